This is an optimization exercise on Yosys and OpenROAD, whose aim is small area and a short achievable clock period, not a production implementation.
The RTL was checked by simulation tests, not by an equivalence proof against the original design.
Order is by start time. A run may have started before the one above it ended, and the first run may already hold edits.
The series may have gaps, and a smaller design here may also do less where the tests do not look.

File: flow/run.sh
#!/bin/bash
# synth_recipe.tcl (not shown) runs the flow's synth.tcl, then flattens the netlist and writes it again
# the make line also repeats each setting of config.mk as NAME=value (left out here)
make -C /OpenROAD-flow-scripts/flow DESIGN_CONFIG=/design/flow/config.mk WORK_HOME=/design/flow/orfs CLKGATE_MAP_FILE= SYNTH_SCRIPT=/design/flow/synth_recipe.tcl finish
File: flow/design.v
module cnt(
	input wire			clk,
	input wire			rst_n,
	output reg[3:0]		cnt
);
	always@(posedge clk or negedge rst_n)
	begin
		if(!rst_n)
			cnt <= 4'b1111;
		else begin
			cnt <= cnt + 1'b1;
			if (cnt == 4'b0111)
				cnt <= 4'b0;
		end
	end		
endmodule
module mul(
	input wire signed[7:0]    mul1,
	input wire signed[16:0]   mul2,
	output reg signed[16:0]  res
);
always@(*)
begin
	case (mul1)
	8'b1:
		res = mul2;
	8'b11101100:
	begin
		res = (mul2>>>1)+(mul2>>>2)+(mul2>>>3)+(mul2>>>5)+(mul2>>>6);
	end
	8'b01100001:
	begin
		res = (mul2>>>2)+(mul2>>>3)+(mul2>>>8);
	end
	8'b10110101:
	begin
		res = (mul2>>>1)+(mul2>>>3)+(mul2>>>4)+(mul2>>>6)+(mul2>>>8);
	end
	default
		res = mul2;
	endcase
end
endmodule
module butterfly1(
	input wire			clk,
	input wire			rst_n,
	input wire[16:0]	data_i0_R,
	input wire[16:0]	data_i0_I,
	input wire[16:0]	data_i1_R,
	input wire[16:0]	data_i1_I,
	input wire[16:0]	data_i2_R,
	input wire[16:0]	data_i2_I,
	input wire[16:0]	data_i3_R,
	input wire[16:0]	data_i3_I,
	input wire[16:0]	data_i4_R,
	input wire[16:0]	data_i4_I,
	input wire[16:0]	data_i5_R,
	input wire[16:0]	data_i5_I,
	input wire[16:0]	data_i6_R,
	input wire[16:0]	data_i6_I,
	input wire[16:0]	data_i7_R,
	input wire[16:0]	data_i7_I,
	input wire[16:0]	data_i8_R,
	input wire[16:0]	data_i8_I,
	input wire[16:0]	data_i9_R,
	input wire[16:0]	data_i9_I,
	input wire[16:0]	data_i10_R,
	input wire[16:0]	data_i10_I,
	input wire[16:0]	data_i11_R,
	input wire[16:0]	data_i11_I,
	input wire[16:0]	data_i12_R,
	input wire[16:0]	data_i12_I,
	input wire[16:0]	data_i13_R,
	input wire[16:0]	data_i13_I,
	input wire[16:0]	data_i14_R,
	input wire[16:0]	data_i14_I,
	input wire[16:0]	data_i15_R,
	input wire[16:0]	data_i15_I,
	output reg[16:0]	data_o0_R,
	output reg[16:0]	data_o0_I,
	output reg[16:0]	data_o1_R,
	output reg[16:0]	data_o1_I,
	output reg[16:0]	data_o2_R,
	output reg[16:0]	data_o2_I,
	output reg[16:0]	data_o3_R,
	output reg[16:0]	data_o3_I,
	output reg[16:0]	data_o4_R,
	output reg[16:0]	data_o4_I,
	output reg[16:0]	data_o5_R,
	output reg[16:0]	data_o5_I,
	output reg[16:0]	data_o6_R,
	output reg[16:0]	data_o6_I,
	output reg[16:0]	data_o7_R,
	output reg[16:0]	data_o7_I,
	output reg[16:0]	data_o8_R,
	output reg[16:0]	data_o8_I,
	output reg[16:0]	data_o9_R,
	output reg[16:0]	data_o9_I,
	output reg[16:0]	data_o10_R,
	output reg[16:0]	data_o10_I,
	output reg[16:0]	data_o11_R,
	output reg[16:0]	data_o11_I,
	output reg[16:0]	data_o12_R,
	output reg[16:0]	data_o12_I,
	output reg[16:0]	data_o13_R,
	output reg[16:0]	data_o13_I,
	output reg[16:0]	data_o14_R,
	output reg[16:0]	data_o14_I,
	output reg[16:0]	data_o15_R,
	output reg[16:0]	data_o15_I
);
reg	 signed	  [16:0]   far0;
reg	 signed	  [16:0]   fai0;
reg	 signed	  [16:0]   fbr0;
reg	 signed	  [16:0]   fbi0;
reg	 signed	  [16:0]   far1;
reg	 signed	  [16:0]   fai1;
reg	 signed	  [16:0]   fbr1;
reg	 signed	  [16:0]   fbi1;
reg	 signed	  [16:0]   far2;
reg	 signed	  [16:0]   fai2;
reg	 signed	  [16:0]   fbr2;
reg	 signed	  [16:0]   fbi2;
reg	 signed	  [16:0]   far3;
reg	 signed	  [16:0]   fai3;
reg	 signed	  [16:0]   fbr3;
reg	 signed	  [16:0]   fbi3;
reg	 signed	  [16:0]   far4;
reg	 signed	  [16:0]   fai4;
reg	 signed	  [16:0]   fbr4;
reg	 signed	  [16:0]   fbi4;
reg	 signed	  [16:0]   far5;
reg	 signed	  [16:0]   fai5;
reg	 signed	  [16:0]   fbr5;
reg	 signed	  [16:0]   fbi5;
reg	 signed	  [16:0]   far6;
reg	 signed	  [16:0]   fai6;
reg	 signed	  [16:0]   fbr6;
reg	 signed	  [16:0]   fbi6;
reg	 signed	  [16:0]   far7;
reg	 signed	  [16:0]   fai7;
reg	 signed	  [16:0]   fbr7;
reg	 signed	  [16:0]   fbi7;
always@(*)
begin
if(!rst_n)
			begin
				far0=0;
				fai0=0;
				fbr0=0;
				fbi0=0;
				far1=0;
				fai1=0;
				fbr1=0;
				fbi1=0;
				far2=0;
				fai2=0;
				fbr2=0;
				fbi2=0;
				far3=0;
				fai3=0;
				fbr3=0;
				fbi3=0;
				far4=0;
				fai4=0;
				fbr4=0;
				fbi4=0;
				far5=0;
				fai5=0;
				fbr5=0;
				fbi5=0;
				far6=0;
				fai6=0;
				fbr6=0;
				fbi6=0;
				far7=0;
				fai7=0;
				fbr7=0;
				fbi7=0;
			end
		else
	begin 
		far0  = data_i0_R + data_i8_R;
		fai0  = data_i0_I + data_i8_I;
		fbr0  = data_i0_R - data_i8_R;
		fbi0  = data_i0_I - data_i8_I;
		far1  = data_i4_R + data_i12_R;
		fai1  = data_i4_I + data_i12_I;
		fbr1  = data_i4_R - data_i12_R;
		fbi1  = data_i4_I - data_i12_I;
		far2  = data_i2_R + data_i10_R;
		fai2  = data_i2_I + data_i10_I;
		fbr2  = data_i2_R - data_i10_R;
		fbi2  = data_i2_I - data_i10_I;
		far3  = data_i6_R + data_i14_R;
		fai3  = data_i6_I + data_i14_I;
		fbr3  = data_i6_R - data_i14_R;
		fbi3  = data_i6_I - data_i14_I;
		far4  = data_i1_R + data_i9_R;
		fai4  = data_i1_I + data_i9_I;
		fbr4  = data_i1_R - data_i9_R;
		fbi4  = data_i1_I - data_i9_I;
		far5  = data_i5_R + data_i13_R;
		fai5  = data_i5_I + data_i13_I;
		fbr5  = data_i5_R - data_i13_R;
		fbi5  = data_i5_I - data_i13_I;
		far6  = data_i3_R + data_i11_R;
		fai6  = data_i3_I + data_i11_I;
		fbr6  = data_i3_R - data_i11_R;
		fbi6  = data_i3_I - data_i11_I;
		far7  = data_i7_R + data_i15_R;
		fai7  = data_i7_I + data_i15_I;
		fbr7  = data_i7_R - data_i15_R;
		fbi7  = data_i7_I - data_i15_I;
	end
end
always@(posedge clk or negedge rst_n)
	begin
		if(!rst_n)
		begin
			data_o0_R <= 0;
			data_o0_I <= 0;
			data_o1_R <= 0;
			data_o1_I <= 0;
			data_o2_R <= 0;
			data_o2_I <= 0;
			data_o3_R <= 0;
			data_o3_I <= 0;
			data_o4_R <= 0;
			data_o4_I <= 0;
			data_o5_R <= 0;
			data_o5_I <= 0;
			data_o6_R <= 0;
			data_o6_I <= 0;
			data_o7_R <= 0;
			data_o7_I <= 0;
			data_o8_R <= 0;
			data_o8_I <= 0;
			data_o9_R <= 0;
			data_o9_I <= 0;
			data_o10_R <= 0;
			data_o10_I <= 0;
			data_o11_R <= 0;
			data_o11_I <= 0;
			data_o12_R <= 0;
			data_o12_I <= 0;
			data_o13_R <= 0;
			data_o13_I <= 0;
			data_o14_R <= 0;
			data_o14_I <= 0;
			data_o15_R <= 0;
			data_o15_I <= 0;
		end
		else
			begin
			data_o0_R <= far0;
			data_o0_I <= fai0;
			data_o1_R <= far4;
			data_o1_I <= fai4;
			data_o2_R <= far2;
			data_o2_I <= fai2;
			data_o3_R <= far6;
			data_o3_I <= fai6;
			data_o4_R <= far1;
			data_o4_I <= fai1;
			data_o5_R <= far5;
			data_o5_I <= fai5;
			data_o6_R <= far3;
			data_o6_I <= fai3;
			data_o7_R <= far7;
			data_o7_I <= fai7;
			data_o8_R <= fbr0;
			data_o8_I <= fbi0;
			data_o9_R <= fbr4;
			data_o9_I <= fbi4;
			data_o10_R <= fbr2;
			data_o10_I <= fbi2;
			data_o11_R <= fbr6;
			data_o11_I <= fbi6;
			data_o12_R <= fbr1;
			data_o12_I <= fbi1;
			data_o13_R <= fbr5;
			data_o13_I <= fbi5;
			data_o14_R <= fbr3;
			data_o14_I <= fbi3;
			data_o15_R <= fbr7;
			data_o15_I <= fbi7;
			end
	end
endmodule
module butterfly2(
	input wire			clk,
	input wire			rst_n,
	input wire signed[16:0]	data_i0_R,
	input wire signed[16:0]	data_i0_I,
	input wire signed[16:0]	data_i1_R,
	input wire signed[16:0]	data_i1_I,
	input wire signed[16:0]	data_i2_R,
	input wire signed[16:0]	data_i2_I,
	input wire signed[16:0]	data_i3_R,
	input wire signed[16:0]	data_i3_I,
	input wire signed[16:0]	data_i4_R,
	input wire signed[16:0]	data_i4_I,
	input wire signed[16:0]	data_i5_R,
	input wire signed[16:0]	data_i5_I,
	input wire signed[16:0]	data_i6_R,
	input wire signed[16:0]	data_i6_I,
	input wire signed[16:0]	data_i7_R,
	input wire signed[16:0]	data_i7_I,
	input wire signed[16:0]	data_i8_R,
	input wire signed[16:0]	data_i8_I,
	input wire signed[16:0]	data_i9_R,
	input wire signed[16:0]	data_i9_I,
	input wire signed[16:0]	data_i10_R,
	input wire signed[16:0]	data_i10_I,
	input wire signed[16:0]	data_i11_R,
	input wire signed[16:0]	data_i11_I,
	input wire signed[16:0]	data_i12_R,
	input wire signed[16:0]	data_i12_I,
	input wire signed[16:0]	data_i13_R,
	input wire signed[16:0]	data_i13_I,
	input wire signed[16:0]	data_i14_R,
	input wire signed[16:0]	data_i14_I,
	input wire signed[16:0]	data_i15_R,
	input wire signed[16:0]	data_i15_I,
	input wire signed[16:0]    dick_re0,
	input wire signed[16:0]    dick_im0,
	input wire signed[16:0]    dick_re1,
	input wire signed[16:0]    dick_im1,
	input wire signed[16:0]    dick_re2,
	input wire signed[16:0]    dick_im2,
	input wire signed[16:0]    dick_re3,
	input wire signed[16:0]    dick_im3,
	output reg signed[7:0]     sin,
	output reg signed[7:0]     cos,
	output reg signed[16:0]	data_o0_R,
	output reg signed[16:0]	data_o0_I,
	output reg signed[16:0]	data_o1_R,
	output reg signed[16:0]	data_o1_I,
	output reg signed[16:0]	data_o2_R,
	output reg signed[16:0]	data_o2_I,
	output reg signed[16:0]	data_o3_R,
	output reg signed[16:0]	data_o3_I,
	output reg signed[16:0]	data_o4_R,
	output reg signed[16:0]	data_o4_I,
	output reg signed[16:0]	data_o5_R,
	output reg signed[16:0]	data_o5_I,
	output reg signed[16:0]	data_o6_R,
	output reg signed[16:0]	data_o6_I,
	output reg signed[16:0]	data_o7_R,
	output reg signed[16:0]	data_o7_I,
	output reg signed[16:0]	data_o8_R,
	output reg signed[16:0]	data_o8_I,
	output reg signed[16:0]	data_o9_R,
	output reg signed[16:0]	data_o9_I,
	output reg signed[16:0]	data_o10_R,
	output reg signed[16:0]	data_o10_I,
	output reg signed[16:0]	data_o11_R,
	output reg signed[16:0]	data_o11_I,
	output reg signed[16:0]	data_o12_R,
	output reg signed[16:0]	data_o12_I,
	output reg signed[16:0]	data_o13_R,
	output reg signed[16:0]	data_o13_I,
	output reg signed[16:0]	data_o14_R,
	output reg signed[16:0]	data_o14_I,
	output reg signed[16:0]	data_o15_R,
	output reg signed[16:0]	data_o15_I
);
reg	 signed	  [16:0]   far0;
reg	 signed	  [16:0]   fai0;
reg	 signed	  [16:0]   fbr0;
reg	 signed	  [16:0]   fbi0;
reg	 signed	  [16:0]   far1;
reg	 signed	  [16:0]   fai1;
reg	 signed	  [16:0]   fbr1;
reg	 signed	  [16:0]   fbi1;
reg	 signed	  [16:0]   far2;
reg	 signed	  [16:0]   fai2;
reg	 signed	  [16:0]   fbr2;
reg	 signed	  [16:0]   fbi2;
reg	 signed	  [16:0]   far3;
reg	 signed	  [16:0]   fai3;
reg	 signed	  [16:0]   fbr3;
reg	 signed	  [16:0]   fbi3;
reg	 signed	  [16:0]   far4;
reg	 signed	  [16:0]   fai4;
reg	 signed	  [16:0]   fbr4;
reg	 signed	  [16:0]   fbi4;
reg	 signed	  [16:0]   far5;
reg	 signed	  [16:0]   fai5;
reg	 signed	  [16:0]   fbr5;
reg	 signed	  [16:0]   fbi5;
reg	 signed	  [16:0]   far6;
reg	 signed	  [16:0]   fai6;
reg	 signed	  [16:0]   fbr6;
reg	 signed	  [16:0]   fbi6;
reg	 signed	  [16:0]   far7;
reg	 signed	  [16:0]   fai7;
reg	 signed	  [16:0]   fbr7;
reg	 signed	  [16:0]   fbi7;
always@(*)
begin
	sin = 8'b1;
	cos = 8'b0;
	if(!rst_n)
			begin
				far0=0;
				fai0=0;
				fbr0=0;
				fbi0=0;
				far1=0;
				fai1=0;
				fbr1=0;
				fbi1=0;
				far2=0;
				fai2=0;
				fbr2=0;
				fbi2=0;
				far3=0;
				fai3=0;
				fbr3=0;
				fbi3=0;
				far4=0;
				fai4=0;
				fbr4=0;
				fbi4=0;
				far5=0;
				fai5=0;
				fbr5=0;
				fbi5=0;
				far6=0;
				fai6=0;
				fbr6=0;
				fbi6=0;
				far7=0;
				fai7=0;
				fbr7=0;
				fbi7=0;
			end
		else
			begin
				sin = 8'b1; 
				cos = 8'b0;
				far0  = data_i0_R + data_i4_R;
				fai0  = data_i0_I + data_i4_I;
				fbr0  = data_i0_R - data_i4_R;
				fbi0  = data_i0_I - data_i4_I;
				far1  = data_i8_R + dick_re0;
				fai1  = data_i8_I - dick_im0;
				fbr1  = data_i8_R - dick_re0;
				fbi1  = data_i8_I + dick_im0;
				far2  = data_i2_R + data_i6_R;
				fai2  = data_i2_I + data_i6_I;
				fbr2  = data_i2_R - data_i6_R;
				fbi2  = data_i2_I - data_i6_I;
				far3  = data_i10_R + dick_re1;
				fai3  = data_i10_I - dick_im1;
				fbr3  = data_i10_R - dick_re1;
				fbi3  = data_i10_I + dick_im1;
				far4  = data_i1_R + data_i5_R;
				fai4  = data_i1_I + data_i5_I;
				fbr4  = data_i1_R - data_i5_R;
				fbi4  = data_i1_I - data_i5_I;
				far5  = data_i9_R + dick_re2;
				fai5  = data_i9_I - dick_im2;
				fbr5  = data_i9_R - dick_re2;
				fbi5  = data_i9_I + dick_im2;
				far6  = data_i3_R + data_i7_R;
				fai6  = data_i3_I + data_i7_I;
				fbr6  = data_i3_R - data_i7_R;
				fbi6  = data_i3_I - data_i7_I;
				far7  = data_i11_R + dick_re3;
				fai7  = data_i11_I - dick_im3;
				fbr7  = data_i11_R - dick_re3;
				fbi7  = data_i11_I + dick_im3;
			end
end
always@(posedge clk or negedge rst_n)
	begin
		if(!rst_n)
		begin
			data_o0_R <= 0;
			data_o0_I <= 0;
			data_o1_R <= 0;
			data_o1_I <= 0;
			data_o2_R <= 0;
			data_o2_I <= 0;
			data_o3_R <= 0;
			data_o3_I <= 0;
			data_o4_R <= 0;
			data_o4_I <= 0;
			data_o5_R <= 0;
			data_o5_I <= 0;
			data_o6_R <= 0;
			data_o6_I <= 0;
			data_o7_R <= 0;
			data_o7_I <= 0;
			data_o8_R <= 0;
			data_o8_I <= 0;
			data_o9_R <= 0;
			data_o9_I <= 0;
			data_o10_R <= 0;
			data_o10_I <= 0;
			data_o11_R <= 0;
			data_o11_I <= 0;
			data_o12_R <= 0;
			data_o12_I <= 0;
			data_o13_R <= 0;
			data_o13_I <= 0;
			data_o14_R <= 0;
			data_o14_I <= 0;
			data_o15_R <= 0;
			data_o15_I <= 0;
		end
		else
			begin
			data_o0_R <= far0;
			data_o0_I <= fai0;
			data_o1_R <= far4;
			data_o1_I <= fai4;
			data_o2_R <= far2;
			data_o2_I <= fai2;
			data_o3_R <= far6;
			data_o3_I <= fai6;
			data_o4_R <= fbr0;
			data_o4_I <= fbi0;
			data_o5_R <= fbr4;
			data_o5_I <= fbi4;
			data_o6_R <= fbr2;
			data_o6_I <= fbi2;
			data_o7_R <= fbr6;
			data_o7_I <= fbi6;
			data_o8_R <= far1;
			data_o8_I <= fai1;
			data_o9_R <= far5;
			data_o9_I <= fai5;
			data_o10_R <= far3;
			data_o10_I <= fai3;
			data_o11_R <= far7;
			data_o11_I <= fai7;
			data_o12_R <= fbr1;
			data_o12_I <= fbi1;
			data_o13_R <= fbr5;
			data_o13_I <= fbi5;
			data_o14_R <= fbr3;
			data_o14_I <= fbi3;
			data_o15_R <= fbr7;
			data_o15_I <= fbi7;
			end
	end
endmodule
module butterfly3(
	input wire			clk,
	input wire			rst_n,
	input wire[16:0]	data_i0_R,
	input wire[16:0]	data_i0_I,
	input wire[16:0]	data_i1_R,
	input wire[16:0]	data_i1_I,
	input wire[16:0]	data_i2_R,
	input wire[16:0]	data_i2_I,
	input wire[16:0]	data_i3_R,
	input wire[16:0]	data_i3_I,
	input wire[16:0]	data_i4_R,
	input wire[16:0]	data_i4_I,
	input wire[16:0]	data_i5_R,
	input wire[16:0]	data_i5_I,
	input wire[16:0]	data_i6_R,
	input wire[16:0]	data_i6_I,
	input wire[16:0]	data_i7_R,
	input wire[16:0]	data_i7_I,
	input wire[16:0]	data_i8_R,
	input wire[16:0]	data_i8_I,
	input wire[16:0]	data_i9_R,
	input wire[16:0]	data_i9_I,
	input wire[16:0]	data_i10_R,
	input wire[16:0]	data_i10_I,
	input wire[16:0]	data_i11_R,
	input wire[16:0]	data_i11_I,
	input wire[16:0]	data_i12_R,
	input wire[16:0]	data_i12_I,
	input wire[16:0]	data_i13_R,
	input wire[16:0]	data_i13_I,
	input wire[16:0]	data_i14_R,
	input wire[16:0]	data_i14_I,
	input wire[16:0]	data_i15_R,
	input wire[16:0]	data_i15_I,
	input wire[16:0]    dick_re0,
	input wire[16:0]    dick_im0,
	input wire[16:0]    dick_re1,
	input wire[16:0]    dick_im1,
	input wire[16:0]    dick_re2,
	input wire[16:0]    dick_im2,
	input wire[16:0]    dick_re3,
	input wire[16:0]    dick_im3,
	input wire[16:0]    dick_re4,
	input wire[16:0]    dick_im4,
	input wire[16:0]    dick_re5,
	input wire[16:0]    dick_im5,
	input wire[16:0]    dick_re6,
	input wire[16:0]    dick_im6,
	input wire[16:0]    dick_re7,
	input wire[16:0]    dick_im7,
	input wire[16:0]    dick_re8,
	input wire[16:0]    dick_im8,
	input wire[16:0]    dick_re9,
	input wire[16:0]    dick_im9,
	output reg[7:0]     sin31,
	output reg[7:0]     cos31,
	output reg[7:0]     sin32,
	output reg[7:0]     cos32,
	output reg[7:0]     sin33,
	output reg[7:0]     cos33,
	output reg[16:0]	data_o0_R,
	output reg[16:0]	data_o0_I,
	output reg[16:0]	data_o1_R,
	output reg[16:0]	data_o1_I,
	output reg[16:0]	data_o2_R,
	output reg[16:0]	data_o2_I,
	output reg[16:0]	data_o3_R,
	output reg[16:0]	data_o3_I,
	output reg[16:0]	data_o4_R,
	output reg[16:0]	data_o4_I,
	output reg[16:0]	data_o5_R,
	output reg[16:0]	data_o5_I,
	output reg[16:0]	data_o6_R,
	output reg[16:0]	data_o6_I,
	output reg[16:0]	data_o7_R,
	output reg[16:0]	data_o7_I,
	output reg[16:0]	data_o8_R,
	output reg[16:0]	data_o8_I,
	output reg[16:0]	data_o9_R,
	output reg[16:0]	data_o9_I,
	output reg[16:0]	data_o10_R,
	output reg[16:0]	data_o10_I,
	output reg[16:0]	data_o11_R,
	output reg[16:0]	data_o11_I,
	output reg[16:0]	data_o12_R,
	output reg[16:0]	data_o12_I,
	output reg[16:0]	data_o13_R,
	output reg[16:0]	data_o13_I,
	output reg[16:0]	data_o14_R,
	output reg[16:0]	data_o14_I,
	output reg[16:0]	data_o15_R,
	output reg[16:0]	data_o15_I
);
reg	 signed	  [16:0]   far0;
reg	 signed	  [16:0]   fai0;
reg	 signed	  [16:0]   fbr0;
reg	 signed	  [16:0]   fbi0;
reg	 signed	  [16:0]   far1;
reg	 signed	  [16:0]   fai1;
reg	 signed	  [16:0]   fbr1;
reg	 signed	  [16:0]   fbi1;
reg	 signed	  [16:0]   far2;
reg	 signed	  [16:0]   fai2;
reg	 signed	  [16:0]   fbr2;
reg	 signed	  [16:0]   fbi2;
reg	 signed	  [16:0]   far3;
reg	 signed	  [16:0]   fai3;
reg	 signed	  [16:0]   fbr3;
reg	 signed	  [16:0]   fbi3;
reg	 signed	  [16:0]   far4;
reg	 signed	  [16:0]   fai4;
reg	 signed	  [16:0]   fbr4;
reg	 signed	  [16:0]   fbi4;
reg	 signed	  [16:0]   far5;
reg	 signed	  [16:0]   fai5;
reg	 signed	  [16:0]   fbr5;
reg	 signed	  [16:0]   fbi5;
reg	 signed	  [16:0]   far6;
reg	 signed	  [16:0]   fai6;
reg	 signed	  [16:0]   fbr6;
reg	 signed	  [16:0]   fbi6;
reg	 signed	  [16:0]   far7;
reg	 signed	  [16:0]   fai7;
reg	 signed	  [16:0]   fbr7;
reg	 signed	  [16:0]   fbi7;
always@(*)
	begin
	sin31 = 8'b10110101;
	cos31 = 8'b10110101;
	sin32 = 8'b1;
	cos32 = 8'b0;
	sin33 = 8'b10110101;
	cos33 = 8'b10110101;
		if(!rst_n)
			begin
				far0=0;
				fai0=0;
				fbr0=0;
				fbi0=0;
				far1=0;
				fai1=0;
				fbr1=0;
				fbi1=0;
				far2=0;
				fai2=0;
				fbr2=0;
				fbi2=0;
				far3=0;
				fai3=0;
				fbr3=0;
				fbi3=0;
				far4=0;
				fai4=0;
				fbr4=0;
				fbi4=0;
				far5=0;
				fai5=0;
				fbr5=0;
				fbi5=0;
				far6=0;
				fai6=0;
				fbr6=0;
				fbi6=0;
				far7=0;
				fai7=0;
				fbr7=0;
				fbi7=0;
			end
		else
			begin 
				far0  = data_i0_R + data_i2_R;
				fai0  = data_i0_I + data_i2_I;
				fbr0  = data_i0_R - data_i2_R;
				fbi0  = data_i0_I - data_i2_I;
				sin31 = 8'b10110101; 
				cos31 = 8'b10110101;
				far1  = data_i8_R + dick_re0 + dick_re1;
				fai1  = data_i8_I - dick_im1 + dick_im0;
				fbr1  = data_i8_R - dick_re0 - dick_re1;
				fbi1  = data_i8_I + dick_im1 - dick_im0;				
				sin32 = 8'b1;
				cos32 = 8'b0;
				far2  = data_i4_R + dick_re2;
				fai2  = data_i4_I - dick_im2;
				fbr2  = data_i4_R - dick_re2;
				fbi2  = data_i4_I + dick_im2;
				sin33 = 8'b10110101; 
				cos33 = 8'b10110101; 
				far3  = data_i12_R - dick_re3 + dick_re4;
				fai3  = data_i12_I - dick_im4 - dick_im3;
				fbr3  = data_i12_R + dick_re3 - dick_re4;
				fbi3  = data_i12_I + dick_im4 + dick_im3;
				far4  = data_i1_R + data_i3_R;
				fai4  = data_i1_I + data_i3_I;
				fbr4  = data_i1_R - data_i3_R;
				fbi4  = data_i1_I - data_i3_I;
				sin31 = 8'b10110101; 
				cos31 = 8'b10110101;				
				far5  = data_i9_R + dick_re5 + dick_re6;
				fai5  = data_i9_I - dick_im6 + dick_im5;
				fbr5  = data_i9_R - dick_re5 - dick_re6;
				fbi5  = data_i9_I + dick_im6 - dick_im5;				
				sin32 = 8'b1;
				cos32 = 8'b0;
				far6  = data_i5_R + dick_re7;
				fai6  = data_i5_I - dick_im7;
				fbr6  = data_i5_R - dick_re7;
				fbi6  = data_i5_I + dick_im7;
				sin33 = 8'b10110101; 
				cos33 = 8'b10110101; 
				far7  = data_i13_R - dick_re8 + dick_re9;
				fai7  = data_i13_I - dick_im9 - dick_im8;
				fbr7  = data_i13_R + dick_re8 - dick_re9;
				fbi7  = data_i13_I + dick_im9 + dick_im8;
				end		
end
always@(posedge clk or negedge rst_n)
	begin
		if(!rst_n)
		begin
			data_o0_R <= 0;
			data_o0_I <= 0;
			data_o1_R <= 0;
			data_o1_I <= 0;
			data_o2_R <= 0;
			data_o2_I <= 0;
			data_o3_R <= 0;
			data_o3_I <= 0;
			data_o4_R <= 0;
			data_o4_I <= 0;
			data_o5_R <= 0;
			data_o5_I <= 0;
			data_o6_R <= 0;
			data_o6_I <= 0;
			data_o7_R <= 0;
			data_o7_I <= 0;
			data_o8_R <= 0;
			data_o8_I <= 0;
			data_o9_R <= 0;
			data_o9_I <= 0;
			data_o10_R <= 0;
			data_o10_I <= 0;
			data_o11_R <= 0;
			data_o11_I <= 0;
			data_o12_R <= 0;
			data_o12_I <= 0;
			data_o13_R <= 0;
			data_o13_I <= 0;
			data_o14_R <= 0;
			data_o14_I <= 0;
			data_o15_R <= 0;
			data_o15_I <= 0;
		end
		else
			begin
			data_o0_R <= far0;
			data_o0_I <= fai0;
			data_o1_R <= far4;
			data_o1_I <= fai4;
			data_o2_R <= fbr0;
			data_o2_I <= fbi0;
			data_o3_R <= fbr4;
			data_o3_I <= fbi4;
			data_o4_R <= far2;
			data_o4_I <= fai2;
			data_o5_R <= far6;
			data_o5_I <= fai6;
			data_o6_R <= fbr2;
			data_o6_I <= fbi2;
			data_o7_R <= fbr6;
			data_o7_I <= fbi6;
			data_o8_R <= far1;
			data_o8_I <= fai1;
			data_o9_R <= far5;
			data_o9_I <= fai5;
			data_o10_R <= fbr1;
			data_o10_I <= fbi1;
			data_o11_R <= fbr5;
			data_o11_I <= fbi5;
			data_o12_R <= far3;
			data_o12_I <= fai3;
			data_o13_R <= far7;
			data_o13_I <= fai7;
			data_o14_R <= fbr3;
			data_o14_I <= fbi3;
			data_o15_R <= fbr7;
			data_o15_I <= fbi7;
			end
	end
endmodule
module butterfly4(
	input wire			clk,
	input wire			rst_n,
	input wire[16:0]	data_i0_R,
	input wire[16:0]	data_i0_I,
	input wire[16:0]	data_i1_R,
	input wire[16:0]	data_i1_I,
	input wire[16:0]	data_i2_R,
	input wire[16:0]	data_i2_I,
	input wire[16:0]	data_i3_R,
	input wire[16:0]	data_i3_I,
	input wire[16:0]	data_i4_R,
	input wire[16:0]	data_i4_I,
	input wire[16:0]	data_i5_R,
	input wire[16:0]	data_i5_I,
	input wire[16:0]	data_i6_R,
	input wire[16:0]	data_i6_I,
	input wire[16:0]	data_i7_R,
	input wire[16:0]	data_i7_I,
	input wire[16:0]	data_i8_R,
	input wire[16:0]	data_i8_I,
	input wire[16:0]	data_i9_R,
	input wire[16:0]	data_i9_I,
	input wire[16:0]	data_i10_R,
	input wire[16:0]	data_i10_I,
	input wire[16:0]	data_i11_R,
	input wire[16:0]	data_i11_I,
	input wire[16:0]	data_i12_R,
	input wire[16:0]	data_i12_I,
	input wire[16:0]	data_i13_R,
	input wire[16:0]	data_i13_I,
	input wire[16:0]	data_i14_R,
	input wire[16:0]	data_i14_I,
	input wire[16:0]	data_i15_R,
	input wire[16:0]	data_i15_I,
	input wire[16:0]    dick_re0,
	input wire[16:0]    dick_im0,
	input wire[16:0]    dick_re1,
	input wire[16:0]    dick_im1,
	input wire[16:0]    dick_re2,
	input wire[16:0]    dick_im2,
	input wire[16:0]    dick_re3,
	input wire[16:0]    dick_im3,
	input wire[16:0]    dick_re4,
	input wire[16:0]    dick_im4,
	input wire[16:0]    dick_re5,
	input wire[16:0]    dick_im5,
	input wire[16:0]    dick_re6,
	input wire[16:0]    dick_im6,
	input wire[16:0]    dick_re7,
	input wire[16:0]    dick_im7,
	input wire[16:0]    dick_re8,
	input wire[16:0]    dick_im8,
	input wire[16:0]    dick_re9,
	input wire[16:0]    dick_im9,
	input wire[16:0]    dick_re10,
	input wire[16:0]    dick_im10,
	input wire[16:0]    dick_re11,
	input wire[16:0]    dick_im11,
	input wire[16:0]    dick_re12,
	input wire[16:0]    dick_im12,
	output reg[7:0]     sin41,
	output reg[7:0]     cos41,
	output reg[7:0]     sin42,
	output reg[7:0]     cos42,
	output reg[7:0]     sin43,
	output reg[7:0]     cos43,
	output reg[7:0]     sin44,
	output reg[7:0]     cos44,
	output reg[7:0]     sin45,
	output reg[7:0]     cos45,
	output reg[7:0]     sin46,
	output reg[7:0]     cos46,
	output reg[7:0]     sin47,
	output reg[7:0]     cos47,
	output reg[16:0]	data_o0_R,
	output reg[16:0]	data_o0_I,
	output reg[16:0]	data_o1_R,
	output reg[16:0]	data_o1_I,
	output reg[16:0]	data_o2_R,
	output reg[16:0]	data_o2_I,
	output reg[16:0]	data_o3_R,
	output reg[16:0]	data_o3_I,
	output reg[16:0]	data_o4_R,
	output reg[16:0]	data_o4_I,
	output reg[16:0]	data_o5_R,
	output reg[16:0]	data_o5_I,
	output reg[16:0]	data_o6_R,
	output reg[16:0]	data_o6_I,
	output reg[16:0]	data_o7_R,
	output reg[16:0]	data_o7_I,
	output reg[16:0]	data_o8_R,
	output reg[16:0]	data_o8_I,
	output reg[16:0]	data_o9_R,
	output reg[16:0]	data_o9_I,
	output reg[16:0]	data_o10_R,
	output reg[16:0]	data_o10_I,
	output reg[16:0]	data_o11_R,
	output reg[16:0]	data_o11_I,
	output reg[16:0]	data_o12_R,
	output reg[16:0]	data_o12_I,
	output reg[16:0]	data_o13_R,
	output reg[16:0]	data_o13_I,
	output reg[16:0]	data_o14_R,
	output reg[16:0]	data_o14_I,
	output reg[16:0]	data_o15_R,
	output reg[16:0]	data_o15_I
);
reg	 signed	  [16:0]   far0;
reg	 signed	  [16:0]   fai0;
reg	 signed	  [16:0]   fbr0;
reg	 signed	  [16:0]   fbi0;
reg	 signed	  [16:0]   far1;
reg	 signed	  [16:0]   fai1;
reg	 signed	  [16:0]   fbr1;
reg	 signed	  [16:0]   fbi1;
reg	 signed	  [16:0]   far2;
reg	 signed	  [16:0]   fai2;
reg	 signed	  [16:0]   fbr2;
reg	 signed	  [16:0]   fbi2;
reg	 signed	  [16:0]   far3;
reg	 signed	  [16:0]   fai3;
reg	 signed	  [16:0]   fbr3;
reg	 signed	  [16:0]   fbi3;
reg	 signed	  [16:0]   far4;
reg	 signed	  [16:0]   fai4;
reg	 signed	  [16:0]   fbr4;
reg	 signed	  [16:0]   fbi4;
reg	 signed	  [16:0]   far5;
reg	 signed	  [16:0]   fai5;
reg	 signed	  [16:0]   fbr5;
reg	 signed	  [16:0]   fbi5;
reg	 signed	  [16:0]   far6;
reg	 signed	  [16:0]   fai6;
reg	 signed	  [16:0]   fbr6;
reg	 signed	  [16:0]   fbi6;
reg	 signed	  [16:0]   far7;
reg	 signed	  [16:0]   fai7;
reg	 signed	  [16:0]   fbr7;
reg	 signed	  [16:0]   fbi7;
always@(*)
begin
	sin41 = 8'b01100001;
	cos41 = 8'b11101100;
	sin42 = 8'b10110101;
	cos42 = 8'b10110101;
	sin43 = 8'b11101100;
	cos43 = 8'b01100001;
	sin44 = 8'b1;
	cos44 = 8'b0;
	sin45 = 8'b11101100;
	cos45 = 8'b01100001;
	sin46 = 8'b10110101;
	cos46 = 8'b10110101;
	sin47 = 8'b01100001;
	cos47 = 8'b11101100;
	if(!rst_n)
			begin
				far0=0;
				fai0=0;
				fbr0=0;
				fbi0=0;
				far1=0;
				fai1=0;
				fbr1=0;
				fbi1=0;
				far2=0;
				fai2=0;
				fbr2=0;
				fbi2=0;
				far3=0;
				fai3=0;
				fbr3=0;
				fbi3=0;
				far4=0;
				fai4=0;
				fbr4=0;
				fbi4=0;
				far5=0;
				fai5=0;
				fbr5=0;
				fbi5=0;
				far6=0;
				fai6=0;
				fbr6=0;
				fbi6=0;
				far7=0;
				fai7=0;
				fbr7=0;
				fbi7=0;
			end
		else
		begin
				far0  = data_i0_R + data_i1_R;
				fai0  = data_i0_I + data_i1_I;
				fbr0  = data_i0_R - data_i1_R ;
				fbi0  = data_i0_I - data_i1_I;
				sin41 = 8'b01100001; 
				cos41 = 8'b11101100;
				far1  = data_i8_R + dick_re0 + dick_re1;
				fai1  = data_i8_I - dick_im1 + dick_im0;
				fbr1  = data_i8_R - dick_re0 - dick_re1;
				fbi1  = data_i8_I + dick_im1 - dick_im0;
				sin42 = 8'b10110101; 
				cos42 = 8'b10110101;
				far2  = data_i4_R + dick_re2 + dick_re3;
				fai2  = data_i4_I - dick_im3 + dick_im2;
				fbr2  = data_i4_R - dick_re2 - dick_re3;
				fbi2  = data_i4_I + dick_im3 - dick_im2;
				sin43 = 8'b11101100; 
				cos43 = 8'b01100001;
				far3  = data_i12_R + dick_re4 + dick_re5;
				fai3  = data_i12_I - dick_im5 + dick_im4;
				fbr3  = data_i12_R - dick_re4 - dick_re5;
				fbi3  = data_i12_I + dick_im5 - dick_im4;
				sin44 = 8'b1;
				cos44 = 8'b0;				
				far4  = data_i2_R + dick_re6;
				fai4  = data_i2_I - dick_im6;
				fbr4  = data_i2_R - dick_re6;
				fbi4  = data_i2_I + dick_im6;
				sin45 = 8'b11101100; 
				cos45 = 8'b01100001; 
				far5  = data_i10_R - dick_re7 + dick_re8;
				fai5  = data_i10_I - dick_im8 - dick_im7;
				fbr5  = data_i10_R + dick_re7 - dick_re8;
				fbi5  = data_i10_I + dick_im8 + dick_im7;
				sin46 = 8'b10110101; 
				cos46 = 8'b10110101; 
				far6  = data_i6_R - dick_re9 + dick_re10;
				fai6  = data_i6_I - dick_im10 - dick_im9;
				fbr6  = data_i6_R + dick_re9 - dick_re10;
				fbi6  = data_i6_I + dick_im10 + dick_im9;
				sin47 = 8'b01100001; 
				cos47 = 8'b11101100; 
				far7  = data_i14_R - dick_re11 + dick_re12;
				fai7  = data_i14_I - dick_im12 - dick_im11;
				fbr7  = data_i14_R + dick_re11 - dick_re12;
				fbi7  = data_i14_I + dick_im12 + dick_im11;
			end
	end
always@(posedge clk or negedge rst_n)
	begin
		if(!rst_n)
		begin
			data_o0_R <= 0;
			data_o0_I <= 0;
			data_o1_R <= 0;
			data_o1_I <= 0;
			data_o2_R <= 0;
			data_o2_I <= 0;
			data_o3_R <= 0;
			data_o3_I <= 0;
			data_o4_R <= 0;
			data_o4_I <= 0;
			data_o5_R <= 0;
			data_o5_I <= 0;
			data_o6_R <= 0;
			data_o6_I <= 0;
			data_o7_R <= 0;
			data_o7_I <= 0;
			data_o8_R <= 0;
			data_o8_I <= 0;
			data_o9_R <= 0;
			data_o9_I <= 0;
			data_o10_R <= 0;
			data_o10_I <= 0;
			data_o11_R <= 0;
			data_o11_I <= 0;
			data_o12_R <= 0;
			data_o12_I <= 0;
			data_o13_R <= 0;
			data_o13_I <= 0;
			data_o14_R <= 0;
			data_o14_I <= 0;
			data_o15_R <= 0;
			data_o15_I <= 0;
		end
		else
			begin
			data_o0_R <= far0;
			data_o0_I <= fai0;
			data_o1_R <= fbr0;
			data_o1_I <= fbi0;
			data_o2_R <= far4;
			data_o2_I <= fai4;
			data_o3_R <= fbr4;
			data_o3_I <= fbi4;
			data_o4_R <= far2;
			data_o4_I <= fai2;
			data_o5_R <= fbr2;
			data_o5_I <= fbi2;
			data_o6_R <= far6;
			data_o6_I <= fai6;
			data_o7_R <= fbr6;
			data_o7_I <= fbi6;
			data_o8_R <= far1;
			data_o8_I <= fai1;
			data_o9_R <= fbr1;
			data_o9_I <= fbi1;
			data_o10_R <= far5;
			data_o10_I <= fai5;
			data_o11_R <= fbr5;
			data_o11_I <= fbi5;
			data_o12_R <= far3;
			data_o12_I <= fai3;
			data_o13_R <= fbr3;
			data_o13_I <= fbi3;
			data_o14_R <= far7;
			data_o14_I <= fai7;
			data_o15_R <= fbr7;
			data_o15_I <= fbi7;
			end
	end
endmodule
module fft_core(
	input wire			clk,
	input wire			rst_n,
	input wire[16:0]	data_i0_R,
	input wire[16:0]	data_i0_I,
	input wire[16:0]	data_i1_R,
	input wire[16:0]	data_i1_I,
	input wire[16:0]	data_i2_R,
	input wire[16:0]	data_i2_I,
	input wire[16:0]	data_i3_R,
	input wire[16:0]	data_i3_I,
	input wire[16:0]	data_i4_R,
	input wire[16:0]	data_i4_I,
	input wire[16:0]	data_i5_R,
	input wire[16:0]	data_i5_I,
	input wire[16:0]	data_i6_R,
	input wire[16:0]	data_i6_I,
	input wire[16:0]	data_i7_R,
	input wire[16:0]	data_i7_I,
	input wire[16:0]	data_i8_R,
	input wire[16:0]	data_i8_I,
	input wire[16:0]	data_i9_R,
	input wire[16:0]	data_i9_I,
	input wire[16:0]	data_i10_R,
	input wire[16:0]	data_i10_I,
	input wire[16:0]	data_i11_R,
	input wire[16:0]	data_i11_I,
	input wire[16:0]	data_i12_R,
	input wire[16:0]	data_i12_I,
	input wire[16:0]	data_i13_R,
	input wire[16:0]	data_i13_I,
	input wire[16:0]	data_i14_R,
	input wire[16:0]	data_i14_I,
	input wire[16:0]	data_i15_R,
	input wire[16:0]	data_i15_I,
	output wire[16:0]	data_o0_R,
	output wire[16:0]	data_o0_I,
	output wire[16:0]	data_o1_R,
	output wire[16:0]	data_o1_I,
	output wire[16:0]	data_o2_R,
	output wire[16:0]	data_o2_I,
	output wire[16:0]	data_o3_R,
	output wire[16:0]	data_o3_I,
	output wire[16:0]	data_o4_R,
	output wire[16:0]	data_o4_I,
	output wire[16:0]	data_o5_R,
	output wire[16:0]	data_o5_I,
	output wire[16:0]	data_o6_R,
	output wire[16:0]	data_o6_I,
	output wire[16:0]	data_o7_R,
	output wire[16:0]	data_o7_I,
	output wire[16:0]	data_o8_R,
	output wire[16:0]	data_o8_I,
	output wire[16:0]	data_o9_R,
	output wire[16:0]	data_o9_I,
	output wire[16:0]	data_o10_R,
	output wire[16:0]	data_o10_I,
	output wire[16:0]	data_o11_R,
	output wire[16:0]	data_o11_I,
	output wire[16:0]	data_o12_R,
	output wire[16:0]	data_o12_I,
	output wire[16:0]	data_o13_R,
	output wire[16:0]	data_o13_I,
	output wire[16:0]	data_o14_R,
	output wire[16:0]	data_o14_I,
	output wire[16:0]	data_o15_R,
	output wire[16:0]	data_o15_I
);
	wire [16:0]    butterfly1o0_R;
	wire [16:0]    butterfly1o0_I;
	wire [16:0]    butterfly1o1_R;
	wire [16:0]    butterfly1o1_I;
	wire [16:0]    butterfly1o2_R;
	wire [16:0]    butterfly1o2_I;
	wire [16:0]    butterfly1o3_R;
	wire [16:0]    butterfly1o3_I;
	wire [16:0]    butterfly1o4_R;
	wire [16:0]    butterfly1o4_I;
	wire [16:0]    butterfly1o5_R;
	wire [16:0]    butterfly1o5_I;
	wire [16:0]    butterfly1o6_R;
	wire [16:0]    butterfly1o6_I;
	wire [16:0]    butterfly1o7_R;
	wire [16:0]    butterfly1o7_I;
	wire [16:0]    butterfly1o8_R;
	wire [16:0]    butterfly1o8_I;
	wire [16:0]    butterfly1o9_R;
	wire [16:0]    butterfly1o9_I;
	wire [16:0]    butterfly1o10_R;
	wire [16:0]    butterfly1o10_I;
	wire [16:0]    butterfly1o11_R;
	wire [16:0]    butterfly1o11_I;
	wire [16:0]    butterfly1o12_R;
	wire [16:0]    butterfly1o12_I;
	wire [16:0]    butterfly1o13_R;
	wire [16:0]    butterfly1o13_I;
	wire [16:0]    butterfly1o14_R;
	wire [16:0]    butterfly1o14_I;
	wire [16:0]    butterfly1o15_R;
	wire [16:0]    butterfly1o15_I;
	wire [16:0]    dick1_re0;
	wire [16:0]    dick1_im0;
	wire [16:0]    dick1_re1;
	wire [16:0]    dick1_im1;
	wire [16:0]    dick1_re2;
	wire [16:0]    dick1_im2;
	wire [16:0]    dick1_re3;
	wire [16:0]    dick1_im3;
	wire [16:0]    butterfly2o0_R;
	wire [16:0]    butterfly2o0_I;
	wire [16:0]    butterfly2o1_R;
	wire [16:0]    butterfly2o1_I;
	wire [16:0]    butterfly2o2_R;
	wire [16:0]    butterfly2o2_I;
	wire [16:0]    butterfly2o3_R;
	wire [16:0]    butterfly2o3_I;	
	wire [16:0]    butterfly2o4_R;
	wire [16:0]    butterfly2o4_I;
	wire [16:0]    butterfly2o5_R;
	wire [16:0]    butterfly2o5_I;
	wire [16:0]    butterfly2o6_R;
	wire [16:0]    butterfly2o6_I;
	wire [16:0]    butterfly2o7_R;
	wire [16:0]    butterfly2o7_I;
	wire [16:0]    butterfly2o8_R;
	wire [16:0]    butterfly2o8_I;
	wire [16:0]    butterfly2o9_R;
	wire [16:0]    butterfly2o9_I;
	wire [16:0]    butterfly2o10_R;
	wire [16:0]    butterfly2o10_I;
	wire [16:0]    butterfly2o11_R;
	wire [16:0]    butterfly2o11_I;
	wire [16:0]    butterfly2o12_R;
	wire [16:0]    butterfly2o12_I;
	wire [16:0]    butterfly2o13_R;
	wire [16:0]    butterfly2o13_I;	
	wire [16:0]    butterfly2o14_R;
	wire [16:0]    butterfly2o14_I;
	wire [16:0]    butterfly2o15_R;
	wire [16:0]    butterfly2o15_I;
	wire [16:0]    dick2_re0;
	wire [16:0]    dick2_im0;
	wire [16:0]    dick2_re1;
	wire [16:0]    dick2_im1;
	wire [16:0]    dick2_re2;
	wire [16:0]    dick2_im2;
	wire [16:0]    dick2_re3;
	wire [16:0]    dick2_im3;
	wire [16:0]    dick2_re4;
	wire [16:0]    dick2_im4;
	wire [16:0]    dick2_re5;
	wire [16:0]    dick2_im5;
	wire [16:0]    dick2_re6;
	wire [16:0]    dick2_im6;
	wire [16:0]    dick2_re7;
	wire [16:0]    dick2_im7;
	wire [16:0]    dick2_re8;
	wire [16:0]    dick2_im8;
	wire [16:0]    dick2_re9;
	wire [16:0]    dick2_im9;
	wire [7:0]     sin2;
	wire [7:0]     cos2;
	wire [16:0]    butterfly3o0_R;
	wire [16:0]    butterfly3o0_I;
	wire [16:0]    butterfly3o1_R;
	wire [16:0]    butterfly3o1_I;
	wire [16:0]    butterfly3o2_R;
	wire [16:0]    butterfly3o2_I;
	wire [16:0]    butterfly3o3_R;
	wire [16:0]    butterfly3o3_I;
	wire [16:0]    butterfly3o4_R;
	wire [16:0]    butterfly3o4_I;
	wire [16:0]    butterfly3o5_R;
	wire [16:0]    butterfly3o5_I;
	wire [16:0]    butterfly3o6_R;
	wire [16:0]    butterfly3o6_I;
	wire [16:0]    butterfly3o7_R;
	wire [16:0]    butterfly3o7_I;
	wire [16:0]    butterfly3o8_R;
	wire [16:0]    butterfly3o8_I;
	wire [16:0]    butterfly3o9_R;
	wire [16:0]    butterfly3o9_I;
	wire [16:0]    butterfly3o10_R;
	wire [16:0]    butterfly3o10_I;
	wire [16:0]    butterfly3o11_R;
	wire [16:0]    butterfly3o11_I;
	wire [16:0]    butterfly3o12_R;
	wire [16:0]    butterfly3o12_I;
	wire [16:0]    butterfly3o13_R;
	wire [16:0]    butterfly3o13_I;
	wire [16:0]    butterfly3o14_R;
	wire [16:0]    butterfly3o14_I;
	wire [16:0]    butterfly3o15_R;
	wire [16:0]    butterfly3o15_I;
	wire [16:0]    dick3_re0;
	wire [16:0]    dick3_im0;
	wire [16:0]    dick3_re1;
	wire [16:0]    dick3_im1;
	wire [16:0]    dick3_re2;
	wire [16:0]    dick3_im2;
	wire [16:0]    dick3_re3;
	wire [16:0]    dick3_im3;
	wire [16:0]    dick3_re4;
	wire [16:0]    dick3_im4;
	wire [16:0]    dick3_re5;
	wire [16:0]    dick3_im5;
	wire [16:0]    dick3_re6;
	wire [16:0]    dick3_im6;
	wire [16:0]    dick3_re7;
	wire [16:0]    dick3_im7;
	wire [16:0]    dick3_re8;
	wire [16:0]    dick3_im8;
	wire [16:0]    dick3_re9;
	wire [16:0]    dick3_im9;
	wire [16:0]    dick3_re10;
	wire [16:0]    dick3_im10;
	wire [16:0]    dick3_re11;
	wire [16:0]    dick3_im11;
	wire [16:0]    dick3_re12;
	wire [16:0]    dick3_im12;
	wire [7:0]     sin31;
	wire [7:0]     cos31;
	wire [7:0]     sin32;
	wire [7:0]     cos32;
	wire [7:0]     sin33;
	wire [7:0]     cos33;
	wire [7:0]     sin41;
	wire [7:0]     cos41;
	wire [7:0]     sin42;
	wire [7:0]     cos42;
	wire [7:0]     sin43;
	wire [7:0]     cos43;
	wire [7:0]     sin44;
	wire [7:0]     cos44;
	wire [7:0]     sin45;
	wire [7:0]     cos45;
	wire [7:0]     sin46;
	wire [7:0]     cos46;
	wire [7:0]     sin47;
	wire [7:0]     cos47;
	butterfly1 butterfly1(
		.clk(clk),
		.rst_n(rst_n),
		.data_i0_R(data_i0_R),
		.data_i0_I(data_i0_I),
		.data_i1_R(data_i1_R),
		.data_i1_I(data_i1_I),
		.data_i2_R(data_i2_R),
		.data_i2_I(data_i2_I),
		.data_i3_R(data_i3_R),
		.data_i3_I(data_i3_I),
		.data_i4_R(data_i4_R),
		.data_i4_I(data_i4_I),
		.data_i5_R(data_i5_R),
		.data_i5_I(data_i5_I),
		.data_i6_R(data_i6_R),
		.data_i6_I(data_i6_I),
		.data_i7_R(data_i7_R),
		.data_i7_I(data_i7_I),
		.data_i8_R(data_i8_R),
		.data_i8_I(data_i8_I),
		.data_i9_R(data_i9_R),
		.data_i9_I(data_i9_I),
		.data_i10_R(data_i10_R),
		.data_i10_I(data_i10_I),
		.data_i11_R(data_i11_R),
		.data_i11_I(data_i11_I),
		.data_i12_R(data_i12_R),
		.data_i12_I(data_i12_I),
		.data_i13_R(data_i13_R),
		.data_i13_I(data_i13_I),
		.data_i14_R(data_i14_R),
		.data_i14_I(data_i14_I),
		.data_i15_R(data_i15_R),
		.data_i15_I(data_i15_I),
		.data_o0_R(butterfly1o0_R),
		.data_o0_I(butterfly1o0_I),
		.data_o1_R(butterfly1o1_R),
		.data_o1_I(butterfly1o1_I),
		.data_o2_R(butterfly1o2_R),
		.data_o2_I(butterfly1o2_I),
		.data_o3_R(butterfly1o3_R),
		.data_o3_I(butterfly1o3_I),	
		.data_o4_R(butterfly1o4_R),
		.data_o4_I(butterfly1o4_I),
		.data_o5_R(butterfly1o5_R),
		.data_o5_I(butterfly1o5_I),
		.data_o6_R(butterfly1o6_R),
		.data_o6_I(butterfly1o6_I),
		.data_o7_R(butterfly1o7_R),
		.data_o7_I(butterfly1o7_I),
		.data_o8_R(butterfly1o8_R),
		.data_o8_I(butterfly1o8_I),
		.data_o9_R(butterfly1o9_R),
		.data_o9_I(butterfly1o9_I),
		.data_o10_R(butterfly1o10_R),
		.data_o10_I(butterfly1o10_I),
		.data_o11_R(butterfly1o11_R),
		.data_o11_I(butterfly1o11_I),
		.data_o12_R(butterfly1o12_R),
		.data_o12_I(butterfly1o12_I),
		.data_o13_R(butterfly1o13_R),
		.data_o13_I(butterfly1o13_I),	
		.data_o14_R(butterfly1o14_R),
		.data_o14_I(butterfly1o14_I),
		.data_o15_R(butterfly1o15_R),
		.data_o15_I(butterfly1o15_I)
	);
	butterfly2 butterfly2(
		.clk(clk),
		.rst_n(rst_n),
		.data_i0_R(butterfly1o0_R),
		.data_i0_I(butterfly1o0_I),
		.data_i1_R(butterfly1o1_R),
		.data_i1_I(butterfly1o1_I),
		.data_i2_R(butterfly1o2_R),
		.data_i2_I(butterfly1o2_I),
		.data_i3_R(butterfly1o3_R),
		.data_i3_I(butterfly1o3_I),
		.data_i4_R(butterfly1o4_R),
		.data_i4_I(butterfly1o4_I),
		.data_i5_R(butterfly1o5_R),
		.data_i5_I(butterfly1o5_I),
		.data_i6_R(butterfly1o6_R),
		.data_i6_I(butterfly1o6_I),
		.data_i7_R(butterfly1o7_R),
		.data_i7_I(butterfly1o7_I),
		.data_i8_R(butterfly1o8_R),
		.data_i8_I(butterfly1o8_I),
		.data_i9_R(butterfly1o9_R),
		.data_i9_I(butterfly1o9_I),
		.data_i10_R(butterfly1o10_R),
		.data_i10_I(butterfly1o10_I),
		.data_i11_R(butterfly1o11_R),
		.data_i11_I(butterfly1o11_I),
		.data_i12_R(butterfly1o12_R),
		.data_i12_I(butterfly1o12_I),
		.data_i13_R(butterfly1o13_R),
		.data_i13_I(butterfly1o13_I),
		.data_i14_R(butterfly1o14_R),
		.data_i14_I(butterfly1o14_I),
		.data_i15_R(butterfly1o15_R),
		.data_i15_I(butterfly1o15_I),
		.dick_re0(dick1_re0),
		.dick_im0(dick1_im0),
		.dick_re1(dick1_re1),
		.dick_im1(dick1_im1),
		.dick_re2(dick1_re2),
		.dick_im2(dick1_im2),
		.dick_re3(dick1_re3),
		.dick_im3(dick1_im3),
		.sin(sin2),
		.cos(cos2),
		.data_o0_R(butterfly2o0_R),
		.data_o0_I(butterfly2o0_I),
		.data_o1_R(butterfly2o1_R),
		.data_o1_I(butterfly2o1_I),
		.data_o2_R(butterfly2o2_R),
		.data_o2_I(butterfly2o2_I),
		.data_o3_R(butterfly2o3_R),
		.data_o3_I(butterfly2o3_I),	
		.data_o4_R(butterfly2o4_R),
		.data_o4_I(butterfly2o4_I),
		.data_o5_R(butterfly2o5_R),
		.data_o5_I(butterfly2o5_I),
		.data_o6_R(butterfly2o6_R),
		.data_o6_I(butterfly2o6_I),
		.data_o7_R(butterfly2o7_R),
		.data_o7_I(butterfly2o7_I),
		.data_o8_R(butterfly2o8_R),
		.data_o8_I(butterfly2o8_I),
		.data_o9_R(butterfly2o9_R),
		.data_o9_I(butterfly2o9_I),
		.data_o10_R(butterfly2o10_R),
		.data_o10_I(butterfly2o10_I),
		.data_o11_R(butterfly2o11_R),
		.data_o11_I(butterfly2o11_I),
		.data_o12_R(butterfly2o12_R),
		.data_o12_I(butterfly2o12_I),
		.data_o13_R(butterfly2o13_R),
		.data_o13_I(butterfly2o13_I),	
		.data_o14_R(butterfly2o14_R),
		.data_o14_I(butterfly2o14_I),
		.data_o15_R(butterfly2o15_R),
		.data_o15_I(butterfly2o15_I)
	);
	mul mul1(
		.mul1(sin2),
		.mul2(butterfly1o12_R),
		.res(dick1_im0)
	);
	mul mul2(
		.mul1(sin2),
		.mul2(butterfly1o12_I),
		.res(dick1_re0)
	);
	mul mul3(
		.mul1(sin2),
		.mul2(butterfly1o14_R),
		.res(dick1_im1)
	);
	mul mul4(
		.mul1(sin2),
		.mul2(butterfly1o14_I),
		.res(dick1_re1)
	);
	mul mul5(
		.mul1(sin2),
		.mul2(butterfly1o13_R),
		.res(dick1_im2)
	);
	mul mul6(
		.mul1(sin2),
		.mul2(butterfly1o13_I),
		.res(dick1_re2)
	);
	mul mul7(
		.mul1(sin2),
		.mul2(butterfly1o15_R),
		.res(dick1_im3)
	);
	mul mul8(
		.mul1(sin2),
		.mul2(butterfly1o15_I),
		.res(dick1_re3)
	);		
	butterfly3 butterfly3(
		.clk(clk),
		.rst_n(rst_n),
		.data_i0_R(butterfly2o0_R),
		.data_i0_I(butterfly2o0_I),
		.data_i1_R(butterfly2o1_R),
		.data_i1_I(butterfly2o1_I),
		.data_i2_R(butterfly2o2_R),
		.data_i2_I(butterfly2o2_I),
		.data_i3_R(butterfly2o3_R),
		.data_i3_I(butterfly2o3_I),
		.data_i4_R(butterfly2o4_R),
		.data_i4_I(butterfly2o4_I),
		.data_i5_R(butterfly2o5_R),
		.data_i5_I(butterfly2o5_I),
		.data_i6_R(butterfly2o6_R),
		.data_i6_I(butterfly2o6_I),
		.data_i7_R(butterfly2o7_R),
		.data_i7_I(butterfly2o7_I),
		.data_i8_R(butterfly2o8_R),
		.data_i8_I(butterfly2o8_I),
		.data_i9_R(butterfly2o9_R),
		.data_i9_I(butterfly2o9_I),
		.data_i10_R(butterfly2o10_R),
		.data_i10_I(butterfly2o10_I),
		.data_i11_R(butterfly2o11_R),
		.data_i11_I(butterfly2o11_I),
		.data_i12_R(butterfly2o12_R),
		.data_i12_I(butterfly2o12_I),
		.data_i13_R(butterfly2o13_R),
		.data_i13_I(butterfly2o13_I),
		.data_i14_R(butterfly2o14_R),
		.data_i14_I(butterfly2o14_I),
		.data_i15_R(butterfly2o15_R),
		.data_i15_I(butterfly2o15_I),
		.dick_re0(dick2_re0),
		.dick_im0(dick2_im0),
		.dick_re1(dick2_re1),
		.dick_im1(dick2_im1),
		.dick_re2(dick2_re2),
		.dick_im2(dick2_im2),
		.dick_re3(dick2_re3),
		.dick_im3(dick2_im3),
		.dick_re4(dick2_re4),
		.dick_im4(dick2_im4),
		.dick_re5(dick2_re5),
		.dick_im5(dick2_im5),
		.dick_re6(dick2_re6),
		.dick_im6(dick2_im6),
		.dick_re7(dick2_re7),
		.dick_im7(dick2_im7),
		.dick_re8(dick2_re8),
		.dick_im8(dick2_im8),
		.dick_re9(dick2_re9),
		.dick_im9(dick2_im9),
		.sin31(sin31),
		.cos31(cos31),
		.sin32(sin32),
		.cos32(cos32),
		.sin33(sin33),
		.cos33(cos33),
		.data_o0_R(butterfly3o0_R),
		.data_o0_I(butterfly3o0_I),
		.data_o1_R(butterfly3o1_R),
		.data_o1_I(butterfly3o1_I),
		.data_o2_R(butterfly3o2_R),
		.data_o2_I(butterfly3o2_I),
		.data_o3_R(butterfly3o3_R),
		.data_o3_I(butterfly3o3_I),	
		.data_o4_R(butterfly3o4_R),
		.data_o4_I(butterfly3o4_I),
		.data_o5_R(butterfly3o5_R),
		.data_o5_I(butterfly3o5_I),
		.data_o6_R(butterfly3o6_R),
		.data_o6_I(butterfly3o6_I),
		.data_o7_R(butterfly3o7_R),
		.data_o7_I(butterfly3o7_I),
		.data_o8_R(butterfly3o8_R),
		.data_o8_I(butterfly3o8_I),
		.data_o9_R(butterfly3o9_R),
		.data_o9_I(butterfly3o9_I),
		.data_o10_R(butterfly3o10_R),
		.data_o10_I(butterfly3o10_I),
		.data_o11_R(butterfly3o11_R),
		.data_o11_I(butterfly3o11_I),
		.data_o12_R(butterfly3o12_R),
		.data_o12_I(butterfly3o12_I),
		.data_o13_R(butterfly3o13_R),
		.data_o13_I(butterfly3o13_I),
		.data_o14_R(butterfly3o14_R),
		.data_o14_I(butterfly3o14_I),
		.data_o15_R(butterfly3o15_R),
		.data_o15_I(butterfly3o15_I)
	);
	mul mul9(
		.mul1(cos31),
		.mul2(butterfly2o10_R),
		.res(dick2_re0)
	);
	mul mul10(
		.mul1(sin31),
		.mul2(butterfly2o10_I),
		.res(dick2_re1)
	);
	mul mul11(
		.mul1(cos31),
		.mul2(butterfly2o10_I),
		.res(dick2_im0)
	);
	mul mul12(
		.mul1(sin31),
		.mul2(butterfly2o10_R),
		.res(dick2_im1)
	);
	mul mul13(
		.mul1(sin32),
		.mul2(butterfly2o6_I),
		.res(dick2_re2)
	);
	mul mul14(
		.mul1(sin32),
		.mul2(butterfly2o6_R),
		.res(dick2_im2)
	);
	mul mul15(
		.mul1(cos33),
		.mul2(butterfly2o14_R),
		.res(dick2_re3)
	);
	mul mul16(
		.mul1(sin33),
		.mul2(butterfly2o14_I),
		.res(dick2_re4)
	);
	mul mul17(
		.mul1(cos33),
		.mul2(butterfly2o14_I),
		.res(dick2_im3)
	);
	mul mul18(
		.mul1(sin33),
		.mul2(butterfly2o14_R),
		.res(dick2_im4)
	);
	mul mul19(
		.mul1(cos31),
		.mul2(butterfly2o11_R),
		.res(dick2_re5)
	);
	mul mul20(
		.mul1(sin31),
		.mul2(butterfly2o11_I),
		.res(dick2_re6)
	);
	mul mul21(
		.mul1(cos31),
		.mul2(butterfly2o11_I),
		.res(dick2_im5)
	);
	mul mul22(
		.mul1(sin31),
		.mul2(butterfly2o11_R),
		.res(dick2_im6)
	);
	mul mul23(
		.mul1(sin32),
		.mul2(butterfly2o7_I),
		.res(dick2_re7)
	);
	mul mul24(
		.mul1(sin32),
		.mul2(butterfly2o7_R),
		.res(dick2_im7)
	);
	mul mul25(
		.mul1(cos33),
		.mul2(butterfly2o15_R),
		.res(dick2_re8)
	);
	mul mul26(
		.mul1(sin33),
		.mul2(butterfly2o15_I),
		.res(dick2_re9)
	);
	mul mul27(
		.mul1(cos33),
		.mul2(butterfly2o15_I),
		.res(dick2_im8)
	);
	mul mul28(
		.mul1(sin33),
		.mul2(butterfly2o15_R),
		.res(dick2_im9)
	);
	butterfly4 butterfly4(
		.clk(clk),
		.rst_n(rst_n),
		.data_i0_R(butterfly3o0_R),
		.data_i0_I(butterfly3o0_I),
		.data_i1_R(butterfly3o1_R),
		.data_i1_I(butterfly3o1_I),
		.data_i2_R(butterfly3o2_R),
		.data_i2_I(butterfly3o2_I),
		.data_i3_R(butterfly3o3_R),
		.data_i3_I(butterfly3o3_I),
		.data_i4_R(butterfly3o4_R),
		.data_i4_I(butterfly3o4_I),
		.data_i5_R(butterfly3o5_R),
		.data_i5_I(butterfly3o5_I),
		.data_i6_R(butterfly3o6_R),
		.data_i6_I(butterfly3o6_I),
		.data_i7_R(butterfly3o7_R),
		.data_i7_I(butterfly3o7_I),
		.data_i8_R(butterfly3o8_R),
		.data_i8_I(butterfly3o8_I),
		.data_i9_R(butterfly3o9_R),
		.data_i9_I(butterfly3o9_I),
		.data_i10_R(butterfly3o10_R),
		.data_i10_I(butterfly3o10_I),
		.data_i11_R(butterfly3o11_R),
		.data_i11_I(butterfly3o11_I),
		.data_i12_R(butterfly3o12_R),
		.data_i12_I(butterfly3o12_I),
		.data_i13_R(butterfly3o13_R),
		.data_i13_I(butterfly3o13_I),
		.data_i14_R(butterfly3o14_R),
		.data_i14_I(butterfly3o14_I),
		.data_i15_R(butterfly3o15_R),
		.data_i15_I(butterfly3o15_I),
		.dick_re0(dick3_re0),
		.dick_im0(dick3_im0),
		.dick_re1(dick3_re1),
		.dick_im1(dick3_im1),
		.dick_re2(dick3_re2),
		.dick_im2(dick3_im2),
		.dick_re3(dick3_re3),
		.dick_im3(dick3_im3),
		.dick_re4(dick3_re4),
		.dick_im4(dick3_im4),
		.dick_re5(dick3_re5),
		.dick_im5(dick3_im5),
		.dick_re6(dick3_re6),
		.dick_im6(dick3_im6),
		.dick_re7(dick3_re7),
		.dick_im7(dick3_im7),
		.dick_re8(dick3_re8),
		.dick_im8(dick3_im8),
		.dick_re9(dick3_re9),
		.dick_im9(dick3_im9),
		.dick_re10(dick3_re10),
		.dick_im10(dick3_im10),
		.dick_re11(dick3_re11),
		.dick_im11(dick3_im11),
		.dick_re12(dick3_re12),
		.dick_im12(dick3_im12),
		.sin41(sin41),
		.cos41(cos41),
		.sin42(sin42),
		.cos42(cos42),
		.sin43(sin43),
		.cos43(cos43),
		.sin44(sin44),
		.cos44(cos44),
		.sin45(sin45),
		.cos45(cos45),
		.sin46(sin46),
		.cos46(cos46),
		.sin47(sin47),
		.cos47(cos47),
		.data_o0_R(data_o0_R),
		.data_o0_I(data_o0_I),
		.data_o1_R(data_o1_R),
		.data_o1_I(data_o1_I),
		.data_o2_R(data_o2_R),
		.data_o2_I(data_o2_I),
		.data_o3_R(data_o3_R),
		.data_o3_I(data_o3_I),	
		.data_o4_R(data_o4_R),
		.data_o4_I(data_o4_I),
		.data_o5_R(data_o5_R),
		.data_o5_I(data_o5_I),
		.data_o6_R(data_o6_R),
		.data_o6_I(data_o6_I),
		.data_o7_R(data_o7_R),
		.data_o7_I(data_o7_I),
		.data_o8_R(data_o8_R),
		.data_o8_I(data_o8_I),
		.data_o9_R(data_o9_R),
		.data_o9_I(data_o9_I),
		.data_o10_R(data_o10_R),
		.data_o10_I(data_o10_I),
		.data_o11_R(data_o11_R),
		.data_o11_I(data_o11_I),
		.data_o12_R(data_o12_R),
		.data_o12_I(data_o12_I),
		.data_o13_R(data_o13_R),
		.data_o13_I(data_o13_I),
		.data_o14_R(data_o14_R),
		.data_o14_I(data_o14_I),
		.data_o15_R(data_o15_R),
		.data_o15_I(data_o15_I)
	);
	mul mul29(
		.mul1(cos41),
		.mul2(butterfly3o9_R),
		.res(dick3_re0)
	);
	mul mul30(
		.mul1(sin41),
		.mul2(butterfly3o9_I),
		.res(dick3_re1)
	);
	mul mul31(
		.mul1(cos41),
		.mul2(butterfly3o9_I),
		.res(dick3_im0)
	);
	mul mul32(
		.mul1(sin41),
		.mul2(butterfly3o9_R),
		.res(dick3_im1)
	);
	mul mul33(
		.mul1(cos42),
		.mul2(butterfly3o5_R),
		.res(dick3_re2)
	);
	mul mul34(
		.mul1(sin42),
		.mul2(butterfly3o5_I),
		.res(dick3_re3)
	);
	mul mul135(
		.mul1(cos42),
		.mul2(butterfly3o5_I),
		.res(dick3_im2)
	);
	mul mul36(
		.mul1(sin42),
		.mul2(butterfly3o5_R),
		.res(dick3_im3)
	);
	mul mul37(
		.mul1(cos43),
		.mul2(butterfly3o13_R),
		.res(dick3_re4)
	);
	mul mul38(
		.mul1(sin43),
		.mul2(butterfly3o13_I),
		.res(dick3_re5)
	);
	mul mul39(
		.mul1(cos43),
		.mul2(butterfly3o13_I),
		.res(dick3_im4)
	);
	mul mul40(
		.mul1(sin43),
		.mul2(butterfly3o13_R),
		.res(dick3_im5)
	);
	mul mul41(
		.mul1(sin44),
		.mul2(butterfly3o3_I),
		.res(dick3_re6)
	);
	mul mul42(
		.mul1(sin44),
		.mul2(butterfly3o3_R),
		.res(dick3_im6)
	);
	mul mul43(
		.mul1(cos45),
		.mul2(butterfly3o11_R),
		.res(dick3_re7)
	);
	mul mul44(
		.mul1(sin45),
		.mul2(butterfly3o11_I),
		.res(dick3_re8)
	);
	mul mul45(
		.mul1(cos45),
		.mul2(butterfly3o11_I),
		.res(dick3_im7)
	);
	mul mul46(
		.mul1(sin45),
		.mul2(butterfly3o11_R),
		.res(dick3_im8)
	);
	mul mul47(
		.mul1(cos46),
		.mul2(butterfly3o7_R),
		.res(dick3_re9)
	);
	mul mul48(
		.mul1(sin46),
		.mul2(butterfly3o7_I),
		.res(dick3_re10)
	);
	mul mul49(
		.mul1(cos46),
		.mul2(butterfly3o7_I),
		.res(dick3_im9)
	);
	mul mul50(
		.mul1(sin46),
		.mul2(butterfly3o7_R),
		.res(dick3_im10)
	);
	mul mul51(
		.mul1(cos47),
		.mul2(butterfly3o15_R),
		.res(dick3_re11)
	);
	mul mul52(
		.mul1(sin47),
		.mul2(butterfly3o15_I),
		.res(dick3_re12)
	);
	mul mul53(
		.mul1(cos47),
		.mul2(butterfly3o15_I),
		.res(dick3_im11)
	);
	mul mul54(
		.mul1(sin47),
		.mul2(butterfly3o15_R),
		.res(dick3_im12)
	);
endmodule
module ser2par(
	input wire			clk,
	input wire			rst_n,
	input wire[3:0]		cnt,
	input wire[16:0]	data_i0_R,
	input wire[16:0]	data_i0_I,
	input wire[16:0]	data_i1_R,
	input wire[16:0]	data_i1_I,
	output reg[16:0]	data_o0_R,
	output reg[16:0]	data_o0_I,
	output reg[16:0]	data_o1_R,
	output reg[16:0]	data_o1_I,
	output reg[16:0]	data_o2_R,
	output reg[16:0]	data_o2_I,
	output reg[16:0]	data_o3_R,
	output reg[16:0]	data_o3_I,
	output reg[16:0]	data_o4_R,
	output reg[16:0]	data_o4_I,
	output reg[16:0]	data_o5_R,
	output reg[16:0]	data_o5_I,
	output reg[16:0]	data_o6_R,
	output reg[16:0]	data_o6_I,
	output reg[16:0]	data_o7_R,
	output reg[16:0]	data_o7_I,
	output reg[16:0]	data_o8_R,
	output reg[16:0]	data_o8_I,
	output reg[16:0]	data_o9_R,
	output reg[16:0]	data_o9_I,
	output reg[16:0]	data_o10_R,
	output reg[16:0]	data_o10_I,
	output reg[16:0]	data_o11_R,
	output reg[16:0]	data_o11_I,
	output reg[16:0]	data_o12_R,
	output reg[16:0]	data_o12_I,
	output reg[16:0]	data_o13_R,
	output reg[16:0]	data_o13_I,
	output reg[16:0]	data_o14_R,
	output reg[16:0]	data_o14_I,
	output reg[16:0]	data_o15_R,
	output reg[16:0]	data_o15_I
);
	reg[16:0]  data[0:31];
	integer i;
	always@(posedge clk or negedge rst_n)
	begin
		if(!rst_n) begin
			for(i = 0; i < 32; i = i + 1)
				data[i] <= 17'b0;
		end
		else begin
			case(cnt)
			4'd0: begin
				data[0] <= data_i0_R;
				data[1] <= data_i0_I;
				data[2] <= data_i1_R;
				data[3] <= data_i1_I;
			end
			4'd1: begin
				data[4] <= data_i0_R;
				data[5] <= data_i0_I;
				data[6] <= data_i1_R;
				data[7] <= data_i1_I;
			end
			4'd2: begin
				data[8] <= data_i0_R;
				data[9] <= data_i0_I;
				data[10] <= data_i1_R;
				data[11] <= data_i1_I;
			end
			4'd3: begin
				data[12] <= data_i0_R;
				data[13] <= data_i0_I;
				data[14] <= data_i1_R;
				data[15] <= data_i1_I;
			end
			4'd4: begin
				data[16] <= data_i0_R;
				data[17] <= data_i0_I;
				data[18] <= data_i1_R;
				data[19] <= data_i1_I;
			end
			4'd5: begin
				data[20] <= data_i0_R;
				data[21] <= data_i0_I;
				data[22] <= data_i1_R;
				data[23] <= data_i1_I;
			end
			4'd6: begin
				data[24] <= data_i0_R;
				data[25] <= data_i0_I;
				data[26] <= data_i1_R;
				data[27] <= data_i1_I;
			end
			4'd7: ;
			default:
				for(i = 0; i < 32; i = i + 1)
					data[i] <= 17'b0;
			endcase
		end
	end
	always@(posedge clk or negedge rst_n)
	begin
		if(!rst_n) begin
			data_o0_R <= 17'b0;
			data_o0_I <= 17'b0;
			data_o1_R <= 17'b0;
			data_o1_I <= 17'b0;
			data_o2_R <= 17'b0;
			data_o2_I <= 17'b0;
			data_o3_R <= 17'b0;
			data_o3_I <= 17'b0;
			data_o4_R <= 17'b0;
			data_o4_I <= 17'b0;
			data_o5_R <= 17'b0;
			data_o5_I <= 17'b0;
			data_o6_R <= 17'b0;
			data_o6_I <= 17'b0;
			data_o7_R <= 17'b0;
			data_o7_I <= 17'b0;
			data_o8_R <= 17'b0;
			data_o8_I <= 17'b0;
			data_o9_R <= 17'b0;
			data_o9_I <= 17'b0;
			data_o10_R <= 17'b0;
			data_o10_I <= 17'b0;
			data_o11_R <= 17'b0;
			data_o11_I <= 17'b0;
			data_o12_R <= 17'b0;
			data_o12_I <= 17'b0;
			data_o13_R <= 17'b0;
			data_o13_I <= 17'b0;
			data_o14_R <= 17'b0;
			data_o14_I <= 17'b0;
			data_o15_R <= 17'b0;
			data_o15_I <= 17'b0;
		end
		else if(cnt != 4'b0111) begin
			data_o0_R <= 17'b0;
			data_o0_I <= 17'b0;
			data_o1_R <= 17'b0;
			data_o1_I <= 17'b0;
			data_o2_R <= 17'b0;
			data_o2_I <= 17'b0;
			data_o3_R <= 17'b0;
			data_o3_I <= 17'b0;
			data_o4_R <= 17'b0;
			data_o4_I <= 17'b0;
			data_o5_R <= 17'b0;
			data_o5_I <= 17'b0;
			data_o6_R <= 17'b0;
			data_o6_I <= 17'b0;
			data_o7_R <= 17'b0;
			data_o7_I <= 17'b0;
			data_o8_R <= 17'b0;
			data_o8_I <= 17'b0;
			data_o9_R <= 17'b0;
			data_o9_I <= 17'b0;
			data_o10_R <= 17'b0;
			data_o10_I <= 17'b0;
			data_o11_R <= 17'b0;
			data_o11_I <= 17'b0;
			data_o12_R <= 17'b0;
			data_o12_I <= 17'b0;
			data_o13_R <= 17'b0;
			data_o13_I <= 17'b0;
			data_o14_R <= 17'b0;
			data_o14_I <= 17'b0;
			data_o15_R <= 17'b0;
			data_o15_I <= 17'b0;
		end
		else begin
			data_o0_R <= data[0];
			data_o0_I <= data[1];
			data_o1_R <= data[2];
			data_o1_I <= data[3];
			data_o2_R <= data[4];
			data_o2_I <= data[5];
			data_o3_R <= data[6];
			data_o3_I <= data[7];
			data_o4_R <= data[8];
			data_o4_I <= data[9];
			data_o5_R <= data[10];
			data_o5_I <= data[11];
			data_o6_R <= data[12];
			data_o6_I <= data[13];
			data_o7_R <= data[14];
			data_o7_I <= data[15];
			data_o8_R <= data[16];
			data_o8_I <= data[17];
			data_o9_R <= data[18];
			data_o9_I <= data[19];
			data_o10_R <= data[20];
			data_o10_I <= data[21];
			data_o11_R <= data[22];
			data_o11_I <= data[23];
			data_o12_R <= data[24];
			data_o12_I <= data[25];
			data_o13_R <= data[26];
			data_o13_I <= data[27];
			data_o14_R <= data_i0_R;
			data_o14_I <= data_i0_I;
			data_o15_R <= data_i1_R;
			data_o15_I <= data_i1_I;
		end
	end
endmodule
module par2ser(
	input wire			clk,
	input wire			rst_n,
	input wire[3:0]		cnt,
	input wire[16:0]	data_i0_R,
	input wire[16:0]	data_i0_I,
	input wire[16:0]	data_i1_R,
	input wire[16:0]	data_i1_I,
	input wire[16:0]	data_i2_R,
	input wire[16:0]	data_i2_I,
	input wire[16:0]	data_i3_R,
	input wire[16:0]	data_i3_I,
	input wire[16:0]	data_i4_R,
	input wire[16:0]	data_i4_I,
	input wire[16:0]	data_i5_R,
	input wire[16:0]	data_i5_I,
	input wire[16:0]	data_i6_R,
	input wire[16:0]	data_i6_I,
	input wire[16:0]	data_i7_R,
	input wire[16:0]	data_i7_I,
	input wire[16:0]	data_i8_R,
	input wire[16:0]	data_i8_I,
	input wire[16:0]	data_i9_R,
	input wire[16:0]	data_i9_I,
	input wire[16:0]	data_i10_R,
	input wire[16:0]	data_i10_I,
	input wire[16:0]	data_i11_R,
	input wire[16:0]	data_i11_I,
	input wire[16:0]	data_i12_R,
	input wire[16:0]	data_i12_I,
	input wire[16:0]	data_i13_R,
	input wire[16:0]	data_i13_I,
	input wire[16:0]	data_i14_R,
	input wire[16:0]	data_i14_I,
	input wire[16:0]	data_i15_R,
	input wire[16:0]	data_i15_I,
	output reg[16:0]	data_o0_R,
	output reg[16:0]	data_o0_I,
	output reg[16:0]	data_o1_R,
	output reg[16:0]	data_o1_I
);
	reg[16:0]  data[0:31];
	integer i;
	always@(posedge clk or negedge rst_n)
	begin
		if(!rst_n) begin
			for(i = 0; i < 32; i = i + 1)
				data[i] <= 17'b0;
		end
		else if(cnt == 4'b0100) begin
			data[0] <= data_i0_R;
			data[1] <= data_i0_I;
			data[2] <= data_i1_R;
			data[3] <= data_i1_I;
			data[4] <= data_i2_R;
			data[5] <= data_i2_I;
			data[6] <= data_i3_R;
			data[7] <= data_i3_I;
			data[8] <= data_i4_R;
			data[9] <= data_i4_I;
			data[10] <= data_i5_R;
			data[11] <= data_i5_I;
			data[12] <= data_i6_R;
			data[13] <= data_i6_I;
			data[14] <= data_i7_R;
			data[15] <= data_i7_I;
			data[16] <= data_i8_R;
			data[17] <= data_i8_I;
			data[18] <= data_i9_R;
			data[19] <= data_i9_I;
			data[20] <= data_i10_R;
			data[21] <= data_i10_I;
			data[22] <= data_i11_R;
			data[23] <= data_i11_I;
			data[24] <= data_i12_R;
			data[25] <= data_i12_I;
			data[26] <= data_i13_R;
			data[27] <= data_i13_I;
			data[28] <= data_i14_R;
			data[29] <= data_i14_I;
			data[30] <= data_i15_R;
			data[31] <= data_i15_I;
		end
	end
	always@(posedge clk or negedge rst_n)
	begin
		if(!rst_n) begin
			data_o0_R <= 17'b0;
			data_o0_I <= 17'b0;
			data_o1_R <= 17'b0;
			data_o1_I <= 17'b0;
		end
		else begin
			case(cnt)
			4'b0100:
			begin
				data_o0_R <= data_i0_R;
				data_o0_I <= data_i0_I;
				data_o1_R <= data_i8_R;
				data_o1_I <= data_i8_I;
			end
			4'b0101:
			begin
				data_o0_R <= data[8];
				data_o0_I <= data[9];
				data_o1_R <= data[24];
				data_o1_I <= data[25];
			end
			4'b0110:
			begin
				data_o0_R <= data[4];
				data_o0_I <= data[5];
				data_o1_R <= data[20];
				data_o1_I <= data[21];
			end
			4'b0111:
			begin
				data_o0_R <= data[12];
				data_o0_I <= data[13];
				data_o1_R <= data[28];
				data_o1_I <= data[29];
			end
			4'b0000:
			begin
				data_o0_R <= data[2];
				data_o0_I <= data[3];
				data_o1_R <= data[18];
				data_o1_I <= data[19];
			end
			4'b0001:
			begin
				data_o0_R <= data[10];
				data_o0_I <= data[11];
				data_o1_R <= data[26];
				data_o1_I <= data[27];
			end
			4'b0010:
			begin
				data_o0_R <= data[6];
				data_o0_I <= data[7];
				data_o1_R <= data[22];
				data_o1_I <= data[23];
			end
			4'b0011:
			begin
				data_o0_R <= data[14];
				data_o0_I <= data[15];
				data_o1_R <= data[30];
				data_o1_I <= data[31];
			end
			default:
			begin
				data_o0_R <= 17'b0;
				data_o0_I <= 17'b0;
				data_o1_R <= 17'b0;
				data_o1_I <= 17'b0;
			end
			endcase
		end
	end
endmodule
module fft(
	input wire			clk,
	input wire			rst_n,
	input wire[16:0]	data_i0_R,
	input wire[16:0]	data_i0_I,
	input wire[16:0]	data_i1_R,
	input wire[16:0]	data_i1_I,
	output wire[16:0]	data_o0_R,
	output wire[16:0]	data_o0_I,
	output wire[16:0]	data_o1_R,
	output wire[16:0]	data_o1_I
);
	wire [3:0]	cnt;
	wire [16:0]	ser2par_data_o0_R;
	wire [16:0]	ser2par_data_o0_I;
	wire [16:0]	ser2par_data_o1_R;
	wire [16:0]	ser2par_data_o1_I;
	wire [16:0]	ser2par_data_o2_R;
	wire [16:0]	ser2par_data_o2_I;
	wire [16:0]	ser2par_data_o3_R;
	wire [16:0]	ser2par_data_o3_I;
	wire [16:0]	ser2par_data_o4_R;
	wire [16:0]	ser2par_data_o4_I;
	wire [16:0]	ser2par_data_o5_R;
	wire [16:0]	ser2par_data_o5_I;
	wire [16:0]	ser2par_data_o6_R;
	wire [16:0]	ser2par_data_o6_I;
	wire [16:0]	ser2par_data_o7_R;
	wire [16:0]	ser2par_data_o7_I;
	wire [16:0]	ser2par_data_o8_R;
	wire [16:0]	ser2par_data_o8_I;
	wire [16:0]	ser2par_data_o9_R;
	wire [16:0]	ser2par_data_o9_I;
	wire [16:0]	ser2par_data_o10_R;
	wire [16:0]	ser2par_data_o10_I;
	wire [16:0]	ser2par_data_o11_R;
	wire [16:0]	ser2par_data_o11_I;
	wire [16:0]	ser2par_data_o12_R;
	wire [16:0]	ser2par_data_o12_I;
	wire [16:0]	ser2par_data_o13_R;
	wire [16:0]	ser2par_data_o13_I;
	wire [16:0]	ser2par_data_o14_R;
	wire [16:0]	ser2par_data_o14_I;
	wire [16:0]	ser2par_data_o15_R;
	wire [16:0]	ser2par_data_o15_I;
	wire [16:0]	fft_data_o0_R;
	wire [16:0]	fft_data_o0_I;
	wire [16:0]	fft_data_o1_R;
	wire [16:0]	fft_data_o1_I;
	wire [16:0]	fft_data_o2_R;
	wire [16:0]	fft_data_o2_I;
	wire [16:0]	fft_data_o3_R;
	wire [16:0]	fft_data_o3_I;
	wire [16:0]	fft_data_o4_R;
	wire [16:0]	fft_data_o4_I;
	wire [16:0]	fft_data_o5_R;
	wire [16:0]	fft_data_o5_I;
	wire [16:0]	fft_data_o6_R;
	wire [16:0]	fft_data_o6_I;
	wire [16:0]	fft_data_o7_R;
	wire [16:0]	fft_data_o7_I;
	wire [16:0]	fft_data_o8_R;
	wire [16:0]	fft_data_o8_I;
	wire [16:0]	fft_data_o9_R;
	wire [16:0]	fft_data_o9_I;
	wire [16:0]	fft_data_o10_R;
	wire [16:0]	fft_data_o10_I;
	wire [16:0]	fft_data_o11_R;
	wire [16:0]	fft_data_o11_I;
	wire [16:0]	fft_data_o12_R;
	wire [16:0]	fft_data_o12_I;
	wire [16:0]	fft_data_o13_R;
	wire [16:0]	fft_data_o13_I;
	wire [16:0]	fft_data_o14_R;
	wire [16:0]	fft_data_o14_I;
	wire [16:0]	fft_data_o15_R;
	wire [16:0]	fft_data_o15_I;
	cnt cnt0(
		.clk(clk),
		.rst_n(rst_n),
		.cnt(cnt)
	);
	ser2par ser2par0(
		.clk(clk),
		.rst_n(rst_n),
		.cnt(cnt),
		.data_i0_R(data_i0_R),
		.data_i0_I(data_i0_I),
		.data_i1_R(data_i1_R),
		.data_i1_I(data_i1_I),
		.data_o0_R(ser2par_data_o0_R),
		.data_o0_I(ser2par_data_o0_I),
		.data_o1_R(ser2par_data_o1_R),
		.data_o1_I(ser2par_data_o1_I),
		.data_o2_R(ser2par_data_o2_R),
		.data_o2_I(ser2par_data_o2_I),
		.data_o3_R(ser2par_data_o3_R),
		.data_o3_I(ser2par_data_o3_I),	
		.data_o4_R(ser2par_data_o4_R),
		.data_o4_I(ser2par_data_o4_I),
		.data_o5_R(ser2par_data_o5_R),
		.data_o5_I(ser2par_data_o5_I),
		.data_o6_R(ser2par_data_o6_R),
		.data_o6_I(ser2par_data_o6_I),
		.data_o7_R(ser2par_data_o7_R),
		.data_o7_I(ser2par_data_o7_I),
		.data_o8_R(ser2par_data_o8_R),
		.data_o8_I(ser2par_data_o8_I),
		.data_o9_R(ser2par_data_o9_R),
		.data_o9_I(ser2par_data_o9_I),
		.data_o10_R(ser2par_data_o10_R),
		.data_o10_I(ser2par_data_o10_I),
		.data_o11_R(ser2par_data_o11_R),
		.data_o11_I(ser2par_data_o11_I),
		.data_o12_R(ser2par_data_o12_R),
		.data_o12_I(ser2par_data_o12_I),
		.data_o13_R(ser2par_data_o13_R),
		.data_o13_I(ser2par_data_o13_I),	
		.data_o14_R(ser2par_data_o14_R),
		.data_o14_I(ser2par_data_o14_I),
		.data_o15_R(ser2par_data_o15_R),
		.data_o15_I(ser2par_data_o15_I)
	);
	fft_core fft_core0(
		.clk(clk),
		.rst_n(rst_n),
		.data_i0_R(ser2par_data_o0_R),
		.data_i0_I(ser2par_data_o0_I),
		.data_i1_R(ser2par_data_o1_R),
		.data_i1_I(ser2par_data_o1_I),
		.data_i2_R(ser2par_data_o2_R),
		.data_i2_I(ser2par_data_o2_I),
		.data_i3_R(ser2par_data_o3_R),
		.data_i3_I(ser2par_data_o3_I),
		.data_i4_R(ser2par_data_o4_R),
		.data_i4_I(ser2par_data_o4_I),
		.data_i5_R(ser2par_data_o5_R),
		.data_i5_I(ser2par_data_o5_I),
		.data_i6_R(ser2par_data_o6_R),
		.data_i6_I(ser2par_data_o6_I),
		.data_i7_R(ser2par_data_o7_R),
		.data_i7_I(ser2par_data_o7_I),
		.data_i8_R(ser2par_data_o8_R),
		.data_i8_I(ser2par_data_o8_I),
		.data_i9_R(ser2par_data_o9_R),
		.data_i9_I(ser2par_data_o9_I),
		.data_i10_R(ser2par_data_o10_R),
		.data_i10_I(ser2par_data_o10_I),
		.data_i11_R(ser2par_data_o11_R),
		.data_i11_I(ser2par_data_o11_I),
		.data_i12_R(ser2par_data_o12_R),
		.data_i12_I(ser2par_data_o12_I),
		.data_i13_R(ser2par_data_o13_R),
		.data_i13_I(ser2par_data_o13_I),
		.data_i14_R(ser2par_data_o14_R),
		.data_i14_I(ser2par_data_o14_I),
		.data_i15_R(ser2par_data_o15_R),
		.data_i15_I(ser2par_data_o15_I),
		.data_o0_R(fft_data_o0_R),
		.data_o0_I(fft_data_o0_I),
		.data_o1_R(fft_data_o1_R),
		.data_o1_I(fft_data_o1_I),
		.data_o2_R(fft_data_o2_R),
		.data_o2_I(fft_data_o2_I),
		.data_o3_R(fft_data_o3_R),
		.data_o3_I(fft_data_o3_I),	
		.data_o4_R(fft_data_o4_R),
		.data_o4_I(fft_data_o4_I),
		.data_o5_R(fft_data_o5_R),
		.data_o5_I(fft_data_o5_I),
		.data_o6_R(fft_data_o6_R),
		.data_o6_I(fft_data_o6_I),
		.data_o7_R(fft_data_o7_R),
		.data_o7_I(fft_data_o7_I),
		.data_o8_R(fft_data_o8_R),
		.data_o8_I(fft_data_o8_I),
		.data_o9_R(fft_data_o9_R),
		.data_o9_I(fft_data_o9_I),
		.data_o10_R(fft_data_o10_R),
		.data_o10_I(fft_data_o10_I),
		.data_o11_R(fft_data_o11_R),
		.data_o11_I(fft_data_o11_I),
		.data_o12_R(fft_data_o12_R),
		.data_o12_I(fft_data_o12_I),
		.data_o13_R(fft_data_o13_R),
		.data_o13_I(fft_data_o13_I),	
		.data_o14_R(fft_data_o14_R),
		.data_o14_I(fft_data_o14_I),
		.data_o15_R(fft_data_o15_R),
		.data_o15_I(fft_data_o15_I)
	);
	par2ser par2ser0(
		.clk(clk),
		.rst_n(rst_n),
		.cnt(cnt),
		.data_i0_R(fft_data_o0_R),
		.data_i0_I(fft_data_o0_I),
		.data_i1_R(fft_data_o1_R),
		.data_i1_I(fft_data_o1_I),
		.data_i2_R(fft_data_o2_R),
		.data_i2_I(fft_data_o2_I),
		.data_i3_R(fft_data_o3_R),
		.data_i3_I(fft_data_o3_I),	
		.data_i4_R(fft_data_o4_R),
		.data_i4_I(fft_data_o4_I),
		.data_i5_R(fft_data_o5_R),
		.data_i5_I(fft_data_o5_I),
		.data_i6_R(fft_data_o6_R),
		.data_i6_I(fft_data_o6_I),
		.data_i7_R(fft_data_o7_R),
		.data_i7_I(fft_data_o7_I),
		.data_i8_R(fft_data_o8_R),
		.data_i8_I(fft_data_o8_I),
		.data_i9_R(fft_data_o9_R),
		.data_i9_I(fft_data_o9_I),
		.data_i10_R(fft_data_o10_R),
		.data_i10_I(fft_data_o10_I),
		.data_i11_R(fft_data_o11_R),
		.data_i11_I(fft_data_o11_I),
		.data_i12_R(fft_data_o12_R),
		.data_i12_I(fft_data_o12_I),
		.data_i13_R(fft_data_o13_R),
		.data_i13_I(fft_data_o13_I),	
		.data_i14_R(fft_data_o14_R),
		.data_i14_I(fft_data_o14_I),
		.data_i15_R(fft_data_o15_R),
		.data_i15_I(fft_data_o15_I),
		.data_o0_R(data_o0_R),
		.data_o0_I(data_o0_I),
		.data_o1_R(data_o1_R),
		.data_o1_I(data_o1_I)
	);
endmodule	
File: flow/constraint.sdc
create_clock -name core_clock -period 7.5 [get_ports {clk}]
set_input_delay 1.5000 -clock core_clock [delete_from_list [all_inputs] [get_ports {clk}]]
set_output_delay 1.5000 -clock core_clock [all_outputs]
set_load 0.01 [all_outputs]
File: flow/config.mk
export PLATFORM = sky130hd
export DESIGN_NAME = fft
export DESIGN_NICKNAME = fft
export VERILOG_FILES = /design/flow/design.v
export SDC_FILE = /design/flow/constraint.sdc
export NUM_CORES = 8
export LEC_CHECK = 0
export CAP_MARGIN = 20
export CORE_MARGIN = 2
export CORE_UTILIZATION = 40
export SLEW_MARGIN = 20
==> results of run 1 <==
==> placed cells by master (no fill, tap or decap), types with 537 or more instances in the layout <==
cell type	synthesis	final
inv_1	3900	3899
dfrtp_1	3680	3679
nand2_1	3310	3309
ha_1	2802	2801
nor2_1	2426	2425
a21oi_1	1432	1426
fa_1	1396	1396
xnor2_1	1298	1293
o21ai_0	1207	1206
and3_1	821	821
nor3_1	704	701
xor2_1	537	537
==> report_power, final <==
part           internal, mW  switching, mW
logic                  2.87           5.71
clock network          12.7           9.29
registers              21.6           1.47
==> timing repair <==
| item | in CTS | in global routing |
|---|---|---|
| setup endpoints to repair | 0 | 2 |
| resized for setup | 0 | 2 |
| hold buffers | 0 | 0 |
==> cells in the mapped netlist (215+ instances only) <==
cell	number	share of area, %
o21ai_0	1207	2.2
nor2b_1	215	0.50
a22oi_1	274	0.76
xnor2_1	1298	4.2
nand3_1	431	0.80
ha_1	2802	13
dfrtp_1	3680	34
a21oi_1	1432	2.7
xor2_1	537	1.7
and3_1	821	1.9
nand2_1	3310	4.6
nor2_1	2426	3.4
and2_1	307	0.71
fa_1	1396	10
a21o_1	521	1.4
nor3_1	704	1.3
o21bai_1	400	1.1
inv_1	3900	5.4
nand2b_1	265	0.61
clkbuf_1	1081	1.5
or3_1	309	0.72
==> final cells by class <==
type / instances / share of cell area [%]
tap: 8938 / 3.78
sequential: 3684 / 31.2
antenna: 91 / 0.0770
multi-input combinational: 21000 / 53.8
timing repair buffer: 365 / 1.29
clock buffer: 560 / 3.97
inverter: 3900 / 4.95
clock inverter: 213 / 0.983
==> layer usage <==
layer	global-route usage, %	wire length (µm)	vias up
met4	8.28	33500	80
met5	0	529	-
met1	40.9	448000	105000
met2	41.4	413000	6599
li1	-	-	97200
met3	3.73	64100	1135
==> kinds of logic (layout without fill, tap and decap cells) <==
group | Yosys count | count (layout)
other | 0 | 91
DFF | 3684 | 3684
adders and majority gates | 4198 | 4198
xor gates and xnor gates | 1845 | 1845
and+or+nand+nor | 9506 | 9506
buffers and inverters | 5077 | 5038
muxes | 71 | 71
AOI/OAI and AO/OA | 5347 | 5347
==> path summary, 6_finish.rpt <==
kind                                               startpoint                                   to  slack [ns]  depth (start not counted)
min reg2reg                 fft_core0.butterfly4.data_o2_I[5]                  par2ser0.data[5][5]        0.39                          2
min                                                     rst_n               ser2par0.data_o6_R[12]        0.28                          1
max                        fft_core0.butterfly2.data_o15_I[5]  fft_core0.butterfly3.data_o15_R[15]        0.42                         22
max reg2reg                fft_core0.butterfly2.data_o15_I[5]  fft_core0.butterfly3.data_o15_R[15]        0.42                         22
min in group core_clock     fft_core0.butterfly4.data_o2_I[5]                  par2ser0.data[5][5]        0.39                          2
max in group asynchronous                               rst_n   fft_core0.butterfly4.data_o11_R[8]        4.49                          4
==> stage by stage <==
| step | area (µm²) | util [%] | hold WS [ns] | instances |
|---|---|---|---|---|
| 4_1_cts | 296000 | 44.0 | 0.218 | 38600 |
| 6_report | 296000 | 44.0 | 0.284 | 38700 |
| 2_1_floorplan | 270000 | - | 0.414 | 29700 |
| 3_5_place_dp | 281000 | 41.8 | 0.420 | 37900 |
| 3_3_place_gp | 281000 | 41.8 | 0.418 | 37900 |
| 5_1_grt | 296000 | 44.0 | 0.281 | 38700 |
==> worst max-delay path, stage by stage (launching register included) <==
cell	delay, ns
dfrtp_1	0.36
inv_1	0.15
fa_1	0.45
fa_1	0.46
fa_1	0.49
inv_1	0.04
ha_1	0.22
fa_1	0.47
a21oi_1	0.21
nor2_1	0.11
or4_1	0.62
a31oi_1	0.22
o21bai_1	0.11
xor2_1	0.26
inv_1	0.15
fa_1	0.51
inv_1	0.06
ha_1	0.39
nand3_1	0.13
a211oi_1	0.48
o31a_1	0.25
o21ai_0	0.13
o311ai_0	0.60
==> flow_metrics.env, run 1 <==
export IMPL_vias_per_cell=5.43
export IMPL_synth_simple_area_share_pct=16.4
export IMPL_status="timing/DRC/antenna clean"
export IMPL_htreeDepth=5
export IMPL_grt_usage_pct=27.4
export IMPL_die_h_um=826
export IMPL_final_antenna_net_count=0
export IMPL_synth_area_um2=270000
export IMPL_cp_data_required_time_ns=8.37
export IMPL_rsz0062_at_grt="no"
export IMPL_slew_viol_final=0
export IMPL_start_util_pct=40.2
export IMPL_synthFlopType="dfrtp_1"
export IMPL_hold_class="in2async"
export IMPL_cts_made_buffers=417
export IMPL_ys_seq_area_share_pct=34.1
export IMPL_synth_compound_area_share_pct=12.8
export IMPL_coreArea_um2=672000
export IMPL_syn_mean_instance_area_um2=9.08
export IMPL_fmax_ghz=0.141
export IMPL_antenna_found_initial=169
export IMPL_grt_overflow=0
export IMPL_synth_top_family_by_area="adder cells"
export IMPL_max_slew_margin_pct=18.6
export IMPL_multiInputGateArea_um2=159000
export IMPL_grt_pass1_wl_um=1390000
export IMPL_post_drt_wl_per_cell_um=24.8
export IMPL_synth_mux_area_share_pct=0.265
export IMPL_numPortBuffers=137
export IMPL_core_rowCount=301
export IMPL_drt_iter0_markers=21300
export IMPL_endpoint_kind="flop"
export IMPL_synthDistinctLibCells=87
export IMPL_finClkSkew_ns=0.0977
export IMPL_syn_to_final_growth_pct=9.52
export IMPL_drt_total_wl_um=959000
export IMPL_grt_pass1_vias=200000
export IMPL_clock_sinks=3684
export IMPL_power_density_nw_per_um2=181
export IMPL_layout_nets=33600
export IMPL_leakage_nw=152
export IMPL_place_congestion=0.983
export IMPL_syn_inst=29700
export IMPL_finalCritPeriodShare_pct=94.4
export IMPL_setup_viol=0
export IMPL_clock_latency_ns=1.10
export IMPL_synth_nets=34000
export IMPL_synth_fa_ha_area_share_pct=23.3
export IMPL_vias=210000
export IMPL_tightest_slew_ns=1.21
export IMPL_clk_pin_slew_ns=0.06
export IMPL_yosys_warnings=10
export IMPL_cts_root_buf="clkbuf_16"
export IMPL_reg_top3="ser2par0.data (476), par2ser0.data (474)"
export IMPL_cts_buffer_depth=4
export IMPL_finalWorstSetupSlack_ns=0.421
export IMPL_post_place_ws_ns=0.382
export IMPL_layout_drive_gt1_share_pct=3.76
export IMPL_post_cts_buffers=0
export IMPL_path_class="reg2reg"
export IMPL_synthArstFlopShare_pct=100
export IMPL_drc=0
export IMPL_finalHoldViolCount=0
export IMPL_cap_viol_max_count=0
export IMPL_io_pins=138
export IMPL_p_total_mw=53.6
export IMPL_fin_tns_setup_ns=0
export IMPL_ys_ff_latch=3684
export IMPL_grt_max_degree=226
export IMPL_crit_fanout=7
export IMPL_synth_edff_count=0
export IMPL_largest_register_ffs=476
export IMPL_seqCellArea_um2=92200
export IMPL_arrival_ns=7.95
export IMPL_period_needed_ns=7.08
export IMPL_vdd_ir_drop_max_uv=214
export IMPL_start_kind="flop"
export IMPL_largest_register="ser2par0.data"
export IMPL_dp_hpwl_um=778000
export IMPL_fillers=65100
export IMPL_die_w_um=826
export IMPL_dieArea_um2=682000
export IMPL_synth_xor_area_share_pct=6.03
export IMPL_firstDrtPassIters=6
export IMPL_cts_tree="yes"
==> inputs of run 2 (changes only) <==
==> flow/design.v (replaced) <==
module fft(
	input wire			clk,
	input wire			rst_n,
	input wire[16:0]	data_i0_R,
	input wire[16:0]	data_i0_I,
	input wire[16:0]	data_i1_R,
	input wire[16:0]	data_i1_I,
	output reg[16:0]	data_o0_R,
	output reg[16:0]	data_o0_I,
	output reg[16:0]	data_o1_R,
	output reg[16:0]	data_o1_I
);
  reg [2:0] ph;
  reg [1:0] fd;
  wire [2:0] pn = ph + 3'd1;
  wire [1:0] fdn = (ph == 3'd7 && fd != 2'd3) ? fd + 2'd1 : fd;
  reg [3:0] oplus, ominus;
  wire vnext = (fdn == 2'd3) || (fdn == 2'd2 && pn[2]);
  always @(posedge clk or negedge rst_n)
    if (!rst_n) begin ph <= 3'd7; fd <= 2'd0; oplus <= 4'd0; ominus <= 4'd0; end
    else begin ph <= pn; fd <= fdn; oplus <= {4{vnext & pn[2]}}; ominus <= {4{vnext & ~pn[2]}}; end
  reg [16:0] XA0_0_R, XA0_0_I;
  reg [16:0] XA1_0_R, XA1_0_I;
  reg [16:0] XA2_0_R, XA2_0_I;
  reg [16:0] PU_0_R, PU_0_I;
  reg [16:0] PV_0_R, PV_0_I;
  reg [16:0] PP_0_R, PP_0_I;
  reg [16:0] R0_0_R, R0_0_I;
  reg [16:0] R1_0_R, R1_0_I;
  reg [16:0] QP_0_R, QP_0_I;
  reg [16:0] QU_0_R, QU_0_I;
  reg [16:0] M0_0_R, M0_0_I;
  reg [16:0] M1_0_R, M1_0_I;
  reg [16:0] M2_0_R, M2_0_I;
  reg [16:0] M3_0_R, M3_0_I;
  reg [16:0] QT_0_x0, QT_0_x1, QT_0_x2, QT_0_y0, QT_0_y1, QT_0_y2;
  reg [16:0] XA0_1_R, XA0_1_I;
  reg [16:0] XA1_1_R, XA1_1_I;
  reg [16:0] XA2_1_R, XA2_1_I;
  reg [16:0] PU_1_R, PU_1_I;
  reg [16:0] PV_1_R, PV_1_I;
  reg [16:0] R0_1_R, R0_1_I;
  reg [16:0] R1_1_R, R1_1_I;
  reg [16:0] QP_1_R, QP_1_I;
  reg [16:0] QU_1_R, QU_1_I;
  reg [16:0] HV_1_R, HV_1_I;
  reg [16:0] M0_1_R, M0_1_I;
  reg [16:0] M1_1_R, M1_1_I;
  reg [16:0] M2_1_R, M2_1_I;
  reg [16:0] M3_1_R, M3_1_I;
  reg [16:0] QT_1_x0, QT_1_x1, QT_1_x2, QT_1_y0, QT_1_y1, QT_1_y2;
  reg s_w3a;
  reg s_w3b;
  reg s_Ppin0;
  reg s_mP0;
  reg s_mQ0;
  reg s_Ppin1;
  reg s_mP1;
  reg s_mQ1;
  reg s_XA0_0_R_0;
  reg s_XA0_0_R_1;
  reg s_PU_0_R_0;
  reg s_PU_0_R_1;
  reg s_PU_0_R_2;
  reg s_PV_0_R_0;
  reg s_PV_0_R_1;
  reg s_PV_0_R_2;
  reg s_PP_0_R_0;
  reg s_PP_0_R_1;
  reg s_PP_0_R_2;
  reg s_QP_0_R_0;
  reg s_QP_0_R_1;
  reg s_QP_0_R_2;
  reg s_QU_0_R_0;
  reg s_QU_0_R_1;
  reg s_QU_0_R_2;
  reg s_QU_0_R_3;
  reg s_QU_0_R_4;
  reg s_XA0_0_I_0;
  reg s_XA0_0_I_1;
  reg s_PU_0_I_0;
  reg s_PU_0_I_1;
  reg s_PU_0_I_2;
  reg s_PV_0_I_0;
  reg s_PV_0_I_1;
  reg s_PV_0_I_2;
  reg s_PP_0_I_0;
  reg s_PP_0_I_1;
  reg s_PP_0_I_2;
  reg s_QP_0_I_0;
  reg s_QP_0_I_1;
  reg s_QP_0_I_2;
  reg s_QU_0_I_0;
  reg s_QU_0_I_1;
  reg s_QU_0_I_2;
  reg s_QU_0_I_3;
  reg s_QU_0_I_4;
  reg s_QT_0_x0_0;
  reg s_QT_0_x0_1;
  reg s_QT_0_x0_2;
  reg s_QT_0_x0_3;
  reg s_QT_0_x0_4;
  reg s_QT_0_x0_5;
  reg s_QT_0_x1_0;
  reg s_QT_0_x1_1;
  reg s_QT_0_x1_2;
  reg s_QT_0_x1_3;
  reg s_QT_0_x1_4;
  reg s_QT_0_x2_0;
  reg s_QT_0_x2_1;
  reg s_QT_0_x2_2;
  reg s_QT_0_x2_3;
  reg s_QT_0_x2_4;
  reg s_QT_0_y0_0;
  reg s_QT_0_y0_1;
  reg s_QT_0_y0_2;
  reg s_QT_0_y0_3;
  reg s_QT_0_y0_4;
  reg s_QT_0_y0_5;
  reg s_QT_0_y0_6;
  reg s_QT_0_y1_0;
  reg s_QT_0_y1_1;
  reg s_QT_0_y1_2;
  reg s_QT_0_y1_3;
  reg s_QT_0_y1_4;
  reg s_QT_0_y1_5;
  reg s_QT_0_y2_0;
  reg s_QT_0_y2_1;
  reg s_QT_0_y2_2;
  reg s_QT_0_y2_3;
  reg s_QT_0_y2_4;
  reg s_QT_0_y2_5;
  reg s_XA0_1_R_0;
  reg s_XA0_1_R_1;
  reg s_PU_1_R_0;
  reg s_PU_1_R_1;
  reg s_PU_1_R_2;
  reg s_PV_1_R_0;
  reg s_PV_1_R_1;
  reg s_PV_1_R_2;
  reg s_QP_1_R_0;
  reg s_QP_1_R_1;
  reg s_QP_1_R_2;
  reg s_QP_1_R_3;
  reg s_QP_1_R_4;
  reg s_QU_1_R_0;
  reg s_QU_1_R_1;
  reg s_QU_1_R_2;
  reg s_QU_1_R_3;
  reg s_QU_1_R_4;
  reg s_HV_1_R_0;
  reg s_HV_1_R_1;
  reg s_HV_1_R_2;
  reg s_HV_1_R_3;
  reg s_HV_1_R_4;
  reg s_XA0_1_I_0;
  reg s_XA0_1_I_1;
  reg s_PU_1_I_0;
  reg s_PU_1_I_1;
  reg s_PU_1_I_2;
  reg s_PV_1_I_0;
  reg s_PV_1_I_1;
  reg s_PV_1_I_2;
  reg s_QP_1_I_0;
  reg s_QP_1_I_1;
  reg s_QP_1_I_2;
  reg s_QP_1_I_3;
  reg s_QP_1_I_4;
  reg s_QU_1_I_0;
  reg s_QU_1_I_1;
  reg s_QU_1_I_2;
  reg s_QU_1_I_3;
  reg s_QU_1_I_4;
  reg s_HV_1_I_0;
  reg s_HV_1_I_1;
  reg s_HV_1_I_2;
  reg s_HV_1_I_3;
  reg s_HV_1_I_4;
  reg s_QT_1_x0_0;
  reg s_QT_1_x0_1;
  reg s_QT_1_x0_2;
  reg s_QT_1_x0_3;
  reg s_QT_1_x1_0;
  reg s_QT_1_x1_1;
  reg s_QT_1_x1_2;
  reg s_QT_1_x1_3;
  reg s_QT_1_x1_4;
  reg s_QT_1_x2_0;
  reg s_QT_1_x2_1;
  reg s_QT_1_x2_2;
  reg s_QT_1_x2_3;
  reg s_QT_1_x2_4;
  reg s_QT_1_y0_0;
  reg s_QT_1_y0_1;
  reg s_QT_1_y0_2;
  reg s_QT_1_y0_3;
  reg s_QT_1_y0_4;
  reg s_QT_1_y1_0;
  reg s_QT_1_y1_1;
  reg s_QT_1_y1_2;
  reg s_QT_1_y1_3;
  reg s_QT_1_y1_4;
  reg s_QT_1_y1_5;
  reg s_QT_1_y2_0;
  reg s_QT_1_y2_1;
  reg s_QT_1_y2_2;
  reg s_QT_1_y2_3;
  reg s_QT_1_y2_4;
  reg s_QT_1_y2_5;
  wire [16:0] h0rs1 = {{1{QP_0_R[16]}}, QP_0_R[16:1]} ^ {{3{QP_0_R[16]}}, QP_0_R[16:3]} ^ {{4{QP_0_R[16]}}, QP_0_R[16:4]};
  wire [16:0] h0rm2 = (({{1{QP_0_R[16]}}, QP_0_R[16:1]} & {{3{QP_0_R[16]}}, QP_0_R[16:3]}) | ({{1{QP_0_R[16]}}, QP_0_R[16:1]} & {{4{QP_0_R[16]}}, QP_0_R[16:4]}) | ({{3{QP_0_R[16]}}, QP_0_R[16:3]} & {{4{QP_0_R[16]}}, QP_0_R[16:4]}));
  wire [16:0] h0rs3 = h0rs1 ^ {h0rm2[15:0], 1'b0} ^ {{6{QP_0_R[16]}}, QP_0_R[16:6]};
  wire [16:0] h0rm4 = ((h0rs1 & {h0rm2[15:0], 1'b0}) | (h0rs1 & {{6{QP_0_R[16]}}, QP_0_R[16:6]}) | ({h0rm2[15:0], 1'b0} & {{6{QP_0_R[16]}}, QP_0_R[16:6]}));
  wire [16:0] h0rs5 = h0rs3 ^ {h0rm4[15:0], 1'b0} ^ {{8{QP_0_R[16]}}, QP_0_R[16:8]};
  wire [16:0] h0rm6 = ((h0rs3 & {h0rm4[15:0], 1'b0}) | (h0rs3 & {{8{QP_0_R[16]}}, QP_0_R[16:8]}) | ({h0rm4[15:0], 1'b0} & {{8{QP_0_R[16]}}, QP_0_R[16:8]}));
  wire [16:0] h0is7 = {{1{QP_0_I[16]}}, QP_0_I[16:1]} ^ {{3{QP_0_I[16]}}, QP_0_I[16:3]} ^ {{4{QP_0_I[16]}}, QP_0_I[16:4]};
  wire [16:0] h0im8 = (({{1{QP_0_I[16]}}, QP_0_I[16:1]} & {{3{QP_0_I[16]}}, QP_0_I[16:3]}) | ({{1{QP_0_I[16]}}, QP_0_I[16:1]} & {{4{QP_0_I[16]}}, QP_0_I[16:4]}) | ({{3{QP_0_I[16]}}, QP_0_I[16:3]} & {{4{QP_0_I[16]}}, QP_0_I[16:4]}));
  wire [16:0] h0is9 = h0is7 ^ {h0im8[15:0], 1'b0} ^ {{6{QP_0_I[16]}}, QP_0_I[16:6]};
  wire [16:0] h0im10 = ((h0is7 & {h0im8[15:0], 1'b0}) | (h0is7 & {{6{QP_0_I[16]}}, QP_0_I[16:6]}) | ({h0im8[15:0], 1'b0} & {{6{QP_0_I[16]}}, QP_0_I[16:6]}));
  wire [16:0] h0is11 = h0is9 ^ {h0im10[15:0], 1'b0} ^ {{8{QP_0_I[16]}}, QP_0_I[16:8]};
  wire [16:0] h0im12 = ((h0is9 & {h0im10[15:0], 1'b0}) | (h0is9 & {{8{QP_0_I[16]}}, QP_0_I[16:8]}) | ({h0im10[15:0], 1'b0} & {{8{QP_0_I[16]}}, QP_0_I[16:8]}));
  wire [16:0] h0na13 = ~h0rs5;
  wire [16:0] h0nb14 = ~{h0rm6[15:0], 1'b0};
  wire [16:0] h0tras15 = h0rs5 ^ {h0rm6[15:0], 1'b0} ^ h0is11;
  wire [16:0] h0tram16 = ((h0rs5 & {h0rm6[15:0], 1'b0}) | (h0rs5 & h0is11) | ({h0rm6[15:0], 1'b0} & h0is11));
  wire [16:0] h0tias17 = h0is11 ^ h0na13 ^ h0nb14;
  wire [16:0] h0tiam18 = ((h0is11 & h0na13) | (h0is11 & h0nb14) | (h0na13 & h0nb14));
  wire [16:0] h1rs19 = {{1{HV_1_R[16]}}, HV_1_R[16:1]} ^ {{3{HV_1_R[16]}}, HV_1_R[16:3]} ^ {{4{HV_1_R[16]}}, HV_1_R[16:4]};
  wire [16:0] h1rm20 = (({{1{HV_1_R[16]}}, HV_1_R[16:1]} & {{3{HV_1_R[16]}}, HV_1_R[16:3]}) | ({{1{HV_1_R[16]}}, HV_1_R[16:1]} & {{4{HV_1_R[16]}}, HV_1_R[16:4]}) | ({{3{HV_1_R[16]}}, HV_1_R[16:3]} & {{4{HV_1_R[16]}}, HV_1_R[16:4]}));
  wire [16:0] h1rs21 = h1rs19 ^ {h1rm20[15:0], 1'b0} ^ {{6{HV_1_R[16]}}, HV_1_R[16:6]};
  wire [16:0] h1rm22 = ((h1rs19 & {h1rm20[15:0], 1'b0}) | (h1rs19 & {{6{HV_1_R[16]}}, HV_1_R[16:6]}) | ({h1rm20[15:0], 1'b0} & {{6{HV_1_R[16]}}, HV_1_R[16:6]}));
  wire [16:0] h1rs23 = h1rs21 ^ {h1rm22[15:0], 1'b0} ^ {{8{HV_1_R[16]}}, HV_1_R[16:8]};
  wire [16:0] h1rm24 = ((h1rs21 & {h1rm22[15:0], 1'b0}) | (h1rs21 & {{8{HV_1_R[16]}}, HV_1_R[16:8]}) | ({h1rm22[15:0], 1'b0} & {{8{HV_1_R[16]}}, HV_1_R[16:8]}));
  wire [16:0] h1is25 = {{1{HV_1_I[16]}}, HV_1_I[16:1]} ^ {{3{HV_1_I[16]}}, HV_1_I[16:3]} ^ {{4{HV_1_I[16]}}, HV_1_I[16:4]};
  wire [16:0] h1im26 = (({{1{HV_1_I[16]}}, HV_1_I[16:1]} & {{3{HV_1_I[16]}}, HV_1_I[16:3]}) | ({{1{HV_1_I[16]}}, HV_1_I[16:1]} & {{4{HV_1_I[16]}}, HV_1_I[16:4]}) | ({{3{HV_1_I[16]}}, HV_1_I[16:3]} & {{4{HV_1_I[16]}}, HV_1_I[16:4]}));
  wire [16:0] h1is27 = h1is25 ^ {h1im26[15:0], 1'b0} ^ {{6{HV_1_I[16]}}, HV_1_I[16:6]};
  wire [16:0] h1im28 = ((h1is25 & {h1im26[15:0], 1'b0}) | (h1is25 & {{6{HV_1_I[16]}}, HV_1_I[16:6]}) | ({h1im26[15:0], 1'b0} & {{6{HV_1_I[16]}}, HV_1_I[16:6]}));
  wire [16:0] h1is29 = h1is27 ^ {h1im28[15:0], 1'b0} ^ {{8{HV_1_I[16]}}, HV_1_I[16:8]};
  wire [16:0] h1im30 = ((h1is27 & {h1im28[15:0], 1'b0}) | (h1is27 & {{8{HV_1_I[16]}}, HV_1_I[16:8]}) | ({h1im28[15:0], 1'b0} & {{8{HV_1_I[16]}}, HV_1_I[16:8]}));
  wire [16:0] h1na31 = ~h1rs23;
  wire [16:0] h1nb32 = ~{h1rm24[15:0], 1'b0};
  wire [16:0] h1tras33 = h1rs23 ^ {h1rm24[15:0], 1'b0} ^ h1is29;
  wire [16:0] h1tram34 = ((h1rs23 & {h1rm24[15:0], 1'b0}) | (h1rs23 & h1is29) | ({h1rm24[15:0], 1'b0} & h1is29));
  wire [16:0] h1tias35 = h1is29 ^ h1na31 ^ h1nb32;
  wire [16:0] h1tiam36 = ((h1is29 & h1na31) | (h1is29 & h1nb32) | (h1na31 & h1nb32));
  wire [16:0] cpR = QP_1_R;
  wire [16:0] spR = QP_1_I;
  wire [16:0] cpI = QP_1_I;
  wire [16:0] spI = QP_1_R;
  wire [16:0] ucrs37 = {{1{cpR[16]}}, cpR[16:1]} ^ {{2{cpR[16]}}, cpR[16:2]} ^ {{3{cpR[16]}}, cpR[16:3]};
  wire [16:0] ucrm38 = (({{1{cpR[16]}}, cpR[16:1]} & {{2{cpR[16]}}, cpR[16:2]}) | ({{1{cpR[16]}}, cpR[16:1]} & {{3{cpR[16]}}, cpR[16:3]}) | ({{2{cpR[16]}}, cpR[16:2]} & {{3{cpR[16]}}, cpR[16:3]}));
  wire [16:0] ucrs39 = ucrs37 ^ {ucrm38[15:0], 1'b0} ^ {{5{cpR[16]}}, cpR[16:5]};
  wire [16:0] ucrm40 = ((ucrs37 & {ucrm38[15:0], 1'b0}) | (ucrs37 & {{5{cpR[16]}}, cpR[16:5]}) | ({ucrm38[15:0], 1'b0} & {{5{cpR[16]}}, cpR[16:5]}));
  wire [16:0] ucrs41 = ucrs39 ^ {ucrm40[15:0], 1'b0} ^ {{6{cpR[16]}}, cpR[16:6]};
  wire [16:0] ucrm42 = ((ucrs39 & {ucrm40[15:0], 1'b0}) | (ucrs39 & {{6{cpR[16]}}, cpR[16:6]}) | ({ucrm40[15:0], 1'b0} & {{6{cpR[16]}}, cpR[16:6]}));
  wire [16:0] usrs43 = {{2{spR[16]}}, spR[16:2]} ^ {{3{spR[16]}}, spR[16:3]} ^ {{8{spR[16]}}, spR[16:8]};
  wire [16:0] usrm44 = (({{2{spR[16]}}, spR[16:2]} & {{3{spR[16]}}, spR[16:3]}) | ({{2{spR[16]}}, spR[16:2]} & {{8{spR[16]}}, spR[16:8]}) | ({{3{spR[16]}}, spR[16:3]} & {{8{spR[16]}}, spR[16:8]}));
  wire [16:0] utras45 = ucrs41 ^ {ucrm42[15:0], 1'b0} ^ usrs43;
  wire [16:0] utram46 = ((ucrs41 & {ucrm42[15:0], 1'b0}) | (ucrs41 & usrs43) | ({ucrm42[15:0], 1'b0} & usrs43));
  wire [16:0] ucis47 = {{1{cpI[16]}}, cpI[16:1]} ^ {{2{cpI[16]}}, cpI[16:2]} ^ {{3{cpI[16]}}, cpI[16:3]};
  wire [16:0] ucim48 = (({{1{cpI[16]}}, cpI[16:1]} & {{2{cpI[16]}}, cpI[16:2]}) | ({{1{cpI[16]}}, cpI[16:1]} & {{3{cpI[16]}}, cpI[16:3]}) | ({{2{cpI[16]}}, cpI[16:2]} & {{3{cpI[16]}}, cpI[16:3]}));
  wire [16:0] ucis49 = ucis47 ^ {ucim48[15:0], 1'b0} ^ {{5{cpI[16]}}, cpI[16:5]};
  wire [16:0] ucim50 = ((ucis47 & {ucim48[15:0], 1'b0}) | (ucis47 & {{5{cpI[16]}}, cpI[16:5]}) | ({ucim48[15:0], 1'b0} & {{5{cpI[16]}}, cpI[16:5]}));
  wire [16:0] ucis51 = ucis49 ^ {ucim50[15:0], 1'b0} ^ {{6{cpI[16]}}, cpI[16:6]};
  wire [16:0] ucim52 = ((ucis49 & {ucim50[15:0], 1'b0}) | (ucis49 & {{6{cpI[16]}}, cpI[16:6]}) | ({ucim50[15:0], 1'b0} & {{6{cpI[16]}}, cpI[16:6]}));
  wire [16:0] usis53 = {{2{spI[16]}}, spI[16:2]} ^ {{3{spI[16]}}, spI[16:3]} ^ {{8{spI[16]}}, spI[16:8]};
  wire [16:0] usim54 = (({{2{spI[16]}}, spI[16:2]} & {{3{spI[16]}}, spI[16:3]}) | ({{2{spI[16]}}, spI[16:2]} & {{8{spI[16]}}, spI[16:8]}) | ({{3{spI[16]}}, spI[16:3]} & {{8{spI[16]}}, spI[16:8]}));
  wire [16:0] uA55 = ucis51 ^ {17{s_w3b}};
  wire [16:0] uB56 = ({ucim52[15:0], 1'b0} ^ {17{s_w3b}}) | 17'd1;
  wire [16:0] uC57 = usis53 ^ {17{~s_w3b}};
  wire [16:0] uD58 = ({usim54[15:0], 1'b0} ^ {17{~s_w3b}}) | 17'd1;
  wire [16:0] utias59 = uA55 ^ uB56 ^ uC57;
  wire [16:0] utiam60 = ((uA55 & uB56) | (uA55 & uC57) | (uB56 & uC57));
  wire [16:0] vP0_R = s_Ppin0 ? data_i0_R : PV_0_R;
  wire [16:0] vP0_I = s_Ppin0 ? data_i0_I : PV_0_I;
  wire [16:0] plusP0_R = PU_0_R + vP0_R;
  wire [16:0] minusP0_R = PU_0_R - vP0_R;
  wire [17:0] sumP0_I = {PU_0_I, 1'b1} + {vP0_I, s_mP0};
  wire [17:0] difP0_I = {PU_0_I, 1'b1} + {~vP0_I, ~s_mP0};
  wire [16:0] plusP0_I = sumP0_I[17:1];
  wire [16:0] minusP0_I = difP0_I[17:1];
  wire mQc0 = s_mQ0;
  wire [16:0] nQU_0_R = ~QU_0_R;
  wire [16:0] nQU_0_I = ~QU_0_I;
  wire [16:0] q0xs61 = QT_0_x0 ^ QT_0_x1 ^ QT_0_x2;
  wire [16:0] q0xm62 = ((QT_0_x0 & QT_0_x1) | (QT_0_x0 & QT_0_x2) | (QT_0_x1 & QT_0_x2));
  wire [16:0] q0ys63 = QT_0_y0 ^ QT_0_y1 ^ QT_0_y2;
  wire [16:0] q0ym64 = ((QT_0_y0 & QT_0_y1) | (QT_0_y0 & QT_0_y2) | (QT_0_y1 & QT_0_y2));
  wire [16:0] q0prs65 = QU_0_R ^ q0xs61 ^ {q0xm62[15:0], 1'b0};
  wire [16:0] q0prm66 = ((QU_0_R & q0xs61) | (QU_0_R & {q0xm62[15:0], 1'b0}) | (q0xs61 & {q0xm62[15:0], 1'b0}));
  wire [16:0] q0mrs67 = nQU_0_R ^ q0xs61 ^ {q0xm62[15:0], 1'b0};
  wire [16:0] q0mrm68 = ((nQU_0_R & q0xs61) | (nQU_0_R & {q0xm62[15:0], 1'b0}) | (q0xs61 & {q0xm62[15:0], 1'b0}));
  wire [16:0] q0pis69 = QU_0_I ^ q0ys63 ^ {q0ym64[15:0], mQc0};
  wire [16:0] q0pim70 = ((QU_0_I & q0ys63) | (QU_0_I & {q0ym64[15:0], mQc0}) | (q0ys63 & {q0ym64[15:0], mQc0}));
  wire [16:0] q0mis71 = nQU_0_I ^ q0ys63 ^ {q0ym64[15:0], mQc0};
  wire [16:0] q0mim72 = ((nQU_0_I & q0ys63) | (nQU_0_I & {q0ym64[15:0], mQc0}) | (q0ys63 & {q0ym64[15:0], mQc0}));
  wire [16:0] plusQ0_R = q0prs65 + {q0prm66[15:0], 1'b0};
  wire [16:0] minusQ0_R = ~(q0mrs67 + {q0mrm68[15:0], 1'b0});
  wire [17:0] ysum0_p = {q0pis69, 1'b1} + {{q0pim70[15:0], mQc0}, mQc0};
  wire [17:0] ysum0_m = {q0mis71, 1'b1} + {{q0mim72[15:0], mQc0}, mQc0};
  wire [16:0] plusQ0_I = ysum0_p[17:1];
  wire [16:0] minusQ0_I = ~ysum0_m[17:1];
  wire [16:0] vP1_R = s_Ppin1 ? data_i1_R : PV_1_R;
  wire [16:0] vP1_I = s_Ppin1 ? data_i1_I : PV_1_I;
  wire [16:0] plusP1_R = PU_1_R + vP1_R;
  wire [16:0] minusP1_R = PU_1_R - vP1_R;
  wire [17:0] sumP1_I = {PU_1_I, 1'b1} + {vP1_I, s_mP1};
  wire [17:0] difP1_I = {PU_1_I, 1'b1} + {~vP1_I, ~s_mP1};
  wire [16:0] plusP1_I = sumP1_I[17:1];
  wire [16:0] minusP1_I = difP1_I[17:1];
  wire mQc1 = s_mQ1;
  wire [16:0] nQU_1_R = ~QU_1_R;
  wire [16:0] nQU_1_I = ~QU_1_I;
  wire [16:0] q1xs73 = QT_1_x0 ^ QT_1_x1 ^ QT_1_x2;
  wire [16:0] q1xm74 = ((QT_1_x0 & QT_1_x1) | (QT_1_x0 & QT_1_x2) | (QT_1_x1 & QT_1_x2));
  wire [16:0] q1ys75 = QT_1_y0 ^ QT_1_y1 ^ QT_1_y2;
  wire [16:0] q1ym76 = ((QT_1_y0 & QT_1_y1) | (QT_1_y0 & QT_1_y2) | (QT_1_y1 & QT_1_y2));
  wire [16:0] q1prs77 = QU_1_R ^ q1xs73 ^ {q1xm74[15:0], 1'b0};
  wire [16:0] q1prm78 = ((QU_1_R & q1xs73) | (QU_1_R & {q1xm74[15:0], 1'b0}) | (q1xs73 & {q1xm74[15:0], 1'b0}));
  wire [16:0] q1mrs79 = nQU_1_R ^ q1xs73 ^ {q1xm74[15:0], 1'b0};
  wire [16:0] q1mrm80 = ((nQU_1_R & q1xs73) | (nQU_1_R & {q1xm74[15:0], 1'b0}) | (q1xs73 & {q1xm74[15:0], 1'b0}));
  wire [16:0] q1pis81 = QU_1_I ^ q1ys75 ^ {q1ym76[15:0], mQc1};
  wire [16:0] q1pim82 = ((QU_1_I & q1ys75) | (QU_1_I & {q1ym76[15:0], mQc1}) | (q1ys75 & {q1ym76[15:0], mQc1}));
  wire [16:0] q1mis83 = nQU_1_I ^ q1ys75 ^ {q1ym76[15:0], mQc1};
  wire [16:0] q1mim84 = ((nQU_1_I & q1ys75) | (nQU_1_I & {q1ym76[15:0], mQc1}) | (q1ys75 & {q1ym76[15:0], mQc1}));
  wire [16:0] plusQ1_R = q1prs77 + {q1prm78[15:0], 1'b0};
  wire [16:0] minusQ1_R = ~(q1mrs79 + {q1mrm80[15:0], 1'b0});
  wire [17:0] ysum1_p = {q1pis81, 1'b1} + {{q1pim82[15:0], mQc1}, mQc1};
  wire [17:0] ysum1_m = {q1mis83, 1'b1} + {{q1mim84[15:0], mQc1}, mQc1};
  wire [16:0] plusQ1_I = ysum1_p[17:1];
  wire [16:0] minusQ1_I = ~ysum1_m[17:1];
  always @(posedge clk) begin
    s_w3a <= (pn == 3'd4) | (pn == 3'd6);
    s_w3b <= (pn == 3'd4) | (pn == 3'd6);
    s_Ppin0 <= (pn == 3'd4) | (pn == 3'd5) | (pn == 3'd6) | (pn == 3'd7);
    s_mP0 <= (pn == 3'd3);
    s_mQ0 <= (pn == 3'd0) | (pn == 3'd1) | (pn == 3'd3) | (pn == 3'd6) | (pn == 3'd7);
    s_Ppin1 <= (pn == 3'd4) | (pn == 3'd5) | (pn == 3'd6) | (pn == 3'd7);
    s_mP1 <= (pn == 3'd3);
    s_mQ1 <= (pn == 3'd0) | (pn == 3'd1) | (pn == 3'd3) | (pn == 3'd6) | (pn == 3'd7);
    s_XA0_0_R_0 <= (pn == 3'd4) | (pn == 3'd5) | (pn == 3'd6) | (pn == 3'd7);
    s_XA0_0_R_1 <= (pn == 3'd0) | (pn == 3'd1) | (pn == 3'd2) | (pn == 3'd3);
    s_PU_0_R_0 <= (pn == 3'd0) | (pn == 3'd3) | (pn == 3'd4) | (pn == 3'd5) | (pn == 3'd6) | (pn == 3'd7);
    s_PU_0_R_1 <= (pn == 3'd1);
    s_PU_0_R_2 <= (pn == 3'd2);
    s_PV_0_R_0 <= (pn == 3'd0) | (pn == 3'd7);
    s_PV_0_R_1 <= (pn == 3'd1);
    s_PV_0_R_2 <= (pn == 3'd2);
    s_PP_0_R_0 <= (pn == 3'd0) | (pn == 3'd1) | (pn == 3'd2) | (pn == 3'd3);
    s_PP_0_R_1 <= (pn == 3'd4) | (pn == 3'd5) | (pn == 3'd6);
    s_PP_0_R_2 <= (pn == 3'd7);
    s_QP_0_R_0 <= (pn == 3'd0) | (pn == 3'd2) | (pn == 3'd3);
    s_QP_0_R_1 <= (pn == 3'd1);
    s_QP_0_R_2 <= (pn == 3'd4) | (pn == 3'd5) | (pn == 3'd6) | (pn == 3'd7);
    s_QU_0_R_0 <= (pn == 3'd7);
    s_QU_0_R_1 <= (pn == 3'd0);
    s_QU_0_R_2 <= (pn == 3'd1);
    s_QU_0_R_3 <= (pn == 3'd2);
    s_QU_0_R_4 <= (pn == 3'd3) | (pn == 3'd4) | (pn == 3'd5) | (pn == 3'd6);
    s_XA0_0_I_0 <= (pn == 3'd4) | (pn == 3'd5) | (pn == 3'd6) | (pn == 3'd7);
    s_XA0_0_I_1 <= (pn == 3'd0) | (pn == 3'd1) | (pn == 3'd2) | (pn == 3'd3);
    s_PU_0_I_0 <= (pn == 3'd0) | (pn == 3'd3) | (pn == 3'd4) | (pn == 3'd5) | (pn == 3'd6) | (pn == 3'd7);
    s_PU_0_I_1 <= (pn == 3'd1);
    s_PU_0_I_2 <= (pn == 3'd2);
    s_PV_0_I_0 <= (pn == 3'd0) | (pn == 3'd7);
    s_PV_0_I_1 <= (pn == 3'd1);
    s_PV_0_I_2 <= (pn == 3'd2);
    s_PP_0_I_0 <= (pn == 3'd0) | (pn == 3'd1) | (pn == 3'd2) | (pn == 3'd3);
    s_PP_0_I_1 <= (pn == 3'd4) | (pn == 3'd5) | (pn == 3'd6);
    s_PP_0_I_2 <= (pn == 3'd7);
    s_QP_0_I_0 <= (pn == 3'd0) | (pn == 3'd2) | (pn == 3'd3);
    s_QP_0_I_1 <= (pn == 3'd1);
    s_QP_0_I_2 <= (pn == 3'd4) | (pn == 3'd5) | (pn == 3'd6) | (pn == 3'd7);
    s_QU_0_I_0 <= (pn == 3'd7);
    s_QU_0_I_1 <= (pn == 3'd0);
    s_QU_0_I_2 <= (pn == 3'd1);
    s_QU_0_I_3 <= (pn == 3'd2);
    s_QU_0_I_4 <= (pn == 3'd3) | (pn == 3'd4) | (pn == 3'd5) | (pn == 3'd6);
    s_QT_0_x0_0 <= (pn == 3'd1);
    s_QT_0_x0_1 <= (pn == 3'd2);
    s_QT_0_x0_2 <= (pn == 3'd3);
    s_QT_0_x0_3 <= (pn == 3'd4);
    s_QT_0_x0_4 <= (pn == 3'd5);
    s_QT_0_x0_5 <= (pn == 3'd6);
    s_QT_0_x1_0 <= (pn == 3'd7);
    s_QT_0_x1_1 <= (pn == 3'd1);
    s_QT_0_x1_2 <= (pn == 3'd2);
    s_QT_0_x1_3 <= (pn == 3'd4);
    s_QT_0_x1_4 <= (pn == 3'd6);
    s_QT_0_x2_0 <= (pn == 3'd0);
    s_QT_0_x2_1 <= (pn == 3'd1);
    s_QT_0_x2_2 <= (pn == 3'd2);
    s_QT_0_x2_3 <= (pn == 3'd4);
    s_QT_0_x2_4 <= (pn == 3'd6);
    s_QT_0_y0_0 <= (pn == 3'd1);
    s_QT_0_y0_1 <= (pn == 3'd2);
    s_QT_0_y0_2 <= (pn == 3'd3);
    s_QT_0_y0_3 <= (pn == 3'd4);
    s_QT_0_y0_4 <= (pn == 3'd5);
    s_QT_0_y0_5 <= (pn == 3'd6);
    s_QT_0_y0_6 <= (pn == 3'd0) | (pn == 3'd7);
    s_QT_0_y1_0 <= (pn == 3'd7);
    s_QT_0_y1_1 <= (pn == 3'd1);
    s_QT_0_y1_2 <= (pn == 3'd2);
    s_QT_0_y1_3 <= (pn == 3'd4);
    s_QT_0_y1_4 <= (pn == 3'd6);
    s_QT_0_y1_5 <= (pn == 3'd0) | (pn == 3'd5);
    s_QT_0_y2_0 <= (pn == 3'd0);
    s_QT_0_y2_1 <= (pn == 3'd1);
    s_QT_0_y2_2 <= (pn == 3'd2);
    s_QT_0_y2_3 <= (pn == 3'd4);
    s_QT_0_y2_4 <= (pn == 3'd6);
    s_QT_0_y2_5 <= (pn == 3'd5) | (pn == 3'd7);
    s_XA0_1_R_0 <= (pn == 3'd4) | (pn == 3'd5) | (pn == 3'd6) | (pn == 3'd7);
    s_XA0_1_R_1 <= (pn == 3'd0) | (pn == 3'd1) | (pn == 3'd2) | (pn == 3'd3);
    s_PU_1_R_0 <= (pn == 3'd0) | (pn == 3'd3) | (pn == 3'd4) | (pn == 3'd5) | (pn == 3'd6) | (pn == 3'd7);
    s_PU_1_R_1 <= (pn == 3'd1);
    s_PU_1_R_2 <= (pn == 3'd2);
    s_PV_1_R_0 <= (pn == 3'd0) | (pn == 3'd7);
    s_PV_1_R_1 <= (pn == 3'd1);
    s_PV_1_R_2 <= (pn == 3'd2);
    s_QP_1_R_0 <= (pn == 3'd0);
    s_QP_1_R_1 <= (pn == 3'd2);
    s_QP_1_R_2 <= (pn == 3'd3);
    s_QP_1_R_3 <= (pn == 3'd4);
    s_QP_1_R_4 <= (pn == 3'd5);
    s_QU_1_R_0 <= (pn == 3'd7);
    s_QU_1_R_1 <= (pn == 3'd0);
    s_QU_1_R_2 <= (pn == 3'd1);
    s_QU_1_R_3 <= (pn == 3'd2);
    s_QU_1_R_4 <= (pn == 3'd3) | (pn == 3'd4) | (pn == 3'd5) | (pn == 3'd6);
    s_HV_1_R_0 <= (pn == 3'd0);
    s_HV_1_R_1 <= (pn == 3'd1);
    s_HV_1_R_2 <= (pn == 3'd2) | (pn == 3'd3);
    s_HV_1_R_3 <= (pn == 3'd4) | (pn == 3'd5) | (pn == 3'd6);
    s_HV_1_R_4 <= (pn == 3'd7);
    s_XA0_1_I_0 <= (pn == 3'd4) | (pn == 3'd5) | (pn == 3'd6) | (pn == 3'd7);
    s_XA0_1_I_1 <= (pn == 3'd0) | (pn == 3'd1) | (pn == 3'd2) | (pn == 3'd3);
    s_PU_1_I_0 <= (pn == 3'd0) | (pn == 3'd3) | (pn == 3'd4) | (pn == 3'd5) | (pn == 3'd6) | (pn == 3'd7);
    s_PU_1_I_1 <= (pn == 3'd1);
    s_PU_1_I_2 <= (pn == 3'd2);
    s_PV_1_I_0 <= (pn == 3'd0) | (pn == 3'd7);
    s_PV_1_I_1 <= (pn == 3'd1);
    s_PV_1_I_2 <= (pn == 3'd2);
    s_QP_1_I_0 <= (pn == 3'd0);
    s_QP_1_I_1 <= (pn == 3'd2);
    s_QP_1_I_2 <= (pn == 3'd3);
    s_QP_1_I_3 <= (pn == 3'd4);
    s_QP_1_I_4 <= (pn == 3'd5);
    s_QU_1_I_0 <= (pn == 3'd7);
    s_QU_1_I_1 <= (pn == 3'd0);
    s_QU_1_I_2 <= (pn == 3'd1);
    s_QU_1_I_3 <= (pn == 3'd2);
    s_QU_1_I_4 <= (pn == 3'd3) | (pn == 3'd4) | (pn == 3'd5) | (pn == 3'd6);
    s_HV_1_I_0 <= (pn == 3'd0);
    s_HV_1_I_1 <= (pn == 3'd1);
    s_HV_1_I_2 <= (pn == 3'd2) | (pn == 3'd3);
    s_HV_1_I_3 <= (pn == 3'd4) | (pn == 3'd5) | (pn == 3'd6);
    s_HV_1_I_4 <= (pn == 3'd7);
    s_QT_1_x0_0 <= (pn == 3'd1);
    s_QT_1_x0_1 <= (pn == 3'd2);
    s_QT_1_x0_2 <= (pn == 3'd3) | (pn == 3'd4);
    s_QT_1_x0_3 <= (pn == 3'd5) | (pn == 3'd6);
    s_QT_1_x1_0 <= (pn == 3'd7);
    s_QT_1_x1_1 <= (pn == 3'd1);
    s_QT_1_x1_2 <= (pn == 3'd2);
    s_QT_1_x1_3 <= (pn == 3'd3) | (pn == 3'd4);
    s_QT_1_x1_4 <= (pn == 3'd5) | (pn == 3'd6);
    s_QT_1_x2_0 <= (pn == 3'd0);
    s_QT_1_x2_1 <= (pn == 3'd1);
    s_QT_1_x2_2 <= (pn == 3'd2);
    s_QT_1_x2_3 <= (pn == 3'd3) | (pn == 3'd4);
    s_QT_1_x2_4 <= (pn == 3'd5) | (pn == 3'd6);
    s_QT_1_y0_0 <= (pn == 3'd1);
    s_QT_1_y0_1 <= (pn == 3'd2);
    s_QT_1_y0_2 <= (pn == 3'd3) | (pn == 3'd4);
    s_QT_1_y0_3 <= (pn == 3'd5) | (pn == 3'd6);
    s_QT_1_y0_4 <= (pn == 3'd0) | (pn == 3'd7);
    s_QT_1_y1_0 <= (pn == 3'd7);
    s_QT_1_y1_1 <= (pn == 3'd1);
    s_QT_1_y1_2 <= (pn == 3'd2);
    s_QT_1_y1_3 <= (pn == 3'd3) | (pn == 3'd4);
    s_QT_1_y1_4 <= (pn == 3'd5) | (pn == 3'd6);
    s_QT_1_y1_5 <= (pn == 3'd0);
    s_QT_1_y2_0 <= (pn == 3'd0);
    s_QT_1_y2_1 <= (pn == 3'd1);
    s_QT_1_y2_2 <= (pn == 3'd2);
    s_QT_1_y2_3 <= (pn == 3'd3) | (pn == 3'd4);
    s_QT_1_y2_4 <= (pn == 3'd5) | (pn == 3'd6);
    s_QT_1_y2_5 <= (pn == 3'd7);
    XA0_0_R <= ({17{s_XA0_0_R_0}} & plusP0_R) | ({17{s_XA0_0_R_1}} & data_i0_R);
    XA1_0_R <= XA0_0_R; XA2_0_R <= XA1_0_R;
    PU_0_R <= ({17{s_PU_0_R_0}} & XA2_0_R) | ({17{s_PU_0_R_1}} & PP_0_R) | ({17{s_PU_0_R_2}} & R1_0_R);
    PV_0_R <= ({17{s_PV_0_R_0}} & XA0_0_R) | ({17{s_PV_0_R_1}} & plusP0_R) | ({17{s_PV_0_R_2}} & R0_0_I);
    PP_0_R <= ({17{s_PP_0_R_0}} & plusP0_R) | ({17{s_PP_0_R_1}} & R1_0_R) | ({17{s_PP_0_R_2}} & PP_0_R);
    R0_0_R <= minusP0_R; R1_0_R <= R0_0_R;
    QP_0_R <= ({17{s_QP_0_R_0}} & plusQ0_R) | ({17{s_QP_0_R_1}} & M0_0_R) | ({17{s_QP_0_R_2}} & M1_0_R);
    QU_0_R <= ({17{s_QU_0_R_0}} & R1_0_R) | ({17{s_QU_0_R_1}} & PP_0_R) | ({17{s_QU_0_R_2}} & plusQ0_R) | ({17{s_QU_0_R_3}} & M0_0_R) | ({17{s_QU_0_R_4}} & PP_0_R);
    M0_0_R <= minusQ0_R; M1_0_R <= M0_0_R; M2_0_R <= M1_0_R; M3_0_R <= M2_0_R;
    XA0_0_I <= ({17{s_XA0_0_I_0}} & plusP0_I) | ({17{s_XA0_0_I_1}} & data_i0_I);
    XA1_0_I <= XA0_0_I; XA2_0_I <= XA1_0_I;
    PU_0_I <= ({17{s_PU_0_I_0}} & XA2_0_I) | ({17{s_PU_0_I_1}} & PP_0_I) | ({17{s_PU_0_I_2}} & R1_0_I);
    PV_0_I <= ({17{s_PV_0_I_0}} & XA0_0_I) | ({17{s_PV_0_I_1}} & plusP0_I) | ({17{s_PV_0_I_2}} & (~R0_0_R));
    PP_0_I <= ({17{s_PP_0_I_0}} & plusP0_I) | ({17{s_PP_0_I_1}} & R1_0_I) | ({17{s_PP_0_I_2}} & PP_0_I);
    R0_0_I <= minusP0_I; R1_0_I <= R0_0_I;
    QP_0_I <= ({17{s_QP_0_I_0}} & plusQ0_I) | ({17{s_QP_0_I_1}} & M0_0_I) | ({17{s_QP_0_I_2}} & M1_0_I);
    QU_0_I <= ({17{s_QU_0_I_0}} & R1_0_I) | ({17{s_QU_0_I_1}} & PP_0_I) | ({17{s_QU_0_I_2}} & plusQ0_I) | ({17{s_QU_0_I_3}} & M0_0_I) | ({17{s_QU_0_I_4}} & PP_0_I);
    M0_0_I <= minusQ0_I; M1_0_I <= M0_0_I; M2_0_I <= M1_0_I; M3_0_I <= M2_0_I;
    QT_0_x0 <= ({17{s_QT_0_x0_0}} & h0tras15) | ({17{s_QT_0_x0_1}} & h0tias17) | ({17{s_QT_0_x0_2}} & HV_1_R) | ({17{s_QT_0_x0_3}} & h1tras33) | ({17{s_QT_0_x0_4}} & HV_1_I) | ({17{s_QT_0_x0_5}} & h1tias35);
    QT_0_x1 <= ({17{s_QT_0_x1_0}} & minusP0_I) | ({17{s_QT_0_x1_1}} & {h0tram16[15:0], 1'b0}) | ({17{s_QT_0_x1_2}} & {h0tiam18[15:0], 1'b1}) | ({17{s_QT_0_x1_3}} & {h1tram34[15:0], 1'b0}) | ({17{s_QT_0_x1_4}} & {h1tiam36[15:0], 1'b1});
    QT_0_x2 <= ({17{s_QT_0_x2_0}} & R1_0_I) | ({17{s_QT_0_x2_1}} & {h0im12[15:0], 1'b0}) | ({17{s_QT_0_x2_2}} & ({h0im12[15:0], 1'b0} | 17'd1)) | ({17{s_QT_0_x2_3}} & {h1im30[15:0], 1'b0}) | ({17{s_QT_0_x2_4}} & ({h1im30[15:0], 1'b0} | 17'd1));
    QT_0_y0 <= ({17{s_QT_0_y0_0}} & h0tias17) | ({17{s_QT_0_y0_1}} & (~h0tras15)) | ({17{s_QT_0_y0_2}} & HV_1_I) | ({17{s_QT_0_y0_3}} & h1tias35) | ({17{s_QT_0_y0_4}} & (~HV_1_R)) | ({17{s_QT_0_y0_5}} & (~h1tras33)) | ({17{s_QT_0_y0_6}} & 17'h1ffff);
    QT_0_y1 <= ({17{s_QT_0_y1_0}} & (~minusP0_R)) | ({17{s_QT_0_y1_1}} & {h0tiam18[15:0], 1'b1}) | ({17{s_QT_0_y1_2}} & (~{h0tram16[15:0], 1'b0})) | ({17{s_QT_0_y1_3}} & {h1tiam36[15:0], 1'b1}) | ({17{s_QT_0_y1_4}} & (~{h1tram34[15:0], 1'b0})) | ({17{s_QT_0_y1_5}} & 17'h1ffff);
    QT_0_y2 <= ({17{s_QT_0_y2_0}} & (~R1_0_R)) | ({17{s_QT_0_y2_1}} & ({h0im12[15:0], 1'b0} | 17'd1)) | ({17{s_QT_0_y2_2}} & (~{h0im12[15:0], 1'b0})) | ({17{s_QT_0_y2_3}} & ({h1im30[15:0], 1'b0} | 17'd1)) | ({17{s_QT_0_y2_4}} & (~{h1im30[15:0], 1'b0})) | ({17{s_QT_0_y2_5}} & 17'h1ffff);
    XA0_1_R <= ({17{s_XA0_1_R_0}} & plusP1_R) | ({17{s_XA0_1_R_1}} & data_i1_R);
    XA1_1_R <= XA0_1_R; XA2_1_R <= XA1_1_R;
    PU_1_R <= ({17{s_PU_1_R_0}} & XA2_1_R) | ({17{s_PU_1_R_1}} & QP_1_R) | ({17{s_PU_1_R_2}} & R1_1_R);
    PV_1_R <= ({17{s_PV_1_R_0}} & XA0_1_R) | ({17{s_PV_1_R_1}} & plusP1_R) | ({17{s_PV_1_R_2}} & R0_1_I);
    R0_1_R <= minusP1_R; R1_1_R <= R0_1_R;
    QP_1_R <= ({17{s_QP_1_R_0}} & plusP1_R) | ({17{s_QP_1_R_1}} & plusQ1_R) | ({17{s_QP_1_R_2}} & plusQ1_I) | ({17{s_QP_1_R_3}} & M1_1_R) | ({17{s_QP_1_R_4}} & M1_1_I);
    QU_1_R <= ({17{s_QU_1_R_0}} & R1_1_R) | ({17{s_QU_1_R_1}} & HV_1_R) | ({17{s_QU_1_R_2}} & plusQ1_R) | ({17{s_QU_1_R_3}} & M0_1_R) | ({17{s_QU_1_R_4}} & QP_0_R);
    HV_1_R <= ({17{s_HV_1_R_0}} & plusQ1_R) | ({17{s_HV_1_R_1}} & M0_1_R) | ({17{s_HV_1_R_2}} & plusP1_R) | ({17{s_HV_1_R_3}} & R1_1_R) | ({17{s_HV_1_R_4}} & HV_1_R);
    M0_1_R <= minusQ1_R; M1_1_R <= M0_1_R; M2_1_R <= M1_1_R; M3_1_R <= M2_1_R;
    XA0_1_I <= ({17{s_XA0_1_I_0}} & plusP1_I) | ({17{s_XA0_1_I_1}} & data_i1_I);
    XA1_1_I <= XA0_1_I; XA2_1_I <= XA1_1_I;
    PU_1_I <= ({17{s_PU_1_I_0}} & XA2_1_I) | ({17{s_PU_1_I_1}} & QP_1_I) | ({17{s_PU_1_I_2}} & R1_1_I);
    PV_1_I <= ({17{s_PV_1_I_0}} & XA0_1_I) | ({17{s_PV_1_I_1}} & plusP1_I) | ({17{s_PV_1_I_2}} & (~R0_1_R));
    R0_1_I <= minusP1_I; R1_1_I <= R0_1_I;
    QP_1_I <= ({17{s_QP_1_I_0}} & plusP1_I) | ({17{s_QP_1_I_1}} & plusQ1_I) | ({17{s_QP_1_I_2}} & plusQ1_R) | ({17{s_QP_1_I_3}} & M1_1_I) | ({17{s_QP_1_I_4}} & M1_1_R);
    QU_1_I <= ({17{s_QU_1_I_0}} & R1_1_I) | ({17{s_QU_1_I_1}} & HV_1_I) | ({17{s_QU_1_I_2}} & plusQ1_I) | ({17{s_QU_1_I_3}} & M0_1_I) | ({17{s_QU_1_I_4}} & QP_0_I);
    HV_1_I <= ({17{s_HV_1_I_0}} & plusQ1_I) | ({17{s_HV_1_I_1}} & M0_1_I) | ({17{s_HV_1_I_2}} & plusP1_I) | ({17{s_HV_1_I_3}} & R1_1_I) | ({17{s_HV_1_I_4}} & HV_1_I);
    M0_1_I <= minusQ1_I; M1_1_I <= M0_1_I; M2_1_I <= M1_1_I; M3_1_I <= M2_1_I;
    QT_1_x0 <= ({17{s_QT_1_x0_0}} & h1tras33) | ({17{s_QT_1_x0_1}} & h1tias35) | ({17{s_QT_1_x0_2}} & utras45) | ({17{s_QT_1_x0_3}} & utias59);
    QT_1_x1 <= ({17{s_QT_1_x1_0}} & minusP1_I) | ({17{s_QT_1_x1_1}} & {h1tram34[15:0], 1'b0}) | ({17{s_QT_1_x1_2}} & {h1tiam36[15:0], 1'b1}) | ({17{s_QT_1_x1_3}} & {utram46[15:0], 1'b0}) | ({17{s_QT_1_x1_4}} & {utiam60[15:0], 1'b1});
    QT_1_x2 <= ({17{s_QT_1_x2_0}} & R1_1_I) | ({17{s_QT_1_x2_1}} & {h1im30[15:0], 1'b0}) | ({17{s_QT_1_x2_2}} & ({h1im30[15:0], 1'b0} | 17'd1)) | ({17{s_QT_1_x2_3}} & {usrm44[15:0], 1'b0}) | ({17{s_QT_1_x2_4}} & uD58);
    QT_1_y0 <= ({17{s_QT_1_y0_0}} & h1tias35) | ({17{s_QT_1_y0_1}} & (~h1tras33)) | ({17{s_QT_1_y0_2}} & utias59) | ({17{s_QT_1_y0_3}} & (~utras45)) | ({17{s_QT_1_y0_4}} & 17'h1ffff);
    QT_1_y1 <= ({17{s_QT_1_y1_0}} & (~minusP1_R)) | ({17{s_QT_1_y1_1}} & {h1tiam36[15:0], 1'b1}) | ({17{s_QT_1_y1_2}} & (~{h1tram34[15:0], 1'b0})) | ({17{s_QT_1_y1_3}} & {utiam60[15:0], 1'b1}) | ({17{s_QT_1_y1_4}} & (~{utram46[15:0], 1'b0})) | ({17{s_QT_1_y1_5}} & 17'h1ffff);
    QT_1_y2 <= ({17{s_QT_1_y2_0}} & (~R1_1_R)) | ({17{s_QT_1_y2_1}} & ({h1im30[15:0], 1'b0} | 17'd1)) | ({17{s_QT_1_y2_2}} & (~{h1im30[15:0], 1'b0})) | ({17{s_QT_1_y2_3}} & uD58) | ({17{s_QT_1_y2_4}} & (~{usrm44[15:0], 1'b0})) | ({17{s_QT_1_y2_5}} & 17'h1ffff);
  end
  always @(posedge clk or negedge rst_n)
    if (!rst_n) begin
      data_o0_R <= 17'd0; data_o0_I <= 17'd0; data_o1_R <= 17'd0; data_o1_I <= 17'd0;
    end else begin
      data_o0_R <= ({17{oplus[0]}} & plusQ0_R) | ({17{ominus[0]}} & M3_0_R);
      data_o0_I <= ({17{oplus[1]}} & plusQ0_I) | ({17{ominus[1]}} & M3_0_I);
      data_o1_R <= ({17{oplus[2]}} & plusQ1_R) | ({17{ominus[2]}} & M3_1_R);
      data_o1_I <= ({17{oplus[3]}} & plusQ1_I) | ({17{ominus[3]}} & M3_1_I);
    end
endmodule
--- a/flow/config.mk
+++ b/flow/config.mk
@@ -9,3 +9,6 @@
 export CORE_MARGIN = 2
-export CORE_UTILIZATION = 40
+export CORE_UTILIZATION = 50
+export CTS_CLUSTER_DIAMETER = 100
+export CTS_CLUSTER_SIZE = 20
+export SETUP_SLACK_MARGIN = 3.5
 export SLEW_MARGIN = 20
==> run 2 against run 1 <==
Effect of this change:
- critical path depth is 10 lower
- first-iteration DRC count down 64%
- cell area decreased by 76%
- die area is 80% lower
- register-to-register slack better by 3.0 ns
- worst setup slack better by 3.0 ns
- final cell count decreased by 79%
- routed wire length is 74% lower
==> flow_metrics.env, run 2 <==
export IMPL_syn_to_final_growth_pct=10.1
export IMPL_start_util_pct=50.5
export IMPL_synth_xor_area_share_pct=5.11
export IMPL_synth_most_common_cell="dfxtp_1"
export IMPL_synth_nets=7356
export IMPL_use_met1_pct=51.9
export IMPL_dieArea_um2=134000
export IMPL_dp_hpwl_um=190000
export IMPL_synthTopCellsByCount="dfxtp_1, inv_1, fa_1, nand2_1, ha_1"
export IMPL_slew_viol_final=0
export IMPL_synth_area_um2=65700
export IMPL_drc=0
export IMPL_synthDistinctLibCells=88
export IMPL_max_slew_margin_pct=18.8
export IMPL_setup_viol=0
export IMPL_path_buf_inv=3
export IMPL_layout_commonest_cell="dfxtp_1"
export IMPL_grt_pass1_vias=49600
export IMPL_grt_use_met3_pct=11.9
export IMPL_ys_ff_latch=1253
export IMPL_firstDrtPassIters=10
export IMPL_layout_drive_gt1_share_pct=7.28
export IMPL_tightest_slew_ns=1.21
export IMPL_cts_tree="yes"
export IMPL_fin_area_um2=72300
export IMPL_synthTopCellsByArea="dfxtp_1, fa_1, ha_1"
export IMPL_drt_iter0_markers=7567
export IMPL_rsz0062_at_grt="yes"
export IMPL_htreeDepth=3
export IMPL_hold_buffers=0
export IMPL_synth_simple_area_share_pct=7.12
export IMPL_cp_cell_sequence="clkdlybuf4s50_1 > mux2i_1 > inv_1 > fa_1 > nor2b_4 > o21ai_2 > a21oi_2 > o41ai_4 > buf_4 > xnor2_1 > nand2_1 > nand3_1"
export IMPL_synth_edff_count=0
export IMPL_synth_compound_area_share_pct=17.9
export IMPL_synthArstFlopShare_pct=5.99
export IMPL_status="timing/DRC/antenna clean"
export IMPL_synthFlopType="dfxtp_1"
export IMPL_fmax_ghz=0.248
export IMPL_synth_fa_ha_area_share_pct=22.0
export IMPL_finalHoldViolCount=0
export IMPL_layout_cells_most_common_list="dfxtp_1, inv_1, fa_1"
export IMPL_slowest_delay_ns=0.58
export IMPL_ys_seq_area_share_pct=38.8
export IMPL_yosysTopAreaCellShare_pct=35.9
export IMPL_grt_usage_pct=37.1
export IMPL_finalCritPeriodShare_pct=53.8
export IMPL_yosysTopAreaCell="dfxtp_1"
export IMPL_core_rowCount=132
export IMPL_start_kind="input pin"
export IMPL_vias=51200
export IMPL_clock_latency_ns=0.74
export IMPL_hold_class="reg2reg"
export IMPL_clk_pin_slew_ns=0.09
export IMPL_crit_family="buffers and inverters"
export IMPL_grt_pass1_wl_um=359000
export IMPL_grt_busiest_layer="met2"
export IMPL_cp_slowest_cell="xnor2_1"
export IMPL_fin_tns_setup_ns=0
export IMPL_finClkSkew_ns=0.0478
export IMPL_cp_data_required_time_ns=8.14
export IMPL_crit_fanout=3
export IMPL_grt_overflow=0
export IMPL_cap_viol_max_count=0
export IMPL_met2_usage_pct=52.3
export IMPL_cts_made_buffers=74
export IMPL_clock_sinks=1253
export IMPL_drt_total_wl_um=253000
export IMPL_place_area_um2=68700
export IMPL_place_congestion=0.997
export IMPL_path_class="in2reg"
export IMPL_synth_mux_area_share_pct=1.93
export IMPL_syn_inst=6445
export IMPL_coreArea_um2=130000
export IMPL_grt_max_degree=143
export IMPL_numPortBuffers=137
export IMPL_layout_nets=7353
export IMPL_die_w_um=366
export IMPL_yosys_warnings=1
export IMPL_arrival_ns=4.67
export IMPL_die_h_um=366
export IMPL_syn_mean_instance_area_um2=10.2
export IMPL_period_needed_ns=4.03
export IMPL_endpoint_kind="flop"
export IMPL_vias_per_cell=6.23
export IMPL_io_pins=138
export IMPL_synth_top_family_by_area="adder cells"
export IMPL_cts_root_buf="clkbuf_16"
export IMPL_antenna_found_initial=28
export IMPL_cts_buffer_depth=3
export IMPL_final_antenna_net_count=0
export IMPL_post_drt_wl_per_cell_um=30.8
[run 2: cell count changes after synthesis, moves of 802 or more]
cell and change:
a21oi_1 -1199, and3_1 -802, clkbuf_1 -808, dfrtp_1 -3608, dfxtp_1 +1178, fa_1 -872, ha_1 -2485, inv_1 -3003
nand2_1 -2856, nor2_1 -2220, o21ai_0 -1070, xnor2_1 -1033
[run 2: final cells by class]
| cell class | instances | area (µm²) |
|---|---|---|
| antenna | 6 | 15.0 |
| clock buffer | 94 | 1970 |
| clock inverter | 12 | 123 |
| fill | 11700 | 57700 |
| inverter | 909 | 3410 |
| multi-input combinational | 3949 | 36800 |
| sequential | 1253 | 25500 |
| tap | 1742 | 2180 |
| timing repair buffer | 255 | 2300 |
[run 2: cells by family (layout without fill, tap and decap cells)]
logic type | after synthesis | count (layout)
compound gates | 1563 | 1563
flops | 1253 | 1253
buf+inv | 1243 | 1270
simple gates | 1036 | 1036
fa+ha+maj | 841 | 841
xor+xnor | 383 | 383
mux | 126 | 126
other cells | 0 | 6
[run 2: stage by stage]
step           setup slack [ns]  hold WS [ns]  std cells  util (%)
4_1_cts                    3.43         0.318       8195      54.8
3_3_place_gp               2.44         0.310       8080      52.8
5_1_grt                    3.37         0.331       8216      55.6
3_5_place_dp               2.39         0.312       8080      52.9
2_1_floorplan              3.52         0.310       6445         -
6_report                   3.47         0.313       8220      55.6
[run 2: worst paths after layout]
path / depth (start not counted) / start / slack (ns) / to
max in group asynchronous: 2 / rst_n / 5.56 / ominus[0]
worst max register to register: 14 / QT_1_y0[2] / 3.47 / QP_1_R[10]
worst min-delay path: 0 / M2_0_R[6] / 0.31 / M3_0_R[6]
worst min register to register: 0 / M2_0_R[6] / 0.31 / M3_0_R[6]
worst max-delay path: 12 / data_i1_I[0] / 3.47 / QT_1_x1[7]
min in group asynchronous: 1 / rst_n / 0.70 / data_o1_R[6]
[run 2: layer usage]
layer | vias to the layer above | wire [µm]
met5 | - | 93
met4 | 14 | 12700
met3 | 475 | 32700
met2 | 2931 | 104000
met1 | 25700 | 104000
li1 | 22100 | -
[run 2: repair_timing]
action / CTS / global route
pin swaps: 15 / 62
setup buffers: 9 / 19
endpoints found under the hold margin: 0 / 0
setup endpoints to repair: 177 / 159
resized for setup: 81 / 157
Power of run 2 is not shown: default switching activity piles up to over one toggle a cycle in this logic, so the estimate is an artifact.
==> inputs of run 3 (changes only) <==
--- a/flow/design.v
+++ b/flow/design.v
@@ -35,3 +35,3 @@
   reg [16:0] M3_0_R, M3_0_I;
-  reg [16:0] QT_0_x0, QT_0_x1, QT_0_x2, QT_0_y0, QT_0_y1, QT_0_y2;
+  reg [16:0] QT_0_x0, QT_0_x1, QT_0_y0, QT_0_y1;
   reg [16:0] XA0_1_R, XA0_1_I;
@@ -50,3 +50,3 @@
   reg [16:0] M3_1_R, M3_1_I;
-  reg [16:0] QT_1_x0, QT_1_x1, QT_1_x2, QT_1_y0, QT_1_y1, QT_1_y2;
+  reg [16:0] QT_1_x0, QT_1_x1, QT_1_y0, QT_1_y1;
   reg s_w3a;
@@ -108,7 +108,3 @@
   reg s_QT_0_x1_4;
-  reg s_QT_0_x2_0;
-  reg s_QT_0_x2_1;
-  reg s_QT_0_x2_2;
-  reg s_QT_0_x2_3;
-  reg s_QT_0_x2_4;
+  reg s_QT_0_x1_5;
   reg s_QT_0_y0_0;
@@ -126,8 +122,3 @@
   reg s_QT_0_y1_5;
-  reg s_QT_0_y2_0;
-  reg s_QT_0_y2_1;
-  reg s_QT_0_y2_2;
-  reg s_QT_0_y2_3;
-  reg s_QT_0_y2_4;
-  reg s_QT_0_y2_5;
+  reg s_QT_0_y1_6;
   reg s_XA0_1_R_0;
@@ -187,7 +178,3 @@
   reg s_QT_1_x1_4;
-  reg s_QT_1_x2_0;
-  reg s_QT_1_x2_1;
-  reg s_QT_1_x2_2;
-  reg s_QT_1_x2_3;
-  reg s_QT_1_x2_4;
+  reg s_QT_1_x1_5;
   reg s_QT_1_y0_0;
@@ -203,8 +190,2 @@
   reg s_QT_1_y1_5;
-  reg s_QT_1_y2_0;
-  reg s_QT_1_y2_1;
-  reg s_QT_1_y2_2;
-  reg s_QT_1_y2_3;
-  reg s_QT_1_y2_4;
-  reg s_QT_1_y2_5;
   wire [16:0] h0rs1 = {{1{QP_0_R[16]}}, QP_0_R[16:1]} ^ {{3{QP_0_R[16]}}, QP_0_R[16:3]} ^ {{4{QP_0_R[16]}}, QP_0_R[16:4]};
@@ -225,22 +206,30 @@
   wire [16:0] h0tram16 = ((h0rs5 & {h0rm6[15:0], 1'b0}) | (h0rs5 & h0is11) | ({h0rm6[15:0], 1'b0} & h0is11));
-  wire [16:0] h0tias17 = h0is11 ^ h0na13 ^ h0nb14;
-  wire [16:0] h0tiam18 = ((h0is11 & h0na13) | (h0is11 & h0nb14) | (h0na13 & h0nb14));
-  wire [16:0] h1rs19 = {{1{HV_1_R[16]}}, HV_1_R[16:1]} ^ {{3{HV_1_R[16]}}, HV_1_R[16:3]} ^ {{4{HV_1_R[16]}}, HV_1_R[16:4]};
-  wire [16:0] h1rm20 = (({{1{HV_1_R[16]}}, HV_1_R[16:1]} & {{3{HV_1_R[16]}}, HV_1_R[16:3]}) | ({{1{HV_1_R[16]}}, HV_1_R[16:1]} & {{4{HV_1_R[16]}}, HV_1_R[16:4]}) | ({{3{HV_1_R[16]}}, HV_1_R[16:3]} & {{4{HV_1_R[16]}}, HV_1_R[16:4]}));
-  wire [16:0] h1rs21 = h1rs19 ^ {h1rm20[15:0], 1'b0} ^ {{6{HV_1_R[16]}}, HV_1_R[16:6]};
-  wire [16:0] h1rm22 = ((h1rs19 & {h1rm20[15:0], 1'b0}) | (h1rs19 & {{6{HV_1_R[16]}}, HV_1_R[16:6]}) | ({h1rm20[15:0], 1'b0} & {{6{HV_1_R[16]}}, HV_1_R[16:6]}));
-  wire [16:0] h1rs23 = h1rs21 ^ {h1rm22[15:0], 1'b0} ^ {{8{HV_1_R[16]}}, HV_1_R[16:8]};
-  wire [16:0] h1rm24 = ((h1rs21 & {h1rm22[15:0], 1'b0}) | (h1rs21 & {{8{HV_1_R[16]}}, HV_1_R[16:8]}) | ({h1rm22[15:0], 1'b0} & {{8{HV_1_R[16]}}, HV_1_R[16:8]}));
-  wire [16:0] h1is25 = {{1{HV_1_I[16]}}, HV_1_I[16:1]} ^ {{3{HV_1_I[16]}}, HV_1_I[16:3]} ^ {{4{HV_1_I[16]}}, HV_1_I[16:4]};
-  wire [16:0] h1im26 = (({{1{HV_1_I[16]}}, HV_1_I[16:1]} & {{3{HV_1_I[16]}}, HV_1_I[16:3]}) | ({{1{HV_1_I[16]}}, HV_1_I[16:1]} & {{4{HV_1_I[16]}}, HV_1_I[16:4]}) | ({{3{HV_1_I[16]}}, HV_1_I[16:3]} & {{4{HV_1_I[16]}}, HV_1_I[16:4]}));
-  wire [16:0] h1is27 = h1is25 ^ {h1im26[15:0], 1'b0} ^ {{6{HV_1_I[16]}}, HV_1_I[16:6]};
-  wire [16:0] h1im28 = ((h1is25 & {h1im26[15:0], 1'b0}) | (h1is25 & {{6{HV_1_I[16]}}, HV_1_I[16:6]}) | ({h1im26[15:0], 1'b0} & {{6{HV_1_I[16]}}, HV_1_I[16:6]}));
-  wire [16:0] h1is29 = h1is27 ^ {h1im28[15:0], 1'b0} ^ {{8{HV_1_I[16]}}, HV_1_I[16:8]};
-  wire [16:0] h1im30 = ((h1is27 & {h1im28[15:0], 1'b0}) | (h1is27 & {{8{HV_1_I[16]}}, HV_1_I[16:8]}) | ({h1im28[15:0], 1'b0} & {{8{HV_1_I[16]}}, HV_1_I[16:8]}));
-  wire [16:0] h1na31 = ~h1rs23;
-  wire [16:0] h1nb32 = ~{h1rm24[15:0], 1'b0};
-  wire [16:0] h1tras33 = h1rs23 ^ {h1rm24[15:0], 1'b0} ^ h1is29;
-  wire [16:0] h1tram34 = ((h1rs23 & {h1rm24[15:0], 1'b0}) | (h1rs23 & h1is29) | ({h1rm24[15:0], 1'b0} & h1is29));
-  wire [16:0] h1tias35 = h1is29 ^ h1na31 ^ h1nb32;
-  wire [16:0] h1tiam36 = ((h1is29 & h1na31) | (h1is29 & h1nb32) | (h1na31 & h1nb32));
+  wire [16:0] h0trbs17 = h0tras15 ^ {h0tram16[15:0], 1'b0} ^ {h0im12[15:0], 1'b0};
+  wire [16:0] h0trbm18 = ((h0tras15 & {h0tram16[15:0], 1'b0}) | (h0tras15 & {h0im12[15:0], 1'b0}) | ({h0tram16[15:0], 1'b0} & {h0im12[15:0], 1'b0}));
+  wire [16:0] h0tias19 = h0is11 ^ h0na13 ^ h0nb14;
+  wire [16:0] h0tiam20 = ((h0is11 & h0na13) | (h0is11 & h0nb14) | (h0na13 & h0nb14));
+  wire [16:0] h0tibs21 = h0tias19 ^ {h0tiam20[15:0], 1'b1} ^ ({h0im12[15:0], 1'b0} | 17'd1);
+  wire [16:0] h0tibm22 = ((h0tias19 & {h0tiam20[15:0], 1'b1}) | (h0tias19 & ({h0im12[15:0], 1'b0} | 17'd1)) | ({h0tiam20[15:0], 1'b1} & ({h0im12[15:0], 1'b0} | 17'd1)));
+  wire [16:0] h1rs23 = {{1{HV_1_R[16]}}, HV_1_R[16:1]} ^ {{3{HV_1_R[16]}}, HV_1_R[16:3]} ^ {{4{HV_1_R[16]}}, HV_1_R[16:4]};
+  wire [16:0] h1rm24 = (({{1{HV_1_R[16]}}, HV_1_R[16:1]} & {{3{HV_1_R[16]}}, HV_1_R[16:3]}) | ({{1{HV_1_R[16]}}, HV_1_R[16:1]} & {{4{HV_1_R[16]}}, HV_1_R[16:4]}) | ({{3{HV_1_R[16]}}, HV_1_R[16:3]} & {{4{HV_1_R[16]}}, HV_1_R[16:4]}));
+  wire [16:0] h1rs25 = h1rs23 ^ {h1rm24[15:0], 1'b0} ^ {{6{HV_1_R[16]}}, HV_1_R[16:6]};
+  wire [16:0] h1rm26 = ((h1rs23 & {h1rm24[15:0], 1'b0}) | (h1rs23 & {{6{HV_1_R[16]}}, HV_1_R[16:6]}) | ({h1rm24[15:0], 1'b0} & {{6{HV_1_R[16]}}, HV_1_R[16:6]}));
+  wire [16:0] h1rs27 = h1rs25 ^ {h1rm26[15:0], 1'b0} ^ {{8{HV_1_R[16]}}, HV_1_R[16:8]};
+  wire [16:0] h1rm28 = ((h1rs25 & {h1rm26[15:0], 1'b0}) | (h1rs25 & {{8{HV_1_R[16]}}, HV_1_R[16:8]}) | ({h1rm26[15:0], 1'b0} & {{8{HV_1_R[16]}}, HV_1_R[16:8]}));
+  wire [16:0] h1is29 = {{1{HV_1_I[16]}}, HV_1_I[16:1]} ^ {{3{HV_1_I[16]}}, HV_1_I[16:3]} ^ {{4{HV_1_I[16]}}, HV_1_I[16:4]};
+  wire [16:0] h1im30 = (({{1{HV_1_I[16]}}, HV_1_I[16:1]} & {{3{HV_1_I[16]}}, HV_1_I[16:3]}) | ({{1{HV_1_I[16]}}, HV_1_I[16:1]} & {{4{HV_1_I[16]}}, HV_1_I[16:4]}) | ({{3{HV_1_I[16]}}, HV_1_I[16:3]} & {{4{HV_1_I[16]}}, HV_1_I[16:4]}));
+  wire [16:0] h1is31 = h1is29 ^ {h1im30[15:0], 1'b0} ^ {{6{HV_1_I[16]}}, HV_1_I[16:6]};
+  wire [16:0] h1im32 = ((h1is29 & {h1im30[15:0], 1'b0}) | (h1is29 & {{6{HV_1_I[16]}}, HV_1_I[16:6]}) | ({h1im30[15:0], 1'b0} & {{6{HV_1_I[16]}}, HV_1_I[16:6]}));
+  wire [16:0] h1is33 = h1is31 ^ {h1im32[15:0], 1'b0} ^ {{8{HV_1_I[16]}}, HV_1_I[16:8]};
+  wire [16:0] h1im34 = ((h1is31 & {h1im32[15:0], 1'b0}) | (h1is31 & {{8{HV_1_I[16]}}, HV_1_I[16:8]}) | ({h1im32[15:0], 1'b0} & {{8{HV_1_I[16]}}, HV_1_I[16:8]}));
+  wire [16:0] h1na35 = ~h1rs27;
+  wire [16:0] h1nb36 = ~{h1rm28[15:0], 1'b0};
+  wire [16:0] h1tras37 = h1rs27 ^ {h1rm28[15:0], 1'b0} ^ h1is33;
+  wire [16:0] h1tram38 = ((h1rs27 & {h1rm28[15:0], 1'b0}) | (h1rs27 & h1is33) | ({h1rm28[15:0], 1'b0} & h1is33));
+  wire [16:0] h1trbs39 = h1tras37 ^ {h1tram38[15:0], 1'b0} ^ {h1im34[15:0], 1'b0};
+  wire [16:0] h1trbm40 = ((h1tras37 & {h1tram38[15:0], 1'b0}) | (h1tras37 & {h1im34[15:0], 1'b0}) | ({h1tram38[15:0], 1'b0} & {h1im34[15:0], 1'b0}));
+  wire [16:0] h1tias41 = h1is33 ^ h1na35 ^ h1nb36;
+  wire [16:0] h1tiam42 = ((h1is33 & h1na35) | (h1is33 & h1nb36) | (h1na35 & h1nb36));
+  wire [16:0] h1tibs43 = h1tias41 ^ {h1tiam42[15:0], 1'b1} ^ ({h1im34[15:0], 1'b0} | 17'd1);
+  wire [16:0] h1tibm44 = ((h1tias41 & {h1tiam42[15:0], 1'b1}) | (h1tias41 & ({h1im34[15:0], 1'b0} | 17'd1)) | ({h1tiam42[15:0], 1'b1} & ({h1im34[15:0], 1'b0} | 17'd1)));
   wire [16:0] cpR = QP_1_R;
@@ -249,26 +238,30 @@
   wire [16:0] spI = QP_1_R;
-  wire [16:0] ucrs37 = {{1{cpR[16]}}, cpR[16:1]} ^ {{2{cpR[16]}}, cpR[16:2]} ^ {{3{cpR[16]}}, cpR[16:3]};
-  wire [16:0] ucrm38 = (({{1{cpR[16]}}, cpR[16:1]} & {{2{cpR[16]}}, cpR[16:2]}) | ({{1{cpR[16]}}, cpR[16:1]} & {{3{cpR[16]}}, cpR[16:3]}) | ({{2{cpR[16]}}, cpR[16:2]} & {{3{cpR[16]}}, cpR[16:3]}));
-  wire [16:0] ucrs39 = ucrs37 ^ {ucrm38[15:0], 1'b0} ^ {{5{cpR[16]}}, cpR[16:5]};
-  wire [16:0] ucrm40 = ((ucrs37 & {ucrm38[15:0], 1'b0}) | (ucrs37 & {{5{cpR[16]}}, cpR[16:5]}) | ({ucrm38[15:0], 1'b0} & {{5{cpR[16]}}, cpR[16:5]}));
-  wire [16:0] ucrs41 = ucrs39 ^ {ucrm40[15:0], 1'b0} ^ {{6{cpR[16]}}, cpR[16:6]};
-  wire [16:0] ucrm42 = ((ucrs39 & {ucrm40[15:0], 1'b0}) | (ucrs39 & {{6{cpR[16]}}, cpR[16:6]}) | ({ucrm40[15:0], 1'b0} & {{6{cpR[16]}}, cpR[16:6]}));
-  wire [16:0] usrs43 = {{2{spR[16]}}, spR[16:2]} ^ {{3{spR[16]}}, spR[16:3]} ^ {{8{spR[16]}}, spR[16:8]};
-  wire [16:0] usrm44 = (({{2{spR[16]}}, spR[16:2]} & {{3{spR[16]}}, spR[16:3]}) | ({{2{spR[16]}}, spR[16:2]} & {{8{spR[16]}}, spR[16:8]}) | ({{3{spR[16]}}, spR[16:3]} & {{8{spR[16]}}, spR[16:8]}));
-  wire [16:0] utras45 = ucrs41 ^ {ucrm42[15:0], 1'b0} ^ usrs43;
-  wire [16:0] utram46 = ((ucrs41 & {ucrm42[15:0], 1'b0}) | (ucrs41 & usrs43) | ({ucrm42[15:0], 1'b0} & usrs43));
-  wire [16:0] ucis47 = {{1{cpI[16]}}, cpI[16:1]} ^ {{2{cpI[16]}}, cpI[16:2]} ^ {{3{cpI[16]}}, cpI[16:3]};
-  wire [16:0] ucim48 = (({{1{cpI[16]}}, cpI[16:1]} & {{2{cpI[16]}}, cpI[16:2]}) | ({{1{cpI[16]}}, cpI[16:1]} & {{3{cpI[16]}}, cpI[16:3]}) | ({{2{cpI[16]}}, cpI[16:2]} & {{3{cpI[16]}}, cpI[16:3]}));
-  wire [16:0] ucis49 = ucis47 ^ {ucim48[15:0], 1'b0} ^ {{5{cpI[16]}}, cpI[16:5]};
-  wire [16:0] ucim50 = ((ucis47 & {ucim48[15:0], 1'b0}) | (ucis47 & {{5{cpI[16]}}, cpI[16:5]}) | ({ucim48[15:0], 1'b0} & {{5{cpI[16]}}, cpI[16:5]}));
-  wire [16:0] ucis51 = ucis49 ^ {ucim50[15:0], 1'b0} ^ {{6{cpI[16]}}, cpI[16:6]};
-  wire [16:0] ucim52 = ((ucis49 & {ucim50[15:0], 1'b0}) | (ucis49 & {{6{cpI[16]}}, cpI[16:6]}) | ({ucim50[15:0], 1'b0} & {{6{cpI[16]}}, cpI[16:6]}));
-  wire [16:0] usis53 = {{2{spI[16]}}, spI[16:2]} ^ {{3{spI[16]}}, spI[16:3]} ^ {{8{spI[16]}}, spI[16:8]};
-  wire [16:0] usim54 = (({{2{spI[16]}}, spI[16:2]} & {{3{spI[16]}}, spI[16:3]}) | ({{2{spI[16]}}, spI[16:2]} & {{8{spI[16]}}, spI[16:8]}) | ({{3{spI[16]}}, spI[16:3]} & {{8{spI[16]}}, spI[16:8]}));
-  wire [16:0] uA55 = ucis51 ^ {17{s_w3b}};
-  wire [16:0] uB56 = ({ucim52[15:0], 1'b0} ^ {17{s_w3b}}) | 17'd1;
-  wire [16:0] uC57 = usis53 ^ {17{~s_w3b}};
-  wire [16:0] uD58 = ({usim54[15:0], 1'b0} ^ {17{~s_w3b}}) | 17'd1;
-  wire [16:0] utias59 = uA55 ^ uB56 ^ uC57;
-  wire [16:0] utiam60 = ((uA55 & uB56) | (uA55 & uC57) | (uB56 & uC57));
+  wire [16:0] ucrs45 = {{1{cpR[16]}}, cpR[16:1]} ^ {{2{cpR[16]}}, cpR[16:2]} ^ {{3{cpR[16]}}, cpR[16:3]};
+  wire [16:0] ucrm46 = (({{1{cpR[16]}}, cpR[16:1]} & {{2{cpR[16]}}, cpR[16:2]}) | ({{1{cpR[16]}}, cpR[16:1]} & {{3{cpR[16]}}, cpR[16:3]}) | ({{2{cpR[16]}}, cpR[16:2]} & {{3{cpR[16]}}, cpR[16:3]}));
+  wire [16:0] ucrs47 = ucrs45 ^ {ucrm46[15:0], 1'b0} ^ {{5{cpR[16]}}, cpR[16:5]};
+  wire [16:0] ucrm48 = ((ucrs45 & {ucrm46[15:0], 1'b0}) | (ucrs45 & {{5{cpR[16]}}, cpR[16:5]}) | ({ucrm46[15:0], 1'b0} & {{5{cpR[16]}}, cpR[16:5]}));
+  wire [16:0] ucrs49 = ucrs47 ^ {ucrm48[15:0], 1'b0} ^ {{6{cpR[16]}}, cpR[16:6]};
+  wire [16:0] ucrm50 = ((ucrs47 & {ucrm48[15:0], 1'b0}) | (ucrs47 & {{6{cpR[16]}}, cpR[16:6]}) | ({ucrm48[15:0], 1'b0} & {{6{cpR[16]}}, cpR[16:6]}));
+  wire [16:0] usrs51 = {{2{spR[16]}}, spR[16:2]} ^ {{3{spR[16]}}, spR[16:3]} ^ {{8{spR[16]}}, spR[16:8]};
+  wire [16:0] usrm52 = (({{2{spR[16]}}, spR[16:2]} & {{3{spR[16]}}, spR[16:3]}) | ({{2{spR[16]}}, spR[16:2]} & {{8{spR[16]}}, spR[16:8]}) | ({{3{spR[16]}}, spR[16:3]} & {{8{spR[16]}}, spR[16:8]}));
+  wire [16:0] utras53 = ucrs49 ^ {ucrm50[15:0], 1'b0} ^ usrs51;
+  wire [16:0] utram54 = ((ucrs49 & {ucrm50[15:0], 1'b0}) | (ucrs49 & usrs51) | ({ucrm50[15:0], 1'b0} & usrs51));
+  wire [16:0] utrbs55 = utras53 ^ {utram54[15:0], 1'b0} ^ {usrm52[15:0], 1'b0};
+  wire [16:0] utrbm56 = ((utras53 & {utram54[15:0], 1'b0}) | (utras53 & {usrm52[15:0], 1'b0}) | ({utram54[15:0], 1'b0} & {usrm52[15:0], 1'b0}));
+  wire [16:0] ucis57 = {{1{cpI[16]}}, cpI[16:1]} ^ {{2{cpI[16]}}, cpI[16:2]} ^ {{3{cpI[16]}}, cpI[16:3]};
+  wire [16:0] ucim58 = (({{1{cpI[16]}}, cpI[16:1]} & {{2{cpI[16]}}, cpI[16:2]}) | ({{1{cpI[16]}}, cpI[16:1]} & {{3{cpI[16]}}, cpI[16:3]}) | ({{2{cpI[16]}}, cpI[16:2]} & {{3{cpI[16]}}, cpI[16:3]}));
+  wire [16:0] ucis59 = ucis57 ^ {ucim58[15:0], 1'b0} ^ {{5{cpI[16]}}, cpI[16:5]};
+  wire [16:0] ucim60 = ((ucis57 & {ucim58[15:0], 1'b0}) | (ucis57 & {{5{cpI[16]}}, cpI[16:5]}) | ({ucim58[15:0], 1'b0} & {{5{cpI[16]}}, cpI[16:5]}));
+  wire [16:0] ucis61 = ucis59 ^ {ucim60[15:0], 1'b0} ^ {{6{cpI[16]}}, cpI[16:6]};
+  wire [16:0] ucim62 = ((ucis59 & {ucim60[15:0], 1'b0}) | (ucis59 & {{6{cpI[16]}}, cpI[16:6]}) | ({ucim60[15:0], 1'b0} & {{6{cpI[16]}}, cpI[16:6]}));
+  wire [16:0] usis63 = {{2{spI[16]}}, spI[16:2]} ^ {{3{spI[16]}}, spI[16:3]} ^ {{8{spI[16]}}, spI[16:8]};
+  wire [16:0] usim64 = (({{2{spI[16]}}, spI[16:2]} & {{3{spI[16]}}, spI[16:3]}) | ({{2{spI[16]}}, spI[16:2]} & {{8{spI[16]}}, spI[16:8]}) | ({{3{spI[16]}}, spI[16:3]} & {{8{spI[16]}}, spI[16:8]}));
+  wire [16:0] uA65 = ucis61 ^ {17{s_w3b}};
+  wire [16:0] uB66 = ({ucim62[15:0], 1'b0} ^ {17{s_w3b}}) | 17'd1;
+  wire [16:0] uC67 = usis63 ^ {17{~s_w3b}};
+  wire [16:0] uD68 = ({usim64[15:0], 1'b0} ^ {17{~s_w3b}}) | 17'd1;
+  wire [16:0] utias69 = uA65 ^ uB66 ^ uC67;
+  wire [16:0] utiam70 = ((uA65 & uB66) | (uA65 & uC67) | (uB66 & uC67));
+  wire [16:0] utibs71 = utias69 ^ {utiam70[15:0], 1'b1} ^ uD68;
+  wire [16:0] utibm72 = ((utias69 & {utiam70[15:0], 1'b1}) | (utias69 & uD68) | ({utiam70[15:0], 1'b1} & uD68));
   wire [16:0] vP0_R = s_Ppin0 ? data_i0_R : PV_0_R;
@@ -284,18 +277,14 @@
   wire [16:0] nQU_0_I = ~QU_0_I;
-  wire [16:0] q0xs61 = QT_0_x0 ^ QT_0_x1 ^ QT_0_x2;
-  wire [16:0] q0xm62 = ((QT_0_x0 & QT_0_x1) | (QT_0_x0 & QT_0_x2) | (QT_0_x1 & QT_0_x2));
-  wire [16:0] q0ys63 = QT_0_y0 ^ QT_0_y1 ^ QT_0_y2;
-  wire [16:0] q0ym64 = ((QT_0_y0 & QT_0_y1) | (QT_0_y0 & QT_0_y2) | (QT_0_y1 & QT_0_y2));
-  wire [16:0] q0prs65 = QU_0_R ^ q0xs61 ^ {q0xm62[15:0], 1'b0};
-  wire [16:0] q0prm66 = ((QU_0_R & q0xs61) | (QU_0_R & {q0xm62[15:0], 1'b0}) | (q0xs61 & {q0xm62[15:0], 1'b0}));
-  wire [16:0] q0mrs67 = nQU_0_R ^ q0xs61 ^ {q0xm62[15:0], 1'b0};
-  wire [16:0] q0mrm68 = ((nQU_0_R & q0xs61) | (nQU_0_R & {q0xm62[15:0], 1'b0}) | (q0xs61 & {q0xm62[15:0], 1'b0}));
-  wire [16:0] q0pis69 = QU_0_I ^ q0ys63 ^ {q0ym64[15:0], mQc0};
-  wire [16:0] q0pim70 = ((QU_0_I & q0ys63) | (QU_0_I & {q0ym64[15:0], mQc0}) | (q0ys63 & {q0ym64[15:0], mQc0}));
-  wire [16:0] q0mis71 = nQU_0_I ^ q0ys63 ^ {q0ym64[15:0], mQc0};
-  wire [16:0] q0mim72 = ((nQU_0_I & q0ys63) | (nQU_0_I & {q0ym64[15:0], mQc0}) | (q0ys63 & {q0ym64[15:0], mQc0}));
-  wire [16:0] plusQ0_R = q0prs65 + {q0prm66[15:0], 1'b0};
-  wire [16:0] minusQ0_R = ~(q0mrs67 + {q0mrm68[15:0], 1'b0});
-  wire [17:0] ysum0_p = {q0pis69, 1'b1} + {{q0pim70[15:0], mQc0}, mQc0};
-  wire [17:0] ysum0_m = {q0mis71, 1'b1} + {{q0mim72[15:0], mQc0}, mQc0};
+  wire [16:0] q0prs73 = QU_0_R ^ QT_0_x0 ^ QT_0_x1;
+  wire [16:0] q0prm74 = ((QU_0_R & QT_0_x0) | (QU_0_R & QT_0_x1) | (QT_0_x0 & QT_0_x1));
+  wire [16:0] q0mrs75 = nQU_0_R ^ QT_0_x0 ^ QT_0_x1;
+  wire [16:0] q0mrm76 = ((nQU_0_R & QT_0_x0) | (nQU_0_R & QT_0_x1) | (QT_0_x0 & QT_0_x1));
+  wire [16:0] q0pis77 = QU_0_I ^ QT_0_y0 ^ QT_0_y1;
+  wire [16:0] q0pim78 = ((QU_0_I & QT_0_y0) | (QU_0_I & QT_0_y1) | (QT_0_y0 & QT_0_y1));
+  wire [16:0] q0mis79 = nQU_0_I ^ QT_0_y0 ^ QT_0_y1;
+  wire [16:0] q0mim80 = ((nQU_0_I & QT_0_y0) | (nQU_0_I & QT_0_y1) | (QT_0_y0 & QT_0_y1));
+  wire [16:0] plusQ0_R = q0prs73 + {q0prm74[15:0], 1'b0};
+  wire [16:0] minusQ0_R = ~(q0mrs75 + {q0mrm76[15:0], 1'b0});
+  wire [17:0] ysum0_p = {q0pis77, 1'b1} + {{q0pim78[15:0], mQc0}, mQc0};
+  wire [17:0] ysum0_m = {q0mis79, 1'b1} + {{q0mim80[15:0], mQc0}, mQc0};
   wire [16:0] plusQ0_I = ysum0_p[17:1];
@@ -313,18 +302,14 @@
   wire [16:0] nQU_1_I = ~QU_1_I;
-  wire [16:0] q1xs73 = QT_1_x0 ^ QT_1_x1 ^ QT_1_x2;
-  wire [16:0] q1xm74 = ((QT_1_x0 & QT_1_x1) | (QT_1_x0 & QT_1_x2) | (QT_1_x1 & QT_1_x2));
-  wire [16:0] q1ys75 = QT_1_y0 ^ QT_1_y1 ^ QT_1_y2;
-  wire [16:0] q1ym76 = ((QT_1_y0 & QT_1_y1) | (QT_1_y0 & QT_1_y2) | (QT_1_y1 & QT_1_y2));
-  wire [16:0] q1prs77 = QU_1_R ^ q1xs73 ^ {q1xm74[15:0], 1'b0};
-  wire [16:0] q1prm78 = ((QU_1_R & q1xs73) | (QU_1_R & {q1xm74[15:0], 1'b0}) | (q1xs73 & {q1xm74[15:0], 1'b0}));
-  wire [16:0] q1mrs79 = nQU_1_R ^ q1xs73 ^ {q1xm74[15:0], 1'b0};
-  wire [16:0] q1mrm80 = ((nQU_1_R & q1xs73) | (nQU_1_R & {q1xm74[15:0], 1'b0}) | (q1xs73 & {q1xm74[15:0], 1'b0}));
-  wire [16:0] q1pis81 = QU_1_I ^ q1ys75 ^ {q1ym76[15:0], mQc1};
-  wire [16:0] q1pim82 = ((QU_1_I & q1ys75) | (QU_1_I & {q1ym76[15:0], mQc1}) | (q1ys75 & {q1ym76[15:0], mQc1}));
-  wire [16:0] q1mis83 = nQU_1_I ^ q1ys75 ^ {q1ym76[15:0], mQc1};
-  wire [16:0] q1mim84 = ((nQU_1_I & q1ys75) | (nQU_1_I & {q1ym76[15:0], mQc1}) | (q1ys75 & {q1ym76[15:0], mQc1}));
-  wire [16:0] plusQ1_R = q1prs77 + {q1prm78[15:0], 1'b0};
-  wire [16:0] minusQ1_R = ~(q1mrs79 + {q1mrm80[15:0], 1'b0});
-  wire [17:0] ysum1_p = {q1pis81, 1'b1} + {{q1pim82[15:0], mQc1}, mQc1};
-  wire [17:0] ysum1_m = {q1mis83, 1'b1} + {{q1mim84[15:0], mQc1}, mQc1};
+  wire [16:0] q1prs81 = QU_1_R ^ QT_1_x0 ^ QT_1_x1;
+  wire [16:0] q1prm82 = ((QU_1_R & QT_1_x0) | (QU_1_R & QT_1_x1) | (QT_1_x0 & QT_1_x1));
+  wire [16:0] q1mrs83 = nQU_1_R ^ QT_1_x0 ^ QT_1_x1;
+  wire [16:0] q1mrm84 = ((nQU_1_R & QT_1_x0) | (nQU_1_R & QT_1_x1) | (QT_1_x0 & QT_1_x1));
+  wire [16:0] q1pis85 = QU_1_I ^ QT_1_y0 ^ QT_1_y1;
+  wire [16:0] q1pim86 = ((QU_1_I & QT_1_y0) | (QU_1_I & QT_1_y1) | (QT_1_y0 & QT_1_y1));
+  wire [16:0] q1mis87 = nQU_1_I ^ QT_1_y0 ^ QT_1_y1;
+  wire [16:0] q1mim88 = ((nQU_1_I & QT_1_y0) | (nQU_1_I & QT_1_y1) | (QT_1_y0 & QT_1_y1));
+  wire [16:0] plusQ1_R = q1prs81 + {q1prm82[15:0], 1'b0};
+  wire [16:0] minusQ1_R = ~(q1mrs83 + {q1mrm84[15:0], 1'b0});
+  wire [17:0] ysum1_p = {q1pis85, 1'b1} + {{q1pim86[15:0], mQc1}, mQc1};
+  wire [17:0] ysum1_m = {q1mis87, 1'b1} + {{q1mim88[15:0], mQc1}, mQc1};
   wire [16:0] plusQ1_I = ysum1_p[17:1];
@@ -385,11 +370,7 @@
     s_QT_0_x1_0 <= (pn == 3'd7);
-    s_QT_0_x1_1 <= (pn == 3'd1);
-    s_QT_0_x1_2 <= (pn == 3'd2);
-    s_QT_0_x1_3 <= (pn == 3'd4);
-    s_QT_0_x1_4 <= (pn == 3'd6);
-    s_QT_0_x2_0 <= (pn == 3'd0);
-    s_QT_0_x2_1 <= (pn == 3'd1);
-    s_QT_0_x2_2 <= (pn == 3'd2);
-    s_QT_0_x2_3 <= (pn == 3'd4);
-    s_QT_0_x2_4 <= (pn == 3'd6);
+    s_QT_0_x1_1 <= (pn == 3'd0);
+    s_QT_0_x1_2 <= (pn == 3'd1);
+    s_QT_0_x1_3 <= (pn == 3'd2);
+    s_QT_0_x1_4 <= (pn == 3'd4);
+    s_QT_0_x1_5 <= (pn == 3'd6);
     s_QT_0_y0_0 <= (pn == 3'd1);
@@ -402,13 +383,8 @@
     s_QT_0_y1_0 <= (pn == 3'd7);
-    s_QT_0_y1_1 <= (pn == 3'd1);
-    s_QT_0_y1_2 <= (pn == 3'd2);
-    s_QT_0_y1_3 <= (pn == 3'd4);
-    s_QT_0_y1_4 <= (pn == 3'd6);
-    s_QT_0_y1_5 <= (pn == 3'd0) | (pn == 3'd5);
-    s_QT_0_y2_0 <= (pn == 3'd0);
-    s_QT_0_y2_1 <= (pn == 3'd1);
-    s_QT_0_y2_2 <= (pn == 3'd2);
-    s_QT_0_y2_3 <= (pn == 3'd4);
-    s_QT_0_y2_4 <= (pn == 3'd6);
-    s_QT_0_y2_5 <= (pn == 3'd5) | (pn == 3'd7);
+    s_QT_0_y1_1 <= (pn == 3'd0);
+    s_QT_0_y1_2 <= (pn == 3'd1);
+    s_QT_0_y1_3 <= (pn == 3'd2);
+    s_QT_0_y1_4 <= (pn == 3'd4);
+    s_QT_0_y1_5 <= (pn == 3'd6);
+    s_QT_0_y1_6 <= (pn == 3'd5);
     s_XA0_1_R_0 <= (pn == 3'd4) | (pn == 3'd5) | (pn == 3'd6) | (pn == 3'd7);
@@ -464,11 +440,7 @@
     s_QT_1_x1_0 <= (pn == 3'd7);
-    s_QT_1_x1_1 <= (pn == 3'd1);
-    s_QT_1_x1_2 <= (pn == 3'd2);
-    s_QT_1_x1_3 <= (pn == 3'd3) | (pn == 3'd4);
-    s_QT_1_x1_4 <= (pn == 3'd5) | (pn == 3'd6);
-    s_QT_1_x2_0 <= (pn == 3'd0);
-    s_QT_1_x2_1 <= (pn == 3'd1);
-    s_QT_1_x2_2 <= (pn == 3'd2);
-    s_QT_1_x2_3 <= (pn == 3'd3) | (pn == 3'd4);
-    s_QT_1_x2_4 <= (pn == 3'd5) | (pn == 3'd6);
+    s_QT_1_x1_1 <= (pn == 3'd0);
+    s_QT_1_x1_2 <= (pn == 3'd1);
+    s_QT_1_x1_3 <= (pn == 3'd2);
+    s_QT_1_x1_4 <= (pn == 3'd3) | (pn == 3'd4);
+    s_QT_1_x1_5 <= (pn == 3'd5) | (pn == 3'd6);
     s_QT_1_y0_0 <= (pn == 3'd1);
@@ -479,13 +451,7 @@
     s_QT_1_y1_0 <= (pn == 3'd7);
-    s_QT_1_y1_1 <= (pn == 3'd1);
-    s_QT_1_y1_2 <= (pn == 3'd2);
-    s_QT_1_y1_3 <= (pn == 3'd3) | (pn == 3'd4);
-    s_QT_1_y1_4 <= (pn == 3'd5) | (pn == 3'd6);
-    s_QT_1_y1_5 <= (pn == 3'd0);
-    s_QT_1_y2_0 <= (pn == 3'd0);
-    s_QT_1_y2_1 <= (pn == 3'd1);
-    s_QT_1_y2_2 <= (pn == 3'd2);
-    s_QT_1_y2_3 <= (pn == 3'd3) | (pn == 3'd4);
-    s_QT_1_y2_4 <= (pn == 3'd5) | (pn == 3'd6);
-    s_QT_1_y2_5 <= (pn == 3'd7);
+    s_QT_1_y1_1 <= (pn == 3'd0);
+    s_QT_1_y1_2 <= (pn == 3'd1);
+    s_QT_1_y1_3 <= (pn == 3'd2);
+    s_QT_1_y1_4 <= (pn == 3'd3) | (pn == 3'd4);
+    s_QT_1_y1_5 <= (pn == 3'd5) | (pn == 3'd6);
     XA0_0_R <= ({17{s_XA0_0_R_0}} & plusP0_R) | ({17{s_XA0_0_R_1}} & data_i0_R);
@@ -508,8 +474,6 @@
     M0_0_I <= minusQ0_I; M1_0_I <= M0_0_I; M2_0_I <= M1_0_I; M3_0_I <= M2_0_I;
-    QT_0_x0 <= ({17{s_QT_0_x0_0}} & h0tras15) | ({17{s_QT_0_x0_1}} & h0tias17) | ({17{s_QT_0_x0_2}} & HV_1_R) | ({17{s_QT_0_x0_3}} & h1tras33) | ({17{s_QT_0_x0_4}} & HV_1_I) | ({17{s_QT_0_x0_5}} & h1tias35);
-    QT_0_x1 <= ({17{s_QT_0_x1_0}} & minusP0_I) | ({17{s_QT_0_x1_1}} & {h0tram16[15:0], 1'b0}) | ({17{s_QT_0_x1_2}} & {h0tiam18[15:0], 1'b1}) | ({17{s_QT_0_x1_3}} & {h1tram34[15:0], 1'b0}) | ({17{s_QT_0_x1_4}} & {h1tiam36[15:0], 1'b1});
-    QT_0_x2 <= ({17{s_QT_0_x2_0}} & R1_0_I) | ({17{s_QT_0_x2_1}} & {h0im12[15:0], 1'b0}) | ({17{s_QT_0_x2_2}} & ({h0im12[15:0], 1'b0} | 17'd1)) | ({17{s_QT_0_x2_3}} & {h1im30[15:0], 1'b0}) | ({17{s_QT_0_x2_4}} & ({h1im30[15:0], 1'b0} | 17'd1));
-    QT_0_y0 <= ({17{s_QT_0_y0_0}} & h0tias17) | ({17{s_QT_0_y0_1}} & (~h0tras15)) | ({17{s_QT_0_y0_2}} & HV_1_I) | ({17{s_QT_0_y0_3}} & h1tias35) | ({17{s_QT_0_y0_4}} & (~HV_1_R)) | ({17{s_QT_0_y0_5}} & (~h1tras33)) | ({17{s_QT_0_y0_6}} & 17'h1ffff);
-    QT_0_y1 <= ({17{s_QT_0_y1_0}} & (~minusP0_R)) | ({17{s_QT_0_y1_1}} & {h0tiam18[15:0], 1'b1}) | ({17{s_QT_0_y1_2}} & (~{h0tram16[15:0], 1'b0})) | ({17{s_QT_0_y1_3}} & {h1tiam36[15:0], 1'b1}) | ({17{s_QT_0_y1_4}} & (~{h1tram34[15:0], 1'b0})) | ({17{s_QT_0_y1_5}} & 17'h1ffff);
-    QT_0_y2 <= ({17{s_QT_0_y2_0}} & (~R1_0_R)) | ({17{s_QT_0_y2_1}} & ({h0im12[15:0], 1'b0} | 17'd1)) | ({17{s_QT_0_y2_2}} & (~{h0im12[15:0], 1'b0})) | ({17{s_QT_0_y2_3}} & ({h1im30[15:0], 1'b0} | 17'd1)) | ({17{s_QT_0_y2_4}} & (~{h1im30[15:0], 1'b0})) | ({17{s_QT_0_y2_5}} & 17'h1ffff);
+    QT_0_x0 <= ({17{s_QT_0_x0_0}} & h0trbs17) | ({17{s_QT_0_x0_1}} & h0tibs21) | ({17{s_QT_0_x0_2}} & HV_1_R) | ({17{s_QT_0_x0_3}} & h1trbs39) | ({17{s_QT_0_x0_4}} & HV_1_I) | ({17{s_QT_0_x0_5}} & h1tibs43);
+    QT_0_x1 <= ({17{s_QT_0_x1_0}} & minusP0_I) | ({17{s_QT_0_x1_1}} & R1_0_I) | ({17{s_QT_0_x1_2}} & {h0trbm18[15:0], 1'b0}) | ({17{s_QT_0_x1_3}} & {h0tibm22[15:0], 1'b0}) | ({17{s_QT_0_x1_4}} & {h1trbm40[15:0], 1'b0}) | ({17{s_QT_0_x1_5}} & {h1tibm44[15:0], 1'b0});
+    QT_0_y0 <= ({17{s_QT_0_y0_0}} & h0tibs21) | ({17{s_QT_0_y0_1}} & (~h0trbs17)) | ({17{s_QT_0_y0_2}} & HV_1_I) | ({17{s_QT_0_y0_3}} & h1tibs43) | ({17{s_QT_0_y0_4}} & (~HV_1_R)) | ({17{s_QT_0_y0_5}} & (~h1trbs39)) | ({17{s_QT_0_y0_6}} & 17'h1ffff);
+    QT_0_y1 <= ({17{s_QT_0_y1_0}} & (~minusP0_R)) | ({17{s_QT_0_y1_1}} & (~R1_0_R)) | ({17{s_QT_0_y1_2}} & {h0tibm22[15:0], 1'b0}) | ({17{s_QT_0_y1_3}} & (~{h0trbm18[15:0], 1'b0})) | ({17{s_QT_0_y1_4}} & {h1tibm44[15:0], 1'b0}) | ({17{s_QT_0_y1_5}} & (~{h1trbm40[15:0], 1'b0})) | ({17{s_QT_0_y1_6}} & 17'h1ffff);
     XA0_1_R <= ({17{s_XA0_1_R_0}} & plusP1_R) | ({17{s_XA0_1_R_1}} & data_i1_R);
@@ -532,8 +496,6 @@
     M0_1_I <= minusQ1_I; M1_1_I <= M0_1_I; M2_1_I <= M1_1_I; M3_1_I <= M2_1_I;
-    QT_1_x0 <= ({17{s_QT_1_x0_0}} & h1tras33) | ({17{s_QT_1_x0_1}} & h1tias35) | ({17{s_QT_1_x0_2}} & utras45) | ({17{s_QT_1_x0_3}} & utias59);
-    QT_1_x1 <= ({17{s_QT_1_x1_0}} & minusP1_I) | ({17{s_QT_1_x1_1}} & {h1tram34[15:0], 1'b0}) | ({17{s_QT_1_x1_2}} & {h1tiam36[15:0], 1'b1}) | ({17{s_QT_1_x1_3}} & {utram46[15:0], 1'b0}) | ({17{s_QT_1_x1_4}} & {utiam60[15:0], 1'b1});
-    QT_1_x2 <= ({17{s_QT_1_x2_0}} & R1_1_I) | ({17{s_QT_1_x2_1}} & {h1im30[15:0], 1'b0}) | ({17{s_QT_1_x2_2}} & ({h1im30[15:0], 1'b0} | 17'd1)) | ({17{s_QT_1_x2_3}} & {usrm44[15:0], 1'b0}) | ({17{s_QT_1_x2_4}} & uD58);
-    QT_1_y0 <= ({17{s_QT_1_y0_0}} & h1tias35) | ({17{s_QT_1_y0_1}} & (~h1tras33)) | ({17{s_QT_1_y0_2}} & utias59) | ({17{s_QT_1_y0_3}} & (~utras45)) | ({17{s_QT_1_y0_4}} & 17'h1ffff);
-    QT_1_y1 <= ({17{s_QT_1_y1_0}} & (~minusP1_R)) | ({17{s_QT_1_y1_1}} & {h1tiam36[15:0], 1'b1}) | ({17{s_QT_1_y1_2}} & (~{h1tram34[15:0], 1'b0})) | ({17{s_QT_1_y1_3}} & {utiam60[15:0], 1'b1}) | ({17{s_QT_1_y1_4}} & (~{utram46[15:0], 1'b0})) | ({17{s_QT_1_y1_5}} & 17'h1ffff);
-    QT_1_y2 <= ({17{s_QT_1_y2_0}} & (~R1_1_R)) | ({17{s_QT_1_y2_1}} & ({h1im30[15:0], 1'b0} | 17'd1)) | ({17{s_QT_1_y2_2}} & (~{h1im30[15:0], 1'b0})) | ({17{s_QT_1_y2_3}} & uD58) | ({17{s_QT_1_y2_4}} & (~{usrm44[15:0], 1'b0})) | ({17{s_QT_1_y2_5}} & 17'h1ffff);
+    QT_1_x0 <= ({17{s_QT_1_x0_0}} & h1trbs39) | ({17{s_QT_1_x0_1}} & h1tibs43) | ({17{s_QT_1_x0_2}} & utrbs55) | ({17{s_QT_1_x0_3}} & utibs71);
+    QT_1_x1 <= ({17{s_QT_1_x1_0}} & minusP1_I) | ({17{s_QT_1_x1_1}} & R1_1_I) | ({17{s_QT_1_x1_2}} & {h1trbm40[15:0], 1'b0}) | ({17{s_QT_1_x1_3}} & {h1tibm44[15:0], 1'b0}) | ({17{s_QT_1_x1_4}} & {utrbm56[15:0], 1'b0}) | ({17{s_QT_1_x1_5}} & {utibm72[15:0], 1'b0});
+    QT_1_y0 <= ({17{s_QT_1_y0_0}} & h1tibs43) | ({17{s_QT_1_y0_1}} & (~h1trbs39)) | ({17{s_QT_1_y0_2}} & utibs71) | ({17{s_QT_1_y0_3}} & (~utrbs55)) | ({17{s_QT_1_y0_4}} & 17'h1ffff);
+    QT_1_y1 <= ({17{s_QT_1_y1_0}} & (~minusP1_R)) | ({17{s_QT_1_y1_1}} & (~R1_1_R)) | ({17{s_QT_1_y1_2}} & {h1tibm44[15:0], 1'b0}) | ({17{s_QT_1_y1_3}} & (~{h1trbm40[15:0], 1'b0})) | ({17{s_QT_1_y1_4}} & {utibm72[15:0], 1'b0}) | ({17{s_QT_1_y1_5}} & (~{utrbm56[15:0], 1'b0}));
   end
==> run 3 against run 2 <==
Effect of this change:
- still clean on timing, DRC and antenna
- first-iteration DRC count shrank 5.0%
- synthesized cell count rose by 1.3%
- via count shrank 0.73%
- global-route usage shrank 0.55 points
- synthesized area fell by 1.8%
- cell area down 0.84%
- largest cell class unchanged
==> flow_metrics.env, run 3 <==
export IMPL_cp_data_required_time_ns=8.09
export IMPL_layout_drive_gt1_share_pct=9.10
export IMPL_synth_edff_count=0
export IMPL_clock_sinks=1183
export IMPL_vias=50900
export IMPL_synth_compound_area_share_pct=17.7
export IMPL_synth_simple_area_share_pct=7.61
export IMPL_layout_commonest_cell="inv_1"
export IMPL_synth_mux_area_share_pct=1.28
export IMPL_htreeDepth=3
export IMPL_cts_tree="yes"
export IMPL_io_pins=138
export IMPL_wl_met3_um=31800
export IMPL_dieArea_um2=132000
export IMPL_post_drt_wl_per_cell_um=29.4
export IMPL_synth_nets=7443
export IMPL_grt_pass1_wl_um=345000
export IMPL_clock_latency_ns=0.74
export IMPL_synthFlopType="dfxtp_1"
export IMPL_yosysTopAreaCellShare_pct=34.4
export IMPL_dp_hpwl_um=184000
export IMPL_path_buf_inv=3
export IMPL_syn_to_final_growth_pct=11.1
export IMPL_synthTopCellsByArea="dfxtp_1, fa_1, ha_1"
export IMPL_setup_viol=0
export IMPL_finClkSkew_ns=0.0465
export IMPL_hold_class="reg2reg"
export IMPL_die_h_um=363
export IMPL_synth_most_common_cell="dfxtp_1"
export IMPL_grt_overflow=0
export IMPL_die_w_um=363
export IMPL_finalCritPeriodShare_pct=53.6
export IMPL_ys_seq_area_share_pct=37.3
export IMPL_crit_fanout=6
export IMPL_antenna_found_initial=17
export IMPL_finalHoldViolCount=0
export IMPL_syn_inst=6529
export IMPL_dr_max_layer_used="met5"
export IMPL_arrival_ns=4.60
export IMPL_synth_top_family_by_area="adder cells"
export IMPL_status="timing/DRC/antenna clean"
export IMPL_rsz0062_at_grt="yes"
export IMPL_vias_per_cell=6.14
export IMPL_grt_usage_pct=36.5
export IMPL_drt_total_wl_um=244000
export IMPL_cap_viol_max_count=0
export IMPL_slowest_delay_ns=0.61
export IMPL_drc=0
export IMPL_final_antenna_net_count=0
export IMPL_layout_cells_most_common_list="inv_1, dfxtp_1, fa_1"
export IMPL_synth_xor_area_share_pct=5.59
export IMPL_slew_viol_final=0
export IMPL_grt_pass1_vias=48500
export IMPL_crit_top_cell="fa_1"
export IMPL_fmax_ghz=0.249
export IMPL_yosysTopAreaCell="dfxtp_1"
export IMPL_grt_max_degree=127
export IMPL_synthArstFlopShare_pct=6.34
export IMPL_ys_ff_latch=1183
export IMPL_period_needed_ns=4.02
export IMPL_tightest_slew_ns=1.21
export IMPL_start_kind="flop"
export IMPL_synth_fa_ha_area_share_pct=22.4
export IMPL_hold_slack_ns=0.298
export IMPL_clk_pin_slew_ns=0.09
export IMPL_synth_area_um2=64500
export IMPL_endpoint_kind="flop"
export IMPL_wl_met2_um=98700
export IMPL_cts_made_buffers=72
export IMPL_max_slew_margin_pct=18.5
export IMPL_cp_slowest_cell="fa_1"
export IMPL_path_class="reg2reg"
export IMPL_start_util_pct=50.5
export IMPL_hold_buffers=0
export IMPL_layout_nets=7502
export IMPL_wl_met1_um=102000
export IMPL_synthDistinctLibCells=73
export IMPL_synthTopCellsByCount="dfxtp_1, inv_1, fa_1, nand2_1, ha_1"
export IMPL_crit_family="adder cells"
export IMPL_fin_tns_setup_ns=0
export IMPL_yosys_warnings=1
export IMPL_syn_mean_instance_area_um2=9.88
export IMPL_firstDrtPassIters=14
export IMPL_drt_iter0_markers=7189
export IMPL_coreArea_um2=128000
export IMPL_numPortBuffers=137
export IMPL_cts_buffer_depth=3
export IMPL_core_rowCount=131
export IMPL_cp_cell_sequence="fa_1 > fa_1 > inv_2 > fa_1 > inv_1 > fa_1 > inv_2 > fa_1 > o22ai_1 > or4b_4"
export IMPL_place_congestion=1.01
export IMPL_cts_root_buf="clkbuf_16"
[run 3: cell types whose count changed after synthesis, moves of 31 or more]
| cell | change |
|---|---|
| mux2i_1 | -44 |
| inv_1 | +176 |
| o2111ai_1 | -48 |
| a22oi_1 | -40 |
| o21ai_0 | +75 |
| xor2_1 | +31 |
| o21ai_1 | -51 |
| dfxtp_1 | -70 |
[run 3: what timing repair did]
action / 4_1_cts / 5_1_grt
pin swaps: 22 / 69
resized for setup: 201 / 189
setup buffers: 30 / 57
setup endpoints to repair: 216 / 189
[run 3: area by class of cell]
| cell class | count | area [µm²] |
|---|---|---|
| fillers | 11500 | 56100 |
| multi-input cells | 3954 | 36400 |
| flip-flops and latches | 1183 | 24300 |
| inverters | 1074 | 4050 |
| repair buffers | 303 | 2760 |
| well taps | 1662 | 2080 |
| clock buffers | 93 | 1890 |
| clock inverters | 12 | 181 |
| diodes | 6 | 15.0 |
[run 3: cell families after synthesis]
kind of cell	after synthesis
XOR/XNOR	412
multiplexers	82
AO/OA/AOI/OAI	1536
buffers and inverters	1392
flip-flops	1183
AND/OR/NAND/NOR	1080
adder cells (fa/ha/maj)	844
[run 3: metal layers]
| metal | up-vias | GRT usage [%] |
|---|---|---|
| li1 | 22300 | - |
| met1 | 25400 | 51.3 |
| met2 | 2731 | 51.2 |
| met3 | 468 | 12.1 |
| met4 | 14 | 15.1 |
| met5 | - | 0.799 |
[run 3: path summary, 6_finish.rpt]
path	start	end	slack [ns]	cells past startpoint
worst max-delay path	HV_1_I[5]	QT_0_y0[1]	3.48	10
worst min-delay path	XA1_1_R[3]	XA2_1_R[3]	0.30	0
worst max register to register	HV_1_I[5]	QT_0_y0[1]	3.48	10
worst min register to register	XA1_1_R[3]	XA2_1_R[3]	0.30	0
max in group asynchronous	rst_n	oplus[0]	5.74	2
min in group asynchronous	rst_n	data_o1_I[13]	0.67	1
[run 3: metrics by stage]
step	cells	util, %	setup slack [ns]	instance area [µm²]
CTS	8223	55.1	3.35	70500
global placement	8088	52.8	2.37	67500
detailed placement	8088	52.8	2.32	67500
finish	8287	56.1	3.48	71700
floorplan	6529	-	3.42	64600
global route	8281	56.1	3.37	71700
Power of run 3 is left out for the same reason.
==> inputs of run 4 (changes only) <==
--- a/flow/config.mk
+++ b/flow/config.mk
@@ -12,3 +12,3 @@
 export CTS_CLUSTER_SIZE = 20
-export SETUP_SLACK_MARGIN = 3.5
+export SETUP_SLACK_MARGIN = 3.3
 export SLEW_MARGIN = 20
==> run 4 against run 3 <==
Effect of this change:
- sequential share of layout area grew 0.48 points
- worst setup slack worse by 0.15 ns
- cell area fell by 1.7%
- non-clock buffer count is 56 lower
- flip-flop and latch count did not move
- critical path type unchanged
- maximum frequency down 3.5%
- synthesized area unchanged
- still clean
- routed wire length fell by 1.4%
- utilization decreased by 0.93 points
- synthesized cell count stayed put
- worst hold slack better by 0.023 ns
- die area did not move
==> flow_metrics.env, run 4 <==
export IMPL_status="timing/DRC/antenna clean"
export IMPL_fmax_ghz=0.240
export IMPL_max_slew_margin_pct=16.4
export IMPL_cts_root_buf="clkbuf_16"
export IMPL_arrival_ns=4.64
export IMPL_synth_nets=7443
export IMPL_clock_sinks=1183
export IMPL_endpoint_kind="flop"
export IMPL_cts_made_buffers=71
export IMPL_fin_tns_setup_ns=0
export IMPL_core_rowCount=131
export IMPL_r2r_start="HV_1_I[9]"
export IMPL_ys_seq_area_share_pct=37.3
export IMPL_finalHoldViolCount=0
export IMPL_grt_usage_pct=36.0
export IMPL_synthTopCellsByArea="dfxtp_1, fa_1, ha_1"
export IMPL_yosysTopAreaCellShare_pct=34.4
export IMPL_grt_pass1_wl_um=341000
export IMPL_dp_hpwl_um=182000
export IMPL_wl_met2_um=97100
export IMPL_path_class="reg2reg"
export IMPL_final_util_pct=55.2
export IMPL_slew_viol_final=0
export IMPL_htreeDepth=3
export IMPL_antenna_found_initial=22
export IMPL_slowest_delay_ns=0.69
export IMPL_wl_met1_um=102000
export IMPL_syn_inst=6529
export IMPL_cp_data_required_time_ns=7.98
export IMPL_period_needed_ns=4.16
export IMPL_grt_pass1_vias=47900
export IMPL_layout_nets=7445
export IMPL_crit_family="adder cells"
export IMPL_yosys_warnings=1
export IMPL_layout_cells_most_common_list="inv_1, dfxtp_1, fa_1"
export IMPL_place_congestion=1.01
export IMPL_syn_mean_instance_area_um2=9.88
export IMPL_cts_tree="yes"
export IMPL_synth_most_common_cell="dfxtp_1"
export IMPL_rsz0062_at_grt="yes"
export IMPL_post_drt_wl_per_cell_um=29.2
export IMPL_synth_edff_count=0
export IMPL_firstDrtPassIters=13
export IMPL_finClkSkew_ns=0.0440
export IMPL_ys_ff_latch=1183
export IMPL_layout_drive_gt1_share_pct=6.39
export IMPL_grt_max_degree=113
export IMPL_layout_commonest_cell="inv_1"
export IMPL_holdPathStages=0
export IMPL_crit_fanout=8
export IMPL_yosysTopAreaCell="dfxtp_1"
export IMPL_dieArea_um2=132000
export IMPL_r2r_cells=12
export IMPL_hold_class="reg2reg"
export IMPL_setup_viol=0
export IMPL_start_util_pct=50.5
export IMPL_cp_cell_sequence="buf_6 > fa_1 > inv_1 > fa_1 > fa_1 > inv_1 > fa_1 > inv_1 > fa_1 > o22ai_1 > nor2_1 > o221ai_1"
export IMPL_die_h_um=363
export IMPL_synthArstFlopShare_pct=6.34
export IMPL_die_w_um=363
export IMPL_coreArea_um2=128000
export IMPL_drt_iter0_markers=7364
export IMPL_clk_pin_slew_ns=0.09
export IMPL_final_antenna_net_count=0
export IMPL_r2r_slack_ns=3.34
export IMPL_cap_viol_max_count=0
export IMPL_tightest_slew_ns=1.24
export IMPL_grt_overflow=0
export IMPL_drc=0
export IMPL_wl_met3_um=30200
export IMPL_synthDistinctLibCells=73
export IMPL_path_buf_inv=4
export IMPL_numPortBuffers=137
export IMPL_cp_slowest_cell="fa_1"
export IMPL_io_pins=138
export IMPL_vias=50700
export IMPL_finalCritPeriodShare_pct=55.5
export IMPL_hold_buffers=0
export IMPL_drt_total_wl_um=241000
export IMPL_hp_start="XA1_0_I[15]"
export IMPL_r2r_end="QT_0_x0[5]"
export IMPL_min_to="XA2_0_I[15]"
export IMPL_synthTopCellsByCount="dfxtp_1, inv_1, fa_1, nand2_1, ha_1"
export IMPL_start_kind="flop"
export IMPL_synth_area_um2=64500
export IMPL_cts_buffer_depth=3
export IMPL_crit_top_cell="fa_1"
export IMPL_clock_latency_ns=0.73
export IMPL_synthFlopType="dfxtp_1"
export IMPL_vias_per_cell=6.15
export IMPL_syn_to_final_growth_pct=9.27
export IMPL_dr_max_layer_used="met5"
run 4: what timing repair did:
| item | 4_1_cts | 5_1_grt |
|---|---|---|
| setup endpoints to repair | 142 | 110 |
| buffers inserted | 6 | 25 |
| pin swaps | 9 | 28 |
| resized for setup | 112 | 114 |
| gates cloned | 0 | 0 |
run 4: worst max path at each step:
stage | from | to | slack, ns | cells past startpoint
after floorplan | data_i1_R[0] | QP_1_R[16] | 3.30 | 12
after detailed placement | data_i1_R[0] | QP_1_R[16] | 2.13 | 13
after CTS | HV_1_R[16] | QT_0_y0[12] | 3.22 | 10
after global routing | QP_0_I[15] | QT_0_y0[12] | 3.23 | 12
final | HV_1_I[9] | QT_0_x0[5] | 3.34 | 12
after global placement | data_i1_R[0] | QP_1_R[16] | 2.18 | 13
run 4: routing by layer:
| metal | up-vias | GRT usage, % |
|---|---|---|
| met5 | - | 0 |
| met4 | 16 | 15.1 |
| met3 | 460 | 11.0 |
| met2 | 2751 | 50.1 |
| met1 | 25300 | 51.6 |
| li1 | 22100 | - |
run 4: layout make-up:
class | instances | area, µm²
well taps | 1662 | 2080
fillers | 11500 | 57300
clock inverters | 10 | 143
repair buffers | 247 | 2300
diodes | 9 | 22.5
inverters | 1074 | 4050
clock buffers | 94 | 1890
multi-input cells | 3954 | 35800
flip-flops and latches | 1183 | 24200
run 4: kinds of logic after synthesis:
family,after synthesis,share of synthesized area (%)
buffers and inverters,1392,8.11
flip-flops,1183,37.3
AND/OR/NAND/NOR,1080,7.61
XOR/XNOR,412,5.59
AO/OA/AOI/OAI,1536,17.7
multiplexers,82,1.28
adder cells (fa/ha/maj),844,22.4
run 4: per-stage QoR:
step | hold WS, ns | std cells | area [µm²] | setup slack, ns
2_1_floorplan | 0.310 | 6529 | 64500 | 3.30
3_3_place_gp | 0.310 | 8089 | 67500 | 2.18
3_5_place_dp | 0.312 | 8089 | 67500 | 2.13
4_1_cts | 0.328 | 8199 | 69800 | 3.22
5_1_grt | 0.331 | 8224 | 70500 | 3.23
6_report | 0.321 | 8233 | 70500 | 3.34
Power of run 4 is left out for the same reason.
==> inputs of run 5 (changes only) <==
--- a/flow/config.mk
+++ b/flow/config.mk
@@ -9,6 +9,6 @@
 export CORE_MARGIN = 2
-export CORE_UTILIZATION = 50
+export CORE_UTILIZATION = 55
 export CTS_CLUSTER_DIAMETER = 100
 export CTS_CLUSTER_SIZE = 20
-export SETUP_SLACK_MARGIN = 3.3
+export SETUP_SLACK_MARGIN = 3.6
 export SLEW_MARGIN = 20
==> run 5 against run 4 <==
Effect of this change:
- synthesized cell count did not move
- clock skew is 0.0069 ns higher
- synthesized area stayed put
- critical path type unchanged
- register-to-register slack improved by 0.15 ns
- non-clock buffer count is 141 higher
- still clean on timing, DRC and antenna
- routed wire length grew 1.6%
- maximum frequency grew 3.7%
- first-iteration DRC count grew 7.6%
==> flow_metrics.env, run 5 <==
export IMPL_r2r_end="QT_0_y0[4]"
export IMPL_grt_pass1_vias=49000
export IMPL_cts_root_buf="clkbuf_16"
export IMPL_tightest_slew_ns=1.18
export IMPL_endpoint_kind="flop"
export IMPL_grt_pass1_wl_um=344000
export IMPL_yosysTopAreaCellShare_pct=34.4
export IMPL_start_util_pct=55.5
export IMPL_numPortBuffers=137
export IMPL_synthTopCellsByArea="dfxtp_1, fa_1, ha_1"
export IMPL_drt_iter0_markers=7922
export IMPL_syn_to_final_growth_pct=12.9
export IMPL_hold_class="reg2reg"
export IMPL_final_antenna_net_count=0
export IMPL_path_buf_inv=3
export IMPL_r2r_start="HV_1_I[5]"
export IMPL_period_needed_ns=4.02
export IMPL_grt_use_met3_pct=13.3
export IMPL_crit_top_cell="fa_1"
export IMPL_cp_slowest_cell="fa_1"
export IMPL_vias=51600
export IMPL_core_rowCount=125
export IMPL_start_kind="flop"
export IMPL_cp_data_required_time_ns=8.10
export IMPL_synth_edff_count=0
export IMPL_use_met1_pct=56.2
export IMPL_status="timing/DRC/antenna clean"
export IMPL_r2r_cells=10
export IMPL_worstSetupEndpoint="QT_0_y0[4]"
export IMPL_layout_commonest_cell="inv_1"
export IMPL_finalCritPeriodShare_pct=53.5
export IMPL_drt_total_wl_um=244000
export IMPL_place_congestion=1.01
export IMPL_die_w_um=347
export IMPL_synth_nets=7443
export IMPL_hold_slack_ns=0.304
export IMPL_synth_most_common_cell="dfxtp_1"
export IMPL_yosysTopAreaCell="dfxtp_1"
export IMPL_rsz0062_at_grt="yes"
export IMPL_crit_family="adder cells"
export IMPL_clock_latency_ns=0.72
export IMPL_layout_nets=7587
export IMPL_ys_seq_area_share_pct=37.3
export IMPL_seqCellArea_um2=24300
export IMPL_fin_tns_setup_ns=0
export IMPL_io_pins=138
export IMPL_ys_ff_latch=1183
export IMPL_coreArea_um2=116000
export IMPL_synthTopCellsByCount="dfxtp_1, inv_1, fa_1, nand2_1, ha_1"
export IMPL_synth_area_um2=64500
export IMPL_clk_pin_slew_ns=0.09
export IMPL_syn_inst=6529
export IMPL_synthDistinctLibCells=73
export IMPL_cap_viol_max_count=0
export IMPL_layout_drive_gt1_share_pct=11.9
export IMPL_dp_hpwl_um=183000
export IMPL_clock_sinks=1183
export IMPL_cp_cell_sequence="fa_1 > inv_1 > fa_1 > fa_1 > inv_2 > fa_1 > inv_2 > fa_2 > a222oi_1 > or4b_4"
export IMPL_finClkSkew_ns=0.0509
export IMPL_dieArea_um2=120000
export IMPL_multiInputGateArea_um2=36900
export IMPL_post_drt_wl_per_cell_um=29.7
export IMPL_cp_depth=10
export IMPL_arrival_ns=4.62
export IMPL_synthArstFlopShare_pct=6.34
export IMPL_crit_fanout=6
export IMPL_slowest_delay_ns=0.55
export IMPL_cts_made_buffers=72
export IMPL_cp_startpoint="HV_1_I[5]"
export IMPL_cts_buffer_depth=3
export IMPL_slew_viol_final=0
export IMPL_drc=0
export IMPL_synthFlopType="dfxtp_1"
export IMPL_met2_usage_pct=55.3
export IMPL_r2r_slack_ns=3.48
export IMPL_yosys_warnings=1
export IMPL_htreeDepth=3
export IMPL_grt_usage_pct=39.9
export IMPL_layout_cells_most_common_list="inv_1, dfxtp_1, fa_1"
export IMPL_grt_max_degree=116
export IMPL_setup_viol=0
export IMPL_finalHoldViolCount=0
export IMPL_vias_per_cell=6.27
export IMPL_fmax_ghz=0.249
export IMPL_max_slew_margin_pct=21.1
export IMPL_cts_tree="yes"
export IMPL_firstDrtPassIters=14
export IMPL_syn_mean_instance_area_um2=9.88
export IMPL_grt_busiest_layer="met1"
export IMPL_grt_overflow=0
export IMPL_die_h_um=347
export IMPL_fillers=9818
export IMPL_path_class="reg2reg"
export IMPL_antenna_found_initial=25
[run 5: repair_timing]
item                                   in CTS  in global routing
resized for setup                         273                269
buffers inserted                           69                 97
setup endpoints to repair                 260                221
cloned                                      0                  2
pin swaps                                  60                125
hold buffers                                0                  0
endpoints found under the hold margin       0                  0
[run 5: cell families after synthesis]
kind of cell	Yosys count	share of synthesized area [%]
XOR/XNOR	412	5.59
flip-flops	1183	37.3
adder cells (fa/ha/maj)	844	22.4
buffers and inverters	1392	8.11
AO/OA/AOI/OAI	1536	17.7
AND/OR/NAND/NOR	1080	7.61
multiplexers	82	1.28
[run 5: layout make-up]
cell class	instances	area share (%)
diodes	4	0.0137
clock buffers	95	2.65
clock inverters	13	0.263
inverters	1074	5.58
multi-input cells	3954	50.6
flip-flops and latches	1183	33.4
well taps	1524	2.62
repair buffers	388	4.85
[run 5: layer usage]
metal,vias up,part of all wire (%)
met5,-,0.016
met3,496,14
li1,22500,-
met1,25700,40
met2,3004,40
met4,6,5.2
[run 5: worst min-delay path by stage]
stage                          start    endpoint  slack [ns]  depth (start not counted)
after floorplan            M2_0_I[0]   M3_0_I[0]        0.31                          0
after global placement     M2_0_I[3]   M3_0_I[3]        0.31                          0
after detailed placement  M2_0_I[13]  M3_0_I[13]        0.31                          0
after CTS                  M2_0_I[6]   M3_0_I[6]        0.31                          0
after global routing      XA1_1_R[9]  XA2_1_R[9]        0.32                          0
final                      M2_0_I[6]   M3_0_I[6]        0.30                          0
[run 5: per-stage QoR]
stage | std cells | setup WS, ns | area [µm²] | util [%]
after floorplan | 6529 | 3.42 | 64600 | -
after global placement | 7954 | 2.37 | 67400 | 57.9
after detailed placement | 7954 | 2.37 | 67400 | 57.9
after CTS | 8131 | 3.38 | 71000 | 61.0
after global routing | 8231 | 3.31 | 72900 | 62.6
final | 8235 | 3.48 | 72900 | 62.6
Power of run 5 is left out for the same reason.
==> inputs of run 6 (changes only) <==
--- a/flow/design.v
+++ b/flow/design.v
@@ -501,11 +501,8 @@
   end
-  always @(posedge clk or negedge rst_n)
-    if (!rst_n) begin
-      data_o0_R <= 17'd0; data_o0_I <= 17'd0; data_o1_R <= 17'd0; data_o1_I <= 17'd0;
-    end else begin
-      data_o0_R <= ({17{oplus[0]}} & plusQ0_R) | ({17{ominus[0]}} & M3_0_R);
-      data_o0_I <= ({17{oplus[1]}} & plusQ0_I) | ({17{ominus[1]}} & M3_0_I);
-      data_o1_R <= ({17{oplus[2]}} & plusQ1_R) | ({17{ominus[2]}} & M3_1_R);
-      data_o1_I <= ({17{oplus[3]}} & plusQ1_I) | ({17{ominus[3]}} & M3_1_I);
-    end
+  always @(posedge clk) begin
+    data_o0_R <= ({17{oplus[0]}} & plusQ0_R) | ({17{ominus[0]}} & M3_0_R);
+    data_o0_I <= ({17{oplus[1]}} & plusQ0_I) | ({17{ominus[1]}} & M3_0_I);
+    data_o1_R <= ({17{oplus[2]}} & plusQ1_R) | ({17{ominus[2]}} & M3_1_R);
+    data_o1_I <= ({17{oplus[3]}} & plusQ1_I) | ({17{ominus[3]}} & M3_1_I);
+  end
 endmodule
--- a/flow/config.mk
+++ b/flow/config.mk
@@ -9,6 +9,6 @@
 export CORE_MARGIN = 2
-export CORE_UTILIZATION = 55
+export CORE_UTILIZATION = 50
 export CTS_CLUSTER_DIAMETER = 100
 export CTS_CLUSTER_SIZE = 20
-export SETUP_SLACK_MARGIN = 3.6
+export SETUP_SLACK_MARGIN = 3.5
 export SLEW_MARGIN = 20
==> run 6 against run 5 <==
Effect of this change:
- still clean on timing, DRC and antenna
- clock-buffer cell count decreased by 19
- cell area decreased by 2.1%
- sequential share of layout area increased by 0.17 points
- flip-flop and latch count unchanged
- critical path depth increased by 1
- non-clock buffer count decreased by 86
- global-route usage decreased by 3.1 points
- utilization decreased by 6.7 points
- synthesized cell count unchanged
- critical path type unchanged
- critical endpoint is now QT_0_y0[12]
==> flow_metrics.env, run 6 <==
export IMPL_ys_ff_latch=1183
export IMPL_synthDistinctLibCells=73
export IMPL_synth_nets=7443
export IMPL_dp_hpwl_um=184000
export IMPL_clock_sinks=1183
export IMPL_crit_top_cell="fa_1"
export IMPL_finalCritPeriodShare_pct=55.0
export IMPL_final_antenna_net_count=0
export IMPL_coreArea_um2=128000
export IMPL_core_rowCount=131
export IMPL_syn_to_final_growth_pct=11.2
export IMPL_drc=0
export IMPL_fillers=11400
export IMPL_synth_most_common_cell="dfxtp_1"
export IMPL_drt_total_wl_um=245000
export IMPL_syn_inst=6529
export IMPL_antenna_found_initial=29
export IMPL_grt_pass1_wl_um=346000
export IMPL_vias_per_cell=6.19
export IMPL_firstDrtPassIters=10
export IMPL_start_kind="flop"
export IMPL_slowest_delay_ns=0.67
export IMPL_fin_tns_setup_ns=0
export IMPL_yosys_warnings=1
export IMPL_cts_made_buffers=71
export IMPL_grt_overflow=0
export IMPL_synthArstFlopShare_pct=0.592
export IMPL_start_util_pct=50.3
export IMPL_io_pins=138
export IMPL_cp_slowest_cell="or4b_2"
export IMPL_synthTopCellsByCount="dfxtp_1, inv_1, fa_1, nand2_1, ha_1"
export IMPL_die_h_um=362
export IMPL_cts_tree="yes"
export IMPL_clock_latency_ns=0.74
export IMPL_synth_area_um2=64200
export IMPL_syn_mean_instance_area_um2=9.83
export IMPL_post_drt_wl_per_cell_um=29.6
export IMPL_path_buf_inv=3
export IMPL_die_w_um=362
export IMPL_htreeDepth=3
export IMPL_fmax_ghz=0.242
export IMPL_grt_max_degree=134
export IMPL_period_needed_ns=4.12
export IMPL_cap_viol_max_count=0
export IMPL_grt_usage_pct=36.7
export IMPL_crit_family="adder cells"
export IMPL_layout_cells_most_common_list="dfxtp_1, inv_1, fa_1"
export IMPL_finalHoldViolCount=0
export IMPL_tightest_slew_ns=1.16
export IMPL_cp_data_required_time_ns=8.09
export IMPL_drt_iter0_markers=7346
export IMPL_path_class="reg2reg"
export IMPL_synthTopCellsByArea="dfxtp_1, fa_1, ha_1"
export IMPL_setup_viol=0
export IMPL_cts_buffer_depth=3
export IMPL_layout_drive_gt1_share_pct=9.16
export IMPL_endpoint_kind="flop"
export IMPL_max_slew_margin_pct=22.5
export IMPL_synth_edff_count=0
export IMPL_seqCellArea_um2=24000
export IMPL_crit_fanout=7
export IMPL_arrival_ns=4.72
export IMPL_slew_viol_final=0
export IMPL_yosysTopAreaCell="dfxtp_1"
export IMPL_dieArea_um2=131000
export IMPL_cts_root_buf="clkbuf_16"
export IMPL_place_congestion=0.992
export IMPL_ys_seq_area_share_pct=37.0
export IMPL_vias=51200
export IMPL_rsz0062_at_grt="yes"
export IMPL_hold_class="reg2reg"
export IMPL_yosysTopAreaCellShare_pct=36.7
export IMPL_hold_buffers=0
export IMPL_status="timing/DRC/antenna clean"
export IMPL_layout_nets=7500
export IMPL_synthFlopType="dfxtp_1"
export IMPL_cp_cell_sequence="buf_12 > fa_1 > inv_1 > fa_1 > xnor2_1 > xnor2_1 > inv_1 > fa_1 > fa_2 > a222oi_1 > or4b_2"
export IMPL_finClkSkew_ns=0.0252
export IMPL_numPortBuffers=137
export IMPL_layout_commonest_cell="dfxtp_1"
export IMPL_grt_pass1_vias=48700
export IMPL_clk_pin_slew_ns=0.09
export IMPL_multiInputGateArea_um2=36400
run 6: layer usage:
layer	up-vias	global-route usage (%)	routed length, µm
met4	12	16.4	12600
met1	25500	51.1	99900
met2	2929	51.2	98400
met3	543	12.7	34000
li1	22300	-	-
met5	-	0	78
run 6: cell families (layout without fill, tap and decap cells):
logic type,count (synthesis),in the layout,synth area share [%]
AOI/OAI and AO/OA,1536,1536,17.8
xor gates and xnor gates,412,412,5.62
adders and majority gates,844,844,22.6
buffers and inverters,1392,1465,8.15
DFF,1183,1183,37.0
muxes,82,82,1.29
other,0,11,0
and+or+nand+nor,1080,1080,7.65
run 6: what timing repair did:
action / in CTS / in global routing
resized for setup: 192 / 200
gates cloned: 1 / 0
endpoints found under the hold margin: 0 / 0
pin swaps: 29 / 68
setup buffers: 39 / 48
setup endpoints to repair: 213 / 178
run 6: worst paths after layout:
check	cells past startpoint	slack [ns]	end	from
max in group asynchronous	1	6.09	ph[2]	rst_n
min reg2reg	0	0.32	M3_1_R[12]	M2_1_R[12]
min	0	0.32	M3_1_R[12]	M2_1_R[12]
max reg2reg	11	3.38	QT_0_y0[12]	HV_1_I[12]
min in group asynchronous	1	1.07	fd[0]	rst_n
max	11	3.38	QT_0_y0[12]	HV_1_I[12]
run 6: cell type report:
| cell class | count | share of cell area (%) |
|---|---|---|
| multi-input cells | 3954 | 51.0 |
| flip-flops and latches | 1183 | 33.6 |
| inverters | 1074 | 5.70 |
| repair buffers | 302 | 3.99 |
| well taps | 1662 | 2.91 |
| clock buffers | 76 | 2.52 |
| clock inverters | 13 | 0.321 |
| diodes | 11 | 0.0386 |
run 6: through the flow:
step	worst slack (ns)	hold WS, ns	cells	cell area [µm²]	util, %
after floorplan	3.42	0.310	6529	64200	-
after global placement	2.38	0.310	8086	67200	52.7
after detailed placement	2.33	0.312	8086	67200	52.7
after CTS	3.34	0.326	8215	70100	55.0
after global routing	3.26	0.326	8264	71300	55.9
final	3.38	0.323	8275	71400	56.0
Power of run 6 is left out for the same reason.
==> inputs of run 7 (changes only) <==
--- a/flow/design.v
+++ b/flow/design.v
@@ -277,16 +277,19 @@
   wire [16:0] nQU_0_I = ~QU_0_I;
+  wire [16:0] nQTx0_0 = ~QT_0_x0, nQTx1_0 = ~QT_0_x1, nQTy0_0 = ~QT_0_y0, nQTy1_0 = ~QT_0_y1;
+  wire nmQc0 = ~mQc0;
   wire [16:0] q0prs73 = QU_0_R ^ QT_0_x0 ^ QT_0_x1;
   wire [16:0] q0prm74 = ((QU_0_R & QT_0_x0) | (QU_0_R & QT_0_x1) | (QT_0_x0 & QT_0_x1));
-  wire [16:0] q0mrs75 = nQU_0_R ^ QT_0_x0 ^ QT_0_x1;
-  wire [16:0] q0mrm76 = ((nQU_0_R & QT_0_x0) | (nQU_0_R & QT_0_x1) | (QT_0_x0 & QT_0_x1));
+  wire [16:0] q0mrs75 = QU_0_R ^ nQTx0_0 ^ nQTx1_0;
+  wire [16:0] q0mrm76 = ((QU_0_R & nQTx0_0) | (QU_0_R & nQTx1_0) | (nQTx0_0 & nQTx1_0));
   wire [16:0] q0pis77 = QU_0_I ^ QT_0_y0 ^ QT_0_y1;
   wire [16:0] q0pim78 = ((QU_0_I & QT_0_y0) | (QU_0_I & QT_0_y1) | (QT_0_y0 & QT_0_y1));
-  wire [16:0] q0mis79 = nQU_0_I ^ QT_0_y0 ^ QT_0_y1;
-  wire [16:0] q0mim80 = ((nQU_0_I & QT_0_y0) | (nQU_0_I & QT_0_y1) | (QT_0_y0 & QT_0_y1));
+  wire [16:0] q0mis79 = QU_0_I ^ nQTy0_0 ^ nQTy1_0;
+  wire [16:0] q0mim80 = ((QU_0_I & nQTy0_0) | (QU_0_I & nQTy1_0) | (nQTy0_0 & nQTy1_0));
   wire [16:0] plusQ0_R = q0prs73 + {q0prm74[15:0], 1'b0};
-  wire [16:0] minusQ0_R = ~(q0mrs75 + {q0mrm76[15:0], 1'b0});
+  wire [17:0] msumR0 = {q0mrs75, 1'b1} + {{q0mrm76[15:0], 1'b1}, 1'b1};
+  wire [16:0] minusQ0_R = msumR0[17:1];
   wire [17:0] ysum0_p = {q0pis77, 1'b1} + {{q0pim78[15:0], mQc0}, mQc0};
-  wire [17:0] ysum0_m = {q0mis79, 1'b1} + {{q0mim80[15:0], mQc0}, mQc0};
+  wire [17:0] ysum0_m = {q0mis79, 1'b1} + {{q0mim80[15:0], nmQc0}, nmQc0};
   wire [16:0] plusQ0_I = ysum0_p[17:1];
-  wire [16:0] minusQ0_I = ~ysum0_m[17:1];
+  wire [16:0] minusQ0_I = ysum0_m[17:1];
   wire [16:0] vP1_R = s_Ppin1 ? data_i1_R : PV_1_R;
@@ -302,16 +305,19 @@
   wire [16:0] nQU_1_I = ~QU_1_I;
+  wire [16:0] nQTx0_1 = ~QT_1_x0, nQTx1_1 = ~QT_1_x1, nQTy0_1 = ~QT_1_y0, nQTy1_1 = ~QT_1_y1;
+  wire nmQc1 = ~mQc1;
   wire [16:0] q1prs81 = QU_1_R ^ QT_1_x0 ^ QT_1_x1;
   wire [16:0] q1prm82 = ((QU_1_R & QT_1_x0) | (QU_1_R & QT_1_x1) | (QT_1_x0 & QT_1_x1));
-  wire [16:0] q1mrs83 = nQU_1_R ^ QT_1_x0 ^ QT_1_x1;
-  wire [16:0] q1mrm84 = ((nQU_1_R & QT_1_x0) | (nQU_1_R & QT_1_x1) | (QT_1_x0 & QT_1_x1));
+  wire [16:0] q1mrs83 = QU_1_R ^ nQTx0_1 ^ nQTx1_1;
+  wire [16:0] q1mrm84 = ((QU_1_R & nQTx0_1) | (QU_1_R & nQTx1_1) | (nQTx0_1 & nQTx1_1));
   wire [16:0] q1pis85 = QU_1_I ^ QT_1_y0 ^ QT_1_y1;
   wire [16:0] q1pim86 = ((QU_1_I & QT_1_y0) | (QU_1_I & QT_1_y1) | (QT_1_y0 & QT_1_y1));
-  wire [16:0] q1mis87 = nQU_1_I ^ QT_1_y0 ^ QT_1_y1;
-  wire [16:0] q1mim88 = ((nQU_1_I & QT_1_y0) | (nQU_1_I & QT_1_y1) | (QT_1_y0 & QT_1_y1));
+  wire [16:0] q1mis87 = QU_1_I ^ nQTy0_1 ^ nQTy1_1;
+  wire [16:0] q1mim88 = ((QU_1_I & nQTy0_1) | (QU_1_I & nQTy1_1) | (nQTy0_1 & nQTy1_1));
   wire [16:0] plusQ1_R = q1prs81 + {q1prm82[15:0], 1'b0};
-  wire [16:0] minusQ1_R = ~(q1mrs83 + {q1mrm84[15:0], 1'b0});
+  wire [17:0] msumR1 = {q1mrs83, 1'b1} + {{q1mrm84[15:0], 1'b1}, 1'b1};
+  wire [16:0] minusQ1_R = msumR1[17:1];
   wire [17:0] ysum1_p = {q1pis85, 1'b1} + {{q1pim86[15:0], mQc1}, mQc1};
-  wire [17:0] ysum1_m = {q1mis87, 1'b1} + {{q1mim88[15:0], mQc1}, mQc1};
+  wire [17:0] ysum1_m = {q1mis87, 1'b1} + {{q1mim88[15:0], nmQc1}, nmQc1};
   wire [16:0] plusQ1_I = ysum1_p[17:1];
-  wire [16:0] minusQ1_I = ~ysum1_m[17:1];
+  wire [16:0] minusQ1_I = ysum1_m[17:1];
   always @(posedge clk) begin
==> run 7 against run 6 <==
Effect of this change:
- still clean on timing, DRC and antenna
- routed wire length increased by 0.77%
- via count shrank 0.11%
- worst setup slack better by 0.040 ns
- flip-flop and latch count unchanged
- critical endpoint is now QT_1_y1[12]
==> flow_metrics.env, run 7 <==
export IMPL_synthArstFlopShare_pct=0.592
export IMPL_yosys_warnings=1
export IMPL_layout_commonest_cell="dfxtp_1"
export IMPL_vias_per_cell=6.30
export IMPL_r2r_cells=12
export IMPL_crit_fanout=4
export IMPL_ys_seq_area_share_pct=36.9
export IMPL_syn_to_final_growth_pct=10.1
export IMPL_grt_overflow=0
export IMPL_layout_cells_most_common_list="dfxtp_1, inv_1, fa_1"
export IMPL_tightest_slew_ns=1.21
export IMPL_synthTopCellsByCount="dfxtp_1, inv_1, fa_1, nand2_1, ha_1"
export IMPL_synth_nets=7321
export IMPL_cts_root_buf="clkbuf_16"
export IMPL_synthTopCellsByArea="dfxtp_1, fa_1, ha_1"
export IMPL_max_slew_margin_pct=19.3
export IMPL_status="timing/DRC/antenna clean"
export IMPL_vias=51200
export IMPL_antenna_found_initial=22
export IMPL_drc=0
export IMPL_r2r_slack_ns=3.41
export IMPL_core_rowCount=131
export IMPL_numPortBuffers=137
export IMPL_die_w_um=363
export IMPL_grt_pass1_wl_um=347000
export IMPL_finClkSkew_ns=0.0393
export IMPL_holdPathStages=0
export IMPL_clk_pin_slew_ns=0.09
export IMPL_hold_buffers=0
export IMPL_fin_tns_setup_ns=0
export IMPL_dp_hpwl_um=185000
export IMPL_drt_total_wl_um=247000
export IMPL_arrival_ns=4.66
export IMPL_dieArea_um2=131000
export IMPL_synth_most_common_cell="dfxtp_1"
export IMPL_drt_iter0_markers=7335
export IMPL_grt_pass1_vias=48200
export IMPL_clock_sinks=1183
export IMPL_io_pins=138
export IMPL_start_util_pct=50.4
export IMPL_r2r_start="HV_1_R[14]"
export IMPL_final_antenna_net_count=0
export IMPL_cts_made_buffers=71
export IMPL_path_class="reg2reg"
export IMPL_hp_start="M2_0_R[7]"
export IMPL_hold_class="reg2reg"
export IMPL_cap_viol_max_count=0
export IMPL_ys_ff_latch=1183
export IMPL_yosysTopAreaCellShare_pct=36.6
export IMPL_yosysTopAreaCell="dfxtp_1"
export IMPL_place_congestion=1.02
export IMPL_coreArea_um2=128000
export IMPL_htreeDepth=3
export IMPL_min_to="M3_0_R[7]"
export IMPL_clock_latency_ns=0.72
export IMPL_grt_usage_pct=36.9
export IMPL_cts_buffer_depth=3
export IMPL_finalHoldViolCount=0
export IMPL_period_needed_ns=4.09
export IMPL_rsz0062_at_grt="yes"
export IMPL_fmax_ghz=0.245
export IMPL_cts_tree="yes"
export IMPL_synthDistinctLibCells=93
export IMPL_syn_mean_instance_area_um2=10.0
export IMPL_layout_drive_gt1_share_pct=8.44
export IMPL_finalCritPeriodShare_pct=54.5
export IMPL_cp_data_required_time_ns=8.08
export IMPL_setup_viol=0
export IMPL_synth_area_um2=64300
export IMPL_grt_max_degree=79
export IMPL_die_h_um=363
export IMPL_synth_edff_count=0
export IMPL_slew_viol_final=0
export IMPL_layout_nets=7357
export IMPL_r2r_end="QT_1_y1[12]"
export IMPL_firstDrtPassIters=10
export IMPL_endpoint_kind="flop"
export IMPL_post_drt_wl_per_cell_um=30.4
export IMPL_synthFlopType="dfxtp_1"
export IMPL_syn_inst=6408
export IMPL_start_kind="flop"
run 7: cell count changes in the layout (fill, tap and decap cells not counted), moves of 17 or more:
cell     delta
a21oi_1    -21
a22oi_1    +22
inv_1     -219
nand2_1    -31
nor2_1     +25
nor3_1     +27
o21a_1     +18
o31ai_1    +17
or3_1      +18
run 7: logic make-up after synthesis:
| logic type | share of synthesized area, % |
|---|---|
| compound gates | 18.8 |
| simple gates | 8.26 |
| fa+ha+maj | 22.5 |
| flops | 36.9 |
| xor+xnor | 5.34 |
| buf+inv | 6.89 |
| mux | 1.33 |
run 7: cell type report:
cell class                 count  area (µm²)
clock inverter                 7        96.3
timing repair buffer         292        2660
multi-input combinational   4050       36900
fill                       11300       56700
sequential                  1183       24000
antenna                        9        22.5
inverter                     846        3190
clock buffer                  81        1910
tap                         1662        2080
run 7: worst max path at each step:
| stage | to | from |
|---|---|---|
| global route | QT_0_x1[3] | HV_1_I[3] |
| global placement | QT_1_y1[4] | HV_1_R[7] |
| CTS | QT_1_y1[4] | HV_1_R[6] |
| detailed placement | PV_1_R[16] | data_i1_R[0] |
| finish | QT_1_y1[12] | HV_1_R[14] |
| floorplan | PV_1_R[16] | data_i1_R[0] |
run 7: repair_timing:
item                       4_1_cts  5_1_grt
pin swaps                       15       48
gates cloned                     1        0
resized for setup              132      156
setup buffers                   28       48
setup endpoints to repair      176      159
run 7: per-layer routing:
layer	routed length [µm]	share of wire (%)	global-route usage (%)	vias up
li1	-	-	-	22300
met1	102000	42	52.6	25400
met2	99700	40	51.1	3008
met3	32400	13	11.3	458
met4	12000	4.9	16.2	6
met5	266	0.11	0	-
run 7: per-stage QoR:
| step | setup WS, ns | instances | instance area [µm²] | hold WS, ns | utilization (%) |
|---|---|---|---|---|---|
| finish | 3.41 | 8130 | 70800 | 0.321 | 55.5 |
| CTS | 3.43 | 8073 | 69800 | 0.323 | 54.7 |
| global route | 3.35 | 8121 | 70800 | 0.325 | 55.5 |
| detailed placement | 2.55 | 7956 | 67200 | 0.312 | 52.7 |
| global placement | 2.40 | 7956 | 67100 | 0.310 | 52.7 |
| floorplan | 3.51 | 6408 | 64300 | 0.310 | - |
run 7: critical path, stage by stage (launching register included):
cell and delay (ns):
dfxtp_4 0.41, fa_1 0.57, inv_1 0.07, fa_1 0.51, xnor2_2 0.17, xnor2_2 0.21, fa_1 0.44, inv_1 0.12
fa_1 0.23, inv_1 0.09, a222oi_1 0.60, o221ai_1 0.31, o21bai_1 0.22
Power of run 7 is left out for the same reason.
==> inputs of run 8 (changes only) <==
--- a/flow/config.mk
+++ b/flow/config.mk
@@ -9,3 +9,3 @@
 export CORE_MARGIN = 2
-export CORE_UTILIZATION = 50
+export CORE_UTILIZATION = 45
 export CTS_CLUSTER_DIAMETER = 100
==> run 8 against run 7 <==
Effect of this change:
- first-iteration DRC count fell by 1.6%
- worst hold slack worse by 0.0081 ns
- maximum frequency decreased by 1.6%
- synthesized cell count did not move
- worst setup slack worse by 0.066 ns
- routed wire length shrank 1.6%
- register-to-register slack got worse by 0.07 ns
- utilization fell by 5.3 points
- clock-buffer cell count rose by 2
- final cell count is 3.0% higher
- largest cell class unchanged
- highest routed layer unchanged
==> flow_metrics.env, run 8 <==
export IMPL_grt_pass1_wl_um=345000
export IMPL_crit_fanout=8
export IMPL_start_kind="flop"
export IMPL_cts_made_buffers=73
export IMPL_layout_nets=7364
export IMPL_finalCritPeriodShare_pct=55.3
export IMPL_fin_area_um2=71200
export IMPL_dp_hpwl_um=184000
export IMPL_status="timing/DRC/antenna clean"
export IMPL_fillers=12900
export IMPL_cp_data_required_time_ns=8.12
export IMPL_antenna_found_initial=25
export IMPL_clock_sinks=1183
export IMPL_syn_mean_instance_area_um2=10.0
export IMPL_r2r_slack_ns=3.35
export IMPL_clock_latency_ns=0.74
export IMPL_layout_commonest_cell="dfxtp_1"
export IMPL_path_class="reg2reg"
export IMPL_synthTopCellsByCount="dfxtp_1, inv_1, fa_1, nand2_1, ha_1"
export IMPL_rsz0062_at_grt="yes"
export IMPL_hold_slack_ns=0.312
export IMPL_core_rowCount=138
export IMPL_drt_iter0_markers=7221
export IMPL_yosys_warnings=1
export IMPL_tightest_slew_ns=1.22
export IMPL_grt_overflow=0
export IMPL_slew_viol_final=0
export IMPL_ys_ff_latch=1183
export IMPL_final_antenna_net_count=0
export IMPL_die_h_um=382
export IMPL_finalHoldViolCount=0
export IMPL_synth_most_common_cell="dfxtp_1"
export IMPL_vias_per_cell=6.07
export IMPL_cap_viol_max_count=0
export IMPL_cts_root_buf="clkbuf_16"
export IMPL_ys_seq_area_share_pct=36.9
export IMPL_die_w_um=382
export IMPL_arrival_ns=4.77
export IMPL_syn_to_final_growth_pct=10.8
export IMPL_hold_class="reg2reg"
export IMPL_vias=50800
export IMPL_synthFlopType="dfxtp_1"
export IMPL_dieArea_um2=146000
export IMPL_layout_cells_most_common_list="dfxtp_1, inv_1, fa_1"
export IMPL_period_needed_ns=4.15
export IMPL_cts_buffer_depth=3
export IMPL_place_area_um2=67400
export IMPL_synthTopCellsByArea="dfxtp_1, fa_1, ha_1"
export IMPL_post_drt_wl_per_cell_um=29.0
export IMPL_yosysTopAreaCellShare_pct=36.6
export IMPL_grt_usage_pct=32.6
export IMPL_firstDrtPassIters=11
export IMPL_numPortBuffers=137
export IMPL_synth_nets=7321
export IMPL_place_congestion=1.01
export IMPL_max_slew_margin_pct=18.1
export IMPL_yosysTopAreaCell="dfxtp_1"
export IMPL_drt_total_wl_um=243000
export IMPL_synth_area_um2=64300
export IMPL_fmax_ghz=0.241
export IMPL_cts_tree="yes"
export IMPL_seqCellArea_um2=24000
export IMPL_finClkSkew_ns=0.0407
export IMPL_setup_viol=0
export IMPL_synth_edff_count=0
export IMPL_grt_pass1_vias=48900
export IMPL_multiInputGateArea_um2=36900
export IMPL_clk_pin_slew_ns=0.09
export IMPL_start_util_pct=45.4
export IMPL_grt_max_degree=125
export IMPL_synthDistinctLibCells=93
export IMPL_syn_inst=6408
export IMPL_endpoint_kind="flop"
export IMPL_synthArstFlopShare_pct=0.592
export IMPL_htreeDepth=3
export IMPL_fin_tns_setup_ns=0
export IMPL_layout_drive_gt1_share_pct=8.59
export IMPL_io_pins=138
export IMPL_drc=0
export IMPL_coreArea_um2=142000
==> run 8: worst paths after layout <==
| check | start | to | cells past startpoint |
|---|---|---|---|
| max in group asynchronous | rst_n | ph[1] | 1 |
| hold reg to reg | XA1_1_I[9] | XA2_1_I[9] | 0 |
| setup reg to reg | HV_1_I[12] | QT_1_y1[12] | 12 |
| setup / recovery | HV_1_I[12] | QT_1_y1[12] | 12 |
| min in group asynchronous | rst_n | fd[0] | 1 |
| hold / removal | XA1_1_I[9] | XA2_1_I[9] | 0 |
==> run 8: cell families (layout without fill, tap and decap cells) <==
kind of cell             count (synthesis)  count (layout)  share of synthesized area [%]
XOR/XNOR                               392             392                           5.34
AND/OR/NAND/NOR                       1147            1147                           8.26
other                                    0               9                              0
buffers and inverters                 1175            1241                           6.89
multiplexers                            85              85                           1.33
AO/OA/AOI/OAI                         1583            1583                           18.8
adder cells (fa/ha/maj)                843             843                           22.5
flip-flops                            1183            1183                           36.9
==> run 8: layout make-up <==
class | instances | area share, %
Multi-Input combinational cell | 4050 | 51.8
Clock inverter | 15 | 0.260
Inverter | 846 | 4.49
Sequential cell | 1183 | 33.6
Clock buffer | 83 | 2.69
Timing Repair Buffer | 297 | 3.81
Antenna cell | 9 | 0.0316
Tap cell | 1890 | 3.32
==> run 8: worst max-delay path: stages, from the launching register on <==
cell and delay [ns]:
dfxtp_4 0.42, fa_1 0.58, inv_1 0.06, fa_1 0.45, xnor2_1 0.15, xnor2_1 0.25, fa_1 0.47, inv_2 0.09
fa_2 0.26, inv_4 0.06, a222oi_1 0.63, o221ai_1 0.35, o21bai_1 0.24
==> run 8: per-stage QoR <==
| stage | cells | utilization [%] | setup WS (ns) |
|---|---|---|---|
| after floorplan | 6408 | - | 3.51 |
| after global placement | 8182 | 47.6 | 2.57 |
| after detailed placement | 8182 | 47.6 | 2.53 |
| after CTS | 8304 | 49.4 | 3.34 |
| after global routing | 8364 | 50.2 | 3.30 |
| final | 8373 | 50.2 | 3.35 |
==> run 8: layer usage <==
| layer | global-route usage [%] | part of all wire (%) |
|---|---|---|
| met5 | 0 | 0.034 |
| met4 | 13.8 | 4.7 |
| met3 | 11.0 | 13 |
| met2 | 46.9 | 41 |
| met1 | 44.5 | 41 |
==> run 8: what timing repair did <==
| action | 4_1_cts | 5_1_grt |
|---|---|---|
| pin swaps | 18 | 56 |
| buffers inserted | 24 | 60 |
| setup endpoints to repair | 175 | 168 |
| gates resized for setup | 123 | 172 |
| hold buffers | 0 | 0 |
Power of run 8 is left out for the same reason.
==> inputs of run 9 (changes only) <==
--- a/flow/config.mk
+++ b/flow/config.mk
@@ -9,6 +9,7 @@
 export CORE_MARGIN = 2
-export CORE_UTILIZATION = 45
+export CORE_UTILIZATION = 50
 export CTS_CLUSTER_DIAMETER = 100
 export CTS_CLUSTER_SIZE = 20
-export SETUP_SLACK_MARGIN = 3.5
+export PLACE_DENSITY = 0.65
+export SETUP_SLACK_MARGIN = 3.6
 export SLEW_MARGIN = 20
==> run 9 against run 8 <==
Effect of this change:
- still clean
- worst hold slack improved by 0.0011 ns
- worst setup slack improved by 0.033 ns
- clock skew barely moved
- critical path type unchanged
==> flow_metrics.env, run 9 <==
export IMPL_drt_total_wl_um=241000
export IMPL_layout_cells_most_common_list="dfxtp_1, inv_1, fa_1"
export IMPL_r2r_cells=11
export IMPL_grt_max_degree=167
export IMPL_synth_edff_count=0
export IMPL_yosysTopAreaCellShare_pct=36.6
export IMPL_grt_pass1_vias=48700
export IMPL_hp_start="XA1_1_R[6]"
export IMPL_r2r_start="HV_1_I[9]"
export IMPL_grt_pass1_wl_um=340000
export IMPL_crit_top_cell="fa_1"
export IMPL_dieArea_um2=131000
export IMPL_firstDrtPassIters=10
export IMPL_start_util_pct=50.4
export IMPL_cts_buffer_depth=3
export IMPL_numPortBuffers=137
export IMPL_synth_compound_area_share_pct=18.8
export IMPL_ys_ff_latch=1183
export IMPL_vias=51900
export IMPL_synth_area_um2=64300
export IMPL_synthFlopType="dfxtp_1"
export IMPL_drt_iter0_markers=8115
export IMPL_start_kind="flop"
export IMPL_r2r_slack_ns=3.38
export IMPL_setup_viol=0
export IMPL_synth_simple_area_share_pct=8.26
export IMPL_place_congestion=1.04
export IMPL_die_h_um=363
export IMPL_synthArstFlopShare_pct=0.592
export IMPL_synth_most_common_cell="dfxtp_1"
export IMPL_cts_made_buffers=72
export IMPL_hold_buffers=0
export IMPL_endpoint_kind="flop"
export IMPL_die_w_um=363
export IMPL_period_needed_ns=4.12
export IMPL_cp_cell_sequence="fa_1 > inv_1 > fa_1 > fa_1 > inv_1 > fa_1 > inv_2 > fa_2 > a222oi_1 > o221ai_1 > o21bai_1"
export IMPL_antenna_found_initial=21
export IMPL_synth_top_family_by_area="adder cells"
export IMPL_holdPathStages=0
export IMPL_fin_tns_setup_ns=0
export IMPL_finClkSkew_ns=0.0405
export IMPL_grt_overflow=0
export IMPL_cap_viol_max_count=0
export IMPL_core_rowCount=131
export IMPL_fmax_ghz=0.243
export IMPL_clk_pin_slew_ns=0.09
export IMPL_synth_fa_ha_area_share_pct=22.5
export IMPL_slew_viol_final=0
export IMPL_slowest_delay_ns=0.55
export IMPL_cts_tree="yes"
export IMPL_drc=0
export IMPL_fillers=11100
export IMPL_layout_drive_gt1_share_pct=10.9
export IMPL_clock_latency_ns=0.74
export IMPL_htreeDepth=3
export IMPL_cp_data_required_time_ns=8.09
export IMPL_syn_mean_instance_area_um2=10.0
export IMPL_cp_slowest_cell="a222oi_1"
export IMPL_crit_family="adder cells"
export IMPL_path_class="reg2reg"
export IMPL_synthDistinctLibCells=93
export IMPL_yosys_warnings=1
export IMPL_vias_per_cell=6.32
export IMPL_r2r_end="QT_1_y1[9]"
export IMPL_finalCritPeriodShare_pct=54.9
export IMPL_syn_inst=6408
export IMPL_min_to="XA2_1_R[6]"
export IMPL_synth_nets=7321
export IMPL_crit_fanout=5
export IMPL_cp_depth=11
export IMPL_io_pins=138
export IMPL_max_slew_margin_pct=18.8
export IMPL_final_util_pct=56.4
export IMPL_status="timing/DRC/antenna clean"
export IMPL_arrival_ns=4.71
export IMPL_post_drt_wl_per_cell_um=29.4
export IMPL_layout_nets=7432
export IMPL_ys_seq_area_share_pct=36.9
export IMPL_synthTopCellsByArea="dfxtp_1, fa_1, ha_1"
export IMPL_yosysTopAreaCell="dfxtp_1"
export IMPL_dp_hpwl_um=179000
export IMPL_synth_xor_area_share_pct=5.34
export IMPL_syn_to_final_growth_pct=12.0
export IMPL_synthTopCellsByCount="dfxtp_1, inv_1, fa_1, nand2_1, ha_1"
export IMPL_layout_commonest_cell="dfxtp_1"
export IMPL_synth_mux_area_share_pct=1.33
export IMPL_clock_sinks=1183
export IMPL_coreArea_um2=128000
export IMPL_cts_root_buf="clkbuf_16"
export IMPL_finalHoldViolCount=0
export IMPL_path_buf_inv=3
export IMPL_final_antenna_net_count=0
export IMPL_rsz0062_at_grt="yes"
export IMPL_tightest_slew_ns=1.22
export IMPL_hold_class="reg2reg"
export IMPL_grt_usage_pct=35.8
==> run 9: worst register-to-register path, cell delays in order (launching register included) <==
cell,delay (ns)
dfxtp_4,0.42
fa_1,0.55
inv_1,0.05
fa_1,0.46
fa_1,0.52
inv_1,0.07
fa_1,0.49
inv_2,0.05
fa_2,0.34
a222oi_1,0.55
o221ai_1,0.28
o21bai_1,0.22
==> run 9: layout make-up <==
type,count,area (µm²),share of cell area (%)
sequential,1183,24000,33.3
tap,1662,2080,2.89
multi-input combinational,4050,37300,51.8
inverter,846,3210,4.47
timing repair buffer,366,3350,4.66
clock inverter,13,195,0.271
antenna,4,10.0,0.0139
clock buffer,80,1850,2.57
==> run 9: routing by layer <==
metal | GRT usage [%] | part of all wire (%)
met5 | 0 | 0.054
met4 | 18.5 | 5.9
met3 | 12.9 | 14
met2 | 50.1 | 41
met1 | 48.3 | 39
==> run 9: repair_timing <==
action | in CTS | in global routing
endpoints found under the setup margin | 231 | 205
pin swaps | 54 | 126
gates resized for setup | 208 | 222
buffers inserted | 57 | 102
==> run 9: worst max-delay path by stage <==
| stage | end | startpoint |
|---|---|---|
| finish | QT_1_y1[9] | HV_1_I[9] |
| global route | QT_1_y1[9] | HV_1_R[12] |
| CTS | QT_1_y1[9] | HV_1_I[11] |
| detailed placement | PV_1_I[15] | data_i1_I[1] |
| global placement | HV_1_I[10] | data_i1_I[1] |
| floorplan | XA0_0_R[16] | data_i0_R[0] |
==> run 9: kinds of logic (layout without fill, tap and decap cells) <==
| logic type | count (synthesis) | in the layout |
|---|---|---|
| buf+inv | 1175 | 1305 |
| fa+ha+maj | 843 | 843 |
| other cells | 0 | 4 |
| mux | 85 | 85 |
| xor+xnor | 392 | 392 |
| flops | 1183 | 1183 |
| compound gates | 1583 | 1583 |
| simple gates | 1147 | 1147 |
==> run 9: metrics by stage <==
stage / hold WS (ns) / instance area [µm²] / worst slack (ns) / std cells
after floorplan: 0.310 / 64300 / 3.59 / 6408
after global placement: 0.310 / 67100 / 2.70 / 7946
after detailed placement: 0.312 / 67100 / 2.63 / 7947
after CTS: 0.320 / 70300 / 3.44 / 8097
after global routing: 0.319 / 72000 / 3.37 / 8200
final: 0.314 / 72000 / 3.38 / 8204
Power of run 9 is left out for the same reason.
==> inputs of run 10 (changes only) <==
--- a/flow/config.mk
+++ b/flow/config.mk
@@ -9,7 +9,6 @@
 export CORE_MARGIN = 2
-export CORE_UTILIZATION = 50
+export CORE_UTILIZATION = 52
 export CTS_CLUSTER_DIAMETER = 100
 export CTS_CLUSTER_SIZE = 20
-export PLACE_DENSITY = 0.65
-export SETUP_SLACK_MARGIN = 3.6
+export SETUP_SLACK_MARGIN = 3.45
 export SLEW_MARGIN = 20
==> run 10 against run 9 <==
Effect of this change:
- worst setup slack better by 0.0070 ns
- global-route usage rose by 2.0 points
- synthesized area did not move
- non-clock buffer count is 89 lower
- critical path type unchanged
- final cell count decreased by 1.4%
==> flow_metrics.env, run 10 <==
export IMPL_io_pins=138
export IMPL_hold_class="reg2reg"
export IMPL_die_w_um=356
export IMPL_final_antenna_net_count=0
export IMPL_yosys_warnings=1
export IMPL_place_area_um2=67100
export IMPL_finClkSkew_ns=0.0413
export IMPL_layout_drive_gt1_share_pct=7.68
export IMPL_layout_cells_most_common_list="dfxtp_1, inv_1, fa_1"
export IMPL_path_class="reg2reg"
export IMPL_dp_hpwl_um=183000
export IMPL_drc=0
export IMPL_start_util_pct=52.2
export IMPL_cts_root_buf="clkbuf_16"
export IMPL_place_congestion=1.02
export IMPL_holdPathStages=0
export IMPL_start_kind="flop"
export IMPL_rsz0062_at_grt="yes"
export IMPL_r2r_start="HV_1_R[16]"
export IMPL_r2r_end="QT_1_y1[14]"
export IMPL_grt_max_degree=89
export IMPL_clock_latency_ns=0.70
export IMPL_clock_sinks=1183
export IMPL_syn_to_final_growth_pct=9.55
export IMPL_ys_ff_latch=1183
export IMPL_dp_cells=7928
export IMPL_vias_per_cell=6.27
export IMPL_cts_tree="yes"
export IMPL_cts_buffer_depth=3
export IMPL_grt_usage_pct=37.8
export IMPL_numPortBuffers=137
export IMPL_syn_mean_instance_area_um2=10.0
export IMPL_arrival_ns=4.65
export IMPL_fin_tns_setup_ns=0
export IMPL_finalCritPeriodShare_pct=54.8
export IMPL_synthTopCellsByArea="dfxtp_1, fa_1, ha_1"
export IMPL_yosysTopAreaCell="dfxtp_1"
export IMPL_synth_most_common_cell="dfxtp_1"
export IMPL_endpoint_kind="flop"
export IMPL_status="timing/DRC/antenna clean"
export IMPL_yosysTopAreaCellShare_pct=36.6
export IMPL_r2r_cells=11
export IMPL_antenna_found_initial=31
export IMPL_synthArstFlopShare_pct=0.592
export IMPL_r2r_slack_ns=3.39
export IMPL_cts_made_buffers=71
export IMPL_grt_pass1_wl_um=343000
export IMPL_post_drt_wl_per_cell_um=30.0
export IMPL_core_rowCount=129
export IMPL_layout_commonest_cell="dfxtp_1"
export IMPL_fin_cells=8086
export IMPL_hp_start="M2_1_R[13]"
export IMPL_ys_seq_area_share_pct=36.9
export IMPL_tightest_slew_ns=1.21
export IMPL_period_needed_ns=4.11
export IMPL_finalHoldViolCount=0
export IMPL_max_slew_margin_pct=19.6
export IMPL_setup_viol=0
export IMPL_slew_viol_final=0
export IMPL_dieArea_um2=126000
export IMPL_htreeDepth=3
export IMPL_min_to="M3_1_R[13]"
export IMPL_drt_iter0_markers=7877
export IMPL_synth_nets=7321
export IMPL_synth_area_um2=64300
export IMPL_synthTopCellsByCount="dfxtp_1, inv_1, fa_1, nand2_1, ha_1"
export IMPL_syn_inst=6408
export IMPL_hold_slack_ns=0.299
export IMPL_crit_fanout=18
export IMPL_clk_pin_slew_ns=0.09
export IMPL_fmax_ghz=0.243
export IMPL_cp_data_required_time_ns=8.04
export IMPL_grt_pass1_vias=48200
export IMPL_hold_buffers=0
export IMPL_cap_viol_max_count=0
export IMPL_synthDistinctLibCells=93
export IMPL_die_h_um=356
export IMPL_vias=50700
export IMPL_coreArea_um2=123000
export IMPL_grt_overflow=0
export IMPL_firstDrtPassIters=10
export IMPL_drt_total_wl_um=243000
export IMPL_layout_nets=7342
export IMPL_synth_edff_count=0
export IMPL_synthFlopType="dfxtp_1"
export IMPL_fin_area_um2=70400
run 10: cells by family after synthesis:
group                    Yosys count  share of synthesized area [%]
AO/OA/AOI/OAI                   1583                           18.8
XOR/XNOR                         392                           5.34
adder cells (fa/ha/maj)          843                           22.5
buffers and inverters           1175                           6.89
flip-flops                      1183                           36.9
multiplexers                      85                           1.33
AND/OR/NAND/NOR                 1147                           8.26
run 10: what timing repair did:
action | 4_1_cts | 5_1_grt
pin swaps | 6 | 45
gates resized for setup | 105 | 133
setup endpoints to repair | 129 | 128
setup buffers | 18 | 47
run 10: stage by stage:
step | utilization [%] | setup slack, ns
floorplan | - | 3.49
global placement | 54.5 | 2.39
detailed placement | 54.5 | 2.61
CTS | 56.4 | 3.45
global route | 57.2 | 3.33
finish | 57.2 | 3.39
run 10: cell type report:
| class | instances | area, µm² |
|---|---|---|
| inverters | 846 | 3190 |
| diodes | 7 | 17.5 |
| clock buffers | 76 | 1840 |
| multi-input cells | 4050 | 36700 |
| clock inverters | 10 | 138 |
| repair buffers | 277 | 2520 |
| well taps | 1637 | 2050 |
| fillers | 10700 | 52700 |
| flip-flops and latches | 1183 | 23900 |
run 10: worst max-delay path, cell delays in order, from the launching register on:
cell and delay, ns:
dfxtp_1 0.32, buf_4 0.29, clkinvlp_4 0.20, fa_1 0.55
xor2_1 0.26, nor2_1 0.07, a21o_1 0.19, fa_1 0.54
fa_1 0.57, a222oi_1 0.41, o221ai_1 0.32, o21bai_1 0.26
run 10: worst max-delay path by stage:
stage,endpoint,slack [ns],from,depth (start not counted)
6_report,QT_1_y1[14],3.39,HV_1_R[16],11
5_1_grt,QT_1_y1[14],3.33,HV_1_R[16],11
4_1_cts,QT_0_x0[1],3.45,QP_0_R[5],10
3_5_place_dp,HV_1_R[16],2.61,data_i1_R[0],12
3_3_place_gp,QT_1_y1[4],2.39,HV_1_R[7],9
2_1_floorplan,QT_0_y0[9],3.49,HV_1_I[10],10
run 10: metal layers:
metal  vias to the layer above  track usage (%)  share of wire [%]
met4                        22             15.3                4.9
met2                      2801             53.3                 41
li1                      22300                -                  -
met1                     25200             51.8                 41
met3                       493             14.5                 14
met5                         -                0               0.13
Power of run 10 is left out for the same reason.
==> inputs of run 11 (changes only) <==
--- a/flow/config.mk
+++ b/flow/config.mk
@@ -9,6 +9,6 @@
 export CORE_MARGIN = 2
-export CORE_UTILIZATION = 52
-export CTS_CLUSTER_DIAMETER = 100
-export CTS_CLUSTER_SIZE = 20
-export SETUP_SLACK_MARGIN = 3.45
+export CORE_UTILIZATION = 50
+export CTS_CLUSTER_DIAMETER = 120
+export CTS_CLUSTER_SIZE = 18
+export SETUP_SLACK_MARGIN = 3.5
 export SLEW_MARGIN = 20
==> run 11 against run 10 <==
Effect of this change:
- still clean
- maximum frequency increased by 0.37%
- first-iteration DRC count decreased by 5.1%
- critical path depth increased by 2
- worst setup slack improved by 0.015 ns
- routed wire length increased by 1.7%
- sequential share of layout area decreased by 0.26 points
- cell area increased by 0.85%
- flip-flop and latch count unchanged
- via count increased by 0.93%
- synthesized cell count unchanged
- worst hold slack improved by 0.024 ns
- critical path type unchanged
==> flow_metrics.env, run 11 <==
export IMPL_status="timing/DRC/antenna clean"
export IMPL_grt_pass1_wl_um=347000
export IMPL_finalHoldViolCount=0
export IMPL_synthTopCellsByCount="dfxtp_1, inv_1, fa_1, nand2_1, ha_1"
export IMPL_r2r_end="QT_1_y1[12]"
export IMPL_setup_viol=0
export IMPL_r2r_cells=13
export IMPL_antenna_found_initial=20
export IMPL_layout_nets=7379
export IMPL_period_needed_ns=4.10
export IMPL_clock_latency_ns=0.73
export IMPL_dp_hpwl_um=185000
export IMPL_die_w_um=363
export IMPL_crit_top_cell="fa_1"
export IMPL_syn_mean_instance_area_um2=10.0
export IMPL_hold_buffers=0
export IMPL_seqCellArea_um2=24000
export IMPL_crit_fanout=3
export IMPL_cap_viol_max_count=0
export IMPL_layout_commonest_cell="dfxtp_1"
export IMPL_synth_area_um2=64300
export IMPL_finClkSkew_ns=0.0407
export IMPL_yosysTopAreaCellShare_pct=36.6
export IMPL_fmax_ghz=0.244
export IMPL_min_to="XA2_0_I[2]"
export IMPL_die_h_um=363
export IMPL_clock_sinks=1183
export IMPL_slowest_delay_ns=0.59
export IMPL_dieArea_um2=131000
export IMPL_path_class="reg2reg"
export IMPL_core_rowCount=131
export IMPL_drt_total_wl_um=247000
export IMPL_yosys_warnings=1
export IMPL_r2r_slack_ns=3.40
export IMPL_endpoint_kind="flop"
export IMPL_start_kind="flop"
export IMPL_ys_seq_area_share_pct=36.9
export IMPL_synthTopCellsByArea="dfxtp_1, fa_1, ha_1"
export IMPL_cp_slowest_cell="a222oi_1"
export IMPL_grt_max_degree=79
export IMPL_synth_nets=7321
export IMPL_grt_usage_pct=36.9
export IMPL_firstDrtPassIters=10
export IMPL_max_slew_margin_pct=18.4
export IMPL_dp_cells=7956
export IMPL_coreArea_um2=128000
export IMPL_cts_made_buffers=76
export IMPL_hp_start="XA1_0_I[2]"
export IMPL_post_place_ws_ns=2.55
export IMPL_grt_pass1_vias=48200
export IMPL_start_util_pct=50.4
export IMPL_synth_most_common_cell="dfxtp_1"
export IMPL_holdPathStages=0
export IMPL_syn_inst=6408
export IMPL_yosysTopAreaCell="dfxtp_1"
export IMPL_slew_viol_final=0
export IMPL_cp_cell_sequence="buf_6 > fa_1 > inv_1 > fa_1 > xnor2_2 > xnor2_2 > fa_1 > inv_2 > fa_2 > inv_1 > a222oi_1 > o221ai_1 > o21bai_1"
export IMPL_numPortBuffers=137
export IMPL_cp_data_required_time_ns=8.10
export IMPL_hold_class="reg2reg"
export IMPL_final_antenna_net_count=0
export IMPL_synth_edff_count=0
export IMPL_ys_ff_latch=1183
export IMPL_finalCritPeriodShare_pct=54.6
export IMPL_place_congestion=1.02
export IMPL_clk_pin_slew_ns=0.08
export IMPL_syn_to_final_growth_pct=10.5
export IMPL_tightest_slew_ns=1.22
export IMPL_layout_drive_gt1_share_pct=8.85
export IMPL_htreeDepth=3
export IMPL_fin_tns_setup_ns=0
export IMPL_multiInputGateArea_um2=36900
export IMPL_drc=0
export IMPL_layout_cells_most_common_list="dfxtp_1, inv_1, fa_1"
export IMPL_drt_iter0_markers=7472
export IMPL_vias=51200
export IMPL_cts_buffer_depth=3
export IMPL_finalWorstSetupSlack_ns=3.40
export IMPL_final_util_pct=55.7
export IMPL_rsz0062_at_grt="yes"
export IMPL_vias_per_cell=6.29
export IMPL_cts_root_buf="clkbuf_16"
export IMPL_post_drt_wl_per_cell_um=30.3
export IMPL_fillers=11300
export IMPL_arrival_ns=4.70
export IMPL_synthFlopType="dfxtp_1"
export IMPL_synthArstFlopShare_pct=0.592
export IMPL_io_pins=138
export IMPL_r2r_start="HV_1_R[12]"
export IMPL_cts_tree="yes"
export IMPL_synthDistinctLibCells=93
export IMPL_grt_overflow=0
export IMPL_fin_cells=8146
==> run 11: cell count changes in the layout (fill, tap and decap cells not counted), moves of 4 or more <==
cell       delta
buf_4        +21
inv_1        -14
inv_2        +12
buf_6         +8
dfxtp_1       -7
fa_1          -7
fa_2          +7
a31oi_1       -4
a31oi_2       +4
clkbuf_16     +4
dfxtp_4       +4
xnor2_1       -4
xnor2_2       +4
==> run 11: metrics by stage <==
stage	hold WS, ns	area [µm²]
finish	0.322	71000
global route	0.326	71000
CTS	0.318	69900
detailed placement	0.312	67200
global placement	0.310	67100
floorplan	0.310	64300
==> run 11: how the worst max path moves through the flow <==
stage            startpoint           to
6_report         HV_1_R[12]  QT_1_y1[12]
5_1_grt           HV_1_R[6]   QT_1_y1[4]
4_1_cts           HV_1_R[6]   QT_1_y1[4]
3_5_place_dp   data_i1_R[0]   PV_1_R[16]
3_3_place_gp      HV_1_R[7]   QT_1_y1[4]
2_1_floorplan  data_i1_R[0]   PV_1_R[16]
==> run 11: final cells by class <==
cell class / instances / area share, %
diodes: 9 / 0.0317
clock buffers: 81 / 2.73
clock inverters: 6 / 0.125
inverters: 846 / 4.49
multi-input cells: 4050 / 52.0
flip-flops and latches: 1183 / 33.7
well taps: 1662 / 2.93
repair buffers: 309 / 4.00
==> run 11: repair_timing <==
action	4_1_cts	5_1_grt
endpoints found under the setup margin	178	149
setup buffers	33	60
cloned	1	0
pin swaps	19	67
hold endpoints to repair	0	0
resized for setup	130	171
==> run 11: cell families (layout without fill, tap and decap cells) <==
logic type / after synthesis / after routing / synth area share (%)
xor+xnor: 392 / 392 / 5.34
simple gates: 1147 / 1147 / 8.26
compound gates: 1583 / 1583 / 18.8
buf+inv: 1175 / 1242 / 6.89
mux: 85 / 85 / 1.33
fa+ha+maj: 843 / 843 / 22.5
other cells: 0 / 9 / 0
flops: 1183 / 1183 / 36.9
==> run 11: metal layers <==
layer | up-vias | GRT usage (%) | share of wire [%]
met5 | - | 0 | 0.020
li1 | 22300 | - | -
met3 | 449 | 11.8 | 13
met4 | 6 | 15.7 | 4.7
met2 | 2997 | 51.4 | 40
met1 | 25400 | 52.3 | 41
==> run 11: worst max-delay path, delay by kind of cell, from the launching register on <==
family                   cells  cell delay, ns
adder cells (fa/ha/maj)      4            1.66
AO/OA/AOI/OAI                3            1.14
buffers and inverters        4            0.38
flip-flops                   1            0.39
XOR/XNOR                     2            0.39
Power of run 11 is left out for the same reason.
==> inputs of run 12 (changes only) <==
--- a/flow/config.mk
+++ b/flow/config.mk
@@ -10,5 +10,5 @@
 export CORE_UTILIZATION = 50
-export CTS_CLUSTER_DIAMETER = 120
-export CTS_CLUSTER_SIZE = 18
-export SETUP_SLACK_MARGIN = 3.5
+export CTS_CLUSTER_DIAMETER = 100
+export CTS_CLUSTER_SIZE = 20
+export SETUP_SLACK_MARGIN = 3.55
 export SLEW_MARGIN = 20
==> run 12 against run 11 <==
Effect of this change:
- still clean on timing, DRC and antenna
- clock-buffer cell count decreased by 3
- critical path depth shrank 1
- non-clock buffer count rose by 25
- clock skew is 0.0036 ns lower
- register-to-register slack gained 0.05 ns
- worst hold slack better by 0.0023 ns
- global-route usage fell by 0.20 points
- sequential share of layout area decreased by 0.23 points
- synthesized area stayed put
- critical endpoint unchanged
==> flow_metrics.env, run 12 <==
export IMPL_post_place_ws_ns=2.62
export IMPL_crit_fanout=4
export IMPL_coreArea_um2=128000
export IMPL_syn_to_final_growth_pct=11.3
export IMPL_endpoint_kind="flop"
export IMPL_seqCellArea_um2=24000
export IMPL_clk_pin_slew_ns=0.09
export IMPL_cap_viol_max_count=0
export IMPL_drt_total_wl_um=245000
export IMPL_grt_pass1_wl_um=347000
export IMPL_synth_nets=7321
export IMPL_r2r_start="HV_1_R[14]"
export IMPL_synth_area_um2=64300
export IMPL_layout_commonest_cell="dfxtp_1"
export IMPL_ys_ff_latch=1183
export IMPL_finClkSkew_ns=0.0371
export IMPL_synthArstFlopShare_pct=0.592
export IMPL_fin_cells=8172
export IMPL_synthTopCellsByCount="dfxtp_1, inv_1, fa_1, nand2_1, ha_1"
export IMPL_firstDrtPassIters=13
export IMPL_cts_buffer_depth=3
export IMPL_place_congestion=1.02
export IMPL_tightest_slew_ns=1.27
export IMPL_holdPathStages=0
export IMPL_layout_drive_gt1_share_pct=10.0
export IMPL_finalCritPeriodShare_pct=53.9
export IMPL_hold_class="reg2reg"
export IMPL_yosys_warnings=1
export IMPL_dieArea_um2=131000
export IMPL_syn_inst=6408
export IMPL_r2r_cells=12
export IMPL_setup_viol=0
export IMPL_fillers=11200
export IMPL_grt_usage_pct=36.7
export IMPL_hold_slack_ns=0.324
export IMPL_fmax_ghz=0.247
export IMPL_fin_tns_setup_ns=0
export IMPL_dp_cells=7954
export IMPL_post_drt_wl_per_cell_um=30.0
export IMPL_synthFlopType="dfxtp_1"
export IMPL_synthDistinctLibCells=93
export IMPL_status="timing/DRC/antenna clean"
export IMPL_syn_mean_instance_area_um2=10.0
export IMPL_path_class="reg2reg"
export IMPL_grt_overflow=0
export IMPL_antenna_found_initial=28
export IMPL_yosysTopAreaCellShare_pct=36.6
export IMPL_io_pins=138
export IMPL_grt_pass1_vias=48800
export IMPL_yosysTopAreaCell="dfxtp_1"
export IMPL_layout_nets=7400
export IMPL_vias=51500
export IMPL_synthTopCellsByArea="dfxtp_1, fa_1, ha_1"
export IMPL_period_needed_ns=4.05
export IMPL_clock_latency_ns=0.72
export IMPL_final_antenna_net_count=0
export IMPL_r2r_slack_ns=3.45
export IMPL_cts_made_buffers=72
export IMPL_finalHoldViolCount=0
export IMPL_layout_cells_most_common_list="dfxtp_1, inv_1, fa_1"
export IMPL_synth_most_common_cell="dfxtp_1"
export IMPL_numPortBuffers=137
export IMPL_rsz0062_at_grt="yes"
export IMPL_hp_start="XA1_1_R[11]"
export IMPL_arrival_ns=4.63
export IMPL_die_h_um=363
export IMPL_cts_tree="yes"
export IMPL_cp_startpoint="HV_1_R[14]"
export IMPL_max_slew_margin_pct=14.6
export IMPL_multiInputGateArea_um2=37200
export IMPL_dp_hpwl_um=183000
export IMPL_clock_sinks=1183
export IMPL_min_to="XA2_1_R[11]"
export IMPL_slew_viol_final=0
export IMPL_core_rowCount=131
export IMPL_start_kind="flop"
export IMPL_vias_per_cell=6.30
export IMPL_drt_iter0_markers=7160
export IMPL_drc=0
export IMPL_die_w_um=363
export IMPL_cp_data_required_time_ns=8.08
export IMPL_start_util_pct=50.4
export IMPL_r2r_end="QT_1_y1[12]"
export IMPL_finalWorstSetupSlack_ns=3.45
export IMPL_grt_max_degree=149
export IMPL_synth_edff_count=0
export IMPL_htreeDepth=3
export IMPL_cts_root_buf="clkbuf_16"
export IMPL_ys_seq_area_share_pct=36.9
[run 12: cell counts after synthesis]
Identical to the previous run, type by type.
[run 12: worst max path at each step]
stage / endpoint / slack [ns] / depth (start not counted)
3_3_place_gp: HV_1_I[15] / 2.63 / 11
5_1_grt: QT_1_y1[12] / 3.40 / 13
2_1_floorplan: QT_0_y0[9] / 3.52 / 9
6_report: QT_1_y1[12] / 3.45 / 12
4_1_cts: QT_1_y1[12] / 3.49 / 12
3_5_place_dp: PV_1_I[15] / 2.62 / 11
[run 12: layout make-up]
type	count	share of cell area, %
Tap cell	1662	2.91
Clock inverter	11	0.187
Inverter	846	4.48
Clock buffer	78	2.58
Sequential cell	1183	33.5
Multi-Input combinational cell	4050	52.0
Timing Repair Buffer	334	4.29
Antenna cell	8	0.0280
[run 12: through the flow]
| stage | utilization (%) | cell area (µm²) |
|---|---|---|
| CTS | 55.0 | 70100 |
| finish | 56.1 | 71500 |
| floorplan | - | 64300 |
| global placement | 52.7 | 67200 |
| global route | 56.1 | 71500 |
| detailed placement | 52.7 | 67200 |
[run 12: worst max-delay path: stages (launching register included)]
cell and delay (ns):
dfxtp_4 0.39, buf_8 0.13, fa_1 0.57, inv_2 0.05, fa_1 0.51, xnor2_2 0.17, xnor2_2 0.15, fa_1 0.52
inv_2 0.06, fa_2 0.37, a222oi_1 0.49, o221ai_1 0.27, o21bai_1 0.22
[run 12: timing repair]
| item | in CTS | in global routing |
|---|---|---|
| hold endpoints to repair | 0 | 0 |
| setup endpoints to repair | 189 | 183 |
| gates resized for setup | 175 | 210 |
| setup buffers | 44 | 77 |
| gates cloned | 0 | 0 |
| pin swaps | 36 | 106 |
| hold buffers | 0 | 0 |
[run 12: metal layers]
metal	share of wire, %	global-route usage (%)	vias up	wire [µm]
met2	40	51.1	2894	99000
met3	13	12.4	479	32400
met1	41	51.2	25700	101000
met5	0.023	0	-	57
met4	5.1	16.4	8	12500
li1	-	-	22400	-
[run 12: cells by family after synthesis]
family,share of synthesized area [%]
buf+inv,6.89
compound gates,18.8
fa+ha+maj,22.5
simple gates,8.26
xor+xnor,5.34
mux,1.33
flops,36.9
Power of run 12 is left out for the same reason.
==> inputs of run 13 (changes only) <==
--- a/flow/config.mk
+++ b/flow/config.mk
@@ -12,3 +12,4 @@
 export CTS_CLUSTER_SIZE = 20
-export SETUP_SLACK_MARGIN = 3.55
+export GPL_ROUTABILITY_DRIVEN = 0
+export SETUP_SLACK_MARGIN = 3.5
 export SLEW_MARGIN = 20
==> run 13 against run 12 <==
Effect of this change:
- still clean
- cell area down 0.94%
- routed wire length down 1.5%
- final cell count down 0.45%
- maximum frequency down 3.3%
- via count down 0.20%
- first-iteration DRC count up 9.8%
- critical path depth unchanged
- register-to-register slack worse by 0.14 ns
- sequential share of layout area up 0.29 points
- critical path type unchanged
==> flow_metrics.env, run 13 <==
export IMPL_layout_commonest_cell="dfxtp_1"
export IMPL_layout_nets=7362
export IMPL_synth_edff_count=0
export IMPL_coreArea_um2=128000
export IMPL_synthTopCellsByCount="dfxtp_1, inv_1, fa_1, nand2_1, ha_1"
export IMPL_finClkSkew_ns=0.0312
export IMPL_path_class="reg2reg"
export IMPL_ys_ff_latch=1183
export IMPL_grt_max_degree=162
export IMPL_r2r_start="HV_1_R[15]"
export IMPL_start_util_pct=50.4
export IMPL_numPortBuffers=137
export IMPL_syn_inst=6408
export IMPL_r2r_cells=12
export IMPL_syn_to_final_growth_pct=10.2
export IMPL_clock_sinks=1183
export IMPL_final_antenna_net_count=0
export IMPL_io_pins=138
export IMPL_cp_cell_sequence="buf_8 > fa_1 > inv_1 > fa_1 > xnor2_2 > xnor2_2 > fa_1 > inv_2 > fa_1 > a222oi_1 > o221ai_1 > o21bai_1"
export IMPL_hp_start="XA1_1_I[6]"
export IMPL_yosysTopAreaCellShare_pct=36.6
export IMPL_cp_startpoint="HV_1_R[15]"
export IMPL_synth_nets=7321
export IMPL_hold_class="reg2reg"
export IMPL_grt_usage_pct=36.1
export IMPL_cp_depth=12
export IMPL_synthTopCellsByArea="dfxtp_1, fa_1, ha_1"
export IMPL_multiInputGateArea_um2=36900
export IMPL_core_rowCount=131
export IMPL_crit_family="adder cells"
export IMPL_grt_pass1_vias=48600
export IMPL_cp_slowest_cell="a222oi_1"
export IMPL_crit_top_cell="fa_1"
export IMPL_vias=51400
export IMPL_drt_iter0_markers=7865
export IMPL_period_needed_ns=4.18
export IMPL_cts_made_buffers=72
export IMPL_synthDistinctLibCells=93
export IMPL_arrival_ns=4.79
export IMPL_post_drt_wl_per_cell_um=29.6
export IMPL_start_kind="flop"
export IMPL_setup_viol=0
export IMPL_tightest_slew_ns=1.25
export IMPL_fin_tns_setup_ns=0
export IMPL_drt_total_wl_um=241000
export IMPL_synthFlopType="dfxtp_1"
export IMPL_path_buf_inv=3
export IMPL_synthArstFlopShare_pct=0.592
export IMPL_endpoint_kind="flop"
export IMPL_htreeDepth=3
export IMPL_syn_mean_instance_area_um2=10.0
export IMPL_slowest_delay_ns=0.62
export IMPL_yosys_warnings=1
export IMPL_holdPathStages=0
export IMPL_hold_slack_ns=0.315
export IMPL_seqCellArea_um2=23900
export IMPL_fillers=11200
export IMPL_status="timing/DRC/antenna clean"
export IMPL_finalHoldViolCount=0
export IMPL_firstDrtPassIters=9
export IMPL_use_met1_pct=49.6
export IMPL_ys_seq_area_share_pct=36.9
export IMPL_cp_data_required_time_ns=8.11
export IMPL_yosysTopAreaCell="dfxtp_1"
export IMPL_max_slew_margin_pct=16.1
export IMPL_antenna_found_initial=24
export IMPL_layout_drive_gt1_share_pct=8.47
export IMPL_dieArea_um2=131000
export IMPL_cts_buffer_depth=3
export IMPL_clk_pin_slew_ns=0.09
export IMPL_die_w_um=363
export IMPL_layout_cells_most_common_list="dfxtp_1, inv_1, fa_1"
export IMPL_cts_root_buf="clkbuf_16"
export IMPL_slew_viol_final=0
export IMPL_vias_per_cell=6.31
export IMPL_clock_latency_ns=0.73
export IMPL_crit_fanout=10
export IMPL_fmax_ghz=0.239
export IMPL_die_h_um=363
export IMPL_grt_overflow=0
export IMPL_grt_use_met3_pct=13.3
export IMPL_dp_hpwl_um=180000
export IMPL_grt_busiest_layer="met2"
export IMPL_rsz0062_at_grt="yes"
export IMPL_synth_area_um2=64300
export IMPL_cap_viol_max_count=0
export IMPL_drc=0
export IMPL_grt_pass1_wl_um=342000
export IMPL_met2_usage_pct=50.6
export IMPL_cts_tree="yes"
export IMPL_synth_most_common_cell="dfxtp_1"
export IMPL_finalCritPeriodShare_pct=55.8
-- run 13: changes by cell type in the layout (fill, tap and decap cells not counted), sizes merged --
cell | previous run | this run
buf | 197 | 159
inv | 844 | 849
clkdlybuf4s50 | 133 | 137
dlymetal6s2s | 4 | 0
diode | 8 | 5
clkinvlp | 5 | 4
-- run 13: path summary, 6_finish.rpt --
| path | to | slack, ns |
|---|---|---|
| hold / removal | XA2_1_I[6] | 0.31 |
| hold reg to reg | XA2_1_I[6] | 0.31 |
| min in group asynchronous | ominus[0] | 1.07 |
| setup reg to reg | QT_1_y1[12] | 3.32 |
| setup / recovery | QT_1_y1[12] | 3.32 |
| max in group asynchronous | ph[1] | 6.12 |
-- run 13: timing repair --
item | CTS | global route
setup endpoints to repair | 163 | 161
setup buffers | 13 | 74
hold buffers | 0 | 0
gates resized for setup | 115 | 166
pin swaps | 8 | 63
-- run 13: per-stage QoR --
stage	util, %	cell area [µm²]	setup WS (ns)	instances
floorplan	-	64300	3.51	6408
global placement	52.6	67100	2.64	7949
detailed placement	52.6	67100	2.62	7949
CTS	54.6	69600	3.34	8055
global route	55.6	70900	3.25	8130
finish	55.6	70900	3.32	8135
-- run 13: cell type report --
| cell class | count | area share, % |
|---|---|---|
| diodes | 5 | 0.0177 |
| clock buffers | 78 | 2.60 |
| clock inverters | 15 | 0.240 |
| inverters | 846 | 4.51 |
| multi-input cells | 4050 | 52.0 |
| flip-flops and latches | 1183 | 33.8 |
| well taps | 1662 | 2.93 |
| repair buffers | 296 | 3.89 |
-- run 13: cell families (layout without fill, tap and decap cells) --
kind of cell / Yosys count / in the layout / share of synthesized area [%]
buffers and inverters: 1175 / 1235 / 6.89
multiplexers: 85 / 85 / 1.33
adder cells (fa/ha/maj): 843 / 843 / 22.5
AND/OR/NAND/NOR: 1147 / 1147 / 8.26
flip-flops: 1183 / 1183 / 36.9
other: 0 / 5 / 0
AO/OA/AOI/OAI: 1583 / 1583 / 18.8
XOR/XNOR: 392 / 392 / 5.34
-- run 13: layer usage --
layer	share of wire, %	vias up
li1	-	22300
met1	40	25600
met2	41	2950
met3	14	529
met4	5.4	4
met5	0.012	-
Power of run 13 is left out for the same reason.
==> inputs of run 14 (changes only) <==
--- a/flow/config.mk
+++ b/flow/config.mk
@@ -12,4 +12,4 @@
 export CTS_CLUSTER_SIZE = 20
-export GPL_ROUTABILITY_DRIVEN = 0
 export SETUP_SLACK_MARGIN = 3.5
 export SLEW_MARGIN = 20
+export TNS_END_PERCENT = 50
==> run 14 against run 13 <==
Effect of this change:
- utilization shrank 0.15 points
- final cell count is essentially flat
- routed wire length grew 2.2%
- maximum frequency grew 0.42%
- die area is the same
- highest routed layer unchanged
==> flow_metrics.env, run 14 <==
export IMPL_fmax_ghz=0.240
export IMPL_tightest_slew_ns=1.18
export IMPL_synthArstFlopShare_pct=0.592
export IMPL_cp_data_required_time_ns=8.04
export IMPL_layout_commonest_cell="dfxtp_1"
export IMPL_crit_fanout=6
export IMPL_synthFlopType="dfxtp_1"
export IMPL_htreeDepth=3
export IMPL_status="timing/DRC/antenna clean"
export IMPL_synth_edff_count=0
export IMPL_syn_mean_instance_area_um2=10.0
export IMPL_cts_buffer_depth=3
export IMPL_final_util_pct=55.4
export IMPL_grt_pass1_wl_um=347000
export IMPL_cts_made_buffers=71
export IMPL_grt_max_degree=79
export IMPL_cp_cell_sequence="fa_1 > ha_1 > a211oi_1 > o21ai_1 > a22oi_1 > a31oi_1 > nor4_1 > a311o_1 > a22o_1"
export IMPL_hold_class="reg2reg"
export IMPL_firstDrtPassIters=12
export IMPL_cts_tree="yes"
export IMPL_max_slew_margin_pct=21.3
export IMPL_layout_nets=7359
export IMPL_path_class="reg2reg"
export IMPL_setup_viol=0
export IMPL_vias=51100
export IMPL_fin_tns_setup_ns=0
export IMPL_die_h_um=363
export IMPL_start_util_pct=50.4
export IMPL_vias_per_cell=6.29
export IMPL_r2r_end="data_o1_I[15]"
export IMPL_place_congestion=1.02
export IMPL_post_drt_wl_per_cell_um=30.3
export IMPL_antenna_found_initial=22
export IMPL_dieArea_um2=131000
export IMPL_finalHoldViolCount=0
export IMPL_yosysTopAreaCellShare_pct=36.6
export IMPL_clk_pin_slew_ns=0.09
export IMPL_drc=0
export IMPL_synthTopCellsByArea="dfxtp_1, fa_1, ha_1"
export IMPL_cts_root_buf="clkbuf_16"
export IMPL_hp_start="M2_0_R[7]"
export IMPL_drt_total_wl_um=247000
export IMPL_place_area_um2=67200
export IMPL_synth_area_um2=64300
export IMPL_coreArea_um2=128000
export IMPL_arrival_ns=4.71
export IMPL_clock_latency_ns=0.71
export IMPL_core_rowCount=131
export IMPL_grt_usage_pct=36.9
export IMPL_slew_viol_final=0
export IMPL_finalCritPeriodShare_pct=55.5
export IMPL_seqCellArea_um2=24000
export IMPL_holdPathStages=0
export IMPL_r2r_start="QU_1_I[1]"
export IMPL_clock_sinks=1183
export IMPL_r2r_slack_ns=3.33
export IMPL_final_antenna_net_count=0
export IMPL_synthDistinctLibCells=93
export IMPL_grt_overflow=0
export IMPL_io_pins=138
export IMPL_fin_area_um2=70700
export IMPL_ys_seq_area_share_pct=36.9
export IMPL_ys_ff_latch=1183
export IMPL_min_to="M3_0_R[7]"
export IMPL_finClkSkew_ns=0.0329
export IMPL_dp_hpwl_um=185000
export IMPL_grt_pass1_vias=48200
export IMPL_die_w_um=363
export IMPL_endpoint_kind="flop"
export IMPL_layout_cells_most_common_list="dfxtp_1, inv_1, fa_1"
export IMPL_rsz0062_at_grt="yes"
export IMPL_path_buf_inv=0
export IMPL_syn_inst=6408
export IMPL_start_kind="flop"
export IMPL_syn_to_final_growth_pct=9.93
export IMPL_crit_family="compound AO/OA/AOI/OAI gates"
export IMPL_slowest_delay_ns=0.58
export IMPL_yosysTopAreaCell="dfxtp_1"
export IMPL_synth_nets=7321
export IMPL_r2r_cells=9
export IMPL_fillers=11300
export IMPL_synthTopCellsByCount="dfxtp_1, inv_1, fa_1, nand2_1, ha_1"
export IMPL_cp_slowest_cell="a211oi_1"
export IMPL_synth_most_common_cell="dfxtp_1"
export IMPL_drt_iter0_markers=7497
export IMPL_multiInputGateArea_um2=36700
export IMPL_cp_startpoint="QU_1_I[1]"
export IMPL_numPortBuffers=137
export IMPL_layout_drive_gt1_share_pct=8.03
export IMPL_cap_viol_max_count=0
export IMPL_yosys_warnings=1
export IMPL_period_needed_ns=4.17
## run 14: cell count changes in the layout (fill, tap and decap cells not counted), sizes merged
cell / change
buf: -3
bufbuf: +1
clkbuf: +3
clkdlybuf4s50: -2
diode: +1
dlymetal6s2s: +2
inv: -8
## run 14: repair_timing
item,4_1_cts,5_1_grt
resized for setup,127,123
pin swaps,15,39
hold buffers,0,0
setup endpoints to repair,176,174
cloned,1,0
buffers inserted,28,50
## run 14: kinds of logic after synthesis
kind of cell,share of synthesized area (%)
AOI/OAI and AO/OA,18.8
DFF,36.9
buffers and inverters,6.89
and+or+nand+nor,8.26
adders and majority gates,22.5
xor gates and xnor gates,5.34
muxes,1.33
## run 14: worst register-to-register path, delay by kind of cell (launching register included)
family          cells  cell delay (ns)
compound gates      6             2.49
fa+ha+maj           2             0.92
flops               1             0.36
simple gates        1             0.26
## run 14: stage by stage
step,setup slack [ns],hold slack [ns],instances
6_report,3.33,0.320,8129
3_5_place_dp,2.55,0.312,7956
5_1_grt,3.35,0.325,8123
3_3_place_gp,2.40,0.310,7956
2_1_floorplan,3.51,0.310,6408
4_1_cts,3.41,0.323,8073
## run 14: how the worst max path moves through the flow
| stage | end | slack, ns | cells after the start |
|---|---|---|---|
| after floorplan | PV_1_R[16] | 3.51 | 11 |
| after global placement | QT_1_y1[4] | 2.40 | 9 |
| after detailed placement | PV_1_R[16] | 2.55 | 12 |
| after CTS | QT_1_y0[11] | 3.41 | 9 |
| after global routing | QT_0_x1[3] | 3.35 | 12 |
| final | data_o1_I[15] | 3.33 | 9 |
## run 14: layout make-up
class                      instances  area share (%)
multi-input combinational       4050            52.0
sequential                      1183            33.9
inverter                         846            4.51
timing repair buffer             294            3.77
tap                             1662            2.94
clock buffer                      81            2.70
clock inverter                     7           0.136
antenna                            6          0.0212
## run 14: metal layers
metal  track usage [%]  vias up  routed length [µm]
met2              51.1     2953               99100
met1              52.6    25400              103000
met5                 0        -                 186
met4              16.2        8               12100
met3              11.3      464               32100
li1                  -    22300                   -
Power of run 14 is left out for the same reason.
==> inputs of run 15 (changes only) <==
--- a/flow/design.v
+++ b/flow/design.v
@@ -35,3 +35,3 @@
   reg [16:0] M3_0_R, M3_0_I;
-  reg [16:0] QT_0_x0, QT_0_x1, QT_0_y0, QT_0_y1;
+  reg [16:0] QT_0_x0, QT_0_x1, QT_0_x2, QT_0_y0, QT_0_y1, QT_0_y2;
   reg [16:0] XA0_1_R, XA0_1_I;
@@ -50,3 +50,3 @@
   reg [16:0] M3_1_R, M3_1_I;
-  reg [16:0] QT_1_x0, QT_1_x1, QT_1_y0, QT_1_y1;
+  reg [16:0] QT_1_x0, QT_1_x1, QT_1_x2, QT_1_y0, QT_1_y1, QT_1_y2;
   reg s_w3a;
@@ -109,2 +109,6 @@
   reg s_QT_0_x1_5;
+  reg s_QT_0_x2_0;
+  reg s_QT_0_x2_1;
+  reg s_QT_0_x2_2;
+  reg s_QT_0_x2_3;
   reg s_QT_0_y0_0;
@@ -123,2 +127,7 @@
   reg s_QT_0_y1_6;
+  reg s_QT_0_y2_0;
+  reg s_QT_0_y2_1;
+  reg s_QT_0_y2_2;
+  reg s_QT_0_y2_3;
+  reg s_QT_0_y2_4;
   reg s_XA0_1_R_0;
@@ -179,2 +188,6 @@
   reg s_QT_1_x1_5;
+  reg s_QT_1_x2_0;
+  reg s_QT_1_x2_1;
+  reg s_QT_1_x2_2;
+  reg s_QT_1_x2_3;
   reg s_QT_1_y0_0;
@@ -190,2 +203,7 @@
   reg s_QT_1_y1_5;
+  reg s_QT_1_y2_0;
+  reg s_QT_1_y2_1;
+  reg s_QT_1_y2_2;
+  reg s_QT_1_y2_3;
+  reg s_QT_1_y2_4;
   wire [16:0] h0rs1 = {{1{QP_0_R[16]}}, QP_0_R[16:1]} ^ {{3{QP_0_R[16]}}, QP_0_R[16:3]} ^ {{4{QP_0_R[16]}}, QP_0_R[16:4]};
@@ -206,30 +224,22 @@
   wire [16:0] h0tram16 = ((h0rs5 & {h0rm6[15:0], 1'b0}) | (h0rs5 & h0is11) | ({h0rm6[15:0], 1'b0} & h0is11));
-  wire [16:0] h0trbs17 = h0tras15 ^ {h0tram16[15:0], 1'b0} ^ {h0im12[15:0], 1'b0};
-  wire [16:0] h0trbm18 = ((h0tras15 & {h0tram16[15:0], 1'b0}) | (h0tras15 & {h0im12[15:0], 1'b0}) | ({h0tram16[15:0], 1'b0} & {h0im12[15:0], 1'b0}));
-  wire [16:0] h0tias19 = h0is11 ^ h0na13 ^ h0nb14;
-  wire [16:0] h0tiam20 = ((h0is11 & h0na13) | (h0is11 & h0nb14) | (h0na13 & h0nb14));
-  wire [16:0] h0tibs21 = h0tias19 ^ {h0tiam20[15:0], 1'b1} ^ ({h0im12[15:0], 1'b0} | 17'd1);
-  wire [16:0] h0tibm22 = ((h0tias19 & {h0tiam20[15:0], 1'b1}) | (h0tias19 & ({h0im12[15:0], 1'b0} | 17'd1)) | ({h0tiam20[15:0], 1'b1} & ({h0im12[15:0], 1'b0} | 17'd1)));
-  wire [16:0] h1rs23 = {{1{HV_1_R[16]}}, HV_1_R[16:1]} ^ {{3{HV_1_R[16]}}, HV_1_R[16:3]} ^ {{4{HV_1_R[16]}}, HV_1_R[16:4]};
-  wire [16:0] h1rm24 = (({{1{HV_1_R[16]}}, HV_1_R[16:1]} & {{3{HV_1_R[16]}}, HV_1_R[16:3]}) | ({{1{HV_1_R[16]}}, HV_1_R[16:1]} & {{4{HV_1_R[16]}}, HV_1_R[16:4]}) | ({{3{HV_1_R[16]}}, HV_1_R[16:3]} & {{4{HV_1_R[16]}}, HV_1_R[16:4]}));
-  wire [16:0] h1rs25 = h1rs23 ^ {h1rm24[15:0], 1'b0} ^ {{6{HV_1_R[16]}}, HV_1_R[16:6]};
-  wire [16:0] h1rm26 = ((h1rs23 & {h1rm24[15:0], 1'b0}) | (h1rs23 & {{6{HV_1_R[16]}}, HV_1_R[16:6]}) | ({h1rm24[15:0], 1'b0} & {{6{HV_1_R[16]}}, HV_1_R[16:6]}));
-  wire [16:0] h1rs27 = h1rs25 ^ {h1rm26[15:0], 1'b0} ^ {{8{HV_1_R[16]}}, HV_1_R[16:8]};
-  wire [16:0] h1rm28 = ((h1rs25 & {h1rm26[15:0], 1'b0}) | (h1rs25 & {{8{HV_1_R[16]}}, HV_1_R[16:8]}) | ({h1rm26[15:0], 1'b0} & {{8{HV_1_R[16]}}, HV_1_R[16:8]}));
-  wire [16:0] h1is29 = {{1{HV_1_I[16]}}, HV_1_I[16:1]} ^ {{3{HV_1_I[16]}}, HV_1_I[16:3]} ^ {{4{HV_1_I[16]}}, HV_1_I[16:4]};
-  wire [16:0] h1im30 = (({{1{HV_1_I[16]}}, HV_1_I[16:1]} & {{3{HV_1_I[16]}}, HV_1_I[16:3]}) | ({{1{HV_1_I[16]}}, HV_1_I[16:1]} & {{4{HV_1_I[16]}}, HV_1_I[16:4]}) | ({{3{HV_1_I[16]}}, HV_1_I[16:3]} & {{4{HV_1_I[16]}}, HV_1_I[16:4]}));
-  wire [16:0] h1is31 = h1is29 ^ {h1im30[15:0], 1'b0} ^ {{6{HV_1_I[16]}}, HV_1_I[16:6]};
-  wire [16:0] h1im32 = ((h1is29 & {h1im30[15:0], 1'b0}) | (h1is29 & {{6{HV_1_I[16]}}, HV_1_I[16:6]}) | ({h1im30[15:0], 1'b0} & {{6{HV_1_I[16]}}, HV_1_I[16:6]}));
-  wire [16:0] h1is33 = h1is31 ^ {h1im32[15:0], 1'b0} ^ {{8{HV_1_I[16]}}, HV_1_I[16:8]};
-  wire [16:0] h1im34 = ((h1is31 & {h1im32[15:0], 1'b0}) | (h1is31 & {{8{HV_1_I[16]}}, HV_1_I[16:8]}) | ({h1im32[15:0], 1'b0} & {{8{HV_1_I[16]}}, HV_1_I[16:8]}));
-  wire [16:0] h1na35 = ~h1rs27;
-  wire [16:0] h1nb36 = ~{h1rm28[15:0], 1'b0};
-  wire [16:0] h1tras37 = h1rs27 ^ {h1rm28[15:0], 1'b0} ^ h1is33;
-  wire [16:0] h1tram38 = ((h1rs27 & {h1rm28[15:0], 1'b0}) | (h1rs27 & h1is33) | ({h1rm28[15:0], 1'b0} & h1is33));
-  wire [16:0] h1trbs39 = h1tras37 ^ {h1tram38[15:0], 1'b0} ^ {h1im34[15:0], 1'b0};
-  wire [16:0] h1trbm40 = ((h1tras37 & {h1tram38[15:0], 1'b0}) | (h1tras37 & {h1im34[15:0], 1'b0}) | ({h1tram38[15:0], 1'b0} & {h1im34[15:0], 1'b0}));
-  wire [16:0] h1tias41 = h1is33 ^ h1na35 ^ h1nb36;
-  wire [16:0] h1tiam42 = ((h1is33 & h1na35) | (h1is33 & h1nb36) | (h1na35 & h1nb36));
-  wire [16:0] h1tibs43 = h1tias41 ^ {h1tiam42[15:0], 1'b1} ^ ({h1im34[15:0], 1'b0} | 17'd1);
-  wire [16:0] h1tibm44 = ((h1tias41 & {h1tiam42[15:0], 1'b1}) | (h1tias41 & ({h1im34[15:0], 1'b0} | 17'd1)) | ({h1tiam42[15:0], 1'b1} & ({h1im34[15:0], 1'b0} | 17'd1)));
+  wire [16:0] h0tias17 = h0is11 ^ h0na13 ^ h0nb14;
+  wire [16:0] h0tiam18 = ((h0is11 & h0na13) | (h0is11 & h0nb14) | (h0na13 & h0nb14));
+  wire [16:0] h1rs19 = {{1{HV_1_R[16]}}, HV_1_R[16:1]} ^ {{3{HV_1_R[16]}}, HV_1_R[16:3]} ^ {{4{HV_1_R[16]}}, HV_1_R[16:4]};
+  wire [16:0] h1rm20 = (({{1{HV_1_R[16]}}, HV_1_R[16:1]} & {{3{HV_1_R[16]}}, HV_1_R[16:3]}) | ({{1{HV_1_R[16]}}, HV_1_R[16:1]} & {{4{HV_1_R[16]}}, HV_1_R[16:4]}) | ({{3{HV_1_R[16]}}, HV_1_R[16:3]} & {{4{HV_1_R[16]}}, HV_1_R[16:4]}));
+  wire [16:0] h1rs21 = h1rs19 ^ {h1rm20[15:0], 1'b0} ^ {{6{HV_1_R[16]}}, HV_1_R[16:6]};
+  wire [16:0] h1rm22 = ((h1rs19 & {h1rm20[15:0], 1'b0}) | (h1rs19 & {{6{HV_1_R[16]}}, HV_1_R[16:6]}) | ({h1rm20[15:0], 1'b0} & {{6{HV_1_R[16]}}, HV_1_R[16:6]}));
+  wire [16:0] h1rs23 = h1rs21 ^ {h1rm22[15:0], 1'b0} ^ {{8{HV_1_R[16]}}, HV_1_R[16:8]};
+  wire [16:0] h1rm24 = ((h1rs21 & {h1rm22[15:0], 1'b0}) | (h1rs21 & {{8{HV_1_R[16]}}, HV_1_R[16:8]}) | ({h1rm22[15:0], 1'b0} & {{8{HV_1_R[16]}}, HV_1_R[16:8]}));
+  wire [16:0] h1is25 = {{1{HV_1_I[16]}}, HV_1_I[16:1]} ^ {{3{HV_1_I[16]}}, HV_1_I[16:3]} ^ {{4{HV_1_I[16]}}, HV_1_I[16:4]};
+  wire [16:0] h1im26 = (({{1{HV_1_I[16]}}, HV_1_I[16:1]} & {{3{HV_1_I[16]}}, HV_1_I[16:3]}) | ({{1{HV_1_I[16]}}, HV_1_I[16:1]} & {{4{HV_1_I[16]}}, HV_1_I[16:4]}) | ({{3{HV_1_I[16]}}, HV_1_I[16:3]} & {{4{HV_1_I[16]}}, HV_1_I[16:4]}));
+  wire [16:0] h1is27 = h1is25 ^ {h1im26[15:0], 1'b0} ^ {{6{HV_1_I[16]}}, HV_1_I[16:6]};
+  wire [16:0] h1im28 = ((h1is25 & {h1im26[15:0], 1'b0}) | (h1is25 & {{6{HV_1_I[16]}}, HV_1_I[16:6]}) | ({h1im26[15:0], 1'b0} & {{6{HV_1_I[16]}}, HV_1_I[16:6]}));
+  wire [16:0] h1is29 = h1is27 ^ {h1im28[15:0], 1'b0} ^ {{8{HV_1_I[16]}}, HV_1_I[16:8]};
+  wire [16:0] h1im30 = ((h1is27 & {h1im28[15:0], 1'b0}) | (h1is27 & {{8{HV_1_I[16]}}, HV_1_I[16:8]}) | ({h1im28[15:0], 1'b0} & {{8{HV_1_I[16]}}, HV_1_I[16:8]}));
+  wire [16:0] h1na31 = ~h1rs23;
+  wire [16:0] h1nb32 = ~{h1rm24[15:0], 1'b0};
+  wire [16:0] h1tras33 = h1rs23 ^ {h1rm24[15:0], 1'b0} ^ h1is29;
+  wire [16:0] h1tram34 = ((h1rs23 & {h1rm24[15:0], 1'b0}) | (h1rs23 & h1is29) | ({h1rm24[15:0], 1'b0} & h1is29));
+  wire [16:0] h1tias35 = h1is29 ^ h1na31 ^ h1nb32;
+  wire [16:0] h1tiam36 = ((h1is29 & h1na31) | (h1is29 & h1nb32) | (h1na31 & h1nb32));
   wire [16:0] cpR = QP_1_R;
@@ -238,30 +248,26 @@
   wire [16:0] spI = QP_1_R;
-  wire [16:0] ucrs45 = {{1{cpR[16]}}, cpR[16:1]} ^ {{2{cpR[16]}}, cpR[16:2]} ^ {{3{cpR[16]}}, cpR[16:3]};
-  wire [16:0] ucrm46 = (({{1{cpR[16]}}, cpR[16:1]} & {{2{cpR[16]}}, cpR[16:2]}) | ({{1{cpR[16]}}, cpR[16:1]} & {{3{cpR[16]}}, cpR[16:3]}) | ({{2{cpR[16]}}, cpR[16:2]} & {{3{cpR[16]}}, cpR[16:3]}));
-  wire [16:0] ucrs47 = ucrs45 ^ {ucrm46[15:0], 1'b0} ^ {{5{cpR[16]}}, cpR[16:5]};
-  wire [16:0] ucrm48 = ((ucrs45 & {ucrm46[15:0], 1'b0}) | (ucrs45 & {{5{cpR[16]}}, cpR[16:5]}) | ({ucrm46[15:0], 1'b0} & {{5{cpR[16]}}, cpR[16:5]}));
-  wire [16:0] ucrs49 = ucrs47 ^ {ucrm48[15:0], 1'b0} ^ {{6{cpR[16]}}, cpR[16:6]};
-  wire [16:0] ucrm50 = ((ucrs47 & {ucrm48[15:0], 1'b0}) | (ucrs47 & {{6{cpR[16]}}, cpR[16:6]}) | ({ucrm48[15:0], 1'b0} & {{6{cpR[16]}}, cpR[16:6]}));
-  wire [16:0] usrs51 = {{2{spR[16]}}, spR[16:2]} ^ {{3{spR[16]}}, spR[16:3]} ^ {{8{spR[16]}}, spR[16:8]};
-  wire [16:0] usrm52 = (({{2{spR[16]}}, spR[16:2]} & {{3{spR[16]}}, spR[16:3]}) | ({{2{spR[16]}}, spR[16:2]} & {{8{spR[16]}}, spR[16:8]}) | ({{3{spR[16]}}, spR[16:3]} & {{8{spR[16]}}, spR[16:8]}));
-  wire [16:0] utras53 = ucrs49 ^ {ucrm50[15:0], 1'b0} ^ usrs51;
-  wire [16:0] utram54 = ((ucrs49 & {ucrm50[15:0], 1'b0}) | (ucrs49 & usrs51) | ({ucrm50[15:0], 1'b0} & usrs51));
-  wire [16:0] utrbs55 = utras53 ^ {utram54[15:0], 1'b0} ^ {usrm52[15:0], 1'b0};
-  wire [16:0] utrbm56 = ((utras53 & {utram54[15:0], 1'b0}) | (utras53 & {usrm52[15:0], 1'b0}) | ({utram54[15:0], 1'b0} & {usrm52[15:0], 1'b0}));
-  wire [16:0] ucis57 = {{1{cpI[16]}}, cpI[16:1]} ^ {{2{cpI[16]}}, cpI[16:2]} ^ {{3{cpI[16]}}, cpI[16:3]};
-  wire [16:0] ucim58 = (({{1{cpI[16]}}, cpI[16:1]} & {{2{cpI[16]}}, cpI[16:2]}) | ({{1{cpI[16]}}, cpI[16:1]} & {{3{cpI[16]}}, cpI[16:3]}) | ({{2{cpI[16]}}, cpI[16:2]} & {{3{cpI[16]}}, cpI[16:3]}));
-  wire [16:0] ucis59 = ucis57 ^ {ucim58[15:0], 1'b0} ^ {{5{cpI[16]}}, cpI[16:5]};
-  wire [16:0] ucim60 = ((ucis57 & {ucim58[15:0], 1'b0}) | (ucis57 & {{5{cpI[16]}}, cpI[16:5]}) | ({ucim58[15:0], 1'b0} & {{5{cpI[16]}}, cpI[16:5]}));
-  wire [16:0] ucis61 = ucis59 ^ {ucim60[15:0], 1'b0} ^ {{6{cpI[16]}}, cpI[16:6]};
-  wire [16:0] ucim62 = ((ucis59 & {ucim60[15:0], 1'b0}) | (ucis59 & {{6{cpI[16]}}, cpI[16:6]}) | ({ucim60[15:0], 1'b0} & {{6{cpI[16]}}, cpI[16:6]}));
-  wire [16:0] usis63 = {{2{spI[16]}}, spI[16:2]} ^ {{3{spI[16]}}, spI[16:3]} ^ {{8{spI[16]}}, spI[16:8]};
-  wire [16:0] usim64 = (({{2{spI[16]}}, spI[16:2]} & {{3{spI[16]}}, spI[16:3]}) | ({{2{spI[16]}}, spI[16:2]} & {{8{spI[16]}}, spI[16:8]}) | ({{3{spI[16]}}, spI[16:3]} & {{8{spI[16]}}, spI[16:8]}));
-  wire [16:0] uA65 = ucis61 ^ {17{s_w3b}};
-  wire [16:0] uB66 = ({ucim62[15:0], 1'b0} ^ {17{s_w3b}}) | 17'd1;
-  wire [16:0] uC67 = usis63 ^ {17{~s_w3b}};
-  wire [16:0] uD68 = ({usim64[15:0], 1'b0} ^ {17{~s_w3b}}) | 17'd1;
-  wire [16:0] utias69 = uA65 ^ uB66 ^ uC67;
-  wire [16:0] utiam70 = ((uA65 & uB66) | (uA65 & uC67) | (uB66 & uC67));
-  wire [16:0] utibs71 = utias69 ^ {utiam70[15:0], 1'b1} ^ uD68;
-  wire [16:0] utibm72 = ((utias69 & {utiam70[15:0], 1'b1}) | (utias69 & uD68) | ({utiam70[15:0], 1'b1} & uD68));
+  wire [16:0] ucrs37 = {{1{cpR[16]}}, cpR[16:1]} ^ {{2{cpR[16]}}, cpR[16:2]} ^ {{3{cpR[16]}}, cpR[16:3]};
+  wire [16:0] ucrm38 = (({{1{cpR[16]}}, cpR[16:1]} & {{2{cpR[16]}}, cpR[16:2]}) | ({{1{cpR[16]}}, cpR[16:1]} & {{3{cpR[16]}}, cpR[16:3]}) | ({{2{cpR[16]}}, cpR[16:2]} & {{3{cpR[16]}}, cpR[16:3]}));
+  wire [16:0] ucrs39 = ucrs37 ^ {ucrm38[15:0], 1'b0} ^ {{5{cpR[16]}}, cpR[16:5]};
+  wire [16:0] ucrm40 = ((ucrs37 & {ucrm38[15:0], 1'b0}) | (ucrs37 & {{5{cpR[16]}}, cpR[16:5]}) | ({ucrm38[15:0], 1'b0} & {{5{cpR[16]}}, cpR[16:5]}));
+  wire [16:0] ucrs41 = ucrs39 ^ {ucrm40[15:0], 1'b0} ^ {{6{cpR[16]}}, cpR[16:6]};
+  wire [16:0] ucrm42 = ((ucrs39 & {ucrm40[15:0], 1'b0}) | (ucrs39 & {{6{cpR[16]}}, cpR[16:6]}) | ({ucrm40[15:0], 1'b0} & {{6{cpR[16]}}, cpR[16:6]}));
+  wire [16:0] usrs43 = {{2{spR[16]}}, spR[16:2]} ^ {{3{spR[16]}}, spR[16:3]} ^ {{8{spR[16]}}, spR[16:8]};
+  wire [16:0] usrm44 = (({{2{spR[16]}}, spR[16:2]} & {{3{spR[16]}}, spR[16:3]}) | ({{2{spR[16]}}, spR[16:2]} & {{8{spR[16]}}, spR[16:8]}) | ({{3{spR[16]}}, spR[16:3]} & {{8{spR[16]}}, spR[16:8]}));
+  wire [16:0] utras45 = ucrs41 ^ {ucrm42[15:0], 1'b0} ^ usrs43;
+  wire [16:0] utram46 = ((ucrs41 & {ucrm42[15:0], 1'b0}) | (ucrs41 & usrs43) | ({ucrm42[15:0], 1'b0} & usrs43));
+  wire [16:0] ucis47 = {{1{cpI[16]}}, cpI[16:1]} ^ {{2{cpI[16]}}, cpI[16:2]} ^ {{3{cpI[16]}}, cpI[16:3]};
+  wire [16:0] ucim48 = (({{1{cpI[16]}}, cpI[16:1]} & {{2{cpI[16]}}, cpI[16:2]}) | ({{1{cpI[16]}}, cpI[16:1]} & {{3{cpI[16]}}, cpI[16:3]}) | ({{2{cpI[16]}}, cpI[16:2]} & {{3{cpI[16]}}, cpI[16:3]}));
+  wire [16:0] ucis49 = ucis47 ^ {ucim48[15:0], 1'b0} ^ {{5{cpI[16]}}, cpI[16:5]};
+  wire [16:0] ucim50 = ((ucis47 & {ucim48[15:0], 1'b0}) | (ucis47 & {{5{cpI[16]}}, cpI[16:5]}) | ({ucim48[15:0], 1'b0} & {{5{cpI[16]}}, cpI[16:5]}));
+  wire [16:0] ucis51 = ucis49 ^ {ucim50[15:0], 1'b0} ^ {{6{cpI[16]}}, cpI[16:6]};
+  wire [16:0] ucim52 = ((ucis49 & {ucim50[15:0], 1'b0}) | (ucis49 & {{6{cpI[16]}}, cpI[16:6]}) | ({ucim50[15:0], 1'b0} & {{6{cpI[16]}}, cpI[16:6]}));
+  wire [16:0] usis53 = {{2{spI[16]}}, spI[16:2]} ^ {{3{spI[16]}}, spI[16:3]} ^ {{8{spI[16]}}, spI[16:8]};
+  wire [16:0] usim54 = (({{2{spI[16]}}, spI[16:2]} & {{3{spI[16]}}, spI[16:3]}) | ({{2{spI[16]}}, spI[16:2]} & {{8{spI[16]}}, spI[16:8]}) | ({{3{spI[16]}}, spI[16:3]} & {{8{spI[16]}}, spI[16:8]}));
+  wire [16:0] uA55 = ucis51 ^ {17{s_w3b}};
+  wire [16:0] uB56 = ({ucim52[15:0], 1'b0} ^ {17{s_w3b}}) | 17'd1;
+  wire [16:0] uC57 = usis53 ^ {17{~s_w3b}};
+  wire [16:0] uD58 = ({usim54[15:0], 1'b0} ^ {17{~s_w3b}}) | 17'd1;
+  wire [16:0] utias59 = uA55 ^ uB56 ^ uC57;
+  wire [16:0] utiam60 = ((uA55 & uB56) | (uA55 & uC57) | (uB56 & uC57));
   wire [16:0] vP0_R = s_Ppin0 ? data_i0_R : PV_0_R;
@@ -277,17 +283,21 @@
   wire [16:0] nQU_0_I = ~QU_0_I;
-  wire [16:0] nQTx0_0 = ~QT_0_x0, nQTx1_0 = ~QT_0_x1, nQTy0_0 = ~QT_0_y0, nQTy1_0 = ~QT_0_y1;
   wire nmQc0 = ~mQc0;
-  wire [16:0] q0prs73 = QU_0_R ^ QT_0_x0 ^ QT_0_x1;
-  wire [16:0] q0prm74 = ((QU_0_R & QT_0_x0) | (QU_0_R & QT_0_x1) | (QT_0_x0 & QT_0_x1));
-  wire [16:0] q0mrs75 = QU_0_R ^ nQTx0_0 ^ nQTx1_0;
-  wire [16:0] q0mrm76 = ((QU_0_R & nQTx0_0) | (QU_0_R & nQTx1_0) | (nQTx0_0 & nQTx1_0));
-  wire [16:0] q0pis77 = QU_0_I ^ QT_0_y0 ^ QT_0_y1;
-  wire [16:0] q0pim78 = ((QU_0_I & QT_0_y0) | (QU_0_I & QT_0_y1) | (QT_0_y0 & QT_0_y1));
-  wire [16:0] q0mis79 = QU_0_I ^ nQTy0_0 ^ nQTy1_0;
-  wire [16:0] q0mim80 = ((QU_0_I & nQTy0_0) | (QU_0_I & nQTy1_0) | (nQTy0_0 & nQTy1_0));
-  wire [16:0] plusQ0_R = q0prs73 + {q0prm74[15:0], 1'b0};
-  wire [17:0] msumR0 = {q0mrs75, 1'b1} + {{q0mrm76[15:0], 1'b1}, 1'b1};
+  wire [16:0] nxs0 = ~q0xs61, nxk0 = ~{q0xm62[15:0], 1'b0}, nys0 = ~q0ys63, nyk0 = ~{q0ym64[15:0], mQc0};
+  wire [16:0] q0xs61 = QT_0_x0 ^ QT_0_x1 ^ QT_0_x2;
+  wire [16:0] q0xm62 = ((QT_0_x0 & QT_0_x1) | (QT_0_x0 & QT_0_x2) | (QT_0_x1 & QT_0_x2));
+  wire [16:0] q0ys63 = QT_0_y0 ^ QT_0_y1 ^ QT_0_y2;
+  wire [16:0] q0ym64 = ((QT_0_y0 & QT_0_y1) | (QT_0_y0 & QT_0_y2) | (QT_0_y1 & QT_0_y2));
+  wire [16:0] q0prs65 = QU_0_R ^ q0xs61 ^ {q0xm62[15:0], 1'b0};
+  wire [16:0] q0prm66 = ((QU_0_R & q0xs61) | (QU_0_R & {q0xm62[15:0], 1'b0}) | (q0xs61 & {q0xm62[15:0], 1'b0}));
+  wire [16:0] q0mrs67 = QU_0_R ^ nxs0 ^ nxk0;
+  wire [16:0] q0mrm68 = ((QU_0_R & nxs0) | (QU_0_R & nxk0) | (nxs0 & nxk0));
+  wire [16:0] q0pis69 = QU_0_I ^ q0ys63 ^ {q0ym64[15:0], mQc0};
+  wire [16:0] q0pim70 = ((QU_0_I & q0ys63) | (QU_0_I & {q0ym64[15:0], mQc0}) | (q0ys63 & {q0ym64[15:0], mQc0}));
+  wire [16:0] q0mis71 = QU_0_I ^ nys0 ^ nyk0;
+  wire [16:0] q0mim72 = ((QU_0_I & nys0) | (QU_0_I & nyk0) | (nys0 & nyk0));
+  wire [16:0] plusQ0_R = q0prs65 + {q0prm66[15:0], 1'b0};
+  wire [17:0] msumR0 = {q0mrs67, 1'b1} + {{q0mrm68[15:0], 1'b1}, 1'b1};
   wire [16:0] minusQ0_R = msumR0[17:1];
-  wire [17:0] ysum0_p = {q0pis77, 1'b1} + {{q0pim78[15:0], mQc0}, mQc0};
-  wire [17:0] ysum0_m = {q0mis79, 1'b1} + {{q0mim80[15:0], nmQc0}, nmQc0};
+  wire [17:0] ysum0_p = {q0pis69, 1'b1} + {{q0pim70[15:0], mQc0}, mQc0};
+  wire [17:0] ysum0_m = {q0mis71, 1'b1} + {{q0mim72[15:0], nmQc0}, nmQc0};
   wire [16:0] plusQ0_I = ysum0_p[17:1];
@@ -305,17 +315,21 @@
   wire [16:0] nQU_1_I = ~QU_1_I;
-  wire [16:0] nQTx0_1 = ~QT_1_x0, nQTx1_1 = ~QT_1_x1, nQTy0_1 = ~QT_1_y0, nQTy1_1 = ~QT_1_y1;
   wire nmQc1 = ~mQc1;
-  wire [16:0] q1prs81 = QU_1_R ^ QT_1_x0 ^ QT_1_x1;
-  wire [16:0] q1prm82 = ((QU_1_R & QT_1_x0) | (QU_1_R & QT_1_x1) | (QT_1_x0 & QT_1_x1));
-  wire [16:0] q1mrs83 = QU_1_R ^ nQTx0_1 ^ nQTx1_1;
-  wire [16:0] q1mrm84 = ((QU_1_R & nQTx0_1) | (QU_1_R & nQTx1_1) | (nQTx0_1 & nQTx1_1));
-  wire [16:0] q1pis85 = QU_1_I ^ QT_1_y0 ^ QT_1_y1;
-  wire [16:0] q1pim86 = ((QU_1_I & QT_1_y0) | (QU_1_I & QT_1_y1) | (QT_1_y0 & QT_1_y1));
-  wire [16:0] q1mis87 = QU_1_I ^ nQTy0_1 ^ nQTy1_1;
-  wire [16:0] q1mim88 = ((QU_1_I & nQTy0_1) | (QU_1_I & nQTy1_1) | (nQTy0_1 & nQTy1_1));
-  wire [16:0] plusQ1_R = q1prs81 + {q1prm82[15:0], 1'b0};
-  wire [17:0] msumR1 = {q1mrs83, 1'b1} + {{q1mrm84[15:0], 1'b1}, 1'b1};
+  wire [16:0] nxs1 = ~q1xs73, nxk1 = ~{q1xm74[15:0], 1'b0}, nys1 = ~q1ys75, nyk1 = ~{q1ym76[15:0], mQc1};
+  wire [16:0] q1xs73 = QT_1_x0 ^ QT_1_x1 ^ QT_1_x2;
+  wire [16:0] q1xm74 = ((QT_1_x0 & QT_1_x1) | (QT_1_x0 & QT_1_x2) | (QT_1_x1 & QT_1_x2));
+  wire [16:0] q1ys75 = QT_1_y0 ^ QT_1_y1 ^ QT_1_y2;
+  wire [16:0] q1ym76 = ((QT_1_y0 & QT_1_y1) | (QT_1_y0 & QT_1_y2) | (QT_1_y1 & QT_1_y2));
+  wire [16:0] q1prs77 = QU_1_R ^ q1xs73 ^ {q1xm74[15:0], 1'b0};
+  wire [16:0] q1prm78 = ((QU_1_R & q1xs73) | (QU_1_R & {q1xm74[15:0], 1'b0}) | (q1xs73 & {q1xm74[15:0], 1'b0}));
+  wire [16:0] q1mrs79 = QU_1_R ^ nxs1 ^ nxk1;
+  wire [16:0] q1mrm80 = ((QU_1_R & nxs1) | (QU_1_R & nxk1) | (nxs1 & nxk1));
+  wire [16:0] q1pis81 = QU_1_I ^ q1ys75 ^ {q1ym76[15:0], mQc1};
+  wire [16:0] q1pim82 = ((QU_1_I & q1ys75) | (QU_1_I & {q1ym76[15:0], mQc1}) | (q1ys75 & {q1ym76[15:0], mQc1}));
+  wire [16:0] q1mis83 = QU_1_I ^ nys1 ^ nyk1;
+  wire [16:0] q1mim84 = ((QU_1_I & nys1) | (QU_1_I & nyk1) | (nys1 & nyk1));
+  wire [16:0] plusQ1_R = q1prs77 + {q1prm78[15:0], 1'b0};
+  wire [17:0] msumR1 = {q1mrs79, 1'b1} + {{q1mrm80[15:0], 1'b1}, 1'b1};
   wire [16:0] minusQ1_R = msumR1[17:1];
-  wire [17:0] ysum1_p = {q1pis85, 1'b1} + {{q1pim86[15:0], mQc1}, mQc1};
-  wire [17:0] ysum1_m = {q1mis87, 1'b1} + {{q1mim88[15:0], nmQc1}, nmQc1};
+  wire [17:0] ysum1_p = {q1pis81, 1'b1} + {{q1pim82[15:0], mQc1}, mQc1};
+  wire [17:0] ysum1_m = {q1mis83, 1'b1} + {{q1mim84[15:0], nmQc1}, nmQc1};
   wire [16:0] plusQ1_I = ysum1_p[17:1];
@@ -381,2 +395,6 @@
     s_QT_0_x1_5 <= (pn == 3'd6);
+    s_QT_0_x2_0 <= (pn == 3'd1);
+    s_QT_0_x2_1 <= (pn == 3'd2);
+    s_QT_0_x2_2 <= (pn == 3'd4);
+    s_QT_0_x2_3 <= (pn == 3'd6);
     s_QT_0_y0_0 <= (pn == 3'd1);
@@ -395,2 +413,7 @@
     s_QT_0_y1_6 <= (pn == 3'd5);
+    s_QT_0_y2_0 <= (pn == 3'd1);
+    s_QT_0_y2_1 <= (pn == 3'd2);
+    s_QT_0_y2_2 <= (pn == 3'd4);
+    s_QT_0_y2_3 <= (pn == 3'd6);
+    s_QT_0_y2_4 <= (pn == 3'd0) | (pn == 3'd5) | (pn == 3'd7);
     s_XA0_1_R_0 <= (pn == 3'd4) | (pn == 3'd5) | (pn == 3'd6) | (pn == 3'd7);
@@ -451,2 +474,6 @@
     s_QT_1_x1_5 <= (pn == 3'd5) | (pn == 3'd6);
+    s_QT_1_x2_0 <= (pn == 3'd1);
+    s_QT_1_x2_1 <= (pn == 3'd2);
+    s_QT_1_x2_2 <= (pn == 3'd3) | (pn == 3'd4);
+    s_QT_1_x2_3 <= (pn == 3'd5) | (pn == 3'd6);
     s_QT_1_y0_0 <= (pn == 3'd1);
@@ -462,2 +489,7 @@
     s_QT_1_y1_5 <= (pn == 3'd5) | (pn == 3'd6);
+    s_QT_1_y2_0 <= (pn == 3'd1);
+    s_QT_1_y2_1 <= (pn == 3'd2);
+    s_QT_1_y2_2 <= (pn == 3'd3) | (pn == 3'd4);
+    s_QT_1_y2_3 <= (pn == 3'd5) | (pn == 3'd6);
+    s_QT_1_y2_4 <= (pn == 3'd0) | (pn == 3'd7);
     XA0_0_R <= ({17{s_XA0_0_R_0}} & plusP0_R) | ({17{s_XA0_0_R_1}} & data_i0_R);
@@ -480,6 +512,8 @@
     M0_0_I <= minusQ0_I; M1_0_I <= M0_0_I; M2_0_I <= M1_0_I; M3_0_I <= M2_0_I;
-    QT_0_x0 <= ({17{s_QT_0_x0_0}} & h0trbs17) | ({17{s_QT_0_x0_1}} & h0tibs21) | ({17{s_QT_0_x0_2}} & HV_1_R) | ({17{s_QT_0_x0_3}} & h1trbs39) | ({17{s_QT_0_x0_4}} & HV_1_I) | ({17{s_QT_0_x0_5}} & h1tibs43);
-    QT_0_x1 <= ({17{s_QT_0_x1_0}} & minusP0_I) | ({17{s_QT_0_x1_1}} & R1_0_I) | ({17{s_QT_0_x1_2}} & {h0trbm18[15:0], 1'b0}) | ({17{s_QT_0_x1_3}} & {h0tibm22[15:0], 1'b0}) | ({17{s_QT_0_x1_4}} & {h1trbm40[15:0], 1'b0}) | ({17{s_QT_0_x1_5}} & {h1tibm44[15:0], 1'b0});
-    QT_0_y0 <= ({17{s_QT_0_y0_0}} & h0tibs21) | ({17{s_QT_0_y0_1}} & (~h0trbs17)) | ({17{s_QT_0_y0_2}} & HV_1_I) | ({17{s_QT_0_y0_3}} & h1tibs43) | ({17{s_QT_0_y0_4}} & (~HV_1_R)) | ({17{s_QT_0_y0_5}} & (~h1trbs39)) | ({17{s_QT_0_y0_6}} & 17'h1ffff);
-    QT_0_y1 <= ({17{s_QT_0_y1_0}} & (~minusP0_R)) | ({17{s_QT_0_y1_1}} & (~R1_0_R)) | ({17{s_QT_0_y1_2}} & {h0tibm22[15:0], 1'b0}) | ({17{s_QT_0_y1_3}} & (~{h0trbm18[15:0], 1'b0})) | ({17{s_QT_0_y1_4}} & {h1tibm44[15:0], 1'b0}) | ({17{s_QT_0_y1_5}} & (~{h1trbm40[15:0], 1'b0})) | ({17{s_QT_0_y1_6}} & 17'h1ffff);
+    QT_0_x0 <= ({17{s_QT_0_x0_0}} & h0tras15) | ({17{s_QT_0_x0_1}} & h0tias17) | ({17{s_QT_0_x0_2}} & HV_1_R) | ({17{s_QT_0_x0_3}} & h1tras33) | ({17{s_QT_0_x0_4}} & HV_1_I) | ({17{s_QT_0_x0_5}} & h1tias35);
+    QT_0_x1 <= ({17{s_QT_0_x1_0}} & minusP0_I) | ({17{s_QT_0_x1_1}} & R1_0_I) | ({17{s_QT_0_x1_2}} & {h0tram16[15:0], 1'b0}) | ({17{s_QT_0_x1_3}} & {h0tiam18[15:0], 1'b1}) | ({17{s_QT_0_x1_4}} & {h1tram34[15:0], 1'b0}) | ({17{s_QT_0_x1_5}} & {h1tiam36[15:0], 1'b1});
+    QT_0_x2 <= ({17{s_QT_0_x2_0}} & {h0im12[15:0], 1'b0}) | ({17{s_QT_0_x2_1}} & ({h0im12[15:0], 1'b0} | 17'd1)) | ({17{s_QT_0_x2_2}} & {h1im30[15:0], 1'b0}) | ({17{s_QT_0_x2_3}} & ({h1im30[15:0], 1'b0} | 17'd1));
+    QT_0_y0 <= ({17{s_QT_0_y0_0}} & h0tias17) | ({17{s_QT_0_y0_1}} & (~h0tras15)) | ({17{s_QT_0_y0_2}} & HV_1_I) | ({17{s_QT_0_y0_3}} & h1tias35) | ({17{s_QT_0_y0_4}} & (~HV_1_R)) | ({17{s_QT_0_y0_5}} & (~h1tras33)) | ({17{s_QT_0_y0_6}} & 17'h1ffff);
+    QT_0_y1 <= ({17{s_QT_0_y1_0}} & (~minusP0_R)) | ({17{s_QT_0_y1_1}} & (~R1_0_R)) | ({17{s_QT_0_y1_2}} & {h0tiam18[15:0], 1'b1}) | ({17{s_QT_0_y1_3}} & (~{h0tram16[15:0], 1'b0})) | ({17{s_QT_0_y1_4}} & {h1tiam36[15:0], 1'b1}) | ({17{s_QT_0_y1_5}} & (~{h1tram34[15:0], 1'b0})) | ({17{s_QT_0_y1_6}} & 17'h1ffff);
+    QT_0_y2 <= ({17{s_QT_0_y2_0}} & ({h0im12[15:0], 1'b0} | 17'd1)) | ({17{s_QT_0_y2_1}} & (~{h0im12[15:0], 1'b0})) | ({17{s_QT_0_y2_2}} & ({h1im30[15:0], 1'b0} | 17'd1)) | ({17{s_QT_0_y2_3}} & (~{h1im30[15:0], 1'b0})) | ({17{s_QT_0_y2_4}} & 17'h1ffff);
     XA0_1_R <= ({17{s_XA0_1_R_0}} & plusP1_R) | ({17{s_XA0_1_R_1}} & data_i1_R);
@@ -502,6 +536,8 @@
     M0_1_I <= minusQ1_I; M1_1_I <= M0_1_I; M2_1_I <= M1_1_I; M3_1_I <= M2_1_I;
-    QT_1_x0 <= ({17{s_QT_1_x0_0}} & h1trbs39) | ({17{s_QT_1_x0_1}} & h1tibs43) | ({17{s_QT_1_x0_2}} & utrbs55) | ({17{s_QT_1_x0_3}} & utibs71);
-    QT_1_x1 <= ({17{s_QT_1_x1_0}} & minusP1_I) | ({17{s_QT_1_x1_1}} & R1_1_I) | ({17{s_QT_1_x1_2}} & {h1trbm40[15:0], 1'b0}) | ({17{s_QT_1_x1_3}} & {h1tibm44[15:0], 1'b0}) | ({17{s_QT_1_x1_4}} & {utrbm56[15:0], 1'b0}) | ({17{s_QT_1_x1_5}} & {utibm72[15:0], 1'b0});
-    QT_1_y0 <= ({17{s_QT_1_y0_0}} & h1tibs43) | ({17{s_QT_1_y0_1}} & (~h1trbs39)) | ({17{s_QT_1_y0_2}} & utibs71) | ({17{s_QT_1_y0_3}} & (~utrbs55)) | ({17{s_QT_1_y0_4}} & 17'h1ffff);
-    QT_1_y1 <= ({17{s_QT_1_y1_0}} & (~minusP1_R)) | ({17{s_QT_1_y1_1}} & (~R1_1_R)) | ({17{s_QT_1_y1_2}} & {h1tibm44[15:0], 1'b0}) | ({17{s_QT_1_y1_3}} & (~{h1trbm40[15:0], 1'b0})) | ({17{s_QT_1_y1_4}} & {utibm72[15:0], 1'b0}) | ({17{s_QT_1_y1_5}} & (~{utrbm56[15:0], 1'b0}));
+    QT_1_x0 <= ({17{s_QT_1_x0_0}} & h1tras33) | ({17{s_QT_1_x0_1}} & h1tias35) | ({17{s_QT_1_x0_2}} & utras45) | ({17{s_QT_1_x0_3}} & utias59);
+    QT_1_x1 <= ({17{s_QT_1_x1_0}} & minusP1_I) | ({17{s_QT_1_x1_1}} & R1_1_I) | ({17{s_QT_1_x1_2}} & {h1tram34[15:0], 1'b0}) | ({17{s_QT_1_x1_3}} & {h1tiam36[15:0], 1'b1}) | ({17{s_QT_1_x1_4}} & {utram46[15:0], 1'b0}) | ({17{s_QT_1_x1_5}} & {utiam60[15:0], 1'b1});
+    QT_1_x2 <= ({17{s_QT_1_x2_0}} & {h1im30[15:0], 1'b0}) | ({17{s_QT_1_x2_1}} & ({h1im30[15:0], 1'b0} | 17'd1)) | ({17{s_QT_1_x2_2}} & {usrm44[15:0], 1'b0}) | ({17{s_QT_1_x2_3}} & uD58);
+    QT_1_y0 <= ({17{s_QT_1_y0_0}} & h1tias35) | ({17{s_QT_1_y0_1}} & (~h1tras33)) | ({17{s_QT_1_y0_2}} & utias59) | ({17{s_QT_1_y0_3}} & (~utras45)) | ({17{s_QT_1_y0_4}} & 17'h1ffff);
+    QT_1_y1 <= ({17{s_QT_1_y1_0}} & (~minusP1_R)) | ({17{s_QT_1_y1_1}} & (~R1_1_R)) | ({17{s_QT_1_y1_2}} & {h1tiam36[15:0], 1'b1}) | ({17{s_QT_1_y1_3}} & (~{h1tram34[15:0], 1'b0})) | ({17{s_QT_1_y1_4}} & {utiam60[15:0], 1'b1}) | ({17{s_QT_1_y1_5}} & (~{utram46[15:0], 1'b0}));
+    QT_1_y2 <= ({17{s_QT_1_y2_0}} & ({h1im30[15:0], 1'b0} | 17'd1)) | ({17{s_QT_1_y2_1}} & (~{h1im30[15:0], 1'b0})) | ({17{s_QT_1_y2_2}} & uD58) | ({17{s_QT_1_y2_3}} & (~{usrm44[15:0], 1'b0})) | ({17{s_QT_1_y2_4}} & 17'h1ffff);
   end
--- a/flow/config.mk
+++ b/flow/config.mk
@@ -14,2 +14 @@
 export SLEW_MARGIN = 20
-export TNS_END_PERCENT = 50
==> run 15 against run 14 <==
Effect of this change:
- still clean
- utilization grew 0.59 points
- synthesized cell count shrank 3.3%
- clock skew is essentially flat
- flip-flop and latch count grew 69
- worst setup slack lost 0.044 ns
- clock-buffer cell count is the same
- final cell count shrank 2.4%
==> flow_metrics.env, run 15 <==
export IMPL_synth_most_common_cell="dfxtp_1"
export IMPL_cap_viol_max_count=0
export IMPL_holdPathStages=0
export IMPL_layout_drive_gt1_share_pct=8.67
export IMPL_synthArstFlopShare_pct=0.559
export IMPL_layout_nets=7159
export IMPL_cts_made_buffers=74
export IMPL_dp_hpwl_um=176000
export IMPL_path_buf_inv=3
export IMPL_fin_tns_setup_ns=0
export IMPL_r2r_start="QT_0_x1[1]"
export IMPL_cp_cell_sequence="fa_2 > inv_2 > fa_2 > ha_4 > fa_2 > a21o_1 > a21oi_2 > o21bai_1 > a211o_2 > a311oi_4 > buf_6 > xnor2_4 > a222oi_1 > inv_1"
export IMPL_synthTopCellsByCount="dfxtp_1, inv_1, fa_1, nand2_1, ha_1"
export IMPL_slew_viol_final=0
export IMPL_hold_class="reg2reg"
export IMPL_cts_buffer_depth=3
export IMPL_crit_top_cell="fa_2"
export IMPL_grt_pass1_vias=49400
export IMPL_crit_fanout=3
export IMPL_drc=0
export IMPL_synth_edff_count=0
export IMPL_layout_commonest_cell="dfxtp_1"
export IMPL_grt_max_degree=129
export IMPL_final_util_pct=56.0
export IMPL_vias=49800
export IMPL_die_h_um=363
export IMPL_yosys_warnings=1
export IMPL_dieArea_um2=131000
export IMPL_syn_inst=6195
export IMPL_status="timing/DRC/antenna clean"
export IMPL_r2r_cells=14
export IMPL_clock_sinks=1252
export IMPL_drt_total_wl_um=237000
export IMPL_finalHoldViolCount=0
export IMPL_grt_overflow=0
export IMPL_cts_root_buf="clkbuf_16"
export IMPL_yosysTopAreaCell="dfxtp_1"
export IMPL_crit_family="compound AO/OA/AOI/OAI gates"
export IMPL_finClkSkew_ns=0.0331
export IMPL_hp_start="M2_0_I[7]"
export IMPL_die_w_um=363
export IMPL_ys_ff_latch=1252
export IMPL_endpoint_kind="flop"
export IMPL_cp_depth=14
export IMPL_fmax_ghz=0.238
export IMPL_numPortBuffers=137
export IMPL_start_util_pct=50.4
export IMPL_io_pins=138
export IMPL_cp_data_required_time_ns=8.08
export IMPL_rsz0062_at_grt="yes"
export IMPL_start_kind="flop"
export IMPL_clk_pin_slew_ns=0.09
export IMPL_path_class="reg2reg"
export IMPL_layout_cells_most_common_list="dfxtp_1, inv_1, fa_1"
export IMPL_synthFlopType="dfxtp_1"
export IMPL_syn_to_final_growth_pct=11.1
export IMPL_clock_latency_ns=0.73
export IMPL_final_antenna_net_count=0
export IMPL_core_rowCount=131
export IMPL_post_drt_wl_per_cell_um=29.9
export IMPL_htreeDepth=3
export IMPL_firstDrtPassIters=10
export IMPL_grt_usage_pct=35.5
export IMPL_period_needed_ns=4.21
export IMPL_synthTopCellsByArea="dfxtp_1, fa_1, ha_1"
export IMPL_drt_iter0_markers=6344
export IMPL_synth_area_um2=64300
export IMPL_tightest_slew_ns=1.19
export IMPL_fillers=11100
export IMPL_setup_viol=0
export IMPL_place_congestion=1.03
export IMPL_hold_slack_ns=0.320
export IMPL_cp_startpoint="QT_0_x1[1]"
export IMPL_synthDistinctLibCells=78
export IMPL_ys_seq_area_share_pct=39.1
export IMPL_finalCritPeriodShare_pct=56.1
export IMPL_cts_tree="yes"
export IMPL_yosysTopAreaCellShare_pct=38.8
export IMPL_hold_buffers=0
export IMPL_cp_slowest_cell="fa_2"
export IMPL_coreArea_um2=128000
export IMPL_vias_per_cell=6.27
export IMPL_antenna_found_initial=20
export IMPL_max_slew_margin_pct=20.7
export IMPL_syn_mean_instance_area_um2=10.4
export IMPL_arrival_ns=4.79
export IMPL_slowest_delay_ns=0.64
export IMPL_synth_nets=7109
export IMPL_grt_pass1_wl_um=339000
-- run 15: worst register-to-register path, delay by kind of cell (launching register included) --
kind,cells,cell delay [ns]
AOI/OAI and AO/OA,6,1.71
adders and majority gates,4,1.65
DFF,1,0.34
buffers and inverters,3,0.32
xor gates and xnor gates,1,0.07
-- run 15: per-layer routing --
metal  wire, µm  track usage, %  up-vias
met3      22000            7.18      468
li1           -               -    21600
met1      95400            46.8    25100
met4      13200            17.5        4
met2     106000            55.5     2571
met5         21               0        -
-- run 15: kinds of logic after synthesis --
family	synth area share (%)
AO/OA/AOI/OAI	18.1
XOR/XNOR	5.12
adder cells (fa/ha/maj)	22.5
buffers and inverters	6.03
flip-flops	39.1
multiplexers	2.03
AND/OR/NAND/NOR	7.15
-- run 15: timing repair --
item	in CTS	in global routing
endpoints found under the hold margin	0	0
setup buffers	44	36
gates cloned	1	0
endpoints found under the setup margin	218	143
pin swaps	63	83
gates resized for setup	170	155
-- run 15: worst paths after layout --
kind	slack, ns	to
setup / recovery	3.29	QP_0_R[11]
hold / removal	0.32	M3_0_I[7]
setup reg to reg	3.29	QP_0_R[11]
hold reg to reg	0.32	M3_0_I[7]
max in group asynchronous	6.18	ph[2]
min in group asynchronous	1.02	fd[1]
-- run 15: metrics by stage --
step	worst slack [ns]	cell area, µm²	std cells
after floorplan	3.50	64300	6195
after global placement	1.99	67300	7750
after detailed placement	2.01	67300	7750
after CTS	3.24	70400	7886
after global routing	3.22	71400	7928
final	3.29	71400	7932
-- run 15: final cells by class --
cell class | instances | area [µm²] | share of cell area (%)
multi-input cells | 3911 | 36600 | 51.3
flip-flops and latches | 1252 | 25200 | 35.3
repair buffers | 300 | 2750 | 3.85
inverters | 706 | 2650 | 3.71
well taps | 1662 | 2080 | 2.91
clock buffers | 81 | 1920 | 2.69
clock inverters | 10 | 174 | 0.243
diodes | 10 | 25.0 | 0.0350
Power of run 15 is left out for the same reason.
==> inputs of run 16 (changes only) <==
==> flow/design.v: back to that of run 7 <==
--- a/flow/config.mk
+++ b/flow/config.mk
@@ -12,3 +12,3 @@
 export CTS_CLUSTER_SIZE = 20
-export SETUP_SLACK_MARGIN = 3.5
+export SETUP_SLACK_MARGIN = 3.65
 export SLEW_MARGIN = 20
==> run 16 against run 15 <==
Effect of this change:
- first-iteration DRC count is 24% higher
- die area about the same
- clock skew is 0.0030 ns higher
- utilization rose by 0.52 points
- maximum frequency grew 5.7%
- flip-flop and latch count shrank 69
- routed wire length grew 2.8%
- largest cell class unchanged
==> flow_metrics.env, run 16 <==
export IMPL_status="timing/DRC/antenna clean"
export IMPL_grt_max_degree=159
export IMPL_io_pins=138
export IMPL_cap_viol_max_count=0
export IMPL_syn_to_final_growth_pct=12.1
export IMPL_multiInputGateArea_um2=37400
export IMPL_firstDrtPassIters=7
export IMPL_cts_buffer_depth=3
export IMPL_clock_latency_ns=0.74
export IMPL_syn_mean_instance_area_um2=10.0
export IMPL_post_drt_wl_per_cell_um=29.6
export IMPL_synth_area_um2=64300
export IMPL_tightest_slew_ns=1.20
export IMPL_antenna_found_initial=26
export IMPL_coreArea_um2=128000
export IMPL_use_met1_pct=50.7
export IMPL_fillers=11200
export IMPL_grt_pass1_vias=48800
export IMPL_hold_class="reg2reg"
export IMPL_syn_inst=6408
export IMPL_synth_nets=7321
export IMPL_grt_use_met3_pct=12.5
export IMPL_yosysTopAreaCell="dfxtp_1"
export IMPL_clock_sinks=1183
export IMPL_layout_commonest_cell="dfxtp_1"
export IMPL_ys_seq_area_share_pct=36.9
export IMPL_drc=0
export IMPL_synthDistinctLibCells=93
export IMPL_cts_made_buffers=71
export IMPL_start_util_pct=50.4
export IMPL_numPortBuffers=137
export IMPL_arrival_ns=4.58
export IMPL_layout_nets=7438
export IMPL_synthTopCellsByArea="dfxtp_1, fa_1, ha_1"
export IMPL_layout_drive_gt1_share_pct=11.3
export IMPL_seqCellArea_um2=24000
export IMPL_drt_iter0_markers=7861
export IMPL_path_class="reg2reg"
export IMPL_endpoint_kind="flop"
export IMPL_cp_data_required_time_ns=8.10
export IMPL_max_slew_margin_pct=20.0
export IMPL_final_antenna_net_count=0
export IMPL_core_rowCount=131
export IMPL_met2_usage_pct=50.5
export IMPL_place_congestion=1.00
export IMPL_clk_pin_slew_ns=0.09
export IMPL_grt_overflow=0
export IMPL_synth_edff_count=0
export IMPL_synthTopCellsByCount="dfxtp_1, inv_1, fa_1, nand2_1, ha_1"
export IMPL_grt_pass1_wl_um=344000
export IMPL_die_h_um=363
export IMPL_vias=51500
export IMPL_crit_fanout=6
export IMPL_start_kind="flop"
export IMPL_grt_usage_pct=36.4
export IMPL_synth_most_common_cell="dfxtp_1"
export IMPL_dieArea_um2=131000
export IMPL_htreeDepth=3
export IMPL_synthArstFlopShare_pct=0.592
export IMPL_yosysTopAreaCellShare_pct=36.6
export IMPL_cts_root_buf="clkbuf_16"
export IMPL_grt_busiest_layer="met1"
export IMPL_slew_viol_final=0
export IMPL_die_w_um=363
export IMPL_cts_tree="yes"
export IMPL_vias_per_cell=6.27
export IMPL_rsz0062_at_grt="yes"
export IMPL_drt_total_wl_um=243000
export IMPL_yosys_warnings=1
export IMPL_ys_ff_latch=1183
export IMPL_fin_tns_setup_ns=0
export IMPL_period_needed_ns=3.98
export IMPL_layout_cells_most_common_list="dfxtp_1, inv_1, fa_1"
export IMPL_synthFlopType="dfxtp_1"
export IMPL_setup_viol=0
export IMPL_fmax_ghz=0.251
export IMPL_finalHoldViolCount=0
export IMPL_dp_hpwl_um=182000
export IMPL_finClkSkew_ns=0.0362
export IMPL_finalCritPeriodShare_pct=53.1
[run 16: layout make-up]
cell class | count | share of cell area (%)
diodes | 12 | 0.0417
flip-flops and latches | 1183 | 33.3
clock buffers | 80 | 2.54
clock inverters | 11 | 0.210
inverters | 846 | 4.45
multi-input cells | 4050 | 51.9
repair buffers | 373 | 4.64
well taps | 1662 | 2.88
[run 16: cells by family after synthesis]
kind of cell	count (synthesis)	share of synthesized area (%)
compound gates	1583	18.8
xor+xnor	392	5.34
fa+ha+maj	843	22.5
buf+inv	1175	6.89
flops	1183	36.9
mux	85	1.33
simple gates	1147	8.26
[run 16: critical path, stage by stage, from the launching register on]
cell	delay (ns)
dfxtp_4	0.41
fa_1	0.58
fa_1	0.45
fa_2	0.58
inv_2	0.05
fa_1	0.48
inv_2	0.05
fa_2	0.44
a222oi_1	0.29
or4b_4	0.51
[run 16: repair_timing]
item | CTS | global route
pin swaps | 54 | 113
setup endpoints to repair | 198 | 200
gates resized for setup | 229 | 220
buffers inserted | 79 | 87
hold buffers | 0 | 0
[run 16: through the flow]
stage	util, %	worst slack, ns	hold WS, ns	instance area, µm²	cells
after detailed placement	52.7	2.62	0.312	67100	7948
after CTS	55.2	3.53	0.326	70500	8118
after floorplan	-	3.64	0.310	64300	6408
after global routing	56.5	3.45	0.337	72100	8205
final	56.5	3.52	0.324	72100	8217
after global placement	52.7	2.66	0.310	67100	7948
[run 16: worst paths after layout]
| kind | from | end | slack, ns | depth (start not counted) |
|---|---|---|---|---|
| min reg2reg | XA1_0_I[11] | XA2_0_I[11] | 0.32 | 0 |
| max reg2reg | HV_1_R[10] | QT_0_y0[9] | 3.52 | 9 |
| min in group asynchronous | rst_n | fd[0] | 1.06 | 1 |
| max | HV_1_R[10] | QT_0_y0[9] | 3.52 | 9 |
| max in group asynchronous | rst_n | ph[1] | 6.13 | 1 |
| min | XA1_0_I[11] | XA2_0_I[11] | 0.32 | 0 |
[run 16: layer usage]
layer	part of all wire, %	up-vias	wire (µm)
met5	0.025	-	61
met3	13	469	31800
li1	-	22400	-
met4	5.4	8	13200
met1	41	25700	99900
met2	40	2959	98400
Power of run 16 is left out for the same reason.
==> inputs of run 17 (changes only) <==
--- a/flow/config.mk
+++ b/flow/config.mk
@@ -12,3 +12,3 @@
 export CTS_CLUSTER_SIZE = 20
-export SETUP_SLACK_MARGIN = 3.65
+export SETUP_SLACK_MARGIN = 3.9
 export SLEW_MARGIN = 20
==> run 17 against run 16 <==
Effect of this change:
- flip-flop and latch count unchanged
- worst setup slack lost 0.024 ns
- clock skew is 0.0063 ns lower
- die area stayed put
- routed wire length grew 2.9%
- utilization up 2.2 points
- global-route usage increased by 1.0 points
==> flow_metrics.env, run 17 <==
export IMPL_synthTopCellsByCount="dfxtp_1, inv_1, fa_1, nand2_1, ha_1"
export IMPL_clock_sinks=1183
export IMPL_slowest_delay_ns=0.54
export IMPL_path_class="reg2reg"
export IMPL_finalHoldViolCount=0
export IMPL_grt_usage_pct=37.4
export IMPL_yosysTopAreaCellShare_pct=36.6
export IMPL_finClkSkew_ns=0.0299
export IMPL_holdPathStages=0
export IMPL_yosysTopAreaCell="dfxtp_1"
export IMPL_crit_fanout=4
export IMPL_layout_drive_gt1_share_pct=16.4
export IMPL_drt_iter0_markers=7742
export IMPL_synth_most_common_cell="dfxtp_1"
export IMPL_htreeDepth=3
export IMPL_core_rowCount=131
export IMPL_fmax_ghz=0.250
export IMPL_ys_seq_area_share_pct=36.9
export IMPL_clock_latency_ns=0.73
export IMPL_r2r_end="QT_0_y0[9]"
export IMPL_vias=52500
export IMPL_max_slew_margin_pct=15.9
export IMPL_cts_tree="yes"
export IMPL_grt_pass1_wl_um=353000
export IMPL_crit_family="adder cells"
export IMPL_r2r_start="HV_1_I[13]"
export IMPL_synthTopCellsByArea="dfxtp_1, fa_1, ha_1"
export IMPL_yosys_warnings=1
export IMPL_start_util_pct=50.4
export IMPL_vias_per_cell=6.29
export IMPL_antenna_found_initial=30
export IMPL_cp_data_required_time_ns=8.10
export IMPL_cp_cell_sequence="fa_1 > inv_1 > fa_1 > fa_1 > inv_2 > fa_1 > inv_2 > fa_2 > a222oi_1 > or4b_4"
export IMPL_place_congestion=1.01
export IMPL_hold_slack_ns=0.314
export IMPL_final_antenna_net_count=0
export IMPL_dp_hpwl_um=184000
export IMPL_synth_nets=7321
export IMPL_numPortBuffers=137
export IMPL_dieArea_um2=131000
export IMPL_die_h_um=363
export IMPL_r2r_cells=10
export IMPL_coreArea_um2=128000
export IMPL_drt_total_wl_um=250000
export IMPL_r2r_slack_ns=3.50
export IMPL_synthFlopType="dfxtp_1"
export IMPL_grt_pass1_vias=49800
export IMPL_post_drt_wl_per_cell_um=30.0
export IMPL_fin_tns_setup_ns=0
export IMPL_path_buf_inv=3
export IMPL_synthArstFlopShare_pct=0.592
export IMPL_io_pins=138
export IMPL_final_util_pct=58.7
export IMPL_die_w_um=363
export IMPL_clk_pin_slew_ns=0.09
export IMPL_syn_inst=6408
export IMPL_rsz0062_at_grt="yes"
export IMPL_tightest_slew_ns=1.25
export IMPL_layout_nets=7555
export IMPL_synthDistinctLibCells=93
export IMPL_setup_viol=0
export IMPL_cts_made_buffers=73
export IMPL_layout_cells_most_common_list="dfxtp_1, inv_1, fa_1"
export IMPL_syn_to_final_growth_pct=16.4
export IMPL_crit_top_cell="fa_1"
export IMPL_slew_viol_final=0
export IMPL_start_kind="flop"
export IMPL_fillers=11000
export IMPL_grt_max_degree=135
export IMPL_status="timing/DRC/antenna clean"
export IMPL_ys_ff_latch=1183
export IMPL_cap_viol_max_count=0
export IMPL_syn_mean_instance_area_um2=10.0
export IMPL_period_needed_ns=4.00
export IMPL_drc=0
export IMPL_arrival_ns=4.61
export IMPL_hold_buffers=0
export IMPL_layout_commonest_cell="dfxtp_1"
export IMPL_cts_root_buf="clkbuf_16"
export IMPL_synth_area_um2=64300
export IMPL_synth_edff_count=0
export IMPL_cp_slowest_cell="fa_1"
export IMPL_finalCritPeriodShare_pct=53.4
export IMPL_firstDrtPassIters=10
export IMPL_min_to="XA2_0_R[13]"
export IMPL_grt_overflow=0
export IMPL_cts_buffer_depth=3
export IMPL_endpoint_kind="flop"
export IMPL_hold_class="reg2reg"
export IMPL_hp_start="XA1_0_R[13]"
-- run 17: cell type report --
type	count	area [µm²]	area share [%]
well taps	1662	2080	2.78
inverters	846	3250	4.34
flip-flops and latches	1183	24100	32.2
diodes	11	27.5	0.0368
repair buffers	488	4350	5.81
multi-input cells	4050	39000	52.1
clock inverters	11	144	0.192
clock buffers	84	1950	2.61
-- run 17: worst max path at each step --
stage / start / endpoint / slack (ns) / depth (start not counted)
2_1_floorplan: HV_1_R[12] / QT_0_y0[9] / 3.67 / 9
3_3_place_gp: data_i1_I[1] / HV_1_I[16] / 2.68 / 10
3_5_place_dp: data_i1_I[1] / QP_1_I[16] / 2.60 / 10
4_1_cts: HV_1_I[13] / QT_0_y0[9] / 3.56 / 10
5_1_grt: HV_1_I[13] / QT_0_y0[9] / 3.44 / 10
6_report: HV_1_I[13] / QT_0_y0[9] / 3.50 / 10
-- run 17: repair_timing --
action | 4_1_cts | 5_1_grt
cloned | 0 | 1
setup endpoints to repair | 288 | 259
gates resized for setup | 467 | 326
pin swaps | 168 | 197
setup buffers | 195 | 89
-- run 17: logic make-up after synthesis --
| family | Yosys count | share of synthesized area, % |
|---|---|---|
| AO/OA/AOI/OAI | 1583 | 18.8 |
| flip-flops | 1183 | 36.9 |
| buffers and inverters | 1175 | 6.89 |
| AND/OR/NAND/NOR | 1147 | 8.26 |
| adder cells (fa/ha/maj) | 843 | 22.5 |
| XOR/XNOR | 392 | 5.34 |
| multiplexers | 85 | 1.33 |
-- run 17: worst register-to-register path: stages, from the launching register on --
cell and delay (ns):
dfxtp_4 0.41, fa_1 0.54, inv_1 0.05, fa_1 0.45
fa_1 0.54, inv_2 0.07, fa_1 0.52, inv_2 0.05
fa_2 0.46, a222oi_1 0.29, or4b_4 0.52
-- run 17: through the flow --
step                setup WS [ns]  instance area, µm²  instances
finish                       3.50               74800       8335
global route                 3.44               74800       8324
floorplan                    3.67               64600       6408
detailed placement           2.60               67300       7944
CTS                          3.56               72600       8234
global placement             2.68               67300       7944
-- run 17: routing by layer --
layer  wire length (µm)  GRT usage (%)  vias to the layer above
met1             101000           51.7                    26200
met3              32600           11.7                      527
li1                   -              -                    22700
met5                119              0                        -
met2             104000           53.4                     2971
met4              12500           16.7                       18
Power of run 17 is left out for the same reason.
==> inputs of run 18 (changes only) <==
--- a/flow/design.v
+++ b/flow/design.v
@@ -190,46 +190,54 @@
   reg s_QT_1_y1_5;
-  wire [16:0] h0rs1 = {{1{QP_0_R[16]}}, QP_0_R[16:1]} ^ {{3{QP_0_R[16]}}, QP_0_R[16:3]} ^ {{4{QP_0_R[16]}}, QP_0_R[16:4]};
-  wire [16:0] h0rm2 = (({{1{QP_0_R[16]}}, QP_0_R[16:1]} & {{3{QP_0_R[16]}}, QP_0_R[16:3]}) | ({{1{QP_0_R[16]}}, QP_0_R[16:1]} & {{4{QP_0_R[16]}}, QP_0_R[16:4]}) | ({{3{QP_0_R[16]}}, QP_0_R[16:3]} & {{4{QP_0_R[16]}}, QP_0_R[16:4]}));
-  wire [16:0] h0rs3 = h0rs1 ^ {h0rm2[15:0], 1'b0} ^ {{6{QP_0_R[16]}}, QP_0_R[16:6]};
-  wire [16:0] h0rm4 = ((h0rs1 & {h0rm2[15:0], 1'b0}) | (h0rs1 & {{6{QP_0_R[16]}}, QP_0_R[16:6]}) | ({h0rm2[15:0], 1'b0} & {{6{QP_0_R[16]}}, QP_0_R[16:6]}));
-  wire [16:0] h0rs5 = h0rs3 ^ {h0rm4[15:0], 1'b0} ^ {{8{QP_0_R[16]}}, QP_0_R[16:8]};
-  wire [16:0] h0rm6 = ((h0rs3 & {h0rm4[15:0], 1'b0}) | (h0rs3 & {{8{QP_0_R[16]}}, QP_0_R[16:8]}) | ({h0rm4[15:0], 1'b0} & {{8{QP_0_R[16]}}, QP_0_R[16:8]}));
-  wire [16:0] h0is7 = {{1{QP_0_I[16]}}, QP_0_I[16:1]} ^ {{3{QP_0_I[16]}}, QP_0_I[16:3]} ^ {{4{QP_0_I[16]}}, QP_0_I[16:4]};
-  wire [16:0] h0im8 = (({{1{QP_0_I[16]}}, QP_0_I[16:1]} & {{3{QP_0_I[16]}}, QP_0_I[16:3]}) | ({{1{QP_0_I[16]}}, QP_0_I[16:1]} & {{4{QP_0_I[16]}}, QP_0_I[16:4]}) | ({{3{QP_0_I[16]}}, QP_0_I[16:3]} & {{4{QP_0_I[16]}}, QP_0_I[16:4]}));
-  wire [16:0] h0is9 = h0is7 ^ {h0im8[15:0], 1'b0} ^ {{6{QP_0_I[16]}}, QP_0_I[16:6]};
-  wire [16:0] h0im10 = ((h0is7 & {h0im8[15:0], 1'b0}) | (h0is7 & {{6{QP_0_I[16]}}, QP_0_I[16:6]}) | ({h0im8[15:0], 1'b0} & {{6{QP_0_I[16]}}, QP_0_I[16:6]}));
-  wire [16:0] h0is11 = h0is9 ^ {h0im10[15:0], 1'b0} ^ {{8{QP_0_I[16]}}, QP_0_I[16:8]};
-  wire [16:0] h0im12 = ((h0is9 & {h0im10[15:0], 1'b0}) | (h0is9 & {{8{QP_0_I[16]}}, QP_0_I[16:8]}) | ({h0im10[15:0], 1'b0} & {{8{QP_0_I[16]}}, QP_0_I[16:8]}));
-  wire [16:0] h0na13 = ~h0rs5;
-  wire [16:0] h0nb14 = ~{h0rm6[15:0], 1'b0};
-  wire [16:0] h0tras15 = h0rs5 ^ {h0rm6[15:0], 1'b0} ^ h0is11;
-  wire [16:0] h0tram16 = ((h0rs5 & {h0rm6[15:0], 1'b0}) | (h0rs5 & h0is11) | ({h0rm6[15:0], 1'b0} & h0is11));
-  wire [16:0] h0trbs17 = h0tras15 ^ {h0tram16[15:0], 1'b0} ^ {h0im12[15:0], 1'b0};
-  wire [16:0] h0trbm18 = ((h0tras15 & {h0tram16[15:0], 1'b0}) | (h0tras15 & {h0im12[15:0], 1'b0}) | ({h0tram16[15:0], 1'b0} & {h0im12[15:0], 1'b0}));
-  wire [16:0] h0tias19 = h0is11 ^ h0na13 ^ h0nb14;
-  wire [16:0] h0tiam20 = ((h0is11 & h0na13) | (h0is11 & h0nb14) | (h0na13 & h0nb14));
-  wire [16:0] h0tibs21 = h0tias19 ^ {h0tiam20[15:0], 1'b1} ^ ({h0im12[15:0], 1'b0} | 17'd1);
-  wire [16:0] h0tibm22 = ((h0tias19 & {h0tiam20[15:0], 1'b1}) | (h0tias19 & ({h0im12[15:0], 1'b0} | 17'd1)) | ({h0tiam20[15:0], 1'b1} & ({h0im12[15:0], 1'b0} | 17'd1)));
-  wire [16:0] h1rs23 = {{1{HV_1_R[16]}}, HV_1_R[16:1]} ^ {{3{HV_1_R[16]}}, HV_1_R[16:3]} ^ {{4{HV_1_R[16]}}, HV_1_R[16:4]};
-  wire [16:0] h1rm24 = (({{1{HV_1_R[16]}}, HV_1_R[16:1]} & {{3{HV_1_R[16]}}, HV_1_R[16:3]}) | ({{1{HV_1_R[16]}}, HV_1_R[16:1]} & {{4{HV_1_R[16]}}, HV_1_R[16:4]}) | ({{3{HV_1_R[16]}}, HV_1_R[16:3]} & {{4{HV_1_R[16]}}, HV_1_R[16:4]}));
-  wire [16:0] h1rs25 = h1rs23 ^ {h1rm24[15:0], 1'b0} ^ {{6{HV_1_R[16]}}, HV_1_R[16:6]};
-  wire [16:0] h1rm26 = ((h1rs23 & {h1rm24[15:0], 1'b0}) | (h1rs23 & {{6{HV_1_R[16]}}, HV_1_R[16:6]}) | ({h1rm24[15:0], 1'b0} & {{6{HV_1_R[16]}}, HV_1_R[16:6]}));
-  wire [16:0] h1rs27 = h1rs25 ^ {h1rm26[15:0], 1'b0} ^ {{8{HV_1_R[16]}}, HV_1_R[16:8]};
-  wire [16:0] h1rm28 = ((h1rs25 & {h1rm26[15:0], 1'b0}) | (h1rs25 & {{8{HV_1_R[16]}}, HV_1_R[16:8]}) | ({h1rm26[15:0], 1'b0} & {{8{HV_1_R[16]}}, HV_1_R[16:8]}));
-  wire [16:0] h1is29 = {{1{HV_1_I[16]}}, HV_1_I[16:1]} ^ {{3{HV_1_I[16]}}, HV_1_I[16:3]} ^ {{4{HV_1_I[16]}}, HV_1_I[16:4]};
-  wire [16:0] h1im30 = (({{1{HV_1_I[16]}}, HV_1_I[16:1]} & {{3{HV_1_I[16]}}, HV_1_I[16:3]}) | ({{1{HV_1_I[16]}}, HV_1_I[16:1]} & {{4{HV_1_I[16]}}, HV_1_I[16:4]}) | ({{3{HV_1_I[16]}}, HV_1_I[16:3]} & {{4{HV_1_I[16]}}, HV_1_I[16:4]}));
-  wire [16:0] h1is31 = h1is29 ^ {h1im30[15:0], 1'b0} ^ {{6{HV_1_I[16]}}, HV_1_I[16:6]};
-  wire [16:0] h1im32 = ((h1is29 & {h1im30[15:0], 1'b0}) | (h1is29 & {{6{HV_1_I[16]}}, HV_1_I[16:6]}) | ({h1im30[15:0], 1'b0} & {{6{HV_1_I[16]}}, HV_1_I[16:6]}));
-  wire [16:0] h1is33 = h1is31 ^ {h1im32[15:0], 1'b0} ^ {{8{HV_1_I[16]}}, HV_1_I[16:8]};
-  wire [16:0] h1im34 = ((h1is31 & {h1im32[15:0], 1'b0}) | (h1is31 & {{8{HV_1_I[16]}}, HV_1_I[16:8]}) | ({h1im32[15:0], 1'b0} & {{8{HV_1_I[16]}}, HV_1_I[16:8]}));
-  wire [16:0] h1na35 = ~h1rs27;
-  wire [16:0] h1nb36 = ~{h1rm28[15:0], 1'b0};
-  wire [16:0] h1tras37 = h1rs27 ^ {h1rm28[15:0], 1'b0} ^ h1is33;
-  wire [16:0] h1tram38 = ((h1rs27 & {h1rm28[15:0], 1'b0}) | (h1rs27 & h1is33) | ({h1rm28[15:0], 1'b0} & h1is33));
-  wire [16:0] h1trbs39 = h1tras37 ^ {h1tram38[15:0], 1'b0} ^ {h1im34[15:0], 1'b0};
-  wire [16:0] h1trbm40 = ((h1tras37 & {h1tram38[15:0], 1'b0}) | (h1tras37 & {h1im34[15:0], 1'b0}) | ({h1tram38[15:0], 1'b0} & {h1im34[15:0], 1'b0}));
-  wire [16:0] h1tias41 = h1is33 ^ h1na35 ^ h1nb36;
-  wire [16:0] h1tiam42 = ((h1is33 & h1na35) | (h1is33 & h1nb36) | (h1na35 & h1nb36));
-  wire [16:0] h1tibs43 = h1tias41 ^ {h1tiam42[15:0], 1'b1} ^ ({h1im34[15:0], 1'b0} | 17'd1);
-  wire [16:0] h1tibm44 = ((h1tias41 & {h1tiam42[15:0], 1'b1}) | (h1tias41 & ({h1im34[15:0], 1'b0} | 17'd1)) | ({h1tiam42[15:0], 1'b1} & ({h1im34[15:0], 1'b0} | 17'd1)));
+  wire [16:0] h0rs1 = {1'b0, ~QP_0_R[16], QP_0_R[15:1]} ^ {3'b0, ~QP_0_R[16], QP_0_R[15:3]} ^ {4'b0, ~QP_0_R[16], QP_0_R[15:4]};
+  wire [16:0] h0rm2 = (({1'b0, ~QP_0_R[16], QP_0_R[15:1]} & {3'b0, ~QP_0_R[16], QP_0_R[15:3]}) | ({1'b0, ~QP_0_R[16], QP_0_R[15:1]} & {4'b0, ~QP_0_R[16], QP_0_R[15:4]}) | ({3'b0, ~QP_0_R[16], QP_0_R[15:3]} & {4'b0, ~QP_0_R[16], QP_0_R[15:4]}));
+  wire [16:0] h0rs3 = {6'b0, ~QP_0_R[16], QP_0_R[15:6]} ^ {8'b0, ~QP_0_R[16], QP_0_R[15:8]} ^ 17'd84736;
+  wire [16:0] h0rm4 = (({6'b0, ~QP_0_R[16], QP_0_R[15:6]} & {8'b0, ~QP_0_R[16], QP_0_R[15:8]}) | ({6'b0, ~QP_0_R[16], QP_0_R[15:6]} & 17'd84736) | ({8'b0, ~QP_0_R[16], QP_0_R[15:8]} & 17'd84736));
+  wire [16:0] h0rs5 = h0rs1 ^ {h0rm2[15:0], 1'b0} ^ h0rs3;
+  wire [16:0] h0rm6 = ((h0rs1 & {h0rm2[15:0], 1'b0}) | (h0rs1 & h0rs3) | ({h0rm2[15:0], 1'b0} & h0rs3));
+  wire [16:0] h0rs7 = h0rs5 ^ {h0rm6[15:0], 1'b0} ^ {h0rm4[15:0], 1'b0};
+  wire [16:0] h0rm8 = ((h0rs5 & {h0rm6[15:0], 1'b0}) | (h0rs5 & {h0rm4[15:0], 1'b0}) | ({h0rm6[15:0], 1'b0} & {h0rm4[15:0], 1'b0}));
+  wire [16:0] h0is9 = {1'b0, ~QP_0_I[16], QP_0_I[15:1]} ^ {3'b0, ~QP_0_I[16], QP_0_I[15:3]} ^ {4'b0, ~QP_0_I[16], QP_0_I[15:4]};
+  wire [16:0] h0im10 = (({1'b0, ~QP_0_I[16], QP_0_I[15:1]} & {3'b0, ~QP_0_I[16], QP_0_I[15:3]}) | ({1'b0, ~QP_0_I[16], QP_0_I[15:1]} & {4'b0, ~QP_0_I[16], QP_0_I[15:4]}) | ({3'b0, ~QP_0_I[16], QP_0_I[15:3]} & {4'b0, ~QP_0_I[16], QP_0_I[15:4]}));
+  wire [16:0] h0is11 = {6'b0, ~QP_0_I[16], QP_0_I[15:6]} ^ {8'b0, ~QP_0_I[16], QP_0_I[15:8]} ^ 17'd84736;
+  wire [16:0] h0im12 = (({6'b0, ~QP_0_I[16], QP_0_I[15:6]} & {8'b0, ~QP_0_I[16], QP_0_I[15:8]}) | ({6'b0, ~QP_0_I[16], QP_0_I[15:6]} & 17'd84736) | ({8'b0, ~QP_0_I[16], QP_0_I[15:8]} & 17'd84736));
+  wire [16:0] h0is13 = h0is9 ^ {h0im10[15:0], 1'b0} ^ h0is11;
+  wire [16:0] h0im14 = ((h0is9 & {h0im10[15:0], 1'b0}) | (h0is9 & h0is11) | ({h0im10[15:0], 1'b0} & h0is11));
+  wire [16:0] h0is15 = h0is13 ^ {h0im14[15:0], 1'b0} ^ {h0im12[15:0], 1'b0};
+  wire [16:0] h0im16 = ((h0is13 & {h0im14[15:0], 1'b0}) | (h0is13 & {h0im12[15:0], 1'b0}) | ({h0im14[15:0], 1'b0} & {h0im12[15:0], 1'b0}));
+  wire [16:0] h0na17 = ~h0rs7;
+  wire [16:0] h0nb18 = ~{h0rm8[15:0], 1'b0};
+  wire [16:0] h0tras19 = h0rs7 ^ {h0rm8[15:0], 1'b0} ^ h0is15;
+  wire [16:0] h0tram20 = ((h0rs7 & {h0rm8[15:0], 1'b0}) | (h0rs7 & h0is15) | ({h0rm8[15:0], 1'b0} & h0is15));
+  wire [16:0] h0trbs21 = h0tras19 ^ {h0tram20[15:0], 1'b0} ^ {h0im16[15:0], 1'b0};
+  wire [16:0] h0trbm22 = ((h0tras19 & {h0tram20[15:0], 1'b0}) | (h0tras19 & {h0im16[15:0], 1'b0}) | ({h0tram20[15:0], 1'b0} & {h0im16[15:0], 1'b0}));
+  wire [16:0] h0tias23 = h0is15 ^ h0na17 ^ h0nb18;
+  wire [16:0] h0tiam24 = ((h0is15 & h0na17) | (h0is15 & h0nb18) | (h0na17 & h0nb18));
+  wire [16:0] h0tibs25 = h0tias23 ^ {h0tiam24[15:0], 1'b1} ^ ({h0im16[15:0], 1'b0} | 17'd1);
+  wire [16:0] h0tibm26 = ((h0tias23 & {h0tiam24[15:0], 1'b1}) | (h0tias23 & ({h0im16[15:0], 1'b0} | 17'd1)) | ({h0tiam24[15:0], 1'b1} & ({h0im16[15:0], 1'b0} | 17'd1)));
+  wire [16:0] h1rs27 = {1'b0, ~HV_1_R[16], HV_1_R[15:1]} ^ {3'b0, ~HV_1_R[16], HV_1_R[15:3]} ^ {4'b0, ~HV_1_R[16], HV_1_R[15:4]};
+  wire [16:0] h1rm28 = (({1'b0, ~HV_1_R[16], HV_1_R[15:1]} & {3'b0, ~HV_1_R[16], HV_1_R[15:3]}) | ({1'b0, ~HV_1_R[16], HV_1_R[15:1]} & {4'b0, ~HV_1_R[16], HV_1_R[15:4]}) | ({3'b0, ~HV_1_R[16], HV_1_R[15:3]} & {4'b0, ~HV_1_R[16], HV_1_R[15:4]}));
+  wire [16:0] h1rs29 = {6'b0, ~HV_1_R[16], HV_1_R[15:6]} ^ {8'b0, ~HV_1_R[16], HV_1_R[15:8]} ^ 17'd84736;
+  wire [16:0] h1rm30 = (({6'b0, ~HV_1_R[16], HV_1_R[15:6]} & {8'b0, ~HV_1_R[16], HV_1_R[15:8]}) | ({6'b0, ~HV_1_R[16], HV_1_R[15:6]} & 17'd84736) | ({8'b0, ~HV_1_R[16], HV_1_R[15:8]} & 17'd84736));
+  wire [16:0] h1rs31 = h1rs27 ^ {h1rm28[15:0], 1'b0} ^ h1rs29;
+  wire [16:0] h1rm32 = ((h1rs27 & {h1rm28[15:0], 1'b0}) | (h1rs27 & h1rs29) | ({h1rm28[15:0], 1'b0} & h1rs29));
+  wire [16:0] h1rs33 = h1rs31 ^ {h1rm32[15:0], 1'b0} ^ {h1rm30[15:0], 1'b0};
+  wire [16:0] h1rm34 = ((h1rs31 & {h1rm32[15:0], 1'b0}) | (h1rs31 & {h1rm30[15:0], 1'b0}) | ({h1rm32[15:0], 1'b0} & {h1rm30[15:0], 1'b0}));
+  wire [16:0] h1is35 = {1'b0, ~HV_1_I[16], HV_1_I[15:1]} ^ {3'b0, ~HV_1_I[16], HV_1_I[15:3]} ^ {4'b0, ~HV_1_I[16], HV_1_I[15:4]};
+  wire [16:0] h1im36 = (({1'b0, ~HV_1_I[16], HV_1_I[15:1]} & {3'b0, ~HV_1_I[16], HV_1_I[15:3]}) | ({1'b0, ~HV_1_I[16], HV_1_I[15:1]} & {4'b0, ~HV_1_I[16], HV_1_I[15:4]}) | ({3'b0, ~HV_1_I[16], HV_1_I[15:3]} & {4'b0, ~HV_1_I[16], HV_1_I[15:4]}));
+  wire [16:0] h1is37 = {6'b0, ~HV_1_I[16], HV_1_I[15:6]} ^ {8'b0, ~HV_1_I[16], HV_1_I[15:8]} ^ 17'd84736;
+  wire [16:0] h1im38 = (({6'b0, ~HV_1_I[16], HV_1_I[15:6]} & {8'b0, ~HV_1_I[16], HV_1_I[15:8]}) | ({6'b0, ~HV_1_I[16], HV_1_I[15:6]} & 17'd84736) | ({8'b0, ~HV_1_I[16], HV_1_I[15:8]} & 17'd84736));
+  wire [16:0] h1is39 = h1is35 ^ {h1im36[15:0], 1'b0} ^ h1is37;
+  wire [16:0] h1im40 = ((h1is35 & {h1im36[15:0], 1'b0}) | (h1is35 & h1is37) | ({h1im36[15:0], 1'b0} & h1is37));
+  wire [16:0] h1is41 = h1is39 ^ {h1im40[15:0], 1'b0} ^ {h1im38[15:0], 1'b0};
+  wire [16:0] h1im42 = ((h1is39 & {h1im40[15:0], 1'b0}) | (h1is39 & {h1im38[15:0], 1'b0}) | ({h1im40[15:0], 1'b0} & {h1im38[15:0], 1'b0}));
+  wire [16:0] h1na43 = ~h1rs33;
+  wire [16:0] h1nb44 = ~{h1rm34[15:0], 1'b0};
+  wire [16:0] h1tras45 = h1rs33 ^ {h1rm34[15:0], 1'b0} ^ h1is41;
+  wire [16:0] h1tram46 = ((h1rs33 & {h1rm34[15:0], 1'b0}) | (h1rs33 & h1is41) | ({h1rm34[15:0], 1'b0} & h1is41));
+  wire [16:0] h1trbs47 = h1tras45 ^ {h1tram46[15:0], 1'b0} ^ {h1im42[15:0], 1'b0};
+  wire [16:0] h1trbm48 = ((h1tras45 & {h1tram46[15:0], 1'b0}) | (h1tras45 & {h1im42[15:0], 1'b0}) | ({h1tram46[15:0], 1'b0} & {h1im42[15:0], 1'b0}));
+  wire [16:0] h1tias49 = h1is41 ^ h1na43 ^ h1nb44;
+  wire [16:0] h1tiam50 = ((h1is41 & h1na43) | (h1is41 & h1nb44) | (h1na43 & h1nb44));
+  wire [16:0] h1tibs51 = h1tias49 ^ {h1tiam50[15:0], 1'b1} ^ ({h1im42[15:0], 1'b0} | 17'd1);
+  wire [16:0] h1tibm52 = ((h1tias49 & {h1tiam50[15:0], 1'b1}) | (h1tias49 & ({h1im42[15:0], 1'b0} | 17'd1)) | ({h1tiam50[15:0], 1'b1} & ({h1im42[15:0], 1'b0} | 17'd1)));
   wire [16:0] cpR = QP_1_R;
@@ -238,30 +246,38 @@
   wire [16:0] spI = QP_1_R;
-  wire [16:0] ucrs45 = {{1{cpR[16]}}, cpR[16:1]} ^ {{2{cpR[16]}}, cpR[16:2]} ^ {{3{cpR[16]}}, cpR[16:3]};
-  wire [16:0] ucrm46 = (({{1{cpR[16]}}, cpR[16:1]} & {{2{cpR[16]}}, cpR[16:2]}) | ({{1{cpR[16]}}, cpR[16:1]} & {{3{cpR[16]}}, cpR[16:3]}) | ({{2{cpR[16]}}, cpR[16:2]} & {{3{cpR[16]}}, cpR[16:3]}));
-  wire [16:0] ucrs47 = ucrs45 ^ {ucrm46[15:0], 1'b0} ^ {{5{cpR[16]}}, cpR[16:5]};
-  wire [16:0] ucrm48 = ((ucrs45 & {ucrm46[15:0], 1'b0}) | (ucrs45 & {{5{cpR[16]}}, cpR[16:5]}) | ({ucrm46[15:0], 1'b0} & {{5{cpR[16]}}, cpR[16:5]}));
-  wire [16:0] ucrs49 = ucrs47 ^ {ucrm48[15:0], 1'b0} ^ {{6{cpR[16]}}, cpR[16:6]};
-  wire [16:0] ucrm50 = ((ucrs47 & {ucrm48[15:0], 1'b0}) | (ucrs47 & {{6{cpR[16]}}, cpR[16:6]}) | ({ucrm48[15:0], 1'b0} & {{6{cpR[16]}}, cpR[16:6]}));
-  wire [16:0] usrs51 = {{2{spR[16]}}, spR[16:2]} ^ {{3{spR[16]}}, spR[16:3]} ^ {{8{spR[16]}}, spR[16:8]};
-  wire [16:0] usrm52 = (({{2{spR[16]}}, spR[16:2]} & {{3{spR[16]}}, spR[16:3]}) | ({{2{spR[16]}}, spR[16:2]} & {{8{spR[16]}}, spR[16:8]}) | ({{3{spR[16]}}, spR[16:3]} & {{8{spR[16]}}, spR[16:8]}));
-  wire [16:0] utras53 = ucrs49 ^ {ucrm50[15:0], 1'b0} ^ usrs51;
-  wire [16:0] utram54 = ((ucrs49 & {ucrm50[15:0], 1'b0}) | (ucrs49 & usrs51) | ({ucrm50[15:0], 1'b0} & usrs51));
-  wire [16:0] utrbs55 = utras53 ^ {utram54[15:0], 1'b0} ^ {usrm52[15:0], 1'b0};
-  wire [16:0] utrbm56 = ((utras53 & {utram54[15:0], 1'b0}) | (utras53 & {usrm52[15:0], 1'b0}) | ({utram54[15:0], 1'b0} & {usrm52[15:0], 1'b0}));
-  wire [16:0] ucis57 = {{1{cpI[16]}}, cpI[16:1]} ^ {{2{cpI[16]}}, cpI[16:2]} ^ {{3{cpI[16]}}, cpI[16:3]};
-  wire [16:0] ucim58 = (({{1{cpI[16]}}, cpI[16:1]} & {{2{cpI[16]}}, cpI[16:2]}) | ({{1{cpI[16]}}, cpI[16:1]} & {{3{cpI[16]}}, cpI[16:3]}) | ({{2{cpI[16]}}, cpI[16:2]} & {{3{cpI[16]}}, cpI[16:3]}));
-  wire [16:0] ucis59 = ucis57 ^ {ucim58[15:0], 1'b0} ^ {{5{cpI[16]}}, cpI[16:5]};
-  wire [16:0] ucim60 = ((ucis57 & {ucim58[15:0], 1'b0}) | (ucis57 & {{5{cpI[16]}}, cpI[16:5]}) | ({ucim58[15:0], 1'b0} & {{5{cpI[16]}}, cpI[16:5]}));
-  wire [16:0] ucis61 = ucis59 ^ {ucim60[15:0], 1'b0} ^ {{6{cpI[16]}}, cpI[16:6]};
-  wire [16:0] ucim62 = ((ucis59 & {ucim60[15:0], 1'b0}) | (ucis59 & {{6{cpI[16]}}, cpI[16:6]}) | ({ucim60[15:0], 1'b0} & {{6{cpI[16]}}, cpI[16:6]}));
-  wire [16:0] usis63 = {{2{spI[16]}}, spI[16:2]} ^ {{3{spI[16]}}, spI[16:3]} ^ {{8{spI[16]}}, spI[16:8]};
-  wire [16:0] usim64 = (({{2{spI[16]}}, spI[16:2]} & {{3{spI[16]}}, spI[16:3]}) | ({{2{spI[16]}}, spI[16:2]} & {{8{spI[16]}}, spI[16:8]}) | ({{3{spI[16]}}, spI[16:3]} & {{8{spI[16]}}, spI[16:8]}));
-  wire [16:0] uA65 = ucis61 ^ {17{s_w3b}};
-  wire [16:0] uB66 = ({ucim62[15:0], 1'b0} ^ {17{s_w3b}}) | 17'd1;
-  wire [16:0] uC67 = usis63 ^ {17{~s_w3b}};
-  wire [16:0] uD68 = ({usim64[15:0], 1'b0} ^ {17{~s_w3b}}) | 17'd1;
-  wire [16:0] utias69 = uA65 ^ uB66 ^ uC67;
-  wire [16:0] utiam70 = ((uA65 & uB66) | (uA65 & uC67) | (uB66 & uC67));
-  wire [16:0] utibs71 = utias69 ^ {utiam70[15:0], 1'b1} ^ uD68;
-  wire [16:0] utibm72 = ((utias69 & {utiam70[15:0], 1'b1}) | (utias69 & uD68) | ({utiam70[15:0], 1'b1} & uD68));
+  wire [16:0] ucrs53 = {1'b0, ~cpR[16], cpR[15:1]} ^ {2'b0, ~cpR[16], cpR[15:2]} ^ {3'b0, ~cpR[16], cpR[15:3]};
+  wire [16:0] ucrm54 = (({1'b0, ~cpR[16], cpR[15:1]} & {2'b0, ~cpR[16], cpR[15:2]}) | ({1'b0, ~cpR[16], cpR[15:1]} & {3'b0, ~cpR[16], cpR[15:3]}) | ({2'b0, ~cpR[16], cpR[15:2]} & {3'b0, ~cpR[16], cpR[15:3]}));
+  wire [16:0] ucrs55 = {5'b0, ~cpR[16], cpR[15:5]} ^ {6'b0, ~cpR[16], cpR[15:6]} ^ 17'd70656;
+  wire [16:0] ucrm56 = (({5'b0, ~cpR[16], cpR[15:5]} & {6'b0, ~cpR[16], cpR[15:6]}) | ({5'b0, ~cpR[16], cpR[15:5]} & 17'd70656) | ({6'b0, ~cpR[16], cpR[15:6]} & 17'd70656));
+  wire [16:0] ucrs57 = ucrs53 ^ {ucrm54[15:0], 1'b0} ^ ucrs55;
+  wire [16:0] ucrm58 = ((ucrs53 & {ucrm54[15:0], 1'b0}) | (ucrs53 & ucrs55) | ({ucrm54[15:0], 1'b0} & ucrs55));
+  wire [16:0] ucrs59 = ucrs57 ^ {ucrm58[15:0], 1'b0} ^ {ucrm56[15:0], 1'b0};
+  wire [16:0] ucrm60 = ((ucrs57 & {ucrm58[15:0], 1'b0}) | (ucrs57 & {ucrm56[15:0], 1'b0}) | ({ucrm58[15:0], 1'b0} & {ucrm56[15:0], 1'b0}));
+  wire [16:0] usrs61 = {2'b0, ~spR[16], spR[15:2]} ^ {3'b0, ~spR[16], spR[15:3]} ^ {8'b0, ~spR[16], spR[15:8]};
+  wire [16:0] usrm62 = (({2'b0, ~spR[16], spR[15:2]} & {3'b0, ~spR[16], spR[15:3]}) | ({2'b0, ~spR[16], spR[15:2]} & {8'b0, ~spR[16], spR[15:8]}) | ({3'b0, ~spR[16], spR[15:3]} & {8'b0, ~spR[16], spR[15:8]}));
+  wire [16:0] usrs63 = usrs61 ^ {usrm62[15:0], 1'b0} ^ 17'd106240;
+  wire [16:0] usrm64 = ((usrs61 & {usrm62[15:0], 1'b0}) | (usrs61 & 17'd106240) | ({usrm62[15:0], 1'b0} & 17'd106240));
+  wire [16:0] utras65 = ucrs59 ^ {ucrm60[15:0], 1'b0} ^ usrs63;
+  wire [16:0] utram66 = ((ucrs59 & {ucrm60[15:0], 1'b0}) | (ucrs59 & usrs63) | ({ucrm60[15:0], 1'b0} & usrs63));
+  wire [16:0] utrbs67 = utras65 ^ {utram66[15:0], 1'b0} ^ {usrm64[15:0], 1'b0};
+  wire [16:0] utrbm68 = ((utras65 & {utram66[15:0], 1'b0}) | (utras65 & {usrm64[15:0], 1'b0}) | ({utram66[15:0], 1'b0} & {usrm64[15:0], 1'b0}));
+  wire [16:0] ucis69 = {1'b0, ~cpI[16], cpI[15:1]} ^ {2'b0, ~cpI[16], cpI[15:2]} ^ {3'b0, ~cpI[16], cpI[15:3]};
+  wire [16:0] ucim70 = (({1'b0, ~cpI[16], cpI[15:1]} & {2'b0, ~cpI[16], cpI[15:2]}) | ({1'b0, ~cpI[16], cpI[15:1]} & {3'b0, ~cpI[16], cpI[15:3]}) | ({2'b0, ~cpI[16], cpI[15:2]} & {3'b0, ~cpI[16], cpI[15:3]}));
+  wire [16:0] ucis71 = {5'b0, ~cpI[16], cpI[15:5]} ^ {6'b0, ~cpI[16], cpI[15:6]} ^ 17'd70656;
+  wire [16:0] ucim72 = (({5'b0, ~cpI[16], cpI[15:5]} & {6'b0, ~cpI[16], cpI[15:6]}) | ({5'b0, ~cpI[16], cpI[15:5]} & 17'd70656) | ({6'b0, ~cpI[16], cpI[15:6]} & 17'd70656));
+  wire [16:0] ucis73 = ucis69 ^ {ucim70[15:0], 1'b0} ^ ucis71;
+  wire [16:0] ucim74 = ((ucis69 & {ucim70[15:0], 1'b0}) | (ucis69 & ucis71) | ({ucim70[15:0], 1'b0} & ucis71));
+  wire [16:0] ucis75 = ucis73 ^ {ucim74[15:0], 1'b0} ^ {ucim72[15:0], 1'b0};
+  wire [16:0] ucim76 = ((ucis73 & {ucim74[15:0], 1'b0}) | (ucis73 & {ucim72[15:0], 1'b0}) | ({ucim74[15:0], 1'b0} & {ucim72[15:0], 1'b0}));
+  wire [16:0] usis77 = {2'b0, ~spI[16], spI[15:2]} ^ {3'b0, ~spI[16], spI[15:3]} ^ {8'b0, ~spI[16], spI[15:8]};
+  wire [16:0] usim78 = (({2'b0, ~spI[16], spI[15:2]} & {3'b0, ~spI[16], spI[15:3]}) | ({2'b0, ~spI[16], spI[15:2]} & {8'b0, ~spI[16], spI[15:8]}) | ({3'b0, ~spI[16], spI[15:3]} & {8'b0, ~spI[16], spI[15:8]}));
+  wire [16:0] usis79 = usis77 ^ {usim78[15:0], 1'b0} ^ 17'd106240;
+  wire [16:0] usim80 = ((usis77 & {usim78[15:0], 1'b0}) | (usis77 & 17'd106240) | ({usim78[15:0], 1'b0} & 17'd106240));
+  wire [16:0] uA81 = ucis75 ^ {17{s_w3b}};
+  wire [16:0] uB82 = ({ucim76[15:0], 1'b0} ^ {17{s_w3b}}) | 17'd1;
+  wire [16:0] uC83 = usis79 ^ {17{~s_w3b}};
+  wire [16:0] uD84 = ({usim80[15:0], 1'b0} ^ {17{~s_w3b}}) | 17'd1;
+  wire [16:0] utias85 = uA81 ^ uB82 ^ uC83;
+  wire [16:0] utiam86 = ((uA81 & uB82) | (uA81 & uC83) | (uB82 & uC83));
+  wire [16:0] utibs87 = utias85 ^ {utiam86[15:0], 1'b1} ^ uD84;
+  wire [16:0] utibm88 = ((utias85 & {utiam86[15:0], 1'b1}) | (utias85 & uD84) | ({utiam86[15:0], 1'b1} & uD84));
   wire [16:0] vP0_R = s_Ppin0 ? data_i0_R : PV_0_R;
@@ -279,15 +295,15 @@
   wire nmQc0 = ~mQc0;
-  wire [16:0] q0prs73 = QU_0_R ^ QT_0_x0 ^ QT_0_x1;
-  wire [16:0] q0prm74 = ((QU_0_R & QT_0_x0) | (QU_0_R & QT_0_x1) | (QT_0_x0 & QT_0_x1));
-  wire [16:0] q0mrs75 = QU_0_R ^ nQTx0_0 ^ nQTx1_0;
-  wire [16:0] q0mrm76 = ((QU_0_R & nQTx0_0) | (QU_0_R & nQTx1_0) | (nQTx0_0 & nQTx1_0));
-  wire [16:0] q0pis77 = QU_0_I ^ QT_0_y0 ^ QT_0_y1;
-  wire [16:0] q0pim78 = ((QU_0_I & QT_0_y0) | (QU_0_I & QT_0_y1) | (QT_0_y0 & QT_0_y1));
-  wire [16:0] q0mis79 = QU_0_I ^ nQTy0_0 ^ nQTy1_0;
-  wire [16:0] q0mim80 = ((QU_0_I & nQTy0_0) | (QU_0_I & nQTy1_0) | (nQTy0_0 & nQTy1_0));
-  wire [16:0] plusQ0_R = q0prs73 + {q0prm74[15:0], 1'b0};
-  wire [17:0] msumR0 = {q0mrs75, 1'b1} + {{q0mrm76[15:0], 1'b1}, 1'b1};
+  wire [16:0] q0prs89 = QU_0_R ^ QT_0_x0 ^ QT_0_x1;
+  wire [16:0] q0prm90 = ((QU_0_R & QT_0_x0) | (QU_0_R & QT_0_x1) | (QT_0_x0 & QT_0_x1));
+  wire [16:0] q0mrs91 = QU_0_R ^ nQTx0_0 ^ nQTx1_0;
+  wire [16:0] q0mrm92 = ((QU_0_R & nQTx0_0) | (QU_0_R & nQTx1_0) | (nQTx0_0 & nQTx1_0));
+  wire [16:0] q0pis93 = QU_0_I ^ QT_0_y0 ^ QT_0_y1;
+  wire [16:0] q0pim94 = ((QU_0_I & QT_0_y0) | (QU_0_I & QT_0_y1) | (QT_0_y0 & QT_0_y1));
+  wire [16:0] q0mis95 = QU_0_I ^ nQTy0_0 ^ nQTy1_0;
+  wire [16:0] q0mim96 = ((QU_0_I & nQTy0_0) | (QU_0_I & nQTy1_0) | (nQTy0_0 & nQTy1_0));
+  wire [16:0] plusQ0_R = q0prs89 + {q0prm90[15:0], 1'b0};
+  wire [17:0] msumR0 = {q0mrs91, 1'b1} + {{q0mrm92[15:0], 1'b1}, 1'b1};
   wire [16:0] minusQ0_R = msumR0[17:1];
-  wire [17:0] ysum0_p = {q0pis77, 1'b1} + {{q0pim78[15:0], mQc0}, mQc0};
-  wire [17:0] ysum0_m = {q0mis79, 1'b1} + {{q0mim80[15:0], nmQc0}, nmQc0};
+  wire [17:0] ysum0_p = {q0pis93, 1'b1} + {{q0pim94[15:0], mQc0}, mQc0};
+  wire [17:0] ysum0_m = {q0mis95, 1'b1} + {{q0mim96[15:0], nmQc0}, nmQc0};
   wire [16:0] plusQ0_I = ysum0_p[17:1];
@@ -307,15 +323,15 @@
   wire nmQc1 = ~mQc1;
-  wire [16:0] q1prs81 = QU_1_R ^ QT_1_x0 ^ QT_1_x1;
-  wire [16:0] q1prm82 = ((QU_1_R & QT_1_x0) | (QU_1_R & QT_1_x1) | (QT_1_x0 & QT_1_x1));
-  wire [16:0] q1mrs83 = QU_1_R ^ nQTx0_1 ^ nQTx1_1;
-  wire [16:0] q1mrm84 = ((QU_1_R & nQTx0_1) | (QU_1_R & nQTx1_1) | (nQTx0_1 & nQTx1_1));
-  wire [16:0] q1pis85 = QU_1_I ^ QT_1_y0 ^ QT_1_y1;
-  wire [16:0] q1pim86 = ((QU_1_I & QT_1_y0) | (QU_1_I & QT_1_y1) | (QT_1_y0 & QT_1_y1));
-  wire [16:0] q1mis87 = QU_1_I ^ nQTy0_1 ^ nQTy1_1;
-  wire [16:0] q1mim88 = ((QU_1_I & nQTy0_1) | (QU_1_I & nQTy1_1) | (nQTy0_1 & nQTy1_1));
-  wire [16:0] plusQ1_R = q1prs81 + {q1prm82[15:0], 1'b0};
-  wire [17:0] msumR1 = {q1mrs83, 1'b1} + {{q1mrm84[15:0], 1'b1}, 1'b1};
+  wire [16:0] q1prs97 = QU_1_R ^ QT_1_x0 ^ QT_1_x1;
+  wire [16:0] q1prm98 = ((QU_1_R & QT_1_x0) | (QU_1_R & QT_1_x1) | (QT_1_x0 & QT_1_x1));
+  wire [16:0] q1mrs99 = QU_1_R ^ nQTx0_1 ^ nQTx1_1;
+  wire [16:0] q1mrm100 = ((QU_1_R & nQTx0_1) | (QU_1_R & nQTx1_1) | (nQTx0_1 & nQTx1_1));
+  wire [16:0] q1pis101 = QU_1_I ^ QT_1_y0 ^ QT_1_y1;
+  wire [16:0] q1pim102 = ((QU_1_I & QT_1_y0) | (QU_1_I & QT_1_y1) | (QT_1_y0 & QT_1_y1));
+  wire [16:0] q1mis103 = QU_1_I ^ nQTy0_1 ^ nQTy1_1;
+  wire [16:0] q1mim104 = ((QU_1_I & nQTy0_1) | (QU_1_I & nQTy1_1) | (nQTy0_1 & nQTy1_1));
+  wire [16:0] plusQ1_R = q1prs97 + {q1prm98[15:0], 1'b0};
+  wire [17:0] msumR1 = {q1mrs99, 1'b1} + {{q1mrm100[15:0], 1'b1}, 1'b1};
   wire [16:0] minusQ1_R = msumR1[17:1];
-  wire [17:0] ysum1_p = {q1pis85, 1'b1} + {{q1pim86[15:0], mQc1}, mQc1};
-  wire [17:0] ysum1_m = {q1mis87, 1'b1} + {{q1mim88[15:0], nmQc1}, nmQc1};
+  wire [17:0] ysum1_p = {q1pis101, 1'b1} + {{q1pim102[15:0], mQc1}, mQc1};
+  wire [17:0] ysum1_m = {q1mis103, 1'b1} + {{q1mim104[15:0], nmQc1}, nmQc1};
   wire [16:0] plusQ1_I = ysum1_p[17:1];
@@ -480,6 +496,6 @@
     M0_0_I <= minusQ0_I; M1_0_I <= M0_0_I; M2_0_I <= M1_0_I; M3_0_I <= M2_0_I;
-    QT_0_x0 <= ({17{s_QT_0_x0_0}} & h0trbs17) | ({17{s_QT_0_x0_1}} & h0tibs21) | ({17{s_QT_0_x0_2}} & HV_1_R) | ({17{s_QT_0_x0_3}} & h1trbs39) | ({17{s_QT_0_x0_4}} & HV_1_I) | ({17{s_QT_0_x0_5}} & h1tibs43);
-    QT_0_x1 <= ({17{s_QT_0_x1_0}} & minusP0_I) | ({17{s_QT_0_x1_1}} & R1_0_I) | ({17{s_QT_0_x1_2}} & {h0trbm18[15:0], 1'b0}) | ({17{s_QT_0_x1_3}} & {h0tibm22[15:0], 1'b0}) | ({17{s_QT_0_x1_4}} & {h1trbm40[15:0], 1'b0}) | ({17{s_QT_0_x1_5}} & {h1tibm44[15:0], 1'b0});
-    QT_0_y0 <= ({17{s_QT_0_y0_0}} & h0tibs21) | ({17{s_QT_0_y0_1}} & (~h0trbs17)) | ({17{s_QT_0_y0_2}} & HV_1_I) | ({17{s_QT_0_y0_3}} & h1tibs43) | ({17{s_QT_0_y0_4}} & (~HV_1_R)) | ({17{s_QT_0_y0_5}} & (~h1trbs39)) | ({17{s_QT_0_y0_6}} & 17'h1ffff);
-    QT_0_y1 <= ({17{s_QT_0_y1_0}} & (~minusP0_R)) | ({17{s_QT_0_y1_1}} & (~R1_0_R)) | ({17{s_QT_0_y1_2}} & {h0tibm22[15:0], 1'b0}) | ({17{s_QT_0_y1_3}} & (~{h0trbm18[15:0], 1'b0})) | ({17{s_QT_0_y1_4}} & {h1tibm44[15:0], 1'b0}) | ({17{s_QT_0_y1_5}} & (~{h1trbm40[15:0], 1'b0})) | ({17{s_QT_0_y1_6}} & 17'h1ffff);
+    QT_0_x0 <= ({17{s_QT_0_x0_0}} & h0trbs21) | ({17{s_QT_0_x0_1}} & h0tibs25) | ({17{s_QT_0_x0_2}} & HV_1_R) | ({17{s_QT_0_x0_3}} & h1trbs47) | ({17{s_QT_0_x0_4}} & HV_1_I) | ({17{s_QT_0_x0_5}} & h1tibs51);
+    QT_0_x1 <= ({17{s_QT_0_x1_0}} & minusP0_I) | ({17{s_QT_0_x1_1}} & R1_0_I) | ({17{s_QT_0_x1_2}} & {h0trbm22[15:0], 1'b0}) | ({17{s_QT_0_x1_3}} & {h0tibm26[15:0], 1'b0}) | ({17{s_QT_0_x1_4}} & {h1trbm48[15:0], 1'b0}) | ({17{s_QT_0_x1_5}} & {h1tibm52[15:0], 1'b0});
+    QT_0_y0 <= ({17{s_QT_0_y0_0}} & h0tibs25) | ({17{s_QT_0_y0_1}} & (~h0trbs21)) | ({17{s_QT_0_y0_2}} & HV_1_I) | ({17{s_QT_0_y0_3}} & h1tibs51) | ({17{s_QT_0_y0_4}} & (~HV_1_R)) | ({17{s_QT_0_y0_5}} & (~h1trbs47)) | ({17{s_QT_0_y0_6}} & 17'h1ffff);
+    QT_0_y1 <= ({17{s_QT_0_y1_0}} & (~minusP0_R)) | ({17{s_QT_0_y1_1}} & (~R1_0_R)) | ({17{s_QT_0_y1_2}} & {h0tibm26[15:0], 1'b0}) | ({17{s_QT_0_y1_3}} & (~{h0trbm22[15:0], 1'b0})) | ({17{s_QT_0_y1_4}} & {h1tibm52[15:0], 1'b0}) | ({17{s_QT_0_y1_5}} & (~{h1trbm48[15:0], 1'b0})) | ({17{s_QT_0_y1_6}} & 17'h1ffff);
     XA0_1_R <= ({17{s_XA0_1_R_0}} & plusP1_R) | ({17{s_XA0_1_R_1}} & data_i1_R);
@@ -502,6 +518,6 @@
     M0_1_I <= minusQ1_I; M1_1_I <= M0_1_I; M2_1_I <= M1_1_I; M3_1_I <= M2_1_I;
-    QT_1_x0 <= ({17{s_QT_1_x0_0}} & h1trbs39) | ({17{s_QT_1_x0_1}} & h1tibs43) | ({17{s_QT_1_x0_2}} & utrbs55) | ({17{s_QT_1_x0_3}} & utibs71);
-    QT_1_x1 <= ({17{s_QT_1_x1_0}} & minusP1_I) | ({17{s_QT_1_x1_1}} & R1_1_I) | ({17{s_QT_1_x1_2}} & {h1trbm40[15:0], 1'b0}) | ({17{s_QT_1_x1_3}} & {h1tibm44[15:0], 1'b0}) | ({17{s_QT_1_x1_4}} & {utrbm56[15:0], 1'b0}) | ({17{s_QT_1_x1_5}} & {utibm72[15:0], 1'b0});
-    QT_1_y0 <= ({17{s_QT_1_y0_0}} & h1tibs43) | ({17{s_QT_1_y0_1}} & (~h1trbs39)) | ({17{s_QT_1_y0_2}} & utibs71) | ({17{s_QT_1_y0_3}} & (~utrbs55)) | ({17{s_QT_1_y0_4}} & 17'h1ffff);
-    QT_1_y1 <= ({17{s_QT_1_y1_0}} & (~minusP1_R)) | ({17{s_QT_1_y1_1}} & (~R1_1_R)) | ({17{s_QT_1_y1_2}} & {h1tibm44[15:0], 1'b0}) | ({17{s_QT_1_y1_3}} & (~{h1trbm40[15:0], 1'b0})) | ({17{s_QT_1_y1_4}} & {utibm72[15:0], 1'b0}) | ({17{s_QT_1_y1_5}} & (~{utrbm56[15:0], 1'b0}));
+    QT_1_x0 <= ({17{s_QT_1_x0_0}} & h1trbs47) | ({17{s_QT_1_x0_1}} & h1tibs51) | ({17{s_QT_1_x0_2}} & utrbs67) | ({17{s_QT_1_x0_3}} & utibs87);
+    QT_1_x1 <= ({17{s_QT_1_x1_0}} & minusP1_I) | ({17{s_QT_1_x1_1}} & R1_1_I) | ({17{s_QT_1_x1_2}} & {h1trbm48[15:0], 1'b0}) | ({17{s_QT_1_x1_3}} & {h1tibm52[15:0], 1'b0}) | ({17{s_QT_1_x1_4}} & {utrbm68[15:0], 1'b0}) | ({17{s_QT_1_x1_5}} & {utibm88[15:0], 1'b0});
+    QT_1_y0 <= ({17{s_QT_1_y0_0}} & h1tibs51) | ({17{s_QT_1_y0_1}} & (~h1trbs47)) | ({17{s_QT_1_y0_2}} & utibs87) | ({17{s_QT_1_y0_3}} & (~utrbs67)) | ({17{s_QT_1_y0_4}} & 17'h1ffff);
+    QT_1_y1 <= ({17{s_QT_1_y1_0}} & (~minusP1_R)) | ({17{s_QT_1_y1_1}} & (~R1_1_R)) | ({17{s_QT_1_y1_2}} & {h1tibm52[15:0], 1'b0}) | ({17{s_QT_1_y1_3}} & (~{h1trbm48[15:0], 1'b0})) | ({17{s_QT_1_y1_4}} & {utibm88[15:0], 1'b0}) | ({17{s_QT_1_y1_5}} & (~{utrbm68[15:0], 1'b0}));
   end
--- a/flow/config.mk
+++ b/flow/config.mk
@@ -12,3 +12,3 @@
 export CTS_CLUSTER_SIZE = 20
-export SETUP_SLACK_MARGIN = 3.9
+export SETUP_SLACK_MARGIN = 3.65
 export SLEW_MARGIN = 20
==> run 18 against run 17 <==
Effect of this change:
- clock-buffer cell count decreased by 5
- clock skew grew 0.023 ns
- first-iteration DRC count increased by 2.0%
- worst hold slack gained 0.0012 ns
- via count fell by 1.8%
- worst setup slack got worse by 0.12 ns
- sequential share of layout area rose by 0.87 points
- critical path type unchanged
- largest cell class unchanged
==> flow_metrics.env, run 18 <==
export IMPL_status="timing/DRC/antenna clean"
export IMPL_synth_area_um2=64200
export IMPL_finClkSkew_ns=0.0527
export IMPL_numPortBuffers=137
export IMPL_synthArstFlopShare_pct=0.592
export IMPL_die_h_um=362
export IMPL_grt_max_degree=141
export IMPL_dieArea_um2=131000
export IMPL_synth_most_common_cell="dfxtp_1"
export IMPL_layout_cells_most_common_list="dfxtp_1, inv_1, fa_1"
export IMPL_grt_pass1_wl_um=356000
export IMPL_synthFlopType="dfxtp_1"
export IMPL_fin_area_um2=72600
export IMPL_syn_to_final_growth_pct=13.0
export IMPL_drt_total_wl_um=252000
export IMPL_cts_buffer_depth=3
export IMPL_synth_nets=7419
export IMPL_yosys_warnings=1
export IMPL_met2_usage_pct=52.6
export IMPL_coreArea_um2=128000
export IMPL_die_w_um=362
export IMPL_syn_inst=6398
export IMPL_firstDrtPassIters=13
export IMPL_hold_buffers=0
export IMPL_post_drt_wl_per_cell_um=30.7
export IMPL_clock_latency_ns=0.73
export IMPL_arrival_ns=4.74
export IMPL_finalHoldViolCount=0
export IMPL_slew_viol_final=0
export IMPL_vias=51500
export IMPL_place_congestion=0.997
export IMPL_layout_commonest_cell="dfxtp_1"
export IMPL_place_area_um2=67200
export IMPL_clk_pin_slew_ns=0.09
export IMPL_grt_overflow=0
export IMPL_period_needed_ns=4.12
export IMPL_use_met1_pct=55.1
export IMPL_max_slew_margin_pct=14.3
export IMPL_multiInputGateArea_um2=37200
export IMPL_ys_ff_latch=1183
export IMPL_fin_tns_setup_ns=0
export IMPL_fmax_ghz=0.243
export IMPL_core_rowCount=131
export IMPL_endpoint_kind="flop"
export IMPL_cts_made_buffers=71
export IMPL_setup_viol=0
export IMPL_path_class="reg2reg"
export IMPL_clock_sinks=1183
export IMPL_synthTopCellsByArea="dfxtp_1, fa_1, ha_1"
export IMPL_grt_pass1_vias=48800
export IMPL_fillers=11200
export IMPL_rsz0062_at_grt="yes"
export IMPL_cts_tree="yes"
export IMPL_start_util_pct=50.4
export IMPL_start_kind="flop"
export IMPL_drc=0
export IMPL_crit_fanout=4
export IMPL_tightest_slew_ns=1.28
export IMPL_layout_nets=7561
export IMPL_synth_edff_count=0
export IMPL_drt_iter0_markers=7900
export IMPL_finalCritPeriodShare_pct=55.0
export IMPL_syn_mean_instance_area_um2=10.0
export IMPL_grt_usage_pct=37.8
export IMPL_cp_data_required_time_ns=8.11
export IMPL_vias_per_cell=6.26
export IMPL_hold_class="reg2reg"
export IMPL_htreeDepth=3
export IMPL_cts_root_buf="clkbuf_16"
export IMPL_cap_viol_max_count=0
export IMPL_synthDistinctLibCells=88
export IMPL_io_pins=138
export IMPL_layout_drive_gt1_share_pct=12.0
export IMPL_dp_hpwl_um=187000
export IMPL_final_antenna_net_count=0
export IMPL_grt_use_met3_pct=9.50
export IMPL_antenna_found_initial=18
export IMPL_synthTopCellsByCount="dfxtp_1, inv_1, fa_1, ha_1, nand2_1"
export IMPL_grt_busiest_layer="met1"
export IMPL_yosysTopAreaCellShare_pct=36.7
export IMPL_yosysTopAreaCell="dfxtp_1"
export IMPL_ys_seq_area_share_pct=36.9
export IMPL_seqCellArea_um2=24000
run 18: layer usage:
layer  vias to the layer above  part of all wire (%)
met5                         -                 0.016
met1                     25800                    43
met3                       465                    12
li1                      22200                     -
met2                      3012                    40
met4                         6                   4.9
run 18: logic make-up after synthesis:
kind of cell / Yosys count / synth area share (%)
AOI/OAI and AO/OA: 1498 / 17.6
buffers and inverters: 1319 / 7.73
DFF: 1183 / 36.9
and+or+nand+nor: 1023 / 7.31
adders and majority gates: 958 / 24.6
xor gates and xnor gates: 336 / 4.58
muxes: 81 / 1.27
run 18: metrics by stage:
step / setup slack (ns) / std cells / hold slack [ns] / utilization, %
4_1_cts: 3.40 / 8152 / 0.314 / 55.7
6_report: 3.38 / 8226 / 0.316 / 56.9
3_3_place_gp: 2.47 / 7961 / 0.310 / 52.7
3_5_place_dp: 2.45 / 7961 / 0.312 / 52.7
2_1_floorplan: 3.54 / 6398 / 0.310 / -
5_1_grt: 3.32 / 8221 / 0.324 / 56.9
run 18: timing repair:
action | in CTS | in global routing
pin swaps | 84 | 165
endpoints found under the setup margin | 217 | 194
setup buffers | 100 | 68
resized for setup | 308 | 257
run 18: path summary, 6_finish.rpt:
check / startpoint / endpoint / slack [ns] / cells past startpoint
max: HV_1_I[11] / QT_1_y0[8] / 3.38 / 14
min: M2_0_I[16] / M3_0_I[16] / 0.32 / 0
max reg2reg: HV_1_I[11] / QT_1_y0[8] / 3.38 / 14
min reg2reg: M2_0_I[16] / M3_0_I[16] / 0.32 / 0
max in group asynchronous: rst_n / ph[0] / 6.20 / 1
min in group asynchronous: rst_n / fd[1] / 1.02 / 1
run 18: critical path, cell delays in order, from the launching register on:
cell	delay (ns)
dfxtp_4	0.40
fa_1	0.56
inv_2	0.04
fa_2	0.48
fa_1	0.56
inv_2	0.05
fa_1	0.52
inv_2	0.05
fa_2	0.44
buf_6	0.13
buf_6	0.10
buf_6	0.12
nand2_4	0.06
o21ai_2	0.06
or3_4	0.42
run 18: cell type report:
cell class	instances	area share [%]
sequential	1183	33.0
tap	1662	2.87
antenna	6	0.0207
clock buffer	79	2.52
timing repair buffer	377	4.84
multi-input combinational	3896	51.2
clock inverter	12	0.205
inverter	1011	5.29
Power of run 18 is left out for the same reason.
==> inputs of run 19 (changes only) <==
==> flow/design.v: back to that of run 7 <==
--- a/flow/config.mk
+++ b/flow/config.mk
@@ -12,3 +12,3 @@
 export CTS_CLUSTER_SIZE = 20
-export SETUP_SLACK_MARGIN = 3.65
+export SETUP_SLACK_MARGIN = 3.6
 export SLEW_MARGIN = 20
==> run 19 against run 18 <==
Effect of this change:
- via count fell by 0.21%
- clock skew fell by 0.018 ns
- critical path depth did not move
- utilization fell by 0.57 points
- worst setup slack improved by 0.097 ns
- die area rose by 0.12%
- critical path type unchanged
- critical endpoint is now QT_1_y1[12]
- largest cell class unchanged
- highest routed layer unchanged
==> flow_metrics.env, run 19 <==
export IMPL_grt_max_degree=154
export IMPL_clock_latency_ns=0.72
export IMPL_hold_buffers=0
export IMPL_cts_buffer_depth=3
export IMPL_path_class="reg2reg"
export IMPL_use_met1_pct=51.1
export IMPL_clk_pin_slew_ns=0.09
export IMPL_status="timing/DRC/antenna clean"
export IMPL_fillers=11300
export IMPL_crit_fanout=5
export IMPL_cap_viol_max_count=0
export IMPL_drt_iter0_markers=7244
export IMPL_antenna_found_initial=24
export IMPL_multiInputGateArea_um2=37300
export IMPL_vias=51400
export IMPL_yosysTopAreaCell="dfxtp_1"
export IMPL_hold_slack_ns=0.323
export IMPL_fin_cells=8190
export IMPL_tightest_slew_ns=1.20
export IMPL_holdPathStages=0
export IMPL_dp_hpwl_um=183000
export IMPL_finalHoldViolCount=0
export IMPL_coreArea_um2=128000
export IMPL_yosys_warnings=1
export IMPL_cp_data_required_time_ns=8.08
export IMPL_synth_edff_count=0
export IMPL_syn_inst=6408
export IMPL_synthDistinctLibCells=93
export IMPL_slew_viol_final=0
export IMPL_syn_to_final_growth_pct=11.7
export IMPL_dp_cells=7955
export IMPL_yosysTopAreaCellShare_pct=36.6
export IMPL_die_h_um=363
export IMPL_rsz0062_at_grt="yes"
export IMPL_layout_commonest_cell="dfxtp_1"
export IMPL_die_w_um=363
export IMPL_grt_busiest_layer="met2"
export IMPL_met2_usage_pct=51.7
export IMPL_synthFlopType="dfxtp_1"
export IMPL_grt_use_met3_pct=12.1
export IMPL_start_kind="flop"
export IMPL_post_drt_wl_per_cell_um=29.8
export IMPL_endpoint_kind="flop"
export IMPL_layout_nets=7419
export IMPL_seqCellArea_um2=24000
export IMPL_synthArstFlopShare_pct=0.592
export IMPL_firstDrtPassIters=8
export IMPL_htreeDepth=3
export IMPL_vias_per_cell=6.27
export IMPL_post_place_ws_ns=2.57
export IMPL_max_slew_margin_pct=20.3
export IMPL_syn_mean_instance_area_um2=10.0
export IMPL_io_pins=138
export IMPL_grt_overflow=0
export IMPL_synth_most_common_cell="dfxtp_1"
export IMPL_place_congestion=1.01
export IMPL_synthTopCellsByArea="dfxtp_1, fa_1, ha_1"
export IMPL_period_needed_ns=4.03
export IMPL_clock_sinks=1183
export IMPL_cts_made_buffers=73
export IMPL_arrival_ns=4.61
export IMPL_ys_seq_area_share_pct=36.9
export IMPL_cts_tree="yes"
export IMPL_layout_drive_gt1_share_pct=10.7
export IMPL_drc=0
export IMPL_grt_usage_pct=36.7
export IMPL_layout_cells_most_common_list="dfxtp_1, inv_1, fa_1"
export IMPL_cts_root_buf="clkbuf_16"
export IMPL_fmax_ghz=0.248
export IMPL_fin_tns_setup_ns=0
export IMPL_dieArea_um2=131000
export IMPL_ys_ff_latch=1183
export IMPL_drt_total_wl_um=244000
export IMPL_synth_nets=7321
export IMPL_start_util_pct=50.4
export IMPL_setup_viol=0
export IMPL_synthTopCellsByCount="dfxtp_1, inv_1, fa_1, nand2_1, ha_1"
export IMPL_finalWorstSetupSlack_ns=3.47
export IMPL_synth_area_um2=64300
export IMPL_finalCritPeriodShare_pct=53.7
export IMPL_core_rowCount=131
export IMPL_grt_pass1_wl_um=346000
export IMPL_r2r_cells=14
export IMPL_grt_pass1_vias=49100
export IMPL_finClkSkew_ns=0.0348
export IMPL_final_antenna_net_count=0
export IMPL_numPortBuffers=137
export IMPL_hold_class="reg2reg"
run 19: final timing paths:
path	startpoint	to	slack, ns
worst min register to register	M2_1_R[1]	M3_1_R[1]	0.32
min in group asynchronous	rst_n	ominus[0]	1.08
max in group asynchronous	rst_n	ph[2]	6.10
worst max-delay path	HV_1_I[11]	QT_1_y1[12]	3.47
worst min-delay path	M2_1_R[1]	M3_1_R[1]	0.32
worst max register to register	HV_1_I[11]	QT_1_y1[12]	3.47
run 19: worst max-delay path, stage by stage, from the launching register on:
cell and delay [ns]:
dfxtp_4 0.41, buf_4 0.17, fa_1 0.55, inv_1 0.06, fa_2 0.54, xnor2_2 0.13
xnor2_2 0.16, buf_4 0.15, buf_4 0.10, ha_1 0.13, nor2_1 0.06, fa_2 0.39
a222oi_1 0.52, o221ai_1 0.32, o21bai_1 0.23
run 19: cells by family after synthesis:
group                    Yosys count  synth area share, %
buffers and inverters           1175                 6.89
AO/OA/AOI/OAI                   1583                 18.8
AND/OR/NAND/NOR                 1147                 8.26
XOR/XNOR                         392                 5.34
flip-flops                      1183                 36.9
adder cells (fa/ha/maj)          843                 22.5
multiplexers                      85                 1.33
run 19: what timing repair did:
action,4_1_cts,5_1_grt
setup buffers,56,82
setup endpoints to repair,249,210
pin swaps,55,107
gates resized for setup,208,210
cloned,0,0
run 19: area by class of cell:
class,count,area share (%)
diodes,4,0.0139
clock buffers,83,2.65
clock inverters,10,0.225
inverters,846,4.45
multi-input cells,4050,51.9
flip-flops and latches,1183,33.4
well taps,1662,2.89
repair buffers,352,4.43
run 19: per-stage QoR:
stage,area (µm²),util [%]
global route,71800,56.3
detailed placement,67200,52.7
floorplan,64300,-
global placement,67200,52.7
finish,71800,56.3
CTS,70300,55.1
run 19: layer usage:
metal	wire length [µm]	part of all wire (%)
met1	101000	41
met5	46	0.019
met4	11800	4.8
met2	99500	41
met3	31800	13
Power of run 19 is left out for the same reason.
==> inputs of run 20 (changes only) <==
--- a/flow/config.mk
+++ b/flow/config.mk
@@ -12,3 +12,3 @@
 export CTS_CLUSTER_SIZE = 20
-export SETUP_SLACK_MARGIN = 3.6
+export SETUP_SLACK_MARGIN = 3.7
 export SLEW_MARGIN = 20
==> run 20 against run 19 <==
Effect of this change:
- clock-buffer cell count is 4 lower
- critical path depth down 3
- cell area is 1.2% higher
- die area did not move
- worst setup slack worse by 0.072 ns
- first-iteration DRC count is 0.19% lower
- highest routed layer unchanged
- global-route usage about the same
- routed wire length grew 0.54%
- final cell count is 0.61% higher
- sequential share of layout area is 0.31 points lower
==> flow_metrics.env, run 20 <==
export IMPL_status="timing/DRC/antenna clean"
export IMPL_grt_pass1_wl_um=346000
export IMPL_synthFlopType="dfxtp_1"
export IMPL_layout_drive_gt1_share_pct=12.7
export IMPL_coreArea_um2=128000
export IMPL_clock_latency_ns=0.73
export IMPL_grt_overflow=0
export IMPL_drt_total_wl_um=246000
export IMPL_cts_buffer_depth=3
export IMPL_synth_most_common_cell="dfxtp_1"
export IMPL_rsz0062_at_grt="yes"
export IMPL_layout_nets=7461
export IMPL_finClkSkew_ns=0.0336
export IMPL_dr_max_layer_used="met5"
export IMPL_wl_met1_um=101000
export IMPL_syn_mean_instance_area_um2=10.0
export IMPL_yosys_warnings=1
export IMPL_synth_nets=7321
export IMPL_fin_cells=8240
export IMPL_dp_hpwl_um=184000
export IMPL_fmax_ghz=0.244
export IMPL_hp_start="M2_1_I[2]"
export IMPL_start_kind="flop"
export IMPL_final_antenna_net_count=0
export IMPL_syn_to_final_growth_pct=13.0
export IMPL_r2r_start="HV_1_I[12]"
export IMPL_die_h_um=363
export IMPL_finalCritPeriodShare_pct=54.6
export IMPL_firstDrtPassIters=10
export IMPL_arrival_ns=4.70
export IMPL_vias_per_cell=6.25
export IMPL_die_w_um=363
export IMPL_cp_data_required_time_ns=8.10
export IMPL_clock_sinks=1183
export IMPL_synthTopCellsByArea="dfxtp_1, fa_1, ha_1"
export IMPL_yosysTopAreaCell="dfxtp_1"
export IMPL_cts_root_buf="clkbuf_16"
export IMPL_ys_seq_area_share_pct=36.9
export IMPL_cts_made_buffers=71
export IMPL_clk_pin_slew_ns=0.09
export IMPL_antenna_found_initial=29
export IMPL_wl_met2_um=102000
export IMPL_vias=51500
export IMPL_ys_ff_latch=1183
export IMPL_endpoint_kind="flop"
export IMPL_core_rowCount=131
export IMPL_io_pins=138
export IMPL_setup_viol=0
export IMPL_start_util_pct=50.4
export IMPL_tightest_slew_ns=1.23
export IMPL_cap_viol_max_count=0
export IMPL_numPortBuffers=137
export IMPL_r2r_slack_ns=3.40
export IMPL_grt_max_degree=187
export IMPL_synthTopCellsByCount="dfxtp_1, inv_1, fa_1, nand2_1, ha_1"
export IMPL_cp_startpoint="HV_1_I[12]"
export IMPL_syn_inst=6408
export IMPL_seqCellArea_um2=24000
export IMPL_dp_cells=7948
export IMPL_grt_pass1_vias=49100
export IMPL_synth_area_um2=64300
export IMPL_grt_usage_pct=36.6
export IMPL_dieArea_um2=131000
export IMPL_htreeDepth=3
export IMPL_wl_met3_um=30500
export IMPL_crit_fanout=5
export IMPL_finalHoldViolCount=0
export IMPL_cts_tree="yes"
export IMPL_fin_tns_setup_ns=0
export IMPL_drc=0
export IMPL_layout_commonest_cell="dfxtp_1"
export IMPL_final_util_pct=57.0
export IMPL_synth_edff_count=0
export IMPL_period_needed_ns=4.10
export IMPL_path_class="reg2reg"
export IMPL_drt_iter0_markers=7230
export IMPL_post_drt_wl_per_cell_um=29.8
export IMPL_hold_class="reg2reg"
export IMPL_max_slew_margin_pct=17.2
export IMPL_yosysTopAreaCellShare_pct=36.6
export IMPL_synthDistinctLibCells=93
export IMPL_fillers=11100
export IMPL_place_congestion=1.00
export IMPL_synthArstFlopShare_pct=0.592
export IMPL_slew_viol_final=0
export IMPL_multiInputGateArea_um2=37800
export IMPL_layout_cells_most_common_list="dfxtp_1, inv_1, fa_1"
## run 20: cell type report
type / instances / area share, %
Clock inverter: 10 / 0.157
Clock buffer: 79 / 2.51
Tap cell: 1662 / 2.86
Timing Repair Buffer: 396 / 4.88
Sequential cell: 1183 / 33.1
Inverter: 846 / 4.44
Antenna cell: 14 / 0.0482
Multi-Input combinational cell: 4050 / 52.0
## run 20: logic make-up (layout without fill, tap and decap cells)
group	after synthesis	in the layout	share of synthesized area (%)
AO/OA/AOI/OAI	1583	1583	18.8
XOR/XNOR	392	392	5.34
adder cells (fa/ha/maj)	843	843	22.5
buffers and inverters	1175	1331	6.89
flip-flops	1183	1183	36.9
multiplexers	85	85	1.33
other	0	14	0
AND/OR/NAND/NOR	1147	1147	8.26
## run 20: what timing repair did
action | CTS | global route
hold buffers | 0 | 0
pin swaps | 86 | 139
gates cloned | 0 | 0
buffers inserted | 109 | 80
setup endpoints to repair | 240 | 222
resized for setup | 287 | 272
## run 20: worst max-delay path, cell delays in order (launching register included)
cell and delay, ns:
dfxtp_4 0.41, buf_6 0.13, fa_1 0.49, inv_2 0.04
fa_2 0.36, fa_1 0.57, inv_2 0.07, fa_2 0.53
inv_2 0.05, fa_2 0.49, a222oi_1 0.29, or4b_4 0.52
## run 20: metrics by stage
| stage | hold slack, ns | area [µm²] | worst slack, ns |
|---|---|---|---|
| detailed placement | 0.312 | 67100 | 2.54 |
| global route | 0.324 | 72600 | 3.40 |
| CTS | 0.303 | 70900 | 3.49 |
| finish | 0.306 | 72700 | 3.40 |
| global placement | 0.310 | 67100 | 2.59 |
| floorplan | 0.310 | 64300 | 3.64 |
## run 20: final timing paths
path / endpoint / cells past startpoint
hold reg to reg: M3_1_I[2] / 0
setup / recovery: QT_0_y0[9] / 11
max in group asynchronous: ph[2] / 1
setup reg to reg: QT_0_y0[9] / 11
min in group asynchronous: fd[1] / 1
hold / removal: M3_1_I[2] / 0
## run 20: layer usage
metal / global-route usage (%) / up-vias
li1: - / 22500
met1: 50.7 / 25800
met2: 52.2 / 2741
met3: 12.0 / 468
met4: 15.8 / 10
met5: 0 / -
Power of run 20 is left out for the same reason.

[afterwards: timing with drivers on the ports]
No port has a modelled driver above. Below, the same layouts with a new extraction and two added sets of constraints. Step 1, drivers: a clkbuf_16 drives clk and a buf_2 each remaining input, both assumed. Step 2 times the ports against the registers' clock, not the clock port: input delays grow and output delays shrink by t, the midpoint of the rising clock arrivals with the driver on. a / b / c = ideal ports / drivers / drivers and shift; a / b = the first two.
run	t, ns	slack for setup (ns)	latest minus earliest clock arrival (ns)	pins driven straight from the clock port
run 1	1.188	0.421 / 0.421 / 0.421	0.107 / 0.107	1
run 2	0.806	3.468 / 3.468 / 2.724	0.049 / 0.048	1
run 3	0.791	3.483 / 3.483 / 2.766	0.048 / 0.049	1
run 4	0.786	3.335 / 3.335 / 2.695	0.050 / 0.050	1
run 5	0.784	3.485 / 3.485 / 2.878	0.052 / 0.052	1
run 6	0.804	3.375 / 3.375 / 2.825	0.026 / 0.027	1
run 7	0.788	3.415 / 3.415 / 2.806	0.045 / 0.045	1
run 8	0.792	3.349 / 3.349 / 2.787	0.041 / 0.041	1
run 9	0.799	3.382 / 3.382 / 2.865	0.043 / 0.043	1
run 10	0.764	3.389 / 3.389 / 2.748	0.046 / 0.046	1
run 11	0.796	3.404 / 3.404 / 2.747	0.041 / 0.041	1
run 12	0.786	3.454 / 3.454 / 2.852	0.040 / 0.039	1
run 13	0.788	3.317 / 3.317 / 2.795	0.033 / 0.033	1
run 14	0.790	3.335 / 3.335 / 2.774	0.041 / 0.041	1
run 15	0.797	3.291 / 3.291 / 2.760	0.034 / 0.034	1
run 16	0.801	3.520 / 3.520 / 2.903	0.039 / 0.039	1
run 17	0.798	3.495 / 3.495 / 3.089	0.031 / 0.031	1
run 18	0.788	3.378 / 3.378 / 2.975	0.053 / 0.053	1
run 19	0.784	3.474 / 3.474 / 2.879	0.037 / 0.037	1
run 20	0.800	3.403 / 3.403 / 2.915	0.035 / 0.036	1
After both steps every run listed still meets setup and hold. The setup slack of run 2, which loses most, moves by 0.000 ns with the drivers and by -0.744 ns with both steps.
